Source: an optimization exercise on an open RTL-to-GDS flow (aim: small area, a short achievable clock period and few clock cycles per item). Production flows keep margins and buffers that such runs may drop.
Where RTL was checked, it was by simulation tests only, not by an equivalence proof against the original.
The runs stand in the order in which they began. Some may have run side by side, so a run need not build on the results above it, and the first need not be the original design.
Some runs may be left out. An edit can pass the tests and still lose a function that they never use.
Only the layout flow was run in runs 2 to 8, 18, 24 to 26, 31, 33 and 39; the RTL was not checked for function there.

**flow/run.sh**
```bash
#!/bin/bash
# synth_recipe.tcl (not shown) runs the flow's synth.tcl, then flattens the netlist and writes it again
# the make line also repeats each setting of config.mk as NAME=value (left out here)
make -C /OpenROAD-flow-scripts/flow DESIGN_CONFIG=/design/flow/config.mk WORK_HOME=/design/flow/orfs CLKGATE_MAP_FILE= SYNTH_SCRIPT=/design/flow/synth_recipe.tcl finish
```
**flow/config.mk**
```make
export PLATFORM = sky130hd
export DESIGN_NAME = fpmultiplier
export DESIGN_NICKNAME = fpmultiplier
export VERILOG_FILES = /design/flow/design.v
export SDC_FILE = /design/flow/constraint.sdc
export NUM_CORES = 4
export LEC_CHECK = 0
export CAP_MARGIN = 20
export CORE_MARGIN = 2
export CORE_UTILIZATION = 40
export PLACE_DENSITY = 0.6
export SLEW_MARGIN = 20
```
**flow/constraint.sdc**
```tcl
create_clock -name core_clock -period 9.0 [get_ports {clock}]
set_input_delay 1.8000 -clock core_clock [delete_from_list [all_inputs] [get_ports {clock}]]
set_output_delay 1.8000 -clock core_clock [all_outputs]
set_load 0.01 [all_outputs]
```
**flow/design.v**
```verilog
module fpmultiplier (output logic [31:0] product, output logic ready,
		input logic [31:0] a, input logic clock, nreset);
enum {activation, start, loada, loadb, check, special, regularcalculation,carries, final_output}state;
logic [31:0] multi_a, multi_b;
logic [47:0] manti_48bit;
logic [22:0] manti_23bit; 
logic [9:0] expon; 
logic sign;
logic infinite_a,NaN_a,zero_a,infinite_b,NaN_b,zero_b; 
assign  infinite_a = (multi_a[30:23]==8'b11111111)&&(multi_a[22:0]==0);
assign  NaN_a = (multi_a[30:23]==8'b11111111)&&(multi_a[22:0]!=0);
assign  zero_a = (multi_a[30:23]==0);
assign  infinite_b = (multi_b[30:23]==8'b11111111)&&(multi_b[22:0]==0);
assign  NaN_b = (multi_b[30:23]==8'b11111111)&&(multi_b[22:0]!=0);
assign  zero_b = (multi_b[30:23]==0); 
always_ff @(posedge clock, negedge nreset)
if (~nreset)
  begin 
  product <=0;
  multi_a <= 0;
  multi_b <= 0;
  state <= start;
  ready <= 0;
  end
else
begin 
  case (state)
    activation:
           begin
           ready <=1;
           end
    start: 
           begin
           ready <= 0;
           state <= loada;
           end
    loada: 
           begin 
           multi_a <= a;
           state <= loadb;
           end
    loadb: 
           begin
           multi_b <= a;
           state <= check;        
           end
    check:
           begin
           sign <= multi_a[31]^multi_b[31];
           if(NaN_a||infinite_a||zero_a||NaN_b||infinite_b||zero_b)
           state <= special;
           else
           state <= regularcalculation;
           end
    special:
           begin
            state <= final_output;
            if (NaN_a||NaN_b) 
              begin
              expon <= 10'b0011111111;
              manti_23bit <= 1;
              end
            else if (infinite_a||infinite_b) 
              begin
              if (zero_a|zero_b)  
                begin
                expon <= 10'b0011111111;
                manti_23bit <= 1;  
                end
              else 
                begin
                expon <= 10'b0011111111;
                manti_23bit <= 0;
                end
              end
            else 
              begin 
              expon <= 10'b0000000000;
              manti_23bit <= 0;
              end
           end
    regularcalculation:
           begin
           state <= carries;
           sign <= multi_a[31]^multi_b[31];
           manti_48bit <= {1'b1, {multi_a[22:0]}}*{1'b1, {multi_b[22:0]}};
           expon <= {2'b00,multi_a[30:23]}+{2'b00,multi_b[30:23]}-10'd127; 
           end 
    carries:
           begin 
           state <= final_output;
           if (manti_48bit[47]==1)  
             begin
             expon <= expon + 1'b1; 
             manti_48bit <= manti_48bit>>1|{{25{1'b0}},1'b1,{22{1'b0}}}; 
             end
           else
             begin  
             manti_48bit <= manti_48bit|{{25{1'b0}},1'b1,{22{1'b0}}}; 
             end
           end
    final_output:
           begin 
           ready <= 1;
           state <= start;        
           if (NaN_a||infinite_a||zero_a||NaN_b||infinite_b||zero_b)
             product <= {sign,expon[7:0],manti_23bit};
           else if ($signed(expon) >= 255)
             product <= {sign,8'b11111111,23'd0};
           else if ($signed(expon) <= 0)
             product <= {sign,31'd0};
           else 
             product <= {sign,expon[7:0],manti_48bit[45:23]};
           end 
  endcase
end
endmodule
```
==> impl_metrics.csv, run 1 <==
group,metric,value,unit
status,run_status,"no timing/DRC/antenna violations",
detailed_routing,drt-pass1-iter-count,5,
cts,cts-root-buf,"clkbuf_16",
setup_path,cpMostUsedCell,"fa_1",
logic_synthesis,avgSynthCellArea,9.28,µm²
logic_synthesis,netlist_area,24700,µm²
cts,cts_hold_buf,0,
placed_design,gp_congestion,0.949,
logic_synthesis,synth.area.top_cells,"fa_1 39%, dfrtp_1 10%, ha_1 9.4%",
logic_synthesis,synth_common_cells,"596 x inv_1, 482 x fa_1, 353 x nand2_1, 239 x and2_1, 186 x ha_1",
cts,clock-sinks,138,
placed_design,hpwl,55900,µm
logic_synthesis,post-synth-top-area-cell,"fa_1",
cts,htreeDepth,4,
timing,setup_violations,0,
final_layout,diodes,0,
setup_path,max_stage_delay,0.97,ns
worst_hold_path,min_from,"sign$_DFFE_PP_",
worst_hold_path,min_path_cells,2,
cts,clk_latency,0.44,ns
setup_path,worstRegToRegCells,21,
flow_run,drv_cap,0,
floorplan,initial_core_util,40.2,%
logic_synthesis,synth_seq_cells,138,
final_layout,num-nets-final,3364,
logic_synthesis,synth_warnings,1,
worst_hold_path,min_path_type,"register to register",
worst_hold_path,hold-path-endpoint,"product[31]$_DFFE_PN0P_",
detailed_routing,wl_per_cell,20.6,µm
logic_synthesis,synth.distinct_cells,66,
placed_design,placed_area,26200,µm²
setup_path,r2r-end,"manti_48bit[44]$_DFFE_PP_",
logic_synthesis,ys_seq_area_share,14.7,%
final_layout,area_delta_synth_final,8.61,%
setup_path,regToRegSetupSlack,1.04,ns
timing,worst_slack,1.04,ns
cts,cts_buffers,17,
floorplan,rows,91,
setup_path,critPathLaunchType,"register",
logic_synthesis,syn_nets,3363,
setup_path,cp.required,9.25,ns
floorplan,core_area,61400,µm²
floorplan,dieArea,63700,µm²
global_routing,grt_max_degree,72,
setup_path,crit_type,"register to register",
logic_synthesis,synth_edf_count,37,
floorplan,die_h,252,µm
detailed_routing,avgViaCountPerCell,5.32,
global_routing,grt_pass1_vias,20000,
detailed_routing,vias,18400,
timing,fmax,126,MHz
timing,relSlewSlack,23.5,%
logic_synthesis,syn_inst,2661,
cts,cts_tree,"yes",
cts,cts_setup_buffers,0,
timing,hold_viol,0,
setup_path,critPathBufInv,5,
logic_synthesis,synth_ff_type,"dfrtp_1",
detailed_routing,totalWireLength,71300,µm
placed_design,preCtsSetupSlack,1.13,ns
setup_path,critPathMaxFanout,18,
global_routing,grt_pass1_wl,113000,µm
placed_design,io_buffer_count,66,
logic_synthesis,synth_async_sr_flop_share,73.2,%
detailed_routing,ant_nets,0,
setup_path,crit_chain,"buf_4, and2_1, fa_1, fa_1, inv_1, fa_1, fa_1, inv_1, fa_1, fa_1, inv_1, fa_1, inv_1, ha_1, a21o_1, or4_4, o31ai_4, o311ai_2, and3_1, o31a_1, o31ai_1",
timing,finClkSkew,0.0175,ns
logic_synthesis,yosys.cell_count.top_type,"inv_1",
timing,finalCritPeriodShare,88.5,%
floorplan,io-pin-count,67,
global_routing,antenna_found_initial,0,
setup_path,r2r-start,"multi_b[7]$_DFFE_PN0P_",
floorplan,die_x,252,µm
timing,rsz0062_at_grt,"no",
cts,cts_resized,0,
final_layout,drive_gt1_share,5.50,%
timing,slew_viol_final,0,
cts,clock_path_buffers,2,
timing,fin_crit,7.96,ns
logic_synthesis,synth.top_cell.area_share,39.1,%
detailed_routing,drc,0,
timing,fin_tns_setup,0,ns
cts,clkTransAtPathRegs,0.06,ns
global_routing,grt-ovfl-total,0,
setup_path,cp_slowest_cell,"dfrtp_1",
setup_path,crit_path_end_kind,"register",
global_routing,grt_usage,23.4,%
setup_path,worstPathArrival,8.21,ns
timing,timing_worst_slew_pin_value,1.15,ns
detailed_routing,drtIter0Drc,1224,
final_layout,fin_area,26800,µm²
setup_path,critPathTopFamily,"adder cells",
-- layout by cell type, fill, tap and decap left out, types with 37 or more instances in the layout --
master,n
inv_1,596
fa_1,482
nand2_1,352
and2_1,239
ha_1,186
dfrtp_1,97
nor2_1,80
a21oi_1,66
clkdlybuf4s50_1,65
buf_4,54
o21ai_0,52
mux2_2,46
edfxtp_1,37
-- cell families after synthesis --
group,after synthesis,synth area share (%)
flops,138,14.7
simple gates,809,16.1
fa+ha+maj,668,48.5
buf+inv,735,11.2
compound gates,235,6.25
mux,50,2.26
xor+xnor,26,0.922
-- worst reg2reg max path, cell delays in order (launching register included) --
cell and delay [ns]:
dfrtp_1 0.97, buf_4 0.32, and2_1 0.17, fa_1 0.44, fa_1 0.52, inv_1 0.05, fa_1 0.45, fa_1 0.51
inv_1 0.06, fa_1 0.50, fa_1 0.50, inv_1 0.05, fa_1 0.56, inv_1 0.07, ha_1 0.39, a21o_1 0.22
or4_4 0.51, o31ai_4 0.45, o311ai_2 0.25, and3_1 0.25, o31a_1 0.29, o31ai_1 0.25
-- how the worst max path moves through the flow --
stage | from | cells after the start | to
finish | multi_b[7]$_DFFE_PN0P_ | 21 | manti_48bit[44]$_DFFE_PP_
global placement | multi_b[7]$_DFFE_PN0P_ | 21 | manti_48bit[47]$_SDFFCE_PP0P_
CTS | multi_b[7]$_DFFE_PN0P_ | 21 | manti_48bit[44]$_DFFE_PP_
global route | multi_b[7]$_DFFE_PN0P_ | 21 | manti_48bit[44]$_DFFE_PP_
floorplan | multi_b[4]$_DFFE_PN0P_ | 27 | manti_48bit[43]$_DFFE_PP_
detailed placement | multi_b[7]$_DFFE_PN0P_ | 21 | manti_48bit[47]$_SDFFCE_PP0P_
-- flip-flops by register name, indices dropped and copies added, names as in the netlist --
register,flops
ready,1
expon,10
product,32
manti_23bit,1
state,4
manti_48bit,25
multi_a,32
multi_b,32
sign,1
-- metrics by stage --
stage	hold slack (ns)	util (%)	instances
after floorplan	0.415	-	2661
after detailed placement	0.434	42.7	3433
after CTS	0.444	43.7	3465
final	0.443	43.7	3465
after global placement	0.428	42.7	3433
after global routing	0.466	43.7	3465
-- per-layer routing --
layer | global-route usage, % | vias to the layer above | wire length [µm]
met5 | 0 | - | 0
met4 | 9.99 | 0 | 3310
met3 | 3.05 | 161 | 4210
met2 | 39.3 | 615 | 34600
met1 | 30.4 | 9571 | 29100
li1 | - | 8071 | -
-- cell type report --
type | instances | area [µm²]
clock buffers | 21 | 483
repair buffers | 119 | 1060
clock inverters | 11 | 105
flip-flops and latches | 138 | 3640
well taps | 790 | 988
multi-input cells | 1788 | 18300
inverters | 598 | 2240
fillers | 5906 | 34500
Testbench counts, summed over its fixed seeds: cycles 28,000, items 4,000.
Power of run 1 is not shown: the default activity estimate is doubtful for this run.
==> run 2, diff against run 1 <==
==> flow/design.v (replaced) <==
module fpmultiplier (output logic [31:0] product, output logic ready,
		input logic [31:0] a, input logic clock, nreset);
logic q0, q1;
always_ff @(posedge clock, negedge nreset)
  if (~nreset) begin q0 <= 1'b0; q1 <= 1'b0; end
  else begin q0 <= ~(q0 & q1); q1 <= q0; end
assign ready = q1 & ~q0;
logic [31:0] ra;
always_ff @(posedge clock) ra <= a;
logic [23:0] mb;
logic [24:0] ma;
assign mb = {1'b1, a[22:0]};
assign ma = {1'b1, ra[22:0], 1'b0};
logic [11:0] bone, btwo, bneg;
logic [24:0] pp0,pp1,pp2,pp3,pp4,pp5,pp6,pp7,pp8,pp9,pp10,pp11;
logic [24:0] mbx, mb2x;
assign mbx = {1'b0, mb};
assign mb2x = {mb, 1'b0};
assign bone[0] = ma[1] ^ ma[0];
assign btwo[0] = (ma[2] & ~ma[1] & ~ma[0]) | (~ma[2] & ma[1] & ma[0]);
assign bneg[0] = ma[2];
assign pp0 = (({25{bone[0]}} & mbx) | ({25{btwo[0]}} & mb2x)) ^ {25{bneg[0]}};
assign bone[1] = ma[3] ^ ma[2];
assign btwo[1] = (ma[4] & ~ma[3] & ~ma[2]) | (~ma[4] & ma[3] & ma[2]);
assign bneg[1] = ma[4];
assign pp1 = (({25{bone[1]}} & mbx) | ({25{btwo[1]}} & mb2x)) ^ {25{bneg[1]}};
assign bone[2] = ma[5] ^ ma[4];
assign btwo[2] = (ma[6] & ~ma[5] & ~ma[4]) | (~ma[6] & ma[5] & ma[4]);
assign bneg[2] = ma[6];
assign pp2 = (({25{bone[2]}} & mbx) | ({25{btwo[2]}} & mb2x)) ^ {25{bneg[2]}};
assign bone[3] = ma[7] ^ ma[6];
assign btwo[3] = (ma[8] & ~ma[7] & ~ma[6]) | (~ma[8] & ma[7] & ma[6]);
assign bneg[3] = ma[8];
assign pp3 = (({25{bone[3]}} & mbx) | ({25{btwo[3]}} & mb2x)) ^ {25{bneg[3]}};
assign bone[4] = ma[9] ^ ma[8];
assign btwo[4] = (ma[10] & ~ma[9] & ~ma[8]) | (~ma[10] & ma[9] & ma[8]);
assign bneg[4] = ma[10];
assign pp4 = (({25{bone[4]}} & mbx) | ({25{btwo[4]}} & mb2x)) ^ {25{bneg[4]}};
assign bone[5] = ma[11] ^ ma[10];
assign btwo[5] = (ma[12] & ~ma[11] & ~ma[10]) | (~ma[12] & ma[11] & ma[10]);
assign bneg[5] = ma[12];
assign pp5 = (({25{bone[5]}} & mbx) | ({25{btwo[5]}} & mb2x)) ^ {25{bneg[5]}};
assign bone[6] = ma[13] ^ ma[12];
assign btwo[6] = (ma[14] & ~ma[13] & ~ma[12]) | (~ma[14] & ma[13] & ma[12]);
assign bneg[6] = ma[14];
assign pp6 = (({25{bone[6]}} & mbx) | ({25{btwo[6]}} & mb2x)) ^ {25{bneg[6]}};
assign bone[7] = ma[15] ^ ma[14];
assign btwo[7] = (ma[16] & ~ma[15] & ~ma[14]) | (~ma[16] & ma[15] & ma[14]);
assign bneg[7] = ma[16];
assign pp7 = (({25{bone[7]}} & mbx) | ({25{btwo[7]}} & mb2x)) ^ {25{bneg[7]}};
assign bone[8] = ma[17] ^ ma[16];
assign btwo[8] = (ma[18] & ~ma[17] & ~ma[16]) | (~ma[18] & ma[17] & ma[16]);
assign bneg[8] = ma[18];
assign pp8 = (({25{bone[8]}} & mbx) | ({25{btwo[8]}} & mb2x)) ^ {25{bneg[8]}};
assign bone[9] = ma[19] ^ ma[18];
assign btwo[9] = (ma[20] & ~ma[19] & ~ma[18]) | (~ma[20] & ma[19] & ma[18]);
assign bneg[9] = ma[20];
assign pp9 = (({25{bone[9]}} & mbx) | ({25{btwo[9]}} & mb2x)) ^ {25{bneg[9]}};
assign bone[10] = ma[21] ^ ma[20];
assign btwo[10] = (ma[22] & ~ma[21] & ~ma[20]) | (~ma[22] & ma[21] & ma[20]);
assign bneg[10] = ma[22];
assign pp10 = (({25{bone[10]}} & mbx) | ({25{btwo[10]}} & mb2x)) ^ {25{bneg[10]}};
assign bone[11] = ma[23] ^ ma[22];
assign btwo[11] = (ma[24] & ~ma[23] & ~ma[22]) | (~ma[24] & ma[23] & ma[22]);
assign bneg[11] = ma[24];
assign pp11 = (({25{bone[11]}} & mbx) | ({25{btwo[11]}} & mb2x)) ^ {25{bneg[11]}};
logic s1, c2, s3, c4, s5, c6, s7, c8, s9, c10, s11, c12, s13, c14, s15, c16, s17, c18, s19, c20, s21, c22, s23, c24, s25, c26, s27, c28, s29, c30, s31, c32, s33, c34, s35, c36, s37, c38, s39, c40, s41, c42, s43, c44, s45, c46, s47, c48, s49, c50, s51, c52, s53, c54, s55, c56, s57, c58, s59, c60, s61, c62, s63, c64, s65, c66, s67, c68, s69, c70, s71, c72, s73, c74, s75, c76, s77, c78, s79, c80, s81, c82, s83, c84, s85, c86, s87, c88, s89, c90, s91, c92, s93, c94, s95, c96, s97, c98, s99, c100, s101, c102, s103, c104, s105, c106, s107, c108, s109, c110, s111, c112, s113, c114, s115, c116, s117, c118, s119, c120, s121, c122, s123, c124, s125, c126, s127, c128, s129, c130, s131, c132, s133, c134, s135, c136, s137, c138, s139, c140, s141, c142, s143, c144, s145, c146, s147, c148, s149, c150, s151, c152, s153, c154, s155, c156, s157, c158, s159, c160, s161, c162, s163, c164, s165, c166, s167, c168, s169, c170, s171, c172, s173, c174, s175, c176, s177, c178, s179, c180, s181, c182, s183, c184, s185, c186, s187, c188, s189, c190, s191, c192, s193, c194, s195, c196, s197, c198, s199, c200, s201, c202, s203, c204, s205, c206, s207, c208, s209, c210, s211, c212, s213, c214, s215, c216, s217, c218, s219, c220, s221, c222, s223, c224, s225, c226, s227, c228, s229, c230, s231, c232, s233, c234, s235, c236, s237, c238, s239, c240, s241, c242, s243, c244, s245, c246, s247, c248, s249, c250, s251, c252, s253, c254, s255, c256, s257, c258, s259, c260, s261, c262, s263, c264, s265, c266, s267, c268, s269, c270, s271, c272, s273, c274, s275, c276, s277, c278, s279, c280, s281, c282, s283, c284, s285, c286, s287, c288, s289, c290, s291, c292, s293, c294, s295, c296, s297, c298, s299, c300, s301, c302, s303, c304, s305, c306, s307, c308, s309, c310, s311, c312, s313, c314, s315, c316, s317, c318, s319, c320, s321, c322, s323, c324, s325, c326, s327, c328, s329, c330, s331, c332, s333, c334, s335, c336, s337, c338, s339, c340, s341, c342, s343, c344, s345, c346, s347, c348, s349, c350, s351, c352, s353, c354, s355, c356, s357, c358, s359, c360, s361, c362, s363, c364, s365, c366, s367, c368, s369, c370, s371, c372, s373, c374, s375, c376, s377, c378, s379, c380, s381, c382, s383, c384, s385, c386, s387, c388, s389, c390, s391, c392, s393, c394, s395, c396, s397, c398, s399, c400, s401, c402, s403, c404, s405, c406, s407, c408, s409, c410, s411, c412, s413, c414, s415, c416, s417, c418, s419, c420, s421, c422, s423, c424, s425, c426, s427, c428, s429, c430, s431, c432, s433, c434, s435, c436, s437, c438, s439, c440, s441, c442, s443, c444, s445, c446, s447, c448, s449, c450, s451, c452, s453, c454, s455, c456, s457, c458, s459, c460, s461, c462, s463, c464, s465, c466, s467, c468, s469, c470, s471, c472, s473, c474, s475, c476, s477, c478, s479, c480, s481, c482, s483, c484, s485, c486, s487, c488, s489, c490, s491, c492, s493, c494, s495, c496, s497, c498, s499, c500, s501, c502, s503, c504, s505, c506, s507, c508, s509, c510, s511, c512, s513, c514, s515, c516, s517, c518, s519, c520, s521, c522, s523, c524, s525, c526, s527, c528, s529, c530, s531, c532, s533, c534, s535, c536, s537, c538, s539, c540, s541, c542, s543, c544, s545, c546, s547, c548, s549, c550, s551, c552, s553, c554, s555, c556, s557, c558, s559, c560, s561, c562, s563, c564, s565, c566, s567, c568, s569, c570, s571, c572, s573, c574, s575, c576, s577, c578, s579, c580, s581, c582, s583, c584, s585, c586, s587, c588, s589, c590, s591, c592;
assign s1 = pp0[16] ^ pp1[14];
assign c2 = pp0[16] & pp1[14];
assign s3 = pp0[17] ^ pp1[15];
assign c4 = pp0[17] & pp1[15];
assign s5 = pp0[18] ^ pp1[16] ^ pp2[14];
assign c6 = (pp0[18] & pp1[16]) | (pp0[18] & pp2[14]) | (pp1[16] & pp2[14]);
assign s7 = pp3[12] ^ pp4[10];
assign c8 = pp3[12] & pp4[10];
assign s9 = pp0[19] ^ pp1[17] ^ pp2[15];
assign c10 = (pp0[19] & pp1[17]) | (pp0[19] & pp2[15]) | (pp1[17] & pp2[15]);
assign s11 = pp3[13] ^ pp4[11];
assign c12 = pp3[13] & pp4[11];
assign s13 = pp0[20] ^ pp1[18] ^ pp2[16];
assign c14 = (pp0[20] & pp1[18]) | (pp0[20] & pp2[16]) | (pp1[18] & pp2[16]);
assign s15 = pp3[14] ^ pp4[12] ^ pp5[10];
assign c16 = (pp3[14] & pp4[12]) | (pp3[14] & pp5[10]) | (pp4[12] & pp5[10]);
assign s17 = pp6[8] ^ pp7[6];
assign c18 = pp6[8] & pp7[6];
assign s19 = pp0[21] ^ pp1[19] ^ pp2[17];
assign c20 = (pp0[21] & pp1[19]) | (pp0[21] & pp2[17]) | (pp1[19] & pp2[17]);
assign s21 = pp3[15] ^ pp4[13] ^ pp5[11];
assign c22 = (pp3[15] & pp4[13]) | (pp3[15] & pp5[11]) | (pp4[13] & pp5[11]);
assign s23 = pp6[9] ^ pp7[7];
assign c24 = pp6[9] & pp7[7];
assign s25 = pp0[22] ^ pp1[20] ^ pp2[18];
assign c26 = (pp0[22] & pp1[20]) | (pp0[22] & pp2[18]) | (pp1[20] & pp2[18]);
assign s27 = pp3[16] ^ pp4[14] ^ pp5[12];
assign c28 = (pp3[16] & pp4[14]) | (pp3[16] & pp5[12]) | (pp4[14] & pp5[12]);
assign s29 = pp6[10] ^ pp7[8] ^ pp8[6];
assign c30 = (pp6[10] & pp7[8]) | (pp6[10] & pp8[6]) | (pp7[8] & pp8[6]);
assign s31 = pp9[4] ^ pp10[2];
assign c32 = pp9[4] & pp10[2];
assign s33 = pp0[23] ^ pp1[21] ^ pp2[19];
assign c34 = (pp0[23] & pp1[21]) | (pp0[23] & pp2[19]) | (pp1[21] & pp2[19]);
assign s35 = pp3[17] ^ pp4[15] ^ pp5[13];
assign c36 = (pp3[17] & pp4[15]) | (pp3[17] & pp5[13]) | (pp4[15] & pp5[13]);
assign s37 = pp6[11] ^ pp7[9] ^ pp8[7];
assign c38 = (pp6[11] & pp7[9]) | (pp6[11] & pp8[7]) | (pp7[9] & pp8[7]);
assign s39 = pp9[5] ^ pp10[3];
assign c40 = pp9[5] & pp10[3];
assign s41 = pp0[24] ^ pp1[22] ^ pp2[20];
assign c42 = (pp0[24] & pp1[22]) | (pp0[24] & pp2[20]) | (pp1[22] & pp2[20]);
assign s43 = pp3[18] ^ pp4[16] ^ pp5[14];
assign c44 = (pp3[18] & pp4[16]) | (pp3[18] & pp5[14]) | (pp4[16] & pp5[14]);
assign s45 = pp6[12] ^ pp7[10] ^ pp8[8];
assign c46 = (pp6[12] & pp7[10]) | (pp6[12] & pp8[8]) | (pp7[10] & pp8[8]);
assign s47 = pp9[6] ^ pp10[4] ^ pp11[2];
assign c48 = (pp9[6] & pp10[4]) | (pp9[6] & pp11[2]) | (pp10[4] & pp11[2]);
assign s49 = bneg[0] ^ pp1[23] ^ pp2[21];
assign c50 = (bneg[0] & pp1[23]) | (bneg[0] & pp2[21]) | (pp1[23] & pp2[21]);
assign s51 = pp3[19] ^ pp4[17] ^ pp5[15];
assign c52 = (pp3[19] & pp4[17]) | (pp3[19] & pp5[15]) | (pp4[17] & pp5[15]);
assign s53 = pp6[13] ^ pp7[11] ^ pp8[9];
assign c54 = (pp6[13] & pp7[11]) | (pp6[13] & pp8[9]) | (pp7[11] & pp8[9]);
assign s55 = pp9[7] ^ pp10[5] ^ pp11[3];
assign c56 = (pp9[7] & pp10[5]) | (pp9[7] & pp11[3]) | (pp10[5] & pp11[3]);
assign s57 = bneg[0] ^ pp1[24] ^ pp2[22];
assign c58 = (bneg[0] & pp1[24]) | (bneg[0] & pp2[22]) | (pp1[24] & pp2[22]);
assign s59 = pp3[20] ^ pp4[18] ^ pp5[16];
assign c60 = (pp3[20] & pp4[18]) | (pp3[20] & pp5[16]) | (pp4[18] & pp5[16]);
assign s61 = pp6[14] ^ pp7[12] ^ pp8[10];
assign c62 = (pp6[14] & pp7[12]) | (pp6[14] & pp8[10]) | (pp7[12] & pp8[10]);
assign s63 = pp9[8] ^ pp10[6] ^ pp11[4];
assign c64 = (pp9[8] & pp10[6]) | (pp9[8] & pp11[4]) | (pp10[6] & pp11[4]);
assign s65 = ~bneg[0] ^ ~bneg[1] ^ pp2[23];
assign c66 = (~bneg[0] & ~bneg[1]) | (~bneg[0] & pp2[23]) | (~bneg[1] & pp2[23]);
assign s67 = pp3[21] ^ pp4[19] ^ pp5[17];
assign c68 = (pp3[21] & pp4[19]) | (pp3[21] & pp5[17]) | (pp4[19] & pp5[17]);
assign s69 = pp6[15] ^ pp7[13] ^ pp8[11];
assign c70 = (pp6[15] & pp7[13]) | (pp6[15] & pp8[11]) | (pp7[13] & pp8[11]);
assign s71 = pp9[9] ^ pp10[7] ^ pp11[5];
assign c72 = (pp9[9] & pp10[7]) | (pp9[9] & pp11[5]) | (pp10[7] & pp11[5]);
assign s73 = 1'b1 ^ pp2[24] ^ pp3[22];
assign c74 = (1'b1 & pp2[24]) | (1'b1 & pp3[22]) | (pp2[24] & pp3[22]);
assign s75 = pp4[20] ^ pp5[18] ^ pp6[16];
assign c76 = (pp4[20] & pp5[18]) | (pp4[20] & pp6[16]) | (pp5[18] & pp6[16]);
assign s77 = pp7[14] ^ pp8[12] ^ pp9[10];
assign c78 = (pp7[14] & pp8[12]) | (pp7[14] & pp9[10]) | (pp8[12] & pp9[10]);
assign s79 = pp10[8] ^ pp11[6];
assign c80 = pp10[8] & pp11[6];
assign s81 = ~bneg[2] ^ pp3[23] ^ pp4[21];
assign c82 = (~bneg[2] & pp3[23]) | (~bneg[2] & pp4[21]) | (pp3[23] & pp4[21]);
assign s83 = pp5[19] ^ pp6[17] ^ pp7[15];
assign c84 = (pp5[19] & pp6[17]) | (pp5[19] & pp7[15]) | (pp6[17] & pp7[15]);
assign s85 = pp8[13] ^ pp9[11] ^ pp10[9];
assign c86 = (pp8[13] & pp9[11]) | (pp8[13] & pp10[9]) | (pp9[11] & pp10[9]);
assign s87 = 1'b1 ^ pp3[24] ^ pp4[22];
assign c88 = (1'b1 & pp3[24]) | (1'b1 & pp4[22]) | (pp3[24] & pp4[22]);
assign s89 = pp5[20] ^ pp6[18] ^ pp7[16];
assign c90 = (pp5[20] & pp6[18]) | (pp5[20] & pp7[16]) | (pp6[18] & pp7[16]);
assign s91 = pp8[14] ^ pp9[12];
assign c92 = pp8[14] & pp9[12];
assign s93 = ~bneg[3] ^ pp4[23] ^ pp5[21];
assign c94 = (~bneg[3] & pp4[23]) | (~bneg[3] & pp5[21]) | (pp4[23] & pp5[21]);
assign s95 = pp6[19] ^ pp7[17] ^ pp8[15];
assign c96 = (pp6[19] & pp7[17]) | (pp6[19] & pp8[15]) | (pp7[17] & pp8[15]);
assign s97 = 1'b1 ^ pp4[24] ^ pp5[22];
assign c98 = (1'b1 & pp4[24]) | (1'b1 & pp5[22]) | (pp4[24] & pp5[22]);
assign s99 = pp6[20] ^ pp7[18];
assign c100 = pp6[20] & pp7[18];
assign s101 = ~bneg[4] ^ pp5[23] ^ pp6[21];
assign c102 = (~bneg[4] & pp5[23]) | (~bneg[4] & pp6[21]) | (pp5[23] & pp6[21]);
assign s103 = 1'b1 ^ pp5[24];
assign c104 = 1'b1 & pp5[24];
assign s105 = pp0[10] ^ pp1[8];
assign c106 = pp0[10] & pp1[8];
assign s107 = pp0[11] ^ pp1[9];
assign c108 = pp0[11] & pp1[9];
assign s109 = pp0[12] ^ pp1[10] ^ pp2[8];
assign c110 = (pp0[12] & pp1[10]) | (pp0[12] & pp2[8]) | (pp1[10] & pp2[8]);
assign s111 = pp3[6] ^ pp4[4];
assign c112 = pp3[6] & pp4[4];
assign s113 = pp0[13] ^ pp1[11] ^ pp2[9];
assign c114 = (pp0[13] & pp1[11]) | (pp0[13] & pp2[9]) | (pp1[11] & pp2[9]);
assign s115 = pp3[7] ^ pp4[5];
assign c116 = pp3[7] & pp4[5];
assign s117 = pp0[14] ^ pp1[12] ^ pp2[10];
assign c118 = (pp0[14] & pp1[12]) | (pp0[14] & pp2[10]) | (pp1[12] & pp2[10]);
assign s119 = pp3[8] ^ pp4[6] ^ pp5[4];
assign c120 = (pp3[8] & pp4[6]) | (pp3[8] & pp5[4]) | (pp4[6] & pp5[4]);
assign s121 = pp6[2] ^ pp7[0];
assign c122 = pp6[2] & pp7[0];
assign s123 = pp0[15] ^ pp1[13] ^ pp2[11];
assign c124 = (pp0[15] & pp1[13]) | (pp0[15] & pp2[11]) | (pp1[13] & pp2[11]);
assign s125 = pp3[9] ^ pp4[7] ^ pp5[5];
assign c126 = (pp3[9] & pp4[7]) | (pp3[9] & pp5[5]) | (pp4[7] & pp5[5]);
assign s127 = pp6[3] ^ pp7[1];
assign c128 = pp6[3] & pp7[1];
assign s129 = s1 ^ pp2[12] ^ pp3[10];
assign c130 = (s1 & pp2[12]) | (s1 & pp3[10]) | (pp2[12] & pp3[10]);
assign s131 = pp4[8] ^ pp5[6] ^ pp6[4];
assign c132 = (pp4[8] & pp5[6]) | (pp4[8] & pp6[4]) | (pp5[6] & pp6[4]);
assign s133 = pp7[2] ^ pp8[0] ^ bneg[8];
assign c134 = (pp7[2] & pp8[0]) | (pp7[2] & bneg[8]) | (pp8[0] & bneg[8]);
assign s135 = s3 ^ pp2[13] ^ pp3[11];
assign c136 = (s3 & pp2[13]) | (s3 & pp3[11]) | (pp2[13] & pp3[11]);
assign s137 = pp4[9] ^ pp5[7] ^ pp6[5];
assign c138 = (pp4[9] & pp5[7]) | (pp4[9] & pp6[5]) | (pp5[7] & pp6[5]);
assign s139 = pp7[3] ^ pp8[1] ^ c2;
assign c140 = (pp7[3] & pp8[1]) | (pp7[3] & c2) | (pp8[1] & c2);
assign s141 = s5 ^ s7 ^ pp5[8];
assign c142 = (s5 & s7) | (s5 & pp5[8]) | (s7 & pp5[8]);
assign s143 = pp6[6] ^ pp7[4] ^ pp8[2];
assign c144 = (pp6[6] & pp7[4]) | (pp6[6] & pp8[2]) | (pp7[4] & pp8[2]);
assign s145 = pp9[0] ^ bneg[9] ^ c4;
assign c146 = (pp9[0] & bneg[9]) | (pp9[0] & c4) | (bneg[9] & c4);
assign s147 = s9 ^ s11 ^ pp5[9];
assign c148 = (s9 & s11) | (s9 & pp5[9]) | (s11 & pp5[9]);
assign s149 = pp6[7] ^ pp7[5] ^ pp8[3];
assign c150 = (pp6[7] & pp7[5]) | (pp6[7] & pp8[3]) | (pp7[5] & pp8[3]);
assign s151 = pp9[1] ^ c6 ^ c8;
assign c152 = (pp9[1] & c6) | (pp9[1] & c8) | (c6 & c8);
assign s153 = s13 ^ s15 ^ s17;
assign c154 = (s13 & s15) | (s13 & s17) | (s15 & s17);
assign s155 = pp8[4] ^ pp9[2] ^ pp10[0];
assign c156 = (pp8[4] & pp9[2]) | (pp8[4] & pp10[0]) | (pp9[2] & pp10[0]);
assign s157 = bneg[10] ^ c10 ^ c12;
assign c158 = (bneg[10] & c10) | (bneg[10] & c12) | (c10 & c12);
assign s159 = s19 ^ s21 ^ s23;
assign c160 = (s19 & s21) | (s19 & s23) | (s21 & s23);
assign s161 = pp8[5] ^ pp9[3] ^ pp10[1];
assign c162 = (pp8[5] & pp9[3]) | (pp8[5] & pp10[1]) | (pp9[3] & pp10[1]);
assign s163 = c14 ^ c16 ^ c18;
assign c164 = (c14 & c16) | (c14 & c18) | (c16 & c18);
assign s165 = s25 ^ s27 ^ s29;
assign c166 = (s25 & s27) | (s25 & s29) | (s27 & s29);
assign s167 = s31 ^ pp11[0] ^ bneg[11];
assign c168 = (s31 & pp11[0]) | (s31 & bneg[11]) | (pp11[0] & bneg[11]);
assign s169 = c20 ^ c22 ^ c24;
assign c170 = (c20 & c22) | (c20 & c24) | (c22 & c24);
assign s171 = s33 ^ s35 ^ s37;
assign c172 = (s33 & s35) | (s33 & s37) | (s35 & s37);
assign s173 = s39 ^ pp11[1] ^ c26;
assign c174 = (s39 & pp11[1]) | (s39 & c26) | (pp11[1] & c26);
assign s175 = c28 ^ c30 ^ c32;
assign c176 = (c28 & c30) | (c28 & c32) | (c30 & c32);
assign s177 = s41 ^ s43 ^ s45;
assign c178 = (s41 & s43) | (s41 & s45) | (s43 & s45);
assign s179 = s47 ^ mb[0] ^ c34;
assign c180 = (s47 & mb[0]) | (s47 & c34) | (mb[0] & c34);
assign s181 = c36 ^ c38 ^ c40;
assign c182 = (c36 & c38) | (c36 & c40) | (c38 & c40);
assign s183 = s49 ^ s51 ^ s53;
assign c184 = (s49 & s51) | (s49 & s53) | (s51 & s53);
assign s185 = s55 ^ mb[1] ^ c42;
assign c186 = (s55 & mb[1]) | (s55 & c42) | (mb[1] & c42);
assign s187 = c44 ^ c46 ^ c48;
assign c188 = (c44 & c46) | (c44 & c48) | (c46 & c48);
assign s189 = s57 ^ s59 ^ s61;
assign c190 = (s57 & s59) | (s57 & s61) | (s59 & s61);
assign s191 = s63 ^ mb[2] ^ c50;
assign c192 = (s63 & mb[2]) | (s63 & c50) | (mb[2] & c50);
assign s193 = c52 ^ c54 ^ c56;
assign c194 = (c52 & c54) | (c52 & c56) | (c54 & c56);
assign s195 = s65 ^ s67 ^ s69;
assign c196 = (s65 & s67) | (s65 & s69) | (s67 & s69);
assign s197 = s71 ^ mb[3] ^ c58;
assign c198 = (s71 & mb[3]) | (s71 & c58) | (mb[3] & c58);
assign s199 = c60 ^ c62 ^ c64;
assign c200 = (c60 & c62) | (c60 & c64) | (c62 & c64);
assign s201 = s73 ^ s75 ^ s77;
assign c202 = (s73 & s75) | (s73 & s77) | (s75 & s77);
assign s203 = s79 ^ mb[4] ^ c66;
assign c204 = (s79 & mb[4]) | (s79 & c66) | (mb[4] & c66);
assign s205 = c68 ^ c70 ^ c72;
assign c206 = (c68 & c70) | (c68 & c72) | (c70 & c72);
assign s207 = s81 ^ s83 ^ s85;
assign c208 = (s81 & s83) | (s81 & s85) | (s83 & s85);
assign s209 = pp11[7] ^ mb[5] ^ c74;
assign c210 = (pp11[7] & mb[5]) | (pp11[7] & c74) | (mb[5] & c74);
assign s211 = c76 ^ c78 ^ c80;
assign c212 = (c76 & c78) | (c76 & c80) | (c78 & c80);
assign s213 = s87 ^ s89 ^ s91;
assign c214 = (s87 & s89) | (s87 & s91) | (s89 & s91);
assign s215 = pp10[10] ^ pp11[8] ^ mb[6];
assign c216 = (pp10[10] & pp11[8]) | (pp10[10] & mb[6]) | (pp11[8] & mb[6]);
assign s217 = c82 ^ c84 ^ c86;
assign c218 = (c82 & c84) | (c82 & c86) | (c84 & c86);
assign s219 = s93 ^ s95 ^ pp9[13];
assign c220 = (s93 & s95) | (s93 & pp9[13]) | (s95 & pp9[13]);
assign s221 = pp10[11] ^ pp11[9] ^ mb[7];
assign c222 = (pp10[11] & pp11[9]) | (pp10[11] & mb[7]) | (pp11[9] & mb[7]);
assign s223 = c88 ^ c90 ^ c92;
assign c224 = (c88 & c90) | (c88 & c92) | (c90 & c92);
assign s225 = s97 ^ s99 ^ pp8[16];
assign c226 = (s97 & s99) | (s97 & pp8[16]) | (s99 & pp8[16]);
assign s227 = pp9[14] ^ pp10[12] ^ pp11[10];
assign c228 = (pp9[14] & pp10[12]) | (pp9[14] & pp11[10]) | (pp10[12] & pp11[10]);
assign s229 = mb[8] ^ c94 ^ c96;
assign c230 = (mb[8] & c94) | (mb[8] & c96) | (c94 & c96);
assign s231 = s101 ^ pp7[19] ^ pp8[17];
assign c232 = (s101 & pp7[19]) | (s101 & pp8[17]) | (pp7[19] & pp8[17]);
assign s233 = pp9[15] ^ pp10[13] ^ pp11[11];
assign c234 = (pp9[15] & pp10[13]) | (pp9[15] & pp11[11]) | (pp10[13] & pp11[11]);
assign s235 = mb[9] ^ c98 ^ c100;
assign c236 = (mb[9] & c98) | (mb[9] & c100) | (c98 & c100);
assign s237 = s103 ^ pp6[22] ^ pp7[20];
assign c238 = (s103 & pp6[22]) | (s103 & pp7[20]) | (pp6[22] & pp7[20]);
assign s239 = pp8[18] ^ pp9[16] ^ pp10[14];
assign c240 = (pp8[18] & pp9[16]) | (pp8[18] & pp10[14]) | (pp9[16] & pp10[14]);
assign s241 = pp11[12] ^ mb[10] ^ c102;
assign c242 = (pp11[12] & mb[10]) | (pp11[12] & c102) | (mb[10] & c102);
assign s243 = ~bneg[5] ^ pp6[23] ^ pp7[21];
assign c244 = (~bneg[5] & pp6[23]) | (~bneg[5] & pp7[21]) | (pp6[23] & pp7[21]);
assign s245 = pp8[19] ^ pp9[17] ^ pp10[15];
assign c246 = (pp8[19] & pp9[17]) | (pp8[19] & pp10[15]) | (pp9[17] & pp10[15]);
assign s247 = pp11[13] ^ mb[11] ^ c104;
assign c248 = (pp11[13] & mb[11]) | (pp11[13] & c104) | (mb[11] & c104);
assign s249 = 1'b1 ^ pp6[24] ^ pp7[22];
assign c250 = (1'b1 & pp6[24]) | (1'b1 & pp7[22]) | (pp6[24] & pp7[22]);
assign s251 = pp8[20] ^ pp9[18] ^ pp10[16];
assign c252 = (pp8[20] & pp9[18]) | (pp8[20] & pp10[16]) | (pp9[18] & pp10[16]);
assign s253 = pp11[14] ^ mb[12];
assign c254 = pp11[14] & mb[12];
assign s255 = ~bneg[6] ^ pp7[23] ^ pp8[21];
assign c256 = (~bneg[6] & pp7[23]) | (~bneg[6] & pp8[21]) | (pp7[23] & pp8[21]);
assign s257 = pp9[19] ^ pp10[17] ^ pp11[15];
assign c258 = (pp9[19] & pp10[17]) | (pp9[19] & pp11[15]) | (pp10[17] & pp11[15]);
assign s259 = 1'b1 ^ pp7[24] ^ pp8[22];
assign c260 = (1'b1 & pp7[24]) | (1'b1 & pp8[22]) | (pp7[24] & pp8[22]);
assign s261 = pp9[20] ^ pp10[18];
assign c262 = pp9[20] & pp10[18];
assign s263 = ~bneg[7] ^ pp8[23] ^ pp9[21];
assign c264 = (~bneg[7] & pp8[23]) | (~bneg[7] & pp9[21]) | (pp8[23] & pp9[21]);
assign s265 = 1'b1 ^ pp8[24];
assign c266 = 1'b1 & pp8[24];
assign s267 = pp0[6] ^ pp1[4];
assign c268 = pp0[6] & pp1[4];
assign s269 = pp0[7] ^ pp1[5];
assign c270 = pp0[7] & pp1[5];
assign s271 = pp0[8] ^ pp1[6] ^ pp2[4];
assign c272 = (pp0[8] & pp1[6]) | (pp0[8] & pp2[4]) | (pp1[6] & pp2[4]);
assign s273 = pp3[2] ^ pp4[0];
assign c274 = pp3[2] & pp4[0];
assign s275 = pp0[9] ^ pp1[7] ^ pp2[5];
assign c276 = (pp0[9] & pp1[7]) | (pp0[9] & pp2[5]) | (pp1[7] & pp2[5]);
assign s277 = pp3[3] ^ pp4[1];
assign c278 = pp3[3] & pp4[1];
assign s279 = s105 ^ pp2[6] ^ pp3[4];
assign c280 = (s105 & pp2[6]) | (s105 & pp3[4]) | (pp2[6] & pp3[4]);
assign s281 = pp4[2] ^ pp5[0] ^ bneg[5];
assign c282 = (pp4[2] & pp5[0]) | (pp4[2] & bneg[5]) | (pp5[0] & bneg[5]);
assign s283 = s107 ^ pp2[7] ^ pp3[5];
assign c284 = (s107 & pp2[7]) | (s107 & pp3[5]) | (pp2[7] & pp3[5]);
assign s285 = pp4[3] ^ pp5[1] ^ c106;
assign c286 = (pp4[3] & pp5[1]) | (pp4[3] & c106) | (pp5[1] & c106);
assign s287 = s109 ^ s111 ^ pp5[2];
assign c288 = (s109 & s111) | (s109 & pp5[2]) | (s111 & pp5[2]);
assign s289 = pp6[0] ^ bneg[6] ^ c108;
assign c290 = (pp6[0] & bneg[6]) | (pp6[0] & c108) | (bneg[6] & c108);
assign s291 = s113 ^ s115 ^ pp5[3];
assign c292 = (s113 & s115) | (s113 & pp5[3]) | (s115 & pp5[3]);
assign s293 = pp6[1] ^ c110 ^ c112;
assign c294 = (pp6[1] & c110) | (pp6[1] & c112) | (c110 & c112);
assign s295 = s117 ^ s119 ^ s121;
assign c296 = (s117 & s119) | (s117 & s121) | (s119 & s121);
assign s297 = bneg[7] ^ c114 ^ c116;
assign c298 = (bneg[7] & c114) | (bneg[7] & c116) | (c114 & c116);
assign s299 = s123 ^ s125 ^ s127;
assign c300 = (s123 & s125) | (s123 & s127) | (s125 & s127);
assign s301 = c118 ^ c120 ^ c122;
assign c302 = (c118 & c120) | (c118 & c122) | (c120 & c122);
assign s303 = s129 ^ s131 ^ s133;
assign c304 = (s129 & s131) | (s129 & s133) | (s131 & s133);
assign s305 = c124 ^ c126 ^ c128;
assign c306 = (c124 & c126) | (c124 & c128) | (c126 & c128);
assign s307 = s135 ^ s137 ^ s139;
assign c308 = (s135 & s137) | (s135 & s139) | (s137 & s139);
assign s309 = c130 ^ c132 ^ c134;
assign c310 = (c130 & c132) | (c130 & c134) | (c132 & c134);
assign s311 = s141 ^ s143 ^ s145;
assign c312 = (s141 & s143) | (s141 & s145) | (s143 & s145);
assign s313 = c136 ^ c138 ^ c140;
assign c314 = (c136 & c138) | (c136 & c140) | (c138 & c140);
assign s315 = s147 ^ s149 ^ s151;
assign c316 = (s147 & s149) | (s147 & s151) | (s149 & s151);
assign s317 = c142 ^ c144 ^ c146;
assign c318 = (c142 & c144) | (c142 & c146) | (c144 & c146);
assign s319 = s153 ^ s155 ^ s157;
assign c320 = (s153 & s155) | (s153 & s157) | (s155 & s157);
assign s321 = c148 ^ c150 ^ c152;
assign c322 = (c148 & c150) | (c148 & c152) | (c150 & c152);
assign s323 = s159 ^ s161 ^ s163;
assign c324 = (s159 & s161) | (s159 & s163) | (s161 & s163);
assign s325 = c154 ^ c156 ^ c158;
assign c326 = (c154 & c156) | (c154 & c158) | (c156 & c158);
assign s327 = s165 ^ s167 ^ s169;
assign c328 = (s165 & s167) | (s165 & s169) | (s167 & s169);
assign s329 = c160 ^ c162 ^ c164;
assign c330 = (c160 & c162) | (c160 & c164) | (c162 & c164);
assign s331 = s171 ^ s173 ^ s175;
assign c332 = (s171 & s173) | (s171 & s175) | (s173 & s175);
assign s333 = c166 ^ c168 ^ c170;
assign c334 = (c166 & c168) | (c166 & c170) | (c168 & c170);
assign s335 = s177 ^ s179 ^ s181;
assign c336 = (s177 & s179) | (s177 & s181) | (s179 & s181);
assign s337 = c172 ^ c174 ^ c176;
assign c338 = (c172 & c174) | (c172 & c176) | (c174 & c176);
assign s339 = s183 ^ s185 ^ s187;
assign c340 = (s183 & s185) | (s183 & s187) | (s185 & s187);
assign s341 = c178 ^ c180 ^ c182;
assign c342 = (c178 & c180) | (c178 & c182) | (c180 & c182);
assign s343 = s189 ^ s191 ^ s193;
assign c344 = (s189 & s191) | (s189 & s193) | (s191 & s193);
assign s345 = c184 ^ c186 ^ c188;
assign c346 = (c184 & c186) | (c184 & c188) | (c186 & c188);
assign s347 = s195 ^ s197 ^ s199;
assign c348 = (s195 & s197) | (s195 & s199) | (s197 & s199);
assign s349 = c190 ^ c192 ^ c194;
assign c350 = (c190 & c192) | (c190 & c194) | (c192 & c194);
assign s351 = s201 ^ s203 ^ s205;
assign c352 = (s201 & s203) | (s201 & s205) | (s203 & s205);
assign s353 = c196 ^ c198 ^ c200;
assign c354 = (c196 & c198) | (c196 & c200) | (c198 & c200);
assign s355 = s207 ^ s209 ^ s211;
assign c356 = (s207 & s209) | (s207 & s211) | (s209 & s211);
assign s357 = c202 ^ c204 ^ c206;
assign c358 = (c202 & c204) | (c202 & c206) | (c204 & c206);
assign s359 = s213 ^ s215 ^ s217;
assign c360 = (s213 & s215) | (s213 & s217) | (s215 & s217);
assign s361 = c208 ^ c210 ^ c212;
assign c362 = (c208 & c210) | (c208 & c212) | (c210 & c212);
assign s363 = s219 ^ s221 ^ s223;
assign c364 = (s219 & s221) | (s219 & s223) | (s221 & s223);
assign s365 = c214 ^ c216 ^ c218;
assign c366 = (c214 & c216) | (c214 & c218) | (c216 & c218);
assign s367 = s225 ^ s227 ^ s229;
assign c368 = (s225 & s227) | (s225 & s229) | (s227 & s229);
assign s369 = c220 ^ c222 ^ c224;
assign c370 = (c220 & c222) | (c220 & c224) | (c222 & c224);
assign s371 = s231 ^ s233 ^ s235;
assign c372 = (s231 & s233) | (s231 & s235) | (s233 & s235);
assign s373 = c226 ^ c228 ^ c230;
assign c374 = (c226 & c228) | (c226 & c230) | (c228 & c230);
assign s375 = s237 ^ s239 ^ s241;
assign c376 = (s237 & s239) | (s237 & s241) | (s239 & s241);
assign s377 = c232 ^ c234 ^ c236;
assign c378 = (c232 & c234) | (c232 & c236) | (c234 & c236);
assign s379 = s243 ^ s245 ^ s247;
assign c380 = (s243 & s245) | (s243 & s247) | (s245 & s247);
assign s381 = c238 ^ c240 ^ c242;
assign c382 = (c238 & c240) | (c238 & c242) | (c240 & c242);
assign s383 = s249 ^ s251 ^ s253;
assign c384 = (s249 & s251) | (s249 & s253) | (s251 & s253);
assign s385 = c244 ^ c246 ^ c248;
assign c386 = (c244 & c246) | (c244 & c248) | (c246 & c248);
assign s387 = s255 ^ s257 ^ mb[13];
assign c388 = (s255 & s257) | (s255 & mb[13]) | (s257 & mb[13]);
assign s389 = c250 ^ c252 ^ c254;
assign c390 = (c250 & c252) | (c250 & c254) | (c252 & c254);
assign s391 = s259 ^ s261 ^ pp11[16];
assign c392 = (s259 & s261) | (s259 & pp11[16]) | (s261 & pp11[16]);
assign s393 = mb[14] ^ c256 ^ c258;
assign c394 = (mb[14] & c256) | (mb[14] & c258) | (c256 & c258);
assign s395 = s263 ^ pp10[19] ^ pp11[17];
assign c396 = (s263 & pp10[19]) | (s263 & pp11[17]) | (pp10[19] & pp11[17]);
assign s397 = mb[15] ^ c260 ^ c262;
assign c398 = (mb[15] & c260) | (mb[15] & c262) | (c260 & c262);
assign s399 = s265 ^ pp9[22] ^ pp10[20];
assign c400 = (s265 & pp9[22]) | (s265 & pp10[20]) | (pp9[22] & pp10[20]);
assign s401 = pp11[18] ^ mb[16] ^ c264;
assign c402 = (pp11[18] & mb[16]) | (pp11[18] & c264) | (mb[16] & c264);
assign s403 = ~bneg[8] ^ pp9[23] ^ pp10[21];
assign c404 = (~bneg[8] & pp9[23]) | (~bneg[8] & pp10[21]) | (pp9[23] & pp10[21]);
assign s405 = pp11[19] ^ mb[17] ^ c266;
assign c406 = (pp11[19] & mb[17]) | (pp11[19] & c266) | (mb[17] & c266);
assign s407 = 1'b1 ^ pp9[24] ^ pp10[22];
assign c408 = (1'b1 & pp9[24]) | (1'b1 & pp10[22]) | (pp9[24] & pp10[22]);
assign s409 = pp11[20] ^ mb[18];
assign c410 = pp11[20] & mb[18];
assign s411 = ~bneg[9] ^ pp10[23] ^ pp11[21];
assign c412 = (~bneg[9] & pp10[23]) | (~bneg[9] & pp11[21]) | (pp10[23] & pp11[21]);
assign s413 = 1'b1 ^ pp10[24];
assign c414 = 1'b1 & pp10[24];
assign s415 = pp0[4] ^ pp1[2];
assign c416 = pp0[4] & pp1[2];
assign s417 = pp0[5] ^ pp1[3];
assign c418 = pp0[5] & pp1[3];
assign s419 = s267 ^ pp2[2] ^ pp3[0];
assign c420 = (s267 & pp2[2]) | (s267 & pp3[0]) | (pp2[2] & pp3[0]);
assign s421 = s269 ^ pp2[3] ^ pp3[1];
assign c422 = (s269 & pp2[3]) | (s269 & pp3[1]) | (pp2[3] & pp3[1]);
assign s423 = s271 ^ s273 ^ bneg[4];
assign c424 = (s271 & s273) | (s271 & bneg[4]) | (s273 & bneg[4]);
assign s425 = s275 ^ s277 ^ c272;
assign c426 = (s275 & s277) | (s275 & c272) | (s277 & c272);
assign s427 = s279 ^ s281 ^ c276;
assign c428 = (s279 & s281) | (s279 & c276) | (s281 & c276);
assign s429 = s283 ^ s285 ^ c280;
assign c430 = (s283 & s285) | (s283 & c280) | (s285 & c280);
assign s431 = s287 ^ s289 ^ c284;
assign c432 = (s287 & s289) | (s287 & c284) | (s289 & c284);
assign s433 = s291 ^ s293 ^ c288;
assign c434 = (s291 & s293) | (s291 & c288) | (s293 & c288);
assign s435 = s295 ^ s297 ^ c292;
assign c436 = (s295 & s297) | (s295 & c292) | (s297 & c292);
assign s437 = s299 ^ s301 ^ c296;
assign c438 = (s299 & s301) | (s299 & c296) | (s301 & c296);
assign s439 = s303 ^ s305 ^ c300;
assign c440 = (s303 & s305) | (s303 & c300) | (s305 & c300);
assign s441 = s307 ^ s309 ^ c304;
assign c442 = (s307 & s309) | (s307 & c304) | (s309 & c304);
assign s443 = s311 ^ s313 ^ c308;
assign c444 = (s311 & s313) | (s311 & c308) | (s313 & c308);
assign s445 = s315 ^ s317 ^ c312;
assign c446 = (s315 & s317) | (s315 & c312) | (s317 & c312);
assign s447 = s319 ^ s321 ^ c316;
assign c448 = (s319 & s321) | (s319 & c316) | (s321 & c316);
assign s449 = s323 ^ s325 ^ c320;
assign c450 = (s323 & s325) | (s323 & c320) | (s325 & c320);
assign s451 = s327 ^ s329 ^ c324;
assign c452 = (s327 & s329) | (s327 & c324) | (s329 & c324);
assign s453 = s331 ^ s333 ^ c328;
assign c454 = (s331 & s333) | (s331 & c328) | (s333 & c328);
assign s455 = s335 ^ s337 ^ c332;
assign c456 = (s335 & s337) | (s335 & c332) | (s337 & c332);
assign s457 = s339 ^ s341 ^ c336;
assign c458 = (s339 & s341) | (s339 & c336) | (s341 & c336);
assign s459 = s343 ^ s345 ^ c340;
assign c460 = (s343 & s345) | (s343 & c340) | (s345 & c340);
assign s461 = s347 ^ s349 ^ c344;
assign c462 = (s347 & s349) | (s347 & c344) | (s349 & c344);
assign s463 = s351 ^ s353 ^ c348;
assign c464 = (s351 & s353) | (s351 & c348) | (s353 & c348);
assign s465 = s355 ^ s357 ^ c352;
assign c466 = (s355 & s357) | (s355 & c352) | (s357 & c352);
assign s467 = s359 ^ s361 ^ c356;
assign c468 = (s359 & s361) | (s359 & c356) | (s361 & c356);
assign s469 = s363 ^ s365 ^ c360;
assign c470 = (s363 & s365) | (s363 & c360) | (s365 & c360);
assign s471 = s367 ^ s369 ^ c364;
assign c472 = (s367 & s369) | (s367 & c364) | (s369 & c364);
assign s473 = s371 ^ s373 ^ c368;
assign c474 = (s371 & s373) | (s371 & c368) | (s373 & c368);
assign s475 = s375 ^ s377 ^ c372;
assign c476 = (s375 & s377) | (s375 & c372) | (s377 & c372);
assign s477 = s379 ^ s381 ^ c376;
assign c478 = (s379 & s381) | (s379 & c376) | (s381 & c376);
assign s479 = s383 ^ s385 ^ c380;
assign c480 = (s383 & s385) | (s383 & c380) | (s385 & c380);
assign s481 = s387 ^ s389 ^ c384;
assign c482 = (s387 & s389) | (s387 & c384) | (s389 & c384);
assign s483 = s391 ^ s393 ^ c388;
assign c484 = (s391 & s393) | (s391 & c388) | (s393 & c388);
assign s485 = s395 ^ s397 ^ c392;
assign c486 = (s395 & s397) | (s395 & c392) | (s397 & c392);
assign s487 = s399 ^ s401 ^ c396;
assign c488 = (s399 & s401) | (s399 & c396) | (s401 & c396);
assign s489 = s403 ^ s405 ^ c400;
assign c490 = (s403 & s405) | (s403 & c400) | (s405 & c400);
assign s491 = s407 ^ s409 ^ c404;
assign c492 = (s407 & s409) | (s407 & c404) | (s409 & c404);
assign s493 = s411 ^ mb[19] ^ c408;
assign c494 = (s411 & mb[19]) | (s411 & c408) | (mb[19] & c408);
assign s495 = s413 ^ pp11[22] ^ mb[20];
assign c496 = (s413 & pp11[22]) | (s413 & mb[20]) | (pp11[22] & mb[20]);
assign s497 = ~bneg[10] ^ pp11[23] ^ mb[21];
assign c498 = (~bneg[10] & pp11[23]) | (~bneg[10] & mb[21]) | (pp11[23] & mb[21]);
assign s499 = 1'b1 ^ pp11[24];
assign c500 = 1'b1 & pp11[24];
assign s501 = pp0[2] ^ pp1[0];
assign c502 = pp0[2] & pp1[0];
assign s503 = pp0[3] ^ pp1[1];
assign c504 = pp0[3] & pp1[1];
assign s505 = s415 ^ pp2[0] ^ bneg[2];
assign c506 = (s415 & pp2[0]) | (s415 & bneg[2]) | (pp2[0] & bneg[2]);
assign s507 = s417 ^ pp2[1] ^ c416;
assign c508 = (s417 & pp2[1]) | (s417 & c416) | (pp2[1] & c416);
assign s509 = s419 ^ bneg[3] ^ c418;
assign c510 = (s419 & bneg[3]) | (s419 & c418) | (bneg[3] & c418);
assign s511 = s421 ^ c268 ^ c420;
assign c512 = (s421 & c268) | (s421 & c420) | (c268 & c420);
assign s513 = s423 ^ c270 ^ c422;
assign c514 = (s423 & c270) | (s423 & c422) | (c270 & c422);
assign s515 = s425 ^ c274 ^ c424;
assign c516 = (s425 & c274) | (s425 & c424) | (c274 & c424);
assign s517 = s427 ^ c278 ^ c426;
assign c518 = (s427 & c278) | (s427 & c426) | (c278 & c426);
assign s519 = s429 ^ c282 ^ c428;
assign c520 = (s429 & c282) | (s429 & c428) | (c282 & c428);
assign s521 = s431 ^ c286 ^ c430;
assign c522 = (s431 & c286) | (s431 & c430) | (c286 & c430);
assign s523 = s433 ^ c290 ^ c432;
assign c524 = (s433 & c290) | (s433 & c432) | (c290 & c432);
assign s525 = s435 ^ c294 ^ c434;
assign c526 = (s435 & c294) | (s435 & c434) | (c294 & c434);
assign s527 = s437 ^ c298 ^ c436;
assign c528 = (s437 & c298) | (s437 & c436) | (c298 & c436);
assign s529 = s439 ^ c302 ^ c438;
assign c530 = (s439 & c302) | (s439 & c438) | (c302 & c438);
assign s531 = s441 ^ c306 ^ c440;
assign c532 = (s441 & c306) | (s441 & c440) | (c306 & c440);
assign s533 = s443 ^ c310 ^ c442;
assign c534 = (s443 & c310) | (s443 & c442) | (c310 & c442);
assign s535 = s445 ^ c314 ^ c444;
assign c536 = (s445 & c314) | (s445 & c444) | (c314 & c444);
assign s537 = s447 ^ c318 ^ c446;
assign c538 = (s447 & c318) | (s447 & c446) | (c318 & c446);
assign s539 = s449 ^ c322 ^ c448;
assign c540 = (s449 & c322) | (s449 & c448) | (c322 & c448);
assign s541 = s451 ^ c326 ^ c450;
assign c542 = (s451 & c326) | (s451 & c450) | (c326 & c450);
assign s543 = s453 ^ c330 ^ c452;
assign c544 = (s453 & c330) | (s453 & c452) | (c330 & c452);
assign s545 = s455 ^ c334 ^ c454;
assign c546 = (s455 & c334) | (s455 & c454) | (c334 & c454);
assign s547 = s457 ^ c338 ^ c456;
assign c548 = (s457 & c338) | (s457 & c456) | (c338 & c456);
assign s549 = s459 ^ c342 ^ c458;
assign c550 = (s459 & c342) | (s459 & c458) | (c342 & c458);
assign s551 = s461 ^ c346 ^ c460;
assign c552 = (s461 & c346) | (s461 & c460) | (c346 & c460);
assign s553 = s463 ^ c350 ^ c462;
assign c554 = (s463 & c350) | (s463 & c462) | (c350 & c462);
assign s555 = s465 ^ c354 ^ c464;
assign c556 = (s465 & c354) | (s465 & c464) | (c354 & c464);
assign s557 = s467 ^ c358 ^ c466;
assign c558 = (s467 & c358) | (s467 & c466) | (c358 & c466);
assign s559 = s469 ^ c362 ^ c468;
assign c560 = (s469 & c362) | (s469 & c468) | (c362 & c468);
assign s561 = s471 ^ c366 ^ c470;
assign c562 = (s471 & c366) | (s471 & c470) | (c366 & c470);
assign s563 = s473 ^ c370 ^ c472;
assign c564 = (s473 & c370) | (s473 & c472) | (c370 & c472);
assign s565 = s475 ^ c374 ^ c474;
assign c566 = (s475 & c374) | (s475 & c474) | (c374 & c474);
assign s567 = s477 ^ c378 ^ c476;
assign c568 = (s477 & c378) | (s477 & c476) | (c378 & c476);
assign s569 = s479 ^ c382 ^ c478;
assign c570 = (s479 & c382) | (s479 & c478) | (c382 & c478);
assign s571 = s481 ^ c386 ^ c480;
assign c572 = (s481 & c386) | (s481 & c480) | (c386 & c480);
assign s573 = s483 ^ c390 ^ c482;
assign c574 = (s483 & c390) | (s483 & c482) | (c390 & c482);
assign s575 = s485 ^ c394 ^ c484;
assign c576 = (s485 & c394) | (s485 & c484) | (c394 & c484);
assign s577 = s487 ^ c398 ^ c486;
assign c578 = (s487 & c398) | (s487 & c486) | (c398 & c486);
assign s579 = s489 ^ c402 ^ c488;
assign c580 = (s489 & c402) | (s489 & c488) | (c402 & c488);
assign s581 = s491 ^ c406 ^ c490;
assign c582 = (s491 & c406) | (s491 & c490) | (c406 & c490);
assign s583 = s493 ^ c410 ^ c492;
assign c584 = (s493 & c410) | (s493 & c492) | (c410 & c492);
assign s585 = s495 ^ c412 ^ c494;
assign c586 = (s495 & c412) | (s495 & c494) | (c412 & c494);
assign s587 = s497 ^ c414 ^ c496;
assign c588 = (s497 & c414) | (s497 & c496) | (c414 & c496);
assign s589 = s499 ^ mb[22] ^ c498;
assign c590 = (s499 & mb[22]) | (s499 & c498) | (mb[22] & c498);
assign s591 = ~bneg[11] ^ mb[23] ^ c500;
assign c592 = (~bneg[11] & mb[23]) | (~bneg[11] & c500) | (mb[23] & c500);
logic [47:0] row0;
assign row0 = {s591, s589, s587, s585, s583, s581, s579, s577, s575, s573, s571, s569, s567, s565, s563, s561, s559, s557, s555, s553, s551, s549, s547, s545, s543, s541, s539, s537, s535, s533, s531, s529, s527, s525, s523, s521, s519, s517, s515, s513, s511, s509, s507, s505, s503, s501, pp0[1], pp0[0]};
logic [47:0] row1;
assign row1 = {c590, c588, c586, c584, c582, c580, c578, c576, c574, c572, c570, c568, c566, c564, c562, c560, c558, c556, c554, c552, c550, c548, c546, c544, c542, c540, c538, c536, c534, c532, c530, c528, c526, c524, c522, c520, c518, c516, c514, c512, c510, c508, c506, c504, c502, bneg[1], 1'b0, bneg[0]};
logic [7:0] ea, eb;
logic za, zb, fa, fb, nana, nanb, infa, infb;
assign ea = ra[30:23];
assign eb = a[30:23];
assign za = (ea == 8'd0);
assign zb = (eb == 8'd0);
assign fa = (ea == 8'hff);
assign fb = (eb == 8'hff);
assign nana = fa & (ra[22:0] != 23'd0);
assign nanb = fb & (a[22:0] != 23'd0);
assign infa = fa & (ra[22:0] == 23'd0);
assign infb = fb & (a[22:0] == 23'd0);
logic sp_nan, sp_inf, sp_zero, special;
assign sp_nan = nana | nanb | ((infa | infb) & (za | zb));
assign sp_inf = (infa | infb) & ~sp_nan;
assign sp_zero = (za | zb) & ~fa & ~fb;
assign special = fa | fb | za | zb;
logic [9:0] e0;
assign e0 = {2'b00, ea} + {2'b00, eb} - 10'd127;
logic ov0, un0, ov1, un1;
assign ov0 = ($signed(e0) >= 255);
assign un0 = ($signed(e0) <= 0);
assign ov1 = ($signed(e0) >= 254);
assign un1 = ($signed(e0) <= -1);
logic [47:0] r_row0;
logic [47:0] r_row1;
logic [7:0] r_e;
logic r_sign, r_nan, r_i0, r_i1, r_z0, r_z1;
always_ff @(posedge clock) begin
  r_row0 <= row0;
  r_row1 <= row1;
  r_e <= e0[7:0];
  r_sign <= ra[31] ^ a[31];
  r_nan <= sp_nan;
  r_i0 <= sp_nan | sp_inf | (~special & ov0);
  r_i1 <= sp_nan | sp_inf | (~special & ov1);
  r_z0 <= sp_zero | (~special & un0);
  r_z1 <= sp_zero | (~special & un1);
end
logic [47:0] p;
assign p = r_row0 + r_row1;
logic hi, zr, ir;
assign hi = p[47];
assign zr = hi ? r_z1 : r_z0;
assign ir = hi ? r_i1 : r_i0;
logic [7:0] e1;
assign e1 = r_e + 8'd1;
logic [7:0] pe;
logic [22:0] pf;
assign pe = zr ? 8'd0 : ir ? 8'hff : (hi ? e1 : r_e);
assign pf = (zr | ir) ? {22'd0, r_nan} : (hi ? p[46:24] : p[45:23]);
assign product = {r_sign, pe, pf};
endmodule
==> impl_metrics.csv, run 2 <==
group,metric,value,unit
logic_synthesis,synth_ff_type,"dfxtp_1",
placed_design,gp_congestion,0.911,
timing,slew_viol_final,0,
detailed_routing,vias,21100,
cts,clk_latency,0.51,ns
timing,finalCritPeriodShare,79.0,%
detailed_routing,drtIter0Drc,2711,
timing,worst_slack,1.89,ns
timing,relSlewSlack,25.1,%
logic_synthesis,synth_common_cells,"310 x a21oi_1, 276 x inv_1, 262 x o21ai_0, 251 x fa_1",
floorplan,initial_core_util,40.4,%
global_routing,grt_pass1_wl,122000,µm
detailed_routing,drc,0,
setup_path,crit_chain,"ha_1, a21oi_1, o21ai_0, a221oi_1, o221ai_1, a221oi_2, o31ai_4, xnor2_2, nor2_1, nor2_1, nor3_1, clkdlybuf4s50_1",
timing,fin_crit,7.11,ns
setup_path,critPathLaunchType,"register",
logic_synthesis,ys_seq_area_share,13.3,%
final_layout,top_register,"r_row0",
worst_hold_path,min_path_type,"register to register",
cts,cts_setup_buffers,0,
cts,cts_buffers,17,
final_layout,final_common_cell,"a21oi_1",
cts,clock_path_buffers,2,
detailed_routing,avgViaCountPerCell,6.21,
floorplan,die_x,237,µm
timing,fmax,141,MHz
setup_path,worstPathArrival,5.31,ns
logic_synthesis,synth_seq_cells,143,
logic_synthesis,synth_warnings,1,
cts,cts_tree,"yes",
global_routing,grt_pass1_vias,19900,
detailed_routing,ant_nets,0,
global_routing,grt_max_degree,117,
logic_synthesis,synth_edf_count,0,
final_layout,diodes,0,
final_layout,drive_gt1_share,5.28,%
setup_path,crit_type,"register to output pin",
cts,clock-sinks,143,
detailed_routing,wl_per_cell,23.5,µm
cts,cts_resized,0,
detailed_routing,drt-pass1-iter-count,9,
status,run_status,"no timing/DRC/antenna violations",
floorplan,rows,85,
timing,setup_violations,0,
logic_synthesis,avgSynthCellArea,7.59,µm²
logic_synthesis,syn_inst,2852,
placed_design,hpwl,55100,µm
timing,holdWs,0.401,ns
final_layout,fin_area,23000,µm²
logic_synthesis,synth.top_cell.area_share,23.2,%
floorplan,core_area,53600,µm²
final_layout,top_regs,"r_row0 (48), r_row1 (47), ra (32)",
final_layout,final_cell_mix,"310 x a21oi_1, 276 x inv_1, 262 x o21ai_0",
timing,finClkSkew,0.0446,ns
cts,clkTransAtPathRegs,0.06,ns
timing,hold_viol,0,
floorplan,die_h,237,µm
timing,timing_worst_slew_pin_value,1.12,ns
setup_path,max_stage_delay,0.65,ns
floorplan,io-pin-count,67,
global_routing,grt_usage,28.4,%
setup_path,cp_slowest_cell,"xnor2_2",
placed_design,placed_area,22500,µm²
timing,fin_tns_setup,0,ns
detailed_routing,totalWireLength,79800,µm
global_routing,antenna_found_initial,4,
timing,rsz0062_at_grt,"no",
flow_run,drv_cap,0,
placed_design,preCtsSetupSlack,2.06,ns
cts,htreeDepth,4,
logic_synthesis,netlist_area,21600,µm²
logic_synthesis,synth.area.top_cells,"fa_1 23%, dfxtp_1 13%, a21oi_1 7.2%",
final_layout,area_delta_synth_final,6.47,%
placed_design,io_buffer_count,66,
logic_synthesis,syn_nets,3235,
final_layout,largest_reg_flops,48,
setup_path,crit_path_end_kind,"output pin",
logic_synthesis,synth.distinct_cells,72,
setup_path,critPathMaxFanout,18,
setup_path,cpMostUsedCell,"nor2_1",
setup_path,cp.required,7.20,ns
floorplan,dieArea,56000,µm²
final_layout,num-nets-final,3080,
logic_synthesis,synth_async_sr_flop_share,1.40,%
logic_synthesis,post-synth-top-area-cell,"fa_1",
global_routing,grt-ovfl-total,0,
logic_synthesis,yosys.cell_count.top_type,"a21oi_1",
cts,cts-root-buf,"clkbuf_16",
cts,cts_hold_buf,0,
[run 2: cell count changes in the layout (fill, tap and decap cells not counted), moves of 135 or more]
cell     change
o21ai_0    +210
fa_1       -231
and2_1     -224
a21oi_1    +244
dfxtp_1    +135
nor2_1     +159
inv_1      -320
[run 2: worst paths after layout]
| path | endpoint | start | slack [ns] | cells past startpoint |
|---|---|---|---|---|
| worst max-delay path | product[2] | r_row0[24]$_DFF_P_ | 1.89 | 12 |
| worst min-delay path | q1$_DFF_PN0_ | q0$_DFF_PN0_ | 0.40 | 0 |
| worst max register to register | r_row0[29]$_DFF_P_ | ra[11]$_DFF_P_ | 3.34 | 10 |
| worst min register to register | q1$_DFF_PN0_ | q0$_DFF_PN0_ | 0.40 | 0 |
| max in group asynchronous | q0$_DFF_PN0_ | nreset | 7.40 | 1 |
| min in group asynchronous | q1$_DFF_PN0_ | nreset | 1.48 | 1 |
[run 2: cell type report]
class / count / area [µm²]
fill: 5430 / 30600
multi-input combinational: 2125 / 16600
clock inverter: 10 / 115
sequential: 143 / 2880
tap: 696 / 871
timing repair buffer: 131 / 1090
inverter: 279 / 1050
clock buffer: 20 / 447
[run 2: layer usage]
metal  GRT usage [%]  wire length (µm)  up-vias
met5               0                12        -
li1                -                 -     9563
met2            41.8             34000     1253
met3            7.81              9130      191
met4            11.7              3150        2
met1            39.2             33500    10100
[run 2: logic make-up after synthesis]
group           share of synthesized area (%)
compound gates                           29.6
xor+xnor                                 3.15
fa+ha+maj                                31.0
buf+inv                                  10.2
flops                                    13.3
mux                                     0.359
simple gates                             12.4
[run 2: worst max-delay path, delay by kind of cell, from the launching register on]
kind	cells	cell delay (ns)
flip-flops	1	0.31
XOR/XNOR	1	0.65
AND/OR/NAND/NOR	3	1.18
AO/OA/AOI/OAI	6	1.79
adder cells (fa/ha/maj)	1	0.39
buffers and inverters	1	0.51
[run 2: per-stage QoR]
stage                     cells  util (%)
after floorplan            2852         -
after global placement     3374      41.9
after detailed placement   3374      41.9
after CTS                  3404      43.0
after global routing       3404      43.0
final                      3404      43.0
Power of run 2 is not shown: the default activity estimate is doubtful for this run.
==> run 3, diff against run 2 <==
--- a/flow/config.mk
+++ b/flow/config.mk
@@ -5,8 +5,10 @@
 export SDC_FILE = /design/flow/constraint.sdc
 export NUM_CORES = 4
 export LEC_CHECK = 0
+export ABC_CLOCK_PERIOD_IN_PS = 4500
 export CAP_MARGIN = 20
 export CORE_MARGIN = 2
 export CORE_UTILIZATION = 40
 export PLACE_DENSITY = 0.6
+export SETUP_SLACK_MARGIN = 3.5
 export SLEW_MARGIN = 20
==> impl_metrics.csv, run 3 <==
group,metric,value,unit
detailed_routing,drt-pass1-iter-count,9,
floorplan,die_x,237,µm
floorplan,die_h,237,µm
final_layout,final_cell_mix,"293 x a21oi_1, 266 x inv_1, 252 x o21ai_0",
final_layout,fill_cells,5187,
floorplan,io-pin-count,67,
placed_design,gp_congestion,0.937,
cts,clock-sinks,143,
setup_path,critPathLaunchType,"register",
timing,relSlewSlack,27.9,%
timing,finalCritPeriodShare,61.4,%
setup_path,cp.required,7.20,ns
logic_synthesis,netlist_area,21600,µm²
logic_synthesis,syn_nets,3235,
logic_synthesis,avgSynthCellArea,7.59,µm²
logic_synthesis,synth_warnings,1,
logic_synthesis,synth.top_cell.area_share,23.2,%
timing,rsz0062_at_grt,"yes",
timing,timing_worst_slew_pin_value,1.08,ns
global_routing,grt_usage,29.8,%
placed_design,hpwl,55800,µm
logic_synthesis,post-synth-top-area-cell,"fa_1",
final_layout,postLayoutCoreUtil,45.9,%
cts,clock_path_buffers,2,
worst_hold_path,min_path_type,"register to register",
cts,cts-root-buf,"clkbuf_16",
cts,cts_buffers,17,
cts,htreeDepth,4,
setup_path,r2r-end,"r_row0[33]$_DFF_P_",
detailed_routing,ant_nets,0,
worst_hold_path,min_from,"q0$_DFF_PN0_",
logic_synthesis,synth.area.top_cells,"fa_1 23%, dfxtp_1 13%, a21oi_1 7.2%",
timing,fmax,181,MHz
timing,finClkSkew,0.0306,ns
global_routing,grt_max_degree,88,
logic_synthesis,synth_seq_cells,143,
final_layout,drive_gt1_share,13.3,%
setup_path,worstRegToRegCells,8,
global_routing,grt-ovfl-total,0,
setup_path,crit_path_end_kind,"output pin",
status,run_status,"no timing/DRC/antenna violations",
timing,fin_tns_setup,0,ns
floorplan,rows,85,
logic_synthesis,synth_edf_count,0,
detailed_routing,totalWireLength,86300,µm
timing,hold_viol,0,
setup_path,r2r-start,"ra[12]$_DFF_P_",
setup_path,crit_type,"register to output pin",
floorplan,initial_core_util,40.4,%
detailed_routing,wl_per_cell,24.7,µm
logic_synthesis,synth_async_sr_flop_share,1.40,%
final_layout,area_delta_synth_final,13.8,%
setup_path,crit_start,"r_row0[13]$_DFF_P_",
logic_synthesis,synth.distinct_cells,72,
final_layout,num-nets-final,3171,
worst_hold_path,hold-path-endpoint,"q1$_DFF_PN0_",
logic_synthesis,ys_seq_area_share,13.3,%
cts,clkTransAtPathRegs,0.07,ns
cts,cts_hold_buf,0,
floorplan,dieArea,56000,µm²
timing,setup_violations,0,
global_routing,antenna_found_initial,5,
cts,clk_latency,0.51,ns
setup_path,regToRegSetupSlack,3.67,ns
detailed_routing,drtIter0Drc,3170,
logic_synthesis,syn_inst,2852,
final_layout,final_common_cell,"a21oi_1",
final_layout,top_register,"r_row0",
global_routing,grt_pass1_wl,128000,µm
worst_hold_path,min_path_cells,0,
setup_path,critPathMaxFanout,8,
detailed_routing,vias,22000,
logic_synthesis,yosys.cell_count.top_type,"a21oi_1",
setup_path,worstPathArrival,3.73,ns
cts,cts_tree,"yes",
placed_design,io_buffer_count,66,
detailed_routing,avgViaCountPerCell,6.29,
flow_run,drv_cap,0,
final_layout,top_regs,"r_row0 (48), r_row1 (47), ra (32)",
final_layout,largest_reg_flops,48,
timing,fin_crit,5.53,ns
floorplan,core_area,53600,µm²
timing,slew_viol_final,0,
global_routing,grt_pass1_vias,20500,
logic_synthesis,synth_common_cells,"310 x a21oi_1, 276 x inv_1, 262 x o21ai_0, 251 x fa_1",
logic_synthesis,synth_ff_type,"dfxtp_1",
detailed_routing,drc,0,
## run 3: stage by stage
stage / setup WS [ns] / cells / hold WS, ns / instance area [µm²]
after floorplan: 3.52 / 2852 / 0.329 / 21600
after global placement: 2.07 / 3374 / 0.388 / 22500
after detailed placement: 2.23 / 3374 / 0.397 / 22500
after CTS: 3.36 / 3478 / 0.411 / 24200
after global routing: 3.32 / 3497 / 0.427 / 24600
final: 3.47 / 3498 / 0.415 / 24600
## run 3: what timing repair did
action,4_1_cts,5_1_grt
gates resized for setup,235,94
setup endpoints to repair,76,66
gates cloned,4,4
buffers inserted,68,15
pin swaps,25,31
## run 3: area by class of cell
class,count,area [µm²],area share (%)
clock inverters,13,128,0.518
flip-flops and latches,143,2890,11.7
repair buffers,222,2040,8.30
clock buffers,19,433,1.76
diodes,1,2.50,0.0102
multi-input cells,2125,17200,69.7
well taps,696,871,3.54
inverters,279,1080,4.40
## run 3: worst max-delay path by stage
stage                               to  slack, ns  depth (start not counted)
floorplan           r_row0[29]$_DFF_P_       3.52                         10
global placement            product[5]       2.07                         12
detailed placement  r_row0[22]$_DFF_P_       2.23                         11
CTS                         product[5]       3.36                         17
global route                product[5]       3.32                         16
finish                     product[28]       3.47                         16
## run 3: worst max-delay path, cell delays in order (launching register included)
cell and delay [ns]:
dfxtp_2 0.33, ha_4 0.29, nand4_1 0.14, buf_4 0.18, nor3_4 0.14, a31oi_2 0.13, o21ai_2 0.24, o2111ai_4 0.21
o31ai_4 0.27, buf_12 0.16, xor2_4 0.24, buf_4 0.16, buf_6 0.08, buf_6 0.13, nand2b_4 0.07, o221a_2 0.23
clkdlybuf4s15_2 0.22
## run 3: layer usage
metal	routed length, µm	GRT usage, %
met1	34600	40.9
met2	36500	44.1
met3	10700	7.76
met4	4420	13.1
met5	0	0
## run 3: kinds of logic (layout without fill, tap and decap cells)
| group | after synthesis | after routing | synth area share [%] |
|---|---|---|---|
| XOR/XNOR | 76 | 76 | 3.15 |
| buffers and inverters | 584 | 533 | 10.2 |
| AND/OR/NAND/NOR | 621 | 621 | 12.4 |
| AO/OA/AOI/OAI | 1027 | 1027 | 29.6 |
| multiplexers | 7 | 7 | 0.359 |
| flip-flops | 143 | 143 | 13.3 |
| adder cells (fa/ha/maj) | 394 | 394 | 31.0 |
| other | 0 | 1 | 0 |
Power of run 3 is not shown: the default activity estimate is doubtful for this run.
==> run 4, diff against run 3 <==
--- a/flow/config.mk
+++ b/flow/config.mk
@@ -10,5 +10,5 @@
 export CORE_MARGIN = 2
 export CORE_UTILIZATION = 40
 export PLACE_DENSITY = 0.6
-export SETUP_SLACK_MARGIN = 3.5
+export SETUP_SLACK_MARGIN = 5
 export SLEW_MARGIN = 20
==> impl_metrics.csv, run 4 <==
group,metric,value,unit
status,run_status,"no timing/DRC/antenna violations",
detailed_routing,ant_nets,0,
placed_design,gp_congestion,0.921,
logic_synthesis,synth_ff_type,"dfxtp_1",
cts,cts_hold_buf,0,
timing,finClkSkew,0.0225,ns
flow_run,drv_cap,0,
setup_path,cp_slowest_cell,"dfxtp_1",
final_layout,top_regs,"r_row0 (48), r_row1 (47), ra (32)",
logic_synthesis,post-synth-top-area-cell,"fa_1",
logic_synthesis,syn_nets,3235,
detailed_routing,totalWireLength,96100,µm
final_layout,final_cell_mix,"232 x inv_1, 228 x a21oi_1, 214 x nand2_1",
logic_synthesis,synth.area.top_cells,"fa_1 23%, dfxtp_1 13%, a21oi_1 7.2%",
logic_synthesis,synth_async_sr_flop_share,1.40,%
global_routing,grt-ovfl-total,0,
logic_synthesis,synth_seq_cells,143,
detailed_routing,vias,23700,
logic_synthesis,avgSynthCellArea,7.59,µm²
setup_path,worstPathArrival,3.79,ns
global_routing,grt_usage,33.1,%
timing,fmax,179,MHz
worst_hold_path,min_path_type,"register to register",
floorplan,die_x,237,µm
timing,setup_violations,0,
cts,clkTransAtPathRegs,0.06,ns
final_layout,fill_cells,4760,
logic_synthesis,syn_inst,2852,
timing,fin_tns_setup,0,ns
global_routing,antenna_found_initial,8,
global_routing,grt_pass1_wl,140000,µm
timing,fin_crit,5.59,ns
floorplan,initial_core_util,40.4,%
setup_path,cp.required,7.20,ns
floorplan,rows,85,
timing,relSlewSlack,29.6,%
logic_synthesis,synth.distinct_cells,72,
cts,clock_path_buffers,2,
global_routing,grt_pass1_vias,22200,
logic_synthesis,synth_edf_count,0,
setup_path,critPathBufInv,4,
global_routing,grt_max_degree,79,
final_layout,multi_input_area,18700,µm²
floorplan,die_h,237,µm
placed_design,io_buffer_count,66,
logic_synthesis,netlist_area,21600,µm²
worst_hold_path,min_from,"q0$_DFF_PN0_",
cts,cts_tree,"yes",
final_layout,final_common_cell,"inv_1",
cts,clock-sinks,143,
setup_path,crit_chain,"ha_2, nand3_2, nor2_2, a221oi_4, o221ai_2, a221oi_2, o31ai_4, buf_12, xor2_4, buf_12, nor3_4, nor2_2, buf_12, a211oi_2, buf_2",
final_layout,num-nets-final,3282,
timing,timing_worst_slew_pin_value,1.06,ns
logic_synthesis,ys_seq_area_share,13.3,%
logic_synthesis,synth_warnings,1,
setup_path,crit_type,"register to output pin",
floorplan,dieArea,56000,µm²
final_layout,largest_reg_flops,48,
floorplan,io-pin-count,67,
logic_synthesis,yosys.cell_count.top_type,"a21oi_1",
cts,htreeDepth,4,
logic_synthesis,synth.top_cell.area_share,23.2,%
setup_path,crit_start,"r_row1[30]$_DFF_P_",
setup_path,critPathTopFamily,"compound AO/OA/AOI/OAI gates",
final_layout,ff_latch_area,2900,µm²
detailed_routing,avgViaCountPerCell,6.55,
detailed_routing,drtIter0Drc,3537,
detailed_routing,wl_per_cell,26.6,µm
timing,hold_viol,0,
timing,slew_viol_final,0,
detailed_routing,drc,0,
setup_path,critPathLaunchType,"register",
timing,finalCritPeriodShare,62.1,%
cts,cts-root-buf,"clkbuf_16",
cts,cts_buffers,17,
final_layout,top_register,"r_row0",
cts,clk_latency,0.50,ns
setup_path,max_stage_delay,0.38,ns
detailed_routing,drt-pass1-iter-count,9,
setup_path,crit_path_end_kind,"output pin",
setup_path,cpMostUsedCell,"buf_12",
final_layout,area_delta_synth_final,31.6,%
logic_synthesis,synth_common_cells,"310 x a21oi_1, 276 x inv_1, 262 x o21ai_0, 251 x fa_1",
placed_design,hpwl,55900,µm
floorplan,core_area,53600,µm²
setup_path,critPathMaxFanout,12,
setup_path,r2r-start,"ra[13]$_DFF_P_",
timing,rsz0062_at_grt,"yes",
final_layout,drive_gt1_share,29.2,%
-- run 4: cell counts after synthesis --
No cell type changed its count.
-- run 4: path summary, 6_finish.rpt --
check	endpoint	slack, ns	cells after the start
worst max register to register	r_row0[22]$_DFF_P_	4.01	11
worst min register to register	q1$_DFF_PN0_	0.40	0
max in group asynchronous	q1$_DFF_PN0_	7.41	1
min in group asynchronous	q0$_DFF_PN0_	1.47	1
worst max-delay path	product[5]	3.41	15
worst min-delay path	q1$_DFF_PN0_	0.40	0
-- run 4: worst reg2reg max path, cell delays in order (launching register included) --
cell and delay, ns:
dfxtp_1 0.30, buf_4 0.28, nor2_2 0.89, buf_4 0.40
a211oi_1 0.08, o21ai_1 0.26, fa_1 0.52, fa_1 0.58
inv_1 0.06, fa_1 0.50, fa_2 0.56, fa_2 0.42
-- run 4: repair_timing --
item,4_1_cts,5_1_grt
pin swaps,164,133
endpoints found under the hold margin,0,0
setup buffers,127,39
resized for setup,681,207
cloned,33,4
endpoints found under the setup margin,112,103
-- run 4: logic make-up after synthesis --
kind of cell               after synthesis  synth area share [%]
adders and majority gates              394                  31.0
muxes                                    7                 0.359
buffers and inverters                  584                  10.2
and+or+nand+nor                        621                  12.4
xor gates and xnor gates                76                  3.15
AOI/OAI and AO/OA                     1027                  29.6
DFF                                    143                  13.3
-- run 4: cell type report --
cell class / instances / area share, %
clock buffers: 20 / 1.57
diodes: 8 / 0.0703
repair inverters: 1 / 0.0264
inverters: 279 / 3.94
well taps: 696 / 3.06
flip-flops and latches: 143 / 10.2
multi-input cells: 2125 / 65.5
clock inverters: 12 / 0.435
repair buffers: 332 / 15.2
-- run 4: layer usage --
layer,vias to the layer above,GRT usage (%),wire length [µm]
met5,-,0,133
met4,10,21.1,7340
met3,518,12.4,13400
met2,1854,48.7,40200
met1,11300,40.8,35000
li1,10000,-,-
-- run 4: per-stage QoR --
stage / instance area, µm² / hold slack [ns] / instances / worst slack, ns / util [%]
finish: 28500 / 0.404 / 3616 / 3.41 / 53.1
global route: 28500 / 0.425 / 3608 / 3.26 / 53.1
CTS: 27300 / 0.406 / 3565 / 3.40 / 51.0
detailed placement: 23000 / 0.390 / 3373 / 2.36 / 42.9
global placement: 23000 / 0.386 / 3373 / 2.41 / 42.9
floorplan: 22900 / 0.329 / 2852 / 3.95 / -
Power of run 4 is not shown: the default activity estimate is doubtful for this run.
==> run 5, diff against run 4 <==
==> flow/design.v (replaced) <==
module fpmultiplier (output logic [31:0] product, output logic ready,
		input logic [31:0] a, input logic clock, nreset);
logic s_a, s_b, s_x1, s_x2, s_x3;
always_ff @(posedge clock, negedge nreset)
  if (~nreset) begin
    s_a <= 1'b0; s_b <= 1'b0; s_x1 <= 1'b0; s_x2 <= 1'b0; s_x3 <= 1'b0; ready <= 1'b0;
  end else begin
    s_a <= ~(s_a | s_b | s_x1 | s_x2 | s_x3);
    s_b <= s_a;
    s_x1 <= s_b;
    s_x2 <= s_x1;
    s_x3 <= s_x2;
    ready <= s_x3;
  end
logic [8:0] ra_se;
logic [22:0] ra_f;
always_ff @(posedge clock) begin
  ra_se <= a[31:23];
  if (s_a) ra_f <= a[22:0];
end
logic [22:0] rb;
logic rb_p;
always_ff @(posedge clock) begin
  rb <= s_b ? a[22:0] : {8'd0, rb[22:8]};
  rb_p <= ~s_b & rb[7];
end
logic [7:0] ea, eb;
logic za, zb, fa, fb, nana, nanb, infa, infb;
assign ea = ra_se[7:0];
assign eb = a[30:23];
assign za = (ea == 8'd0);
assign zb = (eb == 8'd0);
assign fa = (ea == 8'hff);
assign fb = (eb == 8'hff);
assign nana = fa & (ra_f != 23'd0);
assign nanb = fb & (a[22:0] != 23'd0);
assign infa = fa & (ra_f == 23'd0);
assign infb = fb & (a[22:0] == 23'd0);
logic sp_nan, sp_inf, sp_zero, special;
assign sp_nan = nana | nanb | ((infa | infb) & (za | zb));
assign sp_inf = (infa | infb) & ~sp_nan;
assign sp_zero = (za | zb) & ~fa & ~fb;
assign special = fa | fb | za | zb;
logic [8:0] esum;
assign esum = {1'b0, ea} + {1'b0, eb};
logic [7:0] r_e;
logic r_sign, r_nan, r_i0, r_i1, r_z0, r_z1;
always_ff @(posedge clock)
  if (s_b) begin
    r_e <= esum[7:0] + 8'd129;
    r_sign <= ra_se[8] ^ a[31];
    r_nan <= sp_nan;
    r_i0 <= sp_nan | sp_inf | (~special & (esum >= 9'd382));
    r_i1 <= sp_nan | sp_inf | (~special & (esum >= 9'd381));
    r_z0 <= sp_zero | (~special & (esum <= 9'd127));
    r_z1 <= sp_zero | (~special & (esum <= 9'd126));
  end
logic [8:0] bw;
assign bw = {rb[7:0], rb_p};
logic [24:0] ma, ma2;
assign ma = {2'b01, ra_f};
assign ma2 = {1'b1, ra_f, 1'b0};
logic [3:0] bone, btwo, bneg;
assign bone[0] = bw[1] ^ bw[0];
assign btwo[0] = (bw[2] & ~bw[1] & ~bw[0]) | (~bw[2] & bw[1] & bw[0]);
assign bneg[0] = bw[2];
assign bone[1] = bw[3] ^ bw[2];
assign btwo[1] = (bw[4] & ~bw[3] & ~bw[2]) | (~bw[4] & bw[3] & bw[2]);
assign bneg[1] = bw[4];
assign bone[2] = bw[5] ^ bw[4];
assign btwo[2] = (bw[6] & ~bw[5] & ~bw[4]) | (~bw[6] & bw[5] & bw[4]);
assign bneg[2] = bw[6];
assign bone[3] = bw[7] ^ bw[6];
assign btwo[3] = (bw[8] & ~bw[7] & ~bw[6]) | (~bw[8] & bw[7] & bw[6]);
assign bneg[3] = bw[8];
logic [24:0] pp0, pp1, pp2, pp3;
assign pp0 = (({25{bone[0]}} & ma) | ({25{btwo[0]}} & ma2)) ^ {25{bneg[0]}};
assign pp1 = (({25{bone[1]}} & ma) | ({25{btwo[1]}} & ma2)) ^ {25{bneg[1]}};
assign pp2 = (({25{bone[2]}} & ma) | ({25{btwo[2]}} & ma2)) ^ {25{bneg[2]}};
assign pp3 = (({25{bone[3]}} & ma) | ({25{btwo[3]}} & ma2)) ^ {25{bneg[3]}};
logic [25:0] acc;
logic [24:0] acc_in;
assign acc_in = s_x1 ? 25'd0 : acc[25:1];
logic [23:0] ma_last;
assign ma_last = s_x3 ? {1'b1, ra_f} : 24'd0;
logic ts1, tc1, ts2, tc2, ts3, tc3, ts4, tc4, ts5, tc5, ts6, tc6, ts7, tc7, ts8, tc8, ts9, tc9, ts10, tc10, ts11, tc11, ts12, tc12, ts13, tc13, ts14, tc14, ts15, tc15, ts16, tc16, ts17, tc17, ts18, tc18, ts19, tc19, ts20, tc20, ts21, tc21, ts22, tc22, ts23, tc23, ts24, tc24, ts25, tc25, ts26, tc26, ts27, tc27, ts28, tc28, ts29, tc29, ts30, tc30, ts31, tc31, ts32, tc32, ts33, tc33, ts34, tc34, ts35, tc35, ts36, tc36, ts37, tc37, ts38, tc38, ts39, tc39, ts40, tc40, ts41, tc41, ts42, tc42, ts43, tc43, ts44, tc44, ts45, tc45, ts46, tc46, ts47, tc47, ts48, tc48, ts49, tc49, ts50, tc50, ts51, tc51, ts52, tc52, ts53, tc53, ts54, tc54, ts55, tc55, ts56, tc56, ts57, tc57, ts58, tc58, ts59, tc59, ts60, tc60, ts61, tc61, ts62, tc62, ts63, tc63, ts64, tc64, ts65, tc65, ts66, tc66, ts67, tc67, ts68, tc68, ts69, tc69, ts70, tc70, ts71, tc71, ts72, tc72, ts73, tc73, ts74, tc74, ts75, tc75, ts76, tc76, ts77, tc77, ts78, tc78, ts79, tc79, ts80, tc80, ts81, tc81, ts82, tc82, ts83, tc83, ts84, tc84, ts85, tc85, ts86, tc86, ts87, tc87, ts88, tc88, ts89, tc89, ts90, tc90, ts91, tc91, ts92, tc92, ts93, tc93, ts94, tc94, ts95, tc95, ts96, tc96, ts97, tc97, ts98, tc98, ts99, tc99, ts100, tc100, ts101, tc101, ts102, tc102, ts103, tc103, ts104, tc104, ts105, tc105, ts106, tc106, ts107, tc107;
assign ts1 = acc_in[4] ^ pp0[4];
assign tc1 = acc_in[4] & pp0[4];
assign ts2 = acc_in[5] ^ pp0[5];
assign tc2 = acc_in[5] & pp0[5];
assign ts3 = acc_in[6] ^ pp0[6] ^ pp1[4];
assign tc3 = (acc_in[6] & pp0[6]) | (acc_in[6] & pp1[4]) | (pp0[6] & pp1[4]);
assign ts4 = pp2[2] ^ pp3[0];
assign tc4 = pp2[2] & pp3[0];
assign ts5 = acc_in[7] ^ pp0[7] ^ pp1[5];
assign tc5 = (acc_in[7] & pp0[7]) | (acc_in[7] & pp1[5]) | (pp0[7] & pp1[5]);
assign ts6 = pp2[3] ^ pp3[1] ^ ma_last[0];
assign tc6 = (pp2[3] & pp3[1]) | (pp2[3] & ma_last[0]) | (pp3[1] & ma_last[0]);
assign ts7 = acc_in[8] ^ pp0[8] ^ pp1[6];
assign tc7 = (acc_in[8] & pp0[8]) | (acc_in[8] & pp1[6]) | (pp0[8] & pp1[6]);
assign ts8 = pp2[4] ^ pp3[2] ^ ma_last[1];
assign tc8 = (pp2[4] & pp3[2]) | (pp2[4] & ma_last[1]) | (pp3[2] & ma_last[1]);
assign ts9 = acc_in[9] ^ pp0[9] ^ pp1[7];
assign tc9 = (acc_in[9] & pp0[9]) | (acc_in[9] & pp1[7]) | (pp0[9] & pp1[7]);
assign ts10 = pp2[5] ^ pp3[3] ^ ma_last[2];
assign tc10 = (pp2[5] & pp3[3]) | (pp2[5] & ma_last[2]) | (pp3[3] & ma_last[2]);
assign ts11 = acc_in[10] ^ pp0[10] ^ pp1[8];
assign tc11 = (acc_in[10] & pp0[10]) | (acc_in[10] & pp1[8]) | (pp0[10] & pp1[8]);
assign ts12 = pp2[6] ^ pp3[4] ^ ma_last[3];
assign tc12 = (pp2[6] & pp3[4]) | (pp2[6] & ma_last[3]) | (pp3[4] & ma_last[3]);
assign ts13 = acc_in[11] ^ pp0[11] ^ pp1[9];
assign tc13 = (acc_in[11] & pp0[11]) | (acc_in[11] & pp1[9]) | (pp0[11] & pp1[9]);
assign ts14 = pp2[7] ^ pp3[5] ^ ma_last[4];
assign tc14 = (pp2[7] & pp3[5]) | (pp2[7] & ma_last[4]) | (pp3[5] & ma_last[4]);
assign ts15 = acc_in[12] ^ pp0[12] ^ pp1[10];
assign tc15 = (acc_in[12] & pp0[12]) | (acc_in[12] & pp1[10]) | (pp0[12] & pp1[10]);
assign ts16 = pp2[8] ^ pp3[6] ^ ma_last[5];
assign tc16 = (pp2[8] & pp3[6]) | (pp2[8] & ma_last[5]) | (pp3[6] & ma_last[5]);
assign ts17 = acc_in[13] ^ pp0[13] ^ pp1[11];
assign tc17 = (acc_in[13] & pp0[13]) | (acc_in[13] & pp1[11]) | (pp0[13] & pp1[11]);
assign ts18 = pp2[9] ^ pp3[7] ^ ma_last[6];
assign tc18 = (pp2[9] & pp3[7]) | (pp2[9] & ma_last[6]) | (pp3[7] & ma_last[6]);
assign ts19 = acc_in[14] ^ pp0[14] ^ pp1[12];
assign tc19 = (acc_in[14] & pp0[14]) | (acc_in[14] & pp1[12]) | (pp0[14] & pp1[12]);
assign ts20 = pp2[10] ^ pp3[8] ^ ma_last[7];
assign tc20 = (pp2[10] & pp3[8]) | (pp2[10] & ma_last[7]) | (pp3[8] & ma_last[7]);
assign ts21 = acc_in[15] ^ pp0[15] ^ pp1[13];
assign tc21 = (acc_in[15] & pp0[15]) | (acc_in[15] & pp1[13]) | (pp0[15] & pp1[13]);
assign ts22 = pp2[11] ^ pp3[9] ^ ma_last[8];
assign tc22 = (pp2[11] & pp3[9]) | (pp2[11] & ma_last[8]) | (pp3[9] & ma_last[8]);
assign ts23 = acc_in[16] ^ pp0[16] ^ pp1[14];
assign tc23 = (acc_in[16] & pp0[16]) | (acc_in[16] & pp1[14]) | (pp0[16] & pp1[14]);
assign ts24 = pp2[12] ^ pp3[10] ^ ma_last[9];
assign tc24 = (pp2[12] & pp3[10]) | (pp2[12] & ma_last[9]) | (pp3[10] & ma_last[9]);
assign ts25 = acc_in[17] ^ pp0[17] ^ pp1[15];
assign tc25 = (acc_in[17] & pp0[17]) | (acc_in[17] & pp1[15]) | (pp0[17] & pp1[15]);
assign ts26 = pp2[13] ^ pp3[11] ^ ma_last[10];
assign tc26 = (pp2[13] & pp3[11]) | (pp2[13] & ma_last[10]) | (pp3[11] & ma_last[10]);
assign ts27 = acc_in[18] ^ pp0[18] ^ pp1[16];
assign tc27 = (acc_in[18] & pp0[18]) | (acc_in[18] & pp1[16]) | (pp0[18] & pp1[16]);
assign ts28 = pp2[14] ^ pp3[12] ^ ma_last[11];
assign tc28 = (pp2[14] & pp3[12]) | (pp2[14] & ma_last[11]) | (pp3[12] & ma_last[11]);
assign ts29 = acc_in[19] ^ pp0[19] ^ pp1[17];
assign tc29 = (acc_in[19] & pp0[19]) | (acc_in[19] & pp1[17]) | (pp0[19] & pp1[17]);
assign ts30 = pp2[15] ^ pp3[13] ^ ma_last[12];
assign tc30 = (pp2[15] & pp3[13]) | (pp2[15] & ma_last[12]) | (pp3[13] & ma_last[12]);
assign ts31 = acc_in[20] ^ pp0[20] ^ pp1[18];
assign tc31 = (acc_in[20] & pp0[20]) | (acc_in[20] & pp1[18]) | (pp0[20] & pp1[18]);
assign ts32 = pp2[16] ^ pp3[14] ^ ma_last[13];
assign tc32 = (pp2[16] & pp3[14]) | (pp2[16] & ma_last[13]) | (pp3[14] & ma_last[13]);
assign ts33 = acc_in[21] ^ pp0[21] ^ pp1[19];
assign tc33 = (acc_in[21] & pp0[21]) | (acc_in[21] & pp1[19]) | (pp0[21] & pp1[19]);
assign ts34 = pp2[17] ^ pp3[15] ^ ma_last[14];
assign tc34 = (pp2[17] & pp3[15]) | (pp2[17] & ma_last[14]) | (pp3[15] & ma_last[14]);
assign ts35 = acc_in[22] ^ pp0[22] ^ pp1[20];
assign tc35 = (acc_in[22] & pp0[22]) | (acc_in[22] & pp1[20]) | (pp0[22] & pp1[20]);
assign ts36 = pp2[18] ^ pp3[16] ^ ma_last[15];
assign tc36 = (pp2[18] & pp3[16]) | (pp2[18] & ma_last[15]) | (pp3[16] & ma_last[15]);
assign ts37 = acc_in[23] ^ pp0[23] ^ pp1[21];
assign tc37 = (acc_in[23] & pp0[23]) | (acc_in[23] & pp1[21]) | (pp0[23] & pp1[21]);
assign ts38 = pp2[19] ^ pp3[17] ^ ma_last[16];
assign tc38 = (pp2[19] & pp3[17]) | (pp2[19] & ma_last[16]) | (pp3[17] & ma_last[16]);
assign ts39 = acc_in[24] ^ pp0[24] ^ pp1[22];
assign tc39 = (acc_in[24] & pp0[24]) | (acc_in[24] & pp1[22]) | (pp0[24] & pp1[22]);
assign ts40 = pp2[20] ^ pp3[18] ^ ma_last[17];
assign tc40 = (pp2[20] & pp3[18]) | (pp2[20] & ma_last[17]) | (pp3[18] & ma_last[17]);
assign ts41 = ~acc_in[24] ^ ~bneg[0] ^ pp1[23];
assign tc41 = (~acc_in[24] & ~bneg[0]) | (~acc_in[24] & pp1[23]) | (~bneg[0] & pp1[23]);
assign ts42 = pp2[21] ^ pp3[19] ^ ma_last[18];
assign tc42 = (pp2[21] & pp3[19]) | (pp2[21] & ma_last[18]) | (pp3[19] & ma_last[18]);
assign ts43 = pp1[24] ^ pp2[22] ^ pp3[20];
assign tc43 = (pp1[24] & pp2[22]) | (pp1[24] & pp3[20]) | (pp2[22] & pp3[20]);
assign ts44 = ma_last[19] ^ 1'b1;
assign tc44 = ma_last[19] & 1'b1;
assign ts45 = ~bneg[1] ^ pp2[23] ^ pp3[21];
assign tc45 = (~bneg[1] & pp2[23]) | (~bneg[1] & pp3[21]) | (pp2[23] & pp3[21]);
assign ts46 = pp2[24] ^ pp3[22];
assign tc46 = pp2[24] & pp3[22];
assign ts47 = acc_in[2] ^ pp0[2];
assign tc47 = acc_in[2] & pp0[2];
assign ts48 = acc_in[3] ^ pp0[3];
assign tc48 = acc_in[3] & pp0[3];
assign ts49 = ts1 ^ pp1[2] ^ pp2[0];
assign tc49 = (ts1 & pp1[2]) | (ts1 & pp2[0]) | (pp1[2] & pp2[0]);
assign ts50 = ts2 ^ pp1[3] ^ pp2[1];
assign tc50 = (ts2 & pp1[3]) | (ts2 & pp2[1]) | (pp1[3] & pp2[1]);
assign ts51 = ts3 ^ ts4 ^ bneg[3];
assign tc51 = (ts3 & ts4) | (ts3 & bneg[3]) | (ts4 & bneg[3]);
assign ts52 = ts5 ^ ts6 ^ tc3;
assign tc52 = (ts5 & ts6) | (ts5 & tc3) | (ts6 & tc3);
assign ts53 = ts7 ^ ts8 ^ tc5;
assign tc53 = (ts7 & ts8) | (ts7 & tc5) | (ts8 & tc5);
assign ts54 = ts9 ^ ts10 ^ tc7;
assign tc54 = (ts9 & ts10) | (ts9 & tc7) | (ts10 & tc7);
assign ts55 = ts11 ^ ts12 ^ tc9;
assign tc55 = (ts11 & ts12) | (ts11 & tc9) | (ts12 & tc9);
assign ts56 = ts13 ^ ts14 ^ tc11;
assign tc56 = (ts13 & ts14) | (ts13 & tc11) | (ts14 & tc11);
assign ts57 = ts15 ^ ts16 ^ tc13;
assign tc57 = (ts15 & ts16) | (ts15 & tc13) | (ts16 & tc13);
assign ts58 = ts17 ^ ts18 ^ tc15;
assign tc58 = (ts17 & ts18) | (ts17 & tc15) | (ts18 & tc15);
assign ts59 = ts19 ^ ts20 ^ tc17;
assign tc59 = (ts19 & ts20) | (ts19 & tc17) | (ts20 & tc17);
assign ts60 = ts21 ^ ts22 ^ tc19;
assign tc60 = (ts21 & ts22) | (ts21 & tc19) | (ts22 & tc19);
assign ts61 = ts23 ^ ts24 ^ tc21;
assign tc61 = (ts23 & ts24) | (ts23 & tc21) | (ts24 & tc21);
assign ts62 = ts25 ^ ts26 ^ tc23;
assign tc62 = (ts25 & ts26) | (ts25 & tc23) | (ts26 & tc23);
assign ts63 = ts27 ^ ts28 ^ tc25;
assign tc63 = (ts27 & ts28) | (ts27 & tc25) | (ts28 & tc25);
assign ts64 = ts29 ^ ts30 ^ tc27;
assign tc64 = (ts29 & ts30) | (ts29 & tc27) | (ts30 & tc27);
assign ts65 = ts31 ^ ts32 ^ tc29;
assign tc65 = (ts31 & ts32) | (ts31 & tc29) | (ts32 & tc29);
assign ts66 = ts33 ^ ts34 ^ tc31;
assign tc66 = (ts33 & ts34) | (ts33 & tc31) | (ts34 & tc31);
assign ts67 = ts35 ^ ts36 ^ tc33;
assign tc67 = (ts35 & ts36) | (ts35 & tc33) | (ts36 & tc33);
assign ts68 = ts37 ^ ts38 ^ tc35;
assign tc68 = (ts37 & ts38) | (ts37 & tc35) | (ts38 & tc35);
assign ts69 = ts39 ^ ts40 ^ tc37;
assign tc69 = (ts39 & ts40) | (ts39 & tc37) | (ts40 & tc37);
assign ts70 = ts41 ^ ts42 ^ tc39;
assign tc70 = (ts41 & ts42) | (ts41 & tc39) | (ts42 & tc39);
assign ts71 = ts43 ^ ts44 ^ tc41;
assign tc71 = (ts43 & ts44) | (ts43 & tc41) | (ts44 & tc41);
assign ts72 = ts45 ^ ma_last[20] ^ tc43;
assign tc72 = (ts45 & ma_last[20]) | (ts45 & tc43) | (ma_last[20] & tc43);
assign ts73 = ts46 ^ ma_last[21] ^ 1'b1;
assign tc73 = (ts46 & ma_last[21]) | (ts46 & 1'b1) | (ma_last[21] & 1'b1);
assign ts74 = ~bneg[2] ^ pp3[23] ^ ma_last[22];
assign tc74 = (~bneg[2] & pp3[23]) | (~bneg[2] & ma_last[22]) | (pp3[23] & ma_last[22]);
assign ts75 = pp3[24] ^ ma_last[23];
assign tc75 = pp3[24] & ma_last[23];
assign ts76 = acc_in[0] ^ pp0[0];
assign tc76 = acc_in[0] & pp0[0];
assign ts77 = acc_in[1] ^ pp0[1];
assign tc77 = acc_in[1] & pp0[1];
assign ts78 = ts47 ^ pp1[0] ^ bneg[1];
assign tc78 = (ts47 & pp1[0]) | (ts47 & bneg[1]) | (pp1[0] & bneg[1]);
assign ts79 = ts48 ^ pp1[1] ^ tc47;
assign tc79 = (ts48 & pp1[1]) | (ts48 & tc47) | (pp1[1] & tc47);
assign ts80 = ts49 ^ bneg[2] ^ tc48;
assign tc80 = (ts49 & bneg[2]) | (ts49 & tc48) | (bneg[2] & tc48);
assign ts81 = ts50 ^ tc1 ^ tc49;
assign tc81 = (ts50 & tc1) | (ts50 & tc49) | (tc1 & tc49);
assign ts82 = ts51 ^ tc2 ^ tc50;
assign tc82 = (ts51 & tc2) | (ts51 & tc50) | (tc2 & tc50);
assign ts83 = ts52 ^ tc4 ^ tc51;
assign tc83 = (ts52 & tc4) | (ts52 & tc51) | (tc4 & tc51);
assign ts84 = ts53 ^ tc6 ^ tc52;
assign tc84 = (ts53 & tc6) | (ts53 & tc52) | (tc6 & tc52);
assign ts85 = ts54 ^ tc8 ^ tc53;
assign tc85 = (ts54 & tc8) | (ts54 & tc53) | (tc8 & tc53);
assign ts86 = ts55 ^ tc10 ^ tc54;
assign tc86 = (ts55 & tc10) | (ts55 & tc54) | (tc10 & tc54);
assign ts87 = ts56 ^ tc12 ^ tc55;
assign tc87 = (ts56 & tc12) | (ts56 & tc55) | (tc12 & tc55);
assign ts88 = ts57 ^ tc14 ^ tc56;
assign tc88 = (ts57 & tc14) | (ts57 & tc56) | (tc14 & tc56);
assign ts89 = ts58 ^ tc16 ^ tc57;
assign tc89 = (ts58 & tc16) | (ts58 & tc57) | (tc16 & tc57);
assign ts90 = ts59 ^ tc18 ^ tc58;
assign tc90 = (ts59 & tc18) | (ts59 & tc58) | (tc18 & tc58);
assign ts91 = ts60 ^ tc20 ^ tc59;
assign tc91 = (ts60 & tc20) | (ts60 & tc59) | (tc20 & tc59);
assign ts92 = ts61 ^ tc22 ^ tc60;
assign tc92 = (ts61 & tc22) | (ts61 & tc60) | (tc22 & tc60);
assign ts93 = ts62 ^ tc24 ^ tc61;
assign tc93 = (ts62 & tc24) | (ts62 & tc61) | (tc24 & tc61);
assign ts94 = ts63 ^ tc26 ^ tc62;
assign tc94 = (ts63 & tc26) | (ts63 & tc62) | (tc26 & tc62);
assign ts95 = ts64 ^ tc28 ^ tc63;
assign tc95 = (ts64 & tc28) | (ts64 & tc63) | (tc28 & tc63);
assign ts96 = ts65 ^ tc30 ^ tc64;
assign tc96 = (ts65 & tc30) | (ts65 & tc64) | (tc30 & tc64);
assign ts97 = ts66 ^ tc32 ^ tc65;
assign tc97 = (ts66 & tc32) | (ts66 & tc65) | (tc32 & tc65);
assign ts98 = ts67 ^ tc34 ^ tc66;
assign tc98 = (ts67 & tc34) | (ts67 & tc66) | (tc34 & tc66);
assign ts99 = ts68 ^ tc36 ^ tc67;
assign tc99 = (ts68 & tc36) | (ts68 & tc67) | (tc36 & tc67);
assign ts100 = ts69 ^ tc38 ^ tc68;
assign tc100 = (ts69 & tc38) | (ts69 & tc68) | (tc38 & tc68);
assign ts101 = ts70 ^ tc40 ^ tc69;
assign tc101 = (ts70 & tc40) | (ts70 & tc69) | (tc40 & tc69);
assign ts102 = ts71 ^ tc42 ^ tc70;
assign tc102 = (ts71 & tc42) | (ts71 & tc70) | (tc42 & tc70);
assign ts103 = ts72 ^ tc44 ^ tc71;
assign tc103 = (ts72 & tc44) | (ts72 & tc71) | (tc44 & tc71);
assign ts104 = ts73 ^ tc45 ^ tc72;
assign tc104 = (ts73 & tc45) | (ts73 & tc72) | (tc45 & tc72);
assign ts105 = ts74 ^ tc46 ^ tc73;
assign tc105 = (ts74 & tc46) | (ts74 & tc73) | (tc46 & tc73);
assign ts106 = ts75 ^ 1'b1 ^ tc74;
assign tc106 = (ts75 & 1'b1) | (ts75 & tc74) | (1'b1 & tc74);
assign ts107 = ~bneg[3] ^ tc75;
assign tc107 = ~bneg[3] & tc75;
logic [32:0] z;
assign z = {1'b1, ts107, ts106, ts105, ts104, ts103, ts102, ts101, ts100, ts99, ts98, ts97, ts96, ts95, ts94, ts93, ts92, ts91, ts90, ts89, ts88, ts87, ts86, ts85, ts84, ts83, ts82, ts81, ts80, ts79, ts78, ts77, ts76} + {tc107, tc106, tc105, tc104, tc103, tc102, tc101, tc100, tc99, tc98, tc97, tc96, tc95, tc94, tc93, tc92, tc91, tc90, tc89, tc88, tc87, tc86, tc85, tc84, tc83, tc82, tc81, tc80, tc79, tc78, tc77, tc76, bneg[0]};
always_ff @(posedge clock) acc <= z[32:7];
logic hi, zr, ir;
assign hi = acc[24];
assign zr = hi ? r_z1 : r_z0;
assign ir = hi ? r_i1 : r_i0;
logic [7:0] e1;
assign e1 = r_e + 8'd1;
logic [7:0] pe;
logic [22:0] pf;
assign pe = zr ? 8'd0 : ir ? 8'hff : (hi ? e1 : r_e);
assign pf = (zr | ir) ? {22'd0, r_nan} : (hi ? acc[23:1] : acc[22:0]);
assign product = {r_sign, pe, pf};
endmodule
--- a/flow/config.mk
+++ b/flow/config.mk
@@ -10,5 +10,5 @@
 export CORE_MARGIN = 2
 export CORE_UTILIZATION = 40
 export PLACE_DENSITY = 0.6
-export SETUP_SLACK_MARGIN = 5
+export SETUP_SLACK_MARGIN = 4.5
 export SLEW_MARGIN = 20
==> impl_metrics.csv, run 5 <==
group,metric,value,unit
detailed_routing,drc,0,
logic_synthesis,yosys.cell_count.top_type,"nor2_1",
detailed_routing,drtIter0Drc,1392,
logic_synthesis,synth.area.top_cells,"fa_1 16%, dfxtp_1 10%, edfxtp_1 9.7%",
timing,fin_crit,4.92,ns
final_layout,top_regs,"acc (26), ra_f (23), rb (23)",
logic_synthesis,synth.distinct_cells,66,
cts,htreeDepth,3,
setup_path,worstRegToRegCells,20,
logic_synthesis,synth_seq_cells,102,
detailed_routing,totalWireLength,39200,µm
timing,timing_worst_slew_pin_value,0.976,ns
cts,clock-sinks,102,
final_layout,diodes,0,
setup_path,max_stage_delay,0.57,ns
global_routing,grt-ovfl-total,0,
detailed_routing,vias,11300,
setup_path,r2r-start,"rb[5]$_DFF_P_",
setup_path,crit_path_end_kind,"register",
placed_design,hpwl,24100,µm
worst_hold_path,min_path_type,"register to register",
final_layout,stdcell_count,1931,
worst_hold_path,hold-path-endpoint,"s_x1$_DFF_PN0_",
final_layout,num-nets-final,1731,
floorplan,die_h,173,µm
final_layout,area_delta_synth_final,33.2,%
logic_synthesis,synth_ff_type,"dfxtp_1",
logic_synthesis,synth_warnings,1,
status,run_status,"no timing/DRC/antenna violations",
setup_path,regToRegSetupSlack,4.08,ns
timing,hold_viol,0,
logic_synthesis,synth_common_cells,"182 x nor2_1, 134 x inv_1, 108 x clkbuf_1, 94 x fa_1, 92 x nand2_1",
timing,finClkSkew,0.0154,ns
cts,cts-root-buf,"clkbuf_16",
cts,clk_latency,0.38,ns
detailed_routing,ant_nets,0,
cts,cts_buffers,9,
flow_run,drv_cap,0,
floorplan,rows,61,
setup_path,worstPathArrival,5.23,ns
detailed_routing,avgViaCountPerCell,5.86,
cts,cts_hold_buf,0,
cts,clock_path_buffers,2,
final_layout,top_register,"acc",
placed_design,dp.cells,1745,
placed_design,gp_congestion,0.859,
timing,fmax,203,MHz
setup_path,cp_slowest_cell,"fa_1",
timing,setup_violations,0,
cts,clkTransAtPathRegs,0.09,ns
logic_synthesis,ys_seq_area_share,21.4,%
logic_synthesis,netlist_area,11400,µm²
final_layout,postLayoutCoreUtil,54.5,%
setup_path,critPathMaxFanout,8,
floorplan,io-pin-count,67,
logic_synthesis,syn_nets,1599,
timing,rsz0062_at_grt,"yes",
setup_path,critPathLaunchType,"register",
logic_synthesis,synth_edf_count,37,
logic_synthesis,avgSynthCellArea,8.07,µm²
floorplan,initial_core_util,40.9,%
worst_hold_path,min_from,"s_b$_DFF_PN0_",
timing,slew_viol_final,0,
logic_synthesis,syn_inst,1416,
final_layout,fill_cells,2506,
placed_design,io_buffer_count,66,
timing,relSlewSlack,34.9,%
final_layout,drive_gt1_share,24.5,%
final_layout,largest_reg_flops,26,
floorplan,core_area,27900,µm²
global_routing,antenna_found_initial,0,
setup_path,crit_start,"rb[5]$_DFF_P_",
logic_synthesis,synth.top_cell.area_share,16.5,%
setup_path,crit_type,"register to register",
final_layout,final_cell_mix,"172 x nor2_1, 129 x buf_4, 124 x inv_1",
cts,cts_tree,"yes",
global_routing,grt_pass1_vias,10400,
logic_synthesis,post-synth-top-area-cell,"fa_1",
detailed_routing,drt-pass1-iter-count,8,
setup_path,cp.required,9.30,ns
worst_hold_path,min_path_cells,0,
floorplan,dieArea,29900,µm²
global_routing,grt_usage,25.2,%
global_routing,grt_max_degree,40,
logic_synthesis,synth_async_sr_flop_share,5.88,%
timing,fin_tns_setup,0,ns
floorplan,die_x,173,µm
timing,finalCritPeriodShare,54.7,%
global_routing,grt_pass1_wl,59700,µm
detailed_routing,wl_per_cell,20.3,µm
setup_path,crit_chain,"clkinvlp_4, buf_6, nor2_4, nand2_1, o21ai_1, a21oi_2, fa_1, inv_2, fa_1, inv_1, fa_1, ha_4, a21o_1, a21o_1, a21o_1, a2bb2oi_2, o31ai_4, a311o_2, a31oi_1, xnor2_1",
setup_path,r2r-end,"acc[22]$_DFF_P_",
final_layout,final_common_cell,"nor2_1",
-- run 5: what timing repair did --
item,in CTS,in global routing
setup buffers,113,42
gates resized for setup,142,76
endpoints found under the hold margin,0,0
endpoints found under the setup margin,49,26
cloned,12,3
pin swaps,49,57
-- run 5: logic make-up after synthesis --
| group | after synthesis | share of synthesized area (%) |
|---|---|---|
| multiplexers | 42 | 3.86 |
| AND/OR/NAND/NOR | 412 | 16.5 |
| buffers and inverters | 263 | 8.69 |
| adder cells (fa/ha/maj) | 166 | 24.0 |
| AO/OA/AOI/OAI | 380 | 21.7 |
| flip-flops | 102 | 21.4 |
| XOR/XNOR | 51 | 3.91 |
-- run 5: area by class of cell --
cell class / instances / area, µm² / share of cell area [%]
Inverter: 135 / 523 / 3.44
Sequential cell: 102 / 2470 / 16.3
Clock buffer: 9 / 225 / 1.48
Timing Repair Buffer: 244 / 2510 / 16.5
Clock inverter: 7 / 85.1 / 0.559
Multi-Input combinational cell: 1056 / 8930 / 58.7
Tap cell: 378 / 473 / 3.11
-- run 5: worst max path at each step --
stage,endpoint,slack [ns],cells after the start
floorplan,acc[24]$_DFF_P_,4.40,21
global placement,acc[25]$_DFF_P_,2.76,19
detailed placement,acc[25]$_DFF_P_,2.74,19
CTS,acc[24]$_DFF_P_,4.21,20
global route,acc[22]$_DFF_P_,3.90,21
finish,acc[22]$_DFF_P_,4.08,20
-- run 5: metrics by stage --
stage	hold slack [ns]	instance area [µm²]	setup WS, ns
global route	0.374	15200	3.90
finish	0.364	15200	4.08
global placement	0.348	12300	2.76
detailed placement	0.354	12300	2.74
CTS	0.367	14500	4.21
floorplan	0.346	11800	4.40
-- run 5: per-layer routing --
| layer | vias up | global-route usage [%] | share of wire [%] |
|---|---|---|---|
| met5 | - | 0 | 0 |
| met4 | 0 | 8.86 | 4.0 |
| met3 | 130 | 4.55 | 9.1 |
| met2 | 656 | 40.3 | 46 |
| met1 | 5367 | 34.2 | 41 |
| li1 | 5167 | - | - |
-- run 5: critical path: cells and delay by family (launching register included) --
| family | cells | cell delay, ns |
|---|---|---|
| DFF | 1 | 0.46 |
| and+or+nand+nor | 2 | 0.22 |
| buffers and inverters | 4 | 0.49 |
| xor gates and xnor gates | 1 | 0.13 |
| adders and majority gates | 4 | 1.80 |
| AOI/OAI and AO/OA | 9 | 1.74 |
Power of run 5 is not shown: the default activity estimate is doubtful for this run.
--- run 6: outline of the changes from run 5 ---
flow/design.v: 315 -> 384 lines; modules unchanged: 0
  fpmultiplier: edited, 315 -> 384 lines, shown in part
==> module fpmultiplier, changes in run 6, first 57 of 626 lines <==
@@ -1,41 +1,47 @@
 module fpmultiplier (output logic [31:0] product, output logic ready,
 		input logic [31:0] a, input logic clock, nreset);
-logic s_a, s_b, s_x1, s_x2, s_x3;
+logic s_a, s_b, s_x1, s_x2, s_x3, s_f;
 always_ff @(posedge clock, negedge nreset)
   if (~nreset) begin
-    s_a <= 1'b0; s_b <= 1'b0; s_x1 <= 1'b0; s_x2 <= 1'b0; s_x3 <= 1'b0; ready <= 1'b0;
+    s_a <= 1'b0; s_b <= 1'b0; s_x1 <= 1'b0; s_x2 <= 1'b0; s_x3 <= 1'b0; s_f <= 1'b0;
+    ready <= 1'b0;
   end else begin
-    s_a <= ~(s_a | s_b | s_x1 | s_x2 | s_x3);
+    s_a <= ~(s_a | s_b | s_x1 | s_x2 | s_x3 | s_f);
     s_b <= s_a;
     s_x1 <= s_b;
     s_x2 <= s_x1;
     s_x3 <= s_x2;
-    ready <= s_x3;
+    s_f <= s_x3;
+    ready <= s_f;
   end
-logic [8:0] ra_se;
+logic [8:0] rse1, rse2;
 logic [22:0] ra_f;
 always_ff @(posedge clock) begin
-  ra_se <= a[31:23];
+  rse1 <= a[31:23];
+  rse2 <= rse1;
   if (s_a) ra_f <= a[22:0];
 end
 logic [22:0] rb;
 logic rb_p;
+logic [22:0] pf;
 always_ff @(posedge clock) begin
-  rb <= s_b ? a[22:0] : {8'd0, rb[22:8]};
+  rb[22:16] <= s_f ? pf[22:16] : a[22:16];
+  rb[15] <= s_f ? pf[15] : s_b & a[15];
+  rb[14:0] <= s_f ? pf[14:0] : s_b ? a[14:0] : rb[22:8];
   rb_p <= ~s_b & rb[7];
 end
 logic [7:0] ea, eb;
 logic za, zb, fa, fb, nana, nanb, infa, infb;
-assign ea = ra_se[7:0];
-assign eb = a[30:23];
+assign ea = rse2[7:0];
+assign eb = rse1[7:0];
 assign za = (ea == 8'd0);
 assign zb = (eb == 8'd0);
 assign fa = (ea == 8'hff);
 assign fb = (eb == 8'hff);
 assign nana = fa & (ra_f != 23'd0);
-assign nanb = fb & (a[22:0] != 23'd0);
+assign nanb = fb & (rb != 23'd0);
 assign infa = fa & (ra_f == 23'd0);
-assign infb = fb & (a[22:0] == 23'd0);
+assign infb = fb & (rb == 23'd0);
 logic sp_nan, sp_inf, sp_zero, special;
--- a/flow/config.mk
+++ b/flow/config.mk
@@ -5,10 +5,10 @@
 export SDC_FILE = /design/flow/constraint.sdc
 export NUM_CORES = 4
 export LEC_CHECK = 0
-export ABC_CLOCK_PERIOD_IN_PS = 4500
+export ABC_CLOCK_PERIOD_IN_PS = 3500
 export CAP_MARGIN = 20
 export CORE_MARGIN = 2
 export CORE_UTILIZATION = 40
 export PLACE_DENSITY = 0.6
-export SETUP_SLACK_MARGIN = 4.5
+export SETUP_SLACK_MARGIN = 5
 export SLEW_MARGIN = 20
==> impl_metrics.csv, run 6 <==
group,metric,value,unit
status,run_status,"no timing/DRC/antenna violations",
logic_synthesis,ys_seq_area_share,26.5,%
cts,clock-sinks,151,
detailed_routing,drc,0,
timing,relSlewSlack,29.5,%
timing,fin_crit,3.84,ns
cts,cts_resized,0,
floorplan,dieArea,33700,µm²
placed_design,placed_area,13700,µm²
global_routing,antenna_found_initial,0,
setup_path,critPathBufInv,1,
setup_path,crit_type,"register to register",
timing,setup_violations,0,
setup_path,critPathMaxFanout,21,
final_layout,diodes,0,
final_layout,top_register,"acc_c",
setup_path,worstPathArrival,4.15,ns
setup_path,critical_path_depth,8,
final_layout,num-nets-final,1695,
timing,fmax,261,MHz
cts,clock_path_buffers,2,
cts,htreeDepth,4,
setup_path,max_stage_delay,0.84,ns
detailed_routing,drtIter0Drc,1030,
setup_path,r2r-end,"acc_s[10]$_DFF_P_",
cts,cts_hold_buf,0,
setup_path,crit_end,"acc_s[10]$_DFF_P_",
final_layout,final_common_cell,"nand2_1",
logic_synthesis,avgSynthCellArea,8.51,µm²
floorplan,die_h,184,µm
setup_path,crit_chain,"and2_1, nand2_1, a21oi_1, o21ai_0, fa_1, fa_1, inv_1, fa_1",
timing,finClkSkew,0.0150,ns
global_routing,grt_usage,23.1,%
setup_path,crit_path_end_kind,"register",
final_layout,postLayoutCoreUtil,45.2,%
timing,timing_worst_slew_pin_value,1.05,ns
logic_synthesis,synth_edf_count,37,
setup_path,cpMostUsedCell,"fa_1",
global_routing,grt_pass1_vias,10600,
cts,clkTransAtPathRegs,0.06,ns
placed_design,gp_congestion,0.909,
logic_synthesis,synth_warnings,1,
detailed_routing,ant_nets,0,
logic_synthesis,synth.top_cell.area_share,18.8,%
final_layout,top_regs,"acc_c (33), acc_s (32)",
global_routing,grt_max_degree,54,
logic_synthesis,synth_common_cells,"212 x nand2_1, 139 x inv_1, 125 x a21oi_1, 121 x fa_1, 108 x clkbuf_1",
setup_path,worstRegToRegCells,8,
logic_synthesis,yosys.cell_count.top_type,"nand2_1",
timing,hold_viol,0,
global_routing,grt_pass1_wl,60100,µm
placed_design,preCtsSetupSlack,5.12,ns
cts,clk_latency,0.44,ns
logic_synthesis,synth_async_sr_flop_share,4.64,%
floorplan,rows,65,
floorplan,io-pin-count,67,
setup_path,critPathTopFamily,"adder cells",
logic_synthesis,synth_ff_type,"dfxtp_1",
floorplan,die_x,184,µm
logic_synthesis,syn_inst,1518,
detailed_routing,wl_per_cell,20.2,µm
floorplan,initial_core_util,40.7,%
final_layout,area_delta_synth_final,11.0,%
global_routing,grt-ovfl-total,0,
setup_path,regToRegSetupSlack,5.16,ns
logic_synthesis,synth.area.top_cells,"fa_1 19%, dfxtp_1 17%, edfxtp_1 8.6%",
floorplan,core_area,31700,µm²
final_layout,final_cell_mix,"210 x nand2_1, 139 x inv_1, 125 x a21oi_1",
detailed_routing,totalWireLength,38400,µm
final_layout,multi_input_area,8470,µm²
timing,slew_viol_final,0,
final_layout,drive_gt1_share,4.93,%
logic_synthesis,post-synth-top-area-cell,"fa_1",
placed_design,hpwl,28200,µm
setup_path,r2r-start,"rb[2]$_DFF_P_",
logic_synthesis,netlist_area,12900,µm²
timing,rsz0062_at_grt,"no",
cts,cts_buffers,17,
detailed_routing,drt-pass1-iter-count,6,
detailed_routing,vias,10900,
timing,finalCritPeriodShare,42.6,%
logic_synthesis,synth_seq_cells,151,
setup_path,cp_slowest_cell,"and2_1",
setup_path,critPathLaunchType,"register",
detailed_routing,avgViaCountPerCell,5.75,
placed_design,io_buffer_count,66,
timing,fin_tns_setup,0,ns
cts,cts-root-buf,"clkbuf_16",
logic_synthesis,synth.distinct_cells,69,
final_layout,fin_area,14300,µm²
setup_path,crit_start,"rb[2]$_DFF_P_",
logic_synthesis,syn_nets,1726,
final_layout,largest_reg_flops,33,
worst_hold_path,min_path_type,"register to register",
cts,cts_tree,"yes",
setup_path,cp.required,9.31,ns
timing,worst_slack,5.16,ns
cts,cts_setup_buffers,0,
final_layout,fill_cells,3068,
final_layout,ff_latch_area,3430,µm²
flow_run,drv_cap,0,
==> run 6: cells by family (layout without fill, tap and decap cells) <==
kind of cell,count (synthesis),after routing,share of synthesized area [%]
AO/OA/AOI/OAI,408,408,19.9
XOR/XNOR,50,50,3.39
buffers and inverters,270,252,8.12
flip-flops,151,151,26.5
AND/OR/NAND/NOR,436,436,15.9
multiplexers,28,28,2.21
adder cells (fa/ha/maj),175,175,24.0
==> run 6: how the worst min path moves through the flow <==
stage | slack (ns) | end | cells after the start | start
detailed placement | 0.36 | rse2[8]$_DFF_P_ | 0 | rse1[8]$_DFF_P_
CTS | 0.37 | rse2[8]$_DFF_P_ | 0 | rse1[8]$_DFF_P_
global route | 0.38 | rse2[8]$_DFF_P_ | 0 | rse1[8]$_DFF_P_
global placement | 0.36 | rse2[8]$_DFF_P_ | 0 | rse1[8]$_DFF_P_
floorplan | 0.35 | rse2[8]$_DFF_P_ | 0 | rse1[8]$_DFF_P_
finish | 0.37 | s_x3$_DFF_PN0_ | 0 | s_x2$_DFF_PN0_
==> run 6: per-layer routing <==
layer | track usage [%] | part of all wire, %
met1 | 30.6 | 42
met2 | 38.4 | 49
met3 | 3.68 | 6.4
met4 | 8.26 | 3.0
met5 | 0 | 0
==> run 6: metrics by stage <==
stage               hold slack, ns  cells
floorplan                    0.349   1518
global placement             0.356   1869
detailed placement           0.360   1869
CTS                          0.374   1901
global route                 0.383   1902
finish                       0.371   1902
==> run 6: final cells by class <==
class	instances	area share (%)
Multi-Input combinational cell	1097	59.0
Sequential cell	151	23.9
Timing Repair Buffer	81	5.48
Inverter	139	3.64
Clock buffer	22	3.53
Tap cell	402	3.51
Clock inverter	10	0.890
==> run 6: worst register-to-register path, stage by stage, from the launching register on <==
cell	delay (ns)
dfxtp_1	0.79
and2_1	0.84
nand2_1	0.12
a21oi_1	0.15
o21ai_0	0.21
fa_1	0.56
fa_1	0.53
inv_1	0.06
fa_1	0.46
Power of run 6 is not shown: the default activity estimate is doubtful for this run.
==> run 7, diff against run 6 <==
--- a/flow/config.mk
+++ b/flow/config.mk
@@ -5,10 +5,8 @@
 export SDC_FILE = /design/flow/constraint.sdc
 export NUM_CORES = 4
 export LEC_CHECK = 0
-export ABC_CLOCK_PERIOD_IN_PS = 3500
 export CAP_MARGIN = 20
 export CORE_MARGIN = 2
 export CORE_UTILIZATION = 40
 export PLACE_DENSITY = 0.6
-export SETUP_SLACK_MARGIN = 5
 export SLEW_MARGIN = 20
==> impl_metrics.csv, run 7 <==
group,metric,value,unit
cts,clk_latency,0.45,ns
worst_hold_path,min_path_type,"register to register",
final_layout,drive_gt1_share,4.80,%
floorplan,rows,65,
logic_synthesis,synth_async_sr_flop_share,4.64,%
logic_synthesis,synth.area.top_cells,"fa_1 19%, dfxtp_1 17%, edfxtp_1 8.6%",
logic_synthesis,synth_ff_type,"dfxtp_1",
logic_synthesis,synth_edf_count,37,
cts,cts_hold_buf,0,
logic_synthesis,yosys.cell_count.top_type,"nand2_1",
timing,fmax,248,MHz
floorplan,die_h,184,µm
setup_path,crit_chain,"nand2_1, nand2_1, a21oi_1, o21ai_0, fa_1, fa_1, inv_1, fa_1",
setup_path,cp.required,9.31,ns
placed_design,hpwl,28200,µm
worst_hold_path,min_path_cells,0,
placed_design,gp_congestion,0.909,
final_layout,top_register,"acc_c",
logic_synthesis,avgSynthCellArea,8.51,µm²
logic_synthesis,syn_inst,1518,
timing,slew_viol_final,0,
floorplan,dieArea,33700,µm²
setup_path,cpMostUsedCell,"fa_1",
cts,cts-root-buf,"clkbuf_16",
setup_path,critPathLaunchType,"register",
global_routing,antenna_found_initial,0,
timing,fin_tns_setup,0,ns
detailed_routing,wl_per_cell,20.2,µm
detailed_routing,drtIter0Drc,1027,
timing,relSlewSlack,28.9,%
setup_path,worstPathArrival,4.34,ns
final_layout,final_common_cell,"nand2_1",
logic_synthesis,ys_seq_area_share,26.5,%
timing,setup_violations,0,
timing,hold_viol,0,
cts,htreeDepth,4,
cts,clock-sinks,151,
global_routing,grt_pass1_vias,10600,
logic_synthesis,synth.distinct_cells,69,
cts,clock_path_buffers,2,
detailed_routing,avgViaCountPerCell,5.76,
setup_path,crit_type,"register to register",
setup_path,critPathTopFamily,"adder cells",
floorplan,core_area,31700,µm²
logic_synthesis,netlist_area,12900,µm²
logic_synthesis,syn_nets,1726,
final_layout,top_regs,"acc_c (33), acc_s (32)",
detailed_routing,vias,11000,
cts,cts_resized,0,
final_layout,num-nets-final,1695,
placed_design,io_buffer_count,66,
flow_run,drv_cap,0,
timing,fin_crit,4.03,ns
timing,timing_worst_slew_pin_value,1.06,ns
cts,cts_buffers,17,
setup_path,critPathBufInv,1,
status,run_status,"no timing/DRC/antenna violations",
final_layout,final_cell_mix,"212 x nand2_1, 139 x inv_1, 125 x a21oi_1",
setup_path,worstRegToRegCells,8,
final_layout,postLayoutCoreUtil,45.2,%
setup_path,max_stage_delay,0.79,ns
setup_path,crit_path_end_kind,"register",
global_routing,grt_usage,23.1,%
logic_synthesis,synth.top_cell.area_share,18.8,%
cts,cts_setup_buffers,0,
timing,rsz0062_at_grt,"no",
floorplan,io-pin-count,67,
detailed_routing,drc,0,
final_layout,diodes,0,
floorplan,initial_core_util,40.7,%
detailed_routing,ant_nets,0,
logic_synthesis,synth_warnings,1,
final_layout,stdcell_count,1902,
global_routing,grt-ovfl-total,0,
setup_path,critical_path_depth,8,
global_routing,grt_pass1_wl,60100,µm
final_layout,largest_reg_flops,33,
placed_design,dp.cells,1869,
setup_path,cp_slowest_cell,"dfxtp_1",
timing,finClkSkew,0.0163,ns
global_routing,grt_max_degree,54,
cts,cts_tree,"yes",
timing,finalCritPeriodShare,44.8,%
final_layout,area_delta_synth_final,11.0,%
logic_synthesis,synth_seq_cells,151,
detailed_routing,drt-pass1-iter-count,8,
setup_path,critPathMaxFanout,23,
detailed_routing,totalWireLength,38400,µm
logic_synthesis,synth_common_cells,"212 x nand2_1, 139 x inv_1, 125 x a21oi_1, 121 x fa_1, 108 x clkbuf_1",
logic_synthesis,post-synth-top-area-cell,"fa_1",
cts,clkTransAtPathRegs,0.06,ns
floorplan,die_x,184,µm
==> run 7: cell counts after synthesis <==
Identical to the previous run, type by type.
==> run 7: stage by stage <==
step,hold WS (ns),cell area (µm²),setup WS (ns)
after floorplan,0.349,12900,5.83
after global placement,0.356,13700,5.18
after detailed placement,0.360,13700,5.12
after CTS,0.374,14300,5.10
after global routing,0.383,14300,4.92
final,0.371,14300,4.97
==> run 7: per-layer routing <==
layer | GRT usage, % | vias to the layer above | wire length [µm] | share of wire (%)
met2 | 38.4 | 424 | 18700 | 49
met3 | 3.68 | 65 | 2430 | 6.3
met4 | 8.26 | 0 | 1130 | 2.9
met1 | 30.6 | 5377 | 16200 | 42
li1 | - | 5089 | - | -
met5 | 0 | - | 0 | 0
==> run 7: path summary, 6_finish.rpt <==
check	from	endpoint	slack [ns]
max	rb[2]$_DFF_P_	acc_s[10]$_DFF_P_	4.97
min	s_x2$_DFF_PN0_	s_x3$_DFF_PN0_	0.37
max reg2reg	rb[2]$_DFF_P_	acc_s[10]$_DFF_P_	4.97
min reg2reg	s_x2$_DFF_PN0_	s_x3$_DFF_PN0_	0.37
max in group asynchronous	nreset	s_a$_DFF_PN0_	7.12
min in group asynchronous	nreset	s_x3$_DFF_PN0_	1.62
==> run 7: layout make-up <==
cell class / instances / area [µm²]
Clock buffer: 22 / 505
Clock inverter: 10 / 128
Fill cell: 3069 / 17400
Inverter: 139 / 522
Multi-Input combinational cell: 1097 / 8460
Sequential cell: 151 / 3430
Tap cell: 402 / 503
Timing Repair Buffer: 81 / 786
==> run 7: logic make-up after synthesis <==
kind of cell / after synthesis / share of synthesized area, %
compound gates: 408 / 19.9
xor+xnor: 50 / 3.39
fa+ha+maj: 175 / 24.0
buf+inv: 270 / 8.12
flops: 151 / 26.5
mux: 28 / 2.21
simple gates: 436 / 15.9
==> run 7: worst reg2reg max path, delay by kind of cell, from the launching register on <==
kind                       cells  cell delay, ns
adders and majority gates      3            1.50
and+or+nand+nor                2            1.00
AOI/OAI and AO/OA              2            0.57
DFF                            1            0.79
buffers and inverters          1            0.06
Power of run 7 is not shown: the default activity estimate is doubtful for this run.
==> run 8, diff against run 7 <==
==> flow/flow/run.sh (new file) <==
#!/bin/bash
# The standard layout flow (standard.sh), run with a larger setup margin
# for the resizer's timing repair. Clock, constraints and every step are
# otherwise unchanged.
set -euo pipefail
MARGIN=${MARGIN:-6}
sed -E "s/SETUP_SLACK_MARGIN=[-0-9.]+/SETUP_SLACK_MARGIN=$MARGIN/" standard.sh > standard_margin.sh
grep -q "SETUP_SLACK_MARGIN=$MARGIN" standard_margin.sh
bash standard_margin.sh > standard.log 2>&1
==> flow/standard.sh (new file) <==
#!/bin/bash
# synth_recipe.tcl (not shown) runs the flow's synth.tcl, then flattens the netlist and writes it again
# the make line also repeats each setting of config.mk as NAME=value (left out here)
make -C /OpenROAD-flow-scripts/flow DESIGN_CONFIG=/design/flow/config.mk WORK_HOME=/design/flow/orfs CLKGATE_MAP_FILE= SYNTH_SCRIPT=/design/flow/synth_recipe.tcl "${@:-finish}"
--- a/flow/config.mk
+++ b/flow/config.mk
@@ -5,8 +5,10 @@
 export SDC_FILE = /design/flow/constraint.sdc
 export NUM_CORES = 4
 export LEC_CHECK = 0
+export ABC_CLOCK_PERIOD_IN_PS = 3500
 export CAP_MARGIN = 20
 export CORE_MARGIN = 2
 export CORE_UTILIZATION = 40
 export PLACE_DENSITY = 0.6
+export SETUP_SLACK_MARGIN = 5
 export SLEW_MARGIN = 20
removed: flow/run.sh
==> impl_metrics.csv, run 8 <==
group,metric,value,unit
final_layout,fill_cells,2792,
floorplan,dieArea,33700,µm²
timing,timing_worst_slew_pin_value,1.08,ns
logic_synthesis,yosys.cell_count.top_type,"nand2_1",
flow_run,drv_cap,0,
logic_synthesis,synth.area.top_cells,"fa_1 19%, dfxtp_1 17%, edfxtp_1 8.6%",
detailed_routing,totalWireLength,49100,µm
timing,fin_tns_setup,0,ns
global_routing,grt_max_degree,46,
floorplan,die_h,184,µm
floorplan,initial_core_util,40.7,%
cts,clock-sinks,151,
detailed_routing,avgViaCountPerCell,6.08,
final_layout,area_delta_synth_final,31.8,%
logic_synthesis,netlist_area,12900,µm²
detailed_routing,ant_nets,0,
detailed_routing,drt-pass1-iter-count,6,
detailed_routing,drtIter0Drc,1537,
detailed_routing,wl_per_cell,24.0,µm
logic_synthesis,synth_async_sr_flop_share,4.64,%
setup_path,cp.required,9.38,ns
logic_synthesis,synth_warnings,1,
timing,rsz0062_at_grt,"yes",
logic_synthesis,avgSynthCellArea,8.51,µm²
worst_hold_path,min_path_cells,0,
timing,fmax,313,MHz
floorplan,die_x,184,µm
logic_synthesis,syn_nets,1726,
timing,fin_crit,3.19,ns
detailed_routing,drc,0,
cts,cts_buffers,17,
setup_path,r2r-start,"s_x1$_DFF_PN0_",
cts,htreeDepth,4,
cts,clk_latency,0.45,ns
final_layout,multi_input_area,9440,µm²
cts,cts_tree,"yes",
status,run_status,"no timing/DRC/antenna violations",
floorplan,rows,65,
timing,finClkSkew,0.0179,ns
setup_path,regToRegSetupSlack,5.81,ns
floorplan,core_area,31700,µm²
global_routing,grt_pass1_vias,11900,
logic_synthesis,synth_edf_count,37,
final_layout,final_common_cell,"nand2_1",
final_layout,drive_gt1_share,24.5,%
global_routing,grt_usage,28.6,%
final_layout,num-nets-final,1834,
timing,slew_viol_final,0,
worst_hold_path,min_path_type,"register to register",
detailed_routing,vias,12400,
final_layout,fin_area,17000,µm²
setup_path,r2r-end,"acc_s[13]$_DFF_P_",
final_layout,diodes,0,
worst_hold_path,hold-path-endpoint,"rse2[8]$_DFF_P_",
logic_synthesis,post-synth-top-area-cell,"fa_1",
final_layout,postLayoutCoreUtil,53.7,%
placed_design,gp_congestion,0.866,
final_layout,final_cell_mix,"208 x nand2_1, 118 x a21oi_1, 117 x inv_1",
setup_path,worstRegToRegCells,10,
logic_synthesis,synth.top_cell.area_share,18.8,%
setup_path,critPathLaunchType,"register",
setup_path,worstPathArrival,3.57,ns
final_layout,top_register,"acc_c",
placed_design,placed_area,13700,µm²
setup_path,crit_type,"register to register",
final_layout,top_regs,"acc_c (33), acc_s (32)",
placed_design,io_buffer_count,66,
final_layout,ff_latch_area,3470,µm²
logic_synthesis,ys_seq_area_share,26.5,%
floorplan,io-pin-count,67,
logic_synthesis,syn_inst,1518,
logic_synthesis,synth_common_cells,"212 x nand2_1, 139 x inv_1, 125 x a21oi_1, 121 x fa_1, 108 x clkbuf_1",
global_routing,grt-ovfl-total,0,
placed_design,hpwl,28200,µm
timing,finalCritPeriodShare,35.5,%
cts,clock_path_buffers,2,
cts,clkTransAtPathRegs,0.07,ns
logic_synthesis,synth_ff_type,"dfxtp_1",
cts,cts-root-buf,"clkbuf_16",
timing,relSlewSlack,28.3,%
global_routing,antenna_found_initial,2,
worst_hold_path,min_from,"rse1[8]$_DFF_P_",
logic_synthesis,synth.distinct_cells,69,
setup_path,critPathMaxFanout,6,
logic_synthesis,synth_seq_cells,151,
timing,hold_viol,0,
setup_path,crit_path_end_kind,"register",
global_routing,grt_pass1_wl,72000,µm
timing,setup_violations,0,
final_layout,largest_reg_flops,33,
[run 8: cell counts after synthesis]
No cell type changed its count.
[run 8: repair_timing]
item	in CTS	in global routing
hold buffers	0	0
resized for setup	332	105
pin swaps	98	51
gates cloned	24	2
endpoints found under the setup margin	124	87
buffers inserted	97	16
hold endpoints to repair	0	0
[run 8: cells by family (layout without fill, tap and decap cells)]
group           Yosys count  after routing  synth area share (%)
buf+inv                 270            385                  8.12
fa+ha+maj               175            175                  24.0
xor+xnor                 50             50                  3.39
simple gates            436            441                  15.9
mux                      28             28                  2.21
compound gates          408            409                  19.9
flops                   151            151                  26.5
[run 8: layout make-up]
type                    count  area share, %
multi-input cells        1103           55.4
flip-flops and latches    151           20.4
repair buffers            214           14.7
inverters                 139           3.08
well taps                 402           2.95
clock buffers              17           2.50
clock inverters            15          0.962
[run 8: per-stage QoR]
stage | setup WS [ns] | hold WS, ns | cells
floorplan | 6.00 | 0.349 | 1518
finish | 5.81 | 0.365 | 2041
detailed placement | 5.13 | 0.359 | 1870
CTS | 5.84 | 0.368 | 2023
global route | 5.73 | 0.382 | 2041
global placement | 5.13 | 0.356 | 1870
[run 8: metal layers]
layer,share of wire (%),vias to the layer above,global-route usage (%)
met1,39,6052,36.6
met2,45,755,45.7
met5,0,-,0
li1,-,5379,-
met3,9.9,220,6.85
met4,6.0,0,13.6
[run 8: worst max path at each step]
stage / from / endpoint / depth (start not counted)
2_1_floorplan: ra_f[7]$_DFFE_PP_ / acc_s[14]$_DFF_P_ / 9
3_3_place_gp: rb[3]$_DFF_P_ / acc_s[26]$_DFF_P_ / 10
3_5_place_dp: rb[3]$_DFF_P_ / acc_s[26]$_DFF_P_ / 10
4_1_cts: rb[5]$_DFF_P_ / acc_s[21]$_DFF_P_ / 14
5_1_grt: rb[5]$_DFF_P_ / acc_s[26]$_DFF_P_ / 15
6_report: s_x1$_DFF_PN0_ / acc_s[13]$_DFF_P_ / 10
[run 8: worst max-delay path, stage by stage (launching register included)]
cell     delay [ns]
dfrtp_4        0.54
buf_8          0.16
buf_12         0.14
buf_6          0.12
nor2b_4        0.10
fa_1           0.45
inv_2          0.09
fa_2           0.43
fa_1           0.52
inv_2          0.04
fa_2           0.52
Power of run 8 is not shown: the default activity estimate is doubtful for this run.
==> run 9, diff against run 8 <==
--- a/flow/design.v
+++ b/flow/design.v
@@ -21,15 +21,54 @@
   rse2 <= rse1;
   if (s_a) ra_f <= a[22:0];
 end
-logic [22:0] rb;
-logic rb_p;
+logic [35:0] enc, dg;
+logic [23:0] fb_ext;
+assign fb_ext = {a[22:0], 1'b0};
+assign enc[0] = fb_ext[1] ^ fb_ext[0];
+assign enc[1] = (fb_ext[2] & ~fb_ext[1] & ~fb_ext[0]) | (~fb_ext[2] & fb_ext[1] & fb_ext[0]);
+assign enc[2] = fb_ext[2];
+assign enc[3] = fb_ext[3] ^ fb_ext[2];
+assign enc[4] = (fb_ext[4] & ~fb_ext[3] & ~fb_ext[2]) | (~fb_ext[4] & fb_ext[3] & fb_ext[2]);
+assign enc[5] = fb_ext[4];
+assign enc[6] = fb_ext[5] ^ fb_ext[4];
+assign enc[7] = (fb_ext[6] & ~fb_ext[5] & ~fb_ext[4]) | (~fb_ext[6] & fb_ext[5] & fb_ext[4]);
+assign enc[8] = fb_ext[6];
+assign enc[9] = fb_ext[7] ^ fb_ext[6];
+assign enc[10] = (fb_ext[8] & ~fb_ext[7] & ~fb_ext[6]) | (~fb_ext[8] & fb_ext[7] & fb_ext[6]);
+assign enc[11] = fb_ext[8];
+assign enc[12] = fb_ext[9] ^ fb_ext[8];
+assign enc[13] = (fb_ext[10] & ~fb_ext[9] & ~fb_ext[8]) | (~fb_ext[10] & fb_ext[9] & fb_ext[8]);
+assign enc[14] = fb_ext[10];
+assign enc[15] = fb_ext[11] ^ fb_ext[10];
+assign enc[16] = (fb_ext[12] & ~fb_ext[11] & ~fb_ext[10]) | (~fb_ext[12] & fb_ext[11] & fb_ext[10]);
+assign enc[17] = fb_ext[12];
+assign enc[18] = fb_ext[13] ^ fb_ext[12];
+assign enc[19] = (fb_ext[14] & ~fb_ext[13] & ~fb_ext[12]) | (~fb_ext[14] & fb_ext[13] & fb_ext[12]);
+assign enc[20] = fb_ext[14];
+assign enc[21] = fb_ext[15] ^ fb_ext[14];
+assign enc[22] = (fb_ext[16] & ~fb_ext[15] & ~fb_ext[14]) | (~fb_ext[16] & fb_ext[15] & fb_ext[14]);
+assign enc[23] = fb_ext[16];
+assign enc[24] = fb_ext[17] ^ fb_ext[16];
+assign enc[25] = (fb_ext[18] & ~fb_ext[17] & ~fb_ext[16]) | (~fb_ext[18] & fb_ext[17] & fb_ext[16]);
+assign enc[26] = fb_ext[18];
+assign enc[27] = fb_ext[19] ^ fb_ext[18];
+assign enc[28] = (fb_ext[20] & ~fb_ext[19] & ~fb_ext[18]) | (~fb_ext[20] & fb_ext[19] & fb_ext[18]);
+assign enc[29] = fb_ext[20];
+assign enc[30] = fb_ext[21] ^ fb_ext[20];
+assign enc[31] = (fb_ext[22] & ~fb_ext[21] & ~fb_ext[20]) | (~fb_ext[22] & fb_ext[21] & fb_ext[20]);
+assign enc[32] = fb_ext[22];
+assign enc[33] = fb_ext[23] ^ fb_ext[22];
+assign enc[34] = fb_ext[23] & fb_ext[22];
+assign enc[35] = 1'b0;
 logic [22:0] pf;
 always_ff @(posedge clock) begin
-  rb[22:16] <= s_f ? pf[22:16] : a[22:16];
-  rb[15] <= s_f ? pf[15] : s_b & a[15];
-  rb[14:0] <= s_f ? pf[14:0] : s_b ? a[14:0] : rb[22:8];
-  rb_p <= ~s_b & rb[7];
+  dg[35:24] <= enc[35:24];
+  dg[23] <= s_b ? enc[23] : dg[35];
+  dg[22:12] <= s_f ? pf[22:12] : s_b ? enc[22:12] : dg[34:24];
+  dg[11:0] <= s_f ? pf[11:0] : s_b ? enc[11:0] : dg[23:12];
 end
+logic bnz;
+assign bnz = |(dg[35:0] & 36'o333333333333);
 logic [7:0] ea, eb;
 logic za, zb, fa, fb, nana, nanb, infa, infb;
 assign ea = rse2[7:0];
@@ -39,9 +78,9 @@
 assign fa = (ea == 8'hff);
 assign fb = (eb == 8'hff);
 assign nana = fa & (ra_f != 23'd0);
-assign nanb = fb & (rb != 23'd0);
+assign nanb = fb & bnz;
 assign infa = fa & (ra_f == 23'd0);
-assign infb = fb & (rb == 23'd0);
+assign infb = fb & ~bnz;
 logic sp_nan, sp_inf, sp_zero, special;
 assign sp_nan = nana | nanb | ((infa | infb) & (za | zb));
 assign sp_inf = (infa | infb) & ~sp_nan;
@@ -62,28 +101,26 @@
     r_z0 <= sp_zero | (~special & (esum <= 9'd127));
     r_z1 <= sp_zero | (~special & (esum <= 9'd126));
   end
-logic [8:0] bw;
-assign bw = {rb[7:0], rb_p};
 logic [24:0] ma, ma2;
 assign ma = {2'b01, ra_f};
 assign ma2 = {1'b1, ra_f, 1'b0};
 logic [3:0] bone, btwo, bneg, nneg;
-assign bone[0] = bw[1] ^ bw[0];
-assign btwo[0] = (bw[2] & ~bw[1] & ~bw[0]) | (~bw[2] & bw[1] & bw[0]);
-assign bneg[0] = bw[2];
-assign nneg[0] = ~bw[2];
-assign bone[1] = bw[3] ^ bw[2];
-assign btwo[1] = (bw[4] & ~bw[3] & ~bw[2]) | (~bw[4] & bw[3] & bw[2]);
-assign bneg[1] = bw[4];
-assign nneg[1] = ~bw[4];
-assign bone[2] = bw[5] ^ bw[4];
-assign btwo[2] = (bw[6] & ~bw[5] & ~bw[4]) | (~bw[6] & bw[5] & bw[4]);
-assign bneg[2] = bw[6];
-assign nneg[2] = ~bw[6];
-assign bone[3] = bw[7] ^ bw[6];
-assign btwo[3] = (bw[8] & ~bw[7] & ~bw[6]) | (~bw[8] & bw[7] & bw[6]);
-assign bneg[3] = bw[8];
-assign nneg[3] = ~bw[8];
+assign bone[0] = dg[0];
+assign btwo[0] = dg[1];
+assign bneg[0] = dg[2];
+assign nneg[0] = ~dg[2];
+assign bone[1] = dg[3];
+assign btwo[1] = dg[4];
+assign bneg[1] = dg[5];
+assign nneg[1] = ~dg[5];
+assign bone[2] = dg[6];
+assign btwo[2] = dg[7];
+assign bneg[2] = dg[8];
+assign nneg[2] = ~dg[8];
+assign bone[3] = dg[9];
+assign btwo[3] = dg[10];
+assign bneg[3] = dg[11];
+assign nneg[3] = ~dg[11];
 logic [24:0] pp0, pp1, pp2, pp3;
 assign pp0 = (({25{bone[0]}} & ma) | ({25{btwo[0]}} & ma2)) ^ {25{bneg[0]}};
 assign pp1 = (({25{bone[1]}} & ma) | ({25{btwo[1]}} & ma2)) ^ {25{bneg[1]}};
@@ -380,5 +417,5 @@
 assign ir = hi ? r_i1 : r_i0;
 assign pe = zr ? 8'd0 : ir ? 8'hff : (hi ? r_e + 8'd1 : r_e);
 assign pf = (zr | ir) ? {22'd0, r_nan} : (hi ? p[30:8] : p[29:7]);
-assign product = {r_sign, r_e, rb};
+assign product = {r_sign, r_e, dg[22:0]};
 endmodule
==> flow/run.sh (new file) <==
#!/bin/bash
# synth_recipe.tcl (not shown) runs the flow's synth.tcl, then flattens the netlist and writes it again
# the make line also repeats each setting of config.mk as NAME=value (left out here)
make -C /OpenROAD-flow-scripts/flow DESIGN_CONFIG=/design/flow/config.mk WORK_HOME=/design/flow/orfs CLKGATE_MAP_FILE= SYNTH_SCRIPT=/design/flow/synth_recipe.tcl finish
removed: flow/flow/run.sh
removed: flow/standard.sh
==> impl_metrics.csv, run 9 <==
group,metric,value,unit
status,run_status,"no timing/DRC/antenna violations",
logic_synthesis,syn_inst,1247,
floorplan,rows,64,
final_layout,final_cell_mix,"127 x xnor2_1, 122 x inv_1, 121 x fa_1",
cts,cts_resized,0,
final_layout,drive_gt1_share,5.26,%
setup_path,worstRegToRegCells,9,
timing,slew_viol_final,0,
logic_synthesis,synth.area.top_cells,"fa_1 20%, dfxtp_1 19%, xnor2_1 9.0%",
logic_synthesis,netlist_area,12300,µm²
timing,relSlewSlack,25.1,%
floorplan,initial_core_util,40.5,%
worst_hold_path,min_path_type,"register to register",
setup_path,crit_path_end_kind,"output pin",
cts,clk_latency,0.44,ns
timing,finClkSkew,0.0124,ns
logic_synthesis,post-synth-top-area-cell,"fa_1",
setup_path,regToRegSetupSlack,5.34,ns
worst_hold_path,hold-path-endpoint,"rse2[8]$_DFF_P_",
logic_synthesis,synth_common_cells,"127 x xnor2_1, 122 x inv_1, 121 x fa_1, 118 x dfxtp_1, 95 x a22oi_1",
placed_design,hpwl,25000,µm
placed_design,gp_congestion,0.869,
logic_synthesis,synth.top_cell.area_share,19.6,%
placed_design,preCtsSetupSlack,5.36,ns
timing,worst_slack,5.11,ns
setup_path,crit_type,"register to output pin",
cts,clock_path_buffers,2,
logic_synthesis,yosys.cell_count.top_type,"xnor2_1",
detailed_routing,drc,0,
floorplan,io-pin-count,67,
detailed_routing,wl_per_cell,20.5,µm
global_routing,grt-ovfl-total,0,
timing,hold_viol,0,
timing,setup_violations,0,
placed_design,io_buffer_count,66,
floorplan,die_h,180,µm
final_layout,top_regs,"acc_c (33), acc_s (32)",
final_layout,num-nets-final,1450,
logic_synthesis,synth_ff_type,"dfxtp_1",
logic_synthesis,ys_seq_area_share,29.6,%
timing,fmax,257,MHz
final_layout,top_register,"acc_c",
setup_path,r2r-end,"r_e[5]$_DFFE_PP_",
logic_synthesis,synth_edf_count,37,
cts,htreeDepth,4,
cts,cts_hold_buf,0,
floorplan,core_area,30500,µm²
logic_synthesis,synth_async_sr_flop_share,4.32,%
global_routing,grt_pass1_wl,53300,µm
timing,timing_worst_slew_pin_value,1.12,ns
cts,cts_tree,"yes",
detailed_routing,drtIter0Drc,627,
setup_path,critPathMaxFanout,15,
detailed_routing,avgViaCountPerCell,5.40,
cts,clock-sinks,162,
global_routing,antenna_found_initial,0,
final_layout,largest_reg_flops,33,
global_routing,grt_max_degree,41,
timing,rsz0062_at_grt,"no",
global_routing,grt_usage,21.3,%
floorplan,dieArea,32300,µm²
setup_path,cp.required,7.20,ns
setup_path,r2r-start,"acc_s[6]$_DFF_P_",
logic_synthesis,syn_nets,1456,
final_layout,final_common_cell,"xnor2_1",
logic_synthesis,synth_seq_cells,162,
worst_hold_path,min_from,"rse1[8]$_DFF_P_",
global_routing,grt_pass1_vias,9184,
timing,finalCritPeriodShare,43.2,%
logic_synthesis,synth.distinct_cells,66,
cts,cts-root-buf,"clkbuf_16",
detailed_routing,vias,8911,
setup_path,worstPathArrival,2.09,ns
cts,clkTransAtPathRegs,0.07,ns
setup_path,critPathLaunchType,"register",
cts,cts_buffers,17,
cts,cts_setup_buffers,0,
final_layout,diodes,0,
logic_synthesis,synth_warnings,1,
detailed_routing,drt-pass1-iter-count,5,
floorplan,die_x,180,µm
timing,fin_tns_setup,0,ns
final_layout,area_delta_synth_final,10.7,%
timing,fin_crit,3.89,ns
worst_hold_path,min_path_cells,0,
flow_run,drv_cap,0,
detailed_routing,totalWireLength,33800,µm
detailed_routing,ant_nets,0,
logic_synthesis,avgSynthCellArea,9.90,µm²
run 9: cell types whose count changed in the layout (fill, tap and decap cells not counted), sizes merged, moves of 27 or more:
cell | before | now
nand2 | 213 | 56
a21oi | 129 | 50
o21ai | 98 | 38
buf | 144 | 15
xnor2 | 24 | 128
dlygate4sd2 | 27 | 0
clkdlybuf4s50 | 33 | 66
run 9: metrics by stage:
stage | cells | instance area, µm² | util (%) | hold WS, ns
global route | 1650 | 13700 | 44.8 | 0.381
global placement | 1618 | 13100 | 43.0 | 0.354
finish | 1650 | 13700 | 44.8 | 0.367
detailed placement | 1618 | 13100 | 43.0 | 0.359
floorplan | 1247 | 12300 | - | 0.349
CTS | 1650 | 13700 | 44.8 | 0.368
run 9: area by class of cell:
| type | count | area, µm² |
|---|---|---|
| clock inverters | 14 | 124 |
| repair buffers | 81 | 773 |
| fillers | 2861 | 16800 |
| inverters | 123 | 462 |
| flip-flops and latches | 162 | 3650 |
| clock buffers | 18 | 429 |
| multi-input cells | 856 | 7730 |
| well taps | 396 | 495 |
run 9: worst max-delay path by stage:
stage / from / to / cells after the start
2_1_floorplan: s_x1$_DFF_PN0_ / acc_s[10]$_DFF_P_ / 8
3_3_place_gp: acc_s[6]$_DFF_P_ / r_e[0]$_DFFE_PP_ / 9
3_5_place_dp: acc_s[6]$_DFF_P_ / r_e[2]$_DFFE_PP_ / 9
4_1_cts: product[1]$_DFF_P_ / product[1] / 2
5_1_grt: product[1]$_DFF_P_ / product[1] / 2
6_report: product[1]$_DFF_P_ / product[1] / 2
run 9: logic make-up (layout without fill, tap and decap cells):
logic type	after synthesis	count (layout)	share of synthesized area, %
AO/OA/AOI/OAI	262	262	14.6
flip-flops	162	162	29.6
buffers and inverters	229	236	7.81
AND/OR/NAND/NOR	251	251	10.7
XOR/XNOR	154	154	11.1
multiplexers	14	14	1.16
adder cells (fa/ha/maj)	175	175	25.1
run 9: routing by layer:
layer | vias to the layer above | GRT usage, % | wire length [µm]
met3 | 38 | 2.71 | 1450
met1 | 4476 | 29.8 | 15600
met2 | 227 | 35.0 | 16200
met5 | - | 0 | 0
li1 | 4170 | - | -
met4 | 0 | 5.59 | 516
run 9: critical path, stage by stage (launching register included):
cell,delay (ns)
dfxtp_1,0.76
buf_4,0.32
clkdlybuf4s50_1,0.57
Testbench counts for the RTL of run 9, summed over its fixed seeds: cycles 28,000, items 4,000.
Power of run 9 is not shown: the default activity estimate is doubtful for this run.
==> run 10, diff against run 9 <==
==> flow/flow/run.sh (new file) <==
#!/bin/bash
# The standard layout flow (standard.sh), run with a larger setup margin
# for the resizer's timing repair. Clock, constraints and every step are
# otherwise unchanged.
set -euo pipefail
MARGIN=${MARGIN:-5.4}
sed -E "s/SETUP_SLACK_MARGIN=[-0-9.]+/SETUP_SLACK_MARGIN=$MARGIN/" standard.sh > standard_margin.sh
grep -q "SETUP_SLACK_MARGIN=$MARGIN" standard_margin.sh
bash standard_margin.sh > standard.log 2>&1
==> flow/standard.sh (new file) <==
#!/bin/bash
# synth_recipe.tcl (not shown) runs the flow's synth.tcl, then flattens the netlist and writes it again
# the make line also repeats each setting of config.mk as NAME=value (left out here)
make -C /OpenROAD-flow-scripts/flow DESIGN_CONFIG=/design/flow/config.mk WORK_HOME=/design/flow/orfs CLKGATE_MAP_FILE= SYNTH_SCRIPT=/design/flow/synth_recipe.tcl "${@:-finish}"
removed: flow/run.sh
==> impl_metrics.csv, run 10 <==
group,metric,value,unit
final_layout,area_delta_synth_final,11.1,%
placed_design,gp_congestion,0.869,
timing,hold_viol,0,
logic_synthesis,avgSynthCellArea,9.90,µm²
logic_synthesis,synth.top_cell.area_share,19.6,%
timing,fin_tns_setup,0,ns
worst_hold_path,min_path_cells,0,
placed_design,dp.cells,1618,
detailed_routing,vias,8951,
final_layout,drive_gt1_share,5.89,%
final_layout,top_register,"acc_c",
floorplan,rows,64,
floorplan,dieArea,32300,µm²
final_layout,num-nets-final,1452,
floorplan,io-pin-count,67,
setup_path,critPathMaxFanout,27,
logic_synthesis,synth.area.top_cells,"fa_1 20%, dfxtp_1 19%, xnor2_1 9.0%",
cts,clock-sinks,162,
setup_path,worstPathArrival,1.74,ns
timing,setup_violations,0,
timing,finClkSkew,0.0119,ns
global_routing,grt_pass1_vias,9194,
timing,finalCritPeriodShare,39.3,%
worst_hold_path,min_path_type,"register to register",
logic_synthesis,synth_async_sr_flop_share,4.32,%
flow_run,drv_cap,0,
final_layout,stdcell_count,1652,
final_layout,final_cell_mix,"127 x xnor2_1, 122 x inv_1, 121 x fa_1",
logic_synthesis,syn_inst,1247,
detailed_routing,totalWireLength,33800,µm
setup_path,worstRegToRegCells,7,
final_layout,largest_reg_flops,33,
logic_synthesis,syn_nets,1456,
global_routing,grt_pass1_wl,53400,µm
setup_path,cp.required,7.20,ns
placed_design,io_buffer_count,66,
cts,cts_hold_buf,0,
timing,fmax,283,MHz
logic_synthesis,synth.distinct_cells,66,
logic_synthesis,synth_warnings,1,
setup_path,critPathLaunchType,"register",
floorplan,die_h,180,µm
status,run_status,"no timing/DRC/antenna violations",
logic_synthesis,synth_edf_count,37,
global_routing,grt-ovfl-total,0,
timing,relSlewSlack,48.5,%
cts,clk_latency,0.44,ns
detailed_routing,wl_per_cell,20.5,µm
final_layout,top_regs,"acc_c (33), acc_s (32)",
final_layout,diodes,0,
logic_synthesis,synth_common_cells,"127 x xnor2_1, 122 x inv_1, 121 x fa_1, 118 x dfxtp_1, 95 x a22oi_1",
cts,clkTransAtPathRegs,0.07,ns
cts,cts_buffers,17,
floorplan,initial_core_util,40.5,%
setup_path,crit_path_end_kind,"output pin",
setup_path,r2r-end,"acc_s[12]$_DFF_P_",
detailed_routing,avgViaCountPerCell,5.42,
cts,htreeDepth,4,
logic_synthesis,synth_seq_cells,162,
setup_path,regToRegSetupSlack,5.55,ns
cts,clock_path_buffers,2,
final_layout,ff_latch_area,3660,µm²
logic_synthesis,synth_ff_type,"dfxtp_1",
detailed_routing,drc,0,
final_layout,fill_cells,2851,
cts,cts-root-buf,"clkbuf_16",
final_layout,multi_input_area,7730,µm²
logic_synthesis,netlist_area,12300,µm²
cts,cts_tree,"yes",
floorplan,core_area,30500,µm²
placed_design,hpwl,25000,µm
worst_hold_path,min_from,"rse1[8]$_DFF_P_",
timing,rsz0062_at_grt,"no",
worst_hold_path,hold-path-endpoint,"rse2[8]$_DFF_P_",
timing,slew_viol_final,0,
detailed_routing,drtIter0Drc,703,
setup_path,crit_type,"register to output pin",
logic_synthesis,post-synth-top-area-cell,"fa_1",
floorplan,die_x,180,µm
logic_synthesis,yosys.cell_count.top_type,"xnor2_1",
timing,fin_crit,3.54,ns
setup_path,r2r-start,"s_x1$_DFF_PN0_",
final_layout,final_common_cell,"xnor2_1",
logic_synthesis,ys_seq_area_share,29.6,%
global_routing,grt_max_degree,41,
global_routing,antenna_found_initial,0,
detailed_routing,drt-pass1-iter-count,5,
timing,timing_worst_slew_pin_value,0.772,ns
global_routing,grt_usage,21.4,%
detailed_routing,ant_nets,0,
run 10: cell counts after synthesis:
No cell type changed its count.
run 10: timing repair:
item | 4_1_cts | 5_1_grt
resized for setup | 6 | 5
setup buffers | 0 | 2
pin swaps | 0 | 1
setup endpoints to repair | 12 | 14
run 10: area by class of cell:
class / instances / area share [%]
multi-input combinational: 856 / 56.4
sequential: 162 / 26.7
timing repair buffer: 83 / 5.94
tap: 396 / 3.61
inverter: 123 / 3.37
clock buffer: 18 / 3.13
clock inverter: 14 / 0.903
run 10: worst max path at each step:
stage	startpoint	endpoint	cells after the start
finish	product[11]$_DFF_P_	product[11]	2
global route	product[11]$_DFF_P_	product[11]	2
detailed placement	acc_s[6]$_DFF_P_	r_e[2]$_DFFE_PP_	9
CTS	product[1]$_DFF_P_	product[1]	2
floorplan	s_x1$_DFF_PN0_	acc_s[10]$_DFF_P_	8
global placement	acc_s[6]$_DFF_P_	r_e[0]$_DFFE_PP_	9
run 10: worst max-delay path, stage by stage (launching register included):
cell,delay [ns]
dfxtp_1,0.32
clkbuf_8,0.33
clkdlybuf4s50_1,0.61
run 10: metal layers:
metal,vias up,track usage (%),wire length (µm)
met5,-,0,0
met4,0,5.79,520
met2,233,35.1,16300
met3,31,2.84,1420
li1,4172,-,-
met1,4515,29.8,15600
run 10: metrics by stage:
stage          setup WS (ns)  hold slack [ns]  cell area [µm²]  utilization, %
2_1_floorplan           5.83            0.349            12300               -
3_3_place_gp            5.43            0.354            13100            43.0
3_5_place_dp            5.36            0.359            13100            43.0
4_1_cts                 5.36            0.368            13700            44.8
5_1_grt                 5.41            0.381            13700            45.0
6_report                5.46            0.367            13700            45.0
run 10: cells by family (layout without fill, tap and decap cells):
| family | Yosys count | after routing | synth area share, % |
|---|---|---|---|
| mux | 14 | 14 | 1.16 |
| simple gates | 251 | 251 | 10.7 |
| flops | 162 | 162 | 29.6 |
| fa+ha+maj | 175 | 175 | 25.1 |
| compound gates | 262 | 262 | 14.6 |
| xor+xnor | 154 | 154 | 11.1 |
| buf+inv | 229 | 238 | 7.81 |
Power of run 10 is not shown: the default activity estimate is doubtful for this run.
==> run 11, diff against run 10 <==
==> flow/flow/run.sh (replaced) <==
#!/bin/bash
# The standard layout flow (standard.sh), run with a larger setup margin
# for the resizer's timing repair. Clock, constraints and every step are
# otherwise unchanged.
set -euo pipefail
MARGIN=${MARGIN:-5.6}
sed -E "s/SETUP_SLACK_MARGIN=[-0-9.]+/SETUP_SLACK_MARGIN=$MARGIN/" standard.sh > standard_margin.sh
grep -q "SETUP_SLACK_MARGIN=$MARGIN" standard_margin.sh
bash standard_margin.sh > standard.log 2>&1
==> impl_metrics.csv, run 11 <==
group,metric,value,unit
status,run_status,"no timing/DRC/antenna violations",
final_layout,top_register,"acc_c",
setup_path,crit_end,"product[1]",
final_layout,final_cell_mix,"127 x xnor2_1, 122 x inv_1, 121 x fa_1",
logic_synthesis,avgSynthCellArea,9.90,µm²
final_layout,multi_input_area,7740,µm²
final_layout,ff_latch_area,3680,µm²
logic_synthesis,synth_common_cells,"127 x xnor2_1, 122 x inv_1, 121 x fa_1, 118 x dfxtp_1, 95 x a22oi_1",
setup_path,crit_type,"register to output pin",
floorplan,core_area,30500,µm²
timing,relSlewSlack,52.8,%
global_routing,grt-ovfl-total,0,
detailed_routing,drtIter0Drc,696,
logic_synthesis,synth_edf_count,37,
global_routing,grt_pass1_vias,9186,
logic_synthesis,synth_ff_type,"dfxtp_1",
timing,timing_worst_slew_pin_value,0.690,ns
cts,htreeDepth,4,
logic_synthesis,netlist_area,12300,µm²
global_routing,antenna_found_initial,0,
cts,clk_latency,0.45,ns
setup_path,worstRegToRegCells,7,
flow_run,drv_cap,0,
setup_path,critPathLaunchType,"register",
final_layout,largest_reg_flops,33,
setup_path,r2r-end,"acc_s[12]$_DFF_P_",
final_layout,final_common_cell,"xnor2_1",
logic_synthesis,syn_nets,1456,
global_routing,grt_usage,21.5,%
cts,cts_buffers,17,
logic_synthesis,synth_async_sr_flop_share,4.32,%
logic_synthesis,ys_seq_area_share,29.6,%
placed_design,io_buffer_count,66,
cts,clkTransAtPathRegs,0.07,ns
cts,cts-root-buf,"clkbuf_16",
final_layout,diodes,0,
cts,cts_tree,"yes",
setup_path,r2r-start,"s_x1$_DFF_PN0_",
timing,fmax,288,MHz
final_layout,drive_gt1_share,7.38,%
detailed_routing,totalWireLength,34400,µm
final_layout,num-nets-final,1470,
setup_path,crit_path_end_kind,"output pin",
logic_synthesis,synth.area.top_cells,"fa_1 20%, dfxtp_1 19%, xnor2_1 9.0%",
logic_synthesis,post-synth-top-area-cell,"fa_1",
timing,setup_violations,0,
floorplan,die_h,180,µm
logic_synthesis,yosys.cell_count.top_type,"xnor2_1",
cts,clock-sinks,162,
floorplan,die_x,180,µm
floorplan,dieArea,32300,µm²
detailed_routing,avgViaCountPerCell,5.41,
final_layout,area_delta_synth_final,12.9,%
detailed_routing,drc,0,
setup_path,crit_start,"product[1]$_DFF_P_",
logic_synthesis,synth.top_cell.area_share,19.6,%
timing,hold_viol,0,
floorplan,initial_core_util,40.5,%
detailed_routing,wl_per_cell,20.6,µm
logic_synthesis,synth_warnings,1,
detailed_routing,drt-pass1-iter-count,5,
setup_path,worstPathArrival,1.67,ns
logic_synthesis,synth.distinct_cells,66,
timing,finClkSkew,0.0143,ns
placed_design,hpwl,25000,µm
detailed_routing,ant_nets,0,
timing,finalCritPeriodShare,38.6,%
global_routing,grt_pass1_wl,53700,µm
setup_path,cp.required,7.20,ns
detailed_routing,vias,9031,
floorplan,rows,64,
global_routing,grt_max_degree,41,
logic_synthesis,syn_inst,1247,
logic_synthesis,synth_seq_cells,162,
worst_hold_path,min_path_type,"register to register",
timing,rsz0062_at_grt,"yes",
timing,fin_crit,3.47,ns
placed_design,gp_congestion,0.869,
setup_path,regToRegSetupSlack,5.74,ns
cts,clock_path_buffers,2,
final_layout,fill_cells,2837,
setup_path,critPathMaxFanout,15,
cts,cts_hold_buf,0,
timing,fin_tns_setup,0,ns
floorplan,io-pin-count,67,
timing,slew_viol_final,0,
final_layout,top_regs,"acc_c (33), acc_s (32)",
[run 11: cell counts after synthesis]
Identical to the previous run, type by type.
[run 11: final cells by class]
cell class | count | area share, %
inverter | 123 | 3.31
tap | 396 | 3.56
multi-input combinational | 856 | 55.5
clock inverter | 14 | 0.889
clock buffer | 18 | 3.08
timing repair buffer | 101 | 7.27
sequential | 162 | 26.4
[run 11: metal layers]
metal | share of wire [%] | global-route usage [%] | routed length (µm) | vias up
met5 | 0 | 0 | 0 | -
met4 | 1.7 | 5.14 | 598 | 0
met3 | 4.6 | 3.20 | 1580 | 45
met2 | 48 | 35.3 | 16400 | 242
met1 | 46 | 29.9 | 15800 | 4531
li1 | - | - | - | 4213
[run 11: how the worst min path moves through the flow]
stage / start / endpoint / cells past startpoint
finish: rse1[8]$_DFF_P_ / rse2[8]$_DFF_P_ / 0
CTS: rse1[8]$_DFF_P_ / rse2[8]$_DFF_P_ / 0
detailed placement: rse1[8]$_DFF_P_ / rse2[8]$_DFF_P_ / 0
global route: s_x2$_DFF_PN0_ / s_x3$_DFF_PN0_ / 0
global placement: rse1[8]$_DFF_P_ / rse2[8]$_DFF_P_ / 0
floorplan: rse1[8]$_DFF_P_ / rse2[8]$_DFF_P_ / 0
[run 11: critical path, stage by stage, from the launching register on]
cell	delay [ns]
dfxtp_4	0.48
buf_6	0.19
clkdlybuf4s50_1	0.55
[run 11: kinds of logic after synthesis]
logic type	count (synthesis)	synth area share (%)
AO/OA/AOI/OAI	262	14.6
flip-flops	162	29.6
adder cells (fa/ha/maj)	175	25.1
buffers and inverters	229	7.81
AND/OR/NAND/NOR	251	10.7
XOR/XNOR	154	11.1
multiplexers	14	1.16
[run 11: repair_timing]
item,in CTS,in global routing
gates resized for setup,24,4
endpoints found under the setup margin,44,20
cloned,1,1
buffers inserted,2,16
pin swaps,1,1
[run 11: stage by stage]
step	area [µm²]	setup slack, ns	util (%)	cells	hold slack (ns)
after floorplan	12300	5.83	-	1247	0.349
after global placement	13100	5.43	43.0	1618	0.354
after detailed placement	13100	5.36	43.0	1618	0.359
after CTS	13800	5.47	45.2	1653	0.368
after global routing	13900	5.49	45.7	1670	0.381
final	13900	5.53	45.7	1670	0.367
Power of run 11 is not shown: the default activity estimate is doubtful for this run.
==> run 12, diff against run 11 <==
==> flow/flow/run.sh (replaced) <==
#!/bin/bash
# The standard layout flow (standard.sh), run with a larger setup margin
# for the resizer's timing repair. Clock, constraints and every step are
# otherwise unchanged.
set -euo pipefail
MARGIN=${MARGIN:-6.3}
sed -E "s/SETUP_SLACK_MARGIN=[-0-9.]+/SETUP_SLACK_MARGIN=$MARGIN/" standard.sh > standard_margin.sh
grep -q "SETUP_SLACK_MARGIN=$MARGIN" standard_margin.sh
bash standard_margin.sh > standard.log 2>&1
==> impl_metrics.csv, run 12 <==
group,metric,value,unit
logic_synthesis,synth.top_cell.area_share,19.6,%
detailed_routing,drc,0,
logic_synthesis,avgSynthCellArea,9.90,µm²
placed_design,placed_area,13200,µm²
logic_synthesis,syn_inst,1247,
setup_path,crit_start,"s_x3$_DFF_PN0_",
timing,worst_slack,5.95,ns
timing,fmax,327,MHz
cts,clock_path_buffers,2,
cts,clk_latency,0.45,ns
floorplan,dieArea,32300,µm²
setup_path,critPathMaxFanout,7,
cts,clkTransAtPathRegs,0.08,ns
setup_path,critPathLaunchType,"register",
timing,slew_viol_final,0,
final_layout,fin_area,15800,µm²
worst_hold_path,min_from,"rse1[8]$_DFF_P_",
timing,setup_violations,0,
logic_synthesis,ys_seq_area_share,29.6,%
detailed_routing,wl_per_cell,21.2,µm
logic_synthesis,synth_ff_type,"dfxtp_1",
timing,finClkSkew,0.0122,ns
floorplan,initial_core_util,40.5,%
placed_design,gp_congestion,0.843,
final_layout,top_regs,"acc_c (33), acc_s (32)",
final_layout,num-nets-final,1569,
detailed_routing,drt-pass1-iter-count,5,
setup_path,crit_type,"register to register",
logic_synthesis,synth.distinct_cells,66,
placed_design,preCtsSetupSlack,5.46,ns
setup_path,r2r-start,"s_x3$_DFF_PN0_",
final_layout,drive_gt1_share,31.2,%
placed_design,hpwl,24900,µm
final_layout,final_cell_mix,"124 x xnor2_1, 98 x buf_4, 95 x inv_1",
floorplan,rows,64,
global_routing,grt_usage,22.9,%
worst_hold_path,min_path_type,"register to register",
global_routing,antenna_found_initial,1,
cts,cts_tree,"yes",
flow_run,drv_cap,0,
setup_path,crit_path_end_kind,"register",
timing,hold_viol,0,
final_layout,area_delta_synth_final,27.9,%
timing,rsz0062_at_grt,"yes",
cts,cts-root-buf,"clkbuf_16",
logic_synthesis,synth_seq_cells,162,
final_layout,diodes,0,
final_layout,largest_reg_flops,33,
global_routing,grt_pass1_wl,57000,µm
detailed_routing,totalWireLength,37500,µm
status,run_status,"no timing/DRC/antenna violations",
logic_synthesis,netlist_area,12300,µm²
detailed_routing,vias,9653,
logic_synthesis,synth_warnings,1,
final_layout,top_register,"acc_c",
timing,fin_tns_setup,0,ns
cts,clock-sinks,162,
logic_synthesis,synth_common_cells,"127 x xnor2_1, 122 x inv_1, 121 x fa_1, 118 x dfxtp_1, 95 x a22oi_1",
global_routing,grt_pass1_vias,9705,
detailed_routing,avgViaCountPerCell,5.46,
global_routing,grt_max_degree,42,
timing,fin_crit,3.05,ns
logic_synthesis,synth.area.top_cells,"fa_1 20%, dfxtp_1 19%, xnor2_1 9.0%",
detailed_routing,drtIter0Drc,939,
setup_path,worstPathArrival,3.44,ns
cts,htreeDepth,4,
timing,timing_worst_slew_pin_value,0.833,ns
logic_synthesis,post-synth-top-area-cell,"fa_1",
setup_path,cp.required,9.38,ns
floorplan,die_x,180,µm
logic_synthesis,synth_async_sr_flop_share,4.32,%
final_layout,stdcell_count,1769,
floorplan,core_area,30500,µm²
cts,cts_buffers,17,
floorplan,io-pin-count,67,
placed_design,dp.cells,1617,
timing,relSlewSlack,44.1,%
logic_synthesis,yosys.cell_count.top_type,"xnor2_1",
global_routing,grt-ovfl-total,0,
detailed_routing,ant_nets,0,
final_layout,final_common_cell,"xnor2_1",
placed_design,io_buffer_count,66,
logic_synthesis,syn_nets,1456,
timing,finalCritPeriodShare,33.9,%
floorplan,die_h,180,µm
logic_synthesis,synth_edf_count,37,
## run 12: repair_timing
action,in CTS,in global routing
endpoints found under the setup margin,120,120
setup buffers,72,42
endpoints found under the hold margin,0,0
gates resized for setup,333,115
pin swaps,61,66
cloned,4,2
hold buffers,0,0
## run 12: cell type report
type	count	area, µm²
sequential	162	3730
clock buffer	17	425
multi-input combinational	857	8530
fill	2655	14700
inverter	123	462
timing repair buffer	199	1970
tap	396	495
clock inverter	15	174
## run 12: layer usage
layer	vias to the layer above	track usage (%)	part of all wire, %
met2	347	36.3	47
li1	4412	-	-
met4	0	10.7	4.3
met1	4807	30.8	44
met5	-	0	0
met3	87	3.81	5.4
## run 12: cells by family (layout without fill, tap and decap cells)
kind of cell / count (synthesis) / after routing / share of synthesized area, %
xor+xnor: 154 / 154 / 11.1
mux: 14 / 14 / 1.16
compound gates: 262 / 262 / 14.6
fa+ha+maj: 175 / 175 / 25.1
simple gates: 251 / 252 / 10.7
flops: 162 / 162 / 29.6
buf+inv: 229 / 354 / 7.81
## run 12: worst paths after layout
path,end,slack [ns],depth (start not counted)
max in group asynchronous,s_x3$_DFF_PN0_,7.09,1
min,rse2[8]$_DFF_P_,0.36,0
min reg2reg,rse2[8]$_DFF_P_,0.36,0
max reg2reg,acc_s[12]$_DFF_P_,5.95,8
min in group asynchronous,ready$_DFF_PN0_,1.62,1
max,acc_s[12]$_DFF_P_,5.95,8
## run 12: critical path: stages (launching register included)
cell and delay [ns]:
dfrtp_4 0.52, buf_12 0.17, and2_4 0.15, fa_1 0.48
inv_1 0.05, fa_1 0.49, fa_1 0.52, inv_1 0.05
fa_2 0.55
## run 12: metrics by stage
stage | hold WS [ns] | util (%)
detailed placement | 0.356 | 43.1
floorplan | 0.349 | -
CTS | 0.367 | 49.3
global placement | 0.356 | 43.1
global route | 0.376 | 51.7
finish | 0.364 | 51.7
Power of run 12 is not shown: the default activity estimate is doubtful for this run.
==> run 13, diff against run 12 <==
==> flow/flow/run.sh (replaced) <==
#!/bin/bash
# The standard layout flow (standard.sh), run with a larger setup margin
# for the resizer's timing repair. Clock, constraints and every step are
# otherwise unchanged.
set -euo pipefail
MARGIN=${MARGIN:-6.0}
sed -E "s/SETUP_SLACK_MARGIN=[-0-9.]+/SETUP_SLACK_MARGIN=$MARGIN/" standard.sh > standard_margin.sh
grep -q "SETUP_SLACK_MARGIN=$MARGIN" standard_margin.sh
bash standard_margin.sh > standard.log 2>&1
==> impl_metrics.csv, run 13 <==
group,metric,value,unit
timing,setup_violations,0,
logic_synthesis,synth_seq_cells,162,
final_layout,diodes,0,
global_routing,use_met1,30.9,%
logic_synthesis,synth.distinct_cells,66,
setup_path,crit_type,"register to register",
global_routing,antenna_found_initial,0,
timing,fin_crit,3.13,ns
detailed_routing,ant_nets,0,
floorplan,io-pin-count,67,
timing,fmax,320,MHz
global_routing,grt_use_met2,36.2,%
detailed_routing,drc,0,
global_routing,grt_max_degree,41,
final_layout,num-nets-final,1508,
global_routing,grt_usage,22.5,%
cts,clk_latency,0.44,ns
detailed_routing,drtIter0Drc,689,
setup_path,cpMostUsedCell,"fa_1",
global_routing,grt_pass1_vias,9723,
floorplan,core_area,30500,µm²
status,run_status,"no timing/DRC/antenna violations",
logic_synthesis,synth_async_sr_flop_share,4.32,%
setup_path,crit_chain,"buf_4, buf_12, and2_4, fa_1, inv_2, fa_1, fa_1, inv_2, fa_2",
floorplan,rows,64,
logic_synthesis,syn_inst,1247,
logic_synthesis,synth_edf_count,37,
logic_synthesis,ys_seq_area_share,29.6,%
final_layout,fin_area,14600,µm²
logic_synthesis,post-synth-top-area-cell,"fa_1",
logic_synthesis,synth.area.top_cells,"fa_1 20%, dfxtp_1 19%, xnor2_1 9.0%",
floorplan,dieArea,32300,µm²
detailed_routing,totalWireLength,35600,µm
cts,htreeDepth,4,
final_layout,final_common_cell,"xnor2_1",
timing,finClkSkew,0.0112,ns
setup_path,critPathMaxFanout,4,
final_layout,largest_reg_flops,33,
logic_synthesis,synth.top_cell.area_share,19.6,%
detailed_routing,vias,9312,
timing,slew_viol_final,0,
cts,clock-sinks,162,
setup_path,cp_slowest_cell,"dfrtp_4",
setup_path,critPathTopFamily,"adder cells",
cts,cts_tree,"yes",
global_routing,grt_pass1_wl,56200,µm
logic_synthesis,synth_ff_type,"dfxtp_1",
detailed_routing,wl_per_cell,20.9,µm
logic_synthesis,synth_common_cells,"127 x xnor2_1, 122 x inv_1, 121 x fa_1, 118 x dfxtp_1, 95 x a22oi_1",
timing,relSlewSlack,43.1,%
global_routing,top_usage_layer,"met2",
final_layout,final_cell_mix,"125 x xnor2_1, 108 x inv_1, 107 x dfxtp_1",
floorplan,initial_core_util,40.5,%
timing,finalCritPeriodShare,34.8,%
cts,clock_path_buffers,2,
cts,cts_buffers,17,
cts,clkTransAtPathRegs,0.07,ns
placed_design,io_buffer_count,66,
logic_synthesis,avgSynthCellArea,9.90,µm²
final_layout,top_regs,"acc_c (33), acc_s (32)",
setup_path,worstPathArrival,3.51,ns
flow_run,drv_cap,0,
placed_design,placed_area,13100,µm²
global_routing,grt-ovfl-total,0,
logic_synthesis,synth_warnings,1,
setup_path,max_stage_delay,0.54,ns
placed_design,gp_congestion,0.880,
floorplan,die_x,180,µm
setup_path,crit_path_end_kind,"register",
floorplan,die_h,180,µm
logic_synthesis,yosys.cell_count.top_type,"xnor2_1",
global_routing,use_met3,3.34,%
setup_path,critPathBufInv,4,
placed_design,hpwl,25000,µm
logic_synthesis,syn_nets,1456,
timing,timing_worst_slew_pin_value,0.845,ns
cts,cts-root-buf,"clkbuf_16",
final_layout,area_delta_synth_final,18.3,%
timing,rsz0062_at_grt,"yes",
timing,hold_viol,0,
detailed_routing,drt-pass1-iter-count,4,
setup_path,cp.required,9.38,ns
worst_hold_path,min_path_type,"register to register",
setup_path,critPathLaunchType,"register",
logic_synthesis,netlist_area,12300,µm²
timing,fin_tns_setup,0,ns
final_layout,fill_cells,2837,
detailed_routing,avgViaCountPerCell,5.45,
final_layout,top_register,"acc_c",
final_layout,drive_gt1_share,16.5,%
-- run 13: cell counts after synthesis --
No cell type changed its count.
-- run 13: final timing paths --
path	startpoint	end	slack [ns]	cells after the start
min	rse1[8]$_DFF_P_	rse2[8]$_DFF_P_	0.37	0
max reg2reg	s_x3$_DFF_PN0_	acc_s[17]$_DFF_P_	5.87	9
min reg2reg	rse1[8]$_DFF_P_	rse2[8]$_DFF_P_	0.37	0
max	s_x3$_DFF_PN0_	acc_s[17]$_DFF_P_	5.87	9
min in group asynchronous	nreset	ready$_DFF_PN0_	1.63	1
max in group asynchronous	nreset	s_x3$_DFF_PN0_	7.09	1
-- run 13: metrics by stage --
stage	cells	utilization (%)	hold slack [ns]	setup slack, ns
2_1_floorplan	1247	-	0.349	6.01
3_3_place_gp	1617	43.0	0.353	5.39
3_5_place_dp	1617	43.0	0.359	5.34
4_1_cts	1690	46.8	0.368	5.86
5_1_grt	1708	47.9	0.386	5.81
6_report	1708	47.9	0.370	5.87
-- run 13: layer usage --
metal	vias up	share of wire, %
li1	4285	-
met1	4633	44
met2	322	47
met3	72	5.3
met4	0	3.5
met5	-	0
-- run 13: logic make-up (layout without fill, tap and decap cells) --
kind of cell | after synthesis | in the layout | share of synthesized area (%)
and+or+nand+nor | 251 | 251 | 10.7
buffers and inverters | 229 | 294 | 7.81
muxes | 14 | 14 | 1.16
xor gates and xnor gates | 154 | 154 | 11.1
AOI/OAI and AO/OA | 262 | 262 | 14.6
adders and majority gates | 175 | 175 | 25.1
DFF | 162 | 162 | 29.6
-- run 13: layout make-up --
cell class / count / area (µm²) / area share (%)
multi-input combinational: 856 / 7960 / 54.6
timing repair buffer: 139 / 1390 / 9.52
sequential: 162 / 3680 / 25.2
inverter: 123 / 462 / 3.16
clock buffer: 20 / 468 / 3.21
tap: 396 / 495 / 3.39
clock inverter: 12 / 136 / 0.934
-- run 13: timing repair --
| item | in CTS | in global routing |
|---|---|---|
| hold buffers | 0 | 0 |
| endpoints found under the setup margin | 115 | 79 |
| gates cloned | 3 | 0 |
| buffers inserted | 38 | 18 |
| pin swaps | 55 | 31 |
| resized for setup | 105 | 58 |
Power of run 13 is not shown: the default activity estimate is doubtful for this run.
==> run 14, diff against run 13 <==
==> flow/flow/run.sh (replaced) <==
#!/bin/bash
# The standard layout flow (standard.sh), run with a larger setup margin
# for the resizer's timing repair. Clock, constraints and every step are
# otherwise unchanged.
set -euo pipefail
MARGIN=${MARGIN:-5.8}
sed -E "s/SETUP_SLACK_MARGIN=[-0-9.]+/SETUP_SLACK_MARGIN=$MARGIN/" standard.sh > standard_margin.sh
grep -q "SETUP_SLACK_MARGIN=$MARGIN" standard_margin.sh
bash standard_margin.sh > standard.log 2>&1
--- a/flow/config.mk
+++ b/flow/config.mk
@@ -8,7 +8,7 @@
 export ABC_CLOCK_PERIOD_IN_PS = 3500
 export CAP_MARGIN = 20
 export CORE_MARGIN = 2
-export CORE_UTILIZATION = 40
-export PLACE_DENSITY = 0.6
+export CORE_UTILIZATION = 55
+export PLACE_DENSITY = 0.7
 export SETUP_SLACK_MARGIN = 5
 export SLEW_MARGIN = 20
==> impl_metrics.csv, run 14 <==
group,metric,value,unit
floorplan,core_area,22000,µm²
floorplan,dieArea,23700,µm²
placed_design,gp_congestion,0.870,
timing,relSlewSlack,26.8,%
cts,clock_path_buffers,2,
global_routing,grt_pass1_vias,9520,
cts,cts_buffers,17,
final_layout,drive_gt1_share,8.29,%
timing,rsz0062_at_grt,"yes",
timing,fin_tns_setup,0,ns
floorplan,die_h,154,µm
timing,fin_crit,3.20,ns
floorplan,io-pin-count,67,
cts,clk_latency,0.44,ns
timing,worst_slack,5.80,ns
final_layout,final_common_cell,"xnor2_1",
placed_design,hpwl,22600,µm
status,run_status,"no timing/DRC/antenna violations",
setup_path,critical_path_depth,1,
logic_synthesis,yosys.cell_count.top_type,"xnor2_1",
setup_path,critPathBufInv,1,
timing,setup_violations,0,
timing,slew_viol_final,0,
final_layout,fill_cells,1751,
logic_synthesis,synth_common_cells,"127 x xnor2_1, 122 x inv_1, 121 x fa_1, 118 x dfxtp_1, 95 x a22oi_1",
floorplan,rows,54,
logic_synthesis,synth_seq_cells,162,
setup_path,worstRegToRegCells,8,
setup_path,critPathMaxFanout,2,
cts,clock-sinks,162,
logic_synthesis,netlist_area,12300,µm²
logic_synthesis,ys_seq_area_share,29.6,%
timing,finClkSkew,0.0123,ns
logic_synthesis,synth-adder-area-share,25.1,%
worst_hold_path,min_path_cells,0,
logic_synthesis,synth.mux.area_fraction,1.16,%
setup_path,cp_slowest_cell,"clkdlybuf4s50_1",
setup_path,crit_type,"register to output pin",
logic_synthesis,syn_nets,1456,
timing,timing_worst_slew_pin_value,1.10,ns
setup_path,worstPathArrival,1.40,ns
timing,hold_viol,0,
detailed_routing,ant_nets,0,
logic_synthesis,synth-xor-area-share,11.1,%
logic_synthesis,synth_compound_area_share,14.6,%
global_routing,grt_max_degree,29,
logic_synthesis,synth_ff_type,"dfxtp_1",
detailed_routing,drt-pass1-iter-count,6,
logic_synthesis,synth_edf_count,37,
floorplan,initial_core_util,56.2,%
final_layout,largest_reg_flops,33,
logic_synthesis,synth.area.top_cells,"fa_1 20%, dfxtp_1 19%, xnor2_1 9.0%",
detailed_routing,drtIter0Drc,845,
final_layout,area_delta_synth_final,14.0,%
logic_synthesis,synth_top_family_by_area,"adder cells",
cts,cts_hold_buf,0,
logic_synthesis,syn_inst,1247,
placed_design,io_buffer_count,66,
global_routing,grt_usage,29.6,%
flow_run,drv_cap,0,
setup_path,critPathLaunchType,"register",
detailed_routing,drc,0,
setup_path,regToRegSetupSlack,5.84,ns
global_routing,antenna_found_initial,2,
logic_synthesis,post-synth-top-area-cell,"fa_1",
setup_path,cp.required,7.20,ns
detailed_routing,wl_per_cell,22.0,µm
logic_synthesis,avgSynthCellArea,9.90,µm²
floorplan,die_x,154,µm
final_layout,top_register,"acc_c",
final_layout,top_regs,"acc_c (33), acc_s (32)",
setup_path,crit_chain,"clkdlybuf4s50_1",
detailed_routing,totalWireLength,34400,µm
placed_design,preCtsSetupSlack,5.39,ns
cts,cts_tree,"yes",
worst_hold_path,min_path_type,"register to register",
final_layout,final_cell_mix,"127 x xnor2_1, 122 x inv_1, 121 x fa_1",
detailed_routing,vias,9432,
detailed_routing,avgViaCountPerCell,6.05,
cts,cts-root-buf,"clkbuf_16",
cts,clkTransAtPathRegs,0.07,ns
cts,htreeDepth,4,
timing,fmax,312,MHz
logic_synthesis,synth.top_cell.area_share,19.6,%
global_routing,grt_pass1_wl,53400,µm
setup_path,max_stage_delay,0.61,ns
timing,finalCritPeriodShare,35.6,%
logic_synthesis,synth_simple_gate_area_share,10.7,%
final_layout,num-nets-final,1475,
setup_path,crit_path_end_kind,"output pin",
logic_synthesis,synth_warnings,1,
global_routing,grt-ovfl-total,0,
logic_synthesis,synth_async_sr_flop_share,4.32,%
logic_synthesis,synth.distinct_cells,66,
setup_path,critPathTopFamily,"buffers and inverters",
[run 14: cell counts after synthesis]
No cell type changed its count.
[run 14: final cells by class]
class                      count  area (µm²)  area share, %
multi-input combinational    856        7750           55.0
sequential                   162        3670           26.1
timing repair buffer         106        1210           8.61
inverter                     123         462           3.28
clock buffer                  18         450           3.20
tap                          280         350           2.49
clock inverter                14         176           1.25
antenna                        1        2.50         0.0178
[run 14: kinds of logic after synthesis]
group | Yosys count
compound gates | 262
fa+ha+maj | 175
simple gates | 251
flops | 162
xor+xnor | 154
buf+inv | 229
mux | 14
[run 14: path summary, 6_finish.rpt]
path	startpoint	to
min in group asynchronous	nreset	s_x2$_DFF_PN0_
min	rse1[8]$_DFF_P_	rse2[8]$_DFF_P_
max in group asynchronous	nreset	s_x3$_DFF_PN0_
max	product[10]$_DFF_P_	product[10]
max reg2reg	s_x3$_DFF_PN0_	acc_s[23]$_DFF_P_
min reg2reg	rse1[8]$_DFF_P_	rse2[8]$_DFF_P_
[run 14: what timing repair did]
item / CTS / global route
setup buffers: 10 / 10
endpoints found under the setup margin: 92 / 43
gates cloned: 6 / 0
pin swaps: 2 / 1
gates resized for setup: 49 / 14
[run 14: per-layer routing]
| metal | track usage [%] | up-vias | share of wire, % |
|---|---|---|---|
| met4 | 10.5 | 2 | 4.0 |
| met1 | 39.2 | 4569 | 40 |
| met5 | 0 | - | 0.029 |
| li1 | - | 4231 | - |
| met3 | 6.17 | 117 | 9.3 |
| met2 | 48.5 | 513 | 47 |
[run 14: stage by stage]
| stage | instance area, µm² | hold slack, ns | cells | utilization, % |
|---|---|---|---|---|
| 2_1_floorplan | 12300 | 0.349 | 1247 | - |
| 3_3_place_gp | 13000 | 0.356 | 1501 | 59.0 |
| 3_5_place_dp | 13000 | 0.363 | 1501 | 59.0 |
| 4_1_cts | 13900 | 0.374 | 1549 | 63.5 |
| 5_1_grt | 14100 | 0.393 | 1559 | 64.1 |
| 6_report | 14100 | 0.370 | 1560 | 64.1 |
Power of run 14 is not shown: the default activity estimate is doubtful for this run.
==> run 15, diff against run 14 <==
--- a/flow/config.mk
+++ b/flow/config.mk
@@ -8,7 +8,7 @@
 export ABC_CLOCK_PERIOD_IN_PS = 3500
 export CAP_MARGIN = 20
 export CORE_MARGIN = 2
-export CORE_UTILIZATION = 55
-export PLACE_DENSITY = 0.7
+export CORE_UTILIZATION = 40
+export PLACE_DENSITY = 0.6
 export SETUP_SLACK_MARGIN = 5
 export SLEW_MARGIN = 20
==> impl_metrics.csv, run 15 <==
group,metric,value,unit
logic_synthesis,synth_async_sr_flop_share,4.32,%
floorplan,dieArea,32300,µm²
floorplan,initial_core_util,40.5,%
logic_synthesis,synth.top_cell.area_share,19.6,%
setup_path,cp.required,9.30,ns
final_layout,num-nets-final,1467,
setup_path,crit_path_end_kind,"register",
timing,fin_tns_setup,0,ns
detailed_routing,vias,9104,
global_routing,grt_max_degree,41,
timing,hold_viol,0,
logic_synthesis,netlist_area,12300,µm²
cts,clock_path_buffers,2,
global_routing,antenna_found_initial,0,
detailed_routing,ant_nets,0,
setup_path,worstPathArrival,3.48,ns
logic_synthesis,synth_ff_type,"dfxtp_1",
detailed_routing,drtIter0Drc,641,
global_routing,grt_usage,21.8,%
logic_synthesis,syn_inst,1247,
floorplan,io-pin-count,67,
final_layout,area_delta_synth_final,13.0,%
timing,timing_worst_slew_pin_value,0.711,ns
cts,clock-sinks,162,
final_layout,top_regs,"acc_c (33), acc_s (32)",
placed_design,gp_congestion,0.869,
detailed_routing,wl_per_cell,21.0,µm
logic_synthesis,syn_nets,1456,
timing,worst_slack,5.82,ns
cts,cts_tree,"yes",
final_layout,largest_reg_flops,33,
placed_design,io_buffer_count,66,
logic_synthesis,avgSynthCellArea,9.90,µm²
detailed_routing,totalWireLength,35000,µm
logic_synthesis,ys_seq_area_share,29.6,%
logic_synthesis,synth_edf_count,37,
status,run_status,"no timing/DRC/antenna violations",
timing,slew_viol_final,0,
setup_path,critPathMaxFanout,28,
cts,htreeDepth,4,
cts,cts-root-buf,"clkbuf_16",
detailed_routing,avgViaCountPerCell,5.46,
floorplan,core_area,30500,µm²
global_routing,grt_pass1_wl,54400,µm
floorplan,rows,64,
logic_synthesis,synth.area.top_cells,"fa_1 20%, dfxtp_1 19%, xnor2_1 9.0%",
setup_path,cp_slowest_cell,"dfrtp_4",
setup_path,critPathLaunchType,"register",
timing,setup_violations,0,
timing,finalCritPeriodShare,35.3,%
logic_synthesis,synth.distinct_cells,66,
timing,finClkSkew,0.0138,ns
final_layout,final_cell_mix,"127 x xnor2_1, 122 x inv_1, 121 x fa_1",
setup_path,max_stage_delay,0.64,ns
final_layout,diodes,0,
setup_path,cpMostUsedCell,"fa_1",
worst_hold_path,min_path_type,"register to register",
placed_design,hpwl,25000,µm
floorplan,die_h,180,µm
global_routing,grt_pass1_vias,9269,
timing,rsz0062_at_grt,"yes",
logic_synthesis,synth_seq_cells,162,
final_layout,final_common_cell,"xnor2_1",
logic_synthesis,synth_common_cells,"127 x xnor2_1, 122 x inv_1, 121 x fa_1, 118 x dfxtp_1, 95 x a22oi_1",
setup_path,crit_type,"register to register",
final_layout,top_register,"acc_c",
logic_synthesis,post-synth-top-area-cell,"fa_1",
timing,fmax,314,MHz
flow_run,drv_cap,0,
detailed_routing,drc,0,
cts,clkTransAtPathRegs,0.07,ns
final_layout,drive_gt1_share,7.63,%
global_routing,grt-ovfl-total,0,
cts,cts_buffers,17,
placed_design,preCtsSetupSlack,5.36,ns
timing,fin_crit,3.18,ns
timing,relSlewSlack,51.4,%
setup_path,critPathTopFamily,"adder cells",
cts,clk_latency,0.45,ns
setup_path,critPathBufInv,2,
logic_synthesis,synth_warnings,1,
timing,holdWs,0.368,ns
detailed_routing,drt-pass1-iter-count,5,
setup_path,crit_chain,"and2_1, fa_1, inv_1, fa_1, fa_1, inv_1, fa_1",
cts,cts_hold_buf,0,
floorplan,die_x,180,µm
logic_synthesis,yosys.cell_count.top_type,"xnor2_1",
run 15: cell types whose count changed in the layout (fill, tap and decap cells not counted), sizes merged:
cell,delta
buf,-4
bufbuf,-4
clkdlybuf4s50,+1
clkinvlp,+1
diode,-1
dlygate4sd2,+3
dlymetal6s2s,-4
inv,-1
run 15: cells by family (layout without fill, tap and decap cells):
group / count (synthesis) / in the layout / share of synthesized area [%]
buffers and inverters: 229 / 253 / 7.81
DFF: 162 / 162 / 29.6
xor gates and xnor gates: 154 / 154 / 11.1
and+or+nand+nor: 251 / 251 / 10.7
AOI/OAI and AO/OA: 262 / 262 / 14.6
adders and majority gates: 175 / 175 / 25.1
muxes: 14 / 14 / 1.16
run 15: worst paths after layout:
path                            startpoint           endpoint  slack (ns)  cells past startpoint
hold / removal             rse1[8]$_DFF_P_    rse2[8]$_DFF_P_        0.37                      0
setup reg to reg            s_x3$_DFF_PN0_  acc_s[12]$_DFF_P_        5.82                      7
setup / recovery            s_x3$_DFF_PN0_  acc_s[12]$_DFF_P_        5.82                      7
hold reg to reg            rse1[8]$_DFF_P_    rse2[8]$_DFF_P_        0.37                      0
min in group asynchronous           nreset    ready$_DFF_PN0_        1.62                      1
max in group asynchronous           nreset     s_x3$_DFF_PN0_        7.08                      1
run 15: layer usage:
metal,vias up,GRT usage [%],share of wire (%)
met5,-,0,0
met3,45,3.18,4.7
met1,4580,30.1,46
met2,274,35.7,48
li1,4205,-,-
met4,0,6.44,1.9
run 15: metrics by stage:
step	cells	util [%]	cell area (µm²)
floorplan	1247	-	12300
global placement	1618	43.0	13100
detailed placement	1618	43.0	13100
CTS	1663	45.5	13900
global route	1667	45.7	14000
finish	1667	45.7	14000
run 15: layout make-up:
class,instances,area (µm²)
clock buffer,18,429
clock inverter,14,124
fill,2845,16600
inverter,123,462
multi-input combinational,856,7740
sequential,162,3680
tap,396,495
timing repair buffer,98,1010
run 15: repair_timing:
action	CTS	global route
setup buffers	11	4
endpoints found under the setup margin	100	32
pin swaps	2	0
gates resized for setup	51	6
gates cloned	2	0
Power of run 15 is not shown: the default activity estimate is doubtful for this run.
==> run 16, diff against run 15 <==
--- a/flow/config.mk
+++ b/flow/config.mk
@@ -9,6 +9,7 @@
 export CAP_MARGIN = 20
 export CORE_MARGIN = 2
 export CORE_UTILIZATION = 40
+export CTS_BUF_LIST = sky130_fd_sc_hd__clkbuf_4 sky130_fd_sc_hd__clkbuf_8
 export PLACE_DENSITY = 0.6
 export SETUP_SLACK_MARGIN = 5
 export SLEW_MARGIN = 20
==> impl_metrics.csv, run 16 <==
group,metric,value,unit
logic_synthesis,yosys.cell_count.top_type,"xnor2_1",
placed_design,dp.cells,1618,
detailed_routing,drc,0,
timing,slew_viol_final,0,
placed_design,gp_congestion,0.869,
final_layout,stdcell_count,1674,
timing,relSlewSlack,50.6,%
global_routing,use_met3,2.61,%
global_routing,antenna_found_initial,0,
logic_synthesis,synth_ff_type,"dfxtp_1",
timing,finalCritPeriodShare,35.2,%
floorplan,core_area,30500,µm²
global_routing,top_usage_layer,"met2",
logic_synthesis,avgSynthCellArea,9.90,µm²
placed_design,io_buffer_count,66,
logic_synthesis,ys_seq_area_share,29.6,%
final_layout,diodes,0,
floorplan,initial_core_util,40.5,%
cts,cts_tree,"yes",
worst_hold_path,min_path_type,"register to register",
setup_path,critPathTopFamily,"buffers and inverters",
floorplan,die_h,180,µm
detailed_routing,wl_per_cell,20.8,µm
global_routing,grt_pass1_vias,9306,
setup_path,critical_path_depth,2,
global_routing,use_met1,30.8,%
setup_path,worstPathArrival,1.37,ns
cts,htreeDepth,4,
final_layout,top_regs,"acc_c (33), acc_s (32)",
floorplan,die_x,180,µm
placed_design,hpwl,25000,µm
final_layout,top_register,"acc_c",
cts,cts_hold_buf,0,
setup_path,cp_slowest_cell,"dfxtp_4",
logic_synthesis,synth.distinct_cells,66,
logic_synthesis,syn_nets,1456,
timing,fin_tns_setup,0,ns
detailed_routing,avgViaCountPerCell,5.44,
setup_path,cp.required,7.20,ns
logic_synthesis,synth_edf_count,37,
logic_synthesis,netlist_area,12300,µm²
timing,hold_viol,0,
floorplan,io-pin-count,67,
timing,timing_worst_slew_pin_value,0.723,ns
worst_hold_path,min_path_cells,0,
timing,setup_violations,0,
global_routing,grt_max_degree,41,
logic_synthesis,synth_async_sr_flop_share,4.32,%
final_layout,final_common_cell,"xnor2_1",
setup_path,crit_path_end_kind,"output pin",
logic_synthesis,synth_common_cells,"127 x xnor2_1, 122 x inv_1, 121 x fa_1, 118 x dfxtp_1, 95 x a22oi_1",
flow_run,drv_cap,0,
logic_synthesis,synth_seq_cells,162,
detailed_routing,drtIter0Drc,705,
setup_path,crit_type,"register to output pin",
logic_synthesis,synth_warnings,1,
global_routing,grt_pass1_wl,54900,µm
status,run_status,"no timing/DRC/antenna violations",
floorplan,rows,64,
cts,clk_latency,0.49,ns
detailed_routing,drt-pass1-iter-count,5,
cts,cts_buffers,17,
final_layout,drive_gt1_share,8.84,%
cts,clock-sinks,162,
logic_synthesis,synth.top_cell.area_share,19.6,%
setup_path,critPathMaxFanout,23,
setup_path,critPathBufInv,2,
global_routing,grt_usage,22.0,%
setup_path,critPathLaunchType,"register",
detailed_routing,vias,9113,
cts,clkTransAtPathRegs,0.09,ns
final_layout,final_cell_mix,"127 x xnor2_1, 122 x inv_1, 121 x fa_1",
cts,clock_path_buffers,2,
detailed_routing,totalWireLength,34900,µm
detailed_routing,ant_nets,0,
timing,fmax,315,MHz
timing,rsz0062_at_grt,"yes",
timing,finClkSkew,0.0230,ns
floorplan,dieArea,32300,µm²
global_routing,grt-ovfl-total,0,
final_layout,largest_reg_flops,33,
final_layout,num-nets-final,1474,
final_layout,postLayoutCoreUtil,45.3,%
cts,cts-root-buf,"clkbuf_8",
final_layout,area_delta_synth_final,11.9,%
setup_path,max_stage_delay,0.41,ns
setup_path,worstRegToRegCells,8,
setup_path,crit_chain,"buf_12, dlygate4sd2_1",
timing,fin_crit,3.17,ns
logic_synthesis,synth.area.top_cells,"fa_1 20%, dfxtp_1 19%, xnor2_1 9.0%",
logic_synthesis,syn_inst,1247,
global_routing,grt_use_met2,36.2,%
logic_synthesis,post-synth-top-area-cell,"fa_1",
## run 16: cell type report
cell class                      instances  area [µm²]
Fill cell                            2865       16700
Multi-Input combinational cell        856        7750
Sequential cell                       162        3690
Timing Repair Buffer                  105        1050
Tap cell                              396         495
Inverter                              123         462
Clock buffer                           18         241
Clock inverter                         14         124
## run 16: kinds of logic after synthesis
family / share of synthesized area, %
simple gates: 10.7
buf+inv: 7.81
flops: 29.6
compound gates: 14.6
mux: 1.16
xor+xnor: 11.1
fa+ha+maj: 25.1
## run 16: final timing paths
check / slack (ns) / start / endpoint
worst max-delay path: 5.83 / product[6]$_DFF_P_ / product[6]
worst min-delay path: 0.37 / rse1[8]$_DFF_P_ / rse2[8]$_DFF_P_
worst max register to register: 5.84 / s_x3$_DFF_PN0_ / acc_s[22]$_DFF_P_
worst min register to register: 0.37 / rse1[8]$_DFF_P_ / rse2[8]$_DFF_P_
max in group asynchronous: 7.14 / nreset / s_x3$_DFF_PN0_
min in group asynchronous: 1.57 / nreset / ready$_DFF_PN0_
## run 16: metrics by stage
step	cell area [µm²]	hold slack, ns	setup WS, ns
global placement	13100	0.354	5.43
finish	13800	0.370	5.83
global route	13800	0.386	5.75
CTS	13700	0.371	5.60
detailed placement	13100	0.359	5.36
floorplan	12300	0.349	5.83
## run 16: layer usage
layer	routed length (µm)	vias up	part of all wire (%)
met2	16700	290	48
met3	1720	35	4.9
met1	15900	4576	46
met5	0	-	0
met4	557	0	1.6
li1	-	4212	-
## run 16: what timing repair did
item | in CTS | in global routing
pin swaps | 2 | 0
endpoints found under the setup margin | 104 | 26
resized for setup | 65 | 6
setup buffers | 14 | 8
cloned | 2 | 0
## run 16: worst register-to-register path: stages (launching register included)
cell	delay, ns
dfrtp_4	0.60
buf_8	0.21
and2_1	0.18
fa_1	0.47
inv_1	0.05
fa_1	0.53
fa_1	0.55
inv_1	0.05
fa_1	0.43
Power of run 16 is not shown: the default activity estimate is doubtful for this run.
==> run 17, diff against run 16 <==
--- a/flow/config.mk
+++ b/flow/config.mk
@@ -10,6 +10,8 @@
 export CORE_MARGIN = 2
 export CORE_UTILIZATION = 40
 export CTS_BUF_LIST = sky130_fd_sc_hd__clkbuf_4 sky130_fd_sc_hd__clkbuf_8
+export CTS_CLUSTER_DIAMETER = 100
+export CTS_CLUSTER_SIZE = 40
 export PLACE_DENSITY = 0.6
 export SETUP_SLACK_MARGIN = 5
 export SLEW_MARGIN = 20
==> impl_metrics.csv, run 17 <==
group,metric,value,unit
cts,clock_path_buffers,2,
logic_synthesis,ys_seq_area_share,29.6,%
setup_path,crit_chain,"buf_12, dlygate4sd2_1",
setup_path,crit_path_end_kind,"output pin",
timing,fmax,315,MHz
logic_synthesis,synth.top_cell.area_share,19.6,%
cts,clkTransAtPathRegs,0.09,ns
cts,clk_latency,0.49,ns
detailed_routing,drtIter0Drc,705,
final_layout,top_regs,"acc_c (33), acc_s (32)",
cts,cts_tree,"yes",
timing,holdWs,0.370,ns
final_layout,num-nets-final,1474,
timing,setup_violations,0,
floorplan,die_h,180,µm
setup_path,cp_slowest_cell,"dfxtp_4",
floorplan,core_area,30500,µm²
detailed_routing,drc,0,
floorplan,io-pin-count,67,
timing,rsz0062_at_grt,"yes",
status,run_status,"no timing/DRC/antenna violations",
timing,fin_crit,3.17,ns
logic_synthesis,syn_nets,1456,
setup_path,crit_type,"register to output pin",
setup_path,max_stage_delay,0.41,ns
final_layout,largest_reg_flops,33,
detailed_routing,vias,9113,
logic_synthesis,synth_common_cells,"127 x xnor2_1, 122 x inv_1, 121 x fa_1, 118 x dfxtp_1, 95 x a22oi_1",
final_layout,final_cell_mix,"127 x xnor2_1, 122 x inv_1, 121 x fa_1",
floorplan,rows,64,
cts,cts-root-buf,"clkbuf_8",
timing,fin_tns_setup,0,ns
setup_path,critPathLaunchType,"register",
placed_design,hpwl,25000,µm
timing,finalCritPeriodShare,35.2,%
final_layout,diodes,0,
flow_run,drv_cap,0,
setup_path,worstRegToRegCells,8,
logic_synthesis,yosys.cell_count.top_type,"xnor2_1",
setup_path,r2r-start,"s_x3$_DFF_PN0_",
detailed_routing,avgViaCountPerCell,5.44,
worst_hold_path,min_path_cells,0,
detailed_routing,wl_per_cell,20.8,µm
placed_design,io_buffer_count,66,
setup_path,worstPathArrival,1.37,ns
final_layout,final_common_cell,"xnor2_1",
global_routing,antenna_found_initial,0,
setup_path,critPathMaxFanout,23,
logic_synthesis,synth.distinct_cells,66,
final_layout,top_register,"acc_c",
global_routing,grt-ovfl-total,0,
final_layout,drive_gt1_share,8.84,%
final_layout,area_delta_synth_final,11.9,%
global_routing,grt_usage,22.0,%
timing,timing_worst_slew_pin_value,0.723,ns
setup_path,r2r-end,"acc_s[22]$_DFF_P_",
timing,worst_slack,5.83,ns
global_routing,grt_max_degree,41,
detailed_routing,totalWireLength,34900,µm
logic_synthesis,synth_ff_type,"dfxtp_1",
placed_design,gp_congestion,0.869,
floorplan,initial_core_util,40.5,%
logic_synthesis,synth.area.top_cells,"fa_1 20%, dfxtp_1 19%, xnor2_1 9.0%",
logic_synthesis,post-synth-top-area-cell,"fa_1",
detailed_routing,ant_nets,0,
timing,hold_viol,0,
cts,htreeDepth,4,
timing,relSlewSlack,50.6,%
global_routing,grt_pass1_wl,54900,µm
cts,cts_buffers,17,
floorplan,die_x,180,µm
setup_path,regToRegSetupSlack,5.84,ns
timing,finClkSkew,0.0230,ns
timing,slew_viol_final,0,
detailed_routing,drt-pass1-iter-count,5,
cts,clock-sinks,162,
worst_hold_path,min_from,"rse1[8]$_DFF_P_",
worst_hold_path,hold-path-endpoint,"rse2[8]$_DFF_P_",
placed_design,preCtsSetupSlack,5.36,ns
logic_synthesis,synth_edf_count,37,
logic_synthesis,netlist_area,12300,µm²
logic_synthesis,syn_inst,1247,
floorplan,dieArea,32300,µm²
global_routing,grt_pass1_vias,9306,
logic_synthesis,synth_seq_cells,162,
logic_synthesis,synth_async_sr_flop_share,4.32,%
logic_synthesis,avgSynthCellArea,9.90,µm²
worst_hold_path,min_path_type,"register to register",
setup_path,cp.required,7.20,ns
logic_synthesis,synth_warnings,1,
run 17: layout make-up:
type / count / area (µm²)
fill: 2865 / 16700
tap: 396 / 495
timing repair buffer: 105 / 1050
sequential: 162 / 3690
inverter: 123 / 462
clock inverter: 14 / 124
clock buffer: 18 / 241
multi-input combinational: 856 / 7750
run 17: what timing repair did:
action | CTS | global route
gates cloned | 2 | 0
hold buffers | 0 | 0
endpoints found under the setup margin | 104 | 26
buffers inserted | 14 | 8
resized for setup | 65 | 6
pin swaps | 2 | 0
run 17: worst max-delay path by stage:
stage / start / endpoint / slack, ns / cells past startpoint
detailed placement: acc_s[6]$_DFF_P_ / r_e[2]$_DFFE_PP_ / 5.36 / 9
global placement: acc_s[6]$_DFF_P_ / r_e[0]$_DFFE_PP_ / 5.43 / 9
global route: s_x3$_DFF_PN0_ / acc_s[22]$_DFF_P_ / 5.75 / 8
finish: product[6]$_DFF_P_ / product[6] / 5.83 / 2
floorplan: s_x1$_DFF_PN0_ / acc_s[10]$_DFF_P_ / 5.83 / 8
CTS: product[1]$_DFF_P_ / product[1] / 5.60 / 2
run 17: layer usage:
metal  vias to the layer above  wire [µm]  global-route usage, %
li1                       4212          -                      -
met1                      4576      15900                   30.8
met2                       290      16700                   36.2
met3                        35       1720                   2.61
met4                         0        557                   5.79
met5                         -          0                      0
run 17: worst max-delay path, delay by kind of cell (launching register included):
kind     cells  cell delay, ns
flops        1            0.41
buf+inv      2            0.47
run 17: metrics by stage:
step                      cells  area [µm²]  utilization (%)
after floorplan            1247       12300                -
after global placement     1618       13100             43.0
after detailed placement   1618       13100             43.0
after CTS                  1666       13700             45.0
after global routing       1674       13800             45.3
final                      1674       13800             45.3
run 17: cell families after synthesis:
| kind of cell | Yosys count | share of synthesized area (%) |
|---|---|---|
| buffers and inverters | 229 | 7.81 |
| adder cells (fa/ha/maj) | 175 | 25.1 |
| flip-flops | 162 | 29.6 |
| multiplexers | 14 | 1.16 |
| AO/OA/AOI/OAI | 262 | 14.6 |
| AND/OR/NAND/NOR | 251 | 10.7 |
| XOR/XNOR | 154 | 11.1 |
Power of run 17 is not shown: the default activity estimate is doubtful for this run.
==> run 18, diff against run 17 <==
--- a/flow/design.v
+++ b/flow/design.v
@@ -21,7 +21,8 @@
   rse2 <= rse1;
   if (s_a) ra_f <= a[22:0];
 end
-logic [35:0] enc, dg;
+logic [35:0] enc;
+logic [34:0] dg;
 logic [23:0] fb_ext;
 assign fb_ext = {a[22:0], 1'b0};
 assign enc[0] = fb_ext[1] ^ fb_ext[0];
@@ -62,13 +63,44 @@
 assign enc[35] = 1'b0;
 logic [22:0] pf;
 always_ff @(posedge clock) begin
-  dg[35:24] <= enc[35:24];
-  dg[23] <= s_b ? enc[23] : dg[35];
-  dg[22:12] <= s_f ? pf[22:12] : s_b ? enc[22:12] : dg[34:24];
-  dg[11:0] <= s_f ? pf[11:0] : s_b ? enc[11:0] : dg[23:12];
+  dg[0] <= s_f ? pf[0] : s_b ? enc[0] : dg[12];
+  dg[1] <= s_f ? pf[1] : s_b ? enc[1] : dg[13];
+  dg[2] <= s_f ? pf[2] : s_b ? enc[2] : dg[14];
+  dg[3] <= s_f ? pf[3] : s_b ? enc[3] : dg[15];
+  dg[4] <= s_f ? pf[4] : s_b ? enc[4] : dg[16];
+  dg[5] <= s_f ? pf[5] : s_b ? enc[5] : dg[17];
+  dg[6] <= s_f ? pf[6] : s_b ? enc[6] : dg[18];
+  dg[7] <= s_f ? pf[7] : s_b ? enc[7] : dg[19];
+  dg[8] <= s_f ? pf[8] : s_b ? enc[8] : dg[20];
+  dg[9] <= s_f ? pf[9] : s_b ? enc[9] : dg[21];
+  dg[10] <= s_f ? pf[10] : s_b ? enc[10] : dg[22];
+  dg[11] <= s_f ? pf[11] : s_b ? enc[11] : dg[23];
+  dg[12] <= s_f ? pf[12] : s_b ? enc[12] : dg[24];
+  dg[13] <= s_f ? pf[13] : s_b ? enc[13] : dg[25];
+  dg[14] <= s_f ? pf[14] : s_b ? enc[14] : dg[26];
+  dg[15] <= s_f ? pf[15] : s_b ? enc[15] : dg[27];
+  dg[16] <= s_f ? pf[16] : s_b ? enc[16] : dg[28];
+  dg[17] <= s_f ? pf[17] : s_b ? enc[17] : dg[29];
+  dg[18] <= s_f ? pf[18] : s_b ? enc[18] : dg[30];
+  dg[19] <= s_f ? pf[19] : s_b ? enc[19] : dg[31];
+  dg[20] <= s_f ? pf[20] : s_b ? enc[20] : dg[32];
+  dg[21] <= s_f ? pf[21] : s_b ? enc[21] : dg[33];
+  dg[22] <= s_f ? pf[22] : s_b ? enc[22] : dg[34];
+  dg[23] <= s_b ? enc[23] : 1'b0;
+  dg[24] <= enc[24];
+  dg[25] <= enc[25];
+  dg[26] <= enc[26];
+  dg[27] <= enc[27];
+  dg[28] <= enc[28];
+  dg[29] <= enc[29];
+  dg[30] <= enc[30];
+  dg[31] <= enc[31];
+  dg[32] <= enc[32];
+  dg[33] <= enc[33];
+  dg[34] <= enc[34];
 end
 logic bnz;
-assign bnz = |(dg[35:0] & 36'o333333333333);
+assign bnz = |(dg & 35'o33333333333);
 logic [7:0] ea, eb;
 logic za, zb, fa, fb, nana, nanb, infa, infb;
 assign ea = rse2[7:0];
@@ -131,11 +163,16 @@
 logic [8:0] low;
 assign low = {1'b0, acc_s[7:0]} + {1'b0, acc_c[7:0]};
 logic cl_in;
-assign cl_in = ~s_x1 & low[8];
-assign as_in = s_x1 ? 25'd0 : acc_s[32:8];
-assign ac_in = s_x1 ? 25'd0 : acc_c[32:8];
+logic g_first, g_last;
+always_ff @(posedge clock) begin
+  g_first <= s_b;
+  g_last <= s_x2;
+end
+assign cl_in = ~g_first & low[8];
+assign as_in = g_first ? 25'd0 : acc_s[32:8];
+assign ac_in = g_first ? 25'd0 : acc_c[32:8];
 logic [23:0] ma_last;
-assign ma_last = s_x3 ? {1'b1, ra_f} : 24'd0;
+assign ma_last = g_last ? {1'b1, ra_f} : 24'd0;
 logic ts1, tc1, ts2, tc2, ts3, tc3, ts4, tc4, ts5, tc5, ts6, tc6, ts7, tc7, ts8, tc8, ts9, tc9, ts10, tc10, ts11, tc11, ts12, tc12, ts13, tc13, ts14, tc14, ts15, tc15, ts16, tc16, ts17, tc17, ts18, tc18, ts19, tc19, ts20, tc20, ts21, tc21, ts22, tc22, ts23, tc23, ts24, tc24, ts25, tc25, ts26, tc26, ts27, tc27, ts28, tc28, ts29, tc29, ts30, tc30, ts31, tc31, ts32, tc32, ts33, tc33, ts34, tc34, ts35, tc35, ts36, tc36, ts37, tc37, ts38, tc38, ts39, tc39, ts40, tc40, ts41, tc41, ts42, tc42, ts43, tc43, ts44, tc44, ts45, tc45, ts46, tc46, ts47, tc47, ts48, tc48, ts49, tc49, ts50, tc50, ts51, tc51, ts52, tc52, ts53, tc53, ts54, tc54, ts55, tc55, ts56, tc56, ts57, tc57, ts58, tc58, ts59, tc59, ts60, tc60, ts61, tc61, ts62, tc62, ts63, tc63, ts64, tc64, ts65, tc65, ts66, tc66, ts67, tc67, ts68, tc68, ts69, tc69, ts70, tc70, ts71, tc71, ts72, tc72, ts73, tc73, ts74, tc74, ts75, tc75, ts76, tc76, ts77, tc77, ts78, tc78, ts79, tc79, ts80, tc80, ts81, tc81, ts82, tc82, ts83, tc83, ts84, tc84, ts85, tc85, ts86, tc86, ts87, tc87, ts88, tc88, ts89, tc89, ts90, tc90, ts91, tc91, ts92, tc92, ts93, tc93, ts94, tc94, ts95, tc95, ts96, tc96, ts97, tc97, ts98, tc98, ts99, tc99, ts100, tc100, ts101, tc101, ts102, tc102, ts103, tc103, ts104, tc104, ts105, tc105, ts106, tc106, ts107, tc107, ts108, tc108, ts109, tc109, ts110, tc110, ts111, tc111, ts112, tc112, ts113, tc113, ts114, tc114, ts115, tc115, ts116, tc116, ts117, tc117, ts118, tc118, ts119, tc119, ts120, tc120, ts121, tc121, ts122, tc122, ts123, tc123, ts124, tc124, ts125, tc125, ts126, tc126, ts127, tc127, ts128, tc128, ts129, tc129, ts130, tc130, ts131, tc131, ts132, tc132, ts133, tc133, ts134, tc134;
 assign ts1 = as_in[6] ^ ac_in[6];
 assign tc1 = as_in[6] & ac_in[6];
==> flow/flow/run.sh (replaced) <==
#!/bin/bash
# The standard layout flow (standard.sh), run with a larger setup margin
# for the resizer's timing repair and a smaller cell for the port buffers
# (every port is still buffered). Clock, constraints and every step are
# otherwise unchanged.
set -euo pipefail
MARGIN=${MARGIN:-5.8}
sed -E "s/SETUP_SLACK_MARGIN=[-0-9.]+/SETUP_SLACK_MARGIN=$MARGIN/" standard.sh > standard_margin.sh
grep -q "SETUP_SLACK_MARGIN=$MARGIN" standard_margin.sh
bash standard_margin.sh "BUFFER_PORTS_ARGS=-buffer_cell sky130_fd_sc_hd__buf_2" finish > standard.log 2>&1
--- a/flow/config.mk
+++ b/flow/config.mk
@@ -10,8 +10,6 @@
 export CORE_MARGIN = 2
 export CORE_UTILIZATION = 40
 export CTS_BUF_LIST = sky130_fd_sc_hd__clkbuf_4 sky130_fd_sc_hd__clkbuf_8
-export CTS_CLUSTER_DIAMETER = 100
-export CTS_CLUSTER_SIZE = 40
 export PLACE_DENSITY = 0.6
 export SETUP_SLACK_MARGIN = 5
 export SLEW_MARGIN = 20
==> impl_metrics.csv, run 18 <==
group,metric,value,unit
detailed_routing,drt-pass1-iter-count,5,
detailed_routing,drtIter0Drc,848,
cts,htreeDepth,4,
global_routing,grt_pass1_wl,55700,µm
final_layout,area_delta_synth_final,8.51,%
timing,fin_crit,3.15,ns
setup_path,regToRegSetupSlack,5.86,ns
setup_path,crit_path_end_kind,"output pin",
detailed_routing,totalWireLength,35700,µm
detailed_routing,avgViaCountPerCell,5.59,
detailed_routing,ant_nets,0,
timing,rsz0062_at_grt,"no",
detailed_routing,drc,0,
floorplan,core_area,31400,µm²
cts,cts_hold_buf,0,
logic_synthesis,syn_nets,1484,
logic_synthesis,synth.distinct_cells,81,
cts,clkTransAtPathRegs,0.11,ns
floorplan,initial_core_util,40.5,%
setup_path,critPathLaunchType,"register",
placed_design,gp_congestion,0.902,
timing,slew_viol_final,0,
floorplan,rows,65,
final_layout,ff_latch_area,3700,µm²
timing,setup_violations,0,
timing,hold_viol,0,
placed_design,hpwl,26700,µm
flow_run,drv_cap,0,
final_layout,final_common_cell,"xnor2_1",
global_routing,grt_max_degree,52,
setup_path,crit_type,"register to output pin",
logic_synthesis,synth_common_cells,"127 x xnor2_1, 123 x inv_1, 121 x fa_1, 120 x dfxtp_1, 88 x a22oi_1",
detailed_routing,wl_per_cell,21.0,µm
floorplan,die_h,182,µm
logic_synthesis,synth.top_cell.area_share,19.0,%
global_routing,grt-ovfl-total,0,
logic_synthesis,synth.area.top_cells,"fa_1 19%, dfxtp_1 19%, xnor2_1 8.7%",
timing,finalCritPeriodShare,35.0,%
logic_synthesis,avgSynthCellArea,9.97,µm²
setup_path,worstPathArrival,1.35,ns
final_layout,top_register,"dg",
placed_design,dp.cells,1650,
placed_design,io_buffer_count,66,
logic_synthesis,yosys.cell_count.top_type,"xnor2_1",
logic_synthesis,synth_ff_type,"dfxtp_1",
global_routing,grt_usage,21.9,%
logic_synthesis,syn_inst,1275,
cts,cts-root-buf,"clkbuf_8",
final_layout,multi_input_area,8050,µm²
status,run_status,"no timing/DRC/antenna violations",
timing,fmax,318,MHz
timing,fin_tns_setup,0,ns
cts,clk_latency,0.49,ns
floorplan,io-pin-count,67,
global_routing,antenna_found_initial,1,
final_layout,largest_reg_flops,35,
logic_synthesis,netlist_area,12700,µm²
logic_synthesis,synth_seq_cells,164,
cts,clock_path_buffers,2,
final_layout,drive_gt1_share,13.0,%
cts,cts_buffers,17,
worst_hold_path,min_path_type,"register to register",
cts,clock-sinks,164,
timing,finClkSkew,0.0290,ns
floorplan,dieArea,33200,µm²
detailed_routing,vias,9498,
final_layout,fill_cells,3039,
timing,relSlewSlack,52.4,%
timing,timing_worst_slew_pin_value,0.707,ns
final_layout,final_cell_mix,"127 x xnor2_1, 123 x inv_1, 121 x fa_1",
logic_synthesis,ys_seq_area_share,29.0,%
global_routing,grt_pass1_vias,9632,
final_layout,num-nets-final,1492,
logic_synthesis,synth_async_sr_flop_share,4.27,%
setup_path,cp.required,7.20,ns
final_layout,stdcell_count,1700,
logic_synthesis,synth_edf_count,37,
logic_synthesis,post-synth-top-area-cell,"fa_1",
logic_synthesis,synth_warnings,1,
floorplan,die_x,182,µm
final_layout,top_regs,"dg (35), acc_c (33), acc_s (32)",
setup_path,critPathMaxFanout,27,
cts,cts_tree,"yes",
==> run 18: cell count changes after synthesis, sizes merged, moves of 5 or more <==
cell | before | now
a22oi | 95 | 88
a21oi | 50 | 43
nor3 | 5 | 14
a22o | 0 | 7
nand3 | 14 | 23
nand2 | 56 | 50
o22ai | 13 | 7
xor2 | 26 | 21
o21ai | 38 | 28
==> run 18: per-layer routing <==
layer	track usage, %	up-vias	routed length, µm
met5	0	-	0
met3	4.03	41	1920
met2	36.8	306	17300
met1	28.9	4801	15800
li1	-	4350	-
met4	6.61	0	724
==> run 18: cell families after synthesis <==
| kind of cell | synth area share, % |
|---|---|
| muxes | 1.26 |
| adders and majority gates | 24.4 |
| buffers and inverters | 7.88 |
| AOI/OAI and AO/OA | 15.9 |
| and+or+nand+nor | 11.4 |
| xor gates and xnor gates | 10.2 |
| DFF | 29.0 |
==> run 18: cell type report <==
| type | count | area share (%) |
|---|---|---|
| clock buffer | 17 | 1.70 |
| antenna | 2 | 0.0363 |
| inverter | 124 | 3.37 |
| sequential | 164 | 26.8 |
| timing repair buffer | 97 | 4.70 |
| multi-input combinational | 879 | 58.3 |
| tap | 402 | 3.65 |
| clock inverter | 15 | 1.41 |
==> run 18: critical path, stage by stage, from the launching register on <==
cell and delay [ns]:
dfxtp_1 0.35, buf_8 0.31, buf_2 0.20
==> run 18: repair_timing <==
action | in CTS | in global routing
hold endpoints to repair | 0 | 0
buffers inserted | 1 | 15
setup endpoints to repair | 35 | 51
pin swaps | 0 | 3
gates resized for setup | 25 | 13
==> run 18: path summary, 6_finish.rpt <==
check / startpoint / end / cells past startpoint
min in group asynchronous: nreset / ready$_DFF_PN0_ / 1
worst min-delay path: rse1[8]$_DFF_P_ / rse2[8]$_DFF_P_ / 0
worst min register to register: rse1[8]$_DFF_P_ / rse2[8]$_DFF_P_ / 0
max in group asynchronous: nreset / s_a$_DFF_PN0_ / 1
worst max-delay path: dg[11]$_DFF_P_ / product[11] / 2
worst max register to register: acc_c[12]$_DFF_P_ / dg[12]$_DFF_P_ / 11
==> run 18: per-stage QoR <==
stage                     hold WS (ns)  instance area, µm²  util, %  setup WS [ns]
after floorplan                  0.349               12700        -           5.90
after global placement           0.356               13100     41.8           5.67
after detailed placement         0.359               13100     41.8           5.66
after CTS                        0.377               13600     43.4           5.73
after global routing             0.393               13800     44.0           5.77
final                            0.373               13800     44.0           5.85
Power of run 18 is not shown: the default activity estimate is doubtful for this run.
==> run 19, diff against run 18 <==
==> flow/design.v: back to that of run 9 <==
==> impl_metrics.csv, run 19 <==
group,metric,value,unit
status,run_status,"no timing/DRC/antenna violations",
logic_synthesis,synth_compound_area_share,14.6,%
timing,slew_viol_final,0,
logic_synthesis,post-synth-top-area-cell,"fa_1",
final_layout,final_common_cell,"xnor2_1",
final_layout,area_delta_synth_final,8.58,%
logic_synthesis,synth.top_cell.area_share,19.6,%
setup_path,critPathTopFamily,"adder cells",
global_routing,grt_pass1_vias,9286,
logic_synthesis,syn_inst,1247,
logic_synthesis,synth.area.top_cells,"fa_1 20%, dfxtp_1 19%, xnor2_1 9.0%",
timing,hold_viol,0,
logic_synthesis,netlist_area,12300,µm²
final_layout,num-nets-final,1466,
cts,cts_hold_buf,0,
cts,htreeDepth,4,
logic_synthesis,avgSynthCellArea,9.90,µm²
floorplan,core_area,30500,µm²
floorplan,rows,64,
logic_synthesis,synth_seq_cells,162,
detailed_routing,avgViaCountPerCell,5.44,
global_routing,grt_pass1_wl,53600,µm
setup_path,cp.required,9.36,ns
setup_path,crit_type,"register to register",
logic_synthesis,synth_ff_type,"dfxtp_1",
logic_synthesis,synth_warnings,1,
setup_path,critPathMaxFanout,15,
detailed_routing,ant_nets,0,
global_routing,grt_max_degree,42,
setup_path,max_stage_delay,0.61,ns
timing,timing_worst_slew_pin_value,0.766,ns
cts,clock_path_buffers,2,
cts,clk_latency,0.48,ns
cts,clock-sinks,162,
logic_synthesis,synth_top_family_by_area,"adder cells",
timing,fin_tns_setup,0,ns
worst_hold_path,hold-path-endpoint,"rse2[8]$_DFF_P_",
setup_path,crit_chain,"buf_8, and2_1, fa_1, inv_1, fa_1, fa_1, inv_1, fa_1",
worst_hold_path,min_path_type,"register to register",
worst_hold_path,min_from,"rse1[8]$_DFF_P_",
logic_synthesis,synth.distinct_cells,66,
timing,fin_crit,3.19,ns
floorplan,dieArea,32300,µm²
floorplan,initial_core_util,40.5,%
detailed_routing,wl_per_cell,20.7,µm
timing,finalCritPeriodShare,35.4,%
setup_path,regToRegSetupSlack,5.81,ns
floorplan,die_h,180,µm
placed_design,gp_congestion,0.857,
logic_synthesis,synth_edf_count,37,
detailed_routing,vias,9082,
logic_synthesis,synth-adder-area-share,25.1,%
placed_design,io_buffer_count,66,
flow_run,drv_cap,0,
timing,setup_violations,0,
final_layout,largest_reg_flops,33,
detailed_routing,drc,0,
cts,cts_buffers,17,
final_layout,top_register,"acc_c",
timing,relSlewSlack,48.9,%
setup_path,critPathLaunchType,"register",
setup_path,critPathBufInv,3,
detailed_routing,drtIter0Drc,782,
timing,finClkSkew,0.0241,ns
final_layout,drive_gt1_share,12.8,%
logic_synthesis,synth_async_sr_flop_share,4.32,%
logic_synthesis,synth_simple_gate_area_share,10.7,%
placed_design,hpwl,24800,µm
setup_path,cp_slowest_cell,"dfrtp_4",
logic_synthesis,synth_common_cells,"127 x xnor2_1, 122 x inv_1, 121 x fa_1, 118 x dfxtp_1, 95 x a22oi_1",
global_routing,grt_usage,21.4,%
floorplan,die_x,180,µm
timing,rsz0062_at_grt,"yes",
logic_synthesis,syn_nets,1456,
setup_path,worstRegToRegCells,8,
cts,clkTransAtPathRegs,0.10,ns
final_layout,top_regs,"acc_c (33), acc_s (32)",
worst_hold_path,min_path_cells,0,
setup_path,cpMostUsedCell,"fa_1",
final_layout,final_cell_mix,"127 x xnor2_1, 122 x inv_1, 121 x fa_1",
detailed_routing,drt-pass1-iter-count,5,
cts,cts-root-buf,"clkbuf_8",
logic_synthesis,synth.mux.area_fraction,1.16,%
global_routing,antenna_found_initial,2,
floorplan,io-pin-count,67,
timing,fmax,314,MHz
logic_synthesis,yosys.cell_count.top_type,"xnor2_1",
logic_synthesis,synth-xor-area-share,11.1,%
setup_path,crit_path_end_kind,"register",
setup_path,r2r-end,"acc_s[17]$_DFF_P_",
setup_path,r2r-start,"s_x3$_DFF_PN0_",
cts,cts_tree,"yes",
logic_synthesis,ys_seq_area_share,29.6,%
global_routing,grt-ovfl-total,0,
setup_path,worstPathArrival,3.55,ns
detailed_routing,totalWireLength,34600,µm
[run 19: layout make-up]
type / count / area [µm²]
diodes: 2 / 5.00
clock buffers: 17 / 234
clock inverters: 15 / 144
fillers: 2964 / 17100
inverters: 123 / 462
multi-input cells: 856 / 7740
flip-flops and latches: 162 / 3670
well taps: 396 / 495
repair buffers: 97 / 646
[run 19: worst max-delay path by stage]
stage | from | to | slack [ns] | cells after the start
after CTS | product[8]$_DFF_P_ | product[8] | 5.66 | 1
after global routing | s_x3$_DFF_PN0_ | acc_s[17]$_DFF_P_ | 5.75 | 8
after detailed placement | acc_s[6]$_DFF_P_ | r_e[1]$_DFFE_PP_ | 5.37 | 9
final | s_x3$_DFF_PN0_ | acc_s[17]$_DFF_P_ | 5.81 | 8
after floorplan | s_x1$_DFF_PN0_ | acc_s[10]$_DFF_P_ | 5.83 | 8
after global placement | acc_s[6]$_DFF_P_ | r_e[0]$_DFFE_PP_ | 5.40 | 9
[run 19: timing repair]
item / CTS / global route
endpoints found under the hold margin: 0 / 0
gates resized for setup: 19 / 7
endpoints found under the setup margin: 83 / 20
pin swaps: 2 / 0
buffers inserted: 7 / 10
[run 19: per-layer routing]
| metal | global-route usage [%] | vias to the layer above | wire [µm] | part of all wire [%] |
|---|---|---|---|---|
| met2 | 34.4 | 288 | 16400 | 47 |
| met4 | 5.98 | 0 | 637 | 1.8 |
| li1 | - | 4207 | - | - |
| met3 | 3.20 | 41 | 1810 | 5.2 |
| met1 | 30.0 | 4546 | 15700 | 46 |
| met5 | 0 | - | 0 | 0 |
[run 19: through the flow]
stage	instance area [µm²]	hold slack (ns)	setup slack [ns]	std cells	util [%]
2_1_floorplan	12300	0.349	5.83	1247	-
3_3_place_gp	12800	0.353	5.40	1617	41.9
3_5_place_dp	12800	0.360	5.37	1617	41.9
4_1_cts	13300	0.373	5.66	1656	43.5
5_1_grt	13400	0.383	5.75	1667	43.9
6_report	13400	0.371	5.81	1668	43.9
[run 19: logic make-up after synthesis]
group / after synthesis
XOR/XNOR: 154
multiplexers: 14
buffers and inverters: 229
flip-flops: 162
AND/OR/NAND/NOR: 251
adder cells (fa/ha/maj): 175
AO/OA/AOI/OAI: 262
Testbench counts for the RTL of run 19, summed over its fixed seeds: cycles 28,000, items 4,000.
Power of run 19 is not shown: the default activity estimate is doubtful for this run.
==> run 20, diff against run 19 <==
--- a/flow/flow/run.sh
+++ b/flow/flow/run.sh
@@ -4,7 +4,7 @@
 # (every port is still buffered). Clock, constraints and every step are
 # otherwise unchanged.
 set -euo pipefail
-MARGIN=${MARGIN:-5.8}
+MARGIN=${MARGIN:-6.0}
 sed -E "s/SETUP_SLACK_MARGIN=[-0-9.]+/SETUP_SLACK_MARGIN=$MARGIN/" standard.sh > standard_margin.sh
 grep -q "SETUP_SLACK_MARGIN=$MARGIN" standard_margin.sh
 bash standard_margin.sh "BUFFER_PORTS_ARGS=-buffer_cell sky130_fd_sc_hd__buf_2" finish > standard.log 2>&1
==> impl_metrics.csv, run 20 <==
group,metric,value,unit
global_routing,antenna_found_initial,3,
final_layout,top_register,"acc_c",
timing,setup_violations,0,
detailed_routing,ant_nets,0,
setup_path,cp.required,9.41,ns
detailed_routing,drtIter0Drc,766,
final_layout,final_common_cell,"xnor2_1",
placed_design,gp_congestion,0.862,
logic_synthesis,synth.top_cell.area_share,19.6,%
timing,hold_viol,0,
detailed_routing,wl_per_cell,21.2,µm
detailed_routing,drc,0,
global_routing,top_usage_layer,"met2",
setup_path,crit_path_end_kind,"register",
worst_hold_path,min_from,"rse1[8]$_DFF_P_",
global_routing,grt_pass1_vias,9436,
final_layout,drive_gt1_share,18.7,%
logic_synthesis,synth_warnings,1,
logic_synthesis,synth_async_sr_flop_share,4.32,%
detailed_routing,totalWireLength,36200,µm
timing,timing_worst_slew_pin_value,0.817,ns
global_routing,use_met1,31.6,%
logic_synthesis,synth_ff_type,"dfxtp_1",
cts,clock-sinks,162,
detailed_routing,drt-pass1-iter-count,5,
final_layout,num-nets-final,1503,
timing,rsz0062_at_grt,"yes",
cts,cts_hold_buf,0,
logic_synthesis,post-synth-top-area-cell,"fa_1",
logic_synthesis,synth_seq_cells,162,
final_layout,largest_reg_flops,33,
placed_design,io_buffer_count,66,
setup_path,crit_type,"register to register",
floorplan,core_area,30500,µm²
detailed_routing,avgViaCountPerCell,5.51,
timing,relSlewSlack,45.1,%
cts,clk_latency,0.50,ns
logic_synthesis,avgSynthCellArea,9.90,µm²
global_routing,grt_use_met2,35.5,%
floorplan,die_h,180,µm
logic_synthesis,yosys.cell_count.top_type,"xnor2_1",
final_layout,final_cell_mix,"127 x xnor2_1, 114 x inv_1, 113 x fa_1",
setup_path,cpMostUsedCell,"fa_1",
setup_path,critPathMaxFanout,7,
global_routing,grt_max_degree,42,
cts,clkTransAtPathRegs,0.10,ns
setup_path,worstRegToRegCells,8,
timing,slew_viol_final,0,
cts,clock_path_buffers,2,
final_layout,area_delta_synth_final,14.1,%
setup_path,max_stage_delay,0.56,ns
setup_path,worstPathArrival,3.47,ns
worst_hold_path,min_path_type,"register to register",
detailed_routing,vias,9401,
final_layout,top_regs,"acc_c (33), acc_s (32)",
timing,finalCritPeriodShare,33.9,%
setup_path,critPathTopFamily,"adder cells",
logic_synthesis,ys_seq_area_share,29.6,%
floorplan,rows,64,
logic_synthesis,syn_nets,1456,
cts,cts_buffers,17,
final_layout,fill_cells,2901,
timing,fmax,327,MHz
worst_hold_path,hold-path-endpoint,"rse2[8]$_DFF_P_",
status,run_status,"no timing/DRC/antenna violations",
setup_path,crit_chain,"buf_12, and2_4, fa_1, inv_2, fa_1, fa_1, inv_1, fa_2",
logic_synthesis,synth.area.top_cells,"fa_1 20%, dfxtp_1 19%, xnor2_1 9.0%",
floorplan,dieArea,32300,µm²
setup_path,cp_slowest_cell,"fa_2",
setup_path,r2r-start,"s_x3$_DFF_PN0_",
placed_design,hpwl,24900,µm
global_routing,use_met3,3.32,%
timing,finClkSkew,0.0250,ns
logic_synthesis,synth.distinct_cells,66,
setup_path,regToRegSetupSlack,5.94,ns
floorplan,initial_core_util,40.5,%
global_routing,grt-ovfl-total,0,
floorplan,die_x,180,µm
worst_hold_path,min_path_cells,0,
global_routing,grt_usage,22.5,%
logic_synthesis,netlist_area,12300,µm²
timing,fin_crit,3.06,ns
setup_path,critPathLaunchType,"register",
floorplan,io-pin-count,67,
setup_path,critPathBufInv,3,
cts,cts_tree,"yes",
setup_path,r2r-end,"acc_s[11]$_DFF_P_",
logic_synthesis,syn_inst,1247,
cts,htreeDepth,4,
logic_synthesis,synth_common_cells,"127 x xnor2_1, 122 x inv_1, 121 x fa_1, 118 x dfxtp_1, 95 x a22oi_1",
logic_synthesis,synth_edf_count,37,
cts,cts-root-buf,"clkbuf_8",
timing,fin_tns_setup,0,ns
flow_run,drv_cap,0,
global_routing,grt_pass1_wl,55700,µm
-- run 20: cell counts after synthesis --
No cell type changed its count.
-- run 20: worst register-to-register path, cell delays in order, from the launching register on --
cell and delay [ns]:
dfrtp_4 0.53, buf_12 0.16, and2_4 0.16, fa_1 0.49, inv_2 0.04, fa_1 0.48, fa_1 0.51, inv_1 0.05
fa_2 0.56
-- run 20: layout make-up --
class                   instances  area [µm²]  share of cell area, %
clock buffers                  17         234                   1.66
repair buffers                134        1140                   8.08
flip-flops and latches        162        3690                   26.2
clock inverters                15         166                   1.18
diodes                          3        7.51                 0.0533
multi-input cells             856        7890                   56.0
inverters                     123         462                   3.28
well taps                     396         495                   3.52
-- run 20: repair_timing --
| action | CTS | global route |
|---|---|---|
| setup endpoints to repair | 93 | 47 |
| gates resized for setup | 65 | 36 |
| cloned | 4 | 1 |
| pin swaps | 48 | 24 |
| buffers inserted | 39 | 9 |
-- run 20: how the worst max path moves through the flow --
stage | to | startpoint | slack [ns] | cells after the start
after global routing | acc_s[21]$_DFF_P_ | s_x3$_DFF_PN0_ | 5.90 | 8
after global placement | r_e[0]$_DFFE_PP_ | acc_s[6]$_DFF_P_ | 5.38 | 9
after CTS | acc_s[12]$_DFF_P_ | s_x3$_DFF_PN0_ | 5.94 | 8
after floorplan | acc_s[10]$_DFF_P_ | product[8]$_DFF_P_ | 6.01 | 8
final | acc_s[11]$_DFF_P_ | s_x3$_DFF_PN0_ | 5.94 | 8
after detailed placement | r_e[0]$_DFFE_PP_ | acc_c[6]$_DFF_P_ | 5.29 | 9
-- run 20: per-stage QoR --
stage,util (%),hold WS (ns),instance area [µm²],cells,setup WS (ns)
2_1_floorplan,-,0.349,12400,1247,6.01
3_3_place_gp,41.9,0.355,12800,1617,5.38
3_5_place_dp,41.9,0.357,12800,1618,5.29
4_1_cts,45.5,0.371,13900,1693,5.94
5_1_grt,46.1,0.383,14100,1706,5.90
6_report,46.1,0.368,14100,1706,5.94
-- run 20: cell families after synthesis --
group                      after synthesis  synth area share, %
buffers and inverters                  229                 7.81
muxes                                   14                 1.16
xor gates and xnor gates               154                 11.1
AOI/OAI and AO/OA                      262                 14.6
and+or+nand+nor                        251                 10.7
adders and majority gates              175                 25.1
DFF                                    162                 29.6
-- run 20: layer usage --
| metal | share of wire [%] | vias up |
|---|---|---|
| met1 | 45 | 4736 |
| met2 | 46 | 320 |
| met5 | 0 | - |
| met4 | 3.0 | 0 |
| li1 | - | 4287 |
| met3 | 6.0 | 58 |
Power of run 20 is not shown: the default activity estimate is doubtful for this run.
--- run 21: outline of the changes from run 20 ---
flow/design.v: 421 -> 330 lines; modules unchanged: 0
  fpmultiplier: edited, 421 -> 322 lines, shown in part
  fpmul_fa: new, 4 lines
  fpmul_ha: new, 4 lines
==> module fpmultiplier, changes in run 21, first 45 of 466 lines <==
@@ -21,7 +21,8 @@
   rse2 <= rse1;
   if (s_a) ra_f <= a[22:0];
 end
-logic [35:0] enc, dg;
+logic [35:0] enc;
+logic [34:0] dg;
 logic [23:0] fb_ext;
 assign fb_ext = {a[22:0], 1'b0};
 assign enc[0] = fb_ext[1] ^ fb_ext[0];
@@ -62,13 +63,44 @@
 assign enc[35] = 1'b0;
 logic [22:0] pf;
 always_ff @(posedge clock) begin
-  dg[35:24] <= enc[35:24];
-  dg[23] <= s_b ? enc[23] : dg[35];
-  dg[22:12] <= s_f ? pf[22:12] : s_b ? enc[22:12] : dg[34:24];
-  dg[11:0] <= s_f ? pf[11:0] : s_b ? enc[11:0] : dg[23:12];
+  dg[0] <= s_f ? pf[0] : s_b ? enc[0] : dg[12];
+  dg[1] <= s_f ? pf[1] : s_b ? enc[1] : dg[13];
+  dg[2] <= s_f ? pf[2] : s_b ? enc[2] : dg[14];
+  dg[3] <= s_f ? pf[3] : s_b ? enc[3] : dg[15];
+  dg[4] <= s_f ? pf[4] : s_b ? enc[4] : dg[16];
+  dg[5] <= s_f ? pf[5] : s_b ? enc[5] : dg[17];
+  dg[6] <= s_f ? pf[6] : s_b ? enc[6] : dg[18];
+  dg[7] <= s_f ? pf[7] : s_b ? enc[7] : dg[19];
+  dg[8] <= s_f ? pf[8] : s_b ? enc[8] : dg[20];
+  dg[9] <= s_f ? pf[9] : s_b ? enc[9] : dg[21];
+  dg[10] <= s_f ? pf[10] : s_b ? enc[10] : dg[22];
+  dg[11] <= s_f ? pf[11] : s_b ? enc[11] : dg[23];
+  dg[12] <= s_f ? pf[12] : s_b ? enc[12] : dg[24];
+  dg[13] <= s_f ? pf[13] : s_b ? enc[13] : dg[25];
+  dg[14] <= s_f ? pf[14] : s_b ? enc[14] : dg[26];
+  dg[15] <= s_f ? pf[15] : s_b ? enc[15] : dg[27];
+  dg[16] <= s_f ? pf[16] : s_b ? enc[16] : dg[28];
+  dg[17] <= s_f ? pf[17] : s_b ? enc[17] : dg[29];
+  dg[18] <= s_f ? pf[18] : s_b ? enc[18] : dg[30];
+  dg[19] <= s_f ? pf[19] : s_b ? enc[19] : dg[31];
+  dg[20] <= s_f ? pf[20] : s_b ? enc[20] : dg[32];
+  dg[21] <= s_f ? pf[21] : s_b ? enc[21] : dg[33];
+  dg[22] <= s_f ? pf[22] : s_b ? enc[22] : dg[34];
+  dg[23] <= s_b ? enc[23] : 1'b0;
+  dg[24] <= enc[24];
+  dg[25] <= enc[25];
+  dg[26] <= enc[26];
==> module fpmul_fa as of run 21 <==
module fpmul_fa (input logic a, b, c, output logic s, co);
  assign s = a ^ b ^ c;
  assign co = (a & b) | (a & c) | (b & c);
endmodule
==> module fpmul_ha as of run 21 <==
module fpmul_ha (input logic a, b, output logic s, co);
  assign s = a ^ b;
  assign co = a & b;
endmodule
--- a/flow/flow/run.sh
+++ b/flow/flow/run.sh
@@ -4,7 +4,7 @@
 # (every port is still buffered). Clock, constraints and every step are
 # otherwise unchanged.
 set -euo pipefail
-MARGIN=${MARGIN:-6.0}
+MARGIN=${MARGIN:-5.8}
 sed -E "s/SETUP_SLACK_MARGIN=[-0-9.]+/SETUP_SLACK_MARGIN=$MARGIN/" standard.sh > standard_margin.sh
 grep -q "SETUP_SLACK_MARGIN=$MARGIN" standard_margin.sh
 bash standard_margin.sh "BUFFER_PORTS_ARGS=-buffer_cell sky130_fd_sc_hd__buf_2" finish > standard.log 2>&1
--- a/flow/config.mk
+++ b/flow/config.mk
@@ -13,3 +13,4 @@
 export PLACE_DENSITY = 0.6
 export SETUP_SLACK_MARGIN = 5
 export SLEW_MARGIN = 20
+export SYNTH_HIERARCHICAL = 1
==> impl_metrics.csv, run 21 <==
group,metric,value,unit
status,run_status,"no timing/DRC/antenna violations",
setup_path,crit_chain,"buf_6, buf_2",
cts,cts_tree,"yes",
timing,fin_tns_setup,0,ns
logic_synthesis,post-synth-top-area-cell,"fa_1",
logic_synthesis,yosys.cell_count.top_type,"xnor2_1",
cts,cts_buffers,17,
placed_design,preCtsSetupSlack,5.41,ns
worst_hold_path,min_path_cells,0,
setup_path,critPathLaunchType,"register",
global_routing,grt_use_met2,35.3,%
detailed_routing,ant_nets,0,
final_layout,largest_reg_flops,35,
timing,rsz0062_at_grt,"no",
worst_hold_path,hold-path-endpoint,"rse2[8]$_DFF_P_",
logic_synthesis,syn_inst,1124,
logic_synthesis,synth_async_sr_flop_share,4.32,%
final_layout,top_regs,"dg (35), acc_c (33), acc_s (32)",
floorplan,die_h,177,µm
logic_synthesis,syn_nets,1334,
floorplan,io-pin-count,67,
timing,finalCritPeriodShare,34.9,%
setup_path,crit_path_end_kind,"output pin",
timing,fmax,318,MHz
logic_synthesis,avgSynthCellArea,10.6,µm²
detailed_routing,drtIter0Drc,724,
final_layout,drive_gt1_share,12.7,%
cts,clock_path_buffers,2,
detailed_routing,drc,0,
logic_synthesis,synth_edf_count,37,
global_routing,grt_max_degree,41,
logic_synthesis,ys_seq_area_share,30.5,%
timing,fin_crit,3.14,ns
placed_design,hpwl,23400,µm
logic_synthesis,synth.top_cell.area_share,20.4,%
timing,relSlewSlack,48.1,%
setup_path,max_stage_delay,0.37,ns
setup_path,r2r-start,"ra_f[13]$_DFFE_PP_",
floorplan,rows,63,
setup_path,crit_type,"register to output pin",
timing,worst_slack,5.86,ns
global_routing,use_met1,30.8,%
detailed_routing,vias,8571,
global_routing,grt_usage,22.0,%
setup_path,worstPathArrival,1.34,ns
floorplan,initial_core_util,40.4,%
global_routing,antenna_found_initial,0,
setup_path,cp_slowest_cell,"dfxtp_1",
cts,clock-sinks,162,
floorplan,die_x,177,µm
setup_path,worstRegToRegCells,5,
worst_hold_path,min_path_type,"register to register",
timing,setup_violations,0,
timing,finClkSkew,0.0261,ns
logic_synthesis,synth_seq_cells,162,
setup_path,regToRegSetupSlack,5.92,ns
detailed_routing,wl_per_cell,21.7,µm
global_routing,grt_pass1_wl,52000,µm
global_routing,grt-ovfl-total,0,
logic_synthesis,synth_ff_type,"dfxtp_1",
timing,hold_viol,0,
worst_hold_path,min_from,"rse1[8]$_DFF_P_",
timing,slew_viol_final,0,
global_routing,top_usage_layer,"met2",
final_layout,top_register,"dg",
global_routing,grt_pass1_vias,8785,
final_layout,diodes,0,
logic_synthesis,synth.distinct_cells,71,
cts,cts-root-buf,"clkbuf_8",
final_layout,final_cell_mix,"123 x xnor2_1, 122 x fa_1, 113 x dfxtp_1",
final_layout,final_common_cell,"xnor2_1",
floorplan,core_area,29600,µm²
flow_run,drv_cap,0,
cts,cts_hold_buf,0,
detailed_routing,avgViaCountPerCell,5.61,
final_layout,fill_cells,2821,
final_layout,num-nets-final,1334,
setup_path,cp.required,7.20,ns
cts,htreeDepth,4,
detailed_routing,totalWireLength,33100,µm
setup_path,critPathMaxFanout,25,
detailed_routing,drt-pass1-iter-count,5,
logic_synthesis,synth_common_cells,"123 x xnor2_1, 122 x fa_1, 118 x dfxtp_1, 88 x a22oi_1, 65 x clkbuf_1",
timing,timing_worst_slew_pin_value,0.776,ns
logic_synthesis,netlist_area,11900,µm²
logic_synthesis,synth_warnings,7,
global_routing,use_met3,3.80,%
placed_design,io_buffer_count,66,
floorplan,dieArea,31300,µm²
cts,clkTransAtPathRegs,0.10,ns
cts,clk_latency,0.48,ns
placed_design,gp_congestion,0.874,
final_layout,area_delta_synth_final,8.44,%
setup_path,r2r-end,"acc_s[20]$_DFF_P_",
final_layout,postLayoutCoreUtil,43.8,%
logic_synthesis,synth.area.top_cells,"fa_1 20%, dfxtp_1 20%, edfxtp_1 9.3%",
[run 21: cell count changes after synthesis, moves of 5 or more]
cell     delta
a21oi_1    -14
a22oi_1     -7
a31o_1      +7
and3_1      +6
inv_1     -101
mux2i_1     +7
nand2_1    -10
nand3_1     +7
nand4_1     -5
or2_2       -5
[run 21: how the worst max path moves through the flow]
stage,depth (start not counted),endpoint,slack [ns],startpoint
floorplan,6,acc_s[10]$_DFF_P_,5.92,s_x1$_DFF_PN0_
global placement,5,acc_s[12]$_DFF_P_,5.43,s_x1$_DFF_PN0_
detailed placement,5,acc_s[12]$_DFF_P_,5.41,s_x1$_DFF_PN0_
CTS,2,product[11],5.80,dg[11]$_DFF_P_
global route,2,product[2],5.80,dg[2]$_DFF_P_
finish,2,product[10],5.86,dg[10]$_DFF_P_
[run 21: area by class of cell]
| cell class | count | area (µm²) | area share [%] |
|---|---|---|---|
| Clock buffer | 19 | 255 | 1.97 |
| Timing Repair Buffer | 84 | 552 | 4.26 |
| Clock inverter | 13 | 148 | 1.14 |
| Inverter | 22 | 82.6 | 0.638 |
| Tap cell | 390 | 488 | 3.77 |
| Sequential cell | 162 | 3660 | 28.3 |
| Multi-Input combinational cell | 837 | 7760 | 59.9 |
[run 21: repair_timing]
action	4_1_cts	5_1_grt
resized for setup	16	16
pin swaps	0	0
endpoints found under the setup margin	67	40
buffers inserted	2	1
[run 21: per-layer routing]
| layer | routed length, µm | up-vias |
|---|---|---|
| met5 | 0 | - |
| met4 | 587 | 0 |
| met3 | 1750 | 42 |
| met2 | 15400 | 269 |
| met1 | 15300 | 4363 |
| li1 | - | 3897 |
[run 21: through the flow]
step	area, µm²	hold WS, ns	std cells
6_report	13000	0.371	1527
5_1_grt	13000	0.382	1527
4_1_cts	12900	0.377	1526
3_5_place_dp	12400	0.361	1492
3_3_place_gp	12400	0.354	1492
2_1_floorplan	11900	0.349	1124
[run 21: modules after synthesis (local to each module, per instance)]
module        flops+latches  times used
fpmultiplier            162           1
fpmul_fa                  0         121
fpmul_ha                  0          10
[run 21: logic make-up after synthesis]
| group | Yosys count | share of synthesized area, % |
|---|---|---|
| flip-flops | 162 | 30.5 |
| AO/OA/AOI/OAI | 240 | 14.6 |
| adder cells (fa/ha/maj) | 176 | 26.1 |
| XOR/XNOR | 153 | 11.2 |
| multiplexers | 20 | 1.71 |
| AND/OR/NAND/NOR | 248 | 11.0 |
| buffers and inverters | 125 | 4.78 |
[run 21: worst max-delay path, delay by kind of cell (launching register included)]
family / cells / cell delay, ns
flip-flops: 1 / 0.37
buffers and inverters: 2 / 0.51
Testbench counts for the RTL of run 21, summed over its fixed seeds: cycles 28,000, items 4,000.
Power of run 21 is not shown: the default activity estimate is doubtful for this run.
==> run 22, diff against run 21 <==
--- a/flow/flow/run.sh
+++ b/flow/flow/run.sh
@@ -4,7 +4,7 @@
 # (every port is still buffered). Clock, constraints and every step are
 # otherwise unchanged.
 set -euo pipefail
-MARGIN=${MARGIN:-5.8}
+MARGIN=${MARGIN:-6.2}
 sed -E "s/SETUP_SLACK_MARGIN=[-0-9.]+/SETUP_SLACK_MARGIN=$MARGIN/" standard.sh > standard_margin.sh
 grep -q "SETUP_SLACK_MARGIN=$MARGIN" standard_margin.sh
 bash standard_margin.sh "BUFFER_PORTS_ARGS=-buffer_cell sky130_fd_sc_hd__buf_2" finish > standard.log 2>&1
==> impl_metrics.csv, run 22 <==
group,metric,value,unit
floorplan,dieArea,31300,µm²
logic_synthesis,ys_seq_area_share,30.5,%
final_layout,final_cell_mix,"122 x fa_1, 120 x xnor2_1, 88 x a22oi_1",
detailed_routing,drt-pass1-iter-count,5,
global_routing,grt_max_degree,61,
final_layout,largest_reg_flops,35,
timing,setup_violations,0,
final_layout,diodes,0,
floorplan,initial_core_util,40.4,%
cts,clock_path_buffers,2,
placed_design,hpwl,24300,µm
timing,fmax,330,MHz
logic_synthesis,synth_ff_type,"dfxtp_1",
logic_synthesis,syn_nets,1334,
timing,relSlewSlack,38.3,%
logic_synthesis,synth_warnings,7,
timing,timing_worst_slew_pin_value,0.923,ns
flow_run,drv_cap,0,
detailed_routing,ant_nets,0,
timing,hold_viol,0,
global_routing,grt-ovfl-total,0,
placed_design,io_buffer_count,66,
cts,cts_hold_buf,0,
floorplan,core_area,29600,µm²
cts,clock-sinks,162,
final_layout,final_common_cell,"fa_1",
logic_synthesis,synth_async_sr_flop_share,4.32,%
detailed_routing,drtIter0Drc,696,
final_layout,drive_gt1_share,26.8,%
cts,clk_latency,0.49,ns
final_layout,num-nets-final,1424,
cts,htreeDepth,4,
logic_synthesis,synth_edf_count,37,
setup_path,critPathLaunchType,"register",
floorplan,io-pin-count,67,
setup_path,cp.required,9.36,ns
detailed_routing,wl_met2,17400,µm
detailed_routing,vias,9223,
detailed_routing,drt-met1-wl,15600,µm
setup_path,crit_path_end_kind,"register",
final_layout,top_regs,"dg (35), acc_c (33), acc_s (32)",
detailed_routing,wl_per_cell,23.2,µm
setup_path,critPathMaxFanout,30,
logic_synthesis,synth_seq_cells,162,
cts,cts-root-buf,"clkbuf_8",
timing,rsz0062_at_grt,"yes",
cts,clkTransAtPathRegs,0.12,ns
logic_synthesis,synth.area.top_cells,"fa_1 20%, dfxtp_1 20%, edfxtp_1 9.3%",
logic_synthesis,post-synth-top-area-cell,"fa_1",
floorplan,die_x,177,µm
logic_synthesis,avgSynthCellArea,10.6,µm²
cts,cts_tree,"yes",
logic_synthesis,synth_common_cells,"123 x xnor2_1, 122 x fa_1, 118 x dfxtp_1, 88 x a22oi_1, 65 x clkbuf_1",
timing,slew_viol_final,0,
setup_path,crit_type,"register to register",
final_layout,top_register,"dg",
detailed_routing,avgViaCountPerCell,5.70,
logic_synthesis,synth.top_cell.area_share,20.4,%
detailed_routing,topRoutingLayerUsed,"met4",
logic_synthesis,yosys.cell_count.top_type,"xnor2_1",
logic_synthesis,syn_inst,1124,
global_routing,grt_pass1_vias,9150,
timing,finalCritPeriodShare,33.7,%
cts,cts_buffers,17,
timing,finClkSkew,0.0221,ns
timing,fin_crit,3.03,ns
worst_hold_path,min_path_type,"register to register",
detailed_routing,totalWireLength,37500,µm
setup_path,worstPathArrival,3.39,ns
detailed_routing,met3_length,3280,µm
logic_synthesis,netlist_area,11900,µm²
final_layout,area_delta_synth_final,21.2,%
floorplan,die_h,177,µm
global_routing,grt_usage,24.3,%
status,run_status,"no timing/DRC/antenna violations",
placed_design,gp_congestion,0.866,
global_routing,antenna_found_initial,1,
detailed_routing,drc,0,
logic_synthesis,synth.distinct_cells,71,
timing,fin_tns_setup,0,ns
floorplan,rows,63,
global_routing,grt_pass1_wl,56400,µm
run 22: cell counts after synthesis:
Identical to the previous run, type by type.
run 22: routing by layer:
layer	global-route usage, %	vias to the layer above
met1	33.5	4612
met2	38.0	451
met4	8.16	0
met5	0	-
li1	-	4082
met3	4.88	78
run 22: timing repair:
action	in CTS	in global routing
pin swaps	13	22
setup endpoints to repair	115	104
setup buffers	69	17
resized for setup	105	66
cloned	6	1
endpoints found under the hold margin	0	0
run 22: final cells by class:
class	instances	area, µm²
Timing Repair Buffer	173	1560
Tap cell	390	488
Inverter	22	82.6
Multi-Input combinational cell	838	8160
Clock buffer	17	234
Sequential cell	162	3740
Clock inverter	15	211
Fill cell	2658	15100
run 22: kinds of logic (layout without fill, tap and decap cells):
family,Yosys count,after routing,share of synthesized area [%]
AOI/OAI and AO/OA,240,241,14.6
xor gates and xnor gates,153,153,11.2
adders and majority gates,176,176,26.1
buffers and inverters,125,227,4.78
DFF,162,162,30.5
muxes,20,20,1.71
and+or+nand+nor,248,248,11.0
run 22: worst paths after layout:
check / startpoint / end / slack [ns] / cells past startpoint
min: rse1[8]$_DFF_P_ / rse2[8]$_DFF_P_ / 0.37 / 0
min in group asynchronous: nreset / s_b$_DFF_PN0_ / 1.12 / 1
max reg2reg: s_x1$_DFF_PN0_ / acc_s[15]$_DFF_P_ / 5.97 / 6
min reg2reg: rse1[8]$_DFF_P_ / rse2[8]$_DFF_P_ / 0.37 / 0
max: s_x1$_DFF_PN0_ / acc_s[15]$_DFF_P_ / 5.97 / 6
max in group asynchronous: nreset / s_a$_DFF_PN0_ / 7.71 / 1
run 22: Yosys stat by module (local to each module, per instance):
module        cells  flops+latches  copies in the design
fpmultiplier    993            162                     1
fpmul_fa          1              0                   121
fpmul_ha          1              0                    10
run 22: critical path, cell delays in order (launching register included):
cell,delay [ns]
dfrtp_2,0.49
buf_12,0.19
nor2b_1,0.19
fa_1,0.48
fa_1,0.59
fa_1,0.45
fa_1,0.47
run 22: through the flow:
stage	area, µm²	hold WS, ns	std cells	utilization (%)	setup slack (ns)
finish	14500	0.371	1617	49.0	5.97
global route	14500	0.389	1617	49.0	5.91
CTS	14000	0.374	1599	47.4	5.99
detailed placement	12400	0.357	1492	42.0	5.61
global placement	12400	0.356	1492	42.0	5.59
floorplan	12000	0.349	1124	-	6.11
Power of run 22 is not shown: the default activity estimate is doubtful for this run.
==> run 23, diff against run 22 <==
--- a/flow/flow/run.sh
+++ b/flow/flow/run.sh
@@ -4,7 +4,7 @@
 # (every port is still buffered). Clock, constraints and every step are
 # otherwise unchanged.
 set -euo pipefail
-MARGIN=${MARGIN:-6.2}
+MARGIN=${MARGIN:-6.0}
 sed -E "s/SETUP_SLACK_MARGIN=[-0-9.]+/SETUP_SLACK_MARGIN=$MARGIN/" standard.sh > standard_margin.sh
 grep -q "SETUP_SLACK_MARGIN=$MARGIN" standard_margin.sh
 bash standard_margin.sh "BUFFER_PORTS_ARGS=-buffer_cell sky130_fd_sc_hd__buf_2" finish > standard.log 2>&1
==> impl_metrics.csv, run 23 <==
group,metric,value,unit
floorplan,die_h,177,µm
final_layout,ff_latch_area,3690,µm²
detailed_routing,totalWireLength,37900,µm
cts,cts_buffers,17,
cts,clock-sinks,162,
placed_design,gp_congestion,0.822,
final_layout,num-nets-final,1405,
cts,clock_path_buffers,2,
detailed_routing,avgViaCountPerCell,5.80,
global_routing,grt_usage,24.0,%
final_layout,final_cell_mix,"123 x xnor2_1, 117 x fa_1, 104 x dfxtp_1",
timing,finClkSkew,0.0217,ns
logic_synthesis,syn_nets,1334,
logic_synthesis,netlist_area,11900,µm²
setup_path,crit_chain,"ha_4, and3_1, nand2_2, or2_4, o211ai_4, a31oi_4, buf_6, o311a_4, nor2_8, mux2i_4, a31o_1",
setup_path,critPathMaxFanout,8,
logic_synthesis,synth_warnings,7,
floorplan,rows,63,
logic_synthesis,synth.area.top_cells,"fa_1 20%, dfxtp_1 20%, edfxtp_1 9.3%",
cts,clk_latency,0.48,ns
global_routing,grt-ovfl-total,0,
final_layout,top_regs,"dg (35), acc_c (33), acc_s (32)",
detailed_routing,drc,0,
timing,fmax,326,MHz
logic_synthesis,synth.top_cell.area_share,20.4,%
setup_path,cp.required,9.36,ns
setup_path,critPathTopFamily,"compound AO/OA/AOI/OAI gates",
timing,setup_violations,0,
detailed_routing,vias,9263,
setup_path,worstPathArrival,3.43,ns
cts,htreeDepth,4,
timing,rsz0062_at_grt,"yes",
timing,finalCritPeriodShare,34.1,%
logic_synthesis,synth_common_cells,"123 x xnor2_1, 122 x fa_1, 118 x dfxtp_1, 88 x a22oi_1, 65 x clkbuf_1",
cts,cts-root-buf,"clkbuf_8",
floorplan,die_x,177,µm
detailed_routing,ant_nets,0,
final_layout,top_register,"dg",
global_routing,antenna_found_initial,0,
setup_path,crit_path_end_kind,"register",
timing,timing_worst_slew_pin_value,0.824,ns
setup_path,max_stage_delay,0.42,ns
global_routing,grt_pass1_wl,55800,µm
final_layout,multi_input_area,7980,µm²
logic_synthesis,yosys.cell_count.top_type,"xnor2_1",
logic_synthesis,avgSynthCellArea,10.6,µm²
placed_design,io_buffer_count,66,
logic_synthesis,synth_ff_type,"dfxtp_1",
global_routing,grt_max_degree,61,
detailed_routing,drt-pass1-iter-count,6,
timing,fin_tns_setup,0,ns
logic_synthesis,post-synth-top-area-cell,"fa_1",
cts,clkTransAtPathRegs,0.11,ns
detailed_routing,wl_per_cell,23.7,µm
timing,hold_viol,0,
logic_synthesis,synth.distinct_cells,71,
placed_design,hpwl,23600,µm
logic_synthesis,synth_edf_count,37,
cts,cts_hold_buf,0,
cts,cts_tree,"yes",
timing,relSlewSlack,44.9,%
floorplan,dieArea,31300,µm²
status,run_status,"no timing/DRC/antenna violations",
timing,slew_viol_final,0,
final_layout,diodes,0,
floorplan,initial_core_util,40.4,%
worst_hold_path,min_path_type,"register to register",
logic_synthesis,syn_inst,1124,
detailed_routing,drtIter0Drc,951,
logic_synthesis,ys_seq_area_share,30.5,%
final_layout,fill_cells,2718,
setup_path,crit_type,"register to register",
final_layout,largest_reg_flops,35,
final_layout,area_delta_synth_final,18.5,%
timing,fin_crit,3.07,ns
setup_path,cp_slowest_cell,"o311a_4",
flow_run,drv_cap,0,
floorplan,io-pin-count,67,
logic_synthesis,synth_seq_cells,162,
setup_path,critPathLaunchType,"register",
final_layout,drive_gt1_share,22.4,%
global_routing,grt_pass1_vias,9340,
floorplan,core_area,29600,µm²
setup_path,critPathBufInv,1,
final_layout,final_common_cell,"xnor2_1",
logic_synthesis,synth_async_sr_flop_share,4.32,%
==> run 23: cell counts after synthesis <==
Identical to the previous run, type by type.
==> run 23: final cells by class <==
cell class / instances / share of cell area [%]
multi-input cells: 838 / 56.4
flip-flops and latches: 162 / 26.1
repair buffers: 154 / 10.5
well taps: 390 / 3.45
clock buffers: 18 / 1.71
clock inverters: 14 / 1.33
inverters: 22 / 0.583
==> run 23: worst paths after layout <==
| path | start | endpoint | slack (ns) | cells past startpoint |
|---|---|---|---|---|
| worst max-delay path | acc_s[13]$_DFF_P_ | r_e[5]$_DFFE_PP_ | 5.93 | 11 |
| worst min-delay path | rse1[8]$_DFF_P_ | rse2[8]$_DFF_P_ | 0.37 | 0 |
| worst max register to register | acc_s[13]$_DFF_P_ | r_e[5]$_DFFE_PP_ | 5.93 | 11 |
| worst min register to register | rse1[8]$_DFF_P_ | rse2[8]$_DFF_P_ | 0.37 | 0 |
| max in group asynchronous | nreset | s_x3$_DFF_PN0_ | 7.68 | 1 |
| min in group asynchronous | nreset | ready$_DFF_PN0_ | 1.13 | 1 |
==> run 23: logic make-up after synthesis <==
group | Yosys count | synth area share [%]
and+or+nand+nor | 248 | 11.0
AOI/OAI and AO/OA | 240 | 14.6
adders and majority gates | 176 | 26.1
DFF | 162 | 30.5
xor gates and xnor gates | 153 | 11.2
buffers and inverters | 125 | 4.78
muxes | 20 | 1.71
==> run 23: Yosys stat by module, one instance, submodules excluded <==
module / area (µm²) / flops+latches / copies in the design / cells inside
fpmul_fa: 20.0 / 0 / 121 / 1
fpmul_ha: 12.5 / 0 / 10 / 1
fpmultiplier: 9400 / 162 / 1 / 993
==> run 23: timing repair <==
action | in CTS | in global routing
gates cloned | 9 | 6
gates resized for setup | 67 | 53
pin swaps | 4 | 23
setup buffers | 20 | 39
endpoints found under the setup margin | 87 | 71
hold endpoints to repair | 0 | 0
==> run 23: per-stage QoR <==
step	hold WS [ns]	utilization (%)	instance area, µm²	setup WS (ns)	instances
2_1_floorplan	0.349	-	11900	6.02	1124
3_3_place_gp	0.354	41.9	12400	5.63	1492
3_5_place_dp	0.357	41.9	12400	5.55	1492
4_1_cts	0.373	45.8	13500	5.88	1553
5_1_grt	0.391	47.9	14200	5.85	1598
6_report	0.370	47.9	14200	5.93	1598
==> run 23: per-layer routing <==
metal,vias up,part of all wire (%),GRT usage [%]
met5,-,0,0
met4,0,3.2,9.13
met3,100,8.1,4.47
met2,457,47,38.5
met1,4656,42,32.2
li1,4050,-,-
Power of run 23 is not shown: the default activity estimate is doubtful for this run.
==> run 24, diff against run 23 <==
==> flow/design.v (replaced) <==
module fpmultiplier (output logic [31:0] product, output logic ready,
		input logic [31:0] a, input logic clock, nreset);
logic s_a, s_b, s_x1, s_x2, s_x3, s_x4, s_f;
always_ff @(posedge clock, negedge nreset)
  if (~nreset) begin
    s_a <= 1'b0; s_b <= 1'b0; s_x1 <= 1'b0; s_x2 <= 1'b0; s_x3 <= 1'b0; s_x4 <= 1'b0; s_f <= 1'b0;
    ready <= 1'b0;
  end else begin
    s_a <= ~(s_a | s_b | s_x1 | s_x2 | s_x3 | s_x4 | s_f);
    s_b <= s_a;
    s_x1 <= s_b;
    s_x2 <= s_x1;
    s_x3 <= s_x2;
    s_x4 <= s_x3;
    s_f <= s_x4;
    ready <= s_f;
  end
logic [8:0] rse1, rse2;
logic [22:0] ra_f;
always_ff @(posedge clock) begin
  rse1 <= a[31:23];
  rse2 <= rse1;
  if (s_a) ra_f <= a[22:0];
end
logic [35:0] enc;
logic [34:0] dg;
logic [23:0] fb_ext;
assign fb_ext = {a[22:0], 1'b0};
assign enc[0] = fb_ext[1] ^ fb_ext[0];
assign enc[1] = (fb_ext[2] & ~fb_ext[1] & ~fb_ext[0]) | (~fb_ext[2] & fb_ext[1] & fb_ext[0]);
assign enc[2] = fb_ext[2];
assign enc[3] = fb_ext[3] ^ fb_ext[2];
assign enc[4] = (fb_ext[4] & ~fb_ext[3] & ~fb_ext[2]) | (~fb_ext[4] & fb_ext[3] & fb_ext[2]);
assign enc[5] = fb_ext[4];
assign enc[6] = fb_ext[5] ^ fb_ext[4];
assign enc[7] = (fb_ext[6] & ~fb_ext[5] & ~fb_ext[4]) | (~fb_ext[6] & fb_ext[5] & fb_ext[4]);
assign enc[8] = fb_ext[6];
assign enc[9] = fb_ext[7] ^ fb_ext[6];
assign enc[10] = (fb_ext[8] & ~fb_ext[7] & ~fb_ext[6]) | (~fb_ext[8] & fb_ext[7] & fb_ext[6]);
assign enc[11] = fb_ext[8];
assign enc[12] = fb_ext[9] ^ fb_ext[8];
assign enc[13] = (fb_ext[10] & ~fb_ext[9] & ~fb_ext[8]) | (~fb_ext[10] & fb_ext[9] & fb_ext[8]);
assign enc[14] = fb_ext[10];
assign enc[15] = fb_ext[11] ^ fb_ext[10];
assign enc[16] = (fb_ext[12] & ~fb_ext[11] & ~fb_ext[10]) | (~fb_ext[12] & fb_ext[11] & fb_ext[10]);
assign enc[17] = fb_ext[12];
assign enc[18] = fb_ext[13] ^ fb_ext[12];
assign enc[19] = (fb_ext[14] & ~fb_ext[13] & ~fb_ext[12]) | (~fb_ext[14] & fb_ext[13] & fb_ext[12]);
assign enc[20] = fb_ext[14];
assign enc[21] = fb_ext[15] ^ fb_ext[14];
assign enc[22] = (fb_ext[16] & ~fb_ext[15] & ~fb_ext[14]) | (~fb_ext[16] & fb_ext[15] & fb_ext[14]);
assign enc[23] = fb_ext[16];
assign enc[24] = fb_ext[17] ^ fb_ext[16];
assign enc[25] = (fb_ext[18] & ~fb_ext[17] & ~fb_ext[16]) | (~fb_ext[18] & fb_ext[17] & fb_ext[16]);
assign enc[26] = fb_ext[18];
assign enc[27] = fb_ext[19] ^ fb_ext[18];
assign enc[28] = (fb_ext[20] & ~fb_ext[19] & ~fb_ext[18]) | (~fb_ext[20] & fb_ext[19] & fb_ext[18]);
assign enc[29] = fb_ext[20];
assign enc[30] = fb_ext[21] ^ fb_ext[20];
assign enc[31] = (fb_ext[22] & ~fb_ext[21] & ~fb_ext[20]) | (~fb_ext[22] & fb_ext[21] & fb_ext[20]);
assign enc[32] = fb_ext[22];
assign enc[33] = fb_ext[23] ^ fb_ext[22];
assign enc[34] = fb_ext[23] & fb_ext[22];
assign enc[35] = 1'b0;
logic [22:0] pf;
always_ff @(posedge clock) begin
  dg[0] <= s_f ? pf[0] : s_b ? enc[0] : dg[9];
  dg[1] <= s_f ? pf[1] : s_b ? enc[1] : dg[10];
  dg[2] <= s_f ? pf[2] : s_b ? enc[2] : dg[11];
  dg[3] <= s_f ? pf[3] : s_b ? enc[3] : dg[12];
  dg[4] <= s_f ? pf[4] : s_b ? enc[4] : dg[13];
  dg[5] <= s_f ? pf[5] : s_b ? enc[5] : dg[14];
  dg[6] <= s_f ? pf[6] : s_b ? enc[6] : dg[15];
  dg[7] <= s_f ? pf[7] : s_b ? enc[7] : dg[16];
  dg[8] <= s_f ? pf[8] : s_b ? enc[8] : dg[17];
  dg[9] <= s_f ? pf[9] : s_b ? enc[9] : dg[18];
  dg[10] <= s_f ? pf[10] : s_b ? enc[10] : dg[19];
  dg[11] <= s_f ? pf[11] : s_b ? enc[11] : dg[20];
  dg[12] <= s_f ? pf[12] : s_b ? enc[12] : dg[21];
  dg[13] <= s_f ? pf[13] : s_b ? enc[13] : dg[22];
  dg[14] <= s_f ? pf[14] : s_b ? enc[14] : dg[23];
  dg[15] <= s_f ? pf[15] : s_b ? enc[15] : dg[24];
  dg[16] <= s_f ? pf[16] : s_b ? enc[16] : dg[25];
  dg[17] <= s_f ? pf[17] : s_b ? enc[17] : dg[26];
  dg[18] <= s_f ? pf[18] : s_b ? enc[18] : dg[27];
  dg[19] <= s_f ? pf[19] : s_b ? enc[19] : dg[28];
  dg[20] <= s_f ? pf[20] : s_b ? enc[20] : dg[29];
  dg[21] <= s_f ? pf[21] : s_b ? enc[21] : dg[30];
  dg[22] <= s_f ? pf[22] : s_b ? enc[22] : dg[31];
  dg[23] <= s_b ? enc[23] : dg[32];
  dg[24] <= s_b ? enc[24] : dg[33];
  dg[25] <= s_b ? enc[25] : dg[34];
  dg[26] <= s_b ? enc[26] : 1'b0;
  dg[27] <= enc[27];
  dg[28] <= enc[28];
  dg[29] <= enc[29];
  dg[30] <= enc[30];
  dg[31] <= enc[31];
  dg[32] <= enc[32];
  dg[33] <= enc[33];
  dg[34] <= enc[34];
end
logic bnz;
assign bnz = |(dg & 35'o33333333333);
logic [7:0] ea, eb;
logic za, zb, fa, fb, nana, nanb, infa, infb;
assign ea = rse2[7:0];
assign eb = rse1[7:0];
assign za = (ea == 8'd0);
assign zb = (eb == 8'd0);
assign fa = (ea == 8'hff);
assign fb = (eb == 8'hff);
assign nana = fa & (ra_f != 23'd0);
assign nanb = fb & bnz;
assign infa = fa & (ra_f == 23'd0);
assign infb = fb & ~bnz;
logic sp_nan, sp_inf, sp_zero, special;
assign sp_nan = nana | nanb | ((infa | infb) & (za | zb));
assign sp_inf = (infa | infb) & ~sp_nan;
assign sp_zero = (za | zb) & ~fa & ~fb;
assign special = fa | fb | za | zb;
logic [8:0] esum;
assign esum = {1'b0, ea} + {1'b0, eb};
logic [7:0] r_e, pe;
logic r_sign, r_nan, r_i0, r_i1, r_z0, r_z1;
always_ff @(posedge clock)
  if (s_x1 | s_f) r_e <= s_f ? pe : esum[7:0] + 8'd129;
always_ff @(posedge clock)
  if (s_x1) begin
    r_sign <= rse2[8] ^ rse1[8];
    r_nan <= sp_nan;
    r_i0 <= sp_nan | sp_inf | (~special & (esum >= 9'd382));
    r_i1 <= sp_nan | sp_inf | (~special & (esum >= 9'd381));
    r_z0 <= sp_zero | (~special & (esum <= 9'd127));
    r_z1 <= sp_zero | (~special & (esum <= 9'd126));
  end
logic [24:0] ma, ma2;
assign ma = {2'b01, ra_f};
assign ma2 = {1'b1, ra_f, 1'b0};
logic [2:0] bone, btwo, bneg, nneg;
assign bone[0] = dg[0];
assign btwo[0] = dg[1];
assign bneg[0] = dg[2];
assign nneg[0] = ~dg[2];
assign bone[1] = dg[3];
assign btwo[1] = dg[4];
assign bneg[1] = dg[5];
assign nneg[1] = ~dg[5];
assign bone[2] = dg[6];
assign btwo[2] = dg[7];
assign bneg[2] = dg[8];
assign nneg[2] = ~dg[8];
logic [24:0] pp0, pp1, pp2;
assign pp0 = (({25{bone[0]}} & ma) | ({25{btwo[0]}} & ma2)) ^ {25{bneg[0]}};
assign pp1 = (({25{bone[1]}} & ma) | ({25{btwo[1]}} & ma2)) ^ {25{bneg[1]}};
assign pp2 = (({25{bone[2]}} & ma) | ({25{btwo[2]}} & ma2)) ^ {25{bneg[2]}};
logic [30:0] acc_s, acc_c;
logic [24:0] as_in, ac_in;
logic [6:0] low;
assign low = {1'b0, acc_s[5:0]} + {1'b0, acc_c[5:0]};
logic cl_in;
assign cl_in = ~s_x1 & low[6];
assign as_in = s_x1 ? 25'd0 : acc_s[30:6];
assign ac_in = s_x1 ? 25'd0 : acc_c[30:6];
logic [23:0] ma_last;
assign ma_last = s_x4 ? {1'b1, ra_f} : 24'd0;
logic ts1, tc1, ts2, tc2, ts3, tc3, ts4, tc4, ts5, tc5, ts6, tc6, ts7, tc7, ts8, tc8, ts9, tc9, ts10, tc10, ts11, tc11, ts12, tc12, ts13, tc13, ts14, tc14, ts15, tc15, ts16, tc16, ts17, tc17, ts18, tc18, ts19, tc19, ts20, tc20, ts21, tc21, ts22, tc22, ts23, tc23, ts24, tc24, ts25, tc25, ts26, tc26, ts27, tc27, ts28, tc28, ts29, tc29, ts30, tc30, ts31, tc31, ts32, tc32, ts33, tc33, ts34, tc34, ts35, tc35, ts36, tc36, ts37, tc37, ts38, tc38, ts39, tc39, ts40, tc40, ts41, tc41, ts42, tc42, ts43, tc43, ts44, tc44, ts45, tc45, ts46, tc46, ts47, tc47, ts48, tc48, ts49, tc49, ts50, tc50, ts51, tc51, ts52, tc52, ts53, tc53, ts54, tc54, ts55, tc55, ts56, tc56, ts57, tc57, ts58, tc58, ts59, tc59, ts60, tc60, ts61, tc61, ts62, tc62, ts63, tc63, ts64, tc64, ts65, tc65, ts66, tc66, ts67, tc67, ts68, tc68, ts69, tc69, ts70, tc70, ts71, tc71, ts72, tc72, ts73, tc73, ts74, tc74, ts75, tc75, ts76, tc76, ts77, tc77, ts78, tc78, ts79, tc79, ts80, tc80, ts81, tc81, ts82, tc82, ts83, tc83, ts84, tc84, ts85, tc85, ts86, tc86, ts87, tc87, ts88, tc88, ts89, tc89, ts90, tc90, ts91, tc91, ts92, tc92, ts93, tc93, ts94, tc94, ts95, tc95, ts96, tc96, ts97, tc97, ts98, tc98, ts99, tc99, ts100, tc100, ts101, tc101, ts102, tc102, ts103, tc103, ts104, tc104, ts105, tc105, ts106, tc106, ts107, tc107;
fpmul_ha u_ts1 (.a(as_in[0]), .b(ac_in[0]), .s(ts1), .co(tc1));
fpmul_ha u_ts2 (.a(as_in[2]), .b(ac_in[2]), .s(ts2), .co(tc2));
fpmul_ha u_ts3 (.a(as_in[3]), .b(ac_in[3]), .s(ts3), .co(tc3));
fpmul_fa u_ts4 (.a(as_in[4]), .b(ac_in[4]), .c(bneg[2]), .s(ts4), .co(tc4));
fpmul_ha u_ts5 (.a(pp0[4]), .b(pp1[2]), .s(ts5), .co(tc5));
fpmul_fa u_ts6 (.a(as_in[5]), .b(ac_in[5]), .c(ma_last[0]), .s(ts6), .co(tc6));
fpmul_fa u_ts7 (.a(pp0[5]), .b(pp1[3]), .c(pp2[1]), .s(ts7), .co(tc7));
fpmul_fa u_ts8 (.a(as_in[6]), .b(ac_in[6]), .c(ma_last[1]), .s(ts8), .co(tc8));
fpmul_fa u_ts9 (.a(pp0[6]), .b(pp1[4]), .c(pp2[2]), .s(ts9), .co(tc9));
fpmul_fa u_ts10 (.a(as_in[7]), .b(ac_in[7]), .c(ma_last[2]), .s(ts10), .co(tc10));
fpmul_fa u_ts11 (.a(pp0[7]), .b(pp1[5]), .c(pp2[3]), .s(ts11), .co(tc11));
fpmul_fa u_ts12 (.a(as_in[8]), .b(ac_in[8]), .c(ma_last[3]), .s(ts12), .co(tc12));
fpmul_fa u_ts13 (.a(pp0[8]), .b(pp1[6]), .c(pp2[4]), .s(ts13), .co(tc13));
fpmul_fa u_ts14 (.a(as_in[9]), .b(ac_in[9]), .c(ma_last[4]), .s(ts14), .co(tc14));
fpmul_fa u_ts15 (.a(pp0[9]), .b(pp1[7]), .c(pp2[5]), .s(ts15), .co(tc15));
fpmul_fa u_ts16 (.a(as_in[10]), .b(ac_in[10]), .c(ma_last[5]), .s(ts16), .co(tc16));
fpmul_fa u_ts17 (.a(pp0[10]), .b(pp1[8]), .c(pp2[6]), .s(ts17), .co(tc17));
fpmul_fa u_ts18 (.a(as_in[11]), .b(ac_in[11]), .c(ma_last[6]), .s(ts18), .co(tc18));
fpmul_fa u_ts19 (.a(pp0[11]), .b(pp1[9]), .c(pp2[7]), .s(ts19), .co(tc19));
fpmul_fa u_ts20 (.a(as_in[12]), .b(ac_in[12]), .c(ma_last[7]), .s(ts20), .co(tc20));
fpmul_fa u_ts21 (.a(pp0[12]), .b(pp1[10]), .c(pp2[8]), .s(ts21), .co(tc21));
fpmul_fa u_ts22 (.a(as_in[13]), .b(ac_in[13]), .c(ma_last[8]), .s(ts22), .co(tc22));
fpmul_fa u_ts23 (.a(pp0[13]), .b(pp1[11]), .c(pp2[9]), .s(ts23), .co(tc23));
fpmul_fa u_ts24 (.a(as_in[14]), .b(ac_in[14]), .c(ma_last[9]), .s(ts24), .co(tc24));
fpmul_fa u_ts25 (.a(pp0[14]), .b(pp1[12]), .c(pp2[10]), .s(ts25), .co(tc25));
fpmul_fa u_ts26 (.a(as_in[15]), .b(ac_in[15]), .c(ma_last[10]), .s(ts26), .co(tc26));
fpmul_fa u_ts27 (.a(pp0[15]), .b(pp1[13]), .c(pp2[11]), .s(ts27), .co(tc27));
fpmul_fa u_ts28 (.a(as_in[16]), .b(ac_in[16]), .c(ma_last[11]), .s(ts28), .co(tc28));
fpmul_fa u_ts29 (.a(pp0[16]), .b(pp1[14]), .c(pp2[12]), .s(ts29), .co(tc29));
fpmul_fa u_ts30 (.a(as_in[17]), .b(ac_in[17]), .c(ma_last[12]), .s(ts30), .co(tc30));
fpmul_fa u_ts31 (.a(pp0[17]), .b(pp1[15]), .c(pp2[13]), .s(ts31), .co(tc31));
fpmul_fa u_ts32 (.a(as_in[18]), .b(ac_in[18]), .c(ma_last[13]), .s(ts32), .co(tc32));
fpmul_fa u_ts33 (.a(pp0[18]), .b(pp1[16]), .c(pp2[14]), .s(ts33), .co(tc33));
fpmul_fa u_ts34 (.a(as_in[19]), .b(ac_in[19]), .c(ma_last[14]), .s(ts34), .co(tc34));
fpmul_fa u_ts35 (.a(pp0[19]), .b(pp1[17]), .c(pp2[15]), .s(ts35), .co(tc35));
fpmul_fa u_ts36 (.a(as_in[20]), .b(ac_in[20]), .c(ma_last[15]), .s(ts36), .co(tc36));
fpmul_fa u_ts37 (.a(pp0[20]), .b(pp1[18]), .c(pp2[16]), .s(ts37), .co(tc37));
fpmul_fa u_ts38 (.a(as_in[21]), .b(ac_in[21]), .c(ma_last[16]), .s(ts38), .co(tc38));
fpmul_fa u_ts39 (.a(pp0[21]), .b(pp1[19]), .c(pp2[17]), .s(ts39), .co(tc39));
fpmul_fa u_ts40 (.a(as_in[22]), .b(ac_in[22]), .c(ma_last[17]), .s(ts40), .co(tc40));
fpmul_fa u_ts41 (.a(pp0[22]), .b(pp1[20]), .c(pp2[18]), .s(ts41), .co(tc41));
fpmul_fa u_ts42 (.a(as_in[23]), .b(ac_in[23]), .c(ma_last[18]), .s(ts42), .co(tc42));
fpmul_fa u_ts43 (.a(pp0[23]), .b(pp1[21]), .c(pp2[19]), .s(ts43), .co(tc43));
fpmul_fa u_ts44 (.a(as_in[24]), .b(ac_in[24]), .c(ma_last[19]), .s(ts44), .co(tc44));
fpmul_fa u_ts45 (.a(pp0[24]), .b(pp1[22]), .c(pp2[20]), .s(ts45), .co(tc45));
fpmul_fa u_ts46 (.a(s_x1), .b(ma_last[20]), .c(nneg[0]), .s(ts46), .co(tc46));
fpmul_ha u_ts47 (.a(pp1[23]), .b(pp2[21]), .s(ts47), .co(tc47));
assign ts48 = 1'b1 ^ ma_last[21] ^ pp1[24];
assign tc48 = (1'b1 & ma_last[21]) | (1'b1 & pp1[24]) | (ma_last[21] & pp1[24]);
fpmul_ha u_ts49 (.a(ts1), .b(bneg[0]), .s(ts49), .co(tc49));
fpmul_fa u_ts50 (.a(as_in[1]), .b(ac_in[1]), .c(tc1), .s(ts50), .co(tc50));
fpmul_fa u_ts51 (.a(ts2), .b(bneg[1]), .c(pp0[2]), .s(ts51), .co(tc51));
fpmul_fa u_ts52 (.a(ts3), .b(tc2), .c(pp0[3]), .s(ts52), .co(tc52));
fpmul_fa u_ts53 (.a(tc3), .b(ts4), .c(pp2[0]), .s(ts53), .co(tc53));
fpmul_fa u_ts54 (.a(ts6), .b(tc4), .c(tc5), .s(ts54), .co(tc54));
fpmul_fa u_ts55 (.a(ts8), .b(tc6), .c(ts9), .s(ts55), .co(tc55));
fpmul_fa u_ts56 (.a(ts10), .b(tc8), .c(ts11), .s(ts56), .co(tc56));
fpmul_fa u_ts57 (.a(ts12), .b(tc10), .c(ts13), .s(ts57), .co(tc57));
fpmul_fa u_ts58 (.a(ts14), .b(tc12), .c(ts15), .s(ts58), .co(tc58));
fpmul_fa u_ts59 (.a(ts16), .b(tc14), .c(ts17), .s(ts59), .co(tc59));
fpmul_fa u_ts60 (.a(ts18), .b(tc16), .c(ts19), .s(ts60), .co(tc60));
fpmul_fa u_ts61 (.a(ts20), .b(tc18), .c(ts21), .s(ts61), .co(tc61));
fpmul_fa u_ts62 (.a(ts22), .b(tc20), .c(ts23), .s(ts62), .co(tc62));
fpmul_fa u_ts63 (.a(ts24), .b(tc22), .c(ts25), .s(ts63), .co(tc63));
fpmul_fa u_ts64 (.a(ts26), .b(tc24), .c(ts27), .s(ts64), .co(tc64));
fpmul_fa u_ts65 (.a(ts28), .b(tc26), .c(ts29), .s(ts65), .co(tc65));
fpmul_fa u_ts66 (.a(ts30), .b(tc28), .c(ts31), .s(ts66), .co(tc66));
fpmul_fa u_ts67 (.a(ts32), .b(tc30), .c(ts33), .s(ts67), .co(tc67));
fpmul_fa u_ts68 (.a(ts34), .b(tc32), .c(ts35), .s(ts68), .co(tc68));
fpmul_fa u_ts69 (.a(ts36), .b(tc34), .c(ts37), .s(ts69), .co(tc69));
fpmul_fa u_ts70 (.a(ts38), .b(tc36), .c(ts39), .s(ts70), .co(tc70));
fpmul_fa u_ts71 (.a(ts40), .b(tc38), .c(ts41), .s(ts71), .co(tc71));
fpmul_fa u_ts72 (.a(ts42), .b(tc40), .c(ts43), .s(ts72), .co(tc72));
fpmul_fa u_ts73 (.a(ts44), .b(tc42), .c(ts45), .s(ts73), .co(tc73));
fpmul_fa u_ts74 (.a(tc44), .b(ts46), .c(ts47), .s(ts74), .co(tc74));
fpmul_fa u_ts75 (.a(pp2[22]), .b(tc46), .c(tc47), .s(ts75), .co(tc75));
fpmul_fa u_ts76 (.a(ma_last[22]), .b(nneg[1]), .c(pp2[23]), .s(ts76), .co(tc76));
assign ts77 = 1'b1 ^ ma_last[23];
assign tc77 = 1'b1 & ma_last[23];
fpmul_ha u_ts78 (.a(cl_in), .b(ts49), .s(ts78), .co(tc78));
fpmul_fa u_ts79 (.a(tc49), .b(ts50), .c(pp0[1]), .s(ts79), .co(tc79));
fpmul_fa u_ts80 (.a(tc50), .b(pp1[0]), .c(ts51), .s(ts80), .co(tc80));
fpmul_fa u_ts81 (.a(pp1[1]), .b(ts52), .c(tc51), .s(ts81), .co(tc81));
fpmul_fa u_ts82 (.a(ts5), .b(ts53), .c(tc52), .s(ts82), .co(tc82));
fpmul_fa u_ts83 (.a(ts7), .b(tc53), .c(ts54), .s(ts83), .co(tc83));
fpmul_fa u_ts84 (.a(tc7), .b(tc54), .c(ts55), .s(ts84), .co(tc84));
fpmul_fa u_ts85 (.a(tc9), .b(ts56), .c(tc55), .s(ts85), .co(tc85));
fpmul_fa u_ts86 (.a(tc11), .b(ts57), .c(tc56), .s(ts86), .co(tc86));
fpmul_fa u_ts87 (.a(tc13), .b(ts58), .c(tc57), .s(ts87), .co(tc87));
fpmul_fa u_ts88 (.a(tc15), .b(ts59), .c(tc58), .s(ts88), .co(tc88));
fpmul_fa u_ts89 (.a(tc17), .b(ts60), .c(tc59), .s(ts89), .co(tc89));
fpmul_fa u_ts90 (.a(tc19), .b(ts61), .c(tc60), .s(ts90), .co(tc90));
fpmul_fa u_ts91 (.a(tc21), .b(ts62), .c(tc61), .s(ts91), .co(tc91));
fpmul_fa u_ts92 (.a(tc23), .b(ts63), .c(tc62), .s(ts92), .co(tc92));
fpmul_fa u_ts93 (.a(tc25), .b(ts64), .c(tc63), .s(ts93), .co(tc93));
fpmul_fa u_ts94 (.a(tc27), .b(ts65), .c(tc64), .s(ts94), .co(tc94));
fpmul_fa u_ts95 (.a(tc29), .b(ts66), .c(tc65), .s(ts95), .co(tc95));
fpmul_fa u_ts96 (.a(tc31), .b(ts67), .c(tc66), .s(ts96), .co(tc96));
fpmul_fa u_ts97 (.a(tc33), .b(ts68), .c(tc67), .s(ts97), .co(tc97));
fpmul_fa u_ts98 (.a(tc35), .b(ts69), .c(tc68), .s(ts98), .co(tc98));
fpmul_fa u_ts99 (.a(tc37), .b(ts70), .c(tc69), .s(ts99), .co(tc99));
fpmul_fa u_ts100 (.a(tc39), .b(ts71), .c(tc70), .s(ts100), .co(tc100));
fpmul_fa u_ts101 (.a(tc41), .b(ts72), .c(tc71), .s(ts101), .co(tc101));
fpmul_fa u_ts102 (.a(tc43), .b(ts73), .c(tc72), .s(ts102), .co(tc102));
fpmul_fa u_ts103 (.a(tc45), .b(ts74), .c(tc73), .s(ts103), .co(tc103));
fpmul_fa u_ts104 (.a(ts48), .b(ts75), .c(tc74), .s(ts104), .co(tc104));
fpmul_fa u_ts105 (.a(ts76), .b(tc48), .c(tc75), .s(ts105), .co(tc105));
fpmul_fa u_ts106 (.a(ts77), .b(pp2[24]), .c(tc76), .s(ts106), .co(tc106));
fpmul_ha u_ts107 (.a(tc77), .b(nneg[2]), .s(ts107), .co(tc107));
always_ff @(posedge clock) begin
  acc_s <= {1'b1, ts107, ts106, ts105, ts104, ts103, ts102, ts101, ts100, ts99, ts98, ts97, ts96, ts95, ts94, ts93, ts92, ts91, ts90, ts89, ts88, ts87, ts86, ts85, ts84, ts83, ts82, ts81, ts80, ts79, ts78};
  acc_c <= {tc107, tc106, tc105, tc104, tc103, tc102, tc101, tc100, tc99, tc98, tc97, tc96, tc95, tc94, tc93, tc92, tc91, tc90, tc89, tc88, tc87, tc86, tc85, tc84, tc83, tc82, tc81, tc80, tc79, tc78, pp0[0]};
end
logic [29:0] p;
assign p = acc_s[29:0] + acc_c[29:0];
logic hi, zr, ir;
assign hi = p[29];
assign zr = hi ? r_z1 : r_z0;
assign ir = hi ? r_i1 : r_i0;
assign pe = zr ? 8'd0 : ir ? 8'hff : (hi ? r_e + 8'd1 : r_e);
assign pf = (zr | ir) ? {22'd0, r_nan} : (hi ? p[28:6] : p[27:5]);
assign product = {r_sign, r_e, dg[22:0]};
endmodule
module fpmul_fa (input logic a, b, c, output logic s, co);
  assign s = a ^ b ^ c;
  assign co = (a & b) | (a & c) | (b & c);
endmodule
module fpmul_ha (input logic a, b, output logic s, co);
  assign s = a ^ b;
  assign co = a & b;
endmodule
--- a/flow/flow/run.sh
+++ b/flow/flow/run.sh
@@ -4,7 +4,7 @@
 # (every port is still buffered). Clock, constraints and every step are
 # otherwise unchanged.
 set -euo pipefail
-MARGIN=${MARGIN:-6.0}
+MARGIN=${MARGIN:-6.2}
 sed -E "s/SETUP_SLACK_MARGIN=[-0-9.]+/SETUP_SLACK_MARGIN=$MARGIN/" standard.sh > standard_margin.sh
 grep -q "SETUP_SLACK_MARGIN=$MARGIN" standard_margin.sh
 bash standard_margin.sh "BUFFER_PORTS_ARGS=-buffer_cell sky130_fd_sc_hd__buf_2" finish > standard.log 2>&1
==> impl_metrics.csv, run 24 <==
group,metric,value,unit
timing,rsz0062_at_grt,"yes",
final_layout,final_cell_mix,"104 x xnor2_1, 98 x fa_1, 75 x dfxtp_1",
global_routing,antenna_found_initial,0,
floorplan,die_h,169,µm
logic_synthesis,synth.distinct_cells,64,
global_routing,grt-ovfl-total,0,
logic_synthesis,ys_seq_area_share,32.8,%
global_routing,grt_pass1_vias,8180,
timing,slew_viol_final,0,
timing,setup_violations,0,
timing,relSlewSlack,43.3,%
detailed_routing,drtIter0Drc,704,
logic_synthesis,synth.top_cell.area_share,20.9,%
detailed_routing,drt-pass1-iter-count,7,
floorplan,rows,60,
detailed_routing,totalWireLength,30600,µm
logic_synthesis,synth_ff_type,"dfxtp_1",
cts,cts_tree,"yes",
logic_synthesis,yosys.cell_count.top_type,"dfxtp_1",
logic_synthesis,synth_warnings,7,
floorplan,dieArea,28700,µm²
timing,hold_viol,0,
cts,cts_buffers,17,
setup_path,crit_path_end_kind,"output pin",
status,run_status,"no timing/DRC/antenna violations",
final_layout,num-nets-final,1287,
logic_synthesis,synth_edf_count,37,
final_layout,area_delta_synth_final,18.8,%
cts,clock-sinks,159,
final_layout,top_regs,"dg (35), acc_c (31), acc_s (30)",
setup_path,r2r-start,"acc_s[11]$_DFF_P_",
global_routing,grt_pass1_wl,47100,µm
detailed_routing,ant_nets,0,
cts,clkTransAtPathRegs,0.09,ns
placed_design,gp_congestion,0.875,
final_layout,top_register,"dg",
logic_synthesis,synth.area.top_cells,"dfxtp_1 21%, fa_1 18%, edfxtp_1 10%",
floorplan,io-pin-count,67,
cts,clk_latency,0.47,ns
global_routing,grt_usage,21.7,%
worst_hold_path,min_path_type,"register to register",
worst_hold_path,min_path_cells,0,
floorplan,core_area,26900,µm²
logic_synthesis,syn_inst,1048,
cts,clock_path_buffers,2,
floorplan,initial_core_util,40.7,%
worst_hold_path,min_from,"rse1[8]$_DFF_P_",
cts,cts-root-buf,"clkbuf_8",
setup_path,r2r-end,"r_e[4]$_DFFE_PP_",
worst_hold_path,hold-path-endpoint,"rse2[8]$_DFF_P_",
logic_synthesis,synth_common_cells,"114 x dfxtp_1, 107 x xnor2_1, 98 x fa_1, 66 x a22oi_1, 57 x clkbuf_1",
global_routing,grt_max_degree,61,
setup_path,worstRegToRegCells,11,
timing,timing_worst_slew_pin_value,0.842,ns
logic_synthesis,avgSynthCellArea,10.4,µm²
setup_path,crit_type,"register to output pin",
timing,holdWs,0.367,ns
global_routing,top_usage_layer,"met2",
detailed_routing,vias,8171,
setup_path,worstPathArrival,1.08,ns
timing,fmax,348,MHz
timing,finalCritPeriodShare,32.0,%
logic_synthesis,synth_seq_cells,159,
detailed_routing,drc,0,
final_layout,final_common_cell,"xnor2_1",
detailed_routing,avgViaCountPerCell,5.60,
setup_path,critPathMaxFanout,2,
cts,cts_hold_buf,0,
setup_path,critPathLaunchType,"register",
placed_design,hpwl,21800,µm
global_routing,use_met3,5.22,%
placed_design,io_buffer_count,66,
setup_path,cp.required,7.20,ns
final_layout,diodes,0,
logic_synthesis,synth_async_sr_flop_share,5.03,%
timing,fin_crit,2.88,ns
flow_run,drv_cap,0,
global_routing,use_met1,29.8,%
cts,htreeDepth,4,
timing,fin_tns_setup,0,ns
final_layout,drive_gt1_share,24.6,%
global_routing,grt_use_met2,34.1,%
final_layout,largest_reg_flops,35,
final_layout,postLayoutCoreUtil,48.4,%
setup_path,regToRegSetupSlack,6.20,ns
timing,finClkSkew,0.0115,ns
floorplan,die_x,169,µm
detailed_routing,wl_per_cell,21.0,µm
logic_synthesis,syn_nets,1230,
logic_synthesis,netlist_area,10900,µm²
logic_synthesis,post-synth-top-area-cell,"dfxtp_1",
## run 24: area by class of cell
class	count	area (µm²)
fill	2445	13900
sequential	159	3680
timing repair buffer	132	1160
tap	341	427
clock inverter	15	198
multi-input combinational	773	7220
clock buffer	17	234
inverter	22	82.6
## run 24: per-layer routing
metal | share of wire [%] | vias up
met5 | 0 | -
met4 | 2.1 | 0
met3 | 7.3 | 50
met2 | 46 | 300
met1 | 45 | 4081
li1 | - | 3740
## run 24: worst max path at each step
stage | start | to | depth (start not counted) | slack, ns
final | dg[6]$_DFF_P_ | product[6] | 2 | 6.12
after global routing | acc_s[19]$_DFF_P_ | r_e[5]$_DFFE_PP_ | 11 | 6.06
after CTS | r_e[4]$_DFFE_PP_ | product[27] | 1 | 6.11
after detailed placement | acc_s[2]$_DFF_P_ | r_e[2]$_DFFE_PP_ | 10 | 5.41
after global placement | acc_s[2]$_DFF_P_ | r_e[3]$_DFFE_PP_ | 10 | 5.48
after floorplan | dg[8]$_DFF_P_ | acc_s[19]$_DFF_P_ | 6 | 6.20
## run 24: Yosys stat by module (local to each module, per instance)
module,flops+latches,times used
fpmul_fa,0,97
fpmul_ha,0,8
fpmultiplier,159,1
## run 24: critical path, cell delays in order (launching register included)
cell and delay [ns]:
dfxtp_4 0.37, buf_12 0.13, buf_6 0.11
## run 24: repair_timing
| item | 4_1_cts | 5_1_grt |
|---|---|---|
| buffers inserted | 38 | 12 |
| endpoints found under the setup margin | 110 | 73 |
| pin swaps | 28 | 17 |
| gates resized for setup | 121 | 54 |
| gates cloned | 3 | 0 |
## run 24: logic make-up after synthesis
family | count (synthesis) | share of synthesized area, %
AOI/OAI and AO/OA | 210 | 13.1
muxes | 27 | 2.50
buffers and inverters | 116 | 5.03
and+or+nand+nor | 259 | 12.5
DFF | 159 | 32.8
xor gates and xnor gates | 129 | 10.4
adders and majority gates | 148 | 23.6
## run 24: stage by stage
stage          cell area [µm²]  cells  setup WS, ns
6_report                 13000   1459          6.12
5_1_grt                  13000   1459          6.06
4_1_cts                  12600   1447          6.11
3_5_place_dp             11300   1374          5.41
3_3_place_gp             11300   1374          5.48
2_1_floorplan            10900   1048          6.20
Power of run 24 is not shown: the default activity estimate is doubtful for this run.
==> run 25, diff against run 24 <==
--- a/flow/flow/run.sh
+++ b/flow/flow/run.sh
@@ -4,7 +4,7 @@
 # (every port is still buffered). Clock, constraints and every step are
 # otherwise unchanged.
 set -euo pipefail
-MARGIN=${MARGIN:-6.2}
+MARGIN=${MARGIN:-5.8}
 sed -E "s/SETUP_SLACK_MARGIN=[-0-9.]+/SETUP_SLACK_MARGIN=$MARGIN/" standard.sh > standard_margin.sh
 grep -q "SETUP_SLACK_MARGIN=$MARGIN" standard_margin.sh
 bash standard_margin.sh "BUFFER_PORTS_ARGS=-buffer_cell sky130_fd_sc_hd__buf_2" finish > standard.log 2>&1
==> impl_metrics.csv, run 25 <==
group,metric,value,unit
status,run_status,"no timing/DRC/antenna violations",
logic_synthesis,synth_common_cells,"114 x dfxtp_1, 107 x xnor2_1, 98 x fa_1, 66 x a22oi_1, 57 x clkbuf_1",
timing,relSlewSlack,41.1,%
detailed_routing,drtIter0Drc,588,
detailed_routing,drt-met1-wl,13500,µm
logic_synthesis,ys_seq_area_share,32.8,%
worst_hold_path,min_path_type,"register to register",
setup_path,critPathLaunchType,"register",
final_layout,drive_gt1_share,14.0,%
logic_synthesis,synth_edf_count,37,
timing,fin_crit,3.14,ns
floorplan,initial_core_util,40.7,%
logic_synthesis,synth_warnings,7,
detailed_routing,wl_met2,13100,µm
timing,fin_tns_setup,0,ns
final_layout,final_common_cell,"dfxtp_1",
timing,fmax,319,MHz
final_layout,area_delta_synth_final,9.19,%
detailed_routing,wl_per_cell,20.2,µm
detailed_routing,totalWireLength,28600,µm
cts,clkTransAtPathRegs,0.10,ns
logic_synthesis,syn_nets,1230,
global_routing,grt_pass1_wl,44200,µm
cts,clock_path_buffers,2,
logic_synthesis,synth_ff_type,"dfxtp_1",
global_routing,grt_pass1_vias,7648,
setup_path,crit_path_end_kind,"output pin",
logic_synthesis,synth_async_sr_flop_share,5.03,%
logic_synthesis,avgSynthCellArea,10.4,µm²
cts,htreeDepth,4,
cts,cts_buffers,17,
cts,cts_hold_buf,0,
placed_design,hpwl,21700,µm
final_layout,final_cell_mix,"108 x dfxtp_1, 107 x xnor2_1, 98 x fa_1",
logic_synthesis,netlist_area,10900,µm²
final_layout,top_regs,"dg (35), acc_c (31), acc_s (30)",
logic_synthesis,syn_inst,1048,
placed_design,io_buffer_count,66,
floorplan,die_x,169,µm
timing,setup_violations,0,
floorplan,dieArea,28700,µm²
logic_synthesis,synth_seq_cells,159,
floorplan,rows,60,
cts,clk_latency,0.47,ns
floorplan,die_h,169,µm
global_routing,grt-ovfl-total,0,
detailed_routing,ant_nets,0,
timing,slew_viol_final,0,
cts,cts_tree,"yes",
logic_synthesis,synth.area.top_cells,"dfxtp_1 21%, fa_1 18%, edfxtp_1 10%",
timing,hold_viol,0,
timing,rsz0062_at_grt,"no",
detailed_routing,drt-pass1-iter-count,5,
detailed_routing,drc,0,
final_layout,diodes,0,
final_layout,top_register,"dg",
final_layout,largest_reg_flops,35,
timing,finalCritPeriodShare,34.9,%
cts,cts-root-buf,"clkbuf_8",
final_layout,num-nets-final,1242,
detailed_routing,met3_length,1660,µm
placed_design,gp_congestion,0.869,
logic_synthesis,synth.top_cell.area_share,20.9,%
logic_synthesis,yosys.cell_count.top_type,"dfxtp_1",
setup_path,worstPathArrival,1.34,ns
global_routing,grt_usage,20.3,%
timing,timing_worst_slew_pin_value,0.883,ns
timing,finClkSkew,0.0207,ns
floorplan,io-pin-count,67,
global_routing,antenna_found_initial,0,
detailed_routing,topRoutingLayerUsed,"met4",
logic_synthesis,post-synth-top-area-cell,"dfxtp_1",
flow_run,drv_cap,0,
timing,holdWs,0.368,ns
detailed_routing,vias,7764,
logic_synthesis,synth.distinct_cells,64,
setup_path,cp.required,7.20,ns
detailed_routing,avgViaCountPerCell,5.49,
setup_path,critPathMaxFanout,18,
setup_path,crit_type,"register to output pin",
global_routing,grt_max_degree,61,
cts,clock-sinks,159,
floorplan,core_area,26900,µm²
run 25: routing by layer:
metal / up-vias / global-route usage, %
li1: 3649 / -
met1: 3857 / 29.4
met2: 234 / 31.9
met3: 24 / 3.13
met4: 0 / 4.98
met5: - / 0
run 25: final cells by class:
cell class	instances	area [µm²]
Tap cell	341	427
Fill cell	2554	14900
Multi-Input combinational cell	773	6880
Sequential cell	159	3610
Inverter	22	82.6
Clock buffer	18	241
Timing Repair Buffer	87	566
Clock inverter	14	143
run 25: what timing repair did:
item | 4_1_cts | 5_1_grt
setup buffers | 2 | 4
resized for setup | 25 | 12
cloned | 0 | 1
endpoints found under the setup margin | 41 | 34
pin swaps | 3 | 2
run 25: stage by stage:
stage	utilization (%)	worst slack [ns]	instances	instance area, µm²
3_5_place_dp	42.2	5.39	1375	11300
3_3_place_gp	42.2	5.48	1375	11300
4_1_cts	44.0	5.73	1409	11800
6_report	44.5	5.86	1414	11900
5_1_grt	44.5	5.80	1414	11900
2_1_floorplan	-	6.13	1048	10900
run 25: worst paths after layout:
kind / start / endpoint / slack (ns) / cells after the start
setup / recovery: dg[3]$_DFF_P_ / product[3] / 5.86 / 2
hold / removal: s_x3$_DFF_PN0_ / s_x4$_DFF_PN0_ / 0.37 / 0
setup reg to reg: acc_s[14]$_DFF_P_ / dg[9]$_DFF_P_ / 5.94 / 11
hold reg to reg: s_x3$_DFF_PN0_ / s_x4$_DFF_PN0_ / 0.37 / 0
max in group asynchronous: nreset / s_x1$_DFF_PN0_ / 7.64 / 1
min in group asynchronous: nreset / s_x4$_DFF_PN0_ / 1.16 / 1
run 25: critical path, cell delays in order, from the launching register on:
cell	delay, ns
dfxtp_4	0.46
buf_6	0.24
buf_2	0.17
run 25: kinds of logic after synthesis:
family | count (synthesis) | share of synthesized area (%)
flip-flops | 159 | 32.8
AO/OA/AOI/OAI | 210 | 13.1
adder cells (fa/ha/maj) | 148 | 23.6
multiplexers | 27 | 2.50
XOR/XNOR | 129 | 10.4
buffers and inverters | 116 | 5.03
AND/OR/NAND/NOR | 259 | 12.5
run 25: per-module statistics from Yosys (local to each module, per instance):
module,cells inside,flip-flops and latches,area (µm²)
fpmul_fa,1,0,20.0
fpmul_ha,1,0,12.5
fpmultiplier,943,159,8900
Power of run 25 is not shown: the default activity estimate is doubtful for this run.
==> run 26, diff against run 25 <==
--- a/flow/flow/run.sh
+++ b/flow/flow/run.sh
@@ -4,7 +4,7 @@
 # (every port is still buffered). Clock, constraints and every step are
 # otherwise unchanged.
 set -euo pipefail
-MARGIN=${MARGIN:-5.8}
+MARGIN=${MARGIN:-6.0}
 sed -E "s/SETUP_SLACK_MARGIN=[-0-9.]+/SETUP_SLACK_MARGIN=$MARGIN/" standard.sh > standard_margin.sh
 grep -q "SETUP_SLACK_MARGIN=$MARGIN" standard_margin.sh
 bash standard_margin.sh "BUFFER_PORTS_ARGS=-buffer_cell sky130_fd_sc_hd__buf_2" finish > standard.log 2>&1
==> impl_metrics.csv, run 26 <==
group,metric,value,unit
setup_path,critPathMaxFanout,11,
global_routing,grt-ovfl-total,0,
global_routing,antenna_found_initial,0,
floorplan,io-pin-count,67,
logic_synthesis,synth_ff_type,"dfxtp_1",
final_layout,final_cell_mix,"107 x xnor2_1, 105 x dfxtp_1, 98 x fa_1",
final_layout,num-nets-final,1260,
placed_design,gp_congestion,0.869,
timing,timing_worst_slew_pin_value,0.909,ns
timing,fin_tns_setup,0,ns
timing,fin_crit,2.94,ns
detailed_routing,wl_per_cell,20.9,µm
detailed_routing,drtIter0Drc,633,
cts,clock-sinks,159,
setup_path,cp.required,7.20,ns
logic_synthesis,synth.top_cell.area_share,20.9,%
cts,cts-root-buf,"clkbuf_8",
final_layout,drive_gt1_share,17.0,%
timing,relSlewSlack,39.4,%
timing,fmax,340,MHz
cts,cts_buffers,17,
final_layout,top_register,"dg",
timing,hold_viol,0,
detailed_routing,drt-pass1-iter-count,5,
final_layout,largest_reg_flops,35,
setup_path,critPathLaunchType,"register",
global_routing,grt_usage,21.2,%
detailed_routing,avgViaCountPerCell,5.54,
placed_design,preCtsSetupSlack,5.39,ns
logic_synthesis,synth.distinct_cells,64,
cts,htreeDepth,4,
cts,clk_latency,0.47,ns
placed_design,io_buffer_count,66,
logic_synthesis,synth.area.top_cells,"dfxtp_1 21%, fa_1 18%, edfxtp_1 10%",
placed_design,hpwl,21700,µm
timing,finalCritPeriodShare,32.7,%
status,run_status,"no timing/DRC/antenna violations",
floorplan,die_x,169,µm
floorplan,rows,60,
logic_synthesis,yosys.cell_count.top_type,"dfxtp_1",
global_routing,grt_max_degree,61,
floorplan,core_area,26900,µm²
timing,worst_slack,6.06,ns
final_layout,top_regs,"dg (35), acc_c (31), acc_s (30)",
logic_synthesis,ys_seq_area_share,32.8,%
timing,finClkSkew,0.0130,ns
timing,slew_viol_final,0,
floorplan,die_h,169,µm
detailed_routing,vias,7927,
logic_synthesis,avgSynthCellArea,10.4,µm²
final_layout,diodes,0,
global_routing,grt_pass1_wl,45800,µm
setup_path,crit_type,"register to output pin",
timing,setup_violations,0,
worst_hold_path,min_path_type,"register to register",
detailed_routing,drc,0,
detailed_routing,ant_nets,0,
logic_synthesis,synth_edf_count,37,
floorplan,dieArea,28700,µm²
global_routing,grt_pass1_vias,7847,
setup_path,worstPathArrival,1.14,ns
timing,rsz0062_at_grt,"yes",
logic_synthesis,post-synth-top-area-cell,"dfxtp_1",
final_layout,final_common_cell,"xnor2_1",
logic_synthesis,synth_seq_cells,159,
setup_path,crit_path_end_kind,"output pin",
logic_synthesis,syn_nets,1230,
logic_synthesis,synth_common_cells,"114 x dfxtp_1, 107 x xnor2_1, 98 x fa_1, 66 x a22oi_1, 57 x clkbuf_1",
logic_synthesis,synth_warnings,7,
cts,clkTransAtPathRegs,0.10,ns
cts,cts_tree,"yes",
logic_synthesis,synth_async_sr_flop_share,5.03,%
detailed_routing,totalWireLength,30000,µm
cts,cts_hold_buf,0,
timing,holdWs,0.369,ns
final_layout,area_delta_synth_final,12.7,%
flow_run,drv_cap,0,
cts,clock_path_buffers,2,
logic_synthesis,netlist_area,10900,µm²
floorplan,initial_core_util,40.7,%
logic_synthesis,syn_inst,1048,
[run 26: cell counts after synthesis]
Identical to the previous run, type by type.
[run 26: repair_timing]
item	CTS	global route
gates cloned	4	1
endpoints found under the setup margin	69	44
pin swaps	20	5
hold endpoints to repair	0	0
setup buffers	14	6
resized for setup	48	22
[run 26: final timing paths]
check | start | to | slack, ns | cells after the start
setup / recovery | dg[8]$_DFF_P_ | product[8] | 6.06 | 2
max in group asynchronous | nreset | s_x1$_DFF_PN0_ | 7.65 | 1
hold / removal | rse1[8]$_DFF_P_ | rse2[8]$_DFF_P_ | 0.37 | 0
min in group asynchronous | nreset | s_x4$_DFF_PN0_ | 1.16 | 1
setup reg to reg | acc_c[14]$_DFF_P_ | r_e[0]$_DFFE_PP_ | 6.10 | 11
hold reg to reg | rse1[8]$_DFF_P_ | rse2[8]$_DFF_P_ | 0.37 | 0
[run 26: routing by layer]
metal | up-vias | GRT usage [%] | wire length, µm
met5 | - | 0 | 0
met4 | 0 | 5.28 | 417
met3 | 36 | 4.83 | 2100
met2 | 265 | 33.1 | 13600
met1 | 3928 | 29.8 | 13800
li1 | 3698 | - | -
[run 26: final cells by class]
cell class	instances	area, µm²
clock inverters	14	143
clock buffers	18	241
well taps	341	427
flip-flops and latches	159	3620
multi-input cells	773	6950
fillers	2514	14500
repair buffers	105	861
inverters	22	82.6
[run 26: Yosys stat by module, one instance, submodules excluded]
module,flops+latches,area [µm²],copies in the design
fpmul_ha,0,12.5,8
fpmul_fa,0,20.0,97
fpmultiplier,159,8900,1
[run 26: cells by family after synthesis]
family | share of synthesized area, %
buffers and inverters | 5.03
flip-flops | 32.8
XOR/XNOR | 10.4
adder cells (fa/ha/maj) | 23.6
AND/OR/NAND/NOR | 12.5
multiplexers | 2.50
AO/OA/AOI/OAI | 13.1
[run 26: through the flow]
| step | instances | util, % | cell area, µm² |
|---|---|---|---|
| after floorplan | 1048 | - | 10900 |
| after global placement | 1375 | 42.2 | 11300 |
| after detailed placement | 1375 | 42.2 | 11300 |
| after CTS | 1425 | 45.2 | 12100 |
| after global routing | 1432 | 45.9 | 12300 |
| final | 1432 | 45.9 | 12300 |
[run 26: critical path: stages (launching register included)]
cell and delay [ns]:
dfxtp_4 0.39, buf_12 0.15, buf_2 0.14
Power of run 26 is not shown: the default activity estimate is doubtful for this run.
==> run 27, diff against run 26 <==
==> flow/design.v: back to that of run 21 <==
--- a/flow/flow/run.sh
+++ b/flow/flow/run.sh
@@ -4,7 +4,7 @@
 # (every port is still buffered). Clock, constraints and every step are
 # otherwise unchanged.
 set -euo pipefail
-MARGIN=${MARGIN:-6.0}
+MARGIN=${MARGIN:-5.7}
 sed -E "s/SETUP_SLACK_MARGIN=[-0-9.]+/SETUP_SLACK_MARGIN=$MARGIN/" standard.sh > standard_margin.sh
 grep -q "SETUP_SLACK_MARGIN=$MARGIN" standard_margin.sh
 bash standard_margin.sh "BUFFER_PORTS_ARGS=-buffer_cell sky130_fd_sc_hd__buf_2" finish > standard.log 2>&1
==> impl_metrics.csv, run 27 <==
group,metric,value,unit
final_layout,area_delta_synth_final,7.78,%
logic_synthesis,netlist_area,11900,µm²
floorplan,dieArea,31300,µm²
cts,cts_buffers,17,
timing,fin_tns_setup,0,ns
detailed_routing,drc,0,
timing,setup_violations,0,
final_layout,diodes,0,
worst_hold_path,hold-path-endpoint,"rse2[8]$_DFF_P_",
logic_synthesis,post-synth-top-area-cell,"fa_1",
floorplan,die_h,177,µm
global_routing,grt_pass1_wl,51700,µm
timing,rsz0062_at_grt,"no",
logic_synthesis,synth_async_sr_flop_share,4.32,%
setup_path,worstRegToRegCells,6,
placed_design,hpwl,23400,µm
logic_synthesis,synth.distinct_cells,71,
detailed_routing,avgViaCountPerCell,5.61,
logic_synthesis,synth_ff_type,"dfxtp_1",
cts,clock_path_buffers,2,
timing,fmax,307,MHz
detailed_routing,totalWireLength,33100,µm
logic_synthesis,synth_simple_gate_area_share,11.0,%
setup_path,r2r-start,"s_x1$_DFF_PN0_",
detailed_routing,vias,8565,
logic_synthesis,ys_seq_area_share,30.5,%
logic_synthesis,synth.top_cell.area_share,20.4,%
setup_path,regToRegSetupSlack,5.86,ns
placed_design,gp_congestion,0.874,
logic_synthesis,synth_compound_area_share,14.6,%
floorplan,io-pin-count,67,
final_layout,final_cell_mix,"123 x xnor2_1, 122 x fa_1, 114 x dfxtp_1",
final_layout,final_common_cell,"xnor2_1",
timing,slew_viol_final,0,
detailed_routing,ant_nets,0,
cts,cts_tree,"yes",
floorplan,die_x,177,µm
global_routing,grt_pass1_vias,8731,
final_layout,top_regs,"dg (35), acc_c (33), acc_s (32)",
logic_synthesis,synth.area.top_cells,"fa_1 20%, dfxtp_1 20%, edfxtp_1 9.3%",
logic_synthesis,synth_common_cells,"123 x xnor2_1, 122 x fa_1, 118 x dfxtp_1, 88 x a22oi_1, 65 x clkbuf_1",
flow_run,drv_cap,0,
logic_synthesis,synth_warnings,7,
cts,clkTransAtPathRegs,0.10,ns
final_layout,ff_latch_area,3660,µm²
worst_hold_path,min_path_cells,0,
floorplan,core_area,29600,µm²
logic_synthesis,synth_seq_cells,162,
floorplan,initial_core_util,40.4,%
timing,relSlewSlack,48.9,%
final_layout,multi_input_area,7740,µm²
final_layout,drive_gt1_share,12.5,%
detailed_routing,drtIter0Drc,737,
timing,fin_crit,3.25,ns
setup_path,crit_path_end_kind,"output pin",
cts,htreeDepth,4,
final_layout,postLayoutCoreUtil,43.6,%
setup_path,crit_type,"register to output pin",
logic_synthesis,synth-xor-area-share,11.2,%
logic_synthesis,synth_edf_count,37,
logic_synthesis,synth.mux.area_fraction,1.71,%
final_layout,top_register,"dg",
setup_path,cp.required,7.20,ns
final_layout,num-nets-final,1333,
worst_hold_path,min_from,"rse1[8]$_DFF_P_",
global_routing,grt_max_degree,41,
cts,clock-sinks,162,
logic_synthesis,syn_inst,1124,
timing,timing_worst_slew_pin_value,0.763,ns
setup_path,critPathMaxFanout,19,
setup_path,worstPathArrival,1.45,ns
setup_path,r2r-end,"acc_s[20]$_DFF_P_",
logic_synthesis,syn_nets,1334,
global_routing,grt_usage,21.9,%
logic_synthesis,avgSynthCellArea,10.6,µm²
global_routing,grt-ovfl-total,0,
logic_synthesis,yosys.cell_count.top_type,"xnor2_1",
final_layout,largest_reg_flops,35,
placed_design,io_buffer_count,66,
timing,finClkSkew,0.0242,ns
logic_synthesis,synth-adder-area-share,26.1,%
cts,clk_latency,0.48,ns
timing,finalCritPeriodShare,36.1,%
final_layout,fill_cells,2825,
logic_synthesis,synth_top_family_by_area,"adder cells",
status,run_status,"no timing/DRC/antenna violations",
setup_path,critPathLaunchType,"register",
worst_hold_path,min_path_type,"register to register",
global_routing,antenna_found_initial,0,
timing,hold_viol,0,
detailed_routing,drt-pass1-iter-count,5,
cts,cts-root-buf,"clkbuf_8",
detailed_routing,wl_per_cell,21.7,µm
floorplan,rows,63,
## run 27: metal layers
metal	vias to the layer above	global-route usage (%)	part of all wire [%]	routed length, µm
li1	3896	-	-	-
met1	4336	30.6	46	15100
met2	287	35.1	47	15600
met3	46	3.82	5.4	1770
met4	0	5.79	1.7	578
met5	-	0	0	0
## run 27: metrics by stage
step           std cells  setup slack [ns]  hold WS, ns  cell area, µm²
4_1_cts             1525              5.70        0.377           12800
3_3_place_gp        1492              5.43        0.354           12400
2_1_floorplan       1124              5.92        0.349           11900
6_report            1526              5.75        0.371           12900
3_5_place_dp        1492              5.41        0.361           12400
5_1_grt             1526              5.71        0.382           12900
## run 27: final cells by class
class	count	share of cell area, %
clock inverter	13	1.15
multi-input combinational	837	60.2
sequential	162	28.4
inverter	22	0.641
clock buffer	19	1.98
tap	390	3.79
timing repair buffer	83	3.86
## run 27: worst max-delay path by stage
stage / slack [ns] / start / to
2_1_floorplan: 5.92 / s_x1$_DFF_PN0_ / acc_s[10]$_DFF_P_
3_3_place_gp: 5.43 / s_x1$_DFF_PN0_ / acc_s[12]$_DFF_P_
3_5_place_dp: 5.41 / s_x1$_DFF_PN0_ / acc_s[12]$_DFF_P_
4_1_cts: 5.70 / dg[2]$_DFF_P_ / product[2]
5_1_grt: 5.71 / dg[3]$_DFF_P_ / product[3]
6_report: 5.75 / dg[3]$_DFF_P_ / product[3]
## run 27: cell families (layout without fill, tap and decap cells)
logic type | after synthesis | count (layout)
AO/OA/AOI/OAI | 240 | 240
XOR/XNOR | 153 | 153
adder cells (fa/ha/maj) | 176 | 176
buffers and inverters | 125 | 137
flip-flops | 162 | 162
multiplexers | 20 | 20
AND/OR/NAND/NOR | 248 | 248
## run 27: timing repair
| item | 4_1_cts | 5_1_grt |
|---|---|---|
| endpoints found under the setup margin | 63 | 32 |
| resized for setup | 10 | 5 |
| setup buffers | 1 | 1 |
| hold buffers | 0 | 0 |
## run 27: per-module statistics from Yosys, one instance, submodules excluded
module | flip-flops and latches | times used | cell area (µm²) | cells inside
fpmultiplier | 162 | 1 | 9400 | 993
fpmul_fa | 0 | 121 | 20.0 | 1
fpmul_ha | 0 | 10 | 12.5 | 1
## run 27: worst max-delay path, cell delays in order (launching register included)
cell	delay, ns
dfxtp_2	0.51
buf_6	0.29
buf_2	0.18
Testbench counts for the RTL of run 27, summed over its fixed seeds: cycles 28,000, items 4,000.
Power of run 27 is not shown: the default activity estimate is doubtful for this run.
==> run 28, diff against run 27 <==
--- a/flow/flow/run.sh
+++ b/flow/flow/run.sh
@@ -4,7 +4,7 @@
 # (every port is still buffered). Clock, constraints and every step are
 # otherwise unchanged.
 set -euo pipefail
-MARGIN=${MARGIN:-5.7}
+MARGIN=${MARGIN:-5.9}
 sed -E "s/SETUP_SLACK_MARGIN=[-0-9.]+/SETUP_SLACK_MARGIN=$MARGIN/" standard.sh > standard_margin.sh
 grep -q "SETUP_SLACK_MARGIN=$MARGIN" standard_margin.sh
 bash standard_margin.sh "BUFFER_PORTS_ARGS=-buffer_cell sky130_fd_sc_hd__buf_2" finish > standard.log 2>&1
==> impl_metrics.csv, run 28 <==
group,metric,value,unit
logic_synthesis,synth.area.top_cells,"fa_1 20%, dfxtp_1 20%, edfxtp_1 9.3%",
final_layout,final_cell_mix,"123 x xnor2_1, 122 x fa_1, 109 x dfxtp_1",
final_layout,final_common_cell,"xnor2_1",
setup_path,r2r-start,"s_x1$_DFF_PN0_",
setup_path,critPathBufInv,2,
setup_path,critPathMaxFanout,14,
setup_path,max_stage_delay,0.41,ns
detailed_routing,drt-pass1-iter-count,5,
cts,clock_path_buffers,2,
timing,timing_worst_slew_pin_value,0.875,ns
final_layout,top_regs,"dg (35), acc_c (33), acc_s (32)",
final_layout,top_register,"dg",
global_routing,grt_pass1_wl,52000,µm
logic_synthesis,synth_ff_type,"dfxtp_1",
placed_design,gp_congestion,0.874,
logic_synthesis,synth_seq_cells,162,
final_layout,num-nets-final,1354,
timing,fin_crit,3.05,ns
global_routing,grt_max_degree,41,
flow_run,drv_cap,0,
final_layout,fill_cells,2803,
cts,clock-sinks,162,
setup_path,worstRegToRegCells,6,
cts,cts_buffers,17,
final_layout,postLayoutCoreUtil,45.0,%
logic_synthesis,syn_inst,1124,
logic_synthesis,synth.distinct_cells,71,
detailed_routing,wl_per_cell,22.3,µm
cts,cts_tree,"yes",
floorplan,dieArea,31300,µm²
logic_synthesis,avgSynthCellArea,10.6,µm²
setup_path,r2r-end,"acc_s[20]$_DFF_P_",
timing,holdWs,0.371,ns
timing,rsz0062_at_grt,"yes",
logic_synthesis,yosys.cell_count.top_type,"xnor2_1",
timing,relSlewSlack,41.5,%
logic_synthesis,synth_async_sr_flop_share,4.32,%
setup_path,critPathLaunchType,"register",
logic_synthesis,synth_common_cells,"123 x xnor2_1, 122 x fa_1, 118 x dfxtp_1, 88 x a22oi_1, 65 x clkbuf_1",
detailed_routing,drtIter0Drc,724,
setup_path,crit_start,"dg[5]$_DFF_P_",
worst_hold_path,min_from,"rse1[8]$_DFF_P_",
timing,finClkSkew,0.0218,ns
setup_path,cp_slowest_cell,"dfxtp_2",
global_routing,antenna_found_initial,0,
setup_path,regToRegSetupSlack,5.98,ns
setup_path,cp.required,7.20,ns
logic_synthesis,syn_nets,1334,
floorplan,die_x,177,µm
floorplan,rows,63,
worst_hold_path,min_path_type,"register to register",
floorplan,initial_core_util,40.4,%
floorplan,core_area,29600,µm²
timing,finalCritPeriodShare,33.9,%
global_routing,grt_pass1_vias,8781,
logic_synthesis,synth.top_cell.area_share,20.4,%
placed_design,io_buffer_count,66,
setup_path,crit_chain,"buf_12, buf_2",
logic_synthesis,netlist_area,11900,µm²
global_routing,grt_usage,22.1,%
setup_path,critPathTopFamily,"flip-flops",
logic_synthesis,synth_edf_count,37,
logic_synthesis,ys_seq_area_share,30.5,%
final_layout,largest_reg_flops,35,
timing,slew_viol_final,0,
cts,clk_latency,0.48,ns
global_routing,grt-ovfl-total,0,
setup_path,worstPathArrival,1.25,ns
detailed_routing,drc,0,
cts,cts_hold_buf,0,
detailed_routing,totalWireLength,34500,µm
logic_synthesis,post-synth-top-area-cell,"fa_1",
placed_design,hpwl,23400,µm
final_layout,diodes,0,
logic_synthesis,synth_warnings,7,
cts,cts-root-buf,"clkbuf_8",
setup_path,crit_path_end_kind,"output pin",
worst_hold_path,min_path_cells,0,
final_layout,drive_gt1_share,15.4,%
detailed_routing,vias,8743,
detailed_routing,avgViaCountPerCell,5.65,
cts,clkTransAtPathRegs,0.10,ns
final_layout,area_delta_synth_final,11.3,%
floorplan,die_h,177,µm
timing,hold_viol,0,
detailed_routing,ant_nets,0,
timing,setup_violations,0,
setup_path,crit_type,"register to output pin",
cts,htreeDepth,4,
worst_hold_path,hold-path-endpoint,"rse2[8]$_DFF_P_",
status,run_status,"no timing/DRC/antenna violations",
floorplan,io-pin-count,67,
timing,fin_tns_setup,0,ns
timing,fmax,328,MHz
[run 28: layout make-up]
cell class                      instances  area (µm²)  area share, %
Clock buffer                           19         255           1.92
Clock inverter                         13         148           1.11
Inverter                               22        82.6          0.621
Multi-Input combinational cell        837        7800           58.7
Sequential cell                       162        3670           27.6
Tap cell                              390         488           3.67
Timing Repair Buffer                  104         838           6.31
[run 28: cell families after synthesis]
logic type | share of synthesized area [%]
and+or+nand+nor | 11.0
AOI/OAI and AO/OA | 14.6
adders and majority gates | 26.1
DFF | 30.5
xor gates and xnor gates | 11.2
buffers and inverters | 4.78
muxes | 1.71
[run 28: worst reg2reg max path, delay by kind of cell, from the launching register on]
family,cells,cell delay [ns]
buffers and inverters,1,0.18
DFF,1,0.53
adders and majority gates,4,2.02
and+or+nand+nor,1,0.18
[run 28: stage by stage]
step | std cells | worst slack (ns) | cell area (µm²)
2_1_floorplan | 1124 | 5.92 | 11900
3_3_place_gp | 1492 | 5.43 | 12400
3_5_place_dp | 1492 | 5.41 | 12400
4_1_cts | 1527 | 5.90 | 13000
5_1_grt | 1547 | 5.87 | 13300
6_report | 1547 | 5.95 | 13300
[run 28: what timing repair did]
item / in CTS / in global routing
buffers inserted: 3 / 15
gates resized for setup: 35 / 23
gates cloned: 0 / 5
endpoints found under the hold margin: 0 / 0
pin swaps: 0 / 4
endpoints found under the setup margin: 81 / 43
[run 28: modules after synthesis, one instance, submodules excluded]
module | times used | area (µm²) | flops+latches | cells inside
fpmul_ha | 10 | 12.5 | 0 | 1
fpmul_fa | 121 | 20.0 | 0 | 1
fpmultiplier | 1 | 9400 | 162 | 993
[run 28: routing by layer]
metal / wire, µm / vias to the layer above / GRT usage [%] / share of wire (%)
li1: - / 3937 / - / -
met1: 15600 / 4458 / 30.9 / 45
met2: 16200 / 306 / 35.1 / 47
met3: 2150 / 42 / 3.80 / 6.2
met4: 556 / 0 / 6.23 / 1.6
met5: 0 / - / 0 / 0
[run 28: worst max path at each step]
stage / cells past startpoint / slack (ns) / to
3_5_place_dp: 5 / 5.41 / acc_s[12]$_DFF_P_
5_1_grt: 10 / 5.87 / dg[6]$_DFF_P_
3_3_place_gp: 5 / 5.43 / acc_s[12]$_DFF_P_
2_1_floorplan: 6 / 5.92 / acc_s[10]$_DFF_P_
6_report: 2 / 5.95 / product[5]
4_1_cts: 2 / 5.90 / product[5]
Power of run 28 is not shown: the default activity estimate is doubtful for this run.
==> run 29, diff against run 28 <==
--- a/flow/flow/run.sh
+++ b/flow/flow/run.sh
@@ -4,7 +4,7 @@
 # (every port is still buffered). Clock, constraints and every step are
 # otherwise unchanged.
 set -euo pipefail
-MARGIN=${MARGIN:-5.9}
+MARGIN=${MARGIN:-5.8}
 sed -E "s/SETUP_SLACK_MARGIN=[-0-9.]+/SETUP_SLACK_MARGIN=$MARGIN/" standard.sh > standard_margin.sh
 grep -q "SETUP_SLACK_MARGIN=$MARGIN" standard_margin.sh
 bash standard_margin.sh "BUFFER_PORTS_ARGS=-buffer_cell sky130_fd_sc_hd__buf_2" finish > standard.log 2>&1
--- a/flow/config.mk
+++ b/flow/config.mk
@@ -10,7 +10,7 @@
 export CORE_MARGIN = 2
 export CORE_UTILIZATION = 40
 export CTS_BUF_LIST = sky130_fd_sc_hd__clkbuf_4 sky130_fd_sc_hd__clkbuf_8
-export PLACE_DENSITY = 0.6
+export PLACE_DENSITY = 0.5
 export SETUP_SLACK_MARGIN = 5
 export SLEW_MARGIN = 20
 export SYNTH_HIERARCHICAL = 1
==> impl_metrics.csv, run 29 <==
group,metric,value,unit
cts,clock_path_buffers,2,
timing,fin_crit,3.13,ns
setup_path,critPathMaxFanout,16,
global_routing,antenna_found_initial,0,
timing,relSlewSlack,37.0,%
floorplan,dieArea,31300,µm²
logic_synthesis,synth.top_cell.area_share,20.4,%
cts,cts_hold_buf,0,
detailed_routing,drt-pass1-iter-count,5,
detailed_routing,ant_nets,0,
final_layout,diodes,0,
cts,clk_latency,0.48,ns
setup_path,critPathLaunchType,"register",
cts,cts_tree,"yes",
cts,clkTransAtPathRegs,0.09,ns
placed_design,placed_area,12400,µm²
final_layout,largest_reg_flops,35,
detailed_routing,avgViaCountPerCell,5.45,
global_routing,grt_pass1_wl,52000,µm
placed_design,preCtsSetupSlack,5.54,ns
timing,timing_worst_slew_pin_value,0.935,ns
timing,slew_viol_final,0,
logic_synthesis,post-synth-top-area-cell,"fa_1",
final_layout,drive_gt1_share,13.2,%
logic_synthesis,avgSynthCellArea,10.6,µm²
setup_path,cp_slowest_cell,"dfxtp_4",
logic_synthesis,synth_common_cells,"123 x xnor2_1, 122 x fa_1, 118 x dfxtp_1, 88 x a22oi_1, 65 x clkbuf_1",
worst_hold_path,min_path_type,"register to register",
setup_path,max_stage_delay,0.49,ns
setup_path,regToRegSetupSlack,5.90,ns
floorplan,die_x,177,µm
logic_synthesis,synth_ff_type,"dfxtp_1",
logic_synthesis,syn_inst,1124,
floorplan,die_h,177,µm
detailed_routing,drc,0,
logic_synthesis,synth_edf_count,37,
detailed_routing,totalWireLength,33700,µm
final_layout,fin_area,13000,µm²
final_layout,num-nets-final,1339,
placed_design,gp_congestion,0.810,
final_layout,top_register,"dg",
timing,setup_violations,0,
logic_synthesis,yosys.cell_count.top_type,"xnor2_1",
floorplan,core_area,29600,µm²
cts,htreeDepth,4,
floorplan,initial_core_util,40.4,%
logic_synthesis,netlist_area,11900,µm²
timing,finalCritPeriodShare,34.8,%
logic_synthesis,synth.area.top_cells,"fa_1 20%, dfxtp_1 20%, edfxtp_1 9.3%",
timing,fmax,319,MHz
setup_path,critPathBufInv,2,
detailed_routing,vias,8351,
detailed_routing,drtIter0Drc,500,
final_layout,area_delta_synth_final,8.99,%
setup_path,crit_path_end_kind,"output pin",
setup_path,crit_type,"register to output pin",
logic_synthesis,ys_seq_area_share,30.5,%
global_routing,grt-ovfl-total,0,
global_routing,grt_max_degree,61,
final_layout,final_common_cell,"xnor2_1",
timing,rsz0062_at_grt,"no",
placed_design,io_buffer_count,66,
timing,fin_tns_setup,0,ns
floorplan,io-pin-count,67,
setup_path,cp.required,7.20,ns
logic_synthesis,synth.distinct_cells,71,
detailed_routing,wl_per_cell,22.0,µm
timing,worst_slack,5.87,ns
setup_path,worstPathArrival,1.33,ns
logic_synthesis,synth_warnings,7,
logic_synthesis,synth_async_sr_flop_share,4.32,%
cts,cts-root-buf,"clkbuf_8",
global_routing,grt_pass1_vias,8597,
setup_path,crit_chain,"buf_8, buf_2",
logic_synthesis,syn_nets,1334,
floorplan,rows,63,
status,run_status,"no timing/DRC/antenna violations",
final_layout,top_regs,"dg (35), acc_c (33), acc_s (32)",
logic_synthesis,synth_seq_cells,162,
cts,clock-sinks,162,
global_routing,grt_usage,22.3,%
cts,cts_buffers,17,
flow_run,drv_cap,0,
timing,hold_viol,0,
placed_design,hpwl,24600,µm
setup_path,critPathTopFamily,"flip-flops",
timing,finClkSkew,0.0223,ns
final_layout,final_cell_mix,"123 x xnor2_1, 122 x fa_1, 113 x dfxtp_1",
[run 29: changes by cell type in the layout (fill, tap and decap cells not counted), sizes merged]
cell / change
clkinvlp: -1
buf: -10
clkinv: -4
inv: +5
clkbuf: -5
[run 29: Yosys stat by module (local to each module, per instance)]
| module | cells inside | times used | area, µm² | flops+latches |
|---|---|---|---|---|
| fpmul_fa | 1 | 121 | 20.0 | 0 |
| fpmul_ha | 1 | 10 | 12.5 | 0 |
| fpmultiplier | 993 | 1 | 9400 | 162 |
[run 29: cell type report]
type                            count  area [µm²]
Clock buffer                       19         255
Clock inverter                     13         134
Fill cell                        2890       16500
Tap cell                          390         488
Inverter                           22        82.6
Timing Repair Buffer               89         602
Multi-Input combinational cell    837        7790
Sequential cell                   162        3670
[run 29: final timing paths]
kind | from | end | cells past startpoint
setup reg to reg | ra_f[1]$_DFFE_PP_ | acc_s[8]$_DFF_P_ | 5
setup / recovery | dg[4]$_DFF_P_ | product[4] | 2
hold reg to reg | rse1[8]$_DFF_P_ | rse2[8]$_DFF_P_ | 0
max in group asynchronous | nreset | s_x3$_DFF_PN0_ | 1
min in group asynchronous | nreset | ready$_DFF_PN0_ | 1
hold / removal | rse1[8]$_DFF_P_ | rse2[8]$_DFF_P_ | 0
[run 29: routing by layer]
metal  track usage [%]  share of wire (%)
met1              30.0                 45
met2              37.4                 49
met3              3.52                4.6
met4              6.37                1.9
met5                 0                  0
[run 29: kinds of logic after synthesis]
logic type,synth area share [%]
flops,30.5
simple gates,11.0
mux,1.71
fa+ha+maj,26.1
compound gates,14.6
xor+xnor,11.2
buf+inv,4.78
[run 29: through the flow]
stage                     std cells  hold WS (ns)  util [%]
final                          1532         0.368      44.0
after global placement         1494         0.353      42.0
after detailed placement       1494         0.356      42.0
after global routing           1532         0.379      44.0
after floorplan                1124         0.349         -
after CTS                      1526         0.369      43.6
[run 29: repair_timing]
action | CTS | global route
gates resized for setup | 29 | 23
setup endpoints to repair | 75 | 51
pin swaps | 0 | 1
setup buffers | 0 | 6
Power of run 29 is not shown: the default activity estimate is doubtful for this run.
==> run 30, diff against run 29 <==
--- a/flow/config.mk
+++ b/flow/config.mk
@@ -10,7 +10,7 @@
 export CORE_MARGIN = 2
 export CORE_UTILIZATION = 40
 export CTS_BUF_LIST = sky130_fd_sc_hd__clkbuf_4 sky130_fd_sc_hd__clkbuf_8
-export PLACE_DENSITY = 0.5
+export PLACE_DENSITY = 0.7
 export SETUP_SLACK_MARGIN = 5
 export SLEW_MARGIN = 20
 export SYNTH_HIERARCHICAL = 1
==> impl_metrics.csv, run 30 <==
group,metric,value,unit
worst_hold_path,min_path_cells,0,
floorplan,die_h,177,µm
placed_design,hpwl,23100,µm
setup_path,worstPathArrival,1.37,ns
setup_path,critical_path_depth,2,
detailed_routing,ant_nets,0,
logic_synthesis,synth_compound_area_share,14.6,%
logic_synthesis,synth.top_cell.area_share,20.4,%
setup_path,critPathMaxFanout,21,
global_routing,antenna_found_initial,0,
logic_synthesis,synth-xor-area-share,11.2,%
cts,cts_hold_buf,0,
logic_synthesis,synth_edf_count,37,
logic_synthesis,avgSynthCellArea,10.6,µm²
timing,finClkSkew,0.0171,ns
logic_synthesis,synth-adder-area-share,26.1,%
global_routing,grt_pass1_vias,8822,
setup_path,critPathBufInv,2,
worst_hold_path,min_from,"rse1[8]$_DFF_P_",
timing,fin_crit,3.17,ns
logic_synthesis,synth_warnings,7,
final_layout,final_cell_mix,"123 x xnor2_1, 122 x fa_1, 113 x dfxtp_1",
logic_synthesis,synth_common_cells,"123 x xnor2_1, 122 x fa_1, 118 x dfxtp_1, 88 x a22oi_1, 65 x clkbuf_1",
global_routing,grt_pass1_wl,50100,µm
cts,cts-root-buf,"clkbuf_8",
final_layout,final_common_cell,"xnor2_1",
detailed_routing,totalWireLength,31900,µm
logic_synthesis,synth.distinct_cells,71,
setup_path,critPathTopFamily,"flip-flops",
cts,htreeDepth,4,
global_routing,grt_usage,20.9,%
setup_path,crit_type,"register to output pin",
flow_run,drv_cap,0,
cts,clk_latency,0.48,ns
timing,setup_violations,0,
logic_synthesis,synth.mux.area_fraction,1.71,%
cts,cts_buffers,17,
logic_synthesis,ys_seq_area_share,30.5,%
final_layout,postLayoutCoreUtil,43.8,%
logic_synthesis,post-synth-top-area-cell,"fa_1",
logic_synthesis,netlist_area,11900,µm²
logic_synthesis,synth_ff_type,"dfxtp_1",
timing,fin_tns_setup,0,ns
detailed_routing,wl_per_cell,20.9,µm
placed_design,gp_congestion,0.903,
floorplan,die_x,177,µm
placed_design,io_buffer_count,66,
logic_synthesis,synth_async_sr_flop_share,4.32,%
final_layout,drive_gt1_share,12.9,%
timing,timing_worst_slew_pin_value,0.786,ns
status,run_status,"no timing/DRC/antenna violations",
logic_synthesis,synth_seq_cells,162,
final_layout,diodes,0,
logic_synthesis,synth_top_family_by_area,"adder cells",
setup_path,critPathLaunchType,"register",
global_routing,grt-ovfl-total,0,
final_layout,top_register,"dg",
final_layout,num-nets-final,1334,
logic_synthesis,synth.area.top_cells,"fa_1 20%, dfxtp_1 20%, edfxtp_1 9.3%",
floorplan,dieArea,31300,µm²
floorplan,initial_core_util,40.4,%
setup_path,crit_path_end_kind,"output pin",
floorplan,core_area,29600,µm²
final_layout,fill_cells,2785,
worst_hold_path,min_path_type,"register to register",
detailed_routing,drc,0,
worst_hold_path,hold-path-endpoint,"rse2[8]$_DFF_P_",
detailed_routing,vias,8630,
logic_synthesis,syn_inst,1124,
floorplan,rows,63,
cts,clock_path_buffers,2,
timing,rsz0062_at_grt,"no",
setup_path,regToRegSetupSlack,5.88,ns
timing,finalCritPeriodShare,35.3,%
global_routing,grt_max_degree,61,
final_layout,area_delta_synth_final,8.32,%
timing,fmax,315,MHz
setup_path,cp.required,7.20,ns
final_layout,top_regs,"dg (35), acc_c (33), acc_s (32)",
setup_path,cp_slowest_cell,"dfxtp_2",
detailed_routing,drt-pass1-iter-count,5,
timing,relSlewSlack,47.4,%
logic_synthesis,syn_nets,1334,
cts,clock-sinks,162,
final_layout,largest_reg_flops,35,
setup_path,max_stage_delay,0.47,ns
detailed_routing,avgViaCountPerCell,5.65,
cts,clkTransAtPathRegs,0.10,ns
floorplan,io-pin-count,67,
setup_path,r2r-end,"acc_s[21]$_DFF_P_",
logic_synthesis,synth_simple_gate_area_share,11.0,%
detailed_routing,drtIter0Drc,770,
setup_path,r2r-start,"ra_f[14]$_DFFE_PP_",
setup_path,worstRegToRegCells,5,
logic_synthesis,yosys.cell_count.top_type,"xnor2_1",
cts,cts_tree,"yes",
timing,hold_viol,0,
setup_path,crit_chain,"buf_8, buf_2",
timing,slew_viol_final,0,
[run 30: cell counts after synthesis]
Identical to the previous run, type by type.
[run 30: cells by family after synthesis]
family | after synthesis
simple gates | 248
compound gates | 240
fa+ha+maj | 176
flops | 162
xor+xnor | 153
buf+inv | 125
mux | 20
[run 30: how the worst max path moves through the flow]
stage          slack, ns                end             start
2_1_floorplan       5.92  acc_s[10]$_DFF_P_    s_x1$_DFF_PN0_
4_1_cts             5.58         product[5]     dg[5]$_DFF_P_
5_1_grt             5.80         product[7]     dg[7]$_DFF_P_
3_5_place_dp        5.57      dg[5]$_DFF_P_  acc_s[6]$_DFF_P_
3_3_place_gp        5.60      dg[5]$_DFF_P_  acc_s[6]$_DFF_P_
6_report            5.83         product[7]     dg[7]$_DFF_P_
[run 30: layer usage]
layer  vias up  track usage [%]  part of all wire, %  wire length, µm
met1      4339             28.5                   43            13900
met3        55             3.97                  6.6             2100
met5         -                0                    0                0
li1       3895                -                    -                -
met2       341             33.3                   47            15200
met4         0             7.40                  2.5              800
[run 30: modules after synthesis (local to each module, per instance)]
module / cells / area, µm²
fpmultiplier: 993 / 9400
fpmul_fa: 1 / 20.0
fpmul_ha: 1 / 12.5
[run 30: layout make-up]
| cell class | count | area, µm² | share of cell area, % |
|---|---|---|---|
| flip-flops and latches | 162 | 3670 | 28.3 |
| clock buffers | 17 | 234 | 1.81 |
| repair buffers | 84 | 522 | 4.03 |
| well taps | 390 | 488 | 3.77 |
| clock inverters | 15 | 163 | 1.26 |
| multi-input cells | 837 | 7780 | 60.2 |
| inverters | 22 | 82.6 | 0.638 |
[run 30: worst register-to-register path, cell delays in order (launching register included)]
cell	delay, ns
edfxtp_1	0.65
and2_1	0.29
fa_1	0.50
fa_1	0.55
fa_1	0.60
fa_1	0.43
[run 30: timing repair]
item / CTS / global route
gates resized for setup: 18 / 17
setup endpoints to repair: 65 / 41
gates cloned: 0 / 0
setup buffers: 0 / 3
pin swaps: 0 / 1
[run 30: stage by stage]
stage	std cells	worst slack (ns)	area (µm²)	hold slack, ns
6_report	1527	5.83	12900	0.370
2_1_floorplan	1124	5.92	11900	0.349
5_1_grt	1527	5.80	12900	0.385
3_3_place_gp	1492	5.60	12400	0.352
4_1_cts	1524	5.58	12800	0.374
3_5_place_dp	1492	5.57	12400	0.359
Power of run 30 is not shown: the default activity estimate is doubtful for this run.
==> run 31, diff against run 30 <==
--- a/flow/design.v
+++ b/flow/design.v
@@ -163,11 +163,16 @@
 logic [8:0] low;
 assign low = {1'b0, acc_s[7:0]} + {1'b0, acc_c[7:0]};
 logic cl_in;
-assign cl_in = ~s_x1 & low[8];
-assign as_in = s_x1 ? 25'd0 : acc_s[32:8];
-assign ac_in = s_x1 ? 25'd0 : acc_c[32:8];
+logic g_first, g_last;
+always_ff @(posedge clock) begin
+  g_first <= s_b;
+  g_last <= s_x2;
+end
+assign cl_in = ~g_first & low[8];
+assign as_in = g_first ? 25'd0 : acc_s[32:8];
+assign ac_in = g_first ? 25'd0 : acc_c[32:8];
 logic [23:0] ma_last;
-assign ma_last = s_x3 ? {1'b1, ra_f} : 24'd0;
+assign ma_last = g_last ? {1'b1, ra_f} : 24'd0;
 logic ts1, tc1, ts2, tc2, ts3, tc3, ts4, tc4, ts5, tc5, ts6, tc6, ts7, tc7, ts8, tc8, ts9, tc9, ts10, tc10, ts11, tc11, ts12, tc12, ts13, tc13, ts14, tc14, ts15, tc15, ts16, tc16, ts17, tc17, ts18, tc18, ts19, tc19, ts20, tc20, ts21, tc21, ts22, tc22, ts23, tc23, ts24, tc24, ts25, tc25, ts26, tc26, ts27, tc27, ts28, tc28, ts29, tc29, ts30, tc30, ts31, tc31, ts32, tc32, ts33, tc33, ts34, tc34, ts35, tc35, ts36, tc36, ts37, tc37, ts38, tc38, ts39, tc39, ts40, tc40, ts41, tc41, ts42, tc42, ts43, tc43, ts44, tc44, ts45, tc45, ts46, tc46, ts47, tc47, ts48, tc48, ts49, tc49, ts50, tc50, ts51, tc51, ts52, tc52, ts53, tc53, ts54, tc54, ts55, tc55, ts56, tc56, ts57, tc57, ts58, tc58, ts59, tc59, ts60, tc60, ts61, tc61, ts62, tc62, ts63, tc63, ts64, tc64, ts65, tc65, ts66, tc66, ts67, tc67, ts68, tc68, ts69, tc69, ts70, tc70, ts71, tc71, ts72, tc72, ts73, tc73, ts74, tc74, ts75, tc75, ts76, tc76, ts77, tc77, ts78, tc78, ts79, tc79, ts80, tc80, ts81, tc81, ts82, tc82, ts83, tc83, ts84, tc84, ts85, tc85, ts86, tc86, ts87, tc87, ts88, tc88, ts89, tc89, ts90, tc90, ts91, tc91, ts92, tc92, ts93, tc93, ts94, tc94, ts95, tc95, ts96, tc96, ts97, tc97, ts98, tc98, ts99, tc99, ts100, tc100, ts101, tc101, ts102, tc102, ts103, tc103, ts104, tc104, ts105, tc105, ts106, tc106, ts107, tc107, ts108, tc108, ts109, tc109, ts110, tc110, ts111, tc111, ts112, tc112, ts113, tc113, ts114, tc114, ts115, tc115, ts116, tc116, ts117, tc117, ts118, tc118, ts119, tc119, ts120, tc120, ts121, tc121, ts122, tc122, ts123, tc123, ts124, tc124, ts125, tc125, ts126, tc126, ts127, tc127, ts128, tc128, ts129, tc129, ts130, tc130, ts131, tc131, ts132, tc132, ts133, tc133, ts134, tc134;
 fpmul_ha u_ts1 (.a(as_in[6]), .b(ac_in[6]), .s(ts1), .co(tc1));
 fpmul_fa u_ts2 (.a(as_in[7]), .b(ac_in[7]), .c(ma_last[0]), .s(ts2), .co(tc2));
--- a/flow/config.mk
+++ b/flow/config.mk
@@ -10,7 +10,7 @@
 export CORE_MARGIN = 2
 export CORE_UTILIZATION = 40
 export CTS_BUF_LIST = sky130_fd_sc_hd__clkbuf_4 sky130_fd_sc_hd__clkbuf_8
-export PLACE_DENSITY = 0.7
+export PLACE_DENSITY = 0.6
 export SETUP_SLACK_MARGIN = 5
 export SLEW_MARGIN = 20
 export SYNTH_HIERARCHICAL = 1
==> impl_metrics.csv, run 31 <==
group,metric,value,unit
final_layout,diodes,0,
setup_path,critPathLaunchType,"register",
timing,fmax,319,MHz
final_layout,final_common_cell,"xnor2_1",
worst_hold_path,min_path_cells,0,
global_routing,grt_usage,20.8,%
cts,clk_latency,0.47,ns
global_routing,antenna_found_initial,0,
worst_hold_path,hold-path-endpoint,"rse2[8]$_DFF_P_",
floorplan,die_x,177,µm
cts,cts-root-buf,"clkbuf_8",
logic_synthesis,synth_common_cells,"125 x xnor2_1, 122 x fa_1, 120 x dfxtp_1, 89 x a22oi_1, 67 x clkbuf_1",
detailed_routing,drc,0,
setup_path,worstPathArrival,1.34,ns
setup_path,r2r-start,"ra_f[14]$_DFFE_PP_",
logic_synthesis,syn_nets,1361,
logic_synthesis,synth_async_sr_flop_share,4.27,%
placed_design,io_buffer_count,66,
timing,finalCritPeriodShare,34.8,%
logic_synthesis,synth.area.top_cells,"fa_1 20%, dfxtp_1 20%, edfxtp_1 9.2%",
timing,finClkSkew,0.0247,ns
final_layout,num-nets-final,1368,
logic_synthesis,post-synth-top-area-cell,"fa_1",
floorplan,core_area,29600,µm²
detailed_routing,ant_nets,0,
timing,relSlewSlack,51.9,%
logic_synthesis,avgSynthCellArea,10.5,µm²
logic_synthesis,synth_ff_type,"dfxtp_1",
placed_design,hpwl,23400,µm
detailed_routing,avgViaCountPerCell,5.57,
setup_path,r2r-end,"acc_s[21]$_DFF_P_",
cts,clock_path_buffers,2,
cts,clkTransAtPathRegs,0.11,ns
detailed_routing,vias,8688,
logic_synthesis,synth.top_cell.area_share,20.3,%
setup_path,critPathMaxFanout,26,
logic_synthesis,yosys.cell_count.top_type,"xnor2_1",
detailed_routing,wl_per_cell,20.5,µm
logic_synthesis,synth.distinct_cells,55,
worst_hold_path,min_path_type,"register to register",
placed_design,gp_congestion,0.848,
global_routing,grt_pass1_wl,49700,µm
final_layout,area_delta_synth_final,10.2,%
final_layout,final_cell_mix,"125 x xnor2_1, 122 x fa_1, 114 x dfxtp_1",
cts,cts_tree,"yes",
floorplan,dieArea,31500,µm²
status,run_status,"no timing/DRC/antenna violations",
timing,hold_viol,0,
timing,fin_crit,3.14,ns
timing,fin_tns_setup,0,ns
logic_synthesis,syn_inst,1151,
floorplan,die_h,177,µm
detailed_routing,drt-pass1-iter-count,5,
worst_hold_path,min_from,"rse1[8]$_DFF_P_",
final_layout,drive_gt1_share,13.2,%
logic_synthesis,synth_warnings,7,
final_layout,top_regs,"dg (35), acc_c (33), acc_s (32)",
cts,htreeDepth,4,
setup_path,regToRegSetupSlack,5.89,ns
global_routing,grt-ovfl-total,0,
detailed_routing,totalWireLength,32100,µm
detailed_routing,drtIter0Drc,695,
cts,cts_buffers,17,
timing,slew_viol_final,0,
final_layout,top_register,"dg",
timing,setup_violations,0,
global_routing,grt_max_degree,52,
global_routing,grt_pass1_vias,8703,
timing,timing_worst_slew_pin_value,0.719,ns
floorplan,initial_core_util,40.6,%
setup_path,worstRegToRegCells,5,
timing,rsz0062_at_grt,"yes",
logic_synthesis,synth_seq_cells,164,
logic_synthesis,synth_edf_count,37,
setup_path,cp.required,7.20,ns
cts,clock-sinks,164,
logic_synthesis,netlist_area,12000,µm²
logic_synthesis,ys_seq_area_share,30.7,%
setup_path,crit_path_end_kind,"output pin",
floorplan,rows,63,
setup_path,crit_type,"register to output pin",
flow_run,drv_cap,0,
floorplan,io-pin-count,67,
final_layout,largest_reg_flops,35,
## run 31: changes by cell type after synthesis, sizes merged, moves of 8 or more
| cell | before | now |
|---|---|---|
| o22ai | 11 | 30 |
| nand2 | 48 | 64 |
| nor2 | 49 | 36 |
| a21o | 8 | 17 |
| a31o | 9 | 1 |
## run 31: cell families (layout without fill, tap and decap cells)
family	count (synthesis)	after routing	share of synthesized area (%)
simple gates	252	252	10.9
compound gates	252	253	14.4
flops	164	164	30.7
mux	27	27	2.26
fa+ha+maj	176	176	25.9
xor+xnor	149	149	10.8
buf+inv	131	150	5.05
## run 31: through the flow
step / setup slack (ns) / area, µm² / cells / utilization [%] / hold slack, ns
after CTS: 5.73 / 13100 / 1555 / 44.3 / 0.365
after floorplan: 5.95 / 12000 / 1151 / - / 0.349
after global routing: 5.75 / 13300 / 1561 / 44.8 / 0.376
final: 5.86 / 13300 / 1561 / 44.8 / 0.365
after global placement: 5.29 / 12500 / 1515 / 42.0 / 0.355
after detailed placement: 5.27 / 12500 / 1515 / 42.1 / 0.356
## run 31: timing repair
action                     4_1_cts  5_1_grt
pin swaps                        2        6
buffers inserted                 5        6
hold buffers                     0        0
cloned                           3        0
setup endpoints to repair       79       47
gates resized for setup         24       18
## run 31: how the worst max path moves through the flow
stage | startpoint | to | slack, ns
after CTS | acc_s[4]$_DFF_P_ | dg[14]$_DFF_P_ | 5.73
final | dg[0]$_DFF_P_ | product[0] | 5.86
after global placement | acc_s[4]$_DFF_P_ | dg[13]$_DFF_P_ | 5.29
after floorplan | acc_s[16]$_DFF_P_ | r_e[0]$_DFFE_PP_ | 5.95
after global routing | acc_s[4]$_DFF_P_ | dg[19]$_DFF_P_ | 5.75
after detailed placement | acc_s[4]$_DFF_P_ | dg[8]$_DFF_P_ | 5.27
## run 31: per-layer routing
metal  up-vias  GRT usage, %  part of all wire (%)
met5         -             0                     0
met4         0          6.56                   2.6
met3        45          3.04                   4.8
met2       265          33.9                    48
met1      4364          28.5                    45
li1       4014             -                     -
## run 31: per-module statistics from Yosys, one instance, submodules excluded
| module | flops+latches | area, µm² |
|---|---|---|
| fpmul_fa | 0 | 20.0 |
| fpmul_ha | 0 | 12.5 |
| fpmultiplier | 164 | 9480 |
## run 31: layout make-up
cell class	count	area (µm²)
clock buffers	17	234
clock inverters	15	226
fillers	2845	16400
inverters	23	86.3
multi-input cells	857	7840
flip-flops and latches	164	3700
well taps	390	488
repair buffers	95	687
## run 31: worst max-delay path, stage by stage (launching register included)
cell and delay (ns):
dfxtp_1 0.32, buf_4 0.35, buf_2 0.21
Power of run 31 is not shown: the default activity estimate is doubtful for this run.
==> run 32, diff against run 31 <==
--- a/flow/design.v
+++ b/flow/design.v
@@ -63,41 +63,41 @@
 assign enc[35] = 1'b0;
 logic [22:0] pf;
 always_ff @(posedge clock) begin
-  dg[0] <= s_f ? pf[0] : s_b ? enc[0] : dg[12];
-  dg[1] <= s_f ? pf[1] : s_b ? enc[1] : dg[13];
-  dg[2] <= s_f ? pf[2] : s_b ? enc[2] : dg[14];
-  dg[3] <= s_f ? pf[3] : s_b ? enc[3] : dg[15];
-  dg[4] <= s_f ? pf[4] : s_b ? enc[4] : dg[16];
-  dg[5] <= s_f ? pf[5] : s_b ? enc[5] : dg[17];
-  dg[6] <= s_f ? pf[6] : s_b ? enc[6] : dg[18];
-  dg[7] <= s_f ? pf[7] : s_b ? enc[7] : dg[19];
-  dg[8] <= s_f ? pf[8] : s_b ? enc[8] : dg[20];
-  dg[9] <= s_f ? pf[9] : s_b ? enc[9] : dg[21];
-  dg[10] <= s_f ? pf[10] : s_b ? enc[10] : dg[22];
-  dg[11] <= s_f ? pf[11] : s_b ? enc[11] : dg[23];
-  dg[12] <= s_f ? pf[12] : s_b ? enc[12] : dg[24];
-  dg[13] <= s_f ? pf[13] : s_b ? enc[13] : dg[25];
-  dg[14] <= s_f ? pf[14] : s_b ? enc[14] : dg[26];
-  dg[15] <= s_f ? pf[15] : s_b ? enc[15] : dg[27];
-  dg[16] <= s_f ? pf[16] : s_b ? enc[16] : dg[28];
-  dg[17] <= s_f ? pf[17] : s_b ? enc[17] : dg[29];
-  dg[18] <= s_f ? pf[18] : s_b ? enc[18] : dg[30];
-  dg[19] <= s_f ? pf[19] : s_b ? enc[19] : dg[31];
-  dg[20] <= s_f ? pf[20] : s_b ? enc[20] : dg[32];
-  dg[21] <= s_f ? pf[21] : s_b ? enc[21] : dg[33];
-  dg[22] <= s_f ? pf[22] : s_b ? enc[22] : dg[34];
-  dg[23] <= s_b ? enc[23] : 1'b0;
-  dg[24] <= enc[24];
-  dg[25] <= enc[25];
-  dg[26] <= enc[26];
-  dg[27] <= enc[27];
-  dg[28] <= enc[28];
-  dg[29] <= enc[29];
-  dg[30] <= enc[30];
-  dg[31] <= enc[31];
-  dg[32] <= enc[32];
-  dg[33] <= enc[33];
-  dg[34] <= enc[34];
+  dg[0] <= s_b ? enc[0] : dg[12];
+  dg[1] <= s_b ? enc[1] : dg[13];
+  dg[2] <= s_b ? enc[2] : dg[14];
+  dg[3] <= s_b ? enc[3] : dg[15];
+  dg[4] <= s_b ? enc[4] : dg[16];
+  dg[5] <= s_b ? enc[5] : dg[17];
+  dg[6] <= s_b ? enc[6] : dg[18];
+  dg[7] <= s_b ? enc[7] : dg[19];
+  dg[8] <= s_b ? enc[8] : dg[20];
+  dg[9] <= s_b ? enc[9] : dg[21];
+  dg[10] <= s_b ? enc[10] : dg[22];
+  dg[11] <= s_b ? enc[11] : dg[23];
+  dg[12] <= s_f ? pf[0] : s_b ? enc[12] : dg[24];
+  dg[13] <= s_f ? pf[1] : s_b ? enc[13] : dg[25];
+  dg[14] <= s_f ? pf[2] : s_b ? enc[14] : dg[26];
+  dg[15] <= s_f ? pf[3] : s_b ? enc[15] : dg[27];
+  dg[16] <= s_f ? pf[4] : s_b ? enc[16] : dg[28];
+  dg[17] <= s_f ? pf[5] : s_b ? enc[17] : dg[29];
+  dg[18] <= s_f ? pf[6] : s_b ? enc[18] : dg[30];
+  dg[19] <= s_f ? pf[7] : s_b ? enc[19] : dg[31];
+  dg[20] <= s_f ? pf[8] : s_b ? enc[20] : dg[32];
+  dg[21] <= s_f ? pf[9] : s_b ? enc[21] : dg[33];
+  dg[22] <= s_f ? pf[10] : s_b ? enc[22] : dg[34];
+  dg[23] <= s_f ? pf[11] : s_b ? enc[23] : 1'b0;
+  dg[24] <= s_f ? pf[12] : enc[24];
+  dg[25] <= s_f ? pf[13] : enc[25];
+  dg[26] <= s_f ? pf[14] : enc[26];
+  dg[27] <= s_f ? pf[15] : enc[27];
+  dg[28] <= s_f ? pf[16] : enc[28];
+  dg[29] <= s_f ? pf[17] : enc[29];
+  dg[30] <= s_f ? pf[18] : enc[30];
+  dg[31] <= s_f ? pf[19] : enc[31];
+  dg[32] <= s_f ? pf[20] : enc[32];
+  dg[33] <= s_f ? pf[21] : enc[33];
+  dg[34] <= s_f ? pf[22] : enc[34];
 end
 logic bnz;
 assign bnz = |(dg & 35'o33333333333);
@@ -163,16 +163,11 @@
 logic [8:0] low;
 assign low = {1'b0, acc_s[7:0]} + {1'b0, acc_c[7:0]};
 logic cl_in;
-logic g_first, g_last;
-always_ff @(posedge clock) begin
-  g_first <= s_b;
-  g_last <= s_x2;
-end
-assign cl_in = ~g_first & low[8];
-assign as_in = g_first ? 25'd0 : acc_s[32:8];
-assign ac_in = g_first ? 25'd0 : acc_c[32:8];
+assign cl_in = ~s_x1 & low[8];
+assign as_in = s_x1 ? 25'd0 : acc_s[32:8];
+assign ac_in = s_x1 ? 25'd0 : acc_c[32:8];
 logic [23:0] ma_last;
-assign ma_last = g_last ? {1'b1, ra_f} : 24'd0;
+assign ma_last = s_x3 ? {1'b1, ra_f} : 24'd0;
 logic ts1, tc1, ts2, tc2, ts3, tc3, ts4, tc4, ts5, tc5, ts6, tc6, ts7, tc7, ts8, tc8, ts9, tc9, ts10, tc10, ts11, tc11, ts12, tc12, ts13, tc13, ts14, tc14, ts15, tc15, ts16, tc16, ts17, tc17, ts18, tc18, ts19, tc19, ts20, tc20, ts21, tc21, ts22, tc22, ts23, tc23, ts24, tc24, ts25, tc25, ts26, tc26, ts27, tc27, ts28, tc28, ts29, tc29, ts30, tc30, ts31, tc31, ts32, tc32, ts33, tc33, ts34, tc34, ts35, tc35, ts36, tc36, ts37, tc37, ts38, tc38, ts39, tc39, ts40, tc40, ts41, tc41, ts42, tc42, ts43, tc43, ts44, tc44, ts45, tc45, ts46, tc46, ts47, tc47, ts48, tc48, ts49, tc49, ts50, tc50, ts51, tc51, ts52, tc52, ts53, tc53, ts54, tc54, ts55, tc55, ts56, tc56, ts57, tc57, ts58, tc58, ts59, tc59, ts60, tc60, ts61, tc61, ts62, tc62, ts63, tc63, ts64, tc64, ts65, tc65, ts66, tc66, ts67, tc67, ts68, tc68, ts69, tc69, ts70, tc70, ts71, tc71, ts72, tc72, ts73, tc73, ts74, tc74, ts75, tc75, ts76, tc76, ts77, tc77, ts78, tc78, ts79, tc79, ts80, tc80, ts81, tc81, ts82, tc82, ts83, tc83, ts84, tc84, ts85, tc85, ts86, tc86, ts87, tc87, ts88, tc88, ts89, tc89, ts90, tc90, ts91, tc91, ts92, tc92, ts93, tc93, ts94, tc94, ts95, tc95, ts96, tc96, ts97, tc97, ts98, tc98, ts99, tc99, ts100, tc100, ts101, tc101, ts102, tc102, ts103, tc103, ts104, tc104, ts105, tc105, ts106, tc106, ts107, tc107, ts108, tc108, ts109, tc109, ts110, tc110, ts111, tc111, ts112, tc112, ts113, tc113, ts114, tc114, ts115, tc115, ts116, tc116, ts117, tc117, ts118, tc118, ts119, tc119, ts120, tc120, ts121, tc121, ts122, tc122, ts123, tc123, ts124, tc124, ts125, tc125, ts126, tc126, ts127, tc127, ts128, tc128, ts129, tc129, ts130, tc130, ts131, tc131, ts132, tc132, ts133, tc133, ts134, tc134;
 fpmul_ha u_ts1 (.a(as_in[6]), .b(ac_in[6]), .s(ts1), .co(tc1));
 fpmul_fa u_ts2 (.a(as_in[7]), .b(ac_in[7]), .c(ma_last[0]), .s(ts2), .co(tc2));
@@ -323,7 +318,7 @@
 assign ir = hi ? r_i1 : r_i0;
 assign pe = zr ? 8'd0 : ir ? 8'hff : (hi ? r_e + 8'd1 : r_e);
 assign pf = (zr | ir) ? {22'd0, r_nan} : (hi ? p[30:8] : p[29:7]);
-assign product = {r_sign, r_e, dg[22:0]};
+assign product = {r_sign, r_e, dg[34:12]};
 endmodule
 module fpmul_fa (input logic a, b, c, output logic s, co);
   assign s = a ^ b ^ c;
==> impl_metrics.csv, run 32 <==
group,metric,value,unit
status,run_status,"no timing/DRC/antenna violations",
setup_path,critPathLaunchType,"register",
cts,clk_latency,0.49,ns
placed_design,gp_congestion,0.904,
logic_synthesis,netlist_area,11900,µm²
floorplan,rows,63,
global_routing,antenna_found_initial,1,
floorplan,die_h,176,µm
setup_path,critPathMaxFanout,39,
logic_synthesis,synth_async_sr_flop_share,4.32,%
final_layout,num-nets-final,1362,
timing,finClkSkew,0.0188,ns
logic_synthesis,synth_common_cells,"127 x xnor2_1, 122 x fa_1, 118 x dfxtp_1, 93 x a22oi_1, 64 x nor2_1",
timing,fin_crit,3.10,ns
detailed_routing,ant_nets,0,
global_routing,grt_max_degree,42,
setup_path,cp.required,9.36,ns
global_routing,grt_pass1_wl,51300,µm
timing,finalCritPeriodShare,34.5,%
detailed_routing,wl_per_cell,21.2,µm
logic_synthesis,synth.area.top_cells,"fa_1 21%, dfxtp_1 20%, xnor2_1 9.4%",
detailed_routing,drc,0,
floorplan,dieArea,31100,µm²
logic_synthesis,avgSynthCellArea,10.5,µm²
cts,clock_path_buffers,2,
detailed_routing,drt-pass1-iter-count,5,
timing,rsz0062_at_grt,"yes",
setup_path,crit_path_end_kind,"register",
cts,cts_tree,"yes",
final_layout,top_regs,"dg (35), acc_c (33), acc_s (32)",
floorplan,io-pin-count,67,
worst_hold_path,min_path_type,"register to register",
setup_path,crit_chain,"buf_8, nor2b_1, fa_1, fa_1, fa_1, fa_1",
final_layout,postLayoutCoreUtil,43.8,%
global_routing,grt_pass1_vias,8728,
floorplan,initial_core_util,40.4,%
detailed_routing,totalWireLength,33000,µm
logic_synthesis,yosys.cell_count.top_type,"xnor2_1",
final_layout,diodes,0,
final_layout,final_cell_mix,"127 x xnor2_1, 122 x fa_1, 118 x dfxtp_1",
logic_synthesis,synth_warnings,7,
logic_synthesis,synth_ff_type,"dfxtp_1",
cts,clkTransAtPathRegs,0.09,ns
timing,fmax,322,MHz
timing,slew_viol_final,0,
logic_synthesis,ys_seq_area_share,30.7,%
timing,setup_violations,0,
detailed_routing,drtIter0Drc,682,
logic_synthesis,synth.distinct_cells,70,
setup_path,cpMostUsedCell,"fa_1",
final_layout,drive_gt1_share,12.7,%
timing,timing_worst_slew_pin_value,0.926,ns
placed_design,io_buffer_count,66,
logic_synthesis,synth_edf_count,37,
setup_path,cp_slowest_cell,"fa_1",
final_layout,area_delta_synth_final,8.38,%
logic_synthesis,synth.top_cell.area_share,20.6,%
detailed_routing,vias,8664,
cts,htreeDepth,4,
setup_path,max_stage_delay,0.58,ns
cts,cts_buffers,17,
final_layout,top_register,"dg",
global_routing,grt-ovfl-total,0,
floorplan,die_x,176,µm
setup_path,worstPathArrival,3.46,ns
logic_synthesis,syn_inst,1135,
worst_hold_path,min_path_cells,0,
timing,relSlewSlack,37.8,%
setup_path,critPathTopFamily,"adder cells",
cts,cts_hold_buf,0,
floorplan,core_area,29400,µm²
logic_synthesis,post-synth-top-area-cell,"fa_1",
setup_path,worstRegToRegCells,6,
logic_synthesis,synth_seq_cells,162,
setup_path,critical_path_depth,6,
final_layout,largest_reg_flops,35,
timing,fin_tns_setup,0,ns
logic_synthesis,syn_nets,1345,
global_routing,grt_usage,21.9,%
timing,hold_viol,0,
cts,cts-root-buf,"clkbuf_8",
placed_design,hpwl,24500,µm
setup_path,crit_type,"register to register",
flow_run,drv_cap,0,
final_layout,final_common_cell,"xnor2_1",
setup_path,critPathBufInv,1,
cts,clock-sinks,162,
detailed_routing,avgViaCountPerCell,5.57,
[run 32: cell count changes after synthesis, moves of 5 or more]
cell      delta
and3_1       +5
nand2_1     -17
a21oi_1      +6
mux2i_1     -23
nand3_1      +6
buf_4       -23
nor3_1       +6
a21o_1       -7
a221o_2      +5
a221o_1      +7
o22ai_1     -23
clkbuf_1     -7
nor2_1      +28
[run 32: timing repair]
| item | in CTS | in global routing |
|---|---|---|
| cloned | 0 | 0 |
| endpoints found under the setup margin | 50 | 44 |
| setup buffers | 0 | 1 |
| pin swaps | 0 | 1 |
| resized for setup | 9 | 12 |
[run 32: per-layer routing]
layer  routed length (µm)  GRT usage, %  up-vias
met5                    0             0        -
met4                  877          8.20        0
met3                 1740          3.79       54
met2                15400          34.4      279
met1                15000          30.3     4316
li1                     -             -     4015
[run 32: final timing paths]
check / startpoint / end / slack (ns)
worst max register to register: s_x1$_DFF_PN0_ / acc_s[8]$_DFF_P_ / 5.90
worst min register to register: rse1[8]$_DFF_P_ / rse2[8]$_DFF_P_ / 0.37
min in group asynchronous: nreset / ready$_DFF_PN0_ / 1.13
worst max-delay path: s_x1$_DFF_PN0_ / acc_s[8]$_DFF_P_ / 5.90
worst min-delay path: rse1[8]$_DFF_P_ / rse2[8]$_DFF_P_ / 0.37
max in group asynchronous: nreset / s_x1$_DFF_PN0_ / 7.68
[run 32: kinds of logic after synthesis]
| logic type | Yosys count | share of synthesized area (%) |
|---|---|---|
| adder cells (fa/ha/maj) | 176 | 26.3 |
| XOR/XNOR | 150 | 11.1 |
| flip-flops | 162 | 30.7 |
| multiplexers | 8 | 0.727 |
| buffers and inverters | 106 | 3.84 |
| AND/OR/NAND/NOR | 275 | 11.9 |
| AO/OA/AOI/OAI | 258 | 15.4 |
[run 32: through the flow]
step	instances	hold WS (ns)	setup WS (ns)	cell area, µm²
final	1555	0.370	5.90	12900
after global routing	1555	0.384	5.76	12900
after CTS	1554	0.371	5.83	12800
after detailed placement	1522	0.358	5.50	12400
after global placement	1522	0.355	5.51	12400
after floorplan	1135	0.349	5.86	11900
[run 32: Yosys stat by module (local to each module, per instance)]
module,flops+latches,cell area [µm²],cells inside
fpmul_fa,0,20.0,1
fpmul_ha,0,12.5,1
fpmultiplier,162,9330,1004
[run 32: area by class of cell]
cell class / count / area, µm²
clock buffer: 18 / 241
inverter: 21 / 78.8
tap: 390 / 488
clock inverter: 14 / 118
timing repair buffer: 83 / 465
fill: 2795 / 16500
sequential: 162 / 3650
multi-input combinational: 867 / 7830
Testbench counts for the RTL of run 32, summed over its fixed seeds: cycles 28,000, items 4,000.
Power of run 32 is not shown: the default activity estimate is doubtful for this run.
==> run 33, diff against run 32 <==
--- a/flow/design.v
+++ b/flow/design.v
@@ -163,11 +163,16 @@
 logic [8:0] low;
 assign low = {1'b0, acc_s[7:0]} + {1'b0, acc_c[7:0]};
 logic cl_in;
-assign cl_in = ~s_x1 & low[8];
-assign as_in = s_x1 ? 25'd0 : acc_s[32:8];
-assign ac_in = s_x1 ? 25'd0 : acc_c[32:8];
+logic g_first, g_last;
+always_ff @(posedge clock) begin
+  g_first <= s_b;
+  g_last <= s_x2;
+end
+assign cl_in = ~g_first & low[8];
+assign as_in = g_first ? 25'd0 : acc_s[32:8];
+assign ac_in = g_first ? 25'd0 : acc_c[32:8];
 logic [23:0] ma_last;
-assign ma_last = s_x3 ? {1'b1, ra_f} : 24'd0;
+assign ma_last = g_last ? {1'b1, ra_f} : 24'd0;
 logic ts1, tc1, ts2, tc2, ts3, tc3, ts4, tc4, ts5, tc5, ts6, tc6, ts7, tc7, ts8, tc8, ts9, tc9, ts10, tc10, ts11, tc11, ts12, tc12, ts13, tc13, ts14, tc14, ts15, tc15, ts16, tc16, ts17, tc17, ts18, tc18, ts19, tc19, ts20, tc20, ts21, tc21, ts22, tc22, ts23, tc23, ts24, tc24, ts25, tc25, ts26, tc26, ts27, tc27, ts28, tc28, ts29, tc29, ts30, tc30, ts31, tc31, ts32, tc32, ts33, tc33, ts34, tc34, ts35, tc35, ts36, tc36, ts37, tc37, ts38, tc38, ts39, tc39, ts40, tc40, ts41, tc41, ts42, tc42, ts43, tc43, ts44, tc44, ts45, tc45, ts46, tc46, ts47, tc47, ts48, tc48, ts49, tc49, ts50, tc50, ts51, tc51, ts52, tc52, ts53, tc53, ts54, tc54, ts55, tc55, ts56, tc56, ts57, tc57, ts58, tc58, ts59, tc59, ts60, tc60, ts61, tc61, ts62, tc62, ts63, tc63, ts64, tc64, ts65, tc65, ts66, tc66, ts67, tc67, ts68, tc68, ts69, tc69, ts70, tc70, ts71, tc71, ts72, tc72, ts73, tc73, ts74, tc74, ts75, tc75, ts76, tc76, ts77, tc77, ts78, tc78, ts79, tc79, ts80, tc80, ts81, tc81, ts82, tc82, ts83, tc83, ts84, tc84, ts85, tc85, ts86, tc86, ts87, tc87, ts88, tc88, ts89, tc89, ts90, tc90, ts91, tc91, ts92, tc92, ts93, tc93, ts94, tc94, ts95, tc95, ts96, tc96, ts97, tc97, ts98, tc98, ts99, tc99, ts100, tc100, ts101, tc101, ts102, tc102, ts103, tc103, ts104, tc104, ts105, tc105, ts106, tc106, ts107, tc107, ts108, tc108, ts109, tc109, ts110, tc110, ts111, tc111, ts112, tc112, ts113, tc113, ts114, tc114, ts115, tc115, ts116, tc116, ts117, tc117, ts118, tc118, ts119, tc119, ts120, tc120, ts121, tc121, ts122, tc122, ts123, tc123, ts124, tc124, ts125, tc125, ts126, tc126, ts127, tc127, ts128, tc128, ts129, tc129, ts130, tc130, ts131, tc131, ts132, tc132, ts133, tc133, ts134, tc134;
 fpmul_ha u_ts1 (.a(as_in[6]), .b(ac_in[6]), .s(ts1), .co(tc1));
 fpmul_fa u_ts2 (.a(as_in[7]), .b(ac_in[7]), .c(ma_last[0]), .s(ts2), .co(tc2));
@@ -312,12 +317,16 @@
 end
 logic [31:0] p;
 assign p = acc_s[31:0] + acc_c[31:0];
-logic hi, zr, ir;
+logic hi;
 assign hi = p[31];
-assign zr = hi ? r_z1 : r_z0;
-assign ir = hi ? r_i1 : r_i0;
-assign pe = zr ? 8'd0 : ir ? 8'hff : (hi ? r_e + 8'd1 : r_e);
-assign pf = (zr | ir) ? {22'd0, r_nan} : (hi ? p[30:8] : p[29:7]);
+logic [7:0] pe0, pe1;
+assign pe0 = r_z0 ? 8'd0 : r_i0 ? 8'hff : r_e;
+assign pe1 = r_z1 ? 8'd0 : r_i1 ? 8'hff : r_e + 8'd1;
+logic [22:0] pf0, pf1;
+assign pf0 = (r_z0 | r_i0) ? {22'd0, r_nan} : p[29:7];
+assign pf1 = (r_z1 | r_i1) ? {22'd0, r_nan} : p[30:8];
+assign pe = hi ? pe1 : pe0;
+assign pf = hi ? pf1 : pf0;
 assign product = {r_sign, r_e, dg[34:12]};
 endmodule
 module fpmul_fa (input logic a, b, c, output logic s, co);
==> impl_metrics.csv, run 33 <==
group,metric,value,unit
logic_synthesis,synth_async_sr_flop_share,4.27,%
logic_synthesis,synth.distinct_cells,64,
final_layout,area_delta_synth_final,8.81,%
timing,relSlewSlack,30.0,%
final_layout,top_regs,"dg (35), acc_c (33), acc_s (32)",
logic_synthesis,avgSynthCellArea,10.3,µm²
placed_design,hpwl,25200,µm
placed_design,preCtsSetupSlack,5.47,ns
timing,fin_crit,3.11,ns
timing,setup_violations,0,
cts,htreeDepth,4,
final_layout,stdcell_count,1602,
timing,worst_slack,5.89,ns
detailed_routing,vias,8985,
placed_design,io_buffer_count,66,
final_layout,diodes,0,
detailed_routing,ant_nets,0,
floorplan,initial_core_util,40.7,%
cts,cts-root-buf,"clkbuf_8",
logic_synthesis,syn_nets,1386,
final_layout,fill_cells,2838,
global_routing,grt_pass1_wl,52100,µm
global_routing,grt_pass1_vias,8969,
logic_synthesis,yosys.cell_count.top_type,"xnor2_1",
detailed_routing,drt-pass1-iter-count,5,
timing,rsz0062_at_grt,"no",
logic_synthesis,synth.area.top_cells,"fa_1 20%, dfxtp_1 20%, edfxtp_1 9.2%",
logic_synthesis,netlist_area,12100,µm²
final_layout,final_cell_mix,"126 x xnor2_1, 122 x fa_1, 117 x dfxtp_1",
timing,holdWs,0.363,ns
timing,fin_tns_setup,0,ns
logic_synthesis,post-synth-top-area-cell,"fa_1",
global_routing,antenna_found_initial,0,
final_layout,drive_gt1_share,12.5,%
setup_path,crit_path_end_kind,"register",
floorplan,io-pin-count,67,
timing,timing_worst_slew_pin_value,1.04,ns
logic_synthesis,synth_ff_type,"dfxtp_1",
logic_synthesis,synth_common_cells,"126 x xnor2_1, 122 x fa_1, 120 x dfxtp_1, 89 x a22oi_1, 68 x nor2_1",
setup_path,crit_type,"register to register",
cts,cts_hold_buf,0,
flow_run,drv_cap,0,
placed_design,dp.cells,1565,
placed_design,gp_congestion,0.913,
logic_synthesis,synth_warnings,7,
status,run_status,"no timing/DRC/antenna violations",
cts,cts_buffers,17,
logic_synthesis,ys_seq_area_share,30.5,%
detailed_routing,totalWireLength,33600,µm
logic_synthesis,synth.top_cell.area_share,20.2,%
setup_path,cp.required,9.36,ns
final_layout,top_register,"dg",
final_layout,largest_reg_flops,35,
logic_synthesis,synth_seq_cells,164,
cts,clkTransAtPathRegs,0.10,ns
floorplan,core_area,29700,µm²
global_routing,grt_max_degree,52,
timing,hold_viol,0,
cts,clock_path_buffers,2,
cts,clock-sinks,164,
timing,slew_viol_final,0,
global_routing,grt_usage,22.0,%
floorplan,die_x,178,µm
final_layout,num-nets-final,1409,
global_routing,grt-ovfl-total,0,
setup_path,critPathLaunchType,"register",
logic_synthesis,syn_inst,1176,
timing,fmax,321,MHz
logic_synthesis,synth_edf_count,37,
setup_path,critPathMaxFanout,10,
floorplan,rows,63,
detailed_routing,drtIter0Drc,817,
worst_hold_path,min_path_type,"register to register",
setup_path,worstPathArrival,3.48,ns
detailed_routing,drc,0,
detailed_routing,avgViaCountPerCell,5.61,
cts,clk_latency,0.48,ns
floorplan,dieArea,31600,µm²
timing,finClkSkew,0.0119,ns
floorplan,die_h,178,µm
timing,finalCritPeriodShare,34.6,%
cts,cts_tree,"yes",
detailed_routing,wl_per_cell,21.0,µm
final_layout,final_common_cell,"xnor2_1",
==> run 33: cell count changes after synthesis, moves of 5 or more <==
cell	previous run	this run
nand3_1	22	15
nand2_1	47	60
a221o_2	5	0
o22ai_1	7	0
o221ai_1	1	8
a211oi_1	6	15
clkbuf_1	60	65
nor3_1	15	10
a21oi_1	46	60
or2_2	0	6
inv_1	21	29
a2bb2oi_1	1	7
==> run 33: layout make-up <==
class / count / area (µm²) / share of cell area, %
inverters: 29 / 109 / 0.827
multi-input cells: 902 / 8010 / 60.8
repair buffers: 85 / 489 / 3.72
well taps: 390 / 488 / 3.71
flip-flops and latches: 164 / 3690 / 28.1
clock buffers: 18 / 248 / 1.88
clock inverters: 14 / 128 / 0.970
==> run 33: per-layer routing <==
layer,track usage [%],vias up,wire (µm)
met4,5.60,0,523
met5,0,-,0
li1,-,4167,-
met2,35.1,309,15600
met1,31.1,4473,15400
met3,3.66,36,2060
==> run 33: per-module statistics from Yosys, one instance, submodules excluded <==
module | cells inside | copies in the design
fpmul_ha | 1 | 10
fpmultiplier | 1045 | 1
fpmul_fa | 1 | 121
==> run 33: what timing repair did <==
action / CTS / global route
gates resized for setup: 3 / 5
hold endpoints to repair: 0 / 0
buffers inserted: 0 / 5
endpoints found under the setup margin: 52 / 53
pin swaps: 0 / 3
==> run 33: cell families after synthesis <==
logic type               count (synthesis)  synth area share [%]
flip-flops                             164                  30.5
buffers and inverters                  110                  3.49
AO/OA/AOI/OAI                          275                  16.2
XOR/XNOR                               148                  10.7
AND/OR/NAND/NOR                        294                  12.5
adder cells (fa/ha/maj)                176                  25.8
multiplexers                             9                 0.817
==> run 33: worst max-delay path: stages (launching register included) <==
cell      delay, ns
edfxtp_1       0.68
and2_1         0.29
fa_1           0.47
fa_1           0.51
fa_1           0.62
fa_1           0.43
==> run 33: through the flow <==
step / util (%) / cell area, µm²
after floorplan: - / 12100
after global placement: 42.8 / 12700
after detailed placement: 42.8 / 12700
after CTS: 44.1 / 13100
after global routing: 44.3 / 13200
final: 44.3 / 13200
==> run 33: path summary, 6_finish.rpt <==
kind / from / end / slack [ns] / depth (start not counted)
worst max-delay path: ra_f[0]$_DFFE_PP_ / acc_s[7]$_DFF_P_ / 5.89 / 5
worst min-delay path: rse1[8]$_DFF_P_ / rse2[8]$_DFF_P_ / 0.36 / 0
worst max register to register: ra_f[0]$_DFFE_PP_ / acc_s[7]$_DFF_P_ / 5.89 / 5
worst min register to register: rse1[8]$_DFF_P_ / rse2[8]$_DFF_P_ / 0.36 / 0
max in group asynchronous: nreset / s_x1$_DFF_PN0_ / 7.71 / 1
min in group asynchronous: nreset / s_f$_DFF_PN0_ / 1.13 / 1
Power of run 33 is not shown: the default activity estimate is doubtful for this run.
==> run 34, diff against run 33 <==
==> flow/design.v: back to that of run 32 <==
--- a/flow/flow/run.sh
+++ b/flow/flow/run.sh
@@ -4,7 +4,7 @@
 # (every port is still buffered). Clock, constraints and every step are
 # otherwise unchanged.
 set -euo pipefail
-MARGIN=${MARGIN:-5.8}
+MARGIN=${MARGIN:-6.0}
 sed -E "s/SETUP_SLACK_MARGIN=[-0-9.]+/SETUP_SLACK_MARGIN=$MARGIN/" standard.sh > standard_margin.sh
 grep -q "SETUP_SLACK_MARGIN=$MARGIN" standard_margin.sh
 bash standard_margin.sh "BUFFER_PORTS_ARGS=-buffer_cell sky130_fd_sc_hd__buf_2" finish > standard.log 2>&1
==> impl_metrics.csv, run 34 <==
group,metric,value,unit
status,run_status,"no timing/DRC/antenna violations",
final_layout,area_delta_synth_final,11.4,%
global_routing,antenna_found_initial,1,
final_layout,final_common_cell,"xnor2_1",
logic_synthesis,synth_seq_cells,162,
logic_synthesis,netlist_area,11900,µm²
logic_synthesis,synth.top_cell.area_share,20.6,%
placed_design,hpwl,24000,µm
floorplan,rows,63,
timing,finalCritPeriodShare,33.4,%
timing,fin_crit,3.01,ns
global_routing,grt_pass1_wl,52500,µm
logic_synthesis,synth_common_cells,"127 x xnor2_1, 122 x fa_1, 118 x dfxtp_1, 93 x a22oi_1, 64 x nor2_1",
timing,fmax,332,MHz
final_layout,ff_latch_area,3660,µm²
logic_synthesis,synth.distinct_cells,70,
final_layout,top_register,"dg",
logic_synthesis,synth.mux.area_fraction,0.727,%
detailed_routing,drc,0,
setup_path,critPathBufInv,1,
timing,finClkSkew,0.0223,ns
flow_run,drv_cap,0,
timing,slew_viol_final,0,
logic_synthesis,yosys.cell_count.top_type,"xnor2_1",
placed_design,gp_congestion,0.902,
setup_path,critPathLaunchType,"register",
logic_synthesis,synth_ff_type,"dfxtp_1",
final_layout,top_regs,"dg (35), acc_c (33), acc_s (32)",
cts,cts_hold_buf,0,
detailed_routing,drt-pass1-iter-count,6,
logic_synthesis,ys_seq_area_share,30.7,%
logic_synthesis,synth_simple_gate_area_share,11.9,%
cts,clock_path_buffers,2,
logic_synthesis,synth_async_sr_flop_share,4.32,%
final_layout,fill_cells,2800,
logic_synthesis,synth-xor-area-share,11.1,%
timing,relSlewSlack,44.8,%
detailed_routing,vias,8876,
final_layout,multi_input_area,7960,µm²
logic_synthesis,synth_compound_area_share,15.4,%
final_layout,largest_reg_flops,35,
floorplan,initial_core_util,40.4,%
logic_synthesis,synth.area.top_cells,"fa_1 21%, dfxtp_1 20%, xnor2_1 9.4%",
floorplan,core_area,29400,µm²
timing,timing_worst_slew_pin_value,0.820,ns
floorplan,io-pin-count,67,
detailed_routing,drtIter0Drc,804,
setup_path,crit_start,"s_x1$_DFF_PN0_",
logic_synthesis,post-synth-top-area-cell,"fa_1",
setup_path,crit_path_end_kind,"register",
timing,hold_viol,0,
detailed_routing,avgViaCountPerCell,5.63,
final_layout,final_cell_mix,"127 x xnor2_1, 122 x fa_1, 116 x dfxtp_1",
setup_path,max_stage_delay,0.59,ns
worst_hold_path,min_from,"rse1[8]$_DFF_P_",
final_layout,diodes,0,
detailed_routing,wl_per_cell,21.4,µm
final_layout,drive_gt1_share,17.7,%
setup_path,r2r-start,"s_x1$_DFF_PN0_",
global_routing,grt-ovfl-total,0,
floorplan,die_x,176,µm
setup_path,cp_slowest_cell,"fa_1",
timing,rsz0062_at_grt,"yes",
timing,fin_tns_setup,0,ns
setup_path,worstPathArrival,3.35,ns
setup_path,crit_chain,"buf_12, nor2b_1, fa_1, fa_1, fa_1, fa_1",
cts,clkTransAtPathRegs,0.10,ns
detailed_routing,totalWireLength,33800,µm
setup_path,critPathMaxFanout,30,
placed_design,io_buffer_count,66,
setup_path,crit_type,"register to register",
setup_path,cp.required,9.35,ns
logic_synthesis,avgSynthCellArea,10.5,µm²
logic_synthesis,synth_edf_count,37,
global_routing,grt_usage,22.3,%
worst_hold_path,min_path_type,"register to register",
detailed_routing,ant_nets,0,
cts,htreeDepth,4,
logic_synthesis,synth_top_family_by_area,"adder cells",
cts,clk_latency,0.47,ns
global_routing,grt_max_degree,61,
cts,cts-root-buf,"clkbuf_8",
logic_synthesis,syn_nets,1345,
setup_path,critPathTopFamily,"adder cells",
floorplan,dieArea,31100,µm²
logic_synthesis,synth_warnings,7,
setup_path,cpMostUsedCell,"fa_1",
floorplan,die_h,176,µm
cts,cts_tree,"yes",
global_routing,grt_pass1_vias,9024,
final_layout,num-nets-final,1383,
cts,cts_buffers,17,
logic_synthesis,synth-adder-area-share,26.3,%
logic_synthesis,syn_inst,1135,
cts,clock-sinks,162,
timing,setup_violations,0,
[run 34: cell count changes after synthesis, sizes merged, moves of 9 or more]
| cell | delta |
|---|---|
| a211oi | -10 |
| a21oi | -16 |
| buf | +9 |
| nand2 | -13 |
[run 34: cells by family after synthesis]
family | Yosys count
and+or+nand+nor | 275
AOI/OAI and AO/OA | 258
adders and majority gates | 176
DFF | 162
xor gates and xnor gates | 150
buffers and inverters | 106
muxes | 8
[run 34: path summary, 6_finish.rpt]
path                                          end  slack, ns  depth (start not counted)
worst max-delay path            acc_s[23]$_DFF_P_       5.99                          6
worst min-delay path              rse2[8]$_DFF_P_       0.37                          0
worst max register to register  acc_s[23]$_DFF_P_       5.99                          6
worst min register to register    rse2[8]$_DFF_P_       0.37                          0
max in group asynchronous           s_f$_DFF_PN0_       7.69                          1
min in group asynchronous          s_x3$_DFF_PN0_       1.14                          1
[run 34: modules after synthesis, one instance, submodules excluded]
module        copies in the design  cells  flip-flops and latches
fpmul_ha                        10      1                       0
fpmul_fa                       121      1                       0
fpmultiplier                     1   1004                     162
[run 34: final cells by class]
cell class              count  area share (%)
clock buffers              19            1.88
well taps                 390            3.69
inverters                  21           0.596
multi-input cells         867            60.1
flip-flops and latches    162            27.6
clock inverters            13            1.03
repair buffers            104            5.00
[run 34: metrics by stage]
step	setup slack, ns	cells	hold WS (ns)	util [%]	cell area (µm²)
2_1_floorplan	6.01	1135	0.349	-	11900
3_3_place_gp	5.63	1521	0.353	42.3	12400
3_5_place_dp	5.59	1521	0.355	42.3	12400
4_1_cts	5.94	1563	0.369	44.1	13000
5_1_grt	5.92	1576	0.389	45.0	13200
6_report	5.99	1576	0.368	45.0	13200
[run 34: what timing repair did]
item	4_1_cts	5_1_grt
setup endpoints to repair	73	59
cloned	0	1
setup buffers	10	12
gates resized for setup	21	40
pin swaps	2	3
[run 34: routing by layer]
metal  track usage [%]  part of all wire, %  vias up
li1                  -                    -     4060
met1              31.0                   44     4396
met2              35.1                   46      364
met3              4.69                  7.9       54
met4              7.06                  2.4        2
met5                 0                0.030        -
Testbench counts for the RTL of run 34, summed over its fixed seeds: cycles 28,000, items 4,000.
Power of run 34 is not shown: the default activity estimate is doubtful for this run.
==> run 35, diff against run 34 <==
--- a/flow/flow/run.sh
+++ b/flow/flow/run.sh
@@ -4,7 +4,7 @@
 # (every port is still buffered). Clock, constraints and every step are
 # otherwise unchanged.
 set -euo pipefail
-MARGIN=${MARGIN:-6.0}
+MARGIN=${MARGIN:-6.1}
 sed -E "s/SETUP_SLACK_MARGIN=[-0-9.]+/SETUP_SLACK_MARGIN=$MARGIN/" standard.sh > standard_margin.sh
 grep -q "SETUP_SLACK_MARGIN=$MARGIN" standard_margin.sh
 bash standard_margin.sh "BUFFER_PORTS_ARGS=-buffer_cell sky130_fd_sc_hd__buf_2" finish > standard.log 2>&1
==> impl_metrics.csv, run 35 <==
group,metric,value,unit
floorplan,die_x,176,µm
timing,setup_violations,0,
logic_synthesis,synth_warnings,7,
logic_synthesis,synth_common_cells,"127 x xnor2_1, 122 x fa_1, 118 x dfxtp_1, 93 x a22oi_1, 64 x nor2_1",
setup_path,cp_slowest_cell,"fa_1",
setup_path,critPathTopFamily,"adder cells",
global_routing,antenna_found_initial,0,
final_layout,largest_reg_flops,35,
placed_design,placed_area,12500,µm²
floorplan,rows,63,
final_layout,drive_gt1_share,20.6,%
detailed_routing,drtIter0Drc,814,
timing,slew_viol_final,0,
setup_path,worstPathArrival,3.32,ns
cts,cts_tree,"yes",
cts,clock-sinks,162,
final_layout,final_cell_mix,"127 x xnor2_1, 121 x fa_1, 110 x dfxtp_1",
logic_synthesis,synth.top_cell.area_share,20.6,%
floorplan,initial_core_util,40.4,%
timing,relSlewSlack,37.4,%
setup_path,cpMostUsedCell,"fa_1",
logic_synthesis,syn_nets,1345,
timing,fin_crit,2.97,ns
logic_synthesis,syn_inst,1135,
detailed_routing,wl_per_cell,21.9,µm
final_layout,area_delta_synth_final,14.1,%
placed_design,hpwl,24300,µm
final_layout,fill_cells,2694,
logic_synthesis,avgSynthCellArea,10.5,µm²
setup_path,max_stage_delay,0.58,ns
logic_synthesis,yosys.cell_count.top_type,"xnor2_1",
floorplan,core_area,29400,µm²
timing,rsz0062_at_grt,"yes",
final_layout,num-nets-final,1402,
placed_design,gp_congestion,0.899,
setup_path,critPathLaunchType,"register",
timing,finClkSkew,0.0148,ns
floorplan,dieArea,31100,µm²
global_routing,grt_pass1_wl,54300,µm
logic_synthesis,synth.distinct_cells,70,
logic_synthesis,synth_seq_cells,162,
status,run_status,"no timing/DRC/antenna violations",
logic_synthesis,synth.area.top_cells,"fa_1 21%, dfxtp_1 20%, xnor2_1 9.4%",
final_layout,fin_area,13500,µm²
placed_design,dp.cells,1523,
setup_path,crit_path_end_kind,"register",
global_routing,grt-ovfl-total,0,
logic_synthesis,netlist_area,11900,µm²
timing,finalCritPeriodShare,33.0,%
setup_path,crit_chain,"buf_12, nor2b_2, fa_1, fa_1, fa_1, fa_1",
detailed_routing,drt-pass1-iter-count,5,
final_layout,stdcell_count,1595,
detailed_routing,avgViaCountPerCell,5.62,
logic_synthesis,synth_edf_count,37,
cts,clk_latency,0.49,ns
cts,cts-root-buf,"clkbuf_8",
setup_path,critPathBufInv,1,
final_layout,ff_latch_area,3660,µm²
cts,clock_path_buffers,2,
global_routing,grt_pass1_vias,9227,
flow_run,drv_cap,0,
final_layout,diodes,0,
setup_path,crit_type,"register to register",
worst_hold_path,min_path_type,"register to register",
floorplan,die_h,176,µm
logic_synthesis,ys_seq_area_share,30.7,%
final_layout,multi_input_area,8090,µm²
timing,fmax,337,MHz
timing,hold_viol,0,
global_routing,grt_max_degree,42,
setup_path,cp.required,9.35,ns
floorplan,io-pin-count,67,
cts,cts_buffers,17,
detailed_routing,vias,8967,
final_layout,final_common_cell,"xnor2_1",
cts,clkTransAtPathRegs,0.09,ns
global_routing,grt_usage,23.1,%
final_layout,top_register,"dg",
cts,htreeDepth,4,
timing,timing_worst_slew_pin_value,0.932,ns
timing,fin_tns_setup,0,ns
final_layout,top_regs,"dg (35), acc_c (33), acc_s (32)",
logic_synthesis,post-synth-top-area-cell,"fa_1",
detailed_routing,totalWireLength,34900,µm
placed_design,io_buffer_count,66,
detailed_routing,drc,0,
cts,cts_hold_buf,0,
detailed_routing,ant_nets,0,
setup_path,critPathMaxFanout,18,
logic_synthesis,synth_async_sr_flop_share,4.32,%
logic_synthesis,synth_ff_type,"dfxtp_1",
==> run 35: cells by family after synthesis <==
family / share of synthesized area (%)
compound gates: 15.4
flops: 30.7
mux: 0.727
fa+ha+maj: 26.3
xor+xnor: 11.1
buf+inv: 3.84
simple gates: 11.9
==> run 35: area by class of cell <==
type                    instances  area share, %
multi-input cells             868           59.8
flip-flops and latches        162           27.0
repair buffers                122           5.96
well taps                     390           3.60
clock buffers                  17           1.73
clock inverters                15           1.33
inverters                      21          0.582
==> run 35: modules after synthesis (local to each module, per instance) <==
module	cells inside	area [µm²]
fpmultiplier	1004	9330
fpmul_ha	1	12.5
fpmul_fa	1	20.0
==> run 35: layer usage <==
metal	global-route usage (%)	wire (µm)	vias to the layer above
li1	-	-	4096
met1	31.5	15200	4485
met2	36.8	16300	342
met3	5.38	2780	44
met4	6.44	682	0
met5	0	0	-
==> run 35: through the flow <==
step                hold slack (ns)  setup slack [ns]  utilization (%)
detailed placement            0.359              5.46             42.4
global route                  0.385              5.96             46.1
CTS                           0.371              6.03             45.3
global placement              0.355              5.52             42.4
floorplan                     0.349              6.02                -
finish                        0.368              6.03             46.1
==> run 35: timing repair <==
action,4_1_cts,5_1_grt
gates resized for setup,65,30
cloned,1,0
pin swaps,24,23
buffers inserted,27,12
endpoints found under the setup margin,87,86
==> run 35: final timing paths <==
path	start	to	slack, ns	cells past startpoint
worst min-delay path	rse1[8]$_DFF_P_	rse2[8]$_DFF_P_	0.37	0
max in group asynchronous	nreset	s_x1$_DFF_PN0_	7.67	1
worst min register to register	rse1[8]$_DFF_P_	rse2[8]$_DFF_P_	0.37	0
min in group asynchronous	nreset	s_a$_DFF_PN0_	1.14	1
worst max register to register	s_x1$_DFF_PN0_	acc_s[10]$_DFF_P_	6.03	6
worst max-delay path	s_x1$_DFF_PN0_	acc_s[10]$_DFF_P_	6.03	6
Power of run 35 is not shown: the default activity estimate is doubtful for this run.
==> run 36, diff against run 35 <==
--- a/flow/flow/run.sh
+++ b/flow/flow/run.sh
@@ -4,7 +4,7 @@
 # (every port is still buffered). Clock, constraints and every step are
 # otherwise unchanged.
 set -euo pipefail
-MARGIN=${MARGIN:-6.1}
+MARGIN=${MARGIN:-5.9}
 sed -E "s/SETUP_SLACK_MARGIN=[-0-9.]+/SETUP_SLACK_MARGIN=$MARGIN/" standard.sh > standard_margin.sh
 grep -q "SETUP_SLACK_MARGIN=$MARGIN" standard_margin.sh
 bash standard_margin.sh "BUFFER_PORTS_ARGS=-buffer_cell sky130_fd_sc_hd__buf_2" finish > standard.log 2>&1
==> impl_metrics.csv, run 36 <==
group,metric,value,unit
status,run_status,"no timing/DRC/antenna violations",
logic_synthesis,synth_edf_count,37,
timing,setup_violations,0,
final_layout,area_delta_synth_final,9.45,%
global_routing,grt-ovfl-total,0,
logic_synthesis,netlist_area,11900,µm²
logic_synthesis,synth.distinct_cells,70,
cts,cts_tree,"yes",
setup_path,max_stage_delay,0.57,ns
logic_synthesis,synth_ff_type,"dfxtp_1",
flow_run,drv_cap,0,
logic_synthesis,avgSynthCellArea,10.5,µm²
logic_synthesis,synth-adder-area-share,26.3,%
setup_path,critPathBufInv,0,
setup_path,cp.required,9.21,ns
logic_synthesis,synth_seq_cells,162,
final_layout,fill_cells,2789,
timing,worst_slack,5.94,ns
floorplan,die_h,176,µm
setup_path,crit_path_end_kind,"register",
final_layout,final_common_cell,"xnor2_1",
setup_path,critPathTopFamily,"simple AND/OR/NAND/NOR gates",
timing,holdWs,0.367,ns
detailed_routing,vias,8714,
placed_design,preCtsSetupSlack,5.53,ns
placed_design,dp.cells,1522,
logic_synthesis,synth_async_sr_flop_share,4.32,%
floorplan,io-pin-count,67,
global_routing,antenna_found_initial,0,
worst_hold_path,min_path_type,"register to register",
timing,finClkSkew,0.0205,ns
logic_synthesis,ys_seq_area_share,30.7,%
logic_synthesis,yosys.cell_count.top_type,"xnor2_1",
final_layout,diodes,0,
floorplan,dieArea,31100,µm²
setup_path,r2r-end,"r_e[0]$_DFFE_PP_",
timing,fin_crit,3.06,ns
cts,clkTransAtPathRegs,0.09,ns
setup_path,crit_type,"register to register",
logic_synthesis,synth.top_cell.area_share,20.6,%
logic_synthesis,syn_nets,1345,
setup_path,r2r-start,"acc_s[18]$_DFF_P_",
detailed_routing,wl_per_cell,21.3,µm
cts,clock-sinks,162,
placed_design,hpwl,24200,µm
logic_synthesis,synth.mux.area_fraction,0.727,%
floorplan,die_x,176,µm
placed_design,gp_congestion,0.868,
cts,clock_path_buffers,2,
cts,cts_hold_buf,0,
final_layout,drive_gt1_share,14.0,%
setup_path,cp_slowest_cell,"or4_4",
final_layout,final_cell_mix,"127 x xnor2_1, 122 x fa_1, 118 x dfxtp_1",
timing,timing_worst_slew_pin_value,0.919,ns
cts,clk_latency,0.47,ns
final_layout,stdcell_count,1559,
logic_synthesis,synth_compound_area_share,15.4,%
worst_hold_path,min_path_cells,0,
timing,fmax,326,MHz
logic_synthesis,synth.area.top_cells,"fa_1 21%, dfxtp_1 20%, xnor2_1 9.4%",
global_routing,grt_pass1_wl,51800,µm
logic_synthesis,synth-xor-area-share,11.1,%
setup_path,crit_chain,"ha_1, and3_1, a22oi_1, a31oi_2, and2_4, or4_4, and2_4, o211ai_4, o22ai_1",
setup_path,cpMostUsedCell,"and2_4",
final_layout,top_regs,"dg (35), acc_c (33), acc_s (32)",
detailed_routing,avgViaCountPerCell,5.59,
setup_path,worstRegToRegCells,9,
detailed_routing,drt-pass1-iter-count,5,
detailed_routing,drtIter0Drc,611,
logic_synthesis,post-synth-top-area-cell,"fa_1",
floorplan,core_area,29400,µm²
placed_design,io_buffer_count,66,
cts,cts_buffers,17,
global_routing,grt_max_degree,42,
timing,slew_viol_final,0,
floorplan,initial_core_util,40.4,%
global_routing,grt_usage,22.0,%
timing,rsz0062_at_grt,"yes",
timing,relSlewSlack,38.2,%
timing,hold_viol,0,
worst_hold_path,hold-path-endpoint,"rse2[8]$_DFF_P_",
logic_synthesis,syn_inst,1135,
global_routing,grt_pass1_vias,8956,
timing,finalCritPeriodShare,34.1,%
detailed_routing,ant_nets,0,
logic_synthesis,synth_warnings,7,
final_layout,largest_reg_flops,35,
setup_path,worstPathArrival,3.27,ns
setup_path,regToRegSetupSlack,5.94,ns
logic_synthesis,synth_simple_gate_area_share,11.9,%
cts,htreeDepth,4,
worst_hold_path,min_from,"rse1[8]$_DFF_P_",
final_layout,ff_latch_area,3660,µm²
setup_path,critPathLaunchType,"register",
timing,fin_tns_setup,0,ns
final_layout,top_register,"dg",
detailed_routing,drc,0,
floorplan,rows,63,
logic_synthesis,synth_top_family_by_area,"adder cells",
logic_synthesis,synth_common_cells,"127 x xnor2_1, 122 x fa_1, 118 x dfxtp_1, 93 x a22oi_1, 64 x nor2_1",
final_layout,num-nets-final,1366,
final_layout,multi_input_area,7870,µm²
setup_path,critPathMaxFanout,9,
cts,cts-root-buf,"clkbuf_8",
detailed_routing,totalWireLength,33200,µm
## run 36: cell count changes in the layout (fill, tap and decap cells not counted), moves of 8 or more
cell / before / now
buf_4: 49 / 19
nor2b_1: 19 / 49
nor2b_2: 32 / 5
dfxtp_1: 110 / 118
dfxtp_2: 8 / 0
ha_1: 43 / 51
## run 36: cell type report
| class | count | area share, % |
|---|---|---|
| multi-input cells | 867 | 60.6 |
| flip-flops and latches | 162 | 28.1 |
| repair buffers | 87 | 3.95 |
| well taps | 390 | 3.75 |
| clock buffers | 20 | 2.07 |
| clock inverters | 12 | 0.943 |
| inverters | 21 | 0.606 |
## run 36: repair_timing
| item | 4_1_cts | 5_1_grt |
|---|---|---|
| buffers inserted | 1 | 4 |
| gates resized for setup | 12 | 19 |
| pin swaps | 0 | 3 |
| setup endpoints to repair | 54 | 61 |
## run 36: cells by family (layout without fill, tap and decap cells)
family / count (synthesis) / count (layout)
multiplexers: 8 / 8
AND/OR/NAND/NOR: 275 / 275
AO/OA/AOI/OAI: 258 / 258
buffers and inverters: 106 / 140
flip-flops: 162 / 162
adder cells (fa/ha/maj): 176 / 176
XOR/XNOR: 150 / 150
## run 36: metrics by stage
step | util [%] | cell area, µm²
6_report | 44.2 | 13000
5_1_grt | 44.2 | 13000
4_1_cts | 43.8 | 12900
3_5_place_dp | 42.3 | 12400
3_3_place_gp | 42.3 | 12400
2_1_floorplan | - | 11900
## run 36: how the worst max path moves through the flow
stage          depth (start not counted)           endpoint               from
2_1_floorplan                          6  acc_s[10]$_DFF_P_     s_x1$_DFF_PN0_
3_3_place_gp                           6   acc_s[8]$_DFF_P_     s_x1$_DFF_PN0_
3_5_place_dp                           6   acc_s[9]$_DFF_P_     s_x1$_DFF_PN0_
4_1_cts                                6  acc_s[12]$_DFF_P_     s_x1$_DFF_PN0_
5_1_grt                                6  acc_s[12]$_DFF_P_     s_x1$_DFF_PN0_
6_report                               9   r_e[0]$_DFFE_PP_  acc_s[18]$_DFF_P_
## run 36: worst register-to-register path: cells and delay by family (launching register included)
family / cells / cell delay, ns
AND/OR/NAND/NOR: 4 / 1.22
AO/OA/AOI/OAI: 4 / 0.86
adder cells (fa/ha/maj): 1 / 0.38
flip-flops: 1 / 0.34
## run 36: routing by layer
layer	global-route usage, %	vias to the layer above	wire length (µm)
met3	3.94	52	2030
met2	35.0	301	15400
met5	0	-	0
met4	7.54	0	830
met1	30.3	4341	14900
li1	-	4020	-
## run 36: per-module statistics from Yosys, one instance, submodules excluded
module,copies in the design,flip-flops and latches,cells inside
fpmul_ha,10,0,1
fpmultiplier,1,162,1004
fpmul_fa,121,0,1
Power of run 36 is not shown: the default activity estimate is doubtful for this run.
==> run 37, diff against run 36 <==
--- a/flow/flow/run.sh
+++ b/flow/flow/run.sh
@@ -4,7 +4,7 @@
 # (every port is still buffered). Clock, constraints and every step are
 # otherwise unchanged.
 set -euo pipefail
-MARGIN=${MARGIN:-5.9}
+MARGIN=${MARGIN:-6.0}
 sed -E "s/SETUP_SLACK_MARGIN=[-0-9.]+/SETUP_SLACK_MARGIN=$MARGIN/" standard.sh > standard_margin.sh
 grep -q "SETUP_SLACK_MARGIN=$MARGIN" standard_margin.sh
 bash standard_margin.sh "BUFFER_PORTS_ARGS=-buffer_cell sky130_fd_sc_hd__buf_2" finish > standard.log 2>&1
--- a/flow/config.mk
+++ b/flow/config.mk
@@ -14,3 +14,4 @@
 export SETUP_SLACK_MARGIN = 5
 export SLEW_MARGIN = 20
 export SYNTH_HIERARCHICAL = 1
+export TNS_END_PERCENT = 20
==> impl_metrics.csv, run 37 <==
group,metric,value,unit
placed_design,gp_congestion,0.868,
setup_path,cp_slowest_cell,"dfrtp_4",
logic_synthesis,netlist_area,11900,µm²
detailed_routing,wl_met2,16200,µm
final_layout,drive_gt1_share,19.1,%
final_layout,largest_reg_flops,35,
logic_synthesis,synth_common_cells,"127 x xnor2_1, 122 x fa_1, 118 x dfxtp_1, 93 x a22oi_1, 64 x nor2_1",
floorplan,io-pin-count,67,
timing,finClkSkew,0.0167,ns
detailed_routing,vias,8957,
cts,cts-root-buf,"clkbuf_8",
final_layout,final_common_cell,"xnor2_1",
logic_synthesis,synth_ff_type,"dfxtp_1",
cts,cts_buffers,17,
cts,clock-sinks,162,
floorplan,die_x,176,µm
status,run_status,"no timing/DRC/antenna violations",
setup_path,max_stage_delay,0.60,ns
timing,hold_viol,0,
setup_path,crit_chain,"clkbuf_16, nor2b_2, fa_1, fa_1, fa_1, fa_1",
global_routing,grt_pass1_wl,52100,µm
detailed_routing,drtIter0Drc,801,
logic_synthesis,syn_inst,1135,
placed_design,hpwl,24200,µm
detailed_routing,drt-met1-wl,15400,µm
floorplan,initial_core_util,40.4,%
detailed_routing,wl_per_cell,22.0,µm
floorplan,die_h,176,µm
cts,cts_hold_buf,0,
timing,timing_worst_slew_pin_value,0.893,ns
timing,slew_viol_final,0,
final_layout,top_register,"dg",
timing,setup_violations,0,
flow_run,drv_cap,0,
timing,fin_crit,3.02,ns
setup_path,worstPathArrival,3.37,ns
logic_synthesis,synth_warnings,7,
logic_synthesis,synth_edf_count,37,
setup_path,crit_type,"register to register",
final_layout,top_regs,"dg (35), acc_c (33), acc_s (32)",
timing,fmax,331,MHz
placed_design,io_buffer_count,66,
detailed_routing,drc,0,
worst_hold_path,min_path_type,"register to register",
timing,rsz0062_at_grt,"yes",
setup_path,crit_path_end_kind,"register",
logic_synthesis,syn_nets,1345,
final_layout,diodes,0,
logic_synthesis,synth_seq_cells,162,
logic_synthesis,yosys.cell_count.top_type,"xnor2_1",
detailed_routing,avgViaCountPerCell,5.67,
global_routing,grt_max_degree,42,
global_routing,grt_usage,22.1,%
logic_synthesis,synth.top_cell.area_share,20.6,%
cts,clkTransAtPathRegs,0.09,ns
floorplan,core_area,29400,µm²
final_layout,num-nets-final,1388,
cts,clk_latency,0.47,ns
global_routing,grt_pass1_vias,8970,
cts,cts_tree,"yes",
setup_path,cpMostUsedCell,"fa_1",
global_routing,antenna_found_initial,0,
cts,htreeDepth,4,
floorplan,rows,63,
logic_synthesis,synth.area.top_cells,"fa_1 21%, dfxtp_1 20%, xnor2_1 9.4%",
global_routing,grt-ovfl-total,0,
detailed_routing,ant_nets,0,
detailed_routing,topRoutingLayerUsed,"met4",
final_layout,area_delta_synth_final,13.5,%
detailed_routing,totalWireLength,34700,µm
final_layout,final_cell_mix,"127 x xnor2_1, 122 x fa_1, 118 x dfxtp_1",
detailed_routing,met3_length,2350,µm
floorplan,dieArea,31100,µm²
setup_path,cp.required,9.35,ns
final_layout,postLayoutCoreUtil,45.8,%
logic_synthesis,post-synth-top-area-cell,"fa_1",
timing,relSlewSlack,40.0,%
cts,clock_path_buffers,2,
detailed_routing,drt-pass1-iter-count,5,
logic_synthesis,synth.distinct_cells,70,
setup_path,critPathMaxFanout,8,
logic_synthesis,synth_async_sr_flop_share,4.32,%
timing,finalCritPeriodShare,33.6,%
setup_path,critPathLaunchType,"register",
timing,fin_tns_setup,0,ns
logic_synthesis,ys_seq_area_share,30.7,%
logic_synthesis,avgSynthCellArea,10.5,µm²
-- run 37: changes by cell type in the layout (fill, tap and decap cells not counted), moves of 3 or more --
cell / previous run / this run
o22ai_1: 7 / 4
clkbuf_16: 0 / 3
nor2b_4: 0 / 13
nor2b_2: 5 / 22
o22ai_2: 0 / 3
buf_4: 19 / 33
buf_8: 0 / 3
nor2b_1: 49 / 19
-- run 37: path summary, 6_finish.rpt --
kind                                      start           endpoint  slack [ns]  cells past startpoint
worst max-delay path             s_x1$_DFF_PN0_  acc_s[17]$_DFF_P_        5.98                      6
worst min-delay path            rse1[8]$_DFF_P_    rse2[8]$_DFF_P_        0.37                      0
worst max register to register   s_x1$_DFF_PN0_  acc_s[17]$_DFF_P_        5.98                      6
worst min register to register  rse1[8]$_DFF_P_    rse2[8]$_DFF_P_        0.37                      0
max in group asynchronous                nreset     s_x1$_DFF_PN0_        7.68                      1
min in group asynchronous                nreset      s_f$_DFF_PN0_        1.15                      1
-- run 37: logic make-up (layout without fill, tap and decap cells) --
group / Yosys count / in the layout / synth area share [%]
xor gates and xnor gates: 150 / 150 / 11.1
buffers and inverters: 106 / 162 / 3.84
muxes: 8 / 8 / 0.727
adders and majority gates: 176 / 176 / 26.3
AOI/OAI and AO/OA: 258 / 258 / 15.4
DFF: 162 / 162 / 30.7
and+or+nand+nor: 275 / 275 / 11.9
-- run 37: Yosys stat by module, one instance, submodules excluded --
| module | cell area [µm²] | flip-flops and latches |
|---|---|---|
| fpmul_fa | 20.0 | 0 |
| fpmul_ha | 12.5 | 0 |
| fpmultiplier | 9330 | 162 |
-- run 37: layout make-up --
| type | count | area [µm²] |
|---|---|---|
| Fill cell | 2754 | 15900 |
| Multi-Input combinational cell | 867 | 8080 |
| Sequential cell | 162 | 3660 |
| Timing Repair Buffer | 109 | 786 |
| Tap cell | 390 | 488 |
| Clock buffer | 20 | 269 |
| Clock inverter | 12 | 123 |
| Inverter | 21 | 78.8 |
-- run 37: metal layers --
metal	up-vias	track usage, %
met5	-	0
met1	4514	30.5
li1	4070	-
met2	331	35.2
met3	42	4.39
met4	0	6.96
-- run 37: stage by stage --
step           worst slack, ns  instances  hold WS (ns)  area [µm²]
3_5_place_dp              5.53       1522         0.354       12400
4_1_cts                   5.98       1560         0.366       13000
2_1_floorplan             5.92       1135         0.349       11900
3_3_place_gp              5.58       1522         0.354       12400
6_report                  5.98       1581         0.367       13500
5_1_grt                   5.91       1581         0.381       13500
-- run 37: worst max-delay path: cells and delay by family, from the launching register on --
family                   cells  cell delay [ns]
adder cells (fa/ha/maj)      4             1.95
flip-flops                   1             0.60
buffers and inverters        1             0.22
AND/OR/NAND/NOR              1             0.13
-- run 37: what timing repair did --
action                     4_1_cts  5_1_grt
setup endpoints to repair       74       70
resized for setup               25       68
cloned                           0        6
setup buffers                    6       15
pin swaps                        2       44
Power of run 37 is not shown: the default activity estimate is doubtful for this run.
==> run 38, diff against run 37 <==
--- a/flow/config.mk
+++ b/flow/config.mk
@@ -14,4 +14,4 @@
 export SETUP_SLACK_MARGIN = 5
 export SLEW_MARGIN = 20
 export SYNTH_HIERARCHICAL = 1
-export TNS_END_PERCENT = 20
+export TNS_END_PERCENT = 0
==> impl_metrics.csv, run 38 <==
group,metric,value,unit
cts,htreeDepth,4,
logic_synthesis,synth.distinct_cells,70,
timing,fin_crit,3.03,ns
timing,slew_viol_final,0,
floorplan,rows,63,
setup_path,critPathMaxFanout,9,
logic_synthesis,avgSynthCellArea,10.5,µm²
cts,cts_hold_buf,0,
cts,clock_path_buffers,2,
global_routing,grt_pass1_wl,51900,µm
logic_synthesis,synth_seq_cells,162,
cts,cts-root-buf,"clkbuf_8",
placed_design,gp_congestion,0.868,
placed_design,placed_area,12400,µm²
final_layout,num-nets-final,1381,
detailed_routing,vias,8848,
setup_path,critPathLaunchType,"register",
global_routing,antenna_found_initial,0,
detailed_routing,totalWireLength,34200,µm
timing,relSlewSlack,37.3,%
timing,finClkSkew,0.0210,ns
floorplan,initial_core_util,40.4,%
setup_path,worstPathArrival,3.24,ns
logic_synthesis,netlist_area,11900,µm²
timing,setup_violations,0,
setup_path,crit_path_end_kind,"register",
timing,rsz0062_at_grt,"yes",
logic_synthesis,synth_async_sr_flop_share,4.32,%
floorplan,die_x,176,µm
final_layout,final_common_cell,"xnor2_1",
cts,cts_buffers,17,
placed_design,io_buffer_count,66,
floorplan,core_area,29400,µm²
final_layout,largest_reg_flops,35,
setup_path,r2r-start,"acc_s[17]$_DFF_P_",
worst_hold_path,min_path_type,"register to register",
logic_synthesis,synth_common_cells,"127 x xnor2_1, 122 x fa_1, 118 x dfxtp_1, 93 x a22oi_1, 64 x nor2_1",
setup_path,crit_type,"register to register",
global_routing,grt_max_degree,42,
logic_synthesis,synth.area.top_cells,"fa_1 21%, dfxtp_1 20%, xnor2_1 9.4%",
timing,finalCritPeriodShare,33.6,%
logic_synthesis,yosys.cell_count.top_type,"xnor2_1",
logic_synthesis,synth_edf_count,37,
setup_path,crit_start,"acc_s[17]$_DFF_P_",
worst_hold_path,min_from,"rse1[8]$_DFF_P_",
cts,cts_tree,"yes",
setup_path,cp.required,9.21,ns
timing,fmax,330,MHz
floorplan,io-pin-count,67,
logic_synthesis,syn_nets,1345,
placed_design,hpwl,24200,µm
final_layout,top_register,"dg",
global_routing,grt_pass1_vias,8975,
status,run_status,"no timing/DRC/antenna violations",
global_routing,grt-ovfl-total,0,
final_layout,postLayoutCoreUtil,45.4,%
cts,clk_latency,0.47,ns
floorplan,die_h,176,µm
final_layout,fin_area,13400,µm²
detailed_routing,drt-pass1-iter-count,5,
floorplan,dieArea,31100,µm²
timing,fin_tns_setup,0,ns
detailed_routing,avgViaCountPerCell,5.62,
timing,hold_viol,0,
timing,timing_worst_slew_pin_value,0.934,ns
logic_synthesis,post-synth-top-area-cell,"fa_1",
logic_synthesis,synth.top_cell.area_share,20.6,%
detailed_routing,drtIter0Drc,678,
detailed_routing,ant_nets,0,
logic_synthesis,synth_warnings,7,
logic_synthesis,syn_inst,1135,
detailed_routing,wl_per_cell,21.7,µm
final_layout,area_delta_synth_final,12.5,%
detailed_routing,drc,0,
cts,clkTransAtPathRegs,0.09,ns
final_layout,diodes,0,
flow_run,drv_cap,0,
logic_synthesis,synth_ff_type,"dfxtp_1",
final_layout,top_regs,"dg (35), acc_c (33), acc_s (32)",
final_layout,final_cell_mix,"127 x xnor2_1, 122 x fa_1, 118 x dfxtp_1",
cts,clock-sinks,162,
logic_synthesis,ys_seq_area_share,30.7,%
final_layout,drive_gt1_share,17.8,%
global_routing,grt_usage,22.0,%
[run 38: cell counts after synthesis]
No cell type changed its count.
[run 38: metal layers]
| layer | GRT usage [%] | wire length (µm) | vias up |
|---|---|---|---|
| met5 | 0 | 0 | - |
| met3 | 3.98 | 2120 | 56 |
| met1 | 30.3 | 15300 | 4421 |
| met2 | 35.1 | 15900 | 313 |
| li1 | - | - | 4058 |
| met4 | 7.51 | 845 | 0 |
[run 38: repair_timing]
action                                 in CTS  in global routing
pin swaps                                   2                 32
setup endpoints to repair                  74                 68
gates cloned                                0                  6
buffers inserted                            3                 11
gates resized for setup                    20                 64
endpoints found under the hold margin       0                  0
[run 38: layout make-up]
cell class | count | area (µm²)
fillers | 2752 | 16000
well taps | 390 | 488
inverters | 21 | 78.8
multi-input cells | 867 | 8040
flip-flops and latches | 162 | 3660
clock buffers | 20 | 269
repair buffers | 102 | 709
clock inverters | 12 | 123
[run 38: modules after synthesis, one instance, submodules excluded]
| module | area [µm²] | cells | flip-flops and latches | times used |
|---|---|---|---|---|
| fpmul_fa | 20.0 | 1 | 0 | 121 |
| fpmul_ha | 12.5 | 1 | 0 | 10 |
| fpmultiplier | 9330 | 1004 | 162 | 1 |
[run 38: through the flow]
step,cells,hold WS [ns],worst slack [ns]
after global routing,1574,0.381,5.91
after detailed placement,1522,0.354,5.53
after floorplan,1135,0.349,5.92
after global placement,1522,0.354,5.58
final,1574,0.368,5.97
after CTS,1557,0.366,5.98
[run 38: path summary, 6_finish.rpt]
path	endpoint	slack, ns	depth (start not counted)
setup / recovery	r_e[0]$_DFFE_PP_	5.97	9
hold / removal	rse2[8]$_DFF_P_	0.37	0
hold reg to reg	rse2[8]$_DFF_P_	0.37	0
setup reg to reg	r_e[0]$_DFFE_PP_	5.97	9
max in group asynchronous	s_x1$_DFF_PN0_	7.69	1
min in group asynchronous	s_f$_DFF_PN0_	1.14	1
[run 38: critical path: stages (launching register included)]
cell and delay [ns]:
dfxtp_1 0.34, ha_1 0.36, and3_1 0.22, a22oi_1 0.24
a31oi_2 0.17, and2_4 0.19, or4_4 0.58, and2_4 0.24
o211ai_4 0.28, o22ai_1 0.14
[run 38: cell families after synthesis]
kind of cell               count (synthesis)  share of synthesized area [%]
muxes                                      8                          0.727
and+or+nand+nor                          275                           11.9
xor gates and xnor gates                 150                           11.1
AOI/OAI and AO/OA                        258                           15.4
buffers and inverters                    106                           3.84
DFF                                      162                           30.7
adders and majority gates                176                           26.3
Power of run 38 is not shown: the default activity estimate is doubtful for this run.
==> run 39, diff against run 38 <==
--- a/flow/design.v
+++ b/flow/design.v
@@ -14,11 +14,10 @@
     s_f <= s_x3;
     ready <= s_f;
   end
-logic [8:0] rse1, rse2;
+logic [8:0] ra_se;
 logic [22:0] ra_f;
 always_ff @(posedge clock) begin
-  rse1 <= a[31:23];
-  rse2 <= rse1;
+  ra_se <= a[31:23];
   if (s_a) ra_f <= a[22:0];
 end
 logic [35:0] enc;
@@ -99,20 +98,19 @@
   dg[33] <= s_f ? pf[21] : enc[33];
   dg[34] <= s_f ? pf[22] : enc[34];
 end
-logic bnz;
-assign bnz = |(dg & 35'o33333333333);
 logic [7:0] ea, eb;
-logic za, zb, fa, fb, nana, nanb, infa, infb;
-assign ea = rse2[7:0];
-assign eb = rse1[7:0];
+logic za, zb, fa, fb, nana, nanb, infa, infb, fbnz;
+assign ea = ra_se[7:0];
+assign eb = a[30:23];
+assign fbnz = (a[22:0] != 23'd0);
 assign za = (ea == 8'd0);
 assign zb = (eb == 8'd0);
 assign fa = (ea == 8'hff);
 assign fb = (eb == 8'hff);
 assign nana = fa & (ra_f != 23'd0);
-assign nanb = fb & bnz;
+assign nanb = fb & fbnz;
 assign infa = fa & (ra_f == 23'd0);
-assign infb = fb & ~bnz;
+assign infb = fb & ~fbnz;
 logic sp_nan, sp_inf, sp_zero, special;
 assign sp_nan = nana | nanb | ((infa | infb) & (za | zb));
 assign sp_inf = (infa | infb) & ~sp_nan;
@@ -123,10 +121,10 @@
 logic [7:0] r_e, pe;
 logic r_sign, r_nan, r_i0, r_i1, r_z0, r_z1;
 always_ff @(posedge clock)
-  if (s_x1 | s_f) r_e <= s_f ? pe : esum[7:0] + 8'd129;
+  if (s_b | s_f) r_e <= s_f ? pe : esum[7:0] + 8'd129;
 always_ff @(posedge clock)
-  if (s_x1) begin
-    r_sign <= rse2[8] ^ rse1[8];
+  if (s_b) begin
+    r_sign <= ra_se[8] ^ a[31];
     r_nan <= sp_nan;
     r_i0 <= sp_nan | sp_inf | (~special & (esum >= 9'd382));
     r_i1 <= sp_nan | sp_inf | (~special & (esum >= 9'd381));
--- a/flow/config.mk
+++ b/flow/config.mk
@@ -14,4 +14,3 @@
 export SETUP_SLACK_MARGIN = 5
 export SLEW_MARGIN = 20
 export SYNTH_HIERARCHICAL = 1
-export TNS_END_PERCENT = 0
==> impl_metrics.csv, run 39 <==
group,metric,value,unit
logic_synthesis,synth_compound_area_share,15.2,%
setup_path,critPathTopFamily,"compound AO/OA/AOI/OAI gates",
setup_path,crit_end,"r_z0$_DFFE_PP_",
setup_path,cp_slowest_cell,"fa_2",
cts,cts_tree,"yes",
floorplan,die_h,176,µm
detailed_routing,totalWireLength,36800,µm
logic_synthesis,netlist_area,11900,µm²
setup_path,cp.required,9.23,ns
global_routing,grt_max_degree,47,
final_layout,multi_input_area,8770,µm²
final_layout,largest_reg_flops,35,
logic_synthesis,synth.distinct_cells,73,
flow_run,drv_cap,0,
timing,timing_worst_slew_pin_value,0.793,ns
setup_path,r2r-end,"acc_s[12]$_DFF_P_",
timing,relSlewSlack,46.5,%
cts,cts_buffers,17,
detailed_routing,drt-pass1-iter-count,5,
final_layout,final_common_cell,"xnor2_1",
logic_synthesis,synth.top_cell.area_share,20.6,%
timing,rsz0062_at_grt,"yes",
final_layout,fill_cells,2634,
timing,fin_crit,3.48,ns
logic_synthesis,synth_warnings,7,
status,run_status,"no timing/DRC/antenna violations",
cts,clkTransAtPathRegs,0.08,ns
final_layout,ff_latch_area,3480,µm²
final_layout,top_regs,"dg (35), acc_c (33), acc_s (32)",
logic_synthesis,synth_async_sr_flop_share,4.58,%
logic_synthesis,avgSynthCellArea,10.3,µm²
floorplan,core_area,29400,µm²
logic_synthesis,synth_simple_gate_area_share,12.5,%
logic_synthesis,ys_seq_area_share,29.2,%
cts,cts-root-buf,"clkbuf_8",
setup_path,worstPathArrival,3.71,ns
logic_synthesis,yosys.cell_count.top_type,"xnor2_1",
final_layout,diodes,0,
cts,clock_path_buffers,2,
setup_path,critPathLaunchType,"input port",
global_routing,grt_usage,23.5,%
global_routing,grt-ovfl-total,0,
logic_synthesis,synth.mux.area_fraction,2.18,%
final_layout,final_cell_mix,"122 x xnor2_1, 110 x fa_1, 104 x dfxtp_1",
setup_path,critPathMaxFanout,2,
setup_path,worstRegToRegCells,7,
final_layout,top_register,"dg",
setup_path,crit_start,"a[23]",
logic_synthesis,synth_top_family_by_area,"adder cells",
timing,hold_viol,0,
global_routing,grt_pass1_vias,9587,
placed_design,hpwl,24600,µm
logic_synthesis,synth_ff_type,"dfxtp_1",
placed_design,preCtsSetupSlack,4.79,ns
placed_design,io_buffer_count,66,
floorplan,die_x,176,µm
setup_path,crit_chain,"buf_8, ha_4, fa_2, a21o_1, a21oi_2, o21bai_1, a21oi_2, xnor2_2, nand4_1, a31o_2, a21oi_2, nor2_1",
final_layout,fin_area,14500,µm²
setup_path,regToRegSetupSlack,5.98,ns
worst_hold_path,min_path_type,"register to register",
logic_synthesis,synth-xor-area-share,11.1,%
setup_path,crit_path_end_kind,"register",
detailed_routing,vias,9414,
setup_path,max_stage_delay,0.34,ns
timing,slew_viol_final,0,
timing,finalCritPeriodShare,38.6,%
detailed_routing,avgViaCountPerCell,5.71,
floorplan,io-pin-count,67,
logic_synthesis,synth_seq_cells,153,
placed_design,gp_congestion,0.866,
logic_synthesis,synth_edf_count,37,
detailed_routing,drtIter0Drc,998,
final_layout,num-nets-final,1457,
cts,cts_hold_buf,0,
logic_synthesis,post-synth-top-area-cell,"fa_1",
logic_synthesis,syn_nets,1362,
detailed_routing,drc,0,
final_layout,area_delta_synth_final,21.7,%
timing,worst_slack,5.52,ns
detailed_routing,ant_nets,0,
global_routing,grt_pass1_wl,55300,µm
logic_synthesis,syn_inst,1152,
timing,setup_violations,0,
floorplan,dieArea,31100,µm²
timing,finClkSkew,0.0194,ns
logic_synthesis,synth_common_cells,"126 x xnor2_1, 122 x fa_1, 109 x dfxtp_1, 88 x a22oi_1, 60 x a21oi_1",
placed_design,placed_area,12500,µm²
logic_synthesis,synth-adder-area-share,26.3,%
setup_path,critPathBufInv,1,
timing,fin_tns_setup,0,ns
global_routing,antenna_found_initial,1,
detailed_routing,wl_per_cell,22.3,µm
setup_path,crit_type,"input port to register",
cts,htreeDepth,4,
final_layout,drive_gt1_share,26.2,%
floorplan,initial_core_util,40.4,%
logic_synthesis,synth.area.top_cells,"fa_1 21%, dfxtp_1 18%, edfxtp_1 9.4%",
floorplan,rows,63,
cts,clk_latency,0.48,ns
cts,clock-sinks,153,
timing,fmax,288,MHz
setup_path,cpMostUsedCell,"a21oi_2",
setup_path,critical_path_depth,12,
setup_path,r2r-start,"s_x1$_DFF_PN0_",
==> run 39: worst min-delay path by stage <==
stage	from	endpoint	slack, ns	cells past startpoint
floorplan	s_f$_DFF_PN0_	ready$_DFF_PN0_	0.35	0
global placement	s_x1$_DFF_PN0_	s_x2$_DFF_PN0_	0.36	0
detailed placement	s_x2$_DFF_PN0_	s_x3$_DFF_PN0_	0.37	0
CTS	s_x2$_DFF_PN0_	s_x3$_DFF_PN0_	0.39	0
global route	s_x2$_DFF_PN0_	s_x3$_DFF_PN0_	0.41	0
finish	s_x2$_DFF_PN0_	s_x3$_DFF_PN0_	0.40	0
==> run 39: final cells by class <==
class / count / share of cell area [%]
inverters: 25 / 0.649
multi-input cells: 896 / 60.7
clock inverters: 12 / 1.06
well taps: 390 / 3.38
clock buffers: 20 / 1.78
repair buffers: 154 / 8.33
flip-flops and latches: 153 / 24.1
==> run 39: metrics by stage <==
step | util [%] | hold slack, ns | std cells
floorplan | - | 0.352 | 1152
detailed placement | 42.6 | 0.368 | 1541
finish | 49.1 | 0.400 | 1650
CTS | 46.7 | 0.388 | 1606
global placement | 42.6 | 0.359 | 1541
global route | 49.1 | 0.411 | 1650
==> run 39: cells by family after synthesis <==
| kind of cell | Yosys count |
|---|---|
| AO/OA/AOI/OAI | 266 |
| AND/OR/NAND/NOR | 276 |
| XOR/XNOR | 151 |
| multiplexers | 25 |
| flip-flops | 153 |
| adder cells (fa/ha/maj) | 176 |
| buffers and inverters | 105 |
==> run 39: worst reg2reg max path: stages (launching register included) <==
cell and delay [ns]:
dfrtp_2 0.47, buf_6 0.16, clkbuf_16 0.17, nor2b_4 0.13, fa_1 0.42, fa_1 0.51
fa_1 0.57, fa_1 0.45
==> run 39: per-layer routing <==
metal	GRT usage (%)	routed length [µm]
met5	0	0
met4	7.99	828
met3	4.31	2270
met2	39.5	18000
met1	30.6	15700
==> run 39: modules after synthesis (local to each module, per instance) <==
module | flops+latches | copies in the design
fpmul_ha | 0 | 10
fpmul_fa | 0 | 121
fpmultiplier | 153 | 1
==> run 39: timing repair <==
item,CTS,global route
resized for setup,108,68
cloned,3,5
endpoints found under the setup margin,86,62
pin swaps,69,62
buffers inserted,30,39
Power of run 39 is not shown: the default activity estimate is doubtful for this run.

[re-timing with driven ports]
Ports are ideal in the flow. The routed layouts listed here were re-timed in OpenROAD.
Step 1 sets driving cells, clkbuf_16 on the clock port and buf_2 on the other inputs (assumed; they add their load-dependent delay and slew).
Step 2, shift: input delay + t, output delay - t, t = (earliest + latest rising clock arrival at the registers) / 2. This alone moves slack from input paths to output paths.
Slacks: ideal ports / drivers / drivers and shift; pairs: ideal ports / drivers.
| run | t, ns | setup WS [ns] | worst setup path at the end | worst data-port slew with drivers (ns) |
|---|---|---|---|---|
| run 1 | 0.478 | 1.039 / 1.039 / 1.039 | register to register | 0.07 |
| run 2 | 0.556 | 1.887 / 1.823 / 2.367 | input to register | 0.06 |
| run 3 | 0.558 | 3.470 / 3.405 / 3.004 | input to register | 0.06 |
| run 4 | 0.553 | 3.409 / 3.343 / 3.401 | input to register | 0.24 |
| run 5 | 0.417 | 4.075 / 4.075 / 4.075 | register to register | 0.03 |
| run 6 | 0.483 | 5.164 / 5.164 / 5.164 | register to register | 0.03 |
| run 7 | 0.484 | 4.965 / 4.965 / 4.965 | register to register | 0.03 |
| run 8 | 0.491 | 5.808 / 5.808 / 5.808 | register to register | 0.04 |
| run 9 | 0.486 | 5.110 / 5.061 / 5.343 | register to register | 0.07 |
| run 10 | 0.487 | 5.463 / 5.414 / 5.554 | register to register | 0.07 |
| run 11 | 0.491 | 5.526 / 5.476 / 5.577 | input to register | 0.07 |
| run 12 | 0.491 | 5.946 / 5.946 / 5.774 | input to register | 0.07 |
| run 13 | 0.484 | 5.871 / 5.871 / 5.643 | input to register | 0.06 |
| run 14 | 0.477 | 5.798 / 5.755 / 5.514 | input to register | 0.03 |
| run 15 | 0.489 | 5.820 / 5.788 / 5.557 | input to register | 0.07 |
| run 16 | 0.520 | 5.829 / 5.785 / 5.565 | input to register | 0.07 |
| run 17 | 0.520 | 5.829 / 5.785 / 5.565 | input to register | 0.07 |
| run 18 | 0.520 | 5.854 / 5.807 / 5.863 | register to register | 0.07 |
| run 19 | 0.516 | 5.812 / 5.812 / 5.812 | register to register | 0.05 |
| run 20 | 0.530 | 5.945 / 5.945 / 5.945 | register to register | 0.07 |
| run 21 | 0.516 | 5.855 / 5.809 / 5.920 | register to register | 0.04 |
| run 22 | 0.529 | 5.969 / 5.969 / 5.969 | register to register | 0.05 |
| run 23 | 0.524 | 5.928 / 5.928 / 5.928 | register to register | 0.05 |
| run 24 | 0.506 | 6.124 / 6.077 / 6.200 | register to register | 0.04 |
| run 25 | 0.508 | 5.862 / 5.815 / 5.936 | register to register | 0.04 |
| run 26 | 0.508 | 6.058 / 6.011 / 6.097 | register to register | 0.04 |
| run 27 | 0.523 | 5.748 / 5.695 / 5.862 | register to register | 0.05 |
| run 28 | 0.513 | 5.952 / 5.904 / 5.981 | register to register | 0.05 |
| run 29 | 0.514 | 5.869 / 5.823 / 5.902 | register to register | 0.03 |
| run 30 | 0.514 | 5.827 / 5.785 / 5.877 | register to register | 0.05 |
| run 31 | 0.497 | 5.864 / 5.823 / 5.886 | register to register | 0.06 |
| run 32 | 0.528 | 5.896 / 5.896 / 5.896 | register to register | 0.04 |
| run 33 | 0.522 | 5.887 / 5.887 / 5.887 | register to register | 0.03 |
| run 34 | 0.508 | 5.991 / 5.991 / 5.991 | register to register | 0.03 |
| run 35 | 0.526 | 6.030 / 6.030 / 6.030 | register to register | 0.04 |
| run 36 | 0.504 | 5.935 / 5.935 / 5.935 | register to register | 0.04 |
| run 37 | 0.510 | 5.976 / 5.976 / 5.976 | register to register | 0.04 |
| run 38 | 0.508 | 5.973 / 5.973 / 5.973 | register to register | 0.04 |
| run 39 | 0.514 | 5.524 / 5.523 / 5.009 | input to register | 0.07 |
After both steps setup and hold are still met in every run listed. For run 39, which loses most, drivers alone change the setup slack by -0.001 ns; drivers and shift together by -0.515 ns.
